Source: an optimization exercise on an open RTL-to-GDS flow (aim: small area and a short achievable clock period). Production flows keep margins and buffers that such runs may drop. At most, simulation tests tie the RTL to the original design; equivalence was not proved. The runs stand in the order in which they began. Some may have run side by side, so a run need not build on the results above it, and the first need not be the original design. The series may have gaps, and a smaller design here may also do less where the tests do not look. For runs 2, 3, 5 to 8, 10, 13, 15, 17, 20, 23, 24, 37, 39 to 41, 44 and 45, only the layout was checked, not whether the RTL still works. No activity file was given, so power comes from the tool's default toggle rates.

[run.sh]
#!/bin/bash
# synth_recipe.tcl (not shown) runs the flow's synth.tcl, then flattens the netlist and writes it again
# the make line also repeats each setting of config.mk as NAME=value (left out here)
make -C /OpenROAD-flow-scripts/flow DESIGN_CONFIG=/design/flow/config.mk WORK_HOME=/design/flow/orfs CLKGATE_MAP_FILE= SYNTH_SCRIPT=/design/flow/synth_recipe.tcl finish
[design.v]
module divider
(
    input              clk,
    input              reset,
    input  [31:0]    A,
    input  [31:0]    B,
    input              start,
    input [7:0] Physical_address_in,
    input [31:0] PC_in,
    input divider_op_in,
    output reg divide_zero_exception,
    output reg [31:0] Result,
    output reg [7:0] Physical_address_out,
    output reg [31:0] PC_out,
    output reg             done
);
 localparam                      XLEN          = 32;
 localparam [31:0]               STAGE_LIST    = 32'b01010101010101010101010101010101;
   reg  [7:0]        Physical_address_in_reg [XLEN:0]; 
   reg [31:0]        PC_in_reg [XLEN:0];
   reg [3:0]         divider_op_in_reg [XLEN:0];
   reg               divide_zero_exception_reg [XLEN:0];
   reg               ready    [XLEN:0];
   reg [31:0]        dividend [XLEN:0];  
   reg [31:0]        divisor  [XLEN:0];
   reg [31:0]        quotient [XLEN:0];     
   wire [31:0]       quo, rem;
    always@(*) begin
        Physical_address_in_reg[0] = Physical_address_in;
        PC_in_reg[0] = PC_in;
        divider_op_in_reg[0] = divider_op_in;
        divide_zero_exception_reg[0] = (A != 0) && (B == 0);
        ready[0]    = start;    
        dividend[0] = A;
        divisor[0]  = B;
        quotient[0] = 0;
    end   
    generate
        genvar i;
        for (i = 0; i < XLEN; i = i + 1) begin: gen_div
            wire [i:0] m = dividend[i] >> (XLEN-i-1);
            wire [i:0] n = divisor[i];
            wire q = (|(divisor[i] >> (i+1))) ? 1'b0 : (m >= n);
            wire [i:0] t = q ? (m - n) : m;
            wire [XLEN-1:0] u = dividend[i] << (i+1);
            wire [XLEN+i:0] d = {t, u} >> (i+1);
            if (STAGE_LIST[XLEN-i-1]) begin: gen_ff
                always @ (posedge clk) begin
                    if (reset) begin
                        Physical_address_in_reg[i+1] <= 0;
                        PC_in_reg[i+1] <= 0;
                        divider_op_in_reg[i+1] <= 0;
                        divide_zero_exception_reg[i+1] <= 0;
                        ready[i+1] <= 0;
                        dividend[i+1] <= 0;
                        divisor[i+1] <= 0;
                        quotient[i+1] <= 0;
                    end else begin
                        Physical_address_in_reg[i+1] <= Physical_address_in_reg[i];
                        PC_in_reg[i+1] <= PC_in_reg[i];
                        divider_op_in_reg[i+1] <= divider_op_in_reg[i];
                        divide_zero_exception_reg[i+1] <= divide_zero_exception_reg[i];
                        ready[i+1] <= ready[i];
                        dividend[i+1] <= d;
                        divisor[i+1] <= divisor[i];
                        quotient[i+1] <= quotient[i] | (q << (XLEN-i-1));
                    end
                end
            end else begin: gen_comb
                always @* begin
                    Physical_address_in_reg[i+1] = Physical_address_in_reg[i];
                    PC_in_reg[i+1] = PC_in_reg[i];
                    divider_op_in_reg[i+1] = divider_op_in_reg[i];
                    divide_zero_exception_reg[i+1] = divide_zero_exception_reg[i];
                    ready[i+1]    = ready[i];
                    dividend[i+1] = d;
                    divisor[i+1]  = divisor[i];
                    quotient[i+1] = quotient[i] | (q << (XLEN-i-1));                  
                end
            end
        end
    endgenerate
    always @* begin
        Result = (divider_op_in_reg[XLEN] == 4'b0001) ? quo : rem;
        divide_zero_exception = divide_zero_exception_reg[XLEN];
        Physical_address_out = Physical_address_in_reg[XLEN];
        PC_out = PC_in_reg[XLEN];
        done = ready[XLEN];
    end
    assign quo = quotient[XLEN];
    assign rem = dividend[XLEN];
endmodule
[config.mk]
export PLATFORM = sky130hd
export DESIGN_NAME = divider
export DESIGN_NICKNAME = divider
export VERILOG_FILES = /design/flow/design.v
export SDC_FILE = /design/flow/constraint.sdc
export NUM_CORES = 8
export LEC_CHECK = 0
export CAP_MARGIN = 20
export CORE_MARGIN = 2
export CORE_UTILIZATION = 40
export SLEW_MARGIN = 20
[constraint.sdc]
create_clock -name core_clock -period 8.0 [get_ports {clk}]
set_input_delay 1.6000 -clock core_clock [delete_from_list [all_inputs] [get_ports {clk}]]
set_output_delay 1.6000 -clock core_clock [all_outputs]
set_load 0.01 [all_outputs]
==> results of run 1 <==
logic make-up after synthesis:
kind of cell	share of synthesized area (%)
AND/OR/NAND/NOR	20.8
flip-flops	47.2
AO/OA/AOI/OAI	12.1
buffers and inverters	3.57
adder cells (fa/ha/maj)	8.73
XOR/XNOR	4.08
multiplexers	3.44
final cells by class:
type / count / area, um2 / area share [%]
timing repair buffer: 235 / 2320 / 2.46
sequential: 1952 / 39100 / 41.4
tap: 2688 / 3360 / 3.56
antenna: 4 / 10.0 / 0.0106
inverter: 461 / 1730 / 1.83
clock inverter: 95 / 1450 / 1.54
clock buffer: 270 / 5590 / 5.92
multi-input combinational: 5982 / 40800 / 43.3
metrics by stage:
stage / cells / hold slack [ns] / util, % / setup slack (ns) / area (um2)
3_5_place_dp: 11300 / 0.420 / 42.5 / 1.13 / 87300
3_3_place_gp: 11300 / 0.415 / 42.5 / 1.02 / 87200
6_report: 11700 / 0.410 / 46.0 / 0.778 / 94400
2_1_floorplan: 8705 / 0.414 / - / 2.66 / 82800
5_1_grt: 11700 / 0.428 / 46.0 / 0.273 / 94300
4_1_cts: 11700 / 0.412 / 46.0 / 1.02 / 94300
path summary, 6_finish.rpt:
path                                            start                             endpoint  slack (ns)  cells past startpoint
hold / removal    divider_op_in_reg[16][0]$_SDFF_PP0_  divider_op_in_reg[18][0]$_SDFF_PP0_        0.41                      1
hold reg to reg   divider_op_in_reg[16][0]$_SDFF_PP0_  divider_op_in_reg[18][0]$_SDFF_PP0_        0.41                      1
setup reg to reg            divisor[30][1]$_SDFF_PP0_           dividend[32][3]$_SDFF_PP0_        0.78                     23
setup / recovery            divisor[30][1]$_SDFF_PP0_           dividend[32][3]$_SDFF_PP0_        0.78                     23
routing by layer:
metal | up-vias | wire length (um) | part of all wire (%) | global-route usage [%]
met2 | 1193 | 89600 | 45 | 30.0
met1 | 26900 | 94100 | 48 | 24.7
met4 | 0 | 5380 | 2.7 | 5.60
li1 | 29600 | - | - | -
met5 | - | 0 | 0 | 0
met3 | 287 | 8260 | 4.2 | 2.64
synth_stat cells, types with 11 or more instances:
cell type  number  share of area, %
or3_1          28              0.21
a211o_1        15              0.16
dfxtp_1      1952                47
nor2_1        736               3.3
o41ai_1        11              0.12
o211a_1        13              0.16
or4_1          12              0.11
o211ai_1       28              0.25
clkbuf_1      268               1.2
and2_1         22              0.17
o21a_1         70              0.63
nor2b_1      1509                11
o31ai_1        59              0.53
nor4_1         87              0.66
a21o_1        170               1.5
a31o_2         12              0.13
xnor2_1       238               2.5
nor3_1        110              0.66
buf_2          30              0.18
o31a_1         17              0.18
fa_1           31              0.75
a21boi_0       33              0.30
a21oi_1       467               2.8
o21bai_1       56              0.51
nand3_1       120              0.73
nand2b_1       57              0.43
xor2_1        148               1.6
nand4_1        75              0.57
inv_1         459               2.1
a311oi_1       12              0.13
o21ai_1        14             0.085
a31oi_1        50              0.38
nand2_1       376               1.7
and3_1         46              0.35
mux2_2        193               2.6
o21ai_0       295               1.8
mux2i_1        58              0.70
ha_1          528               8.0
a211oi_1       82              0.74
or2_2          19              0.14
a22o_1         25              0.26
worst register-to-register path: cells and delay by family (launching register included):
kind	cells	cell delay [ns]
AND/OR/NAND/NOR	6	1.43
flip-flops	1	0.41
AO/OA/AOI/OAI	12	3.90
adder cells (fa/ha/maj)	2	0.76
buffers and inverters	3	0.67
==> summary.txt, run 1 <==
Result of the run - no timing/DRC/antenna violations
Net count reported at finish - 9496
Post-CTS Hold Buffers - 0
Clk Latency, worst-skew pair - 0.84 ns
Buffers & Inverters on Critical Path - 3
WP data required - 8.77 ns
Startpoint-to-endpoint class of the critical path - reg2reg
Initial Util - 40.3%
RD Place Congestion - 0.923
Max-Cap Viols - 0
Final cycle utilization of the critical path - 90.3%
Count of vias placed by the detailed router - 58000
Post-CTS Setup Bufs - 0
Unique cell type count in the Yosys netlist - 101
Number of endpoints failing setup at the final stage - 0
Largest net degree at the start of global routing - 226
Vias in the first global route - 56500
Row cnt - 166
Highest-count cells in the layout ignoring fill and taps - dfxtp_1, nor2b_1, nor2_1
Hold Path Class - reg2reg
Yosys warns - 9
Most common cell after layout, fill and taps aside - dfxtp_1
Arr. time, crit path - 8.00 ns
Maximum clock frequency - 138 MHz
First-pass GRT wire length - 311000 um
Max_slew headroom - 32.3%
Layout-stage area growth over the synthesis result - 14.0%
Primary FF master, synth - dfxtp_1
Unrepaired setup endpoints after global routing - false
Core ar. - 205000 um2
Overall die area - 211000 um2
Filler Cells Inserted - 19400
CTS buffer count - 197
GRT overflow - 0
Clock transition at the registers of the reported paths - 0.06 ns
Horiz. Die Dim - 459 um
CP top delay family - compound AO/OA/AOI/OAI gates
Layout cell share with drive strength beyond 1 - 7.24%
Top-level I/O count - 182
Number of antenna violations at the first check in global routing - 13
Sequence of cells on the critical path - inv_1 > ha_1 > nand3b_1 > a21oi_1 > o311ai_0 > a31oi_1 > o21ai_1 > a211oi_1 > o21ai_2 > nand2_1 > o21ai_0 > inv_1 > fa_1 > nor2b_1 > o21ai_0 > a21bo_2 > nand3_1 > a21oi_1 > nor4_1 > o31a_1 > nand2_1 > inv_2 > a32o_1
Crit path launch type - flop
Total GRT Usage - 18.3%
Total negative slack - 0 ns
Final hold viol count - 0
Post-Synthesis Net Count - 9372
Clk Tree Root Cell - clkbuf_16
Number of sinks handled by clock tree synthesis - 1952
Critical path fanouts, max - 19
Number of levels the H-tree was split into - 4
Transition time of the tightest slew-check pin - 1.01 ns
Number of synthesized register bits - 1952
Minimum clock period after layout - 7.22 ns
Wire length per cell after detailed routing - 16.9 um
Number of slew-limit violations in the final report - 0
Synthesized area divided by synthesized cell count - 9.51 um2
1st-iter DRT viols - 3461
EDFF count, synth - 0
Synth async-reset ratio - 0%
DR DRC count - 0
Highest-delay cell along the critical path - o311ai_0
Critical Path End Type - flop
Clock buffer depth - 3
Via density per instance - 4.97
Cell count after synthesis - 8705
Wirelength, routed - 197000 um
Count of nets left with antenna violations after detail routing - 0
Setup clock skew after layout - 0.0313 ns
Height of the chip - 459 um
Number of gates resized after cts - 0
CTS tree - yes
Post-Syn Area - 82800 um2
Critical Path Max Stage Delay - 0.75 ns
DPL Wire Length - 149000 um
Number of iterations in the first detailed-routing pass - 6
Sequential fraction of the synthesis area - 47.2%
IO Port Bufs - 181
Testbench counts, summed over its fixed seeds: latency 384,000, ops 24,000.
Power of run 1 is not shown: the default activity estimate is doubtful for this run.
==> run 2, diff against run 1 <==
==> design.v (replaced) <==
module divider
(
    input              clk,
    input              reset,
    input  [31:0]      A,
    input  [31:0]      B,
    input              start,
    input  [7:0]       Physical_address_in,
    input  [31:0]      PC_in,
    input              divider_op_in,
    output             divide_zero_exception,
    output [31:0]      Result,
    output [7:0]       Physical_address_out,
    output [31:0]      PC_out,
    output             done
);
    wire [31:0] x0 = A;
    wire [31:0] d0 = B;
    wire        v0 = start;
    wire        op0 = divider_op_in;
    wire        z0 = (A != 32'd0) && (B == 32'd0);
    wire [7:0]  pa0 = Physical_address_in;
    wire [31:0] pc0 = PC_in;
    wire [31:0] x0_0 = x0;
    wire [0:0] m0_0 = x0_0[31:31];
    wire hz0_0 = ~|d0[31:1];
    wire [1:0] df0_0 = {1'b0, m0_0} - {1'b0, d0[0:0]};
    wire qb0_0 = hz0_0 & ~df0_0[1];
    wire [0:0] t0_0 = qb0_0 ? df0_0[0:0] : m0_0;
    wire [31:0] x0_1 = {t0_0, x0_0[30:0]};
    wire [1:0] m0_1 = x0_1[31:30];
    wire hz0_1 = ~|d0[31:2];
    wire [2:0] df0_1 = {1'b0, m0_1} - {1'b0, d0[1:0]};
    wire qb0_1 = hz0_1 & ~df0_1[2];
    wire [1:0] t0_1 = qb0_1 ? df0_1[1:0] : m0_1;
    wire [31:0] x0_2 = {t0_1, x0_1[29:0]};
    wire [2:0] m0_2 = x0_2[31:29];
    wire hz0_2 = ~|d0[31:3];
    wire [3:0] df0_2 = {1'b0, m0_2} - {1'b0, d0[2:0]};
    wire qb0_2 = hz0_2 & ~df0_2[3];
    wire [2:0] t0_2 = qb0_2 ? df0_2[2:0] : m0_2;
    wire [31:0] x0_3 = {t0_2, x0_2[28:0]};
    wire [2:0] qn0 = {qb0_0, qb0_1, qb0_2};
    reg [31:0] x1, d1;
    reg [2:0] q1;
    reg v1, op1, z1;
    reg [7:0] pa1;
    reg [31:0] pc1;
    always @(posedge clk) begin
        x1 <= x0_3;
        d1 <= d0;
        q1 <= qn0;
        op1 <= op0;
        z1 <= z0;
        pa1 <= pa0;
        pc1 <= pc0;
        v1 <= v0 & ~reset;
    end
    wire [31:0] x1_0 = x1;
    wire [3:0] m1_0 = x1_0[31:28];
    wire hz1_0 = ~|d1[31:4];
    wire [4:0] df1_0 = {1'b0, m1_0} - {1'b0, d1[3:0]};
    wire qb1_0 = hz1_0 & ~df1_0[4];
    wire [3:0] t1_0 = qb1_0 ? df1_0[3:0] : m1_0;
    wire [31:0] x1_1 = {t1_0, x1_0[27:0]};
    wire [4:0] m1_1 = x1_1[31:27];
    wire hz1_1 = ~|d1[31:5];
    wire [5:0] df1_1 = {1'b0, m1_1} - {1'b0, d1[4:0]};
    wire qb1_1 = hz1_1 & ~df1_1[5];
    wire [4:0] t1_1 = qb1_1 ? df1_1[4:0] : m1_1;
    wire [31:0] x1_2 = {t1_1, x1_1[26:0]};
    wire [5:0] m1_2 = x1_2[31:26];
    wire hz1_2 = ~|d1[31:6];
    wire [6:0] df1_2 = {1'b0, m1_2} - {1'b0, d1[5:0]};
    wire qb1_2 = hz1_2 & ~df1_2[6];
    wire [5:0] t1_2 = qb1_2 ? df1_2[5:0] : m1_2;
    wire [31:0] x1_3 = {t1_2, x1_2[25:0]};
    wire [5:0] qn1 = {q1, qb1_0, qb1_1, qb1_2};
    reg [31:0] x2, d2;
    reg [5:0] q2;
    reg v2, op2, z2;
    reg [7:0] pa2;
    reg [31:0] pc2;
    always @(posedge clk) begin
        x2 <= x1_3;
        d2 <= d1;
        q2 <= qn1;
        op2 <= op1;
        z2 <= z1;
        pa2 <= pa1;
        pc2 <= pc1;
        v2 <= v1 & ~reset;
    end
    wire [31:0] x2_0 = x2;
    wire [6:0] m2_0 = x2_0[31:25];
    wire hz2_0 = ~|d2[31:7];
    wire [7:0] df2_0 = {1'b0, m2_0} - {1'b0, d2[6:0]};
    wire qb2_0 = hz2_0 & ~df2_0[7];
    wire [6:0] t2_0 = qb2_0 ? df2_0[6:0] : m2_0;
    wire [31:0] x2_1 = {t2_0, x2_0[24:0]};
    wire [7:0] m2_1 = x2_1[31:24];
    wire hz2_1 = ~|d2[31:8];
    wire [8:0] df2_1 = {1'b0, m2_1} - {1'b0, d2[7:0]};
    wire qb2_1 = hz2_1 & ~df2_1[8];
    wire [7:0] t2_1 = qb2_1 ? df2_1[7:0] : m2_1;
    wire [31:0] x2_2 = {t2_1, x2_1[23:0]};
    wire [8:0] m2_2 = x2_2[31:23];
    wire hz2_2 = ~|d2[31:9];
    wire [9:0] df2_2 = {1'b0, m2_2} - {1'b0, d2[8:0]};
    wire qb2_2 = hz2_2 & ~df2_2[9];
    wire [8:0] t2_2 = qb2_2 ? df2_2[8:0] : m2_2;
    wire [31:0] x2_3 = {t2_2, x2_2[22:0]};
    wire [8:0] qn2 = {q2, qb2_0, qb2_1, qb2_2};
    reg [31:0] x3, d3;
    reg [8:0] q3;
    reg v3, op3, z3;
    reg [7:0] pa3;
    reg [31:0] pc3;
    always @(posedge clk) begin
        x3 <= x2_3;
        d3 <= d2;
        q3 <= qn2;
        op3 <= op2;
        z3 <= z2;
        pa3 <= pa2;
        pc3 <= pc2;
        v3 <= v2 & ~reset;
    end
    wire [31:0] x3_0 = x3;
    wire [9:0] m3_0 = x3_0[31:22];
    wire hz3_0 = ~|d3[31:10];
    wire [10:0] df3_0 = {1'b0, m3_0} - {1'b0, d3[9:0]};
    wire qb3_0 = hz3_0 & ~df3_0[10];
    wire [9:0] t3_0 = qb3_0 ? df3_0[9:0] : m3_0;
    wire [31:0] x3_1 = {t3_0, x3_0[21:0]};
    wire [10:0] m3_1 = x3_1[31:21];
    wire hz3_1 = ~|d3[31:11];
    wire [11:0] df3_1 = {1'b0, m3_1} - {1'b0, d3[10:0]};
    wire qb3_1 = hz3_1 & ~df3_1[11];
    wire [10:0] t3_1 = qb3_1 ? df3_1[10:0] : m3_1;
    wire [31:0] x3_2 = {t3_1, x3_1[20:0]};
    wire [11:0] m3_2 = x3_2[31:20];
    wire hz3_2 = ~|d3[31:12];
    wire [12:0] df3_2 = {1'b0, m3_2} - {1'b0, d3[11:0]};
    wire qb3_2 = hz3_2 & ~df3_2[12];
    wire [11:0] t3_2 = qb3_2 ? df3_2[11:0] : m3_2;
    wire [31:0] x3_3 = {t3_2, x3_2[19:0]};
    wire [11:0] qn3 = {q3, qb3_0, qb3_1, qb3_2};
    reg [31:0] x4, d4;
    reg [11:0] q4;
    reg v4, op4, z4;
    reg [7:0] pa4;
    reg [31:0] pc4;
    always @(posedge clk) begin
        x4 <= x3_3;
        d4 <= d3;
        q4 <= qn3;
        op4 <= op3;
        z4 <= z3;
        pa4 <= pa3;
        pc4 <= pc3;
        v4 <= v3 & ~reset;
    end
    wire [31:0] x4_0 = x4;
    wire [12:0] m4_0 = x4_0[31:19];
    wire hz4_0 = ~|d4[31:13];
    wire [13:0] df4_0 = {1'b0, m4_0} - {1'b0, d4[12:0]};
    wire qb4_0 = hz4_0 & ~df4_0[13];
    wire [12:0] t4_0 = qb4_0 ? df4_0[12:0] : m4_0;
    wire [31:0] x4_1 = {t4_0, x4_0[18:0]};
    wire [13:0] m4_1 = x4_1[31:18];
    wire hz4_1 = ~|d4[31:14];
    wire [14:0] df4_1 = {1'b0, m4_1} - {1'b0, d4[13:0]};
    wire qb4_1 = hz4_1 & ~df4_1[14];
    wire [13:0] t4_1 = qb4_1 ? df4_1[13:0] : m4_1;
    wire [31:0] x4_2 = {t4_1, x4_1[17:0]};
    wire [14:0] m4_2 = x4_2[31:17];
    wire hz4_2 = ~|d4[31:15];
    wire [15:0] df4_2 = {1'b0, m4_2} - {1'b0, d4[14:0]};
    wire qb4_2 = hz4_2 & ~df4_2[15];
    wire [14:0] t4_2 = qb4_2 ? df4_2[14:0] : m4_2;
    wire [31:0] x4_3 = {t4_2, x4_2[16:0]};
    wire [14:0] qn4 = {q4, qb4_0, qb4_1, qb4_2};
    reg [31:0] x5, d5;
    reg [14:0] q5;
    reg v5, op5, z5;
    reg [7:0] pa5;
    reg [31:0] pc5;
    always @(posedge clk) begin
        x5 <= x4_3;
        d5 <= d4;
        q5 <= qn4;
        op5 <= op4;
        z5 <= z4;
        pa5 <= pa4;
        pc5 <= pc4;
        v5 <= v4 & ~reset;
    end
    wire [31:0] x5_0 = x5;
    wire [15:0] m5_0 = x5_0[31:16];
    wire hz5_0 = ~|d5[31:16];
    wire [16:0] df5_0 = {1'b0, m5_0} - {1'b0, d5[15:0]};
    wire qb5_0 = hz5_0 & ~df5_0[16];
    wire [15:0] t5_0 = qb5_0 ? df5_0[15:0] : m5_0;
    wire [31:0] x5_1 = {t5_0, x5_0[15:0]};
    wire [16:0] m5_1 = x5_1[31:15];
    wire hz5_1 = ~|d5[31:17];
    wire [17:0] df5_1 = {1'b0, m5_1} - {1'b0, d5[16:0]};
    wire qb5_1 = hz5_1 & ~df5_1[17];
    wire [16:0] t5_1 = qb5_1 ? df5_1[16:0] : m5_1;
    wire [31:0] x5_2 = {t5_1, x5_1[14:0]};
    wire [17:0] m5_2 = x5_2[31:14];
    wire hz5_2 = ~|d5[31:18];
    wire [18:0] df5_2 = {1'b0, m5_2} - {1'b0, d5[17:0]};
    wire qb5_2 = hz5_2 & ~df5_2[18];
    wire [17:0] t5_2 = qb5_2 ? df5_2[17:0] : m5_2;
    wire [31:0] x5_3 = {t5_2, x5_2[13:0]};
    wire [17:0] qn5 = {q5, qb5_0, qb5_1, qb5_2};
    reg [31:0] x6, d6;
    reg [17:0] q6;
    reg v6, op6, z6;
    reg [7:0] pa6;
    reg [31:0] pc6;
    always @(posedge clk) begin
        x6 <= x5_3;
        d6 <= d5;
        q6 <= qn5;
        op6 <= op5;
        z6 <= z5;
        pa6 <= pa5;
        pc6 <= pc5;
        v6 <= v5 & ~reset;
    end
    wire [31:0] x6_0 = x6;
    wire [18:0] m6_0 = x6_0[31:13];
    wire hz6_0 = ~|d6[31:19];
    wire [19:0] df6_0 = {1'b0, m6_0} - {1'b0, d6[18:0]};
    wire qb6_0 = hz6_0 & ~df6_0[19];
    wire [18:0] t6_0 = qb6_0 ? df6_0[18:0] : m6_0;
    wire [31:0] x6_1 = {t6_0, x6_0[12:0]};
    wire [19:0] m6_1 = x6_1[31:12];
    wire hz6_1 = ~|d6[31:20];
    wire [20:0] df6_1 = {1'b0, m6_1} - {1'b0, d6[19:0]};
    wire qb6_1 = hz6_1 & ~df6_1[20];
    wire [19:0] t6_1 = qb6_1 ? df6_1[19:0] : m6_1;
    wire [31:0] x6_2 = {t6_1, x6_1[11:0]};
    wire [20:0] m6_2 = x6_2[31:11];
    wire hz6_2 = ~|d6[31:21];
    wire [21:0] df6_2 = {1'b0, m6_2} - {1'b0, d6[20:0]};
    wire qb6_2 = hz6_2 & ~df6_2[21];
    wire [20:0] t6_2 = qb6_2 ? df6_2[20:0] : m6_2;
    wire [31:0] x6_3 = {t6_2, x6_2[10:0]};
    wire [20:0] qn6 = {q6, qb6_0, qb6_1, qb6_2};
    reg [31:0] x7, d7;
    reg [20:0] q7;
    reg v7, op7, z7;
    reg [7:0] pa7;
    reg [31:0] pc7;
    always @(posedge clk) begin
        x7 <= x6_3;
        d7 <= d6;
        q7 <= qn6;
        op7 <= op6;
        z7 <= z6;
        pa7 <= pa6;
        pc7 <= pc6;
        v7 <= v6 & ~reset;
    end
    wire [31:0] x7_0 = x7;
    wire [21:0] m7_0 = x7_0[31:10];
    wire hz7_0 = ~|d7[31:22];
    wire [22:0] df7_0 = {1'b0, m7_0} - {1'b0, d7[21:0]};
    wire qb7_0 = hz7_0 & ~df7_0[22];
    wire [21:0] t7_0 = qb7_0 ? df7_0[21:0] : m7_0;
    wire [31:0] x7_1 = {t7_0, x7_0[9:0]};
    wire [22:0] m7_1 = x7_1[31:9];
    wire hz7_1 = ~|d7[31:23];
    wire [23:0] df7_1 = {1'b0, m7_1} - {1'b0, d7[22:0]};
    wire qb7_1 = hz7_1 & ~df7_1[23];
    wire [22:0] t7_1 = qb7_1 ? df7_1[22:0] : m7_1;
    wire [31:0] x7_2 = {t7_1, x7_1[8:0]};
    wire [23:0] m7_2 = x7_2[31:8];
    wire hz7_2 = ~|d7[31:24];
    wire [24:0] df7_2 = {1'b0, m7_2} - {1'b0, d7[23:0]};
    wire qb7_2 = hz7_2 & ~df7_2[24];
    wire [23:0] t7_2 = qb7_2 ? df7_2[23:0] : m7_2;
    wire [31:0] x7_3 = {t7_2, x7_2[7:0]};
    wire [23:0] qn7 = {q7, qb7_0, qb7_1, qb7_2};
    reg [31:0] x8, d8;
    reg [23:0] q8;
    reg v8, op8, z8;
    reg [7:0] pa8;
    reg [31:0] pc8;
    always @(posedge clk) begin
        x8 <= x7_3;
        d8 <= d7;
        q8 <= qn7;
        op8 <= op7;
        z8 <= z7;
        pa8 <= pa7;
        pc8 <= pc7;
        v8 <= v7 & ~reset;
    end
    wire [31:0] x8_0 = x8;
    wire [24:0] m8_0 = x8_0[31:7];
    wire hz8_0 = ~|d8[31:25];
    wire [25:0] df8_0 = {1'b0, m8_0} - {1'b0, d8[24:0]};
    wire qb8_0 = hz8_0 & ~df8_0[25];
    wire [24:0] t8_0 = qb8_0 ? df8_0[24:0] : m8_0;
    wire [31:0] x8_1 = {t8_0, x8_0[6:0]};
    wire [25:0] m8_1 = x8_1[31:6];
    wire hz8_1 = ~|d8[31:26];
    wire [26:0] df8_1 = {1'b0, m8_1} - {1'b0, d8[25:0]};
    wire qb8_1 = hz8_1 & ~df8_1[26];
    wire [25:0] t8_1 = qb8_1 ? df8_1[25:0] : m8_1;
    wire [31:0] x8_2 = {t8_1, x8_1[5:0]};
    wire [26:0] m8_2 = x8_2[31:5];
    wire hz8_2 = ~|d8[31:27];
    wire [27:0] df8_2 = {1'b0, m8_2} - {1'b0, d8[26:0]};
    wire qb8_2 = hz8_2 & ~df8_2[27];
    wire [26:0] t8_2 = qb8_2 ? df8_2[26:0] : m8_2;
    wire [31:0] x8_3 = {t8_2, x8_2[4:0]};
    wire [27:0] m8_3 = x8_3[31:4];
    wire hz8_3 = ~|d8[31:28];
    wire [28:0] df8_3 = {1'b0, m8_3} - {1'b0, d8[27:0]};
    wire qb8_3 = hz8_3 & ~df8_3[28];
    wire [27:0] t8_3 = qb8_3 ? df8_3[27:0] : m8_3;
    wire [31:0] x8_4 = {t8_3, x8_3[3:0]};
    wire [27:0] qn8 = {q8, qb8_0, qb8_1, qb8_2, qb8_3};
    reg [31:0] x9, d9;
    reg [27:0] q9;
    reg v9, op9, z9;
    reg [7:0] pa9;
    reg [31:0] pc9;
    always @(posedge clk) begin
        x9 <= x8_4;
        d9 <= d8;
        q9 <= qn8;
        op9 <= op8;
        z9 <= z8;
        pa9 <= pa8;
        pc9 <= pc8;
        v9 <= v8 & ~reset;
    end
    wire [31:0] x9_0 = x9;
    wire [28:0] m9_0 = x9_0[31:3];
    wire hz9_0 = ~|d9[31:29];
    wire [29:0] df9_0 = {1'b0, m9_0} - {1'b0, d9[28:0]};
    wire qb9_0 = hz9_0 & ~df9_0[29];
    wire [28:0] t9_0 = qb9_0 ? df9_0[28:0] : m9_0;
    wire [31:0] x9_1 = {t9_0, x9_0[2:0]};
    wire [29:0] m9_1 = x9_1[31:2];
    wire hz9_1 = ~|d9[31:30];
    wire [30:0] df9_1 = {1'b0, m9_1} - {1'b0, d9[29:0]};
    wire qb9_1 = hz9_1 & ~df9_1[30];
    wire [29:0] t9_1 = qb9_1 ? df9_1[29:0] : m9_1;
    wire [31:0] x9_2 = {t9_1, x9_1[1:0]};
    wire [30:0] m9_2 = x9_2[31:1];
    wire hz9_2 = ~|d9[31:31];
    wire [31:0] df9_2 = {1'b0, m9_2} - {1'b0, d9[30:0]};
    wire qb9_2 = hz9_2 & ~df9_2[31];
    wire [30:0] t9_2 = qb9_2 ? df9_2[30:0] : m9_2;
    wire [31:0] x9_3 = {t9_2, x9_2[0:0]};
    wire [31:0] m9_3 = x9_3[31:0];
    wire hz9_3 = 1'b1;
    wire [32:0] df9_3 = {1'b0, m9_3} - {1'b0, d9[31:0]};
    wire qb9_3 = hz9_3 & ~df9_3[32];
    wire [31:0] t9_3 = qb9_3 ? df9_3[31:0] : m9_3;
    wire [31:0] x9_4 = t9_3;
    wire [31:0] qn9 = {q9, qb9_0, qb9_1, qb9_2, qb9_3};
    reg [31:0] res_r;
    reg v_r, z_r;
    reg [7:0] pa_r;
    reg [31:0] pc_r;
    always @(posedge clk) begin
        res_r <= op9 ? qn9 : x9_4;
        z_r <= z9;
        pa_r <= pa9;
        pc_r <= pc9;
        v_r <= v9 & ~reset;
    end
    assign Result = res_r;
    assign divide_zero_exception = z_r;
    assign Physical_address_out = pa_r;
    assign PC_out = pc_r;
    assign done = v_r;
endmodule
==> run 2 against run 1 <==
Compared with the run above:
- the layout now fails its checks (negative setup slack)
- worst setup slack got worse by 2.8 ns
- first-iteration DRC count fell by 42%
- die area fell by 35%
- critical path depth rose by 28
- global-route usage rose by 3.0 points
- wire length fell by 24%
- cell count fell by 23%
- non-clock buffer count rose by 1457
- critical endpoint is now res_r[18]$_DFF_P_
- via count fell by 23%
- worst hold slack got worse by 0.11 ns
- final area fell by 19%
==> summary.txt, run 2 <==
Filler-free cell count of the finished design - 9045
Most frequent cell on the critical path - a21o_1
Final setup slack of the worst path - -2.06 ns
Number of endpoints failing setup at the final stage - 86
Synthesized area divided by synthesized cell count - 9.84 um2
Number of slew-limit violations in the final report - 0
Most common cell in the synthesized netlist - dfxtp_1
Count of vias placed by the detailed router - 44600
Global routing met2 resource utilization - 37.4%
Net count reported at finish - 7847
Horiz. Die Dim - 370 um
Result of the run - failed layout checks
Critical Path End Type - flop
Number of antenna violations at the first check in global routing - 1
Count of nets left with antenna violations after detail routing - 0
Main area contributors after synthesis - dfxtp_1, ha_1, mux2_2, a21oi_1, xnor2_1
Final design area excluding fillers - 76200 um2
Worst vdd rail ir drop - 191 uV
Startpoint-to-endpoint class of the critical path - reg2reg
Critical Path Max Stage Delay - 0.42 ns
Total negative slack - -109.28 ns
Number of synthesized register bits - 1173
Failed Checks - negative setup slack
Final hold viol count - 0
Pwr per Cell Area - 220 nW/um2
Crit path launch type - flop
Share of Yosys cell area claimed by the top area cell type - 43.8%
Post-Syn Area - 53700 um2
CTS tree - yes
Arr. time, crit path - 10.62 ns
Placed instance area - 68400 um2
DPL Wire Length - 118000 um
Primary FF master, synth - dfxtp_1
CTS buffer count - 111
IO Port Bufs - 181
Cell total after placement - 8688
Transition time of the tightest slew-check pin - 1.16 ns
Core ar. - 133000 um2
Cell count after synthesis - 5455
Clk Latency, worst-skew pair - 0.75 ns
WP data required - 8.56 ns
Leakage power - 34.9 nW
First-pass GRT wire length - 234000 um
DR DRC count - 0
EDFF count, synth - 0
Clock buffer depth - 3
Max-Cap Viols - 0
Number of sinks handled by clock tree synthesis - 1173
Most common cell after layout, fill and taps aside - buf_4
Synth async-reset ratio - 0%
Maximum clock frequency - 99.4 MHz
Wirelength, routed - 149000 um
Final cycle utilization of the critical path - 126%
Global route hottest layer - met2
Power Total - 0.0168 W
Sequential fraction of the synthesis area - 43.8%
Unique cell type count in the Yosys netlist - 99
Via density per instance - 4.93
Wire length per cell after detailed routing - 16.5 um
GRT overflow - 0
Highest-delay cell along the critical path - fa_2
Clk Tree Root Cell - clkbuf_16
Met1 Track Usage GR - 27.0%
Setup clock skew after layout - 0.0756 ns
Row cnt - 134
Height of the chip - 370 um
Total GRT Usage - 21.2%
Overall die area - 137000 um2
Largest net degree at the start of global routing - 51
Layout-stage area growth over the synthesis result - 42.1%
Number of iterations in the first detailed-routing pass - 5
Initial Util - 40.3%
Unrepaired setup endpoints after global routing - true
1st-iter DRT viols - 1994
Yosys warns - 1
Top-level I/O count - 182
Post-Synthesis Net Count - 6121
RD Place Congestion - 0.942
Critical path fanouts, max - 9
Vias in the first global route - 45000
Clock transition at the registers of the reported paths - 0.07 ns
Layout cell share with drive strength beyond 1 - 32.8%
Most instantiated cells after synthesis - dfxtp_1, ha_1, a21oi_1, nor2_1, inv_1
Max_slew headroom - 22.4%
Highest-count cells in the layout ignoring fill and taps - buf_4, dfxtp_1, ha_1
Routing usage on met3 - 2.56%
Number of levels the H-tree was split into - 3
Hold Path Class - reg2reg
Leading area contributor after synthesis - dfxtp_1
Minimum clock period after layout - 10.06 ns
==> run 2: area by class of cell <==
type	instances	area, um2
diodes	2	5.00
clock buffers	142	3030
clock inverters	65	947
fillers	11500	57000
inverters	382	1460
multi-input cells	3821	31100
flip-flops and latches	1173	23500
well taps	1768	2210
repair buffers	1692	14000
==> run 2: repair_timing <==
action                                  4_1_cts  5_1_grt
endpoints found under the setup margin      152      156
pin swaps                                   109      138
hold endpoints to repair                      0        0
setup buffers                                96       47
hold buffers                                  0        0
resized for setup                           281      243
gates cloned                                  8        3
==> run 2: through the flow <==
stage	util [%]	hold WS (ns)	worst slack [ns]
after CTS	56.1	0.296	-2.00
after global routing	57.2	0.313	-2.35
final	57.2	0.301	-2.06
after detailed placement	51.3	0.312	-2.63
after floorplan	-	0.310	-1.27
after global placement	51.3	0.310	-2.66
==> run 2: report_power, final <==
group / internal, W / leakage [nW] / switching [W]
Combinational: 0.00260 / 23.2 / 0.00229
Sequential: 0.00617 / 9.84 / 0.000159
Clock: 0.00324 / 1.93 / 0.00233
==> run 2: cells by family (layout without fill, tap and decap cells) <==
family | after synthesis | count (layout) | share of synthesized area [%]
compound gates | 1363 | 1363 | 16.3
xor+xnor | 385 | 385 | 6.28
fa+ha+maj | 558 | 558 | 13.4
buf+inv | 461 | 2281 | 3.39
flops | 1173 | 1173 | 43.8
mux | 278 | 278 | 5.76
other cells | 0 | 2 | 0
simple gates | 1237 | 1237 | 11.0
==> run 2: worst paths after layout <==
path | start | endpoint | slack [ns] | depth (start not counted)
max | d9[1]$_DFF_P_ | res_r[18]$_DFF_P_ | -2.06 | 51
min | x4[1]$_DFF_P_ | x5[1]$_DFF_P_ | 0.30 | 0
max reg2reg | d9[1]$_DFF_P_ | res_r[18]$_DFF_P_ | -2.06 | 51
min reg2reg | x4[1]$_DFF_P_ | x5[1]$_DFF_P_ | 0.30 | 0
==> run 2: layer usage <==
metal / wire length [um] / up-vias / share of wire (%)
li1: - / 22700 / -
met1: 68100 / 21000 / 46
met2: 71900 / 659 / 48
met3: 4580 / 246 / 3.1
met4: 4550 / 0 / 3.1
met5: 0 / - / 0
==> run 2: critical path: cells and delay by family, from the launching register on <==
kind,cells,cell delay (ns)
AOI/OAI and AO/OA,26,5.29
adders and majority gates,4,1.17
buffers and inverters,8,0.97
DFF,1,0.39
muxes,2,0.62
and+or+nand+nor,11,1.40
==> run 3, diff against run 2 <==
==> design.v (replaced) <==
module divider
(
    input              clk,
    input              reset,
    input  [31:0]      A,
    input  [31:0]      B,
    input              start,
    input  [7:0]       Physical_address_in,
    input  [31:0]      PC_in,
    input              divider_op_in,
    output             divide_zero_exception,
    output [31:0]      Result,
    output [7:0]       Physical_address_out,
    output [31:0]      PC_out,
    output             done
);
    wire [31:0] x0 = A;
    wire [31:0] d0 = B;
    wire        v0 = start;
    wire        op0 = divider_op_in;
    wire        z0 = (A != 32'd0) && (B == 32'd0);
    wire [7:0]  pa0 = Physical_address_in;
    wire [31:0] pc0 = PC_in;
    wire [31:0] x0_0 = x0;
    wire [0:0] m0_0 = x0_0[31:31];
    wire hz0_0 = ~|d0[31:1];
    wire [1:0] df0_0 = {1'b0, m0_0} - {1'b0, d0[0:0]};
    wire qb0_0 = hz0_0 & ~df0_0[1];
    wire [0:0] t0_0 = qb0_0 ? df0_0[0:0] : m0_0;
    wire [31:0] x0_1 = {t0_0, x0_0[30:0]};
    wire [1:0] m0_1 = x0_1[31:30];
    wire hz0_1 = ~|d0[31:2];
    wire [2:0] df0_1 = {1'b0, m0_1} - {1'b0, d0[1:0]};
    wire qb0_1 = hz0_1 & ~df0_1[2];
    wire [1:0] t0_1 = qb0_1 ? df0_1[1:0] : m0_1;
    wire [31:0] x0_2 = {t0_1, x0_1[29:0]};
    wire [2:0] m0_2 = x0_2[31:29];
    wire hz0_2 = ~|d0[31:3];
    wire [3:0] df0_2 = {1'b0, m0_2} - {1'b0, d0[2:0]};
    wire qb0_2 = hz0_2 & ~df0_2[3];
    wire [2:0] t0_2 = qb0_2 ? df0_2[2:0] : m0_2;
    wire [31:0] x0_3 = {t0_2, x0_2[28:0]};
    wire [3:0] m0_3 = x0_3[31:28];
    wire hz0_3 = ~|d0[31:4];
    wire [4:0] df0_3 = {1'b0, m0_3} - {1'b0, d0[3:0]};
    wire qb0_3 = hz0_3 & ~df0_3[4];
    wire [3:0] t0_3 = qb0_3 ? df0_3[3:0] : m0_3;
    wire [31:0] x0_4 = {t0_3, x0_3[27:0]};
    wire [3:0] qn0 = {qb0_0, qb0_1, qb0_2, qb0_3};
    reg [31:0] x1, d1;
    reg [3:0] q1;
    reg v1, op1, z1;
    reg [7:0] pa1;
    reg [31:0] pc1;
    always @(posedge clk) begin
        x1 <= x0_4;
        d1 <= d0;
        q1 <= qn0;
        op1 <= op0;
        z1 <= z0;
        pa1 <= pa0;
        pc1 <= pc0;
        v1 <= v0 & ~reset;
    end
    wire [31:0] x1_0 = x1;
    wire [4:0] m1_0 = x1_0[31:27];
    wire hz1_0 = ~|d1[31:5];
    wire [5:0] df1_0 = {1'b0, m1_0} - {1'b0, d1[4:0]};
    wire qb1_0 = hz1_0 & ~df1_0[5];
    wire [4:0] t1_0 = qb1_0 ? df1_0[4:0] : m1_0;
    wire [31:0] x1_1 = {t1_0, x1_0[26:0]};
    wire [5:0] m1_1 = x1_1[31:26];
    wire hz1_1 = ~|d1[31:6];
    wire [6:0] df1_1 = {1'b0, m1_1} - {1'b0, d1[5:0]};
    wire qb1_1 = hz1_1 & ~df1_1[6];
    wire [5:0] t1_1 = qb1_1 ? df1_1[5:0] : m1_1;
    wire [31:0] x1_2 = {t1_1, x1_1[25:0]};
    wire [6:0] m1_2 = x1_2[31:25];
    wire hz1_2 = ~|d1[31:7];
    wire [7:0] df1_2 = {1'b0, m1_2} - {1'b0, d1[6:0]};
    wire qb1_2 = hz1_2 & ~df1_2[7];
    wire [6:0] t1_2 = qb1_2 ? df1_2[6:0] : m1_2;
    wire [31:0] x1_3 = {t1_2, x1_2[24:0]};
    wire [7:0] m1_3 = x1_3[31:24];
    wire hz1_3 = ~|d1[31:8];
    wire [8:0] df1_3 = {1'b0, m1_3} - {1'b0, d1[7:0]};
    wire qb1_3 = hz1_3 & ~df1_3[8];
    wire [7:0] t1_3 = qb1_3 ? df1_3[7:0] : m1_3;
    wire [31:0] x1_4 = {t1_3, x1_3[23:0]};
    wire [7:0] qn1 = {q1, qb1_0, qb1_1, qb1_2, qb1_3};
    reg [31:0] x2, d2;
    reg [7:0] q2;
    reg v2, op2, z2;
    reg [7:0] pa2;
    reg [31:0] pc2;
    always @(posedge clk) begin
        x2 <= x1_4;
        d2 <= d1;
        q2 <= qn1;
        op2 <= op1;
        z2 <= z1;
        pa2 <= pa1;
        pc2 <= pc1;
        v2 <= v1 & ~reset;
    end
    wire [31:0] x2_0 = x2;
    wire [8:0] m2_0 = x2_0[31:23];
    wire hz2_0 = ~|d2[31:9];
    wire [9:0] df2_0 = {1'b0, m2_0} - {1'b0, d2[8:0]};
    wire qb2_0 = hz2_0 & ~df2_0[9];
    wire [8:0] t2_0 = qb2_0 ? df2_0[8:0] : m2_0;
    wire [31:0] x2_1 = {t2_0, x2_0[22:0]};
    wire [9:0] m2_1 = x2_1[31:22];
    wire hz2_1 = ~|d2[31:10];
    wire [10:0] df2_1 = {1'b0, m2_1} - {1'b0, d2[9:0]};
    wire qb2_1 = hz2_1 & ~df2_1[10];
    wire [9:0] t2_1 = qb2_1 ? df2_1[9:0] : m2_1;
    wire [31:0] x2_2 = {t2_1, x2_1[21:0]};
    wire [10:0] m2_2 = x2_2[31:21];
    wire hz2_2 = ~|d2[31:11];
    wire [11:0] df2_2 = {1'b0, m2_2} - {1'b0, d2[10:0]};
    wire qb2_2 = hz2_2 & ~df2_2[11];
    wire [10:0] t2_2 = qb2_2 ? df2_2[10:0] : m2_2;
    wire [31:0] x2_3 = {t2_2, x2_2[20:0]};
    wire [11:0] m2_3 = x2_3[31:20];
    wire hz2_3 = ~|d2[31:12];
    wire [12:0] df2_3 = {1'b0, m2_3} - {1'b0, d2[11:0]};
    wire qb2_3 = hz2_3 & ~df2_3[12];
    wire [11:0] t2_3 = qb2_3 ? df2_3[11:0] : m2_3;
    wire [31:0] x2_4 = {t2_3, x2_3[19:0]};
    wire [11:0] qn2 = {q2, qb2_0, qb2_1, qb2_2, qb2_3};
    reg [31:0] x3, d3;
    reg [11:0] q3;
    reg v3, op3, z3;
    reg [7:0] pa3;
    reg [31:0] pc3;
    always @(posedge clk) begin
        x3 <= x2_4;
        d3 <= d2;
        q3 <= qn2;
        op3 <= op2;
        z3 <= z2;
        pa3 <= pa2;
        pc3 <= pc2;
        v3 <= v2 & ~reset;
    end
    wire [31:0] x3_0 = x3;
    wire [12:0] m3_0 = x3_0[31:19];
    wire hz3_0 = ~|d3[31:13];
    wire [13:0] df3_0 = {1'b0, m3_0} - {1'b0, d3[12:0]};
    wire qb3_0 = hz3_0 & ~df3_0[13];
    wire [12:0] t3_0 = qb3_0 ? df3_0[12:0] : m3_0;
    wire [31:0] x3_1 = {t3_0, x3_0[18:0]};
    wire [13:0] m3_1 = x3_1[31:18];
    wire hz3_1 = ~|d3[31:14];
    wire [14:0] df3_1 = {1'b0, m3_1} - {1'b0, d3[13:0]};
    wire qb3_1 = hz3_1 & ~df3_1[14];
    wire [13:0] t3_1 = qb3_1 ? df3_1[13:0] : m3_1;
    wire [31:0] x3_2 = {t3_1, x3_1[17:0]};
    wire [14:0] m3_2 = x3_2[31:17];
    wire hz3_2 = ~|d3[31:15];
    wire [15:0] df3_2 = {1'b0, m3_2} - {1'b0, d3[14:0]};
    wire qb3_2 = hz3_2 & ~df3_2[15];
    wire [14:0] t3_2 = qb3_2 ? df3_2[14:0] : m3_2;
    wire [31:0] x3_3 = {t3_2, x3_2[16:0]};
    wire [15:0] m3_3 = x3_3[31:16];
    wire hz3_3 = ~|d3[31:16];
    wire [16:0] df3_3 = {1'b0, m3_3} - {1'b0, d3[15:0]};
    wire qb3_3 = hz3_3 & ~df3_3[16];
    wire [15:0] t3_3 = qb3_3 ? df3_3[15:0] : m3_3;
    wire [31:0] x3_4 = {t3_3, x3_3[15:0]};
    wire [15:0] qn3 = {q3, qb3_0, qb3_1, qb3_2, qb3_3};
    reg [31:0] x4, d4;
    reg [15:0] q4;
    reg v4, op4, z4;
    reg [7:0] pa4;
    reg [31:0] pc4;
    always @(posedge clk) begin
        x4 <= x3_4;
        d4 <= d3;
        q4 <= qn3;
        op4 <= op3;
        z4 <= z3;
        pa4 <= pa3;
        pc4 <= pc3;
        v4 <= v3 & ~reset;
    end
    wire [31:0] x4_0 = x4;
    wire [16:0] m4_0 = x4_0[31:15];
    wire hz4_0 = ~|d4[31:17];
    wire [17:0] df4_0 = {1'b0, m4_0} - {1'b0, d4[16:0]};
    wire qb4_0 = hz4_0 & ~df4_0[17];
    wire [16:0] t4_0 = qb4_0 ? df4_0[16:0] : m4_0;
    wire [31:0] x4_1 = {t4_0, x4_0[14:0]};
    wire [17:0] m4_1 = x4_1[31:14];
    wire hz4_1 = ~|d4[31:18];
    wire [18:0] df4_1 = {1'b0, m4_1} - {1'b0, d4[17:0]};
    wire qb4_1 = hz4_1 & ~df4_1[18];
    wire [17:0] t4_1 = qb4_1 ? df4_1[17:0] : m4_1;
    wire [31:0] x4_2 = {t4_1, x4_1[13:0]};
    wire [18:0] m4_2 = x4_2[31:13];
    wire hz4_2 = ~|d4[31:19];
    wire [19:0] df4_2 = {1'b0, m4_2} - {1'b0, d4[18:0]};
    wire qb4_2 = hz4_2 & ~df4_2[19];
    wire [18:0] t4_2 = qb4_2 ? df4_2[18:0] : m4_2;
    wire [31:0] x4_3 = {t4_2, x4_2[12:0]};
    wire [19:0] m4_3 = x4_3[31:12];
    wire hz4_3 = ~|d4[31:20];
    wire [20:0] df4_3 = {1'b0, m4_3} - {1'b0, d4[19:0]};
    wire qb4_3 = hz4_3 & ~df4_3[20];
    wire [19:0] t4_3 = qb4_3 ? df4_3[19:0] : m4_3;
    wire [31:0] x4_4 = {t4_3, x4_3[11:0]};
    wire [19:0] qn4 = {q4, qb4_0, qb4_1, qb4_2, qb4_3};
    reg [31:0] x5, d5;
    reg [19:0] q5;
    reg v5, op5, z5;
    reg [7:0] pa5;
    reg [31:0] pc5;
    always @(posedge clk) begin
        x5 <= x4_4;
        d5 <= d4;
        q5 <= qn4;
        op5 <= op4;
        z5 <= z4;
        pa5 <= pa4;
        pc5 <= pc4;
        v5 <= v4 & ~reset;
    end
    wire [31:0] x5_0 = x5;
    wire [20:0] m5_0 = x5_0[31:11];
    wire hz5_0 = ~|d5[31:21];
    wire [21:0] df5_0 = {1'b0, m5_0} - {1'b0, d5[20:0]};
    wire qb5_0 = hz5_0 & ~df5_0[21];
    wire [20:0] t5_0 = qb5_0 ? df5_0[20:0] : m5_0;
    wire [31:0] x5_1 = {t5_0, x5_0[10:0]};
    wire [21:0] m5_1 = x5_1[31:10];
    wire hz5_1 = ~|d5[31:22];
    wire [22:0] df5_1 = {1'b0, m5_1} - {1'b0, d5[21:0]};
    wire qb5_1 = hz5_1 & ~df5_1[22];
    wire [21:0] t5_1 = qb5_1 ? df5_1[21:0] : m5_1;
    wire [31:0] x5_2 = {t5_1, x5_1[9:0]};
    wire [22:0] m5_2 = x5_2[31:9];
    wire hz5_2 = ~|d5[31:23];
    wire [23:0] df5_2 = {1'b0, m5_2} - {1'b0, d5[22:0]};
    wire qb5_2 = hz5_2 & ~df5_2[23];
    wire [22:0] t5_2 = qb5_2 ? df5_2[22:0] : m5_2;
    wire [31:0] x5_3 = {t5_2, x5_2[8:0]};
    wire [23:0] m5_3 = x5_3[31:8];
    wire hz5_3 = ~|d5[31:24];
    wire [24:0] df5_3 = {1'b0, m5_3} - {1'b0, d5[23:0]};
    wire qb5_3 = hz5_3 & ~df5_3[24];
    wire [23:0] t5_3 = qb5_3 ? df5_3[23:0] : m5_3;
    wire [31:0] x5_4 = {t5_3, x5_3[7:0]};
    wire [23:0] qn5 = {q5, qb5_0, qb5_1, qb5_2, qb5_3};
    reg [31:0] x6, d6;
    reg [23:0] q6;
    reg v6, op6, z6;
    reg [7:0] pa6;
    reg [31:0] pc6;
    always @(posedge clk) begin
        x6 <= x5_4;
        d6 <= d5;
        q6 <= qn5;
        op6 <= op5;
        z6 <= z5;
        pa6 <= pa5;
        pc6 <= pc5;
        v6 <= v5 & ~reset;
    end
    wire [31:0] x6_0 = x6;
    wire [24:0] m6_0 = x6_0[31:7];
    wire hz6_0 = ~|d6[31:25];
    wire [25:0] df6_0 = {1'b0, m6_0} - {1'b0, d6[24:0]};
    wire qb6_0 = hz6_0 & ~df6_0[25];
    wire [24:0] t6_0 = qb6_0 ? df6_0[24:0] : m6_0;
    wire [31:0] x6_1 = {t6_0, x6_0[6:0]};
    wire [25:0] m6_1 = x6_1[31:6];
    wire hz6_1 = ~|d6[31:26];
    wire [26:0] df6_1 = {1'b0, m6_1} - {1'b0, d6[25:0]};
    wire qb6_1 = hz6_1 & ~df6_1[26];
    wire [25:0] t6_1 = qb6_1 ? df6_1[25:0] : m6_1;
    wire [31:0] x6_2 = {t6_1, x6_1[5:0]};
    wire [26:0] m6_2 = x6_2[31:5];
    wire hz6_2 = ~|d6[31:27];
    wire [27:0] df6_2 = {1'b0, m6_2} - {1'b0, d6[26:0]};
    wire qb6_2 = hz6_2 & ~df6_2[27];
    wire [26:0] t6_2 = qb6_2 ? df6_2[26:0] : m6_2;
    wire [31:0] x6_3 = {t6_2, x6_2[4:0]};
    wire [27:0] m6_3 = x6_3[31:4];
    wire hz6_3 = ~|d6[31:28];
    wire [28:0] df6_3 = {1'b0, m6_3} - {1'b0, d6[27:0]};
    wire qb6_3 = hz6_3 & ~df6_3[28];
    wire [27:0] t6_3 = qb6_3 ? df6_3[27:0] : m6_3;
    wire [31:0] x6_4 = {t6_3, x6_3[3:0]};
    wire [27:0] qn6 = {q6, qb6_0, qb6_1, qb6_2, qb6_3};
    reg [31:0] x7, d7;
    reg [27:0] q7;
    reg v7, op7, z7;
    reg [7:0] pa7;
    reg [31:0] pc7;
    always @(posedge clk) begin
        x7 <= x6_4;
        d7 <= d6;
        q7 <= qn6;
        op7 <= op6;
        z7 <= z6;
        pa7 <= pa6;
        pc7 <= pc6;
        v7 <= v6 & ~reset;
    end
    wire [31:0] x7_0 = x7;
    wire [28:0] m7_0 = x7_0[31:3];
    wire hz7_0 = ~|d7[31:29];
    wire [29:0] df7_0 = {1'b0, m7_0} - {1'b0, d7[28:0]};
    wire qb7_0 = hz7_0 & ~df7_0[29];
    wire [28:0] t7_0 = qb7_0 ? df7_0[28:0] : m7_0;
    wire [31:0] x7_1 = {t7_0, x7_0[2:0]};
    wire [29:0] m7_1 = x7_1[31:2];
    wire hz7_1 = ~|d7[31:30];
    wire [30:0] df7_1 = {1'b0, m7_1} - {1'b0, d7[29:0]};
    wire qb7_1 = hz7_1 & ~df7_1[30];
    wire [29:0] t7_1 = qb7_1 ? df7_1[29:0] : m7_1;
    wire [31:0] x7_2 = {t7_1, x7_1[1:0]};
    wire [30:0] m7_2 = x7_2[31:1];
    wire hz7_2 = ~|d7[31:31];
    wire [31:0] df7_2 = {1'b0, m7_2} - {1'b0, d7[30:0]};
    wire qb7_2 = hz7_2 & ~df7_2[31];
    wire [30:0] t7_2 = qb7_2 ? df7_2[30:0] : m7_2;
    wire [31:0] x7_3 = {t7_2, x7_2[0:0]};
    wire [31:0] m7_3 = x7_3[31:0];
    wire hz7_3 = 1'b1;
    wire [32:0] df7_3 = {1'b0, m7_3} - {1'b0, d7[31:0]};
    wire qb7_3 = hz7_3 & ~df7_3[32];
    wire [31:0] t7_3 = qb7_3 ? df7_3[31:0] : m7_3;
    wire [31:0] x7_4 = t7_3;
    wire [31:0] qn7 = {q7, qb7_0, qb7_1, qb7_2, qb7_3};
    reg [31:0] res_r;
    reg v_r, z_r;
    reg [7:0] pa_r;
    reg [31:0] pc_r;
    always @(posedge clk) begin
        res_r <= op7 ? qn7 : x7_4;
        z_r <= z7;
        pa_r <= pa7;
        pc_r <= pc7;
        v_r <= v7 & ~reset;
    end
    assign Result = res_r;
    assign divide_zero_exception = z_r;
    assign Physical_address_out = pa_r;
    assign PC_out = pc_r;
    assign done = v_r;
endmodule
==> run 3 against run 2 <==
Compared with the run above:
- the layout fails its checks (antenna violations, negative setup slack)
- power shrank 8.2%
- count of clock-buffer cells in the layout shrank 12
- global-route usage grew 3.1 points
- clock power shrank 15%
- die area fell by 6.5%
- sequential share of layout area fell by 6.6 points
- wire length rose by 9.5%
- cell count rose by 3.1%
- critical endpoint is now x7[21]$_DFF_P_
==> summary.txt, run 3 <==
Main area contributors after synthesis - dfxtp_1, ha_1, mux2_2, xnor2_1, a21oi_1
Max_slew headroom - 23.1%
Post-Synthesis Net Count - 6013
Total area of sequential cells - 18800 um2
Critical Path Max Stage Delay - 0.45 ns
Pwr per Cell Area - 199 nW/um2
Clk Latency, worst-skew pair - 0.73 ns
Wire length per cell after detailed routing - 17.5 um
Max-Cap Viols - 0
Final hold viol count - 0
Transition time of the tightest slew-check pin - 1.14 ns
Number of slew-limit violations in the final report - 0
Number of sinks handled by clock tree synthesis - 935
Overall die area - 128000 um2
Unique cell type count in the Yosys netlist - 94
CTS tree - yes
DPL Wire Length - 130000 um
Final cycle utilization of the critical path - 130%
Synthesized area divided by synthesized cell count - 9.38 um2
Worst vdd rail ir drop - 213 uV
Vias in the first global route - 46200
Startpoint-to-endpoint class of the critical path - reg2reg
Leading area contributor after synthesis - dfxtp_1
Clock transition at the registers of the reported paths - 0.07 ns
Result of the run - failed layout checks
Crit path launch type - flop
Final setup slack of the worst path - -2.37 ns
EDFF count, synth - 0
Pre-CTS WS - -3.11 ns
Highest-delay cell along the critical path - a2111o_1
Most instantiated cells after synthesis - dfxtp_1, ha_1, a21oi_1, inv_1, nor2_1
Number of synthesized register bits - 935
First-pass GRT wire length - 247000 um
Critical Path End Type - flop
Unrepaired setup endpoints after global routing - true
Maximum clock frequency - 96.5 MHz
Row cnt - 129
Total GRT Usage - 24.3%
RD Place Congestion - 0.975
Number of antenna violations at the first check in global routing - 6
1st-iter DRT viols - 2669
DR DRC count - 0
Most common cell in the synthesized netlist - dfxtp_1
Most common cell after layout, fill and taps aside - buf_4
Post-CTS Hold Buffers - 0
Layout-stage area growth over the synthesis result - 54.8%
Total negative slack - -217.02 ns
Hold Path Class - reg2reg
Post-Syn Area - 50100 um2
GRT overflow - 0
Largest net degree at the start of global routing - 43
Count of nets left with antenna violations after detail routing - 1
Failed Checks - antenna violations, negative setup slack
Arr. time, crit path - 10.92 ns
Initial Util - 40.4%
Critical path fanouts, max - 7
Horiz. Die Dim - 358 um
Layout cell share with drive strength beyond 1 - 41.0%
Cell count after synthesis - 5347
Net count reported at finish - 8269
Share of Yosys cell area claimed by the top area cell type - 37.3%
Count of vias placed by the detailed router - 47300
Minimum clock period after layout - 10.37 ns
Top-level I/O count - 182
Height of the chip - 358 um
Primary FF master, synth - dfxtp_1
Clk Tree Root Cell - clkbuf_16
Most frequent cell on the critical path - buf_12
Wirelength, routed - 163000 um
Leakage power - 36.2 nW
Multi-input logic area - 33600 um2
Via density per instance - 5.07
Clock buffer depth - 3
Core ar. - 124000 um2
Number of iterations in the first detailed-routing pass - 6
IO Port Bufs - 181
Sequential fraction of the synthesis area - 37.3%
CTS buffer count - 97
Yosys warns - 1
Highest-count cells in the layout ignoring fill and taps - buf_4, dfxtp_1, ha_1
Number of levels the H-tree was split into - 3
WP data required - 8.55 ns
Filler Cells Inserted - 10200
Number of endpoints failing setup at the final stage - 137
Setup clock skew after layout - 0.0617 ns
Synth async-reset ratio - 0%
[run 3: layout make-up]
class                   count  area share [%]
diodes                      8          0.0258
inverters                 389            1.93
repair inverters            1         0.00806
clock buffers             130            3.59
flip-flops and latches    935            24.2
multi-input cells        3933            43.3
repair buffers           2246            23.5
clock inverters            50           0.864
well taps                1637            2.64
[run 3: where the power goes]
| group | switching (W) | internal (W) | leakage [nW] |
|---|---|---|---|
| Combinational | 0.00260 | 0.00296 | 26.7 |
| Sequential | 0.000173 | 0.00493 | 7.84 |
| Clock | 0.00203 | 0.00273 | 1.67 |
| Total | 0.00480 | 0.0106 | 36.2 |
[run 3: worst paths after layout]
check / startpoint / endpoint / slack (ns) / cells after the start
worst max-delay path: d6[1]$_DFF_P_ / x7[21]$_DFF_P_ / -2.37 / 47
worst min-delay path: pa4[5]$_DFF_P_ / pa5[5]$_DFF_P_ / 0.29 / 0
worst max register to register: d6[1]$_DFF_P_ / x7[21]$_DFF_P_ / -2.37 / 47
worst min register to register: pa4[5]$_DFF_P_ / pa5[5]$_DFF_P_ / 0.29 / 0
[run 3: cells by family (layout without fill, tap and decap cells)]
kind of cell,Yosys count,count (layout),share of synthesized area [%]
flops,935,935,37.3
compound gates,1427,1427,18.6
buf+inv,480,2816,3.72
xor+xnor,355,355,6.20
other cells,0,8,0
simple gates,1252,1253,12.2
fa+ha+maj,558,558,14.4
mux,340,340,7.60
[run 3: per-stage QoR]
stage / total power (W) / cells / cell area (um2) / util, % / hold slack, ns
2_1_floorplan: 0.00781 / 5347 / 52100 / - / 0.310
3_3_place_gp: 0.00995 / 8926 / 69400 / 55.9 / 0.310
3_5_place_dp: 0.0100 / 8926 / 69400 / 55.9 / 0.312
4_1_cts: 0.0151 / 9214 / 75100 / 60.5 / 0.297
5_1_grt: 0.0162 / 9321 / 77600 / 62.5 / 0.293
6_report: 0.0154 / 9329 / 77600 / 62.5 / 0.294
[run 3: metal layers]
metal / routed length, um / vias up / part of all wire (%) / track usage [%]
met5: 0 / - / 0 / 0
met4: 5720 / 0 / 3.5 / 8.24
met3: 6670 / 249 / 4.1 / 3.13
met2: 78100 / 928 / 48 / 42.1
met1: 72800 / 22400 / 45 / 31.2
li1: - / 23700 / - / -
[run 3: timing repair]
item / in CTS / in global routing
gates resized for setup: 248 / 387
hold endpoints to repair: 0 / 0
setup buffers: 103 / 115
gates cloned: 8 / 8
endpoints found under the setup margin: 137 / 144
pin swaps: 129 / 188
[run 3: critical path, delay by kind of cell, from the launching register on]
kind,cells,cell delay (ns)
adders and majority gates,4,1.04
muxes,3,0.97
DFF,1,0.36
and+or+nand+nor,8,1.22
buffers and inverters,8,1.05
AOI/OAI and AO/OA,24,5.53
==> run 4: too many edits to list; what changed since run 3 <==
design.v: 353 -> 410 lines; modules unchanged: 0
  divider: edited, 353 -> 410 lines, not shown
==> run 4 against run 3 <==
Compared with the run above:
- fails the layout checks on negative setup slack
- global-route usage increased by 10 points
- power increased by 33%
- first-iteration DRC count increased by 110%
- largest power group unchanged
- sequential power increased by 1%
- maximum frequency increased by 22%
==> summary.txt, run 4 <==
Filler-free cell count of the finished design - 12900
Wire length per cell after detailed routing - 22.8 um
Clock transition at the registers of the reported paths - 0.09 ns
Arr. time, crit path - 9.18 ns
Number of slew-limit violations in the final report - 0
Global route hottest layer - met2
Most common cell in the synthesized netlist - dfxtp_1
Failed Checks - negative setup slack
Most instantiated cells after synthesis - dfxtp_1, ha_1, a21oi_1, nor2_1, inv_1
Highest-delay cell along the critical path - dfxtp_2
Routing usage on met3 - 3.53%
Critical Path End Type - flop
Share of Yosys cell area claimed by the top area cell type - 26.9%
Synthesized area divided by synthesized cell count - 8.33 um2
Worst vdd rail ir drop - 200 uV
GRT overflow - 0
Number of sinks handled by clock tree synthesis - 864
Utilization after layout - 62.5%
Number of synthesized register bits - 864
Setup clock skew after layout - 0.0461 ns
Critical Path Max Stage Delay - 0.43 ns
Post-Syn Area - 64200 um2
Switching power - 0.00802 W
Leading area contributor after synthesis - dfxtp_1
Layout-stage area growth over the synthesis result - 55.8%
Pwr per Cell Area - 205 nW/um2
Yosys warns - 1
Clock buffer depth - 3
DPL Wire Length - 244000 um
EDFF count, synth - 0
Critical path fanouts, max - 8
Row cnt - 147
Final cycle utilization of the critical path - 107%
Unrepaired setup endpoints after global routing - true
Total area of sequential cells - 17300 um2
Filler Cells Inserted - 13900
Overall die area - 164000 um2
Highest-count cells in the layout ignoring fill and taps - buf_4, dfxtp_1, ha_1
Most common cell after layout, fill and taps aside - buf_4
Synth async-reset ratio - 0%
Via density per instance - 5.50
Hold Path Origin - x2[11]$_DFF_P_
IO Port Bufs - 181
Critical path origin - x4[12]$_DFF_P_
Clock group share of total power - 22.2%
CTS tree - yes
Primary FF master, synth - dfxtp_1
Wirelength, routed - 294000 um
Top-level I/O count - 182
Net count reported at finish - 11700
Transition time of the tightest slew-check pin - 1.06 ns
Unique cell type count in the Yosys netlist - 103
CTS buffer count - 93
Number of antenna violations at the first check in global routing - 28
Number of iterations in the first detailed-routing pass - 7
Count of vias placed by the detailed router - 71000
Initial Util - 40.1%
Max-Cap Viols - 0
Post-CTS Hold Buffers - 0
Max_slew headroom - 28.8%
Most frequent cell on the critical path - buf_4
Internal power - 0.0125 W
Clk Tree Root Cell - clkbuf_16
DR DRC count - 0
Layout cell share with drive strength beyond 1 - 36.3%
Total negative slack - -29.87 ns
Met1 Track Usage GR - 44.5%
Sequential group share of total power - 25.2%
Number of levels the H-tree was split into - 3
WP data required - 8.65 ns
Multi-input logic area - 49800 um2
Core ar. - 160000 um2
Final setup slack of the worst path - -0.521 ns
Post-Synthesis Net Count - 8714
Startpoint of the worst-slack reg-to-reg timing path - x4[12]$_DFF_P_
Crit path launch type - flop
Final hold viol count - 0
Leakage power - 47.1 nW
Switching share of total power - 39.1%
Horiz. Die Dim - 405 um
Result of the run - failed layout checks
Height of the chip - 405 um
Hold Path Class - reg2reg
Cell total after placement - 12400
Number of endpoints failing setup at the final stage - 77
Global routing met2 resource utilization - 56.0%
RD Place Congestion - 1.04
Sequential fraction of the synthesis area - 26.9%
First-pass GRT wire length - 425000 um
Main area contributors after synthesis - dfxtp_1, ha_1, xnor2_1, a21oi_1, o21ai_0
Count of nets left with antenna violations after detail routing - 0
Cell count after synthesis - 7712
1st-iter DRT viols - 5560
Vias in the first global route - 69200
Maximum clock frequency - 117 MHz
Total GRT Usage - 34.4%
Part of the power in combinational logic - 52.6%
Largest net degree at the start of global routing - 50
Minimum clock period after layout - 8.52 ns
Startpoint-to-endpoint class of the critical path - reg2reg
Clk Latency, worst-skew pair - 0.77 ns
## run 4: cell types whose count changed after synthesis, sizes merged, moves of 119 or more
cell,delta
inv,+167
ha,+319
a21o,+119
xnor2,+151
nor2,+198
mux2,-255
nand2,+216
a21oi,+254
o21ai,+235
## run 4: routing by layer
metal / wire length [um] / vias to the layer above
li1: - / 34300
met1: 127000 / 33800
met2: 132000 / 2215
met3: 15600 / 639
met4: 19800 / 16
met5: 123 / -
## run 4: area by class of cell
class,instances,area share [%]
clock inverters,58,0.763
repair buffers,3057,24.9
diodes,10,0.0250
well taps,2086,2.61
multi-input cells,6155,49.8
flip-flops and latches,864,17.3
clock buffers,115,2.50
inverters,560,2.15
## run 4: repair_timing
item	4_1_cts	5_1_grt
pin swaps	349	309
gates resized for setup	785	511
gates cloned	14	2
buffers inserted	209	125
setup endpoints to repair	99	100
## run 4: power groups by stage
stage | clock [W] | sequential [W] | combinational (W)
after floorplan | 0 | 0.00503 | 0.00534
after global placement | 0 | 0.00524 | 0.00966
after detailed placement | 0 | 0.00524 | 0.00971
after CTS | 0.00466 | 0.00516 | 0.0103
after global routing | 0.00481 | 0.00519 | 0.0116
final | 0.00456 | 0.00517 | 0.0108
## run 4: per-stage QoR
stage / cell area, um2 / setup slack (ns) / hold slack [ns] / total power (W)
floorplan: 64800 / -0.0143 / 0.310 / 0.0104
global placement: 88300 / -1.42 / 0.310 / 0.0149
detailed placement: 88300 / -1.64 / 0.312 / 0.0150
CTS: 96800 / -0.471 / 0.297 / 0.0201
global route: 100000 / -0.861 / 0.313 / 0.0216
finish: 100000 / -0.521 / 0.302 / 0.0205
## run 4: worst max-delay path, delay by kind of cell, from the launching register on
kind | cells | cell delay (ns)
and+or+nand+nor | 9 | 1.14
adders and majority gates | 3 | 1.00
buffers and inverters | 10 | 1.59
DFF | 1 | 0.43
AOI/OAI and AO/OA | 21 | 4.19
## run 4: logic make-up (layout without fill, tap and decap cells)
| logic type | Yosys count | in the layout | synth area share, % |
|---|---|---|---|
| XOR/XNOR | 584 | 584 | 7.96 |
| multiplexers | 102 | 102 | 1.64 |
| adder cells (fa/ha/maj) | 894 | 894 | 18.0 |
| flip-flops | 864 | 864 | 26.9 |
| AO/OA/AOI/OAI | 2568 | 2568 | 26.3 |
| AND/OR/NAND/NOR | 2007 | 2007 | 15.1 |
| other | 0 | 10 | 0 |
| buffers and inverters | 693 | 3790 | 4.08 |
## run 4: final timing paths
path	slack [ns]	end	depth (start not counted)
max	-0.52	x5[11]$_DFF_P_	43
min reg2reg	0.30	x3[11]$_DFF_P_	0
min	0.30	x3[11]$_DFF_P_	0
max reg2reg	-0.52	x5[11]$_DFF_P_	43
Testbench counts for the RTL of run 4, summed over its fixed seeds: latency 144,000, ops 24,000.
## Run 5: large edit since run 4, in outline
design.v: 410 -> 429 lines; modules unchanged: 0
  divider: edited, 410 -> 429 lines, not shown
==> run 5 against run 4 <==
Compared with the run above:
- the layout still fails its checks (negative setup slack)
- sequential share of layout area increased by 5.5 points
- clock skew increased by 0.019 ns
- critical path depth increased by 4
- final area decreased by 12%
- maximum frequency decreased by 4.8%
- combinational power decreased by 9%
- flip-flop and latch count increased by 146
- global-route usage decreased by 6.4 points
- die area increased by 3.5%
==> summary.txt, run 5 <==
Cell count after synthesis - 7790
Share of Yosys cell area claimed by the top area cell type - 30.4%
Number of levels the H-tree was split into - 3
Unique cell type count in the Yosys netlist - 98
Synth async-reset ratio - 0%
RD Place Congestion - 1.02
Worst-case reg-to-reg path depth - 47
Synthesized-area fraction occupied by and/or/nand/nor cells - 14.6%
Final setup slack of the worst path - -0.952 ns
Worst hold margin - 0.319 ns
Wire length per cell after detailed routing - 20.9 um
1st-iter DRT viols - 4895
First-pass GRT wire length - 368000 um
DR DRC count - 0
Primary FF master, synth - dfxtp_1
Most frequent cell on the critical path - buf_6
Setup clock skew after layout - 0.0648 ns
Count of nets left with antenna violations after detail routing - 0
Startpoint-to-endpoint class of the critical path - reg2reg
Cells on Worst Hold Path - 0
Final design area excluding fillers - 88500 um2
Worst reg2reg setup slack - -0.95 ns
Most instantiated cells after synthesis - dfxtp_1, ha_1, a21oi_1, inv_1, nor2_1
Proportion of synthesized area in mux cells - 1.81%
Worst vdd rail ir drop - 213 uV
Main area contributors after synthesis - dfxtp_1, ha_1, xnor2_1, a21oi_1, o21ai_0
Xor/xnor cell area share of the yosys netlist - 7.62%
Core ar. - 165000 um2
Post-Syn Area - 66500 um2
Number of slew-limit violations in the final report - 0
Number of sinks handled by clock tree synthesis - 1010
Leading area contributor after synthesis - dfxtp_1
Post-Synthesis Net Count - 8792
Clock buffer depth - 3
Transition time of the tightest slew-check pin - 1.08 ns
Layout cell share with drive strength beyond 1 - 22.5%
GRT overflow - 0
CTS buffer count - 102
Hold Path Class - reg2reg
Critical Path End Type - flop
DPL Wire Length - 204000 um
CTS tree - yes
EDFF count, synth - 0
Number of synthesized register bits - 1010
Layout-stage area growth over the synthesis result - 33.1%
Synthesized-area fraction occupied by adder cells - 17.4%
Overall die area - 170000 um2
Startpoint of the worst-slack reg-to-reg timing path - x6[4]$_DFF_P_
Hold Path Origin - q3[13]$_DFF_P_
Number of antenna violations at the first check in global routing - 15
Most common cell after layout, fill and taps aside - buf_4
Initial Util - 40.3%
Maximum clock frequency - 112 MHz
Synthesized area divided by synthesized cell count - 8.54 um2
Top-level I/O count - 182
Number of endpoints failing setup at the final stage - 32
Via density per instance - 5.51
Pwr per Cell Area - 234 nW/um2
WHS Endpoint - q4[17]$_DFF_P_
Filler Cells Inserted - 15200
Final cycle utilization of the critical path - 112%
Sequential fraction of the synthesis area - 30.4%
Critical path fanouts, max - 9
Highest-count cells in the layout ignoring fill and taps - buf_4, dfxtp_1, ha_1
Final hold viol count - 0
Critical path origin - x6[4]$_DFF_P_
Minimum clock period after layout - 8.95 ns
IO Port Bufs - 181
Largest family of logic cells by synthesized area - compound AO/OA/AOI/OAI gates
Placed instance area - 82000 um2
Row cnt - 149
Largest net degree at the start of global routing - 49
Yosys warns - 1
Count of vias placed by the detailed router - 65000
Failed Checks - negative setup slack
Wirelength, routed - 247000 um
Arr. time, crit path - 9.54 ns
Clk Latency, worst-skew pair - 0.78 ns
Max-Cap Viols - 0
Clock transition at the registers of the reported paths - 0.06 ns
Crit path launch type - flop
Critical Path Max Stage Delay - 0.43 ns
Max_slew headroom - 28.1%
WP data required - 8.59 ns
Result of the run - failed layout checks
Most common cell in the synthesized netlist - dfxtp_1
Compound-gate portion of the synthesized area - 24.2%
Height of the chip - 412 um
Leakage power - 40.7 nW
Number of iterations in the first detailed-routing pass - 6
Unrepaired setup endpoints after global routing - true
Clk Tree Root Cell - clkbuf_16
Horiz. Die Dim - 412 um
Total GRT Usage - 28.1%
Highest-delay cell along the critical path - a2111oi_4
Vias in the first global route - 63100
Capture instance of the worst register-to-register path - res_r[2]$_DFF_P_
Net count reported at finish - 10500
-- run 5: repair_timing --
item,4_1_cts,5_1_grt
setup buffers,69,50
hold endpoints to repair,0,0
cloned,3,2
setup endpoints to repair,38,92
pin swaps,123,97
hold buffers,0,0
gates resized for setup,247,180
-- run 5: logic make-up (layout without fill, tap and decap cells) --
logic type / Yosys count / after routing
multiplexers: 116 / 116
buffers and inverters: 704 / 2513
adder cells (fa/ha/maj): 894 / 894
AO/OA/AOI/OAI: 2453 / 2453
flip-flops: 1010 / 1010
XOR/XNOR: 579 / 579
other: 0 / 6
AND/OR/NAND/NOR: 2034 / 2034
-- run 5: critical path: cells and delay by family, from the launching register on --
kind                       cells  cell delay [ns]
AOI/OAI and AO/OA             23             4.53
buffers and inverters         14             1.71
and+or+nand+nor                6             1.18
DFF                            1             0.32
adders and majority gates      4             1.04
-- run 5: layout make-up --
type                            instances  area [um2]  share of cell area [%]
Clock buffer                          133        2800                    3.16
Timing Repair Buffer                 1759       14200                    16.1
Inverter                              563        2120                    2.39
Sequential cell                      1010       20200                    22.9
Multi-Input combinational cell       6076       45600                    51.5
Tap cell                             2189        2740                    3.09
Antenna cell                            6        15.0                  0.0170
Clock inverter                         58         798                   0.902
-- run 5: where the power goes --
part           internal (W)  switching (W)  total [W]
combinational       0.00473        0.00507    0.00980
clock               0.00288        0.00216    0.00504
sequential          0.00549       0.000408    0.00590
-- run 5: worst max-delay path by stage --
stage                     depth (start not counted)  slack [ns]           endpoint
after detailed placement                         41       -1.80   res_r[5]$_DFF_P_
final                                            47       -0.95   res_r[2]$_DFF_P_
after global routing                             47       -1.26  res_r[27]$_DFF_P_
after floorplan                                  44       -0.21   res_r[7]$_DFF_P_
after global placement                           41       -1.72   res_r[5]$_DFF_P_
after CTS                                        43       -0.91   res_r[2]$_DFF_P_
-- run 5: metrics by stage --
step / setup slack, ns / util (%) / instances / setup TNS [ns] / total power (W)
4_1_cts: -0.908 / 52.8 / 11700 / -26.14 / 0.0204
3_5_place_dp: -1.80 / 49.7 / 11500 / -58.28 / 0.0149
3_3_place_gp: -1.72 / 49.7 / 11500 / -54.19 / 0.0148
5_1_grt: -1.26 / 53.6 / 11800 / -37.42 / 0.0219
6_report: -0.952 / 53.6 / 11800 / -28.23 / 0.0207
2_1_floorplan: -0.206 / - / 7790 / -3.30 / 0.0109
-- run 5: layer usage --
metal	routed length (um)	share of wire [%]	vias to the layer above	global-route usage, %
met5	36	0.015	-	0
met2	112000	46	2096	46.4
met4	14600	5.9	6	14.6
met3	15200	6.2	555	3.95
li1	-	-	31700	-
met1	105000	42	30500	35.4
==> run 6: too many edits to list; what changed since run 5 <==
design.v: 429 -> 590 lines; modules unchanged: 0
  divider: edited, 429 -> 590 lines, shown in part
==> module divider, changes in run 6, first 30 of 931 lines <==
@@ -15,400 +15,561 @@
     output             done
 );
-    wire [31:0] x0 = A;
-    wire [31:0] d0 = B;
-    wire [33:0] e0 = {2'b0, B} + {1'b0, B, 1'b0};   
+    wire        bz = (B == 32'd0);
+    wire        z16 = ~|B[31:16];
+    wire [31:0] n1 = z16 ? {B[15:0], 16'd0} : B;
+    wire        z8 = ~|n1[31:24];
+    wire [31:0] n2 = z8 ? {n1[23:0], 8'd0} : n1;
+    wire        z4 = ~|n2[31:28];
+    wire [31:0] n3 = z4 ? {n2[27:0], 4'd0} : n2;
+    wire        z2 = ~|n3[31:30];
+    wire [31:0] n4 = z2 ? {n3[29:0], 2'd0} : n3;
+    wire        z1 = ~n4[31];
+    wire [31:0] dn0 = z1 ? {n4[30:0], 1'd0} : n4;
+    wire [4:0]  s0 = bz ? 5'd0 : {z16, z8, z4, z2, z1};
+    wire [63:0] a1 = s0[4] ? {16'd0, A, 16'd0} : {32'd0, A};
+    wire [63:0] a2 = s0[3] ? {a1[55:0], 8'd0} : a1;
+    wire [63:0] a3 = s0[2] ? {a2[59:0], 4'd0} : a2;
+    wire [63:0] a4 = s0[1] ? {a3[61:0], 2'd0} : a3;
+    wire [63:0] an = s0[0] ? {a4[62:0], 1'd0} : a4;
+    wire [33:0] ps0 = {2'b00, an[63:32]};
+    wire [33:0] pc0_ = 34'd0;
+    wire [31:0] st0 = an[31:0];
     wire        v0 = start;
     wire        op0 = divider_op_in;
-    wire        z0 = (A != 32'd0) && (B == 32'd0);
+    wire        bz0 = bz;
==> run 6 against run 5 <==
Compared with the run above:
- the layout still fails its checks (negative setup slack)
- global-route usage is 5.1 points lower
- critical path depth is 18 higher
- final area increased by 11%
- via count is 12% lower
- worst hold slack got worse by 0.019 ns
- non-clock buffer count decreased by 377
- wire length is 11% lower
- critical endpoint is now res_r[26]$_DFF_P_
==> summary.txt, run 6 <==
DR DRC count - 0
Post-Syn Area - 75700 um2
Number of sinks handled by clock tree synthesis - 1229
Result of the run - failed layout checks
CTS tree - yes
Post-Synthesis Net Count - 9400
Hold Path Class - reg2reg
Endpoint of the most critical setup path - res_r[26]$_DFF_P_
Leading area contributor after synthesis - dfxtp_1
Wirelength, routed - 220000 um
EDFF count, synth - 0
Critical Path End Type - flop
Total negative slack - -716.50 ns
Arr. time, crit path - 12.83 ns
Buffers & Inverters on Critical Path - 9
Maximum clock frequency - 82.3 MHz
Via density per instance - 4.94
Synthesized area divided by synthesized cell count - 9.47 um2
Overall die area - 193000 um2
Clock buffer depth - 3
Most common cell in the synthesized netlist - dfxtp_1
Number of levels the H-tree was split into - 4
Hold Path Origin - pcx5[10]$_DFF_P_
Critical path depth - 65
Startpoint-to-endpoint class of the critical path - reg2reg
Horiz. Die Dim - 439 um
Capture instance of the worst register-to-register path - res_r[26]$_DFF_P_
Critical path fanouts, max - 7
Highest-delay cell along the critical path - fa_2
Total GRT Usage - 22.9%
Unrepaired setup endpoints after global routing - true
Wire length per cell after detailed routing - 18.9 um
Count of vias placed by the detailed router - 57500
Cell count after synthesis - 7991
Core ar. - 188000 um2
Layout cell share with drive strength beyond 1 - 26.7%
Height of the chip - 439 um
Number of iterations in the first detailed-routing pass - 6
IO Port Bufs - 181
Max-Cap Viols - 0
Clk Latency, worst-skew pair - 0.82 ns
Routed metal-1 wirelength - 87100 um
Critical Path Max Stage Delay - 0.49 ns
Largest net degree at the start of global routing - 60
Max_slew headroom - 27.3%
Synth async-reset ratio - 0%
Sequential fraction of the synthesis area - 32.5%
Final hold viol count - 0
Minimum clock period after layout - 12.14 ns
GRT overflow - 0
Setup clock skew after layout - 0.0452 ns
WP data required - 8.68 ns
Pre-CTS WS - -4.91 ns
Row cnt - 159
Number of slew-limit violations in the final report - 0
DPL Wire Length - 170000 um
Vias in the first global route - 61800
Most common cell after layout, fill and taps aside - dfxtp_1
Failed Checks - negative setup slack
CP top delay family - compound AO/OA/AOI/OAI gates
Clock transition at the registers of the reported paths - 0.06 ns
Antenna diodes - 0
Layout-stage area growth over the synthesis result - 30.2%
Final setup slack of the worst path - -4.14 ns
Clk Tree Root Cell - clkbuf_16
Number of synthesized register bits - 1229
CTS buffer count - 135
Top-level I/O count - 182
Critical path origin - pc6_[30]$_DFF_P_
Final design area excluding fillers - 98600 um2
Initial Util - 40.3%
Transition time of the tightest slew-check pin - 1.09 ns
Number of antenna violations at the first check in global routing - 4
1st-iter DRT viols - 2829
Met2 wire len - 113000 um
Startpoint of the worst-slack reg-to-reg timing path - pc6_[30]$_DFF_P_
Met3 layer wire length in the routed design - 8110 um
Unique cell type count in the Yosys netlist - 80
Final cycle utilization of the critical path - 152%
Highest-count cells in the layout ignoring fill and taps - dfxtp_1, inv_1, buf_4
First-pass GRT wire length - 346000 um
Number of endpoints failing setup at the final stage - 448
Net count reported at finish - 10400
RD Place Congestion - 0.927
Worst reg2reg setup slack - -4.14 ns
Worst-case reg-to-reg path depth - 65
Yosys warns - 1
Most instantiated cells after synthesis - dfxtp_1, inv_1, fa_1, nor2_1, a21oi_1
Primary FF master, synth - dfxtp_1
Crit path launch type - flop
Share of Yosys cell area claimed by the top area cell type - 32.5%
Main area contributors after synthesis - dfxtp_1, fa_1, a21oi_1, inv_1, nor2_1
Count of nets left with antenna violations after detail routing - 0
Placed instance area - 88100 um2
Max layer used - met4
Filler Cells Inserted - 16800
[run 6: changes by cell type after synthesis, moves of 116 or more]
cell / previous run / this run
fa_1: 48 / 1055
inv_1: 562 / 1174
ha_1: 846 / 246
nor2_1: 559 / 912
clkbuf_1: 113 / 453
a21oi_1: 637 / 890
xnor2_1: 367 / 116
dfxtp_1: 1010 / 1229
a21o_1: 226 / 69
o21a_1: 163 / 14
nor3_1: 181 / 39
xor2_1: 212 / 73
nor2b_1: 134 / 18
[run 6: final cells by class]
type	count	area, um2	area share [%]
clock inverters	66	937	0.951
well taps	2495	3120	3.17
repair buffers	1382	11800	12.0
inverters	1182	4440	4.51
multi-input cells	5098	49900	50.7
clock buffers	174	3690	3.75
flip-flops and latches	1229	24600	25.0
[run 6: layer usage]
layer	vias up	track usage [%]
met5	-	0
met4	0	11.0
li1	27400	-
met1	28500	26.3
met3	448	3.03
met2	1174	41.9
[run 6: kinds of logic (layout without fill, tap and decap cells)]
| group | after synthesis | after routing | synth area share [%] |
|---|---|---|---|
| AOI/OAI and AO/OA | 1633 | 1633 | 11.9 |
| xor gates and xnor gates | 193 | 193 | 2.30 |
| adders and majority gates | 1301 | 1301 | 32.0 |
| and+or+nand+nor | 1723 | 1723 | 9.18 |
| DFF | 1229 | 1229 | 32.5 |
| muxes | 248 | 248 | 3.85 |
| buffers and inverters | 1664 | 2804 | 8.30 |
[run 6: worst min path at each step]
| stage | end | slack [ns] | cells past startpoint |
|---|---|---|---|
| 2_1_floorplan | bz2$_DFF_P_ | 0.31 | 0 |
| 3_3_place_gp | pcx4[3]$_DFF_P_ | 0.31 | 0 |
| 3_5_place_dp | bz6$_DFF_P_ | 0.31 | 0 |
| 4_1_cts | qp6[25]$_DFF_P_ | 0.30 | 0 |
| 5_1_grt | pcx6[10]$_DFF_P_ | 0.30 | 0 |
| 6_report | pcx6[10]$_DFF_P_ | 0.30 | 0 |
[run 6: through the flow]
stage               hold WS [ns]  util (%)  instances
floorplan                  0.310         -       7991
finish                     0.300      52.5      11600
global placement           0.310      46.9      11100
global route               0.300      52.5      11600
CTS                        0.304      51.6      11600
detailed placement         0.312      46.9      11100
[run 6: repair_timing]
action / in CTS / in global routing
endpoints found under the hold margin: 0 / 0
cloned: 20 / 4
setup endpoints to repair: 443 / 450
buffers inserted: 259 / 71
hold buffers: 0 / 0
resized for setup: 408 / 304
pin swaps: 249 / 238
[run 6: worst reg2reg max path: cells and delay by family, from the launching register on]
kind / cells / cell delay (ns)
buffers and inverters: 9 / 0.92
XOR/XNOR: 6 / 1.06
AND/OR/NAND/NOR: 14 / 2.00
flip-flops: 1 / 0.35
adder cells (fa/ha/maj): 12 / 3.73
AO/OA/AOI/OAI: 24 / 4.00
Power of run 6 is left out: the tool's default activity adds up to more than one toggle a clock period on the data nets, which glitch-free logic cannot reach.
--- run 7: outline of the changes from run 6 ---
design.v: 590 -> 618 lines; modules unchanged: 0
  divider: edited, 590 -> 618 lines, not shown
==> run 7 against run 6 <==
Compared with the run above:
- global-route usage down 2.1 points
- via count up 0.44%
- critical path depth down 11
- sequential share of layout area up 2.9 points
- still fails the layout checks on negative setup slack
- non-clock buffer count down 230
- highest routed layer unchanged
- maximum frequency up 22%
- core utilization down 0.50 points
- area after synthesis up 4.9%
- first-iteration DRC count down 5.3%
- flip-flop and latch count up 196
==> summary.txt, run 7 <==
GRT overflow - 0
Largest family of logic cells by synthesized area - adder cells
Max_slew headroom - 25.2%
Number of synthesized register bits - 1425
Worst-case reg-to-reg path depth - 54
Final hold viol count - 0
Row cnt - 163
RD Place Congestion - 0.925
Worst reg2reg setup slack - -1.93 ns
Result of the run - failed layout checks
Synthesized-area fraction occupied by and/or/nand/nor cells - 9.21%
Unique cell type count in the Yosys netlist - 96
Number of sinks handled by clock tree synthesis - 1425
Main area contributors after synthesis - dfxtp_1, fa_1, a21oi_1, inv_1, ha_1
Number of antenna violations at the first check in global routing - 9
Most instantiated cells after synthesis - dfxtp_1, fa_1, inv_1, a21oi_1, nor2_1
Synthesized-area fraction occupied by adder cells - 30.1%
DR DRC count - 0
Overall die area - 202000 um2
1st-iter DRT viols - 2678
Critical Path Max Stage Delay - 0.56 ns
Clock transition at the registers of the reported paths - 0.06 ns
Share of Yosys cell area claimed by the top area cell type - 35.9%
Number of levels the H-tree was split into - 4
Most common cell after layout, fill and taps aside - dfxtp_1
Critical Path End Type - flop
Final cycle utilization of the critical path - 124%
DPL Wire Length - 168000 um
Filler Cells Inserted - 17400
Endpoint of the most critical setup path - ps6[13]$_DFF_P_
Leading area contributor after synthesis - dfxtp_1
First-pass GRT wire length - 337000 um
Clk Latency, worst-skew pair - 0.81 ns
Synth async-reset ratio - 0%
Post-Synthesis Net Count - 9542
Core ar. - 197000 um2
Layout-stage area growth over the synthesis result - 29.1%
Via density per instance - 4.93
Sequential fraction of the synthesis area - 35.9%
Startpoint of the worst-slack reg-to-reg timing path - ps5[31]$_DFF_P_
Highest-delay cell along the critical path - fa_1
Layout cell share with drive strength beyond 1 - 25.4%
Primary FF master, synth - dfxtp_1
Number of endpoints failing setup at the final stage - 362
Minimum clock period after layout - 9.93 ns
Setup clock skew after layout - 0.0421 ns
Failed Checks - negative setup slack
Arr. time, crit path - 10.57 ns
Total area of sequential cells - 28600 um2
Capture instance of the worst register-to-register path - ps6[13]$_DFF_P_
CTS tree - yes
Number of slew-limit violations in the final report - 0
Height of the chip - 450 um
Total GRT Usage - 20.9%
Wirelength, routed - 216000 um
EDFF count, synth - 0
Horiz. Die Dim - 450 um
Cell total after placement - 11200
Vias in the first global route - 60800
Initial Util - 40.3%
Critical path fanouts, max - 6
Post-CTS Hold Buffers - 0
Max-Cap Viols - 0
Startpoint-to-endpoint class of the critical path - reg2reg
Most frequent cell on the critical path - xnor2_2
Worst hold margin - 0.301 ns
Cell count after synthesis - 8147
Post-Syn Area - 79400 um2
Placed instance area - 91300 um2
Utilization after layout - 52.0%
Yosys warns - 1
Count of vias placed by the detailed router - 57700
Largest net degree at the start of global routing - 57
Filler-free cell count of the finished design - 11700
Multi-input logic area - 51100 um2
Highest-count cells in the layout ignoring fill and taps - dfxtp_1, inv_1, fa_1
Clk Tree Root Cell - clkbuf_16
Xor/xnor cell area share of the yosys netlist - 2.46%
Synthesized area divided by synthesized cell count - 9.74 um2
Clock buffer depth - 3
Compound-gate portion of the synthesized area - 12.1%
Proportion of synthesized area in mux cells - 3.03%
CTS buffer count - 154
Crit path launch type - flop
WP data required - 8.65 ns
Most common cell in the synthesized netlist - dfxtp_1
Critical path origin - ps5[31]$_DFF_P_
Unrepaired setup endpoints after global routing - true
Maximum clock frequency - 101 MHz
Count of nets left with antenna violations after detail routing - 0
Net count reported at finish - 10300
Final setup slack of the worst path - -1.93 ns
Final design area excluding fillers - 103000 um2
Wire length per cell after detailed routing - 18.5 um
Top-level I/O count - 182
Number of iterations in the first detailed-routing pass - 9
IO Port Bufs - 181
Transition time of the tightest slew-check pin - 1.12 ns
Hold Path Class - reg2reg
run 7: cell count changes after synthesis, moves of 11 or more:
cell and delta:
fa_1 -20, inv_1 -176, dfxtp_1 +196, mux4_2 -19, nand2_1 +134, mux4_1 +11
o21ai_0 +159, a21oi_1 -91, nor2_1 -127, xnor2_1 +34, nor3_1 +15, mux2i_1 -27
and3_1 +12
run 7: stage by stage:
| step | TNS, ns | setup slack, ns |
|---|---|---|
| after floorplan | -752.63 | -2.63 |
| after global placement | -445.72 | -1.72 |
| after detailed placement | -499.56 | -1.88 |
| after CTS | -467.39 | -1.80 |
| after global routing | -604.34 | -2.30 |
| final | -470.26 | -1.93 |
run 7: cell type report:
class                      count  share of cell area [%]
clock buffer                 208                    4.16
clock inverter                69                    1.07
inverter                    1006                    3.71
timing repair buffer        1152                    10.1
antenna                        2                 0.00488
multi-input combinational   5211                    49.8
tap                         2640                    3.22
sequential                  1425                    27.9
run 7: worst min-delay path by stage:
stage                                 end  slack, ns  cells past startpoint            start
after floorplan               bz2$_DFF_P_       0.31                      0      bz1$_DFF_P_
after global placement     pa5[1]$_DFF_P_       0.31                      0   pa4[1]$_DFF_P_
after detailed placement      bz3$_DFF_P_       0.31                      0      bz2$_DFF_P_
after CTS                  st5[0]$_DFF_P_       0.31                      0   st4[0]$_DFF_P_
after global routing      qn6[22]$_DFF_P_       0.32                      0  qn5[17]$_DFF_P_
final                      st5[9]$_DFF_P_       0.30                      0   st4[9]$_DFF_P_
run 7: cells by family after synthesis:
| logic type | after synthesis |
|---|---|
| AND/OR/NAND/NOR | 1784 |
| AO/OA/AOI/OAI | 1718 |
| buffers and inverters | 1511 |
| flip-flops | 1425 |
| adder cells (fa/ha/maj) | 1288 |
| XOR/XNOR | 217 |
| multiplexers | 204 |
run 7: worst max-delay path, delay by kind of cell, from the launching register on:
family | cells | cell delay, ns
adder cells (fa/ha/maj) | 10 | 3.56
AO/OA/AOI/OAI | 20 | 3.05
XOR/XNOR | 9 | 1.45
buffers and inverters | 13 | 1.22
flip-flops | 1 | 0.36
AND/OR/NAND/NOR | 2 | 0.13
run 7: routing by layer:
layer	track usage, %	wire length [um]	vias to the layer above
met2	38.3	113000	1198
met4	9.56	10200	0
li1	-	-	27700
met1	24.3	85900	28300
met3	2.31	7230	448
met5	0	0	-
run 7: repair_timing:
action                                  4_1_cts  5_1_grt
pin swaps                                   121      379
buffers inserted                             86      152
gates cloned                                 11       19
endpoints found under the setup margin      411      444
resized for setup                           177      641
Power of run 7 is left out for the same reason.
==> run 8: too many edits to list; what changed since run 7 <==
design.v: 618 -> 391 lines; modules unchanged: 0
  divider: edited, 618 -> 391 lines, not shown
--- a/config.mk
+++ b/config.mk
@@ -6,4 +6,5 @@
 export NUM_CORES = 8
 export LEC_CHECK = 0
+export ABC_AREA = 1
 export CAP_MARGIN = 20
 export CORE_MARGIN = 2
==> run 8 against run 7 <==
Compared with the run above:
- still fails the layout checks on negative setup slack
- critical path depth rose by 4
- wire length rose by 42%
- via count rose by 31%
- worst hold slack improved by 0.0083 ns
- clock skew rose by 0.015 ns
- cell count rose by 23%
==> summary.txt, run 8 <==
Top-level I/O count - 182
Primary FF master, synth - dfxtp_1
EDFF count, synth - 0
Cell count after synthesis - 9193
Crit path launch type - flop
Number of synthesized register bits - 698
Max_slew headroom - 19.9%
Critical path origin - x2[18]$_DFF_P_
Total GRT Usage - 36.4%
Layout cell share with drive strength beyond 1 - 32.8%
Final setup slack of the worst path - -0.109 ns
Overall die area - 161000 um2
Clock buffer depth - 3
Yosys warns - 1
Vias in the first global route - 73400
DPL Wire Length - 260000 um
Worst reg2reg setup slack - -0.11 ns
Unique cell type count in the Yosys netlist - 64
Critical path fanouts, max - 7
Count of nets left with antenna violations after detail routing - 0
Hold Path Class - reg2reg
Synth async-reset ratio - 0%
Total negative slack - -0.436 ns
Arr. time, crit path - 8.75 ns
Number of sinks handled by clock tree synthesis - 698
Startpoint of the worst-slack reg-to-reg timing path - x2[18]$_DFF_P_
Leakage power - 48.8 nW
Endpoint of the most critical setup path - x3[18]$_DFF_P_
Total area of sequential cells - 14000 um2
Filler-free cell count of the finished design - 14400
Net count reported at finish - 13200
Clock transition at the registers of the reported paths - 0.08 ns
Count of vias placed by the detailed router - 75600
Largest net degree at the start of global routing - 31
Final hold viol count - 0
Clk Tree Root Cell - clkbuf_16
Highest-count cells in the layout ignoring fill and taps - buf_4, nand2_1, inv_1
CTS buffer count - 77
Pwr per Cell Area - 205 nW/um2
Failed Checks - negative setup slack
Startpoint-to-endpoint class of the critical path - reg2reg
DR DRC count - 0
Layout-stage area growth over the synthesis result - 53.7%
Wirelength, routed - 308000 um
Number of levels the H-tree was split into - 3
Cell total after placement - 14100
Horiz. Die Dim - 401 um
CTS tree - yes
Power Total - 0.0198 W
Maximum clock frequency - 123 MHz
Transition time of the tightest slew-check pin - 1.19 ns
Worst hold margin - 0.309 ns
Clk Latency, worst-skew pair - 0.74 ns
Filler Cells Inserted - 14500
Most common cell after layout, fill and taps aside - buf_4
Leading area contributor after synthesis - dfxtp_1
Max-Cap Viols - 0
Share of Yosys cell area claimed by the top area cell type - 22.2%
Via density per instance - 5.27
IO Port Bufs - 181
1st-iter DRT viols - 6012
Most common cell in the synthesized netlist - nand2_1
Result of the run - failed layout checks
Number of antenna violations at the first check in global routing - 13
Post-CTS Hold Buffers - 0
Setup clock skew after layout - 0.0572 ns
Worst-case reg-to-reg path depth - 58
Critical Path Max Stage Delay - 0.39 ns
Number of slew-limit violations in the final report - 0
Sequential fraction of the synthesis area - 22.2%
Multi-input logic area - 48800 um2
Capture instance of the worst register-to-register path - x3[18]$_DFF_P_
Worst vdd rail ir drop - 200 uV
Synthesized area divided by synthesized cell count - 6.86 um2
Critical Path End Type - flop
Main area contributors after synthesis - dfxtp_1, ha_1, nand2_1, a21oi_1, inv_1
Height of the chip - 401 um
Final cycle utilization of the critical path - 101%
Most instantiated cells after synthesis - nand2_1, inv_1, a21oi_1, ha_1, dfxtp_1
Row cnt - 145
WP data required - 8.64 ns
Post-Synthesis Net Count - 10200
Minimum clock period after layout - 8.11 ns
Number of iterations in the first detailed-routing pass - 8
Wire length per cell after detailed routing - 21.4 um
GRT overflow - 0
Post-Syn Area - 63000 um2
Utilization after layout - 61.9%
Number of endpoints failing setup at the final stage - 11
RD Place Congestion - 1.06
Initial Util - 40.3%
Unrepaired setup endpoints after global routing - true
First-pass GRT wire length - 444000 um
Highest-delay cell along the critical path - fa_2
Core ar. - 156000 um2
==> run 8: cell count changes after synthesis, sizes merged, moves of 425 or more <==
cell | before | now
dfxtp | 1425 | 698
clkbuf | 462 | 37
nand3 | 71 | 557
fa | 1035 | 48
nand2 | 714 | 2072
ha | 252 | 846
==> run 8: final cells by class <==
class | instances | share of cell area (%)
Antenna cell | 13 | 0.0336
Tap cell | 2058 | 2.66
Clock inverter | 38 | 0.598
Clock buffer | 100 | 2.20
Timing Repair Buffer | 3063 | 25.1
Inverter | 1120 | 4.46
Multi-Input combinational cell | 7266 | 50.4
Sequential cell | 698 | 14.5
Timing Repair inverter | 2 | 0.0129
==> run 8: cells by family after synthesis <==
group	count (synthesis)	synth area share (%)
fa+ha+maj	894	18.3
simple gates	3650	24.5
flops	698	22.2
compound gates	2113	19.0
buf+inv	1231	7.52
xor+xnor	607	8.44
==> run 8: per-stage QoR <==
step | cell area, um2 | setup WS (ns)
finish | 96800 | -0.109
global route | 96800 | -0.501
CTS | 92300 | 0.00388
detailed placement | 87900 | -0.873
global placement | 87900 | -0.697
floorplan | 63100 | 0.0157
==> run 8: report_power, final <==
part           internal, W  switching [W]  leakage, nW
registers          0.00383       0.000273         5.86
clock network      0.00213        0.00162         1.30
logic              0.00556        0.00641         41.7
total               0.0115        0.00831         48.8
==> run 8: worst min-delay path by stage <==
stage | start | to | cells after the start
after global routing | q3[0]$_SDFF_PP1_ | q4[6]$_DFF_P_ | 0
after global placement | pc2[26]$_DFF_P_ | pc3[26]$_DFF_P_ | 0
after CTS | pc4[19]$_DFF_P_ | pc_r[19]$_DFF_P_ | 0
after detailed placement | pa4[6]$_DFF_P_ | pa_r[6]$_DFF_P_ | 0
after floorplan | op1$_DFF_P_ | op2$_DFF_P_ | 0
final | pc4[19]$_DFF_P_ | pc_r[19]$_DFF_P_ | 0
==> run 8: layer usage <==
metal	global-route usage (%)	share of wire, %	up-vias
met1	45.4	42	35300
met2	60.6	45	2465
li1	-	-	37100
met5	0	0.0036	-
met4	19.4	6.5	2
met3	5.28	6.4	748
==> run 8: what timing repair did <==
item                                    4_1_cts  5_1_grt
endpoints found under the setup margin       82      100
pin swaps                                    73      275
resized for setup                           343      901
buffers inserted                             49       97
gates cloned                                  2        9
==> run 8: critical path: cells and delay by family, from the launching register on <==
kind	cells	cell delay (ns)
AO/OA/AOI/OAI	17	2.54
AND/OR/NAND/NOR	22	2.17
buffers and inverters	14	1.62
adder cells (fa/ha/maj)	5	1.35
flip-flops	1	0.31
==> run 9, diff against run 8 <==
==> design.v: back to that of run 4 <==
==> run 9 against run 8 <==
Compared with the run above:
- the run now finishes clean
- maximum frequency increased by 3.9%
- first-iteration DRC count down 6.1%
- sequential share of layout area up 5.5 points
- area after synthesis grew 9.9%
- register-to-register slack gained 0.31 ns
- core utilization is 11 points lower
- power decreased by 8.8%
- critical endpoint is now x5[26]$_DFF_P_
- cell count down 2.8%
- clock power increased by 19%
- synthesized cell count up 11%
- wire length fell by 5.7%
==> summary.txt, run 9 <==
Startpoint of the worst-slack reg-to-reg timing path - e4[21]$_DFF_P_
Top-level I/O count - 182
Count of vias placed by the detailed router - 73400
Count of nets left with antenna violations after detail routing - 0
Arr. time, crit path - 8.46 ns
Critical Path Max Stage Delay - 0.44 ns
Core ar. - 172000 um2
Worst-case reg-to-reg path depth - 45
Via density per instance - 5.26
Number of sinks handled by clock tree synthesis - 864
Hold Path Class - reg2reg
Number of synthesized register bits - 864
Synthesized area divided by synthesized cell count - 6.81 um2
WP data required - 8.66 ns
Most frequent cell on the critical path - nand2_1
Final cycle utilization of the critical path - 97.5%
Post-CTS Hold Buffers - 0
Critical path depth - 45
Height of the chip - 420 um
Startpoint-to-endpoint class of the critical path - reg2reg
Critical path fanouts, max - 12
Transition time of the tightest slew-check pin - 1.00 ns
Horiz. Die Dim - 420 um
Number of antenna violations at the first check in global routing - 14
Primary FF master, synth - dfxtp_1
Max-Cap Viols - 0
Filler-free cell count of the finished design - 14000
Share of Yosys cell area claimed by the top area cell type - 25.0%
Result of the run - no timing/DRC/antenna violations
Main area contributors after synthesis - dfxtp_1, ha_1, nand2_1, a21oi_1, inv_1
Clk Tree Root Cell - clkbuf_16
Layout cell share with drive strength beyond 1 - 14.4%
Most instantiated cells after synthesis - nand2_1, inv_1, a21oi_1, dfxtp_1, ha_1
Clock transition at the registers of the reported paths - 0.06 ns
Cell count after synthesis - 10200
IO Port Bufs - 181
Total negative slack - 0 ns
Critical path origin - e4[21]$_DFF_P_
GRT overflow - 0
First-pass GRT wire length - 428000 um
CP top delay family - simple AND/OR/NAND/NOR gates
DPL Wire Length - 250000 um
Highest-count cells in the layout ignoring fill and taps - nand2_1, inv_1, buf_4
DR DRC count - 0
Number of endpoints failing setup at the final stage - 0
Highest-delay cell along the critical path - dfxtp_1
Vias in the first global route - 71400
Endpoint of the most critical setup path - x5[26]$_DFF_P_
EDFF count, synth - 0
Number of slew-limit violations in the final report - 0
Minimum clock period after layout - 7.80 ns
Worst reg2reg setup slack - 0.20 ns
Largest net degree at the start of global routing - 40
Most common cell in the synthesized netlist - nand2_1
Maximum clock frequency - 128 MHz
Buffers & Inverters on Critical Path - 9
Most common cell after layout, fill and taps aside - nand2_1
Worst vdd rail ir drop - 171 uV
Number of iterations in the first detailed-routing pass - 6
Sequential fraction of the synthesis area - 25.0%
RD Place Congestion - 1.03
Final hold viol count - 0
CTS tree - yes
Post-Synthesis Net Count - 11200
Layout-stage area growth over the synthesis result - 25.2%
Leading area contributor after synthesis - dfxtp_1
Yosys warns - 1
Wire length per cell after detailed routing - 20.8 um
Net count reported at finish - 12600
Number of levels the H-tree was split into - 3
Clk Latency, worst-skew pair - 0.77 ns
Overall die area - 177000 um2
Critical Path End Type - flop
Cell total after placement - 13800
Synth async-reset ratio - 0%
Leakage power - 44.2 nW
Post-Syn Area - 69300 um2
Capture instance of the worst register-to-register path - x5[26]$_DFF_P_
CTS buffer count - 89
Setup clock skew after layout - 0.111 ns
Crit path launch type - flop
1st-iter DRT viols - 5648
Max_slew headroom - 32.9%
Initial Util - 40.3%
Unique cell type count in the Yosys netlist - 74
Wirelength, routed - 290000 um
Row cnt - 152
Pwr per Cell Area - 208 nW/um2
Total GRT Usage - 32.0%
Clock buffer depth - 3
==> run 9: final cells by class <==
class / instances / area (um2)
fillers: 17600 / 85200
clock inverters: 52 / 790
repair buffers: 1419 / 11500
multi-input cells: 7858 / 46700
flip-flops and latches: 864 / 17300
diodes: 4 / 10.0
clock buffers: 111 / 2430
well taps: 2310 / 2890
inverters: 1341 / 5060
==> run 9: stage by stage <==
| step | area, um2 | power (W) | util (%) | worst slack (ns) | hold slack [ns] |
|---|---|---|---|---|---|
| global route | 86700 | 0.0192 | 50.4 | -0.0526 | 0.275 |
| CTS | 86300 | 0.0180 | 50.2 | 0.0237 | 0.255 |
| global placement | 83000 | 0.0134 | 48.3 | -0.00218 | 0.310 |
| floorplan | 69300 | 0.0101 | - | 1.44 | 0.310 |
| finish | 86700 | 0.0181 | 50.5 | 0.199 | 0.264 |
| detailed placement | 83000 | 0.0135 | 48.3 | -0.0741 | 0.312 |
==> run 9: how the worst min path moves through the flow <==
stage	from	slack, ns	to	depth (start not counted)
2_1_floorplan	op1$_DFF_P_	0.31	op2$_DFF_P_	0
3_3_place_gp	pc3[23]$_DFF_P_	0.31	pc4[23]$_DFF_P_	0
3_5_place_dp	pa4[6]$_DFF_P_	0.31	pa5[6]$_DFF_P_	0
4_1_cts	pc5[29]$_DFF_P_	0.26	pc_r[29]$_DFF_P_	0
5_1_grt	pc2[13]$_DFF_P_	0.28	pc3[13]$_DFF_P_	0
6_report	pc2[12]$_DFF_P_	0.26	pc3[12]$_DFF_P_	0
==> run 9: repair_timing <==
action / in CTS / in global routing
setup endpoints to repair: 2 / 78
pin swaps: 0 / 5
gates resized for setup: 3 / 110
setup buffers: 2 / 10
==> run 9: cell families after synthesis <==
group	share of synthesized area, %
mux	0.0144
xor+xnor	7.04
compound gates	16.5
simple gates	26.7
flops	25.0
buf+inv	8.10
fa+ha+maj	16.7
==> run 9: worst reg2reg max path: cells and delay by family (launching register included) <==
family	cells	cell delay (ns)
adder cells (fa/ha/maj)	3	0.96
AND/OR/NAND/NOR	22	2.63
buffers and inverters	9	1.44
AO/OA/AOI/OAI	11	2.27
flip-flops	1	0.44
==> run 9: layer usage <==
metal	GRT usage [%]	vias up	wire, um
met1	39.4	33700	121000
li1	-	36600	-
met5	0	-	163
met4	19.2	22	19900
met3	3.56	647	16300
met2	53.6	2433	133000
==> run 9: power breakdown <==
part / internal [W] / switching (W) / total, W
sequential: 0.00472 / 0.000404 / 0.00512
clock: 0.00252 / 0.00196 / 0.00448
combinational: 0.00341 / 0.00507 / 0.00848
Testbench counts for the RTL of run 9, summed over its fixed seeds: latency 144,000, ops 24,000.
==> run 10, diff against run 9 <==
==> design.v: back to that of run 3 <==
==> run 10 against run 9 <==
Compared with the run above:
- highest routed layer is now met4
- non-clock buffer count up 17
- first-iteration DRC count down 39%
- die area down 20%
- power down 16%
- critical path depth up 8
- clock skew down 0.067 ns
- global-route usage down 5.0 points
- maximum frequency up 0.69%
- clock power up 7.4%
==> summary.txt, run 10 <==
Result of the run - no timing/DRC/antenna violations
1st-iter DRT viols - 3469
Minimum clock period after layout - 7.75 ns
Total negative slack - 0 ns
Max_slew headroom - 38.9%
Total GRT Usage - 26.9%
Largest net degree at the start of global routing - 34
Layout-stage area growth over the synthesis result - 34.7%
Leading area contributor after synthesis - dfxtp_1
Startpoint-to-endpoint class of the critical path - reg2reg
Most common cell in the synthesized netlist - nand2_1
Proportion of synthesized area in mux cells - 0%
Xor/xnor cell area share of the yosys netlist - 5.57%
RD Place Congestion - 1.05
Setup clock skew after layout - 0.0443 ns
Most frequent cell on the critical path - nand2_1
Final design area excluding fillers - 74500 um2
Critical path depth - 53
Main area contributors after synthesis - dfxtp_1, nand2_1, ha_1, inv_1, nand3_1
DPL Wire Length - 165000 um
Share of Yosys cell area claimed by the top area cell type - 33.8%
Cell count after synthesis - 7707
Number of iterations in the first detailed-routing pass - 6
DR DRC count - 0
Filler Cells Inserted - 13200
Synthesized-area fraction occupied by and/or/nand/nor cells - 27.8%
Count of vias placed by the detailed router - 55200
Transition time of the tightest slew-check pin - 0.907 ns
Critical path fanouts, max - 11
Initial Util - 40.3%
Critical Path End Type - flop
Post-Syn Area - 55300 um2
Wire length per cell after detailed routing - 18.0 um
Clk Latency, worst-skew pair - 0.73 ns
Highest-count cells in the layout ignoring fill and taps - nand2_1, buf_4, inv_1
Max-Cap Viols - 0
Clk Tree Root Cell - clkbuf_16
Clock buffer depth - 3
Row cnt - 136
Cells on Worst Hold Path - 0
Pwr per Cell Area - 205 nW/um2
Unique cell type count in the Yosys netlist - 59
Synthesized area divided by synthesized cell count - 7.18 um2
Final cycle utilization of the critical path - 96.8%
Number of levels the H-tree was split into - 3
Core ar. - 137000 um2
Number of antenna violations at the first check in global routing - 7
First-pass GRT wire length - 296000 um
CP top delay family - simple AND/OR/NAND/NOR gates
Wirelength, routed - 199000 um
CTS tree - yes
Layout cell share with drive strength beyond 1 - 20.9%
Utilization after layout - 54.3%
Critical Path Max Stage Delay - 0.42 ns
GRT overflow - 0
Number of sinks handled by clock tree synthesis - 935
Worst vdd rail ir drop - 166 uV
Synthesized-area fraction occupied by adder cells - 13.0%
Post-CTS Hold Buffers - 0
Worst hold margin - 0.301 ns
Overall die area - 141000 um2
Largest family of logic cells by synthesized area - simple AND/OR/NAND/NOR gates
Arr. time, crit path - 8.35 ns
Yosys warns - 1
Hold Path Class - reg2reg
Sequential fraction of the synthesis area - 33.8%
EDFF count, synth - 0
Horiz. Die Dim - 376 um
Most instantiated cells after synthesis - nand2_1, inv_1, dfxtp_1, nand3_1, ha_1
Primary FF master, synth - dfxtp_1
Number of slew-limit violations in the final report - 0
Buffers & Inverters on Critical Path - 8
Final hold viol count - 0
Net count reported at finish - 9820
Compound-gate portion of the synthesized area - 12.1%
Multi-input logic area - 34300 um2
Highest-delay cell along the critical path - dfxtp_2
Via density per instance - 5.00
Top-level I/O count - 182
CTS buffer count - 99
Number of synthesized register bits - 935
Total area of sequential cells - 18800 um2
Count of nets left with antenna violations after detail routing - 0
Leakage power - 37.4 nW
Maximum clock frequency - 129 MHz
IO Port Bufs - 181
Synth async-reset ratio - 0%
Clock transition at the registers of the reported paths - 0.07 ns
Post-Synthesis Net Count - 8373
Worst-case reg-to-reg path depth - 53
Vias in the first global route - 53400
Height of the chip - 376 um
WP data required - 8.61 ns
Placed instance area - 68100 um2
Crit path launch type - flop
Most common cell after layout, fill and taps aside - nand2_1
Number of endpoints failing setup at the final stage - 0
==> run 10: worst reg2reg max path: cells and delay by family, from the launching register on <==
kind | cells | cell delay, ns
compound gates | 9 | 1.39
fa+ha+maj | 4 | 1.41
buf+inv | 8 | 1.11
flops | 1 | 0.42
simple gates | 32 | 3.33
==> run 10: layout make-up <==
| class | instances | area share (%) |
|---|---|---|
| inverter | 990 | 5.07 |
| clock buffer | 126 | 3.66 |
| sequential | 935 | 25.2 |
| tap | 1794 | 3.01 |
| timing repair inverter | 1 | 0.0101 |
| multi-input combinational | 5691 | 46.1 |
| clock inverter | 55 | 1.02 |
| timing repair buffer | 1436 | 16.0 |
| antenna | 2 | 0.00672 |
==> run 10: report_power, final <==
| group | internal (W) | switching [W] | total (W) | leakage (nW) |
|---|---|---|---|---|
| Combinational | 0.00242 | 0.00293 | 0.00534 | 27.9 |
| Sequential | 0.00493 | 0.000187 | 0.00511 | 7.84 |
| Clock | 0.00279 | 0.00202 | 0.00481 | 1.66 |
==> run 10: cells by family after synthesis <==
group,count (synthesis)
adders and majority gates,558
xor gates and xnor gates,352
AOI/OAI and AO/OA,1181
and+or+nand+nor,3600
buffers and inverters,1081
DFF,935
==> run 10: final timing paths <==
path,from,to,slack (ns)
max reg2reg,d5[19]$_DFF_P_,x6[27]$_DFF_P_,0.25
min reg2reg,pc2[30]$_DFF_P_,pc3[30]$_DFF_P_,0.30
min,pc2[30]$_DFF_P_,pc3[30]$_DFF_P_,0.30
max,d5[19]$_DFF_P_,x6[27]$_DFF_P_,0.25
==> run 10: layer usage <==
metal | routed length (um) | track usage (%)
met1 | 88000 | 34.8
met2 | 93200 | 46.0
met3 | 8740 | 2.81
met4 | 8710 | 10.8
met5 | 0 | 0
==> run 10: per-stage QoR <==
stage               instances  total power (W)  worst slack [ns]
floorplan                7707          0.00784             0.975
CTS                     11000           0.0150           0.00784
finish                  11000           0.0153             0.252
global placement        10800           0.0101            -0.497
global route            11000           0.0161            -0.129
detailed placement      10800           0.0101            -0.467
==> run 10: what timing repair did <==
action | CTS | global route
buffers inserted | 1 | 50
gates cloned | 0 | 14
gates resized for setup | 49 | 492
endpoints found under the setup margin | 86 | 141
pin swaps | 2 | 81
==> run 11, diff against run 10 <==
==> design.v: back to that of run 4 <==
--- a/config.mk
+++ b/config.mk
@@ -10,3 +10,4 @@
 export CORE_MARGIN = 2
 export CORE_UTILIZATION = 40
+export GPL_TIMING_DRIVEN = 0
 export SLEW_MARGIN = 20
==> run 11 against run 10 <==
Compared with the run above:
- core utilization fell by 7.1 points
- via count rose by 28%
- first-iteration DRC count rose by 71%
- largest cell class unchanged
- worst setup slack got worse by 0.022 ns
- count of clock-buffer cells in the layout fell by 14
==> summary.txt, run 11 <==
Number of levels the H-tree was split into - 3
Maximum clock frequency - 129 MHz
Critical path depth - 46
DPL Wire Length - 234000 um
IO Port Bufs - 181
Horiz. Die Dim - 420 um
Critical path fanouts, max - 10
Result of the run - no timing/DRC/antenna violations
Initial Util - 40.3%
Number of slew-limit violations in the final report - 0
Transition time of the tightest slew-check pin - 1.06 ns
Worst vdd rail ir drop - 213 uV
Power Total - 0.0175 W
RD Place Congestion - 1.04
Most common cell in the synthesized netlist - nand2_1
GRT overflow - 0
Clk Tree Root Cell - clkbuf_16
Number of endpoints failing setup at the final stage - 0
Vias in the first global route - 66500
Met3 layer wire length in the routed design - 16900 um
Buffers & Inverters on Critical Path - 8
Layout cell share with drive strength beyond 1 - 9.63%
Number of synthesized register bits - 864
Number of antenna violations at the first check in global routing - 16
Total negative slack - 0 ns
EDFF count, synth - 0
Leading area contributor after synthesis - dfxtp_1
Yosys warns - 1
Leakage power - 39.6 nW
Crit path launch type - flop
Share of Yosys cell area claimed by the top area cell type - 25.0%
Clk Latency, worst-skew pair - 0.77 ns
Highest-count cells in the layout ignoring fill and taps - nand2_1, inv_1, a21oi_1
Most common cell after layout, fill and taps aside - nand2_1
1st-iter DRT viols - 5942
Post-Syn Area - 69300 um2
Count of nets left with antenna violations after detail routing - 0
Number of iterations in the first detailed-routing pass - 8
Core ar. - 172000 um2
Unique cell type count in the Yosys netlist - 74
Via density per instance - 5.42
WP data required - 8.68 ns
Final cycle utilization of the critical path - 97.1%
Worst-case reg-to-reg path depth - 46
Net count reported at finish - 11600
CP top delay family - simple AND/OR/NAND/NOR gates
Synthesized area divided by synthesized cell count - 6.81 um2
Most frequent cell on the critical path - nand2_1
Largest net degree at the start of global routing - 17
Synth async-reset ratio - 0%
Routed metal-1 wirelength - 120000 um
Cell count after synthesis - 10200
Sequential fraction of the synthesis area - 25.0%
Wire length per cell after detailed routing - 21.7 um
Clock transition at the registers of the reported paths - 0.06 ns
Main area contributors after synthesis - dfxtp_1, ha_1, nand2_1, a21oi_1, inv_1
Critical Path Max Stage Delay - 0.58 ns
Final setup slack of the worst path - 0.230 ns
Highest-delay cell along the critical path - a21oi_1
First-pass GRT wire length - 411000 um
Final hold viol count - 0
Setup clock skew after layout - 0.0846 ns
Overall die area - 177000 um2
Wirelength, routed - 282000 um
DR DRC count - 0
Most instantiated cells after synthesis - nand2_1, inv_1, a21oi_1, dfxtp_1, ha_1
Number of sinks handled by clock tree synthesis - 864
Count of vias placed by the detailed router - 70500
Total GRT Usage - 30.8%
Met2 wire len - 126000 um
Minimum clock period after layout - 7.77 ns
CTS tree - yes
Cells on Worst Hold Path - 0
Primary FF master, synth - dfxtp_1
Pwr per Cell Area - 215 nW/um2
Filler-free cell count of the finished design - 13000
Startpoint-to-endpoint class of the critical path - reg2reg
Clock buffer depth - 3
Pre-CTS WS - -2.07 ns
CTS buffer count - 93
Top-level I/O count - 182
Layout-stage area growth over the synthesis result - 17.2%
Row cnt - 152
Max_slew headroom - 28.7%
Critical Path End Type - flop
Max layer used - met5
Arr. time, crit path - 8.45 ns
Post-Synthesis Net Count - 11200
Worst hold margin - 0.295 ns
Max-Cap Viols - 0
Cell total after placement - 12700
Height of the chip - 420 um
Hold Path Class - reg2reg
## run 11: changes by cell type in the layout (fill, tap and decap cells not counted), moves of 64 or more
cell and change:
a21oi_1 +500, and2_1 -86, buf_4 -1035, dfxtp_1 -97, ha_1 +308, inv_1 +289
nand2_1 +393, nand3_1 +64, nor2_1 +320, o211ai_1 +84, o21ai_0 +204, xor2_1 +155
## run 11: what timing repair did
item	CTS	global route
pin swaps	7	32
endpoints found under the setup margin	78	97
gates resized for setup	268	411
hold buffers	0	0
setup buffers	73	86
## run 11: cell type report
type / instances / area, um2
Fill cell: 17700 / 90700
Multi-Input combinational cell: 7858 / 48100
Timing Repair Buffer: 345 / 3310
Buffer: 116 / 792
Inverter: 1341 / 5280
Tap cell: 2310 / 2890
Clock buffer: 112 / 2480
Sequential cell: 864 / 17400
Clock inverter: 59 / 870
Antenna cell: 9 / 22.5
## run 11: cells by family after synthesis
family,after synthesis,synth area share [%]
AOI/OAI and AO/OA,2029,16.5
DFF,864,25.0
muxes,1,0.0144
xor gates and xnor gates,557,7.04
adders and majority gates,894,16.7
buffers and inverters,1457,8.10
and+or+nand+nor,4377,26.7
## run 11: worst paths after layout
kind / start / to / slack, ns
min reg2reg: pc1[19]$_DFF_P_ / pc2[19]$_DFF_P_ / 0.30
min: pc1[19]$_DFF_P_ / pc2[19]$_DFF_P_ / 0.30
max reg2reg: d4[8]$_DFF_P_ / x5[25]$_DFF_P_ / 0.23
max: d4[8]$_DFF_P_ / x5[25]$_DFF_P_ / 0.23
## run 11: routing by layer
layer / vias up / GRT usage (%)
met5: - / 0
met4: 6 / 18.9
met3: 594 / 3.69
met2: 2453 / 49.8
met1: 32700 / 39.1
li1: 34800 / -
## run 11: stage by stage
stage          util, %  instance area, um2
6_report          47.2               81200
3_3_place_gp      43.0               74000
4_1_cts           45.9               78900
2_1_floorplan        -               69300
3_5_place_dp      43.1               74100
5_1_grt           47.2               81200
## run 11: power breakdown
group          leakage [nW]  switching, W  internal, W
Sequential             7.26      0.000405      0.00471
Clock                  1.62       0.00195      0.00267
Combinational          30.8       0.00500      0.00275
Total                  39.6       0.00735       0.0101
Testbench counts for the RTL of run 11, summed over its fixed seeds: latency 144,000, ops 24,000.
==> run 12, diff against run 11 <==
--- a/config.mk
+++ b/config.mk
@@ -9,5 +9,4 @@
 export CAP_MARGIN = 20
 export CORE_MARGIN = 2
-export CORE_UTILIZATION = 40
-export GPL_TIMING_DRIVEN = 0
+export CORE_UTILIZATION = 65
 export SLEW_MARGIN = 20
==> run 12 against run 11 <==
Compared with the run above:
- now fails the layout checks on negative setup slack
- cell count fell by 6.4%
- count of clock-buffer cells in the layout fell by 2
- sequential share of layout area rose by 0.60 points
- sequential power rose by 1%
- flip-flop and latch count did not move
- critical endpoint is now x5[7]$_DFF_P_
- clock skew fell by 0.051 ns
- critical path depth fell by 2
==> summary.txt, run 12 <==
Number of antenna violations at the first check in global routing - 31
Most common cell after layout, fill and taps aside - nand2_1
Startpoint of the worst-slack reg-to-reg timing path - d4[31]$_DFF_P_
DR DRC count - 0
Count of nets left with antenna violations after detail routing - 0
Count of vias placed by the detailed router - 75600
Wire length per cell after detailed routing - 22.3 um
Xor/xnor cell area share of the yosys netlist - 7.04%
Post-CTS Hold Buffers - 0
Multi-input logic area - 46600 um2
Horiz. Die Dim - 330 um
Arr. time, crit path - 8.78 ns
Sequential fraction of the synthesis area - 25.0%
Max-Cap Viols - 0
Total area of sequential cells - 17300 um2
Wirelength, routed - 271000 um
Hold Path Origin - q3[0]$_SDFF_PP1_
Met1 Track Usage GR - 58.6%
EDFF count, synth - 0
Global routing met2 resource utilization - 70.2%
Global route hottest layer - met2
Leakage power - 39.8 nW
Pre-CTS WS - -0.0742 ns
Unique cell type count in the Yosys netlist - 74
Post-Syn Area - 69300 um2
CTS tree - yes
Number of iterations in the first detailed-routing pass - 12
IO Port Bufs - 181
Primary FF master, synth - dfxtp_1
Layout cell share with drive strength beyond 1 - 7.39%
Post-Synthesis Net Count - 11200
Startpoint-to-endpoint class of the critical path - reg2reg
Transition time of the tightest slew-check pin - 1.10 ns
Critical Path Max Stage Delay - 0.37 ns
Synthesized area divided by synthesized cell count - 6.81 um2
Largest family of logic cells by synthesized area - simple AND/OR/NAND/NOR gates
Synthesized-area fraction occupied by adder cells - 16.7%
Most common cell in the synthesized netlist - nand2_1
Total negative slack - -1.60 ns
Worst reg2reg setup slack - -0.13 ns
Max_slew headroom - 26.5%
Highest-delay cell along the critical path - nor2_1
Final hold viol count - 0
Initial Util - 65.6%
Crit path launch type - flop
Share of Yosys cell area claimed by the top area cell type - 25.0%
Failed Checks - negative setup slack
Critical path origin - d4[31]$_DFF_P_
CTS buffer count - 85
Number of endpoints failing setup at the final stage - 24
Proportion of synthesized area in mux cells - 0.0144%
Setup clock skew after layout - 0.0341 ns
Critical path fanouts, max - 25
Worst vdd rail ir drop - 229 uV
Routing usage on met3 - 15.2%
First-pass GRT wire length - 400000 um
Top-level I/O count - 182
Maximum clock frequency - 123 MHz
Clk Latency, worst-skew pair - 0.71 ns
Via density per instance - 6.21
Clock buffer depth - 3
Number of slew-limit violations in the final report - 0
Overall die area - 109000 um2
RD Place Congestion - 1.19
Compound-gate portion of the synthesized area - 16.5%
Total GRT Usage - 47.8%
Largest net degree at the start of global routing - 47
Number of synthesized register bits - 864
Height of the chip - 330 um
Critical Path End Type - flop
Final cycle utilization of the critical path - 102%
Layout-stage area growth over the synthesis result - 13.5%
Cell count after synthesis - 10200
Result of the run - failed layout checks
Final setup slack of the worst path - -0.129 ns
DPL Wire Length - 214000 um
Clock transition at the registers of the reported paths - 0.07 ns
Row cnt - 119
Most instantiated cells after synthesis - nand2_1, inv_1, a21oi_1, dfxtp_1, ha_1
Yosys warns - 1
Pwr per Cell Area - 220 nW/um2
WP data required - 8.65 ns
Main area contributors after synthesis - dfxtp_1, ha_1, nand2_1, a21oi_1, inv_1
Filler Cells Inserted - 8380
Synthesized-area fraction occupied by and/or/nand/nor cells - 26.7%
Hold Path Class - reg2reg
Minimum clock period after layout - 8.13 ns
Net count reported at finish - 11700
Number of sinks handled by clock tree synthesis - 864
Highest-count cells in the layout ignoring fill and taps - nand2_1, inv_1, a21oi_1
1st-iter DRT viols - 10400
GRT overflow - 0
Clk Tree Root Cell - clkbuf_16
Vias in the first global route - 69600
Core ar. - 106000 um2
Most frequent cell on the critical path - nand2_1
Synth async-reset ratio - 0%
Leading area contributor after synthesis - dfxtp_1
Number of levels the H-tree was split into - 3
[run 12: final cells by class]
type	instances	area share, %
multi-input cells	7858	59.3
flip-flops and latches	864	22.1
inverters	1341	6.46
repair buffers	563	6.18
clock buffers	110	2.95
well taps	1391	2.21
clock inverters	41	0.814
diodes	17	0.0541
repair inverters	1	0.00954
[run 12: critical path, delay by kind of cell (launching register included)]
kind / cells / cell delay, ns
AOI/OAI and AO/OA: 6 / 1.20
adders and majority gates: 2 / 0.57
DFF: 1 / 0.34
and+or+nand+nor: 28 / 4.77
buffers and inverters: 8 / 1.17
[run 12: worst paths after layout]
path / endpoint / cells past startpoint
hold reg to reg: q4[6]$_DFF_P_ / 0
setup / recovery: x5[7]$_DFF_P_ / 44
hold / removal: q4[6]$_DFF_P_ / 0
setup reg to reg: x5[7]$_DFF_P_ / 44
[run 12: repair_timing]
action / CTS / global route
endpoints found under the setup margin: 12 / 90
pin swaps: 0 / 9
buffers inserted: 0 / 22
cloned: 0 / 1
hold endpoints to repair: 0 / 0
resized for setup: 1 / 139
[run 12: kinds of logic (layout without fill, tap and decap cells)]
family | Yosys count | in the layout
AOI/OAI and AO/OA | 2029 | 2029
xor gates and xnor gates | 557 | 557
other | 0 | 17
and+or+nand+nor | 4377 | 4377
DFF | 864 | 864
adders and majority gates | 894 | 894
buffers and inverters | 1457 | 2056
muxes | 1 | 1
[run 12: metal layers]
metal,share of wire [%],vias up,wire [um]
met5,0.075,-,204
li1,-,34800,-
met2,40,5275,110000
met1,37,34100,101000
met3,13,1340,35800
met4,9.0,22,24400
[run 12: per-stage QoR]
stage / hold slack (ns) / power (W) / utilization [%] / instances / cell area, um2
after floorplan: 0.310 / 0.0101 / - / 10200 / 69300
after global placement: 0.309 / 0.0123 / 71.2 / 12000 / 75200
after detailed placement: 0.312 / 0.0125 / 71.2 / 12000 / 75200
after CTS: 0.319 / 0.0168 / 74.0 / 12100 / 78100
after global routing: 0.320 / 0.0181 / 74.5 / 12200 / 78600
final: 0.320 / 0.0173 / 74.5 / 12200 / 78700
[run 12: power breakdown]
part           switching (W)  internal (W)  leakage, nW  total (W)
Clock                0.00188       0.00242         1.43    0.00430
Combinational        0.00500       0.00281         31.1    0.00781
Sequential          0.000472       0.00472         7.25    0.00519
--- run 13: outline of the changes from run 12 ---
design.v: 410 -> 421 lines; modules unchanged: 0
  divider: edited, 410 -> 421 lines, not shown
--- a/config.mk
+++ b/config.mk
@@ -9,4 +9,5 @@
 export CAP_MARGIN = 20
 export CORE_MARGIN = 2
-export CORE_UTILIZATION = 65
+export CORE_UTILIZATION = 40
+export GPL_TIMING_DRIVEN = 0
 export SLEW_MARGIN = 20
==> run 13 against run 12 <==
Compared with the run above:
- the run now finishes clean
- final area rose by 1.6%
- cell count rose by 6.5%
- first-iteration DRC count fell by 41%
- sequential power rose by 6.0%
- synthesized cell count rose by 0.14%
- count of clock-buffer cells in the layout rose by 6
- clock skew rose by 0.052 ns
- worst setup slack improved by 0.31 ns
- power fell by 0.68%
- worst hold slack got worse by 0.074 ns
- combinational power fell by 11%
- flip-flop and latch count rose by 81
- critical endpoint is now x6[25]$_DFF_P_
- largest cell class unchanged
- largest power group unchanged
==> summary.txt, run 13 <==
Final hold viol count - 0
Main area contributors after synthesis - dfxtp_1, ha_1, nand2_1, inv_1, a21oi_1
Result of the run - no timing/DRC/antenna violations
Hold Path Origin - q5[10]$_DFF_P_
Final cycle utilization of the critical path - 97.7%
Unique cell type count in the Yosys netlist - 71
Layout-stage area growth over the synthesis result - 14.4%
Clock buffer depth - 3
Max-Cap Viols - 0
Critical path fanouts, max - 10
Wire length per cell after detailed routing - 22.2 um
Critical Path End Type - flop
EDFF count, synth - 0
Sequential fraction of the synthesis area - 27.1%
Arr. time, crit path - 8.43 ns
Worst vdd rail ir drop - 218 uV
Largest net degree at the start of global routing - 17
Final design area excluding fillers - 79900 um2
Sequential group share of total power - 32.0%
DR DRC count - 0
Part of the power in combinational logic - 40.6%
Highest-count cells in the layout ignoring fill and taps - nand2_1, inv_1, dfxtp_1
Clk Tree Root Cell - clkbuf_16
Yosys warns - 1
Worst-case reg-to-reg path depth - 40
Initial Util - 40.2%
WP data required - 8.61 ns
Number of sinks handled by clock tree synthesis - 945
Row cnt - 153
Cell count after synthesis - 10200
Share of Yosys cell area claimed by the top area cell type - 27.1%
Switching power - 0.00700 W
Highest-delay cell along the critical path - dfxtp_2
Startpoint-to-endpoint class of the critical path - reg2reg
Count of nets left with antenna violations after detail routing - 0
Number of iterations in the first detailed-routing pass - 8
Most common cell in the synthesized netlist - nand2_1
Filler Cells Inserted - 18100
IO Port Bufs - 181
RD Place Congestion - 1.08
Most instantiated cells after synthesis - nand2_1, inv_1, dfxtp_1, a21oi_1, ha_1
Synthesized area divided by synthesized cell count - 6.86 um2
Vias in the first global route - 66900
CTS buffer count - 96
Most common cell after layout, fill and taps aside - nand2_1
Number of slew-limit violations in the final report - 0
Pre-CTS WS - -0.782 ns
Crit path launch type - flop
Leading area contributor after synthesis - dfxtp_1
Setup clock skew after layout - 0.0864 ns
Count of vias placed by the detailed router - 70100
Core ar. - 174000 um2
Height of the chip - 422 um
Number of levels the H-tree was split into - 3
Overall die area - 178000 um2
Pwr per Cell Area - 215 nW/um2
Clk Latency, worst-skew pair - 0.77 ns
Most frequent cell on the critical path - nand2_1
Number of endpoints failing setup at the final stage - 0
DPL Wire Length - 239000 um
Number of antenna violations at the first check in global routing - 6
Top-level I/O count - 182
Hold Path Class - reg2reg
Primary FF master, synth - dfxtp_1
Placed instance area - 74600 um2
First-pass GRT wire length - 418000 um
Wirelength, routed - 289000 um
1st-iter DRT viols - 6127
Post-CTS Hold Buffers - 0
Layout cell share with drive strength beyond 1 - 7.47%
CTS tree - yes
Startpoint of the worst-slack reg-to-reg timing path - d5[26]$_DFF_P_
Number of synthesized register bits - 945
Minimum clock period after layout - 7.82 ns
Total GRT Usage - 31.3%
Internal power - 0.0102 W
Post-Syn Area - 69900 um2
Via density per instance - 5.40
Switching share of total power - 40.7%
Final setup slack of the worst path - 0.181 ns
Post-Synthesis Net Count - 11100
Clock group share of total power - 27.4%
Clock transition at the registers of the reported paths - 0.07 ns
Leakage power - 39.4 nW
Critical path origin - d5[26]$_DFF_P_
Maximum clock frequency - 128 MHz
Cells on Worst Hold Path - 0
Max_slew headroom - 27.6%
Transition time of the tightest slew-check pin - 1.08 ns
GRT overflow - 0
Horiz. Die Dim - 422 um
Critical Path Max Stage Delay - 0.55 ns
Net count reported at finish - 11500
Synth async-reset ratio - 0%
-- run 13: changes by cell type in the layout (fill, tap and decap cells not counted), moves of 35 or more --
cell,delta
ha_1,-79
nand4_1,+35
o21ai_0,-45
nand2_1,+182
nand3_1,+95
clkinvlp_4,+41
buf_4,-252
inv_1,-108
xor2_1,-69
buf_2,+53
o211ai_1,-35
dfxtp_1,+77
a21oi_1,-169
-- run 13: path summary, 6_finish.rpt --
check / end / slack [ns]
worst max-delay path: x6[25]$_DFF_P_ / 0.18
worst min-delay path: q6[15]$_DFF_P_ / 0.25
worst max register to register: x6[25]$_DFF_P_ / 0.18
worst min register to register: q6[15]$_DFF_P_ / 0.25
-- run 13: layout make-up --
type / instances / area (um2) / area share, %
sequential: 945 / 19000 / 23.7
clock buffer: 116 / 2570 / 3.21
buffer: 130 / 816 / 1.02
multi-input combinational: 7851 / 46200 / 57.8
antenna: 6 / 15.0 / 0.0188
tap: 2325 / 2910 / 3.64
inverter: 1267 / 4950 / 6.19
clock inverter: 55 / 781 / 0.977
timing repair buffer: 284 / 2750 / 3.44
-- run 13: what timing repair did --
item | 4_1_cts | 5_1_grt
setup endpoints to repair | 88 | 94
setup buffers | 41 | 62
pin swaps | 0 | 15
resized for setup | 80 | 228
-- run 13: power by group through the flow --
stage	sequential [W]	combinational [W]	clock [W]
after floorplan	0.00533	0.00469	0
after global placement	0.00558	0.00664	0
after detailed placement	0.00558	0.00664	0
after CTS	0.00549	0.00671	0.00481
after global routing	0.00552	0.00765	0.00500
final	0.00550	0.00698	0.00471
-- run 13: critical path, delay by kind of cell (launching register included) --
family | cells | cell delay [ns]
AND/OR/NAND/NOR | 22 | 3.14
buffers and inverters | 8 | 1.52
AO/OA/AOI/OAI | 7 | 1.23
adder cells (fa/ha/maj) | 3 | 1.19
flip-flops | 1 | 0.55
-- run 13: metal layers --
metal	wire length, um	vias up	track usage, %
met5	45	-	0
met4	23000	6	21.9
met3	18400	736	4.18
met2	129000	2622	50.8
met1	118000	32300	38.2
li1	-	34500	-
-- run 13: cell families after synthesis --
| group | synth area share (%) |
|---|---|
| AO/OA/AOI/OAI | 14.6 |
| adder cells (fa/ha/maj) | 15.5 |
| XOR/XNOR | 6.21 |
| AND/OR/NAND/NOR | 28.7 |
| flip-flops | 27.1 |
| buffers and inverters | 7.89 |
-- run 13: through the flow --
stage	hold slack [ns]	power (W)	cells	TNS, ns	utilization, %
floorplan	0.310	0.0100	10200	0	-
global placement	0.310	0.0122	12700	-38.82	42.9
detailed placement	0.312	0.0122	12700	-43.79	42.9
CTS	0.242	0.0170	12900	0	45.2
global route	0.273	0.0182	13000	-0.0665	46.0
finish	0.246	0.0172	13000	0	46.0
--- run 14: outline of the changes from run 13 ---
design.v: 421 -> 399 lines; modules unchanged: 0
  divider: edited, 421 -> 399 lines, not shown
==> run 14 against run 13 <==
Compared with the run above:
- core utilization grew 1.6 points
- largest cell class unchanged
- critical path type unchanged
- wire length shrank 0.34%
- clock power shrank 8.1%
- die area shrank 5.3%
- still clean
- first-iteration DRC count shrank 15%
- count of clock-buffer cells in the layout shrank 4
- power shrank 2.7%
- critical endpoint is now x5[16]$_DFF_P_
- non-clock buffer count grew 86
- largest power group unchanged
==> summary.txt, run 14 <==
Result of the run - no timing/DRC/antenna violations
Horiz. Die Dim - 411 um
Critical path origin - d4[30]$_DFF_P_
Internal power - 0.00953 W
Max_slew headroom - 35.7%
Arr. time, crit path - 8.40 ns
CTS buffer count - 88
Number of iterations in the first detailed-routing pass - 8
Startpoint of the worst-slack reg-to-reg timing path - d4[30]$_DFF_P_
Part of the power in combinational logic - 46.3%
Capture instance of the worst register-to-register path - x5[16]$_DFF_P_
Most common cell after layout, fill and taps aside - nand2_1
Clock transition at the registers of the reported paths - 0.06 ns
Layout cell share with drive strength beyond 1 - 11.3%
Row cnt - 149
Core ar. - 165000 um2
Utilization after layout - 47.6%
Endpoint of the most critical setup path - x5[16]$_DFF_P_
Worst hold margin - 0.301 ns
Number of endpoints failing setup at the final stage - 0
Number of synthesized register bits - 790
Clock buffer depth - 3
Count of nets left with antenna violations after detail routing - 0
Clk Tree Root Cell - clkbuf_16
Largest net degree at the start of global routing - 16
Switching share of total power - 43.0%
Layout-stage area growth over the synthesis result - 18.4%
Worst reg2reg setup slack - 0.19 ns
Total negative slack - 0 ns
Power Total - 0.0167 W
Crit path launch type - flop
Vias in the first global route - 65600
CTS tree - yes
Max-Cap Viols - 0
Leakage power - 37.5 nW
Top-level I/O count - 182
EDFF count, synth - 0
Wirelength, routed - 288000 um
Unrepaired setup endpoints after global routing - true
Final setup slack of the worst path - 0.189 ns
Leading area contributor after synthesis - dfxtp_1
Pwr per Cell Area - 213 nW/um2
Overall die area - 169000 um2
DR DRC count - 0
Number of slew-limit violations in the final report - 0
Net count reported at finish - 11100
Highest-delay cell along the critical path - o211ai_1
Hold Path Class - reg2reg
First-pass GRT wire length - 414000 um
Critical Path Max Stage Delay - 0.59 ns
Critical Path End Type - flop
Clk Latency, worst-skew pair - 0.77 ns
Maximum clock frequency - 128 MHz
Number of antenna violations at the first check in global routing - 5
Final hold viol count - 0
Main area contributors after synthesis - dfxtp_1, ha_1, nand2_1, a21oi_1, inv_1
Yosys warns - 1
Count of vias placed by the detailed router - 67300
Synthesized area divided by synthesized cell count - 6.86 um2
IO Port Bufs - 181
WP data required - 8.58 ns
Number of levels the H-tree was split into - 3
Sequential group share of total power - 27.8%
Height of the chip - 411 um
Setup clock skew after layout - 0.0662 ns
Via density per instance - 5.43
Sequential fraction of the synthesis area - 23.9%
Minimum clock period after layout - 7.81 ns
Wire length per cell after detailed routing - 23.2 um
1st-iter DRT viols - 5226
Cell count after synthesis - 9644
Number of sinks handled by clock tree synthesis - 790
Transition time of the tightest slew-check pin - 0.955 ns
Post-Syn Area - 66200 um2
DPL Wire Length - 239000 um
Initial Util - 40.2%
Switching power - 0.00718 W
Most frequent cell on the critical path - nand2_1
Pre-CTS WS - -2.02 ns
Most common cell in the synthesized netlist - nand2_1
Worst vdd rail ir drop - 162 uV
Most instantiated cells after synthesis - nand2_1, inv_1, a21oi_1, ha_1, dfxtp_1
Highest-count cells in the layout ignoring fill and taps - nand2_1, inv_1, a21oi_1
Worst-case reg-to-reg path depth - 43
Clock group share of total power - 25.9%
Total GRT Usage - 32.9%
Post-Synthesis Net Count - 10600
Final cycle utilization of the critical path - 97.6%
Startpoint-to-endpoint class of the critical path - reg2reg
Synth async-reset ratio - 0%
Unique cell type count in the Yosys netlist - 78
RD Place Congestion - 0.995
Share of Yosys cell area claimed by the top area cell type - 23.9%
GRT overflow - 0
Critical path fanouts, max - 10
Primary FF master, synth - dfxtp_1
==> run 14: what timing repair did <==
item                                    in CTS  in global routing
setup buffers                              115                 80
hold buffers                                 0                  0
pin swaps                                   18                 53
endpoints found under the hold margin        0                  0
endpoints found under the setup margin      82                 99
cloned                                       0                  1
resized for setup                          276                461
==> run 14: routing by layer <==
| metal | wire, um | share of wire [%] | track usage, % |
|---|---|---|---|
| met5 | 10 | 0.0035 | 0 |
| met4 | 17900 | 6.2 | 18.2 |
| met3 | 16900 | 5.9 | 4.54 |
| met2 | 133000 | 46 | 55.4 |
| met1 | 120000 | 42 | 40.5 |
==> run 14: logic make-up after synthesis <==
group | share of synthesized area [%]
flip-flops | 23.9
multiplexers | 0.0321
AND/OR/NAND/NOR | 25.6
XOR/XNOR | 7.46
adder cells (fa/ha/maj) | 17.4
buffers and inverters | 7.82
AO/OA/AOI/OAI | 17.7
==> run 14: cell type report <==
cell class              instances  area (um2)
inverters                    1198        4840
fillers                     16900       86300
repair buffers                382        3650
flip-flops and latches        790       15900
clock inverters                50         689
diodes                          3        7.51
multi-input cells            7539       47200
well taps                    2189        2740
clock buffers                 112        2410
plain buffers                 118         847
==> run 14: critical path: cells and delay by family (launching register included) <==
family / cells / cell delay (ns)
simple gates: 27 / 3.98
compound gates: 5 / 1.47
flops: 1 / 0.31
fa+ha+maj: 2 / 0.77
buf+inv: 9 / 1.13
==> run 14: through the flow <==
stage | cell area [um2] | std cells
detailed placement | 70800 | 12000
global route | 78400 | 12400
global placement | 70700 | 12000
finish | 78400 | 12400
floorplan | 66200 | 9644
CTS | 76000 | 12300
==> run 14: worst min path at each step <==
stage / from / endpoint / cells after the start
final: pc1[28]$_DFF_P_ / pc2[28]$_DFF_P_ / 0
after detailed placement: pa2[0]$_DFF_P_ / pa3[0]$_DFF_P_ / 0
after CTS: pc1[28]$_DFF_P_ / pc2[28]$_DFF_P_ / 0
after global placement: pa2[7]$_DFF_P_ / pa3[7]$_DFF_P_ / 0
after global routing: pc1[28]$_DFF_P_ / pc2[28]$_DFF_P_ / 0
after floorplan: op1$_DFF_P_ / op2$_DFF_P_ / 0
==> run 14: power groups by stage <==
stage | clock [W] | sequential (W) | combinational, W
after global placement | 0 | 0.00470 | 0.00718
final | 0.00433 | 0.00465 | 0.00773
after detailed placement | 0 | 0.00470 | 0.00717
after floorplan | 0 | 0.00449 | 0.00500
after CTS | 0.00442 | 0.00463 | 0.00738
after global routing | 0.00457 | 0.00467 | 0.00847
Testbench counts for the RTL of run 14, summed over its fixed seeds: latency 120,000, ops 24,000.
## Run 15: large edit since run 14, in outline
design.v: 399 -> 4143 lines; modules unchanged: 0
  divider: edited, 399 -> 4143 lines, not shown
==> run 15 against run 14 <==
Compared with the run above:
- still clean
- global-route usage down 5.8 points
- sequential share of layout area up 2.0 points
- area after synthesis down 8.2%
- maximum frequency up 0.70%
- die area down 8.1%
- critical path depth up 4
- cell count down 12%
- first-iteration DRC count down 10%
- clock power about the same
- critical path type unchanged
- critical endpoint is now x5[20]$_DFF_P_
==> summary.txt, run 15 <==
Via density per instance - 5.27
Number of endpoints failing setup at the final stage - 0
Number of synthesized register bits - 790
Critical path fanouts, max - 10
Clock transition at the registers of the reported paths - 0.06 ns
Multi-input logic area - 41000 um2
Startpoint-to-endpoint class of the critical path - reg2reg
WHS Endpoint - q4[6]$_DFF_P_
Row cnt - 143
Wire length per cell after detailed routing - 20.1 um
EDFF count, synth - 0
Yosys warns - 1
Primary FF master, synth - dfxtp_1
CTS tree - yes
Worst hold margin - 0.251 ns
RD Place Congestion - 0.989
Unique cell type count in the Yosys netlist - 72
Max_slew headroom - 23.1%
Leakage power - 36.0 nW
Arr. time, crit path - 8.37 ns
Sequential fraction of the synthesis area - 26.0%
Power Total - 0.0148 W
Number of iterations in the first detailed-routing pass - 6
CP top delay family - simple AND/OR/NAND/NOR gates
IO Port Bufs - 181
Count of vias placed by the detailed router - 57600
Capture instance of the worst register-to-register path - x5[20]$_DFF_P_
Minimum clock period after layout - 7.76 ns
Routing usage on met3 - 3.31%
Wirelength, routed - 220000 um
Synth async-reset ratio - 0%
Layout cell share with drive strength beyond 1 - 11.2%
Share of Yosys cell area claimed by the top area cell type - 26.0%
Final cycle utilization of the critical path - 97.0%
Most frequent cell on the critical path - nand2_1
Pwr per Cell Area - 207 nW/um2
Total GRT Usage - 27.2%
Leading area contributor after synthesis - dfxtp_1
Cells on Worst Hold Path - 0
Post-Syn Area - 60800 um2
CTS buffer count - 86
Post-CTS Hold Buffers - 0
Number of levels the H-tree was split into - 3
Number of sinks handled by clock tree synthesis - 790
Result of the run - no timing/DRC/antenna violations
Crit path launch type - flop
Highest-count cells in the layout ignoring fill and taps - nand2_1, inv_1, ha_1
Clock buffer depth - 3
Worst-case reg-to-reg path depth - 47
Critical Path Max Stage Delay - 0.41 ns
Cell total after placement - 10600
Hold Path Origin - q3[0]$_SDFF_PP1_
1st-iter DRT viols - 4678
Net count reported at finish - 9938
Worst vdd rail ir drop - 204 uV
Most common cell in the synthesized netlist - nand2_1
Post-Synthesis Net Count - 9484
First-pass GRT wire length - 322000 um
Initial Util - 40.2%
Most common cell after layout, fill and taps aside - nand2_1
Global routing met2 resource utilization - 43.7%
Count of nets left with antenna violations after detail routing - 0
Hold Path Class - reg2reg
Most instantiated cells after synthesis - nand2_1, inv_1, ha_1, dfxtp_1, nand3_1
DR DRC count - 0
Met1 Track Usage GR - 35.7%
Synthesized area divided by synthesized cell count - 7.25 um2
Largest net degree at the start of global routing - 17
Final hold viol count - 0
Number of antenna violations at the first check in global routing - 16
DPL Wire Length - 179000 um
Total area of sequential cells - 16000 um2
Core ar. - 151000 um2
Max-Cap Viols - 0
GRT overflow - 0
Highest-delay cell along the critical path - dfxtp_4
Top-level I/O count - 182
Global route hottest layer - met2
Maximum clock frequency - 129 MHz
Filler Cells Inserted - 15200
WP data required - 8.61 ns
Clk Tree Root Cell - clkbuf_16
Filler-free cell count of the finished design - 10900
Critical Path End Type - flop
Worst reg2reg setup slack - 0.24 ns
Buffers & Inverters on Critical Path - 10
Cell count after synthesis - 8380
Horiz. Die Dim - 394 um
Vias in the first global route - 54100
Clk Latency, worst-skew pair - 0.75 ns
Height of the chip - 394 um
Startpoint of the worst-slack reg-to-reg timing path - d4[5]$_DFF_P_
Setup clock skew after layout - 0.0937 ns
Critical path origin - d4[5]$_DFF_P_
Main area contributors after synthesis - dfxtp_1, ha_1, nand2_1, inv_1, fa_1
Transition time of the tightest slew-check pin - 1.15 ns
Layout-stage area growth over the synthesis result - 17.8%
Number of slew-limit violations in the final report - 0
Overall die area - 155000 um2
==> run 15: power breakdown <==
group	internal, W	total, W	switching (W)
Sequential	0.00427	0.00470	0.000434
Clock	0.00252	0.00434	0.00182
Combinational	0.00221	0.00575	0.00354
Total	0.00900	0.0148	0.00579
==> run 15: per-layer routing <==
metal	vias to the layer above	routed length [um]
met4	2	12500
met3	507	14300
li1	28200	-
met1	26900	94500
met5	-	15
met2	2011	98200
==> run 15: cells by family after synthesis <==
family / Yosys count / synth area share (%)
AO/OA/AOI/OAI: 1198 / 11.4
XOR/XNOR: 365 / 5.26
adder cells (fa/ha/maj): 996 / 22.7
buffers and inverters: 1318 / 8.51
flip-flops: 790 / 26.0
multiplexers: 1 / 0.0165
AND/OR/NAND/NOR: 3712 / 26.0
==> run 15: stage by stage <==
stage               area (um2)  setup WS [ns]  util, %  setup TNS (ns)
floorplan                60800           1.38        -               0
global placement         65100          -1.60     43.0         -100.81
detailed placement       65200          -1.60     43.0         -108.90
CTS                      69200        0.00111     45.7               0
global route             71600        -0.0978     47.3           -1.78
finish                   71600          0.243     47.3               0
==> run 15: what timing repair did <==
item,in CTS,in global routing
setup buffers,44,138
gates resized for setup,215,357
pin swaps,7,39
endpoints found under the setup margin,97,100
==> run 15: layout make-up <==
class / count / area share, %
diodes: 7 / 0.0245
repair buffers: 366 / 4.54
well taps: 2030 / 3.55
plain buffers: 121 / 1.31
inverters: 1197 / 6.60
flip-flops and latches: 790 / 22.3
multi-input cells: 6272 / 57.3
clock inverters: 59 / 1.23
clock buffers: 99 / 3.17
==> run 15: worst max path at each step <==
| stage | endpoint | slack (ns) | cells past startpoint |
|---|---|---|---|
| finish | x5[20]$_DFF_P_ | 0.24 | 47 |
| global route | x5[29]$_DFF_P_ | -0.1 | 53 |
| CTS | x4[14]$_DFF_P_ | 0.001 | 51 |
| detailed placement | x5[13]$_DFF_P_ | -1.60 | 43 |
| global placement | x5[30]$_DFF_P_ | -1.60 | 45 |
| floorplan | x4[8]$_DFF_P_ | 1.38 | 47 |
==> run 15: worst reg2reg max path, delay by kind of cell, from the launching register on <==
family	cells	cell delay, ns
AO/OA/AOI/OAI	9	1.65
adder cells (fa/ha/maj)	3	1.04
buffers and inverters	10	1.58
flip-flops	1	0.41
AND/OR/NAND/NOR	25	2.97
==> run 16: too many edits to list; what changed since run 15 <==
design.v: 4143 -> 3429 lines; modules unchanged: 0
  divider: edited, 4143 -> 3429 lines, not shown
==> run 16 against run 15 <==
Compared with the run above:
- still clean on timing, DRC and antenna
- critical path depth shrank 23
- via count shrank 12%
- worst setup slack improved by 0.021 ns
- power is 2.2% higher
- clock power about the same
- clock skew shrank 0.016 ns
- die area decreased by 3.2%
- register-to-register slack better by 0.06 ns
- maximum frequency up 0.27%
- synthesized cell count fell by 15%
==> summary.txt, run 16 <==
Result of the run - no timing/DRC/antenna violations
Max-Cap Viols - 0
Overall die area - 150000 um2
Main area contributors after synthesis - dfxtp_1, ha_1, fa_1, nand2_1, inv_1
Clock buffer depth - 3
Clk Tree Root Cell - clkbuf_16
Number of levels the H-tree was split into - 3
Count of vias placed by the detailed router - 50700
Via density per instance - 5.29
EDFF count, synth - 0
Layout-stage area growth over the synthesis result - 19.8%
Wire length per cell after detailed routing - 20.9 um
DPL Wire Length - 162000 um
Clk Latency, worst-skew pair - 0.73 ns
Synth async-reset ratio - 0%
Post-Synthesis Net Count - 8404
Highest-count cells in the layout ignoring fill and taps - nand2_1, inv_1, ha_1
Yosys warns - 1
RD Place Congestion - 0.986
Setup clock skew after layout - 0.0778 ns
Count of nets left with antenna violations after detail routing - 0
Core ar. - 146000 um2
Number of antenna violations at the first check in global routing - 25
Multi-input logic area - 40700 um2
Most common cell after layout, fill and taps aside - nand2_1
Height of the chip - 387 um
Worst vdd rail ir drop - 163 uV
Final hold viol count - 0
CTS buffer count - 89
Highest-delay cell along the critical path - nor2_1
Final cycle utilization of the critical path - 96.7%
Sequence of cells on the critical path - inv_1 > ha_1 > fa_1 > inv_1 > nand3_1 > nand2_1 > nand4_1 > nand2_1 > nand2_1 > nand2_1 > nand2_1 > nand2_1 > nand3_1 > o21ai_2 > nand3_2 > nand2_2 > buf_2 > nand2_1 > nand2_1 > nand2_1 > o21ai_0 > a21oi_1 > nor2_1 > clkdlybuf4s50_1
Total GRT Usage - 25.9%
Number of synthesized register bits - 790
Maximum clock frequency - 129 MHz
Post-Syn Area - 58800 um2
Critical Path End Type - primary output
Max_slew headroom - 23.3%
Worst-case reg-to-reg path depth - 49
Filler-free cell count of the finished design - 9582
1st-iter DRT viols - 3893
Leakage power - 34.3 nW
Leading area contributor after synthesis - dfxtp_1
Synthesized area divided by synthesized cell count - 8.30 um2
Vias in the first global route - 49700
Sequential fraction of the synthesis area - 26.9%
Unrepaired setup endpoints after global routing - true
Crit path launch type - flop
Number of iterations in the first detailed-routing pass - 5
Pwr per Cell Area - 215 nW/um2
Cell count after synthesis - 7087
Startpoint-to-endpoint class of the critical path - reg2out
Hold Path Class - reg2reg
Most frequent cell on the critical path - nand2_1
Total area of sequential cells - 16000 um2
CP top delay family - simple AND/OR/NAND/NOR gates
Most instantiated cells after synthesis - nand2_1, inv_1, ha_1, dfxtp_1, nand3_1
Critical path fanouts, max - 10
Top-level I/O count - 182
Filler Cells Inserted - 14000
Horiz. Die Dim - 387 um
GRT overflow - 0
Most common cell in the synthesized netlist - nand2_1
Minimum clock period after layout - 7.74 ns
Power Total - 0.0151 W
Share of Yosys cell area claimed by the top area cell type - 26.9%
Layout cell share with drive strength beyond 1 - 14.2%
Transition time of the tightest slew-check pin - 1.15 ns
Buffers & Inverters on Critical Path - 4
Wirelength, routed - 200000 um
Arr. time, crit path - 6.14 ns
Number of sinks handled by clock tree synthesis - 790
DR DRC count - 0
Row cnt - 140
Number of endpoints failing setup at the final stage - 0
Largest net degree at the start of global routing - 17
Number of slew-limit violations in the final report - 0
First-pass GRT wire length - 297000 um
Unique cell type count in the Yosys netlist - 65
Cells on Worst Hold Path - 0
Utilization after layout - 48.3%
Critical path depth - 24
Initial Util - 40.3%
Net count reported at finish - 8905
Cell total after placement - 9186
Primary FF master, synth - dfxtp_1
Critical Path Max Stage Delay - 0.85 ns
IO Port Bufs - 181
WP data required - 6.40 ns
Clock transition at the registers of the reported paths - 0.06 ns
CTS tree - yes
[run 16: worst paths after layout]
check,start,end,slack [ns]
setup / recovery,x5[0]$_DFF_P_,Result[5],0.26
hold / removal,x2[3]$_DFF_P_,x3[3]$_DFF_P_,0.25
setup reg to reg,d2[2]$_DFF_P_,x3[15]$_DFF_P_,0.30
hold reg to reg,x2[3]$_DFF_P_,x3[3]$_DFF_P_,0.25
[run 16: cell families (layout without fill, tap and decap cells)]
logic type | after synthesis | in the layout | synth area share, %
AOI/OAI and AO/OA | 937 | 937 | 9.81
buffers and inverters | 1019 | 1594 | 6.72
xor gates and xnor gates | 366 | 366 | 5.45
and+or+nand+nor | 2766 | 2766 | 20.4
adders and majority gates | 1209 | 1209 | 30.7
other | 0 | 3 | 0
DFF | 790 | 790 | 26.9
[run 16: final cells by class]
cell class	instances	area share, %
plain buffers	128	1.43
multi-input cells	5278	57.8
repair buffers	411	5.05
inverters	890	5.05
clock inverters	55	1.06
well taps	1917	3.41
flip-flops and latches	790	22.8
clock buffers	110	3.43
diodes	3	0.0107
[run 16: metal layers]
layer / wire length [um] / up-vias / track usage [%]
met5: 129 / - / 0
li1: - / 24300 / -
met3: 15000 / 504 / 5.24
met1: 82000 / 24100 / 32.2
met4: 12400 / 18 / 14.3
met2: 90800 / 1710 / 42.1
[run 16: repair_timing]
action,CTS,global route
resized for setup,370,383
cloned,0,0
pin swaps,29,63
setup endpoints to repair,100,100
hold buffers,0,0
setup buffers,106,123
[run 16: report_power, final]
group	leakage, nW	switching [W]	internal (W)
clock network	1.52	0.00185	0.00250
registers	6.64	0.000516	0.00430
logic	26.1	0.00353	0.00243
[run 16: per-stage QoR]
stage / TNS, ns / cell area, um2 / setup WS, ns / hold WS (ns)
after floorplan: 0 / 58800 / 0.703 / 0.310
after global placement: -138.34 / 63000 / -2.26 / 0.310
after detailed placement: -146.35 / 63000 / -2.33 / 0.312
after CTS: 0 / 68100 / 0.00474 / 0.239
after global routing: -1.50 / 70400 / -0.128 / 0.254
final: 0 / 70400 / 0.264 / 0.250
[run 16: worst reg2reg max path, delay by kind of cell, from the launching register on]
| kind | cells | cell delay [ns] |
|---|---|---|
| and+or+nand+nor | 30 | 3.27 |
| AOI/OAI and AO/OA | 9 | 1.86 |
| buffers and inverters | 7 | 1.10 |
| adders and majority gates | 3 | 0.93 |
| DFF | 1 | 0.42 |
Testbench counts for the RTL of run 16, summed over its fixed seeds: latency 120,000, ops 24,000.
--- run 17: outline of the changes from run 16 ---
design.v: 3429 -> 3296 lines; modules unchanged: 0
  divider: edited, 3429 -> 3296 lines, not shown
==> run 17 against run 16 <==
Compared with the run above:
- the layout now fails its checks (negative setup slack)
- count of clock-buffer cells in the layout down 9
- area after synthesis is 2.8% lower
- wire length decreased by 3.1%
- cell count decreased by 2.8%
- clock power shrank 5.5%
- power is 1.6% lower
- clock skew fell by 0.00083 ns
- critical path type unchanged
- largest cell class unchanged
==> summary.txt, run 17 <==
CTS buffer count - 82
Count of vias placed by the detailed router - 48900
Unrepaired setup endpoints after global routing - true
GRT overflow - 0
Max-Cap Viols - 0
Filler-free cell count of the finished design - 9316
Count of nets left with antenna violations after detail routing - 0
Layout cell share with drive strength beyond 1 - 18.9%
Row cnt - 138
Top-level I/O count - 182
Result of the run - failed layout checks
Unique cell type count in the Yosys netlist - 74
Number of synthesized register bits - 757
Utilization after layout - 49.3%
WP data required - 6.40 ns
Yosys warns - 1
Transition time of the tightest slew-check pin - 1.03 ns
Maximum clock frequency - 118 MHz
CTS tree - yes
Number of endpoints failing setup at the final stage - 32
Max_slew headroom - 30.6%
Final setup slack of the worst path - -0.495 ns
Final hold viol count - 0
EDFF count, synth - 0
Cell count after synthesis - 6810
Critical path fanouts, max - 6
Synth async-reset ratio - 0%
Main area contributors after synthesis - dfxtp_1, ha_1, fa_1, nand2_1, inv_1
Sequential fraction of the synthesis area - 26.5%
First-pass GRT wire length - 286000 um
Hold Path Class - reg2reg
Most common cell after layout, fill and taps aside - nand2_1
Horiz. Die Dim - 382 um
Clk Tree Root Cell - clkbuf_16
1st-iter DRT viols - 4102
Critical Path End Type - primary output
Via density per instance - 5.25
RD Place Congestion - 0.960
Number of sinks handled by clock tree synthesis - 757
Leakage power - 33.6 nW
Post-Syn Area - 57200 um2
Minimum clock period after layout - 8.49 ns
Most common cell in the synthesized netlist - nand2_1
Overall die area - 146000 um2
Final cycle utilization of the critical path - 106%
IO Port Bufs - 181
Total negative slack - -11.37 ns
Highest-delay cell along the critical path - fa_2
Post-Synthesis Net Count - 8080
Largest net degree at the start of global routing - 16
Pwr per Cell Area - 213 nW/um2
Clock transition at the registers of the reported paths - 0.07 ns
Wirelength, routed - 194000 um
Worst vdd rail ir drop - 211 uV
Most instantiated cells after synthesis - nand2_1, ha_1, inv_1, dfxtp_1, nand3_1
Number of slew-limit violations in the final report - 0
Vias in the first global route - 47200
Number of levels the H-tree was split into - 3
Startpoint-to-endpoint class of the critical path - reg2out
Share of Yosys cell area claimed by the top area cell type - 26.5%
Core ar. - 142000 um2
Clock buffer depth - 3
Net count reported at finish - 8628
DPL Wire Length - 155000 um
Cell total after placement - 8882
Initial Util - 40.3%
Total GRT Usage - 25.7%
Highest-count cells in the layout ignoring fill and taps - nand2_1, ha_1, inv_1
Critical Path Max Stage Delay - 0.47 ns
Leading area contributor after synthesis - dfxtp_1
Height of the chip - 382 um
Power Total - 0.0149 W
Wire length per cell after detailed routing - 20.8 um
DR DRC count - 0
Setup clock skew after layout - 0.0770 ns
Clk Latency, worst-skew pair - 0.72 ns
Synthesized area divided by synthesized cell count - 8.39 um2
Layout-stage area growth over the synthesis result - 22.2%
Failed Checks - negative setup slack
Number of iterations in the first detailed-routing pass - 6
Crit path launch type - flop
Number of antenna violations at the first check in global routing - 11
Arr. time, crit path - 6.89 ns
Primary FF master, synth - dfxtp_1
## run 17: cell count changes after synthesis, moves of 36 or more
cell / delta
inv_1: -98
inv_2: +42
nand2_2: +39
nand3_1: -86
nor2_1: -36
o21ai_0: -51
o21ai_1: +41
xor2_1: -37
## run 17: logic make-up (layout without fill, tap and decap cells)
kind of cell    after synthesis  count (layout)  synth area share, %
compound gates              921             921                 10.3
xor+xnor                    344             344                 5.30
fa+ha+maj                  1162            1162                 30.4
buf+inv                     961            1576                 6.94
flops                       757             757                 26.5
other cells                   0               1                    0
simple gates               2665            2665                 20.5
## run 17: per-stage QoR
step | instance area [um2] | worst slack (ns) | hold WS (ns)
CTS | 67200 | -0.597 | 0.251
floorplan | 57200 | 0.483 | 0.310
finish | 69900 | -0.495 | 0.259
global placement | 61300 | -1.57 | 0.310
detailed placement | 61400 | -1.63 | 0.312
global route | 69900 | -0.856 | 0.258
## run 17: worst max-delay path: cells and delay by family, from the launching register on
family / cells / cell delay [ns]
AOI/OAI and AO/OA: 13 / 1.88
adders and majority gates: 4 / 1.37
DFF: 1 / 0.35
and+or+nand+nor: 20 / 1.62
buffers and inverters: 9 / 0.96
## run 17: layout make-up
| type | instances | area (um2) |
|---|---|---|
| fill | 13400 | 71900 |
| multi-input combinational | 5092 | 40500 |
| sequential | 757 | 15400 |
| timing repair buffer | 465 | 3990 |
| inverter | 840 | 3400 |
| tap | 1890 | 2360 |
| clock buffer | 101 | 2240 |
| buffer | 120 | 1210 |
| clock inverter | 50 | 757 |
| antenna | 1 | 2.50 |
## run 17: worst paths after layout
check | startpoint | endpoint | slack [ns] | cells past startpoint
worst max register to register | d3[11]$_DFF_P_ | x4[30]$_DFF_P_ | 0.18 | 52
worst min register to register | x3[6]$_DFF_P_ | x4[6]$_DFF_P_ | 0.26 | 0
worst max-delay path | d5[6]$_DFF_P_ | Result[22] | -0.49 | 46
worst min-delay path | x3[6]$_DFF_P_ | x4[6]$_DFF_P_ | 0.26 | 0
## run 17: per-layer routing
metal	track usage (%)	routed length, um	vias up
met1	34.3	82200	23300
met3	3.65	13900	387
li1	-	-	23500
met4	10.0	8570	10
met2	42.0	89200	1744
met5	0	58	-
## run 17: repair_timing
item	in CTS	in global routing
setup endpoints to repair	130	132
hold buffers	0	0
buffers inserted	152	131
gates cloned	2	1
pin swaps	89	163
resized for setup	645	425
## run 17: power by group
group	internal [W]	leakage (nW)	total, W	switching [W]
combinational	0.00271	25.8	0.00627	0.00356
sequential	0.00409	6.37	0.00451	0.000414
clock	0.00241	1.43	0.00411	0.00171
total	0.00921	33.6	0.0149	0.00568
==> run 18, diff against run 17 <==
==> design.v: back to that of run 16 <==
--- a/config.mk
+++ b/config.mk
@@ -10,4 +10,5 @@
 export CORE_MARGIN = 2
 export CORE_UTILIZATION = 40
+export CTS_CLUSTER_SIZE = 24
 export GPL_TIMING_DRIVEN = 0
 export SLEW_MARGIN = 20
==> run 18 against run 17 <==
Compared with the run above:
- now clean on timing, DRC and antenna
- clock skew is 0.00083 ns higher
- area after synthesis is 2.8% higher
- critical path depth is 22 lower
- sequential share of layout area is 0.73 points higher
- sequential power is 6.9% higher
- count of clock-buffer cells in the layout is 9 higher
- combinational power is 4.9% lower
- critical endpoint is now Result[5]
==> summary.txt, run 18 <==
Core ar. - 146000 um2
Post-Synthesis Net Count - 8404
Unrepaired setup endpoints after global routing - true
CTS buffer count - 89
Layout cell share with drive strength beyond 1 - 14.2%
Final design area excluding fillers - 70400 um2
IO Port Bufs - 181
Clock buffer depth - 3
Most common cell after layout, fill and taps aside - nand2_1
EDFF count, synth - 0
Max-Cap Viols - 0
Initial Util - 40.3%
Transition time of the tightest slew-check pin - 1.15 ns
WP data required - 6.40 ns
CTS tree - yes
Largest net degree at the start of global routing - 17
Crit path launch type - flop
Net count reported at finish - 8905
Count of vias placed by the detailed router - 50700
Horiz. Die Dim - 387 um
Height of the chip - 387 um
Leading area contributor after synthesis - dfxtp_1
Worst-case reg-to-reg path depth - 49
Highest-delay cell along the critical path - nor2_1
Critical path fanouts, max - 10
Number of antenna violations at the first check in global routing - 25
Maximum clock frequency - 129 MHz
Overall die area - 150000 um2
Filler Cells Inserted - 14000
Total area of sequential cells - 16000 um2
Wire length per cell after detailed routing - 20.9 um
Multi-input logic area - 40700 um2
Number of levels the H-tree was split into - 3
Highest-count cells in the layout ignoring fill and taps - nand2_1, inv_1, ha_1
Utilization after layout - 48.3%
Post-Syn Area - 58800 um2
Setup clock skew after layout - 0.0778 ns
Clk Tree Root Cell - clkbuf_16
Critical Path End Type - primary output
Unique cell type count in the Yosys netlist - 65
Number of endpoints failing setup at the final stage - 0
Sequence of cells on the critical path - inv_1 > ha_1 > fa_1 > inv_1 > nand3_1 > nand2_1 > nand4_1 > nand2_1 > nand2_1 > nand2_1 > nand2_1 > nand2_1 > nand3_1 > o21ai_2 > nand3_2 > nand2_2 > buf_2 > nand2_1 > nand2_1 > nand2_1 > o21ai_0 > a21oi_1 > nor2_1 > clkdlybuf4s50_1
Pwr per Cell Area - 215 nW/um2
Total GRT Usage - 25.9%
Row cnt - 140
Synth async-reset ratio - 0%
Leakage power - 34.3 nW
Most instantiated cells after synthesis - nand2_1, inv_1, ha_1, dfxtp_1, nand3_1
Clock transition at the registers of the reported paths - 0.06 ns
Synthesized area divided by synthesized cell count - 8.30 um2
Minimum clock period after layout - 7.74 ns
Most common cell in the synthesized netlist - nand2_1
Critical Path Max Stage Delay - 0.85 ns
Vias in the first global route - 49700
Layout-stage area growth over the synthesis result - 19.8%
Count of nets left with antenna violations after detail routing - 0
Max_slew headroom - 23.3%
GRT overflow - 0
Clk Latency, worst-skew pair - 0.73 ns
Final hold viol count - 0
Primary FF master, synth - dfxtp_1
Cells on Worst Hold Path - 0
Placed instance area - 63000 um2
Number of slew-limit violations in the final report - 0
Main area contributors after synthesis - dfxtp_1, ha_1, fa_1, nand2_1, inv_1
RD Place Congestion - 0.986
Number of synthesized register bits - 790
Top-level I/O count - 182
Wirelength, routed - 200000 um
Via density per instance - 5.29
Share of Yosys cell area claimed by the top area cell type - 26.9%
Number of sinks handled by clock tree synthesis - 790
Result of the run - no timing/DRC/antenna violations
Hold Path Class - reg2reg
Sequential fraction of the synthesis area - 26.9%
Startpoint-to-endpoint class of the critical path - reg2out
Final cycle utilization of the critical path - 96.7%
Yosys warns - 1
DPL Wire Length - 162000 um
1st-iter DRT viols - 3893
Worst vdd rail ir drop - 163 uV
DR DRC count - 0
First-pass GRT wire length - 297000 um
Most frequent cell on the critical path - nand2_1
Number of iterations in the first detailed-routing pass - 5
Arr. time, crit path - 6.14 ns
Cell count after synthesis - 7087
==> run 18: area by class of cell <==
class / instances / share of cell area [%]
Buffer: 128 / 1.43
Clock inverter: 55 / 1.06
Timing Repair Buffer: 411 / 5.05
Clock buffer: 110 / 3.43
Sequential cell: 790 / 22.8
Inverter: 890 / 5.05
Tap cell: 1917 / 3.41
Multi-Input combinational cell: 5278 / 57.8
Antenna cell: 3 / 0.0107
==> run 18: power by group <==
group | internal (W) | switching [W] | total, W
sequential | 0.00430 | 0.000516 | 0.00482
combinational | 0.00243 | 0.00353 | 0.00596
clock | 0.00250 | 0.00185 | 0.00435
==> run 18: final timing paths <==
| kind | startpoint | endpoint | slack [ns] |
|---|---|---|---|
| worst min-delay path | x2[3]$_DFF_P_ | x3[3]$_DFF_P_ | 0.25 |
| worst max-delay path | x5[0]$_DFF_P_ | Result[5] | 0.26 |
| worst max register to register | d2[2]$_DFF_P_ | x3[15]$_DFF_P_ | 0.30 |
| worst min register to register | x2[3]$_DFF_P_ | x3[3]$_DFF_P_ | 0.25 |
==> run 18: kinds of logic after synthesis <==
kind of cell / Yosys count / synth area share (%)
AOI/OAI and AO/OA: 937 / 9.81
xor gates and xnor gates: 366 / 5.45
adders and majority gates: 1209 / 30.7
buffers and inverters: 1019 / 6.72
DFF: 790 / 26.9
and+or+nand+nor: 2766 / 20.4
==> run 18: layer usage <==
| metal | GRT usage [%] | vias up | share of wire, % |
|---|---|---|---|
| met4 | 14.3 | 18 | 6.2 |
| li1 | - | 24300 | - |
| met1 | 32.2 | 24100 | 41 |
| met3 | 5.24 | 504 | 7.5 |
| met5 | 0 | - | 0.064 |
| met2 | 42.1 | 1710 | 45 |
==> run 18: worst max-delay path: cells and delay by family, from the launching register on <==
kind                     cells  cell delay (ns)
flip-flops                   1             0.48
AO/OA/AOI/OAI                3             0.51
adder cells (fa/ha/maj)      2             0.62
buffers and inverters        4             1.25
AND/OR/NAND/NOR             15             2.51
==> run 18: per-stage QoR <==
step	hold WS [ns]	total power (W)	setup slack, ns	instances	TNS [ns]
after floorplan	0.310	0.00847	0.703	7087	0
after global placement	0.310	0.0102	-2.26	9185	-138.34
after detailed placement	0.312	0.0103	-2.33	9186	-146.35
after CTS	0.239	0.0149	0.00474	9457	0
after global routing	0.254	0.0161	-0.128	9579	-1.50
final	0.250	0.0151	0.264	9582	0
==> run 18: repair_timing <==
action                     in CTS  in global routing
hold buffers                    0                  0
setup endpoints to repair     100                100
gates resized for setup       370                383
pin swaps                      29                 63
buffers inserted              106                123
hold endpoints to repair        0                  0
Testbench counts for the RTL of run 18, summed over its fixed seeds: latency 120,000, ops 24,000.
==> run 19, diff against run 18 <==
--- a/config.mk
+++ b/config.mk
@@ -10,5 +10,6 @@
 export CORE_MARGIN = 2
 export CORE_UTILIZATION = 40
-export CTS_CLUSTER_SIZE = 24
+export CTS_CLUSTER_DIAMETER = 60
+export CTS_CLUSTER_SIZE = 20
 export GPL_TIMING_DRIVEN = 0
 export SLEW_MARGIN = 20
==> run 19 against run 18 <==
Compared with the run above:
- global-route usage is 0.076 points lower
- largest cell class unchanged
- wire length is 0.49% lower
- non-clock buffer count is 8 higher
- clock skew is 0.029 ns lower
- synthesized cell count stayed put
- critical path depth is 20 higher
- worst hold slack better by 0.046 ns
==> summary.txt, run 19 <==
Result of the run - no timing/DRC/antenna violations
Number of antenna violations at the first check in global routing - 25
IO Port Bufs - 181
Minimum clock period after layout - 7.72 ns
Most frequent cell on the critical path - nand2_1
Primary FF master, synth - dfxtp_1
Most common cell after layout, fill and taps aside - nand2_1
Layout-stage area growth over the synthesis result - 19.1%
Most common cell in the synthesized netlist - nand2_1
Top-level I/O count - 182
Hold Path Class - reg2reg
Wire length per cell after detailed routing - 20.8 um
Final setup slack of the worst path - 0.284 ns
Sequential fraction of the synthesis area - 26.9%
Number of slew-limit violations in the final report - 0
Clk Latency, worst-skew pair - 0.70 ns
Clk Tree Root Cell - clkbuf_16
Startpoint-to-endpoint class of the critical path - reg2reg
Cells on Worst Hold Path - 0
WP data required - 8.60 ns
Arr. time, crit path - 8.32 ns
EDFF count, synth - 0
Main area contributors after synthesis - dfxtp_1, ha_1, fa_1, nand2_1, inv_1
Crit path launch type - flop
Worst reg2reg setup slack - 0.28 ns
1st-iter DRT viols - 4022
Pre-CTS WS - -2.33 ns
DPL Wire Length - 162000 um
Highest-delay cell along the critical path - dfxtp_1
Worst-case reg-to-reg path depth - 44
Count of vias placed by the detailed router - 50500
Count of nets left with antenna violations after detail routing - 0
WHS Endpoint - pc4[10]$_DFF_P_
Capture instance of the worst register-to-register path - x4[30]$_DFF_P_
Max-Cap Viols - 0
Net count reported at finish - 8904
Synthesized area divided by synthesized cell count - 8.30 um2
Number of endpoints failing setup at the final stage - 0
Global route hottest layer - met2
Layout cell share with drive strength beyond 1 - 14.1%
Share of Yosys cell area claimed by the top area cell type - 26.9%
Critical Path End Type - flop
Row cnt - 140
Clock buffer depth - 3
Leading area contributor after synthesis - dfxtp_1
CTS tree - yes
Overall die area - 150000 um2
Utilization after layout - 48.0%
Maximum clock frequency - 130 MHz
Core ar. - 146000 um2
Max_slew headroom - 28.9%
Yosys warns - 1
Unique cell type count in the Yosys netlist - 65
CTS buffer count - 79
Global routing met2 resource utilization - 42.0%
RD Place Congestion - 0.986
Number of sinks handled by clock tree synthesis - 790
Worst vdd rail ir drop - 180 uV
Number of iterations in the first detailed-routing pass - 7
Number of levels the H-tree was split into - 3
Filler Cells Inserted - 14000
Transition time of the tightest slew-check pin - 1.06 ns
Pwr per Cell Area - 209 nW/um2
Post-Syn Area - 58800 um2
Hold Path Origin - pc3[10]$_DFF_P_
Clock transition at the registers of the reported paths - 0.08 ns
Cell count after synthesis - 7087
Most instantiated cells after synthesis - nand2_1, inv_1, ha_1, dfxtp_1, nand3_1
Horiz. Die Dim - 387 um
Initial Util - 40.3%
Post-Synthesis Net Count - 8404
GRT overflow - 0
Met1 Track Usage GR - 32.1%
Final hold viol count - 0
Post-CTS Hold Buffers - 0
Startpoint of the worst-slack reg-to-reg timing path - d3[18]$_DFF_P_
Routing usage on met3 - 5.18%
Via density per instance - 5.29
Leakage power - 34.1 nW
Critical Path Max Stage Delay - 0.61 ns
Height of the chip - 387 um
Setup clock skew after layout - 0.0491 ns
Vias in the first global route - 49600
Largest net degree at the start of global routing - 21
Number of synthesized register bits - 790
Critical path fanouts, max - 10
Synth async-reset ratio - 0%
Highest-count cells in the layout ignoring fill and taps - nand2_1, inv_1, ha_1
DR DRC count - 0
Total GRT Usage - 25.9%
First-pass GRT wire length - 296000 um
Wirelength, routed - 199000 um
Final cycle utilization of the critical path - 96.5%
-- run 19: changes by cell type in the layout (fill, tap and decap cells not counted), moves of 9 or more --
cell and delta:
clkinvlp_4 -9, clkinv_2 -10, buf_4 +9, clkbuf_16 -10
-- run 19: worst max-delay path by stage --
stage | from | to | slack (ns)
final | d3[18]$_DFF_P_ | x4[30]$_DFF_P_ | 0.28
after global routing | d4[5]$_DFF_P_ | x5[25]$_DFF_P_ | -0.10
after CTS | d4[2]$_DFF_P_ | x5[25]$_DFF_P_ | 0.0005
after detailed placement | e3[0]$_DFF_P_ | x4[13]$_DFF_P_ | -2.33
after global placement | e3[0]$_DFF_P_ | x4[13]$_DFF_P_ | -2.26
after floorplan | e3[0]$_DFF_P_ | x4[30]$_DFF_P_ | 0.70
-- run 19: what timing repair did --
item	in CTS	in global routing
setup endpoints to repair	100	100
cloned	0	1
resized for setup	378	384
pin swaps	26	60
setup buffers	100	138
-- run 19: kinds of logic after synthesis --
kind of cell | Yosys count | synth area share [%]
and+or+nand+nor | 2766 | 20.4
buffers and inverters | 1019 | 6.72
xor gates and xnor gates | 366 | 5.45
AOI/OAI and AO/OA | 937 | 9.81
DFF | 790 | 26.9
adders and majority gates | 1209 | 30.7
-- run 19: critical path, delay by kind of cell, from the launching register on --
family          cells  cell delay (ns)
compound gates     13             2.23
fa+ha+maj           4             1.50
buf+inv             7             1.13
flops               1             0.61
simple gates       20             2.08
-- run 19: layer usage --
layer,wire (um),vias up
met5,102,-
met1,81700,24100
li1,-,24300
met4,12700,18
met3,14900,498
met2,89800,1624
-- run 19: through the flow --
step / TNS, ns / instances / area [um2] / power [W] / hold WS, ns
finish: 0 / 9558 / 70000 / 0.0147 / 0.296
global route: -1.73 / 9555 / 70000 / 0.0157 / 0.310
CTS: 0 / 9418 / 67600 / 0.0144 / 0.303
detailed placement: -146.35 / 9186 / 63000 / 0.0103 / 0.312
global placement: -138.34 / 9185 / 63000 / 0.0102 / 0.310
floorplan: 0 / 7087 / 58800 / 0.00847 / 0.310
-- run 19: final cells by class --
class	instances	area, um2	area share (%)
timing repair buffer	420	3630	5.19
sequential	790	16000	22.9
clock buffer	83	2010	2.87
buffer	127	1000	1.43
antenna	3	7.51	0.0107
inverter	890	3550	5.08
tap	1917	2400	3.43
multi-input combinational	5279	40700	58.1
clock inverter	49	661	0.944
-- run 19: power by group --
part / leakage (nW) / switching, W / internal [W]
sequential: 6.64 / 0.000511 / 0.00430
combinational: 26.2 / 0.00354 / 0.00244
clock: 1.30 / 0.00187 / 0.00199
==> run 20, diff against run 19 <==
--- a/design.v
+++ b/design.v
@@ -17,5 +17,125 @@
     wire [31:0] x0 = A;
     wire [31:0] d0 = B;
-    wire [33:0] e0 = {2'b0, B} + {1'b0, B, 1'b0};   
+    wire [31:0] ea = B[31:1];
+    wire [31:0] eb = B[31:0];
+    wire [31:0] tb3_g0 = {1'b0, ea} & eb;
+    wire [31:0] tb3_p0 = {1'b0, ea} ^ eb;
+    wire tb3_l0_1_g = tb3_g0[1] | (tb3_p0[1] & tb3_g0[0]);
+    wire tb3_l0_1_p = tb3_p0[1] & tb3_p0[0];
+    wire tb3_l0_3_g = tb3_g0[3] | (tb3_p0[3] & tb3_g0[2]);
+    wire tb3_l0_3_p = tb3_p0[3] & tb3_p0[2];
+    wire tb3_l0_5_g = tb3_g0[5] | (tb3_p0[5] & tb3_g0[4]);
+    wire tb3_l0_5_p = tb3_p0[5] & tb3_p0[4];
+    wire tb3_l0_7_g = tb3_g0[7] | (tb3_p0[7] & tb3_g0[6]);
+    wire tb3_l0_7_p = tb3_p0[7] & tb3_p0[6];
+    wire tb3_l0_9_g = tb3_g0[9] | (tb3_p0[9] & tb3_g0[8]);
+    wire tb3_l0_9_p = tb3_p0[9] & tb3_p0[8];
+    wire tb3_l0_11_g = tb3_g0[11] | (tb3_p0[11] & tb3_g0[10]);
+    wire tb3_l0_11_p = tb3_p0[11] & tb3_p0[10];
+    wire tb3_l0_13_g = tb3_g0[13] | (tb3_p0[13] & tb3_g0[12]);
+    wire tb3_l0_13_p = tb3_p0[13] & tb3_p0[12];
+    wire tb3_l0_15_g = tb3_g0[15] | (tb3_p0[15] & tb3_g0[14]);
+    wire tb3_l0_15_p = tb3_p0[15] & tb3_p0[14];
+    wire tb3_l0_17_g = tb3_g0[17] | (tb3_p0[17] & tb3_g0[16]);
+    wire tb3_l0_17_p = tb3_p0[17] & tb3_p0[16];
+    wire tb3_l0_19_g = tb3_g0[19] | (tb3_p0[19] & tb3_g0[18]);
+    wire tb3_l0_19_p = tb3_p0[19] & tb3_p0[18];
+    wire tb3_l0_21_g = tb3_g0[21] | (tb3_p0[21] & tb3_g0[20]);
+    wire tb3_l0_21_p = tb3_p0[21] & tb3_p0[20];
+    wire tb3_l0_23_g = tb3_g0[23] | (tb3_p0[23] & tb3_g0[22]);
+    wire tb3_l0_23_p = tb3_p0[23] & tb3_p0[22];
+    wire tb3_l0_25_g = tb3_g0[25] | (tb3_p0[25] & tb3_g0[24]);
+    wire tb3_l0_25_p = tb3_p0[25] & tb3_p0[24];
+    wire tb3_l0_27_g = tb3_g0[27] | (tb3_p0[27] & tb3_g0[26]);
+    wire tb3_l0_27_p = tb3_p0[27] & tb3_p0[26];
+    wire tb3_l0_29_g = tb3_g0[29] | (tb3_p0[29] & tb3_g0[28]);
+    wire tb3_l0_29_p = tb3_p0[29] & tb3_p0[28];
+    wire tb3_l0_31_g = tb3_g0[31] | (tb3_p0[31] & tb3_g0[30]);
+    wire tb3_l0_31_p = tb3_p0[31] & tb3_p0[30];
+    wire tb3_l1_3_g = tb3_l0_3_g | (tb3_l0_3_p & tb3_l0_1_g);
+    wire tb3_l1_3_p = tb3_l0_3_p & tb3_l0_1_p;
+    wire tb3_l1_7_g = tb3_l0_7_g | (tb3_l0_7_p & tb3_l0_5_g);
+    wire tb3_l1_7_p = tb3_l0_7_p & tb3_l0_5_p;
+    wire tb3_l1_11_g = tb3_l0_11_g | (tb3_l0_11_p & tb3_l0_9_g);
+    wire tb3_l1_11_p = tb3_l0_11_p & tb3_l0_9_p;
+    wire tb3_l1_15_g = tb3_l0_15_g | (tb3_l0_15_p & tb3_l0_13_g);
+    wire tb3_l1_15_p = tb3_l0_15_p & tb3_l0_13_p;
+    wire tb3_l1_19_g = tb3_l0_19_g | (tb3_l0_19_p & tb3_l0_17_g);
+    wire tb3_l1_19_p = tb3_l0_19_p & tb3_l0_17_p;
+    wire tb3_l1_23_g = tb3_l0_23_g | (tb3_l0_23_p & tb3_l0_21_g);
+    wire tb3_l1_23_p = tb3_l0_23_p & tb3_l0_21_p;
+    wire tb3_l1_27_g = tb3_l0_27_g | (tb3_l0_27_p & tb3_l0_25_g);
+    wire tb3_l1_27_p = tb3_l0_27_p & tb3_l0_25_p;
+    wire tb3_l1_31_g = tb3_l0_31_g | (tb3_l0_31_p & tb3_l0_29_g);
+    wire tb3_l1_31_p = tb3_l0_31_p & tb3_l0_29_p;
+    wire tb3_l2_7_g = tb3_l1_7_g | (tb3_l1_7_p & tb3_l1_3_g);
+    wire tb3_l2_7_p = tb3_l1_7_p & tb3_l1_3_p;
+    wire tb3_l2_15_g = tb3_l1_15_g | (tb3_l1_15_p & tb3_l1_11_g);
+    wire tb3_l2_15_p = tb3_l1_15_p & tb3_l1_11_p;
+    wire tb3_l2_23_g = tb3_l1_23_g | (tb3_l1_23_p & tb3_l1_19_g);
+    wire tb3_l2_23_p = tb3_l1_23_p & tb3_l1_19_p;
+    wire tb3_l2_31_g = tb3_l1_31_g | (tb3_l1_31_p & tb3_l1_27_g);
+    wire tb3_l2_31_p = tb3_l1_31_p & tb3_l1_27_p;
+    wire tb3_l3_15_g = tb3_l2_15_g | (tb3_l2_15_p & tb3_l2_7_g);
+    wire tb3_l3_15_p = tb3_l2_15_p & tb3_l2_7_p;
+    wire tb3_l3_31_g = tb3_l2_31_g | (tb3_l2_31_p & tb3_l2_23_g);
+    wire tb3_l3_31_p = tb3_l2_31_p & tb3_l2_23_p;
+    wire tb3_l4_31_g = tb3_l3_31_g | (tb3_l3_31_p & tb3_l3_15_g);
+    wire tb3_l4_31_p = tb3_l3_31_p & tb3_l3_15_p;
+    wire tb3_l5_23_g = tb3_l2_23_g | (tb3_l2_23_p & tb3_l3_15_g);
+    wire tb3_l5_23_p = tb3_l2_23_p & tb3_l3_15_p;
+    wire tb3_l6_11_g = tb3_l1_11_g | (tb3_l1_11_p & tb3_l2_7_g);
+    wire tb3_l6_11_p = tb3_l1_11_p & tb3_l2_7_p;
+    wire tb3_l6_19_g = tb3_l1_19_g | (tb3_l1_19_p & tb3_l3_15_g);
+    wire tb3_l6_19_p = tb3_l1_19_p & tb3_l3_15_p;
+    wire tb3_l6_27_g = tb3_l1_27_g | (tb3_l1_27_p & tb3_l5_23_g);
+    wire tb3_l6_27_p = tb3_l1_27_p & tb3_l5_23_p;
+    wire tb3_l7_5_g = tb3_l0_5_g | (tb3_l0_5_p & tb3_l1_3_g);
+    wire tb3_l7_5_p = tb3_l0_5_p & tb3_l1_3_p;
+    wire tb3_l7_9_g = tb3_l0_9_g | (tb3_l0_9_p & tb3_l2_7_g);
+    wire tb3_l7_9_p = tb3_l0_9_p & tb3_l2_7_p;
+    wire tb3_l7_13_g = tb3_l0_13_g | (tb3_l0_13_p & tb3_l6_11_g);
+    wire tb3_l7_13_p = tb3_l0_13_p & tb3_l6_11_p;
+    wire tb3_l7_17_g = tb3_l0_17_g | (tb3_l0_17_p & tb3_l3_15_g);
+    wire tb3_l7_17_p = tb3_l0_17_p & tb3_l3_15_p;
+    wire tb3_l7_21_g = tb3_l0_21_g | (tb3_l0_21_p & tb3_l6_19_g);
+    wire tb3_l7_21_p = tb3_l0_21_p & tb3_l6_19_p;
+    wire tb3_l7_25_g = tb3_l0_25_g | (tb3_l0_25_p & tb3_l5_23_g);
+    wire tb3_l7_25_p = tb3_l0_25_p & tb3_l5_23_p;
+    wire tb3_l7_29_g = tb3_l0_29_g | (tb3_l0_29_p & tb3_l6_27_g);
+    wire tb3_l7_29_p = tb3_l0_29_p & tb3_l6_27_p;
+    wire tb3_l8_2_g = tb3_g0[2] | (tb3_p0[2] & tb3_l0_1_g);
+    wire tb3_l8_2_p = tb3_p0[2] & tb3_l0_1_p;
+    wire tb3_l8_4_g = tb3_g0[4] | (tb3_p0[4] & tb3_l1_3_g);
+    wire tb3_l8_4_p = tb3_p0[4] & tb3_l1_3_p;
+    wire tb3_l8_6_g = tb3_g0[6] | (tb3_p0[6] & tb3_l7_5_g);
+    wire tb3_l8_6_p = tb3_p0[6] & tb3_l7_5_p;
+    wire tb3_l8_8_g = tb3_g0[8] | (tb3_p0[8] & tb3_l2_7_g);
+    wire tb3_l8_8_p = tb3_p0[8] & tb3_l2_7_p;
+    wire tb3_l8_10_g = tb3_g0[10] | (tb3_p0[10] & tb3_l7_9_g);
+    wire tb3_l8_10_p = tb3_p0[10] & tb3_l7_9_p;
+    wire tb3_l8_12_g = tb3_g0[12] | (tb3_p0[12] & tb3_l6_11_g);
+    wire tb3_l8_12_p = tb3_p0[12] & tb3_l6_11_p;
+    wire tb3_l8_14_g = tb3_g0[14] | (tb3_p0[14] & tb3_l7_13_g);
+    wire tb3_l8_14_p = tb3_p0[14] & tb3_l7_13_p;
+    wire tb3_l8_16_g = tb3_g0[16] | (tb3_p0[16] & tb3_l3_15_g);
+    wire tb3_l8_16_p = tb3_p0[16] & tb3_l3_15_p;
+    wire tb3_l8_18_g = tb3_g0[18] | (tb3_p0[18] & tb3_l7_17_g);
+    wire tb3_l8_18_p = tb3_p0[18] & tb3_l7_17_p;
+    wire tb3_l8_20_g = tb3_g0[20] | (tb3_p0[20] & tb3_l6_19_g);
+    wire tb3_l8_20_p = tb3_p0[20] & tb3_l6_19_p;
+    wire tb3_l8_22_g = tb3_g0[22] | (tb3_p0[22] & tb3_l7_21_g);
+    wire tb3_l8_22_p = tb3_p0[22] & tb3_l7_21_p;
+    wire tb3_l8_24_g = tb3_g0[24] | (tb3_p0[24] & tb3_l5_23_g);
+    wire tb3_l8_24_p = tb3_p0[24] & tb3_l5_23_p;
+    wire tb3_l8_26_g = tb3_g0[26] | (tb3_p0[26] & tb3_l7_25_g);
+    wire tb3_l8_26_p = tb3_p0[26] & tb3_l7_25_p;
+    wire tb3_l8_28_g = tb3_g0[28] | (tb3_p0[28] & tb3_l6_27_g);
+    wire tb3_l8_28_p = tb3_p0[28] & tb3_l6_27_p;
+    wire tb3_l8_30_g = tb3_g0[30] | (tb3_p0[30] & tb3_l7_29_g);
+    wire tb3_l8_30_p = tb3_p0[30] & tb3_l7_29_p;
+    wire [31:0] tb3_cin = {tb3_l8_30_g, tb3_l7_29_g, tb3_l8_28_g, tb3_l6_27_g, tb3_l8_26_g, tb3_l7_25_g, tb3_l8_24_g, tb3_l5_23_g, tb3_l8_22_g, tb3_l7_21_g, tb3_l8_20_g, tb3_l6_19_g, tb3_l8_18_g, tb3_l7_17_g, tb3_l8_16_g, tb3_l3_15_g, tb3_l8_14_g, tb3_l7_13_g, tb3_l8_12_g, tb3_l6_11_g, tb3_l8_10_g, tb3_l7_9_g, tb3_l8_8_g, tb3_l2_7_g, tb3_l8_6_g, tb3_l7_5_g, tb3_l8_4_g, tb3_l1_3_g, tb3_l8_2_g, tb3_l0_1_g, tb3_g0[0], 1'b0};
+    wire [32:0] tb3_sum = {tb3_l4_31_g, tb3_p0 ^ tb3_cin};
+    wire [33:0] e0 = {tb3_sum, B[0]};   
     wire        v0 = start;
     wire        op0 = divider_op_in;
--- a/config.mk
+++ b/config.mk
@@ -10,6 +10,4 @@
 export CORE_MARGIN = 2
 export CORE_UTILIZATION = 40
-export CTS_CLUSTER_DIAMETER = 60
-export CTS_CLUSTER_SIZE = 20
 export GPL_TIMING_DRIVEN = 0
 export SLEW_MARGIN = 20
==> run 20 against run 19 <==
Compared with the run above:
- still clean on timing, DRC and antenna
- flip-flop and latch count unchanged
- area after synthesis fell by 1.1%
- cell count shrank 0.47%
- sequential power about the same
- global-route usage rose by 1.1 points
- combinational power decreased by 5.0%
- critical path depth fell by 1
- clock skew shrank 0.014 ns
- non-clock buffer count is 70 higher
- critical path type is now in2reg
- largest power group unchanged
- highest routed layer is now met4
==> summary.txt, run 20 <==
Count of vias placed by the detailed router - 50100
Buffers & Inverters on Critical Path - 6
Wirelength, routed - 204000 um
Cell count after synthesis - 6954
Result of the run - no timing/DRC/antenna violations
Filler-free cell count of the finished design - 9513
Via density per instance - 5.27
Maximum clock frequency - 129 MHz
Synth async-reset ratio - 0%
Primary FF master, synth - dfxtp_1
RD Place Congestion - 0.977
Max-Cap Viols - 0
GRT overflow - 0
Minimum clock period after layout - 7.74 ns
Final hold viol count - 0
Vias in the first global route - 48600
Number of antenna violations at the first check in global routing - 19
Horiz. Die Dim - 385 um
Final cycle utilization of the critical path - 96.8%
Clock transition at the registers of the reported paths - 0.06 ns
Largest net degree at the start of global routing - 15
Layout cell share with drive strength beyond 1 - 16.9%
Cells on Worst Hold Path - 0
Worst-case reg-to-reg path depth - 52
Worst reg2reg setup slack - 0.35 ns
Overall die area - 148000 um2
Leading area contributor after synthesis - dfxtp_1
Startpoint-to-endpoint class of the critical path - in2reg
Row cnt - 139
Unrepaired setup endpoints after global routing - true
CTS buffer count - 90
Synthesized area divided by synthesized cell count - 8.36 um2
Height of the chip - 385 um
Post-CTS Hold Buffers - 0
Power Total - 0.0148 W
Post-Synthesis Net Count - 8284
Most instantiated cells after synthesis - nand2_1, inv_1, ha_1, dfxtp_1, nand3_1
Unique cell type count in the Yosys netlist - 60
Main area contributors after synthesis - dfxtp_1, ha_1, fa_1, nand2_1, inv_1
Total GRT Usage - 26.9%
Most common cell in the synthesized netlist - nand2_1
Critical path depth - 43
Number of iterations in the first detailed-routing pass - 6
Hold Path Origin - x1[9]$_DFF_P_
DPL Wire Length - 163000 um
DR DRC count - 0
Most frequent cell on the critical path - nand2_2
Number of synthesized register bits - 790
Critical Path End Type - flop
Count of nets left with antenna violations after detail routing - 0
Worst hold margin - 0.304 ns
Most common cell after layout, fill and taps aside - nand2_1
WP data required - 8.59 ns
Startpoint of the worst-slack reg-to-reg timing path - d4[21]$_DFF_P_
Placed instance area - 62400 um2
Leakage power - 34.5 nW
Layout-stage area growth over the synthesis result - 22.3%
Arr. time, crit path - 8.33 ns
Setup clock skew after layout - 0.0350 ns
Worst vdd rail ir drop - 180 uV
1st-iter DRT viols - 3619
Sequential fraction of the synthesis area - 27.2%
Filler Cells Inserted - 13900
First-pass GRT wire length - 300000 um
Total negative slack - 0 ns
Critical Path Max Stage Delay - 0.50 ns
IO Port Bufs - 181
CTS tree - yes
Highest-delay cell along the critical path - fa_2
Initial Util - 40.4%
Transition time of the tightest slew-check pin - 1.29 ns
Number of sinks handled by clock tree synthesis - 790
Hold Path Class - reg2reg
Core ar. - 144000 um2
Clk Tree Root Cell - clkbuf_16
Yosys warns - 1
Number of levels the H-tree was split into - 3
Wire length per cell after detailed routing - 21.4 um
Net count reported at finish - 8860
Crit path launch type - input pin
CP top delay family - simple AND/OR/NAND/NOR gates
Critical path origin - B[4]
Share of Yosys cell area claimed by the top area cell type - 27.2%
Final design area excluding fillers - 71200 um2
Critical path fanouts, max - 6
Max_slew headroom - 13.2%
Top-level I/O count - 182
Pwr per Cell Area - 208 nW/um2
Clk Latency, worst-skew pair - 0.71 ns
Post-Syn Area - 58200 um2
EDFF count, synth - 0
Cell total after placement - 9040
Number of endpoints failing setup at the final stage - 0
Highest-count cells in the layout ignoring fill and taps - nand2_1, ha_1, inv_1
Clock buffer depth - 3
Number of slew-limit violations in the final report - 0
[run 20: final timing paths]
path                     to
min           x2[9]$_DFF_P_
max          x1[28]$_DFF_P_
max reg2reg  x5[20]$_DFF_P_
min reg2reg   x2[9]$_DFF_P_
[run 20: worst register-to-register path: cells and delay by family (launching register included)]
family                     cells  cell delay [ns]
AOI/OAI and AO/OA              7             1.26
and+or+nand+nor               35             3.54
adders and majority gates      3             1.03
buffers and inverters          7             1.26
DFF                            1             0.53
[run 20: repair_timing]
item	CTS	global route
setup buffers	132	168
pin swaps	50	134
endpoints found under the setup margin	100	101
cloned	0	3
resized for setup	509	528
[run 20: through the flow]
step / setup WS (ns) / utilization [%]
floorplan: 0.0345 / -
global placement: -2.95 / 43.3
detailed placement: -2.95 / 43.3
CTS: 0.0000542 / 47.1
global route: -0.116 / 49.4
finish: 0.258 / 49.4
[run 20: per-layer routing]
layer	track usage [%]	up-vias	wire length [um]	part of all wire, %
met5	0	-	0	0
met3	3.66	430	11700	5.7
li1	-	24100	-	-
met4	14.0	0	11700	5.7
met2	44.1	1644	94300	46
met1	34.5	24000	86200	42
[run 20: report_power, final]
part | switching (W) | total, W | internal, W
registers | 0.000543 | 0.00484 | 0.00430
clock network | 0.00176 | 0.00428 | 0.00252
logic | 0.00330 | 0.00569 | 0.00239
[run 20: cell type report]
class,count,area (um2),area share (%)
repair buffers,486,4210,5.92
flip-flops and latches,790,16000,22.5
plain buffers,131,1070,1.51
multi-input cells,5181,40900,57.5
diodes,10,25.0,0.0352
inverters,850,3450,4.85
clock inverters,46,597,0.839
clock buffers,116,2460,3.46
well taps,1903,2380,3.35
[run 20: cells by family (layout without fill, tap and decap cells)]
group           after synthesis  in the layout  synth area share (%)
other cells                   0             10                     0
xor+xnor                    351            351                  5.29
simple gates               2723           2723                  20.1
fa+ha+maj                  1222           1222                  31.6
buf+inv                     983           1629                  6.50
compound gates              885            885                  9.39
flops                       790            790                  27.2
==> run 21, diff against run 20 <==
==> design.v: back to that of run 16 <==
--- a/config.mk
+++ b/config.mk
@@ -10,4 +10,7 @@
 export CORE_MARGIN = 2
 export CORE_UTILIZATION = 40
+export CTS_CLUSTER_DIAMETER = 60
+export CTS_CLUSTER_SIZE = 20
 export GPL_TIMING_DRIVEN = 0
+export SETUP_SLACK_MARGIN = 0.4
 export SLEW_MARGIN = 20
==> run 21 against run 20 <==
Compared with the run above:
- non-clock buffer count increased by 65
- combinational power increased by 11%
- power increased by 1.2%
- largest power group unchanged
- clock power decreased by 9.8%
- highest routed layer is now met5
- maximum frequency increased by 4.0%
- sequential share of layout area decreased by 0.48 points
- area after synthesis increased by 1.1%
- register-to-register slack improved by 0.21 ns
==> summary.txt, run 21 <==
Result of the run - no timing/DRC/antenna violations
Wirelength, routed - 204000 um
Routed metal-1 wirelength - 82800 um
Initial Util - 40.3%
Leading area contributor after synthesis - dfxtp_1
1st-iter DRT viols - 3844
RD Place Congestion - 0.986
Share of Yosys cell area claimed by the top area cell type - 26.9%
CTS buffer count - 79
Clock buffer depth - 3
Most common cell in the synthesized netlist - nand2_1
Worst reg2reg setup slack - 0.56 ns
Number of synthesized register bits - 790
Max_slew headroom - 25.5%
Primary FF master, synth - dfxtp_1
First-pass GRT wire length - 300000 um
Post-Synthesis Net Count - 8404
Layout-stage area growth over the synthesis result - 24.1%
Critical Path End Type - flop
Cell count after synthesis - 7087
Layout cell share with drive strength beyond 1 - 19.0%
Top-level I/O count - 182
Internal power - 0.00893 W
Number of levels the H-tree was split into - 3
Leakage power - 35.0 nW
Setup clock skew after layout - 0.0483 ns
Post-CTS Hold Buffers - 0
Height of the chip - 387 um
Critical path origin - d3[3]$_DFF_P_
Critical Path Max Stage Delay - 0.51 ns
Unrepaired setup endpoints after global routing - true
Number of iterations in the first detailed-routing pass - 8
Most common cell after layout, fill and taps aside - nand2_1
DR DRC count - 0
Buffers & Inverters on Critical Path - 9
Startpoint of the worst-slack reg-to-reg timing path - d3[3]$_DFF_P_
Clk Latency, worst-skew pair - 0.70 ns
Sequential fraction of the synthesis area - 26.9%
Pwr per Cell Area - 205 nW/um2
Core ar. - 146000 um2
Sequential group share of total power - 32.1%
EDFF count, synth - 0
Power Total - 0.0150 W
Total negative slack - 0 ns
Arr. time, crit path - 7.99 ns
IO Port Bufs - 181
Startpoint-to-endpoint class of the critical path - reg2reg
Minimum clock period after layout - 7.44 ns
Count of nets left with antenna violations after detail routing - 0
CTS tree - yes
Number of endpoints failing setup at the final stage - 0
Transition time of the tightest slew-check pin - 1.11 ns
Met3 layer wire length in the routed design - 15100 um
Part of the power in combinational logic - 42.2%
Main area contributors after synthesis - dfxtp_1, ha_1, fa_1, nand2_1, inv_1
Critical path depth - 48
Clock transition at the registers of the reported paths - 0.08 ns
GRT overflow - 0
Post-Syn Area - 58800 um2
Max layer used - met5
Most frequent cell on the critical path - nand2_2
Net count reported at finish - 9038
Endpoint of the most critical setup path - x4[30]$_DFF_P_
Synthesized area divided by synthesized cell count - 8.30 um2
Vias in the first global route - 50300
Final cycle utilization of the critical path - 93.0%
Worst-case reg-to-reg path depth - 48
Number of slew-limit violations in the final report - 0
Met2 wire len - 91700 um
Wire length per cell after detailed routing - 21.0 um
Switching share of total power - 40.5%
Highest-delay cell along the critical path - fa_2
Row cnt - 140
Final hold viol count - 0
Highest-count cells in the layout ignoring fill and taps - nand2_1, inv_1, ha_1
WP data required - 8.55 ns
Total GRT Usage - 26.2%
Utilization after layout - 50.1%
Clock group share of total power - 25.8%
DPL Wire Length - 162000 um
Unique cell type count in the Yosys netlist - 65
Hold Path Class - reg2reg
Most instantiated cells after synthesis - nand2_1, inv_1, ha_1, dfxtp_1, nand3_1
Number of antenna violations at the first check in global routing - 17
Crit path launch type - flop
Horiz. Die Dim - 387 um
Count of vias placed by the detailed router - 51300
Critical path fanouts, max - 10
Switching power - 0.00607 W
Number of sinks handled by clock tree synthesis - 790
Via density per instance - 5.29
Largest net degree at the start of global routing - 21
Yosys warns - 1
Synth async-reset ratio - 0%
Worst vdd rail ir drop - 181 uV
Clk Tree Root Cell - clkbuf_16
Capture instance of the worst register-to-register path - x4[30]$_DFF_P_
Max-Cap Viols - 0
Maximum clock frequency - 134 MHz
Overall die area - 150000 um2
CP top delay family - simple AND/OR/NAND/NOR gates
run 21: changes by cell type in the layout (fill, tap and decap cells not counted), sizes merged, moves of 14 or more:
cell,previous run,this run
buf,392,466
or2,134,119
fa,408,393
nor4,35,21
a21oi,286,329
inv,801,865
nand3b,14,37
clkbuf,174,123
o21ai,213,229
nand2,1594,1564
nor2,264,323
run 21: metrics by stage:
stage	instances	hold WS [ns]	area, um2	setup WS (ns)
2_1_floorplan	7087	0.310	58800	0.703
3_5_place_dp	9186	0.312	63000	-2.33
5_1_grt	9689	0.310	72900	0.169
3_3_place_gp	9185	0.310	63000	-2.26
4_1_cts	9488	0.303	68900	0.361
6_report	9693	0.296	73000	0.556
run 21: power by group through the flow:
stage          Clock, W  Combinational [W]  Sequential, W
6_report        0.00386            0.00632        0.00481
5_1_grt         0.00411            0.00704        0.00484
4_1_cts         0.00396            0.00579        0.00480
3_5_place_dp          0            0.00545        0.00490
3_3_place_gp          0            0.00530        0.00489
2_1_floorplan         0            0.00385        0.00462
run 21: layer usage:
metal / up-vias / GRT usage, %
met5: - / 0
met1: 24500 / 32.1
met3: 538 / 5.72
met4: 12 / 15.1
met2: 1670 / 42.3
li1: 24600 / -
run 21: kinds of logic (layout without fill, tap and decap cells):
kind of cell | Yosys count | after routing | share of synthesized area (%)
other | 0 | 4 | 0
buffers and inverters | 1019 | 1704 | 6.72
adders and majority gates | 1209 | 1209 | 30.7
AOI/OAI and AO/OA | 937 | 937 | 9.81
DFF | 790 | 790 | 26.9
xor gates and xnor gates | 366 | 366 | 5.45
and+or+nand+nor | 2766 | 2766 | 20.4
run 21: worst min path at each step:
stage / startpoint / endpoint / slack (ns) / depth (start not counted)
after floorplan: op1$_DFF_P_ / op2$_DFF_P_ / 0.31 / 0
after global placement: pc4[20]$_DFF_P_ / pc5[20]$_DFF_P_ / 0.31 / 0
after detailed placement: pc1[16]$_DFF_P_ / pc2[16]$_DFF_P_ / 0.31 / 0
after CTS: pc3[10]$_DFF_P_ / pc4[10]$_DFF_P_ / 0.30 / 0
after global routing: pc3[10]$_DFF_P_ / pc4[10]$_DFF_P_ / 0.31 / 0
final: x2[2]$_DFF_P_ / x3[2]$_DFF_P_ / 0.30 / 0
run 21: repair_timing:
action / CTS / global route
setup buffers: 170 / 200
pin swaps: 62 / 175
setup endpoints to repair: 100 / 104
resized for setup: 588 / 618
gates cloned: 0 / 1
run 21: worst reg2reg max path, delay by kind of cell (launching register included):
| family | cells | cell delay [ns] |
|---|---|---|
| buffers and inverters | 9 | 1.18 |
| AOI/OAI and AO/OA | 12 | 1.97 |
| and+or+nand+nor | 23 | 2.41 |
| DFF | 1 | 0.43 |
| adders and majority gates | 4 | 1.29 |
run 21: layout make-up:
| cell class | instances | area, um2 |
|---|---|---|
| multi-input cells | 5278 | 42300 |
| well taps | 1917 | 2400 |
| repair buffers | 553 | 4710 |
| clock inverters | 49 | 661 |
| flip-flops and latches | 790 | 16100 |
| plain buffers | 129 | 1220 |
| clock buffers | 83 | 2010 |
| fillers | 13700 | 72800 |
| diodes | 4 | 10.0 |
| inverters | 890 | 3600 |
Testbench counts for the RTL of run 21, summed over its fixed seeds: latency 120,000, ops 24,000.
==> run 22, diff against run 21 <==
--- a/config.mk
+++ b/config.mk
@@ -13,4 +13,4 @@
 export CTS_CLUSTER_SIZE = 20
 export GPL_TIMING_DRIVEN = 0
-export SETUP_SLACK_MARGIN = 0.4
+export SETUP_SLACK_MARGIN = 0.8
 export SLEW_MARGIN = 20
==> run 22 against run 21 <==
Compared with the run above:
- synthesized cell count unchanged
- count of clock-buffer cells in the layout increased by 8
- worst setup slack got worse by 0.017 ns
- die area unchanged
- power increased by 1.1%
- sequential share of layout area decreased by 0.30 points
- critical path depth increased by 5
- clock power increased by 2%
- clock skew increased by 0.0041 ns
- sequential power about the same
- largest cell class unchanged
==> summary.txt, run 22 <==
DPL Wire Length - 166000 um
Initial Util - 40.3%
Highest-delay cell along the critical path - fa_2
Clock transition at the registers of the reported paths - 0.08 ns
Number of antenna violations at the first check in global routing - 26
1st-iter DRT viols - 3746
Share of Yosys cell area claimed by the top area cell type - 26.9%
Arr. time, crit path - 8.04 ns
Number of levels the H-tree was split into - 3
Clk Latency, worst-skew pair - 0.74 ns
Wirelength, routed - 210000 um
Most instantiated cells after synthesis - nand2_1, inv_1, ha_1, dfxtp_1, nand3_1
Number of iterations in the first detailed-routing pass - 6
Top-level I/O count - 182
Endpoint of the most critical setup path - x4[16]$_DFF_P_
WP data required - 8.58 ns
Unique cell type count in the Yosys netlist - 65
CTS buffer count - 80
Critical path origin - d3[3]$_DFF_P_
Worst hold margin - 0.312 ns
RD Place Congestion - 0.965
Overall die area - 150000 um2
Critical Path End Type - flop
Number of synthesized register bits - 790
Crit path launch type - flop
Total GRT Usage - 27.2%
Filler Cells Inserted - 13700
Hold Path Origin - q2[11]$_DFF_P_
Highest-count cells in the layout ignoring fill and taps - nand2_1, inv_1, ha_1
Pwr per Cell Area - 205 nW/um2
Unrepaired setup endpoints after global routing - true
Post-Synthesis Net Count - 8404
Maximum clock frequency - 134 MHz
Count of vias placed by the detailed router - 51500
Clock buffer depth - 3
Final hold viol count - 0
Post-CTS Hold Buffers - 0
Critical path fanouts, max - 7
Vias in the first global route - 51100
Synth async-reset ratio - 0%
Startpoint-to-endpoint class of the critical path - reg2reg
Max_slew headroom - 10.7%
Max-Cap Viols - 0
Number of endpoints failing setup at the final stage - 0
Final cycle utilization of the critical path - 93.3%
Startpoint of the worst-slack reg-to-reg timing path - d3[3]$_DFF_P_
Hold Path Class - reg2reg
DR DRC count - 0
Core ar. - 146000 um2
Wire length per cell after detailed routing - 21.7 um
Primary FF master, synth - dfxtp_1
Synthesized area divided by synthesized cell count - 8.30 um2
Horiz. Die Dim - 387 um
Minimum clock period after layout - 7.46 ns
GRT overflow - 0
Pre-CTS WS - -2.40 ns
Worst reg2reg setup slack - 0.54 ns
Total negative slack - 0 ns
Result of the run - no timing/DRC/antenna violations
CTS tree - yes
EDFF count, synth - 0
Height of the chip - 387 um
Worst vdd rail ir drop - 161 uV
Yosys warns - 1
Most common cell after layout, fill and taps aside - nand2_1
First-pass GRT wire length - 310000 um
Capture instance of the worst register-to-register path - x4[16]$_DFF_P_
Most common cell in the synthesized netlist - nand2_1
Worst-case reg-to-reg path depth - 53
Final setup slack of the worst path - 0.540 ns
Post-Syn Area - 58800 um2
Count of nets left with antenna violations after detail routing - 0
Layout-stage area growth over the synthesis result - 25.8%
Number of slew-limit violations in the final report - 0
Via density per instance - 5.30
Setup clock skew after layout - 0.0524 ns
Number of sinks handled by clock tree synthesis - 790
IO Port Bufs - 181
Row cnt - 140
Leakage power - 35.4 nW
Net count reported at finish - 9061
Sequential fraction of the synthesis area - 26.9%
Cell count after synthesis - 7087
Critical Path Max Stage Delay - 0.54 ns
Clk Tree Root Cell - clkbuf_16
Layout cell share with drive strength beyond 1 - 20.0%
Main area contributors after synthesis - dfxtp_1, ha_1, fa_1, nand2_1, inv_1
Largest net degree at the start of global routing - 21
Leading area contributor after synthesis - dfxtp_1
Transition time of the tightest slew-check pin - 1.33 ns
-- run 22: cell count changes in the layout (fill, tap and decap cells not counted), sizes merged --
| cell | before | now |
|---|---|---|
| diode | 4 | 5 |
| dlymetal6s2s | 16 | 15 |
| clkinv | 14 | 23 |
| clkdlybuf4s50 | 160 | 161 |
| clkbuf | 123 | 128 |
| inv | 865 | 850 |
| buf | 466 | 491 |
-- run 22: final cells by class --
type                            instances  area (um2)  share of cell area [%]
Clock inverter                         43         717                   0.969
Multi-Input combinational cell       5278       42600                    57.6
Clock buffer                           91        2090                    2.83
Inverter                              890        3640                    4.92
Tap cell                             1917        2400                    3.24
Buffer                                129        1290                    1.74
Antenna cell                            5        12.5                  0.0169
Sequential cell                       790       16100                    21.7
Timing Repair Buffer                  575        5150                    6.96
-- run 22: per-layer routing --
metal / part of all wire (%) / global-route usage (%) / up-vias
met1: 41 / 33.7 / 24600
met5: 0.059 / 0 / -
li1: - / - / 24600
met4: 6.2 / 14.3 / 22
met2: 46 / 44.9 / 1693
met3: 6.9 / 4.96 / 528
-- run 22: what timing repair did --
item                       in CTS  in global routing
gates cloned                    8                  3
resized for setup             771                576
pin swaps                     127                193
setup endpoints to repair     107                125
buffers inserted              265                117
-- run 22: cell families after synthesis --
group	after synthesis	share of synthesized area [%]
AO/OA/AOI/OAI	937	9.81
XOR/XNOR	366	5.45
adder cells (fa/ha/maj)	1209	30.7
buffers and inverters	1019	6.72
flip-flops	790	26.9
AND/OR/NAND/NOR	2766	20.4
-- run 22: worst min path at each step --
stage | end | slack [ns] | cells past startpoint
after floorplan | op2$_DFF_P_ | 0.31 | 0
after global placement | pa3[7]$_DFF_P_ | 0.31 | 0
after detailed placement | x4[6]$_DFF_P_ | 0.31 | 0
after CTS | pc3[21]$_DFF_P_ | 0.30 | 0
after global routing | q3[17]$_DFF_P_ | 0.31 | 0
final | q3[17]$_DFF_P_ | 0.31 | 0
-- run 22: through the flow --
step                std cells  util, %  power [W]  area [um2]
global placement         9185     43.2     0.0102       63000
CTS                      9593     48.5     0.0148       70700
floorplan                7087        -    0.00847       58800
detailed placement       9186     43.2     0.0104       63000
global route             9713     50.7     0.0162       74000
finish                   9718     50.8     0.0151       74000
-- run 22: worst max-delay path: cells and delay by family (launching register included) --
kind | cells | cell delay [ns]
buffers and inverters | 20 | 2.42
AND/OR/NAND/NOR | 21 | 2.11
adder cells (fa/ha/maj) | 4 | 1.33
AO/OA/AOI/OAI | 8 | 1.00
flip-flops | 1 | 0.44
-- run 22: report_power, final --
| part | internal [W] | switching [W] | leakage, nW |
|---|---|---|---|
| clock | 0.00205 | 0.00188 | 1.33 |
| combinational | 0.00269 | 0.00371 | 27.4 |
| sequential | 0.00430 | 0.000525 | 6.65 |
==> run 23: too many edits to list; what changed since run 22 <==
design.v: 3429 -> 3507 lines; modules unchanged: 0
  divider: edited, 3429 -> 3507 lines, not shown
--- a/config.mk
+++ b/config.mk
@@ -13,4 +13,3 @@
 export CTS_CLUSTER_SIZE = 20
 export GPL_TIMING_DRIVEN = 0
-export SETUP_SLACK_MARGIN = 0.8
 export SLEW_MARGIN = 20
==> run 23 against run 22 <==
Compared with the run above:
- now fails the layout checks on negative setup slack
- core utilization decreased by 1.7 points
- synthesized cell count decreased by 2.7%
- worst setup slack got worse by 0.67 ns
- final area decreased by 3.9%
- wire length decreased by 3.3%
- clock skew decreased by 0.018 ns
- register-to-register slack got worse by 0.42 ns
- critical path type is now in2reg
- critical endpoint is now x1[30]$_DFF_P_
- highest routed layer unchanged
==> summary.txt, run 23 <==
Transition time of the tightest slew-check pin - 1.23 ns
Clk Latency, worst-skew pair - 0.70 ns
Count of vias placed by the detailed router - 50100
Worst reg2reg setup slack - 0.12 ns
Number of iterations in the first detailed-routing pass - 6
Initial Util - 40.1%
Hold Path Class - reg2reg
Overall die area - 149000 um2
Final cycle utilization of the critical path - 102%
Filler Cells Inserted - 13800
Count of nets left with antenna violations after detail routing - 0
Crit path launch type - input pin
Switching power - 0.00567 W
DPL Wire Length - 164000 um
Wirelength, routed - 203000 um
Cell count after synthesis - 6897
Utilization after layout - 49.0%
Net count reported at finish - 8779
Final setup slack of the worst path - -0.130 ns
EDFF count, synth - 0
Via density per instance - 5.31
1st-iter DRT viols - 3990
Top-level I/O count - 182
Final design area excluding fillers - 71100 um2
Result of the run - failed layout checks
Sequential fraction of the synthesis area - 27.2%
Critical Path Max Stage Delay - 0.51 ns
WP data required - 8.57 ns
CTS buffer count - 70
Minimum clock period after layout - 8.13 ns
Pwr per Cell Area - 199 nW/um2
Number of slew-limit violations in the final report - 0
Worst vdd rail ir drop - 187 uV
GRT overflow - 0
Setup clock skew after layout - 0.0348 ns
Height of the chip - 386 um
Most instantiated cells after synthesis - nand2_1, inv_1, dfxtp_1, ha_1, nand3_1
Main area contributors after synthesis - dfxtp_1, ha_1, fa_1, nand2_1, inv_1
Leading area contributor after synthesis - dfxtp_1
Core ar. - 145000 um2
Post-Syn Area - 58200 um2
Horiz. Die Dim - 386 um
Layout cell share with drive strength beyond 1 - 17.9%
Max-Cap Viols - 0
Internal power - 0.00849 W
Critical Path End Type - flop
Number of endpoints failing setup at the final stage - 7
First-pass GRT wire length - 297000 um
Clock transition at the registers of the reported paths - 0.08 ns
Vias in the first global route - 48000
Most common cell in the synthesized netlist - nand2_1
Placed instance area - 62600 um2
RD Place Congestion - 0.961
Unrepaired setup endpoints after global routing - true
Most common cell after layout, fill and taps aside - nand2_1
Failed Checks - negative setup slack
Unique cell type count in the Yosys netlist - 72
DR DRC count - 0
Max_slew headroom - 17.5%
Highest-delay cell along the critical path - fa_2
Sequential group share of total power - 34.3%
Synth async-reset ratio - 0%
Largest net degree at the start of global routing - 21
Share of Yosys cell area claimed by the top area cell type - 27.2%
Critical path fanouts, max - 5
Switching share of total power - 40.0%
CTS tree - yes
Primary FF master, synth - dfxtp_1
Post-Synthesis Net Count - 8209
Worst hold margin - 0.303 ns
Total GRT Usage - 26.7%
Startpoint-to-endpoint class of the critical path - in2reg
Leakage power - 34.2 nW
Part of the power in combinational logic - 40.4%
Maximum clock frequency - 123 MHz
Number of levels the H-tree was split into - 3
Highest-count cells in the layout ignoring fill and taps - nand2_1, inv_1, dfxtp_1
Wire length per cell after detailed routing - 21.6 um
Number of antenna violations at the first check in global routing - 20
IO Port Bufs - 181
Clk Tree Root Cell - clkbuf_16
Clock group share of total power - 25.3%
Row cnt - 140
Number of synthesized register bits - 790
Power Total - 0.0142 W
Yosys warns - 1
Post-CTS Hold Buffers - 0
Layout-stage area growth over the synthesis result - 22.1%
Arr. time, crit path - 8.70 ns
Clock buffer depth - 3
Number of sinks handled by clock tree synthesis - 790
Final hold viol count - 0
Most frequent cell on the critical path - fa_2
Synthesized area divided by synthesized cell count - 8.44 um2
[run 23: cell types whose count changed after synthesis, sizes merged, moves of 21 or more]
| cell | delta |
|---|---|
| ha | -38 |
| nand3b | -27 |
| fa | +33 |
| clkbuf | -22 |
| or2 | -25 |
| buf | +25 |
| nand2 | -21 |
| nor2 | -58 |
| a21oi | -31 |
[run 23: per-stage QoR]
| stage | setup slack [ns] | std cells | TNS, ns |
|---|---|---|---|
| 6_report | -0.130 | 9434 | -0.644 |
| 2_1_floorplan | -0.181 | 6897 | -0.785 |
| 3_5_place_dp | -2.45 | 8995 | -142.83 |
| 5_1_grt | -0.392 | 9432 | -4.97 |
| 3_3_place_gp | -2.35 | 8995 | -139.27 |
| 4_1_cts | -0.154 | 9269 | -0.494 |
[run 23: kinds of logic after synthesis]
logic type,Yosys count,synth area share (%)
buffers and inverters,1048,7.23
AO/OA/AOI/OAI,890,9.67
adder cells (fa/ha/maj),1204,31.4
flip-flops,790,27.2
XOR/XNOR,334,5.02
multiplexers,1,0.0172
AND/OR/NAND/NOR,2630,19.5
[run 23: routing by layer]
| metal | track usage, % | part of all wire (%) | vias to the layer above |
|---|---|---|---|
| met4 | 11.6 | 5.2 | 4 |
| met1 | 35.3 | 43 | 24000 |
| met3 | 4.08 | 7.0 | 450 |
| met5 | 0 | 0.013 | - |
| met2 | 43.2 | 45 | 1848 |
| li1 | - | - | 23800 |
[run 23: power groups by stage]
| stage | combinational, W | clock (W) | sequential [W] |
|---|---|---|---|
| final | 0.00572 | 0.00359 | 0.00485 |
| after global routing | 0.00641 | 0.00382 | 0.00487 |
| after detailed placement | 0.00514 | 0 | 0.00494 |
| after floorplan | 0.00370 | 0 | 0.00461 |
| after global placement | 0.00503 | 0 | 0.00493 |
| after CTS | 0.00539 | 0.00367 | 0.00484 |
[run 23: worst paths after layout]
| check | startpoint | to | cells after the start |
|---|---|---|---|
| min reg2reg | q3[6]$_DFF_P_ | q4[12]$_DFF_P_ | 0 |
| max | B[1] | x1[30]$_DFF_P_ | 43 |
| max reg2reg | d1[1]$_DFF_P_ | x2[31]$_DFF_P_ | 46 |
| min | q3[6]$_DFF_P_ | q4[12]$_DFF_P_ | 0 |
[run 23: critical path, delay by kind of cell]
family / cells / cell delay (ns)
fa+ha+maj: 8 / 3.18
simple gates: 23 / 2.32
compound gates: 5 / 1.00
buf+inv: 7 / 0.59
[run 23: cell type report]
| type | count | area [um2] | area share (%) |
|---|---|---|---|
| inverters | 916 | 3700 | 5.20 |
| flip-flops and latches | 790 | 16000 | 22.5 |
| clock buffers | 80 | 1860 | 2.62 |
| multi-input cells | 5060 | 41100 | 57.9 |
| plain buffers | 130 | 1080 | 1.53 |
| well taps | 1917 | 2400 | 3.37 |
| clock inverters | 39 | 581 | 0.817 |
| diodes | 3 | 7.51 | 0.0106 |
| repair buffers | 499 | 4310 | 6.06 |
[run 23: repair_timing]
action	4_1_cts	5_1_grt
resized for setup	548	459
setup buffers	157	160
endpoints found under the setup margin	100	100
cloned	0	3
pin swaps	120	167
--- run 24: outline of the changes from run 23 ---
design.v: 3507 -> 3420 lines; modules unchanged: 0
  divider: edited, 3507 -> 3420 lines, not shown
==> run 24 against run 23 <==
Compared with the run above:
- still fails the layout checks on negative setup slack
- die area shrank 3.9%
- first-iteration DRC count fell by 26%
- cell count decreased by 2.8%
- via count down 5.1%
- sequential share of layout area is 0.72 points lower
- area after synthesis shrank 3.9%
==> summary.txt, run 24 <==
Number of endpoints failing setup at the final stage - 101
1st-iter DRT viols - 2950
Highest-delay cell along the critical path - fa_2
CTS tree - yes
Cell count after synthesis - 6467
Post-Synthesis Net Count - 7753
Highest-count cells in the layout ignoring fill and taps - nand2_1, inv_1, dfxtp_1
Layout-stage area growth over the synthesis result - 32.2%
Final hold viol count - 0
WHS Endpoint - x2[14]$_DFF_P_
Most instantiated cells after synthesis - nand2_1, inv_1, dfxtp_1, ha_1, fa_1
Clock buffer depth - 3
Number of iterations in the first detailed-routing pass - 5
Worst reg2reg setup slack - -1.03 ns
Number of levels the H-tree was split into - 3
Largest net degree at the start of global routing - 21
Crit path launch type - flop
Vias in the first global route - 47100
Utilization after layout - 53.1%
Initial Util - 40.2%
Transition time of the tightest slew-check pin - 1.01 ns
Hold Path Origin - x1[14]$_DFF_P_
Critical Path End Type - flop
Leakage power - 34.2 nW
Max layer used - met5
Leading area contributor after synthesis - dfxtp_1
Share of Yosys cell area claimed by the top area cell type - 28.4%
DPL Wire Length - 148000 um
Arr. time, crit path - 9.63 ns
Total area of sequential cells - 16100 um2
Number of slew-limit violations in the final report - 0
Startpoint-to-endpoint class of the critical path - reg2reg
Maximum clock frequency - 111 MHz
Pwr per Cell Area - 193 nW/um2
DR DRC count - 0
Top-level I/O count - 182
Overall die area - 143000 um2
Unrepaired setup endpoints after global routing - true
Most frequent cell on the critical path - nand2_2
Count of nets left with antenna violations after detail routing - 0
IO Port Bufs - 181
Core ar. - 139000 um2
Worst-case reg-to-reg path depth - 62
Layout cell share with drive strength beyond 1 - 25.0%
Clk Tree Root Cell - clkbuf_16
Max-Cap Viols - 0
Number of synthesized register bits - 794
Yosys warns - 1
Capture instance of the worst register-to-register path - x4[31]$_DFF_P_
Count of vias placed by the detailed router - 47500
Critical path fanouts, max - 8
Final cycle utilization of the critical path - 113%
Total negative slack - -73.74 ns
Horiz. Die Dim - 378 um
Wire length per cell after detailed routing - 20.5 um
WP data required - 8.60 ns
Wirelength, routed - 188000 um
Multi-input logic area - 41400 um2
Filler Cells Inserted - 12700
Unique cell type count in the Yosys netlist - 64
Setup clock skew after layout - 0.0577 ns
Row cnt - 137
Most common cell after layout, fill and taps aside - nand2_1
Number of sinks handled by clock tree synthesis - 794
GRT overflow - 0
Worst vdd rail ir drop - 189 uV
Main area contributors after synthesis - dfxtp_1, ha_1, fa_1, nand2_1, inv_1
Number of antenna violations at the first check in global routing - 7
Hold Path Class - reg2reg
Cells on Worst Hold Path - 0
CTS buffer count - 80
Clock transition at the registers of the reported paths - 0.07 ns
Via density per instance - 5.18
Cell total after placement - 8525
Met3 layer wire length in the routed design - 6900 um
EDFF count, synth - 0
Synthesized area divided by synthesized cell count - 8.65 um2
Max_slew headroom - 32.3%
Net count reported at finish - 8518
Height of the chip - 378 um
RD Place Congestion - 0.943
Most common cell in the synthesized netlist - nand2_1
Startpoint of the worst-slack reg-to-reg timing path - x3[11]$_DFF_P_
Power Total - 0.0143 W
Met2 wire len - 93600 um
Final setup slack of the worst path - -1.03 ns
Critical Path Max Stage Delay - 0.46 ns
Total GRT Usage - 25.4%
First-pass GRT wire length - 276000 um
Clk Latency, worst-skew pair - 0.71 ns
Synth async-reset ratio - 0%
Filler-free cell count of the finished design - 9171
Primary FF master, synth - dfxtp_1
Result of the run - failed layout checks
Sequential fraction of the synthesis area - 28.4%
Routed metal-1 wirelength - 77600 um
Minimum clock period after layout - 9.03 ns
Post-Syn Area - 56000 um2
Failed Checks - negative setup slack
run 24: changes by cell type after synthesis, sizes merged, moves of 20 or more:
cell	previous run	this run
a21o	102	82
a21oi	298	386
a22oi	1	24
buf	109	46
clkbuf	23	59
nand2	1543	1208
nand3	565	251
nor2	265	392
o21ai	218	268
o221ai	9	58
or2	94	24
run 24: worst max-delay path by stage:
stage,cells past startpoint,slack [ns],startpoint,endpoint
6_report,62,-1.03,x3[11]$_DFF_P_,x4[31]$_DFF_P_
5_1_grt,67,-1.44,x3[11]$_DFF_P_,x4[31]$_DFF_P_
4_1_cts,66,-1.07,e3[0]$_DFF_P_,x4[30]$_DFF_P_
3_5_place_dp,53,-3.76,d4[5]$_DFF_P_,x5[2]$_DFF_P_
3_3_place_gp,53,-3.79,d4[5]$_DFF_P_,x5[11]$_DFF_P_
2_1_floorplan,57,-0.30,B[3],x1[25]$_DFF_P_
run 24: layout make-up:
class / instances / area share, %
diodes: 1 / 0.00338
plain buffers: 104 / 1.73
clock buffers: 84 / 2.77
clock inverters: 60 / 1.21
inverters: 912 / 5.10
multi-input cells: 4659 / 55.9
flip-flops and latches: 794 / 21.8
well taps: 1876 / 3.17
repair buffers: 681 / 8.26
run 24: per-stage QoR:
| stage | cell area (um2) | hold slack, ns | worst slack (ns) |
|---|---|---|---|
| after CTS | 69300 | 0.288 | -1.07 |
| after global placement | 60900 | 0.310 | -3.79 |
| after detailed placement | 60900 | 0.312 | -3.76 |
| after global routing | 74000 | 0.295 | -1.44 |
| final | 74000 | 0.287 | -1.03 |
| after floorplan | 56700 | 0.310 | -0.305 |
run 24: what timing repair did:
| action | in CTS | in global routing |
|---|---|---|
| buffers inserted | 250 | 238 |
| hold buffers | 0 | 0 |
| setup endpoints to repair | 106 | 102 |
| cloned | 8 | 9 |
| pin swaps | 189 | 334 |
| gates resized for setup | 872 | 717 |
run 24: logic make-up after synthesis:
family	Yosys count	share of synthesized area, %
buffers and inverters	1017	6.94
xor gates and xnor gates	335	5.24
and+or+nand+nor	2039	15.3
DFF	794	28.4
AOI/OAI and AO/OA	1104	12.2
adders and majority gates	1178	31.9
run 24: routing by layer:
metal	GRT usage (%)	vias up
met5	0	-
met4	11.6	2
met3	2.46	399
met2	44.8	1180
met1	31.1	23000
li1	-	23000
run 24: power breakdown:
part | total, W | internal, W | switching, W
clock network | 0.00404 | 0.00211 | 0.00193
registers | 0.00471 | 0.00430 | 0.000412
logic | 0.00553 | 0.00244 | 0.00308
run 24: critical path, delay by kind of cell, from the launching register on:
family          cells  cell delay [ns]
simple gates       34             3.12
compound gates      9             1.77
fa+ha+maj           7             2.27
buf+inv            12             1.37
flops               1             0.32
==> run 25, diff against run 24 <==
==> design.v: back to that of run 16 <==
--- a/config.mk
+++ b/config.mk
@@ -10,6 +10,6 @@
 export CORE_MARGIN = 2
 export CORE_UTILIZATION = 40
-export CTS_CLUSTER_DIAMETER = 60
-export CTS_CLUSTER_SIZE = 20
+export CTS_CLUSTER_DIAMETER = 100
+export CTS_CLUSTER_SIZE = 28
 export GPL_TIMING_DRIVEN = 0
 export SLEW_MARGIN = 20
==> run 25 against run 24 <==
Compared with the run above:
- now clean on timing, DRC and antenna
- wire length is 5.6% higher
- cell count is 3.7% higher
- clock power is about 30% lower
- critical endpoint is now Result[5]
- largest power group unchanged
==> summary.txt, run 25 <==
Setup clock skew after layout - 0.0733 ns
Number of endpoints failing setup at the final stage - 0
Final cycle utilization of the critical path - 96.6%
WP data required - 6.40 ns
Sequence of cells on the critical path - inv_1 > ha_1 > fa_1 > inv_1 > nand3_1 > nand2_1 > nand4_1 > nand2_1 > nand2_1 > nand2_1 > nand2_1 > nand2_1 > nand3_1 > o21ai_2 > nand3_2 > nand2_2 > buf_2 > nand2_1 > nand2_1 > nand2_1 > o21ai_0 > a21oi_1 > nor2_1 > clkdlybuf4s50_1
CTS tree - yes
Clock transition at the registers of the reported paths - 0.11 ns
Number of slew-limit violations in the final report - 0
CP top delay family - simple AND/OR/NAND/NOR gates
Core ar. - 146000 um2
Total area of sequential cells - 16000 um2
WHS Endpoint - x2[2]$_DFF_P_
Cells on Worst Hold Path - 0
Post-Syn Area - 58800 um2
Transition time of the tightest slew-check pin - 1.15 ns
GRT overflow - 0
Pre-CTS WS - -2.33 ns
Net count reported at finish - 8883
Overall die area - 150000 um2
Maximum clock frequency - 129 MHz
Count of nets left with antenna violations after detail routing - 0
Unrepaired setup endpoints after global routing - true
Post-Synthesis Net Count - 8404
Total GRT Usage - 25.8%
Clock buffer depth - 3
Count of vias placed by the detailed router - 50300
Yosys warns - 1
Wire length per cell after detailed routing - 20.9 um
Most common cell in the synthesized netlist - nand2_1
Cell count after synthesis - 7087
Height of the chip - 387 um
Result of the run - no timing/DRC/antenna violations
Synth async-reset ratio - 0%
Layout-stage area growth over the synthesis result - 17.5%
IO Port Bufs - 181
Highest-delay cell along the critical path - nor2_1
Startpoint-to-endpoint class of the critical path - reg2out
Most common cell after layout, fill and taps aside - nand2_1
Post-CTS Hold Buffers - 0
Capture instance of the worst register-to-register path - x5[24]$_DFF_P_
Multi-input logic area - 40700 um2
Share of Yosys cell area claimed by the top area cell type - 26.9%
Number of levels the H-tree was split into - 2
Top-level I/O count - 182
Max-Cap Viols - 0
Leakage power - 33.6 nW
Most instantiated cells after synthesis - nand2_1, inv_1, ha_1, dfxtp_1, nand3_1
Sequential fraction of the synthesis area - 26.9%
Leading area contributor after synthesis - dfxtp_1
DR DRC count - 0
Main area contributors after synthesis - dfxtp_1, ha_1, fa_1, nand2_1, inv_1
Filler Cells Inserted - 14100
Unique cell type count in the Yosys netlist - 65
Filler-free cell count of the finished design - 9510
Number of sinks handled by clock tree synthesis - 790
Worst vdd rail ir drop - 154 uV
Max_slew headroom - 23.2%
Arr. time, crit path - 6.13 ns
Final setup slack of the worst path - 0.269 ns
Minimum clock period after layout - 7.73 ns
Worst-case reg-to-reg path depth - 47
Horiz. Die Dim - 387 um
First-pass GRT wire length - 295000 um
Row cnt - 140
Final hold viol count - 0
Critical Path End Type - primary output
Pwr per Cell Area - 197 nW/um2
Number of synthesized register bits - 790
RD Place Congestion - 0.986
Wirelength, routed - 199000 um
CTS buffer count - 47
Initial Util - 40.3%
Primary FF master, synth - dfxtp_1
Number of antenna violations at the first check in global routing - 21
Cell total after placement - 9186
Hold Path Class - reg2reg
Critical path fanouts, max - 10
DPL Wire Length - 162000 um
Via density per instance - 5.29
Layout cell share with drive strength beyond 1 - 13.5%
Buffers & Inverters on Critical Path - 4
Crit path launch type - flop
Clk Tree Root Cell - clkbuf_16
Startpoint of the worst-slack reg-to-reg timing path - e4[3]$_DFF_P_
Highest-count cells in the layout ignoring fill and taps - nand2_1, inv_1, ha_1
Number of iterations in the first detailed-routing pass - 6
Synthesized area divided by synthesized cell count - 8.30 um2
Worst reg2reg setup slack - 0.28 ns
Vias in the first global route - 49300
Largest net degree at the start of global routing - 29
Hold Path Origin - x1[2]$_DFF_P_
Critical Path Max Stage Delay - 0.88 ns
Clk Latency, worst-skew pair - 0.73 ns
1st-iter DRT viols - 3902
Most frequent cell on the critical path - nand2_1
EDFF count, synth - 0
run 25: changes by cell type after synthesis, sizes merged, moves of 24 or more:
| cell | delta |
|---|---|
| a21oi | -57 |
| buf | +38 |
| ha | +54 |
| nand2 | +356 |
| nand3 | +324 |
| nand3b | +24 |
| nor2 | -69 |
| o21ai | -39 |
| o221ai | -55 |
| or2 | +95 |
| xor2 | +30 |
run 25: power breakdown:
group	total (W)	internal (W)	switching [W]	leakage, nW
Combinational	0.00600	0.00245	0.00355	26.2
Clock	0.00281	0.00118	0.00163	0.778
Sequential	0.00481	0.00429	0.000511	6.64
run 25: cell type report:
class | instances | share of cell area (%)
multi-input cells | 5278 | 58.9
clock inverters | 24 | 0.686
flip-flops and latches | 790 | 23.2
plain buffers | 129 | 1.44
clock buffers | 49 | 1.71
repair buffers | 430 | 5.40
diodes | 3 | 0.0109
well taps | 1917 | 3.47
inverters | 890 | 5.15
run 25: kinds of logic after synthesis:
kind of cell,after synthesis,share of synthesized area (%)
adder cells (fa/ha/maj),1209,30.7
buffers and inverters,1019,6.72
AO/OA/AOI/OAI,937,9.81
AND/OR/NAND/NOR,2766,20.4
flip-flops,790,26.9
XOR/XNOR,366,5.45
run 25: routing by layer:
metal	up-vias	wire length [um]	global-route usage (%)
li1	24200	-	-
met1	24000	82100	32.3
met2	1610	89700	41.7
met3	477	14500	4.79
met4	16	12400	14.2
met5	-	100	0
run 25: stage by stage:
stage          total power [W]  setup TNS, ns  hold slack (ns)  utilization [%]  cell area (um2)
2_1_floorplan          0.00847              0            0.310                -            58800
6_report                0.0136              0            0.316             47.4            69100
5_1_grt                 0.0146          -1.39            0.308             47.4            69100
3_3_place_gp            0.0102        -138.34            0.310             43.2            63000
4_1_cts                 0.0134              0            0.298             45.7            66700
3_5_place_dp            0.0103        -146.35            0.312             43.2            63000
run 25: repair_timing:
item                                    4_1_cts  5_1_grt
buffers inserted                            106      142
pin swaps                                    27       72
gates resized for setup                     377      378
endpoints found under the setup margin      100      100
run 25: worst register-to-register path: cells and delay by family, from the launching register on:
kind | cells | cell delay [ns]
adders and majority gates | 4 | 1.40
DFF | 1 | 0.43
buffers and inverters | 8 | 1.14
AOI/OAI and AO/OA | 8 | 1.41
and+or+nand+nor | 27 | 3.25
run 25: how the worst max path moves through the flow:
stage | from | to | slack (ns) | depth (start not counted)
3_3_place_gp | e3[0]$_DFF_P_ | x4[13]$_DFF_P_ | -2.26 | 54
2_1_floorplan | e3[0]$_DFF_P_ | x4[30]$_DFF_P_ | 0.70 | 53
6_report | x5[0]$_DFF_P_ | Result[5] | 0.27 | 24
3_5_place_dp | e3[0]$_DFF_P_ | x4[13]$_DFF_P_ | -2.33 | 54
5_1_grt | x4[6]$_DFF_P_ | x5[25]$_DFF_P_ | -0.11 | 61
4_1_cts | d2[2]$_DFF_P_ | x3[21]$_DFF_P_ | 0.004 | 48
Testbench counts for the RTL of run 25, summed over its fixed seeds: latency 120,000, ops 24,000.
==> run 26, diff against run 25 <==
--- a/config.mk
+++ b/config.mk
@@ -10,6 +10,6 @@
 export CORE_MARGIN = 2
 export CORE_UTILIZATION = 40
-export CTS_CLUSTER_DIAMETER = 100
-export CTS_CLUSTER_SIZE = 28
+export CTS_CLUSTER_DIAMETER = 80
+export CTS_CLUSTER_SIZE = 32
 export GPL_TIMING_DRIVEN = 0
 export SLEW_MARGIN = 20
==> run 26 against run 25 <==
Compared with the run above:
- register-to-register slack barely moved
- maximum frequency shrank 0.50%
- die area stayed put
- via count decreased by 0.18%
- wire length fell by 0.32%
- worst setup slack got worse by 0.039 ns
- highest routed layer unchanged
==> summary.txt, run 26 <==
Result of the run - no timing/DRC/antenna violations
Number of sinks handled by clock tree synthesis - 790
Synthesized area divided by synthesized cell count - 8.30 um2
Minimum clock period after layout - 7.77 ns
Synth async-reset ratio - 0%
Final hold viol count - 0
Clk Latency, worst-skew pair - 0.71 ns
Most common cell after layout, fill and taps aside - nand2_1
Internal power - 0.00820 W
Highest-delay cell along the critical path - nor2_1
Row cnt - 140
EDFF count, synth - 0
Height of the chip - 387 um
RD Place Congestion - 0.986
Number of slew-limit violations in the final report - 0
Worst-case reg-to-reg path depth - 55
Most instantiated cells after synthesis - nand2_1, inv_1, ha_1, dfxtp_1, nand3_1
Largest net degree at the start of global routing - 33
Clock buffer depth - 3
Most common cell in the synthesized netlist - nand2_1
Buffers & Inverters on Critical Path - 4
GRT overflow - 0
Wirelength, routed - 198000 um
Hold Path Class - reg2reg
DR DRC count - 0
Primary FF master, synth - dfxtp_1
Core ar. - 146000 um2
Share of Yosys cell area claimed by the top area cell type - 26.9%
WP data required - 6.40 ns
Maximum clock frequency - 129 MHz
Wire length per cell after detailed routing - 20.8 um
Top-level I/O count - 182
Crit path launch type - flop
DPL Wire Length - 162000 um
Yosys warns - 1
Part of the power in combinational logic - 42.6%
Net count reported at finish - 8873
Worst vdd rail ir drop - 206 uV
Worst hold margin - 0.311 ns
Post-Synthesis Net Count - 8404
Transition time of the tightest slew-check pin - 1.09 ns
Clk Tree Root Cell - clkbuf_16
Leakage power - 33.8 nW
Final cycle utilization of the critical path - 97.1%
Number of levels the H-tree was split into - 2
Number of endpoints failing setup at the final stage - 0
Total GRT Usage - 25.7%
CTS tree - yes
Utilization after layout - 47.7%
Switching share of total power - 41.5%
Vias in the first global route - 49400
Highest-count cells in the layout ignoring fill and taps - nand2_1, inv_1, ha_1
Count of nets left with antenna violations after detail routing - 0
Setup clock skew after layout - 0.0430 ns
Arr. time, crit path - 6.17 ns
Pwr per Cell Area - 202 nW/um2
Max-Cap Viols - 0
Layout cell share with drive strength beyond 1 - 13.7%
Number of iterations in the first detailed-routing pass - 6
Number of antenna violations at the first check in global routing - 23
Initial Util - 40.3%
Critical path depth - 24
Critical Path Max Stage Delay - 0.84 ns
Cell count after synthesis - 7087
CP top delay family - simple AND/OR/NAND/NOR gates
Overall die area - 150000 um2
Layout-stage area growth over the synthesis result - 18.2%
Clock transition at the registers of the reported paths - 0.11 ns
Startpoint-to-endpoint class of the critical path - reg2out
Cells on Worst Hold Path - 0
1st-iter DRT viols - 3699
Number of synthesized register bits - 790
Horiz. Die Dim - 387 um
Main area contributors after synthesis - dfxtp_1, ha_1, fa_1, nand2_1, inv_1
Unique cell type count in the Yosys netlist - 65
CTS buffer count - 54
Via density per instance - 5.28
Post-Syn Area - 58800 um2
Switching power - 0.00582 W
Sequential fraction of the synthesis area - 26.9%
Critical path fanouts, max - 10
Leading area contributor after synthesis - dfxtp_1
Clock group share of total power - 23.1%
IO Port Bufs - 181
Sequential group share of total power - 34.3%
Max_slew headroom - 27.1%
Sequence of cells on the critical path - inv_1 > ha_1 > fa_1 > inv_1 > nand3_1 > nand2_1 > nand4_1 > nand2_1 > nand2_1 > nand2_1 > nand2_1 > nand2_1 > nand3_1 > o21ai_2 > nand3_2 > nand2_2 > buf_2 > nand2_1 > nand2_1 > nand2_1 > o21ai_0 > a21oi_1 > nor2_1 > clkdlybuf4s50_1
Critical Path End Type - primary output
Filler Cells Inserted - 14000
Count of vias placed by the detailed router - 50200
First-pass GRT wire length - 295000 um
Most frequent cell on the critical path - nand2_1
[run 26: layout make-up]
class	instances	area [um2]	area share (%)
Sequential cell	790	16000	23.1
Clock buffer	58	1390	2.00
Clock inverter	39	771	1.11
Buffer	128	996	1.43
Inverter	890	3560	5.13
Multi-Input combinational cell	5278	40700	58.6
Tap cell	1917	2400	3.45
Timing Repair Buffer	414	3590	5.16
Antenna cell	2	5.00	0.00720
[run 26: worst reg2reg max path, delay by kind of cell (launching register included)]
kind	cells	cell delay, ns
fa+ha+maj	3	0.97
simple gates	40	4.51
buf+inv	9	1.33
flops	1	0.44
compound gates	3	0.40
[run 26: timing repair]
action,in CTS,in global routing
setup endpoints to repair,100,100
setup buffers,102,130
resized for setup,371,410
pin swaps,26,65
hold buffers,0,0
hold endpoints to repair,0,0
cloned,0,0
[run 26: final timing paths]
| path | slack [ns] | to | start |
|---|---|---|---|
| worst min register to register | 0.31 | q2[7]$_DFF_P_ | q1[1]$_SDFF_PP1_ |
| worst max register to register | 0.28 | x5[25]$_DFF_P_ | e4[3]$_DFF_P_ |
| worst max-delay path | 0.23 | Result[7] | x5[0]$_DFF_P_ |
| worst min-delay path | 0.31 | q2[7]$_DFF_P_ | q1[1]$_SDFF_PP1_ |
[run 26: cell families (layout without fill, tap and decap cells)]
logic type                 count (synthesis)  count (layout)  share of synthesized area (%)
and+or+nand+nor                         2766            2766                           20.4
adders and majority gates               1209            1209                           30.7
buffers and inverters                   1019            1529                           6.72
AOI/OAI and AO/OA                        937             937                           9.81
DFF                                      790             790                           26.9
xor gates and xnor gates                 366             366                           5.45
other                                      0               2                              0
[run 26: through the flow]
stage	worst slack (ns)	cell area, um2	instances	setup TNS (ns)	total power (W)
after floorplan	0.703	58800	7087	0	0.00847
after global placement	-2.26	63000	9185	-138.34	0.0102
after detailed placement	-2.33	63000	9186	-146.35	0.0103
after CTS	-0.0351	67100	9385	-0.0351	0.0138
after global routing	-0.123	69500	9514	-1.83	0.0150
final	0.231	69500	9516	0	0.0140
[run 26: per-layer routing]
layer / track usage [%] / up-vias / routed length, um
met4: 14.0 / 18 / 12500
li1: - / 24200 / -
met1: 32.0 / 23900 / 81300
met2: 41.6 / 1643 / 89200
met3: 5.28 / 481 / 15100
met5: 0 / - / 103
[run 26: power groups by stage]
stage | sequential, W | clock, W | combinational [W]
after global routing | 0.00485 | 0.00349 | 0.00670
after CTS | 0.00480 | 0.00334 | 0.00566
after detailed placement | 0.00490 | 0 | 0.00545
after floorplan | 0.00462 | 0 | 0.00385
after global placement | 0.00489 | 0 | 0.00530
final | 0.00481 | 0.00324 | 0.00597
==> run 27, diff against run 26 <==
==> flow/run.sh (new file) <==
#!/bin/bash
set -euo pipefail
export BUFFER_PORTS_ARGS="-buffer_cell sky130_fd_sc_hd__buf_2"
export RECOVER_POWER=100
bash standard.sh > standard.log 2>&1
==> standard.sh (new file) <==
#!/bin/bash
# synth_recipe.tcl (not shown) runs the flow's synth.tcl, then flattens the netlist and writes it again
# the make line also repeats each setting of config.mk as NAME=value (left out here)
make -C /OpenROAD-flow-scripts/flow DESIGN_CONFIG=/design/flow/config.mk WORK_HOME=/design/flow/orfs CLKGATE_MAP_FILE= SYNTH_SCRIPT=/design/flow/synth_recipe.tcl "${@:-finish}"
--- a/config.mk
+++ b/config.mk
@@ -10,6 +10,6 @@
 export CORE_MARGIN = 2
 export CORE_UTILIZATION = 40
-export CTS_CLUSTER_DIAMETER = 80
-export CTS_CLUSTER_SIZE = 32
+export CTS_CLUSTER_DIAMETER = 100
+export CTS_CLUSTER_SIZE = 28
 export GPL_TIMING_DRIVEN = 0
 export SLEW_MARGIN = 20
removed: run.sh
==> run 27 against run 26 <==
Compared with the run above:
- still clean on timing, DRC and antenna
- sequential power about the same
- via count is 0.50% lower
- final area is 2.2% lower
- first-iteration DRC count decreased by 8.2%
- power decreased by 5.7%
- worst setup slack improved by 0.046 ns
- clock power decreased by 21%
- area after synthesis unchanged
- flip-flop and latch count stayed put
- clock skew grew 0.015 ns
- critical endpoint is now x5[25]$_DFF_P_
- largest power group unchanged
==> summary.txt, run 27 <==
Number of levels the H-tree was split into - 2
Critical path fanouts, max - 10
Highest-count cells in the layout ignoring fill and taps - nand2_1, inv_1, ha_1
Synth async-reset ratio - 0%
Leading area contributor after synthesis - dfxtp_1
CTS tree - yes
Unrepaired setup endpoints after global routing - true
IO Port Bufs - 181
Yosys warns - 1
First-pass GRT wire length - 300000 um
Max_slew headroom - 27.4%
Maximum clock frequency - 129 MHz
Worst-case reg-to-reg path depth - 44
Switching share of total power - 41.8%
Pwr per Cell Area - 194 nW/um2
Internal power - 0.00769 W
Worst reg2reg setup slack - 0.28 ns
Worst vdd rail ir drop - 154 uV
Sequential fraction of the synthesis area - 26.9%
Count of vias placed by the detailed router - 50000
Main area contributors after synthesis - dfxtp_1, ha_1, fa_1, nand2_1, inv_1
Synthesized area divided by synthesized cell count - 8.30 um2
Post-Syn Area - 58800 um2
Hold Path Origin - x2[3]$_DFF_P_
Clock group share of total power - 19.3%
Highest-delay cell along the critical path - dfxtp_1
Clock transition at the registers of the reported paths - 0.11 ns
Result of the run - no timing/DRC/antenna violations
Unique cell type count in the Yosys netlist - 65
Critical Path Max Stage Delay - 0.58 ns
Count of nets left with antenna violations after detail routing - 0
Final hold viol count - 0
Clock buffer depth - 3
Clk Tree Root Cell - clkbuf_16
DPL Wire Length - 166000 um
RD Place Congestion - 0.981
Total GRT Usage - 26.2%
Core ar. - 146000 um2
Number of iterations in the first detailed-routing pass - 5
Most frequent cell on the critical path - nand2_1
GRT overflow - 0
Post-Synthesis Net Count - 8404
Xor/xnor cell area share of the yosys netlist - 5.45%
Largest family of logic cells by synthesized area - adder cells
WHS Endpoint - x3[3]$_DFF_P_
Most common cell after layout, fill and taps aside - nand2_1
Minimum clock period after layout - 7.72 ns
Largest net degree at the start of global routing - 29
Capture instance of the worst register-to-register path - x5[25]$_DFF_P_
Horiz. Die Dim - 387 um
Height of the chip - 387 um
Switching power - 0.00553 W
Number of antenna violations at the first check in global routing - 20
Clk Latency, worst-skew pair - 0.68 ns
Most instantiated cells after synthesis - nand2_1, inv_1, ha_1, dfxtp_1, nand3_1
WP data required - 8.61 ns
Power Total - 0.0132 W
Number of slew-limit violations in the final report - 0
Top-level I/O count - 182
EDFF count, synth - 0
Wirelength, routed - 202000 um
Cells on Worst Hold Path - 0
Hold Path Class - reg2reg
Setup clock skew after layout - 0.0580 ns
Initial Util - 40.3%
Most common cell in the synthesized netlist - nand2_1
Compound-gate portion of the synthesized area - 9.81%
Net count reported at finish - 8855
DR DRC count - 0
CTS buffer count - 42
Row cnt - 140
Utilization after layout - 46.6%
Number of endpoints failing setup at the final stage - 0
Wire length per cell after detailed routing - 21.3 um
Crit path launch type - flop
Via density per instance - 5.27
Max-Cap Viols - 0
1st-iter DRT viols - 3396
Startpoint of the worst-slack reg-to-reg timing path - e4[15]$_DFF_P_
Number of sinks handled by clock tree synthesis - 790
Proportion of synthesized area in mux cells - 0%
Share of Yosys cell area claimed by the top area cell type - 26.9%
Synthesized-area fraction occupied by adder cells - 30.7%
Layout cell share with drive strength beyond 1 - 15.8%
Final cycle utilization of the critical path - 96.5%
Leakage power - 33.3 nW
Transition time of the tightest slew-check pin - 1.08 ns
Arr. time, crit path - 8.33 ns
Startpoint-to-endpoint class of the critical path - reg2reg
Sequential group share of total power - 36.4%
Critical Path End Type - flop
Overall die area - 150000 um2
Primary FF master, synth - dfxtp_1
Post-CTS Hold Buffers - 0
Layout-stage area growth over the synthesis result - 15.6%
Vias in the first global route - 49100
Number of synthesized register bits - 790
Synthesized-area fraction occupied by and/or/nand/nor cells - 20.4%
Part of the power in combinational logic - 44.3%
Cell count after synthesis - 7087
==> run 27: cell types whose count changed in the layout (fill, tap and decap cells not counted), sizes merged, moves of 8 or more <==
cell / previous run / this run
clkdlybuf4s50: 165 / 0
clkinv: 24 / 8
inv: 854 / 846
dlymetal6s2s: 14 / 0
buf: 324 / 496
clkbuf: 97 / 83
==> run 27: layer usage <==
metal | wire, um | share of wire (%) | up-vias | track usage, %
met5 | 75 | 0.037 | - | 0
met4 | 10600 | 5.2 | 12 | 12.1
met3 | 13000 | 6.5 | 376 | 4.55
met2 | 93000 | 46 | 1461 | 43.6
met1 | 84900 | 42 | 24000 | 33.0
li1 | - | - | 24200 | -
==> run 27: power by group through the flow <==
stage | Combinational (W) | Clock (W) | Sequential (W)
2_1_floorplan | 0.00385 | 0 | 0.00462
4_1_cts | 0.00559 | 0.00263 | 0.00481
3_3_place_gp | 0.00523 | 0 | 0.00490
5_1_grt | 0.00660 | 0.00277 | 0.00485
6_report | 0.00586 | 0.00255 | 0.00481
3_5_place_dp | 0.00536 | 0 | 0.00491
==> run 27: critical path, delay by kind of cell (launching register included) <==
kind            cells  cell delay (ns)
xor+xnor            1             0.13
buf+inv             5             0.66
flops               1             0.58
simple gates       27             3.36
fa+ha+maj           4             1.50
compound gates      7             1.38
==> run 27: how the worst max path moves through the flow <==
stage / startpoint / endpoint / cells past startpoint
2_1_floorplan: e3[0]$_DFF_P_ / x4[30]$_DFF_P_ / 53
3_3_place_gp: e3[0]$_DFF_P_ / x4[13]$_DFF_P_ / 54
3_5_place_dp: e3[0]$_DFF_P_ / x4[13]$_DFF_P_ / 54
4_1_cts: e2[0]$_DFF_P_ / x3[21]$_DFF_P_ / 48
5_1_grt: e3[0]$_DFF_P_ / x4[30]$_DFF_P_ / 50
6_report: e4[15]$_DFF_P_ / x5[25]$_DFF_P_ / 44
==> run 27: layout make-up <==
class / instances / area (um2)
diodes: 5 / 12.5
clock buffers: 43 / 1050
plain buffers: 129 / 1040
inverters: 890 / 3570
well taps: 1917 / 2400
multi-input cells: 5278 / 40900
fillers: 14400 / 77800
repair buffers: 407 / 2670
clock inverters: 20 / 347
flip-flops and latches: 790 / 16000
==> run 27: cells by family after synthesis <==
family / count (synthesis)
compound gates: 937
xor+xnor: 366
flops: 790
fa+ha+maj: 1209
simple gates: 2766
buf+inv: 1019
==> run 27: what timing repair did <==
| item | in CTS | in global routing |
|---|---|---|
| setup endpoints to repair | 93 | 100 |
| cloned | 0 | 1 |
| resized for setup | 401 | 385 |
| setup buffers | 108 | 116 |
| pin swaps | 32 | 66 |
==> run 27: per-stage QoR <==
stage | TNS (ns) | setup slack [ns] | std cells | hold WS [ns] | instance area [um2]
after CTS | 0 | 0.000764 | 9357 | 0.329 | 65600
final | 0 | 0.277 | 9479 | 0.327 | 68000
after global routing | -1.20 | -0.0842 | 9474 | 0.332 | 68000
after global placement | -139.23 | -2.44 | 9185 | 0.310 | 62100
after floorplan | 0 | 0.703 | 7087 | 0.310 | 58800
after detailed placement | -145.91 | -2.48 | 9186 | 0.312 | 62100
==> run 28, diff against run 27 <==
--- a/config.mk
+++ b/config.mk
@@ -13,3 +13,4 @@
 export CTS_CLUSTER_SIZE = 28
 export GPL_TIMING_DRIVEN = 0
+export SETUP_SLACK_MARGIN = 0.1
 export SLEW_MARGIN = 20
==> run 28 against run 27 <==
Compared with the run above:
- critical path depth grew 3
- flip-flop and latch count is the same
- still clean
- clock skew grew 0.0027 ns
==> summary.txt, run 28 <==
Total GRT Usage - 26.3%
CTS tree - yes
Clk Latency, worst-skew pair - 0.68 ns
Vias in the first global route - 49200
Unique cell type count in the Yosys netlist - 65
1st-iter DRT viols - 3242
Number of endpoints failing setup at the final stage - 0
IO Port Bufs - 181
Number of sinks handled by clock tree synthesis - 790
Share of Yosys cell area claimed by the top area cell type - 26.9%
Post-Synthesis Net Count - 8404
Layout-stage area growth over the synthesis result - 16.2%
Utilization after layout - 46.9%
Number of slew-limit violations in the final report - 0
Number of levels the H-tree was split into - 2
Sequential fraction of the synthesis area - 26.9%
Yosys warns - 1
Arr. time, crit path - 8.30 ns
Synthesized area divided by synthesized cell count - 8.30 um2
Final cycle utilization of the critical path - 96.4%
Wire length per cell after detailed routing - 21.3 um
Clock buffer depth - 3
Number of antenna violations at the first check in global routing - 18
Number of synthesized register bits - 790
First-pass GRT wire length - 301000 um
Synth async-reset ratio - 0%
Leading area contributor after synthesis - dfxtp_1
Highest-count cells in the layout ignoring fill and taps - nand2_1, inv_1, ha_1
Via density per instance - 5.27
Overall die area - 150000 um2
Multi-input logic area - 41100 um2
Post-Syn Area - 58800 um2
Filler Cells Inserted - 14400
Setup clock skew after layout - 0.0607 ns
Power Total - 0.0133 W
Horiz. Die Dim - 387 um
Minimum clock period after layout - 7.71 ns
Wirelength, routed - 202000 um
Height of the chip - 387 um
Hold Path Class - reg2reg
Final hold viol count - 0
Clock transition at the registers of the reported paths - 0.11 ns
Clk Tree Root Cell - clkbuf_16
WP data required - 8.59 ns
GRT overflow - 0
Row cnt - 140
Top-level I/O count - 182
Maximum clock frequency - 130 MHz
DPL Wire Length - 166000 um
Unrepaired setup endpoints after global routing - true
Max-Cap Viols - 0
Count of vias placed by the detailed router - 50100
Critical path fanouts, max - 10
Primary FF master, synth - dfxtp_1
Layout cell share with drive strength beyond 1 - 15.1%
Leakage power - 33.2 nW
Critical Path Max Stage Delay - 0.60 ns
Most common cell in the synthesized netlist - nand2_1
CTS buffer count - 42
RD Place Congestion - 0.981
DR DRC count - 0
Pwr per Cell Area - 194 nW/um2
Initial Util - 40.3%
Highest-delay cell along the critical path - dfxtp_1
Largest net degree at the start of global routing - 29
Core ar. - 146000 um2
Crit path launch type - flop
Most common cell after layout, fill and taps aside - nand2_1
Result of the run - no timing/DRC/antenna violations
Startpoint-to-endpoint class of the critical path - reg2reg
Transition time of the tightest slew-check pin - 1.23 ns
Number of iterations in the first detailed-routing pass - 6
Most instantiated cells after synthesis - nand2_1, inv_1, ha_1, dfxtp_1, nand3_1
Net count reported at finish - 8888
Count of nets left with antenna violations after detail routing - 0
EDFF count, synth - 0
Worst vdd rail ir drop - 154 uV
Total area of sequential cells - 16000 um2
Max_slew headroom - 18.2%
Cell count after synthesis - 7087
Most frequent cell on the critical path - nand2_1
Main area contributors after synthesis - dfxtp_1, ha_1, fa_1, nand2_1, inv_1
Critical Path End Type - flop
-- run 28: cell type report --
| class | instances | share of cell area (%) |
|---|---|---|
| flip-flops and latches | 790 | 23.4 |
| well taps | 1917 | 3.51 |
| diodes | 6 | 0.0220 |
| multi-input cells | 5278 | 60.2 |
| repair buffers | 440 | 4.04 |
| clock buffers | 43 | 1.54 |
| inverters | 890 | 5.23 |
| clock inverters | 20 | 0.507 |
| plain buffers | 129 | 1.54 |
-- run 28: per-layer routing --
metal  vias to the layer above  track usage [%]  part of all wire [%]
li1                      24200                -                     -
met1                     24000             33.2                    42
met2                      1444             43.9                    46
met3                       401             4.41                   6.6
met4                        12             12.0                   5.5
met5                         -                0                 0.039
-- run 28: final timing paths --
check,slack (ns),depth (start not counted),endpoint,start
setup reg to reg,0.29,47,x4[31]$_DFF_P_,e3[3]$_DFF_P_
hold / removal,0.32,0,x3[3]$_DFF_P_,x2[3]$_DFF_P_
setup / recovery,0.29,47,x4[31]$_DFF_P_,e3[3]$_DFF_P_
hold reg to reg,0.32,0,x3[3]$_DFF_P_,x2[3]$_DFF_P_
-- run 28: cell families (layout without fill, tap and decap cells) --
group	after synthesis	after routing	synth area share, %
simple gates	2766	2766	20.4
other cells	0	6	0
compound gates	937	937	9.81
flops	790	790	26.9
fa+ha+maj	1209	1209	30.7
xor+xnor	366	366	5.45
buf+inv	1019	1522	6.72
-- run 28: where the power goes --
part           internal, W  switching, W  total [W]
logic              0.00235       0.00356    0.00591
registers          0.00429      0.000520    0.00481
clock network      0.00107       0.00148    0.00255
total              0.00771       0.00556     0.0133
-- run 28: critical path, delay by kind of cell (launching register included) --
family | cells | cell delay [ns]
and+or+nand+nor | 20 | 1.99
buffers and inverters | 9 | 1.25
AOI/OAI and AO/OA | 13 | 2.04
xor gates and xnor gates | 1 | 0.21
adders and majority gates | 4 | 1.48
DFF | 1 | 0.60
-- run 28: repair_timing --
| item | CTS | global route |
|---|---|---|
| gates resized for setup | 456 | 396 |
| cloned | 0 | 1 |
| setup buffers | 122 | 135 |
| setup endpoints to repair | 98 | 100 |
| pin swaps | 39 | 83 |
| hold buffers | 0 | 0 |
-- run 28: metrics by stage --
step	setup slack [ns]	hold WS (ns)	area, um2	setup TNS, ns	cells
CTS	0.100	0.329	65900	0	9371
detailed placement	-2.48	0.312	62100	-145.91	9186
global route	-0.0455	0.332	68300	-0.247	9507
global placement	-2.44	0.310	62100	-139.23	9185
floorplan	0.703	0.310	58800	0	7087
finish	0.288	0.325	68300	0	9513
==> run 29, diff against run 28 <==
--- a/config.mk
+++ b/config.mk
@@ -7,5 +7,5 @@
 export LEC_CHECK = 0
 export ABC_AREA = 1
-export CAP_MARGIN = 20
+export CAP_MARGIN = 5
 export CORE_MARGIN = 2
 export CORE_UTILIZATION = 40
@@ -13,4 +13,3 @@
 export CTS_CLUSTER_SIZE = 28
 export GPL_TIMING_DRIVEN = 0
-export SETUP_SLACK_MARGIN = 0.1
-export SLEW_MARGIN = 20
+export SLEW_MARGIN = 5
==> run 29 against run 28 <==
Compared with the run above:
- largest cell class unchanged
- wire length down 0.16%
- worst setup slack better by 0.041 ns
- power up 0.67%
- cell count down 0.42%
- die area unchanged
- still clean
==> summary.txt, run 29 <==
Total negative slack - 0 ns
Height of the chip - 387 um
Pwr per Cell Area - 196 nW/um2
Leakage power - 33.4 nW
Via density per instance - 5.25
Wirelength, routed - 202000 um
1st-iter DRT viols - 3193
Highest-delay cell along the critical path - dfxtp_4
Critical Path Max Stage Delay - 0.43 ns
Vias in the first global route - 49300
Number of slew-limit violations in the final report - 0
DPL Wire Length - 166000 um
Layout cell share with drive strength beyond 1 - 15.8%
Utilization after layout - 46.7%
Post-CTS Hold Buffers - 0
Part of the power in combinational logic - 43.9%
Startpoint-to-endpoint class of the critical path - reg2reg
Synth async-reset ratio - 0%
Cell count after synthesis - 7087
Number of synthesized register bits - 790
Critical path depth - 54
Top-level I/O count - 182
Most common cell in the synthesized netlist - nand2_1
Critical path fanouts, max - 6
Number of antenna violations at the first check in global routing - 17
Post-Syn Area - 58800 um2
Core ar. - 146000 um2
First-pass GRT wire length - 300000 um
Switching share of total power - 41.8%
Power Total - 0.0134 W
Startpoint of the worst-slack reg-to-reg timing path - d3[2]$_DFF_P_
Wire length per cell after detailed routing - 21.3 um
Clock buffer depth - 3
WP data required - 8.59 ns
Final hold viol count - 0
Arr. time, crit path - 8.26 ns
Overall die area - 150000 um2
Synthesized area divided by synthesized cell count - 8.30 um2
Layout-stage area growth over the synthesis result - 15.8%
Number of iterations in the first detailed-routing pass - 9
Final cycle utilization of the critical path - 95.9%
Total area of sequential cells - 16000 um2
Met1 Track Usage GR - 32.9%
Sequential group share of total power - 36.1%
Clock group share of total power - 20.1%
Buffers & Inverters on Critical Path - 9
Max-Cap Viols - 0
Internal power - 0.00778 W
DR DRC count - 0
Number of endpoints failing setup at the final stage - 0
Primary FF master, synth - dfxtp_1
CP top delay family - simple AND/OR/NAND/NOR gates
Yosys warns - 1
Number of levels the H-tree was split into - 2
Crit path launch type - flop
Worst reg2reg setup slack - 0.33 ns
Count of vias placed by the detailed router - 49700
Share of Yosys cell area claimed by the top area cell type - 26.9%
Leading area contributor after synthesis - dfxtp_1
Max_slew headroom - 16.3%
Filler Cells Inserted - 14300
Clock transition at the registers of the reported paths - 0.10 ns
Pre-CTS WS - -2.52 ns
Horiz. Die Dim - 387 um
Initial Util - 40.3%
Most common cell after layout, fill and taps aside - nand2_1
CTS tree - yes
Worst-case reg-to-reg path depth - 54
RD Place Congestion - 0.981
Main area contributors after synthesis - dfxtp_1, ha_1, fa_1, nand2_1, inv_1
Routing usage on met3 - 4.87%
Net count reported at finish - 8842
Global route hottest layer - met2
Clk Tree Root Cell - clkbuf_16
Worst vdd rail ir drop - 150 uV
Total GRT Usage - 26.3%
Transition time of the tightest slew-check pin - 1.24 ns
Result of the run - no timing/DRC/antenna violations
Unrepaired setup endpoints after global routing - true
Post-Synthesis Net Count - 8404
Highest-count cells in the layout ignoring fill and taps - nand2_1, inv_1, ha_1
Count of nets left with antenna violations after detail routing - 0
Clk Latency, worst-skew pair - 0.70 ns
Switching power - 0.00558 W
Maximum clock frequency - 130 MHz
Hold Path Class - reg2reg
Cell total after placement - 9186
Most instantiated cells after synthesis - nand2_1, inv_1, ha_1, dfxtp_1, nand3_1
Unique cell type count in the Yosys netlist - 65
GRT overflow - 0
Multi-input logic area - 41000 um2
Setup clock skew after layout - 0.0591 ns
Critical Path End Type - flop
CTS buffer count - 45
Capture instance of the worst register-to-register path - x4[30]$_DFF_P_
Global routing met2 resource utilization - 43.6%
EDFF count, synth - 0
IO Port Bufs - 181
Largest net degree at the start of global routing - 29
Sequential fraction of the synthesis area - 26.9%
Filler-free cell count of the finished design - 9473
Endpoint of the most critical setup path - x4[30]$_DFF_P_
Row cnt - 140
Final setup slack of the worst path - 0.330 ns
Number of sinks handled by clock tree synthesis - 790
Minimum clock period after layout - 7.67 ns
Critical path origin - d3[2]$_DFF_P_
==> run 29: power by group through the flow <==
stage | registers (W) | logic, W | clock network, W
global placement | 0.00490 | 0.00523 | 0
CTS | 0.00482 | 0.00560 | 0.00277
finish | 0.00482 | 0.00586 | 0.00268
detailed placement | 0.00491 | 0.00535 | 0
global route | 0.00485 | 0.00661 | 0.00289
floorplan | 0.00462 | 0.00385 | 0
==> run 29: worst min path at each step <==
stage	from	to	slack (ns)	cells after the start
after floorplan	op1$_DFF_P_	op2$_DFF_P_	0.31	0
after global placement	pc2[21]$_DFF_P_	pc3[21]$_DFF_P_	0.31	0
after detailed placement	pa4[1]$_DFF_P_	pa5[1]$_DFF_P_	0.31	0
after CTS	pc3[2]$_DFF_P_	pc4[2]$_DFF_P_	0.32	0
after global routing	pc3[2]$_DFF_P_	pc4[2]$_DFF_P_	0.32	0
final	pc3[2]$_DFF_P_	pc4[2]$_DFF_P_	0.32	0
==> run 29: kinds of logic (layout without fill, tap and decap cells) <==
logic type	count (synthesis)	count (layout)	synth area share, %
flip-flops	790	790	26.9
buffers and inverters	1019	1480	6.72
adder cells (fa/ha/maj)	1209	1209	30.7
other	0	8	0
AND/OR/NAND/NOR	2766	2766	20.4
XOR/XNOR	366	366	5.45
AO/OA/AOI/OAI	937	937	9.81
==> run 29: worst reg2reg max path: cells and delay by family (launching register included) <==
kind | cells | cell delay [ns]
AO/OA/AOI/OAI | 10 | 1.62
adder cells (fa/ha/maj) | 4 | 1.20
buffers and inverters | 9 | 1.00
flip-flops | 1 | 0.43
AND/OR/NAND/NOR | 31 | 3.32
==> run 29: routing by layer <==
metal / up-vias / part of all wire, % / wire length (um)
li1: 24200 / - / -
met3: 388 / 6.8 / 13700
met2: 1400 / 46 / 92500
met5: - / 0.032 / 65
met1: 23800 / 42 / 84400
met4: 10 / 5.6 / 11200
==> run 29: final cells by class <==
cell class	count	area share (%)
clock inverters	23	0.575
well taps	1917	3.52
repair buffers	391	3.70
diodes	8	0.0294
multi-input cells	5278	60.2
flip-flops and latches	790	23.5
inverters	890	5.23
plain buffers	129	1.51
clock buffers	47	1.68
==> run 29: what timing repair did <==
item | CTS | global route
gates resized for setup | 423 | 367
cloned | 0 | 1
setup buffers | 113 | 95
pin swaps | 37 | 65
endpoints found under the setup margin | 92 | 100
==> run 29: through the flow <==
stage	hold slack, ns	area [um2]
2_1_floorplan	0.310	58800
3_3_place_gp	0.310	62100
6_report	0.320	68100
5_1_grt	0.318	68000
4_1_cts	0.317	65800
3_5_place_dp	0.312	62100
==> run 30, diff against run 29 <==
==> flow/run.sh (replaced) <==
#!/bin/bash
set -euo pipefail
export BUFFER_PORTS_ARGS="-buffer_cell sky130_fd_sc_hd__buf_1"
export RECOVER_POWER=100

bash standard.sh > standard.log 2>&1
--- a/config.mk
+++ b/config.mk
@@ -13,3 +13,4 @@
 export CTS_CLUSTER_SIZE = 28
 export GPL_TIMING_DRIVEN = 0
+export SETUP_SLACK_MARGIN = 0.1
 export SLEW_MARGIN = 5
==> run 30 against run 29 <==
Compared with the run above:
- first-iteration DRC count is 14% higher
- non-clock buffer count rose by 57
- clock skew increased by 0.0041 ns
- clock power fell by 4%
- cell count is 0.51% higher
- worst hold slack got worse by 0.0032 ns
- sequential share of layout area fell by 0.057 points
- via count rose by 0.82%
- area after synthesis unchanged
- power down 0.59%
- sequential power barely moved
- count of clock-buffer cells in the layout is the same
- largest cell class unchanged
- still clean on timing, DRC and antenna
==> summary.txt, run 30 <==
Synthesized-area fraction occupied by and/or/nand/nor cells - 20.4%
Proportion of synthesized area in mux cells - 0%
Clock buffer depth - 3
GRT overflow - 0
Startpoint-to-endpoint class of the critical path - reg2reg
Core ar. - 146000 um2
Largest family of logic cells by synthesized area - adder cells
Clock group share of total power - 19.4%
Number of slew-limit violations in the final report - 0
Horiz. Die Dim - 387 um
EDFF count, synth - 0
Synthesized area divided by synthesized cell count - 8.30 um2
Wire length per cell after detailed routing - 21.1 um
Count of vias placed by the detailed router - 50200
Count of nets left with antenna violations after detail routing - 0
Row cnt - 140
Vias in the first global route - 49200
Post-Syn Area - 58800 um2
Critical path fanouts, max - 10
Arr. time, crit path - 8.31 ns
Synthesized-area fraction occupied by adder cells - 30.7%
Unrepaired setup endpoints after global routing - true
Overall die area - 150000 um2
Worst vdd rail ir drop - 175 uV
DPL Wire Length - 165000 um
Wirelength, routed - 201000 um
Switching power - 0.00557 W
Multi-input logic area - 41100 um2
Number of sinks handled by clock tree synthesis - 790
Most common cell after layout, fill and taps aside - nand2_1
RD Place Congestion - 0.979
Number of antenna violations at the first check in global routing - 18
Power Total - 0.0133 W
Internal power - 0.00771 W
Highest-count cells in the layout ignoring fill and taps - nand2_1, inv_1, ha_1
Part of the power in combinational logic - 44.4%
Critical Path End Type - flop
Layout-stage area growth over the synthesis result - 16.1%
Share of Yosys cell area claimed by the top area cell type - 26.9%
Final hold viol count - 0
Most frequent cell on the critical path - nand2_2
Final cycle utilization of the critical path - 96.6%
1st-iter DRT viols - 3635
Clk Tree Root Cell - clkbuf_16
Net count reported at finish - 8898
Unique cell type count in the Yosys netlist - 65
Post-Synthesis Net Count - 8404
Synth async-reset ratio - 0%
Initial Util - 40.3%
Number of synthesized register bits - 790
Most instantiated cells after synthesis - nand2_1, inv_1, ha_1, dfxtp_1, nand3_1
Largest net degree at the start of global routing - 29
Worst hold margin - 0.317 ns
Top-level I/O count - 182
Via density per instance - 5.27
Crit path launch type - flop
Leading area contributor after synthesis - dfxtp_1
Setup clock skew after layout - 0.0632 ns
IO Port Bufs - 181
CTS buffer count - 43
Total negative slack - 0 ns
Height of the chip - 387 um
CTS tree - yes
Pwr per Cell Area - 195 nW/um2
Maximum clock frequency - 129 MHz
Sequential fraction of the synthesis area - 26.9%
Result of the run - no timing/DRC/antenna violations
Number of endpoints failing setup at the final stage - 0
Switching share of total power - 42.0%
Clk Latency, worst-skew pair - 0.69 ns
Highest-delay cell along the critical path - dfxtp_1
Compound-gate portion of the synthesized area - 9.81%
Number of levels the H-tree was split into - 2
Yosys warns - 1
Buffers & Inverters on Critical Path - 6
First-pass GRT wire length - 298000 um
Leakage power - 33.0 nW
WP data required - 8.58 ns
Max_slew headroom - 19.9%
Primary FF master, synth - dfxtp_1
Xor/xnor cell area share of the yosys netlist - 5.45%
Main area contributors after synthesis - dfxtp_1, ha_1, fa_1, nand2_1, inv_1
Clock transition at the registers of the reported paths - 0.10 ns
Hold Path Class - reg2reg
Most common cell in the synthesized netlist - nand2_1
Layout cell share with drive strength beyond 1 - 14.0%
DR DRC count - 0
Max-Cap Viols - 0
Critical Path Max Stage Delay - 0.56 ns
Total area of sequential cells - 16000 um2
CP top delay family - compound AO/OA/AOI/OAI gates
Total GRT Usage - 26.0%
Number of iterations in the first detailed-routing pass - 6
Cell count after synthesis - 7087
Transition time of the tightest slew-check pin - 1.19 ns
Minimum clock period after layout - 7.72 ns
Filler Cells Inserted - 14200
Sequential group share of total power - 36.2%
[run 30: cell counts after synthesis]
Identical to the previous run, type by type.
[run 30: kinds of logic (layout without fill, tap and decap cells)]
logic type               after synthesis  count (layout)
AO/OA/AOI/OAI                        937             937
XOR/XNOR                             366             366
adder cells (fa/ha/maj)             1209            1209
buffers and inverters               1019            1533
flip-flops                           790             790
other                                  0               3
AND/OR/NAND/NOR                     2766            2766
[run 30: final timing paths]
check                                    start        endpoint  slack (ns)  cells after the start
worst max-delay path             e3[3]$_DFF_P_  x4[30]$_DFF_P_        0.28                     45
worst min-delay path            q4[13]$_DFF_P_  q5[19]$_DFF_P_        0.32                      0
worst max register to register   e3[3]$_DFF_P_  x4[30]$_DFF_P_        0.28                     45
worst min register to register  q4[13]$_DFF_P_  q5[19]$_DFF_P_        0.32                      0
[run 30: final cells by class]
type	count	share of cell area [%]
Tap cell	1917	3.52
Clock buffer	47	1.64
Inverter	890	5.23
Sequential cell	790	23.5
Antenna cell	3	0.0110
Timing Repair inverter	1	0.00733
Clock inverter	18	0.475
Timing Repair Buffer	448	3.94
Multi-Input combinational cell	5278	60.2
Buffer	129	1.54
[run 30: power groups by stage]
stage / Sequential (W) / Clock, W / Combinational [W]
finish: 0.00481 / 0.00258 / 0.00589
global route: 0.00484 / 0.00281 / 0.00662
CTS: 0.00481 / 0.00267 / 0.00556
detailed placement: 0.00491 / 0 / 0.00532
global placement: 0.00490 / 0 / 0.00518
floorplan: 0.00462 / 0 / 0.00385
[run 30: stage by stage]
stage          cells  instance area, um2  util, %  worst slack [ns]
6_report        9521               68200     46.8             0.275
5_1_grt         9518               68200     46.8           -0.0492
4_1_cts         9371               65500     45.0             0.101
3_5_place_dp    9186               61900     42.5             -2.46
3_3_place_gp    9185               61900     42.5             -2.38
2_1_floorplan   7087               58800        -             0.703
[run 30: per-layer routing]
layer	global-route usage (%)	part of all wire, %
met5	0	0.066
met4	13.2	6.0
met3	4.62	6.9
met2	42.6	45
met1	32.8	42
[run 30: what timing repair did]
action,CTS,global route
endpoints found under the setup margin,100,100
endpoints found under the hold margin,0,0
gates cloned,0,2
buffers inserted,120,145
pin swaps,35,85
resized for setup,423,438
hold buffers,0,0
==> run 31, diff against run 30 <==
==> flow/run.sh (replaced) <==
#!/bin/bash
set -euo pipefail
export BUFFER_PORTS_ARGS="-buffer_cell sky130_fd_sc_hd__buf_2"
export RECOVER_POWER=100
export SKIP_GATE_CLONING=1
bash standard.sh > standard.log 2>&1
==> run 31 against run 30 <==
Compared with the run above:
- critical endpoint unchanged
- critical path type unchanged
- combinational power up 0.7%
- largest power group unchanged
- worst hold slack better by 0.0031 ns
- area after synthesis unchanged
- register-to-register slack better by 0.02 ns
- wire length up 1.2%
- synthesized cell count unchanged
==> summary.txt, run 31 <==
Part of the power in combinational logic - 44.2%
Number of sinks handled by clock tree synthesis - 790
Number of iterations in the first detailed-routing pass - 8
Minimum clock period after layout - 7.70 ns
Buffers & Inverters on Critical Path - 22
Clock group share of total power - 20.0%
Clock buffer depth - 3
Yosys warns - 1
Global routing met2 resource utilization - 43.9%
Startpoint of the worst-slack reg-to-reg timing path - d3[2]$_DFF_P_
IO Port Bufs - 181
Power Total - 0.0134 W
Transition time of the tightest slew-check pin - 1.22 ns
Cell count after synthesis - 7087
Unrepaired setup endpoints after global routing - true
Wire length per cell after detailed routing - 21.3 um
Clk Tree Root Cell - clkbuf_16
Count of nets left with antenna violations after detail routing - 0
Sequential group share of total power - 35.9%
Largest net degree at the start of global routing - 29
Height of the chip - 387 um
Most frequent cell on the critical path - buf_4
Endpoint of the most critical setup path - x4[30]$_DFF_P_
Vias in the first global route - 49500
Most common cell after layout, fill and taps aside - nand2_1
Utilization after layout - 47.1%
Wirelength, routed - 203000 um
Clock transition at the registers of the reported paths - 0.10 ns
Critical path fanouts, max - 8
Maximum clock frequency - 130 MHz
Count of vias placed by the detailed router - 50100
Worst vdd rail ir drop - 150 uV
Number of endpoints failing setup at the final stage - 0
Highest-count cells in the layout ignoring fill and taps - nand2_1, inv_1, ha_1
Via density per instance - 5.26
Post-Syn Area - 58800 um2
Pre-CTS WS - -2.52 ns
Row cnt - 140
Critical Path Max Stage Delay - 0.44 ns
DPL Wire Length - 166000 um
Result of the run - no timing/DRC/antenna violations
Hold Path Class - reg2reg
CP top delay family - buffers and inverters
Overall die area - 150000 um2
Layout-stage area growth over the synthesis result - 16.7%
1st-iter DRT viols - 3362
Critical path depth - 54
Internal power - 0.00781 W
Number of antenna violations at the first check in global routing - 17
Total GRT Usage - 26.4%
Setup clock skew after layout - 0.0594 ns
CTS tree - yes
Highest-delay cell along the critical path - fa_1
RD Place Congestion - 0.981
GRT overflow - 0
Top-level I/O count - 182
Crit path launch type - flop
Clk Latency, worst-skew pair - 0.70 ns
Worst reg2reg setup slack - 0.30 ns
Post-Synthesis Net Count - 8404
Routing usage on met3 - 4.81%
Startpoint-to-endpoint class of the critical path - reg2reg
Switching power - 0.00562 W
Max_slew headroom - 18.2%
Critical path origin - d3[2]$_DFF_P_
Cell total after placement - 9186
Leakage power - 33.3 nW
Final setup slack of the worst path - 0.298 ns
Most instantiated cells after synthesis - nand2_1, inv_1, ha_1, dfxtp_1, nand3_1
Final cycle utilization of the critical path - 96.3%
Core ar. - 146000 um2
WP data required - 8.59 ns
Share of Yosys cell area claimed by the top area cell type - 26.9%
CTS buffer count - 45
Layout cell share with drive strength beyond 1 - 15.1%
Arr. time, crit path - 8.29 ns
Worst-case reg-to-reg path depth - 54
Net count reported at finish - 8903
Switching share of total power - 41.8%
Initial Util - 40.3%
Number of levels the H-tree was split into - 2
First-pass GRT wire length - 302000 um
Met1 Track Usage GR - 33.1%
Most common cell in the synthesized netlist - nand2_1
Synth async-reset ratio - 0%
Number of synthesized register bits - 790
Pwr per Cell Area - 196 nW/um2
EDFF count, synth - 0
Global route hottest layer - met2
Final hold viol count - 0
Max-Cap Viols - 0
Synthesized area divided by synthesized cell count - 8.30 um2
Leading area contributor after synthesis - dfxtp_1
Main area contributors after synthesis - dfxtp_1, ha_1, fa_1, nand2_1, inv_1
Horiz. Die Dim - 387 um
Unique cell type count in the Yosys netlist - 65
Number of slew-limit violations in the final report - 0
DR DRC count - 0
Sequential fraction of the synthesis area - 26.9%
Filler-free cell count of the finished design - 9533
Primary FF master, synth - dfxtp_1
Capture instance of the worst register-to-register path - x4[30]$_DFF_P_
Filler Cells Inserted - 14300
Critical Path End Type - flop
==> run 31: logic make-up after synthesis <==
group	Yosys count	synth area share, %
simple gates	2766	20.4
fa+ha+maj	1209	30.7
buf+inv	1019	6.72
xor+xnor	366	5.45
compound gates	937	9.81
flops	790	26.9
==> run 31: power groups by stage <==
| stage | Combinational (W) | Sequential, W | Clock [W] |
|---|---|---|---|
| floorplan | 0.00385 | 0.00462 | 0 |
| global placement | 0.00523 | 0.00490 | 0 |
| detailed placement | 0.00535 | 0.00491 | 0 |
| CTS | 0.00563 | 0.00482 | 0.00277 |
| global route | 0.00667 | 0.00485 | 0.00289 |
| finish | 0.00593 | 0.00481 | 0.00268 |
==> run 31: repair_timing <==
| item | 4_1_cts | 5_1_grt |
|---|---|---|
| pin swaps | 42 | 93 |
| buffers inserted | 149 | 121 |
| setup endpoints to repair | 96 | 100 |
| hold endpoints to repair | 0 | 0 |
| gates resized for setup | 472 | 408 |
| hold buffers | 0 | 0 |
==> run 31: how the worst min path moves through the flow <==
stage                         start              end  slack [ns]  depth (start not counted)
finish               pc3[2]$_DFF_P_   pc4[2]$_DFF_P_        0.32                          0
global route         pc3[2]$_DFF_P_   pc4[2]$_DFF_P_        0.32                          0
CTS                  pc3[2]$_DFF_P_   pc4[2]$_DFF_P_        0.32                          0
detailed placement   pa4[1]$_DFF_P_   pa5[1]$_DFF_P_        0.31                          0
global placement    pc2[21]$_DFF_P_  pc3[21]$_DFF_P_        0.31                          0
floorplan               op1$_DFF_P_      op2$_DFF_P_        0.31                          0
==> run 31: cell type report <==
class	instances	area (um2)	share of cell area, %
multi-input combinational	5278	41200	60.1
buffer	129	1040	1.51
clock inverter	23	392	0.571
antenna	7	17.5	0.0255
tap	1917	2400	3.50
timing repair buffer	452	2790	4.07
clock buffer	47	1140	1.67
inverter	890	3580	5.21
sequential	790	16000	23.3
==> run 31: layer usage <==
| metal | wire (um) | part of all wire (%) |
|---|---|---|
| met4 | 11700 | 5.7 |
| met2 | 93100 | 46 |
| met1 | 85300 | 42 |
| met3 | 13200 | 6.5 |
| met5 | 74 | 0.036 |
==> run 31: worst reg2reg max path: cells and delay by family, from the launching register on <==
kind | cells | cell delay, ns
buf+inv | 22 | 2.75
simple gates | 20 | 1.95
compound gates | 9 | 1.42
fa+ha+maj | 3 | 1.06
flops | 1 | 0.43
==> run 31: through the flow <==
stage                     area (um2)  hold slack [ns]  TNS, ns
after CTS                      66300            0.317        0
after floorplan                58800            0.310        0
after detailed placement       62100            0.312  -146.14
after global routing           68600            0.318        0
final                          68600            0.320        0
after global placement         62100            0.310  -139.23
==> run 32, diff against run 31 <==
==> flow/run.sh (replaced) <==
#!/bin/bash
set -euo pipefail
export BUFFER_PORTS_ARGS="-buffer_cell sky130_fd_sc_hd__buf_2"
export RECOVER_POWER=100

bash standard.sh > standard.log 2>&1
--- a/config.mk
+++ b/config.mk
@@ -13,4 +13,5 @@
 export CTS_CLUSTER_SIZE = 28
 export GPL_TIMING_DRIVEN = 0
+export PLACE_DENSITY = 0.7
 export SETUP_SLACK_MARGIN = 0.1
 export SLEW_MARGIN = 5
==> run 32 against run 31 <==
Compared with the run above:
- largest power group unchanged
- still clean on timing, DRC and antenna
- final area down 0.27%
- critical path type unchanged
- critical endpoint is now x5[18]$_DFF_P_
- first-iteration DRC count up 30%
- wire length up 0.73%
- sequential power up 1%
==> summary.txt, run 32 <==
Top-level I/O count - 182
Total negative slack - 0 ns
Critical path fanouts, max - 10
Largest net degree at the start of global routing - 29
Clk Latency, worst-skew pair - 0.69 ns
Yosys warns - 1
Synthesized-area fraction occupied by and/or/nand/nor cells - 20.4%
DR DRC count - 0
IO Port Bufs - 181
Most frequent cell on the critical path - nand2_1
Max_slew headroom - 27.5%
CTS buffer count - 44
1st-iter DRT viols - 4371
Final hold viol count - 0
Layout-stage area growth over the synthesis result - 16.4%
Sequential fraction of the synthesis area - 26.9%
Clk Tree Root Cell - clkbuf_16
Worst hold margin - 0.317 ns
Wirelength, routed - 205000 um
Routing usage on met3 - 3.73%
Via density per instance - 5.38
GRT overflow - 0
WP data required - 8.58 ns
Pre-CTS WS - -1.98 ns
Critical Path End Type - flop
Critical path origin - e4[22]$_DFF_P_
Clock transition at the registers of the reported paths - 0.10 ns
Transition time of the tightest slew-check pin - 1.08 ns
Worst vdd rail ir drop - 182 uV
Primary FF master, synth - dfxtp_1
Number of sinks handled by clock tree synthesis - 790
Count of nets left with antenna violations after detail routing - 0
Highest-delay cell along the critical path - dfxtp_1
Vias in the first global route - 49500
RD Place Congestion - 0.993
Proportion of synthesized area in mux cells - 0%
Setup clock skew after layout - 0.0345 ns
Number of iterations in the first detailed-routing pass - 8
Max-Cap Viols - 0
Highest-count cells in the layout ignoring fill and taps - nand2_1, inv_1, ha_1
Xor/xnor cell area share of the yosys netlist - 5.45%
Cell count after synthesis - 7087
DPL Wire Length - 164000 um
Unrepaired setup endpoints after global routing - true
Unique cell type count in the Yosys netlist - 65
Result of the run - no timing/DRC/antenna violations
Row cnt - 140
Number of synthesized register bits - 790
Synthesized area divided by synthesized cell count - 8.30 um2
Largest family of logic cells by synthesized area - adder cells
Post-Syn Area - 58800 um2
Number of slew-limit violations in the final report - 0
Arr. time, crit path - 8.34 ns
Hold Path Class - reg2reg
Global routing met2 resource utilization - 42.5%
Minimum clock period after layout - 7.77 ns
Post-Synthesis Net Count - 8404
Height of the chip - 387 um
Final setup slack of the worst path - 0.234 ns
Hold Path Origin - pa4[2]$_DFF_P_
Count of vias placed by the detailed router - 51200
Post-CTS Hold Buffers - 0
Global route hottest layer - met2
Main area contributors after synthesis - dfxtp_1, ha_1, fa_1, nand2_1, inv_1
Met1 Track Usage GR - 34.0%
Synth async-reset ratio - 0%
Maximum clock frequency - 129 MHz
Leading area contributor after synthesis - dfxtp_1
Net count reported at finish - 8894
Number of antenna violations at the first check in global routing - 12
Pwr per Cell Area - 197 nW/um2
Synthesized-area fraction occupied by adder cells - 30.7%
Crit path launch type - flop
Most instantiated cells after synthesis - nand2_1, inv_1, ha_1, dfxtp_1, nand3_1
Total GRT Usage - 26.4%
Compound-gate portion of the synthesized area - 9.81%
Utilization after layout - 47.0%
Clock buffer depth - 3
CTS tree - yes
Number of levels the H-tree was split into - 2
Wire length per cell after detailed routing - 21.5 um
Leakage power - 33.3 nW
Layout cell share with drive strength beyond 1 - 14.9%
Critical Path Max Stage Delay - 0.73 ns
Share of Yosys cell area claimed by the top area cell type - 26.9%
Startpoint of the worst-slack reg-to-reg timing path - e4[22]$_DFF_P_
Horiz. Die Dim - 387 um
Startpoint-to-endpoint class of the critical path - reg2reg
Overall die area - 150000 um2
Core ar. - 146000 um2
Most common cell in the synthesized netlist - nand2_1
Initial Util - 40.3%
Final cycle utilization of the critical path - 97.1%
First-pass GRT wire length - 301000 um
Number of endpoints failing setup at the final stage - 0
EDFF count, synth - 0
Most common cell after layout, fill and taps aside - nand2_1
==> run 32: worst paths after layout <==
path | endpoint | slack (ns) | cells past startpoint
min | pa5[2]$_DFF_P_ | 0.32 | 0
max reg2reg | x5[18]$_DFF_P_ | 0.23 | 48
min reg2reg | pa5[2]$_DFF_P_ | 0.32 | 0
max | x5[18]$_DFF_P_ | 0.23 | 48
==> run 32: timing repair <==
item	4_1_cts	5_1_grt
setup buffers	113	147
setup endpoints to repair	98	100
pin swaps	26	79
gates resized for setup	401	452
cloned	0	2
==> run 32: kinds of logic (layout without fill, tap and decap cells) <==
group                      after synthesis  count (layout)
AOI/OAI and AO/OA                      937             937
and+or+nand+nor                       2766            2766
xor gates and xnor gates               366             366
buffers and inverters                 1019            1532
adders and majority gates             1209            1209
DFF                                    790             790
other                                    0               5
==> run 32: worst max-delay path: cells and delay by family, from the launching register on <==
kind	cells	cell delay (ns)
simple gates	33	3.84
compound gates	7	1.26
fa+ha+maj	3	0.95
buf+inv	5	0.84
flops	1	0.73
==> run 32: report_power, final <==
part	leakage (nW)	switching (W)	internal, W	total, W
Clock	0.740	0.00152	0.00115	0.00267
Sequential	6.65	0.000594	0.00429	0.00488
Combinational	25.9	0.00354	0.00236	0.00590
Total	33.3	0.00565	0.00780	0.0134
==> run 32: per-layer routing <==
| layer | vias up | routed length [um] |
|---|---|---|
| li1 | 24300 | - |
| met1 | 24300 | 83300 |
| met2 | 2087 | 91900 |
| met3 | 547 | 16300 |
| met4 | 12 | 13300 |
| met5 | - | 82 |
==> run 32: layout make-up <==
class,count,area (um2)
Fill cell,14200,77300
Multi-Input combinational cell,5278,41100
Sequential cell,790,16000
Inverter,890,3560
Timing Repair Buffer,444,2760
Tap cell,1917,2400
Clock buffer,45,1110
Buffer,129,1040
Clock inverter,24,449
Antenna cell,5,12.5
==> run 32: through the flow <==
stage | area (um2) | instances | power, W
2_1_floorplan | 58800 | 7087 | 0.00847
5_1_grt | 68400 | 9518 | 0.0144
3_3_place_gp | 62100 | 9185 | 0.0101
6_report | 68400 | 9522 | 0.0134
3_5_place_dp | 62100 | 9186 | 0.0103
4_1_cts | 65700 | 9368 | 0.0131
==> run 33, diff against run 32 <==
==> flow/run.sh (replaced) <==
#!/bin/bash
set -euo pipefail
export BUFFER_PORTS_ARGS="-buffer_cell sky130_fd_sc_hd__buf_2"
export RECOVER_POWER=100
bash standard.sh > standard.log 2>&1
--- a/config.mk
+++ b/config.mk
@@ -12,6 +12,6 @@
 export CTS_CLUSTER_DIAMETER = 100
 export CTS_CLUSTER_SIZE = 28
+export GPL_ROUTABILITY_DRIVEN = 0
 export GPL_TIMING_DRIVEN = 0
-export PLACE_DENSITY = 0.7
 export SETUP_SLACK_MARGIN = 0.1
 export SLEW_MARGIN = 5
==> run 33 against run 32 <==
Compared with the run above:
- final area down 0.51%
- clock skew rose by 0.024 ns
- worst hold slack improved by 0.0056 ns
- via count down 1.7%
- non-clock buffer count down 32
- flip-flop and latch count unchanged
- die area is the same
- cell count fell by 0.34%
- register-to-register slack better by 0.07 ns
- sequential share of layout area increased by 0.083 points
- worst setup slack gained 0.065 ns
- critical path type unchanged
- critical endpoint is now x5[25]$_DFF_P_
- highest routed layer unchanged
==> summary.txt, run 33 <==
Worst vdd rail ir drop - 190 uV
Clock buffer depth - 3
Routing usage on met3 - 5.16%
Most instantiated cells after synthesis - nand2_1, inv_1, ha_1, dfxtp_1, nand3_1
Unrepaired setup endpoints after global routing - true
Leakage power - 33.1 nW
Most common cell in the synthesized netlist - nand2_1
Result of the run - no timing/DRC/antenna violations
WP data required - 8.57 ns
Cell count after synthesis - 7087
Leading area contributor after synthesis - dfxtp_1
Number of endpoints failing setup at the final stage - 0
Number of levels the H-tree was split into - 2
Wirelength, routed - 198000 um
Height of the chip - 387 um
Clock transition at the registers of the reported paths - 0.10 ns
1st-iter DRT viols - 3841
Unique cell type count in the Yosys netlist - 65
Number of sinks handled by clock tree synthesis - 790
Vias in the first global route - 49000
Total GRT Usage - 25.5%
Initial Util - 40.3%
Number of slew-limit violations in the final report - 0
Layout cell share with drive strength beyond 1 - 14.2%
Via density per instance - 5.31
Global routing met2 resource utilization - 41.4%
Clk Tree Root Cell - clkbuf_16
Synthesized area divided by synthesized cell count - 8.30 um2
Transition time of the tightest slew-check pin - 1.16 ns
IO Port Bufs - 181
Layout-stage area growth over the synthesis result - 15.8%
Top-level I/O count - 182
Most common cell after layout, fill and taps aside - nand2_1
Met1 Track Usage GR - 31.8%
Primary FF master, synth - dfxtp_1
Minimum clock period after layout - 7.70 ns
Startpoint-to-endpoint class of the critical path - reg2reg
Horiz. Die Dim - 387 um
Row cnt - 140
Largest net degree at the start of global routing - 29
Max_slew headroom - 21.7%
EDFF count, synth - 0
Highest-delay cell along the critical path - dfxtp_1
Final hold viol count - 0
Arr. time, crit path - 8.27 ns
Post-Synthesis Net Count - 8404
Critical Path End Type - flop
Worst-case reg-to-reg path depth - 54
Hold Path Class - reg2reg
Final design area excluding fillers - 68100 um2
DR DRC count - 0
Count of nets left with antenna violations after detail routing - 0
Crit path launch type - flop
Wire length per cell after detailed routing - 20.9 um
Number of iterations in the first detailed-routing pass - 6
Number of synthesized register bits - 790
Filler-free cell count of the finished design - 9490
Critical path fanouts, max - 10
Synth async-reset ratio - 0%
Cell total after placement - 9186
Pwr per Cell Area - 196 nW/um2
Core ar. - 146000 um2
Most frequent cell on the critical path - nand2_1
Filler Cells Inserted - 14200
Clk Latency, worst-skew pair - 0.69 ns
Post-Syn Area - 58800 um2
Final cycle utilization of the critical path - 96.3%
Yosys warns - 1
Setup clock skew after layout - 0.0589 ns
CTS buffer count - 44
Count of vias placed by the detailed router - 50400
CTS tree - yes
Main area contributors after synthesis - dfxtp_1, ha_1, fa_1, nand2_1, inv_1
Share of Yosys cell area claimed by the top area cell type - 26.9%
Cells on Worst Hold Path - 0
DPL Wire Length - 161000 um
Number of antenna violations at the first check in global routing - 23
Placed instance area - 62100 um2
Sequential fraction of the synthesis area - 26.9%
First-pass GRT wire length - 293000 um
Max-Cap Viols - 0
Global route hottest layer - met2
Maximum clock frequency - 130 MHz
GRT overflow - 0
Net count reported at finish - 8862
Highest-count cells in the layout ignoring fill and taps - nand2_1, inv_1, ha_1
Overall die area - 150000 um2
Critical Path Max Stage Delay - 0.55 ns
Worst reg2reg setup slack - 0.30 ns
Post-CTS Hold Buffers - 0
run 33: cell counts after synthesis:
Identical to the previous run, type by type.
run 33: power by group:
| part | internal, W | switching (W) | total (W) |
|---|---|---|---|
| combinational | 0.00232 | 0.00354 | 0.00585 |
| sequential | 0.00429 | 0.000519 | 0.00481 |
| clock | 0.00118 | 0.00152 | 0.00270 |
run 33: logic make-up (layout without fill, tap and decap cells):
family / after synthesis / after routing / synth area share (%)
simple gates: 2766 / 2766 / 20.4
buf+inv: 1019 / 1500 / 6.72
flops: 790 / 790 / 26.9
compound gates: 937 / 937 / 9.81
xor+xnor: 366 / 366 / 5.45
other cells: 0 / 5 / 0
fa+ha+maj: 1209 / 1209 / 30.7
run 33: worst paths after layout:
check	from	end
setup / recovery	e4[13]$_DFF_P_	x5[25]$_DFF_P_
hold / removal	pc4[26]$_DFF_P_	pc5[26]$_DFF_P_
setup reg to reg	e4[13]$_DFF_P_	x5[25]$_DFF_P_
hold reg to reg	pc4[26]$_DFF_P_	pc5[26]$_DFF_P_
run 33: critical path: cells and delay by family (launching register included):
kind            cells  cell delay, ns
simple gates       36            3.71
compound gates      8            1.28
buf+inv             7            1.00
fa+ha+maj           3            0.97
flops               1            0.55
run 33: layout make-up:
type | instances | area, um2 | share of cell area [%]
Buffer | 129 | 1050 | 1.54
Sequential cell | 790 | 16000 | 23.5
Clock buffer | 47 | 1140 | 1.68
Multi-Input combinational cell | 5278 | 41000 | 60.2
Timing Repair Buffer | 412 | 2530 | 3.72
Antenna cell | 5 | 12.5 | 0.0184
Tap cell | 1917 | 2400 | 3.52
Clock inverter | 22 | 380 | 0.559
Inverter | 890 | 3570 | 5.24
run 33: per-layer routing:
metal  wire [um]  vias up
li1            -    24200
met1       80800    23900
met2       89100     1746
met3       15900      459
met4       12300       14
met5          80        -
run 33: per-stage QoR:
step,utilization (%),power (W),setup WS [ns],hold WS [ns],setup TNS (ns)
floorplan,-,0.00847,0.703,0.310,0
global placement,42.6,0.0101,-2.21,0.310,-131.64
detailed placement,42.6,0.0102,-2.31,0.312,-139.51
CTS,45.1,0.0131,0.100,0.329,0
global route,46.7,0.0143,-0.0352,0.333,-0.0907
finish,46.7,0.0134,0.299,0.322,0
run 33: timing repair:
| action | CTS | global route |
|---|---|---|
| endpoints found under the setup margin | 93 | 100 |
| pin swaps | 30 | 81 |
| gates cloned | 0 | 0 |
| buffers inserted | 106 | 124 |
| gates resized for setup | 416 | 408 |
==> run 34, diff against run 33 <==
--- a/config.mk
+++ b/config.mk
@@ -12,5 +12,4 @@
 export CTS_CLUSTER_DIAMETER = 100
 export CTS_CLUSTER_SIZE = 28
-export GPL_ROUTABILITY_DRIVEN = 0
 export GPL_TIMING_DRIVEN = 0
 export SETUP_SLACK_MARGIN = 0.1
==> run 34 against run 33 <==
Compared with the run above:
- still clean on timing, DRC and antenna
- area after synthesis is the same
- register-to-register slack is essentially flat
- core utilization grew 0.37 points
- maximum frequency about the same
- worst hold slack worse by 0.0024 ns
- final area increased by 0.78%
- non-clock buffer count grew 40
- die area did not move
- critical path depth unchanged
- first-iteration DRC count is 12% lower
- largest cell class unchanged
- largest power group unchanged
==> summary.txt, run 34 <==
Core ar. - 146000 um2
Number of slew-limit violations in the final report - 0
Sequential group share of total power - 35.9%
Worst-case reg-to-reg path depth - 54
Final cycle utilization of the critical path - 96.3%
Top-level I/O count - 182
Pwr per Cell Area - 196 nW/um2
Filler-free cell count of the finished design - 9533
CTS buffer count - 45
Filler Cells Inserted - 14300
Maximum clock frequency - 130 MHz
Total area of sequential cells - 16000 um2
Final hold viol count - 0
Number of iterations in the first detailed-routing pass - 8
Hold Path Class - reg2reg
Number of antenna violations at the first check in global routing - 17
Cell count after synthesis - 7087
Unrepaired setup endpoints after global routing - true
Synthesized area divided by synthesized cell count - 8.30 um2
Leakage power - 33.3 nW
Unique cell type count in the Yosys netlist - 65
Sequential fraction of the synthesis area - 26.9%
Clk Latency, worst-skew pair - 0.70 ns
Worst reg2reg setup slack - 0.30 ns
Power Total - 0.0134 W
Clk Tree Root Cell - clkbuf_16
Number of sinks handled by clock tree synthesis - 790
Share of Yosys cell area claimed by the top area cell type - 26.9%
Most common cell after layout, fill and taps aside - nand2_1
Max-Cap Viols - 0
Startpoint of the worst-slack reg-to-reg timing path - d3[2]$_DFF_P_
Switching share of total power - 41.8%
Most instantiated cells after synthesis - nand2_1, inv_1, ha_1, dfxtp_1, nand3_1
DPL Wire Length - 166000 um
Leading area contributor after synthesis - dfxtp_1
Most common cell in the synthesized netlist - nand2_1
Max_slew headroom - 18.2%
Setup clock skew after layout - 0.0594 ns
Count of nets left with antenna violations after detail routing - 0
Net count reported at finish - 8903
WP data required - 8.59 ns
Total GRT Usage - 26.4%
Capture instance of the worst register-to-register path - x4[30]$_DFF_P_
CTS tree - yes
RD Place Congestion - 0.981
Result of the run - no timing/DRC/antenna violations
1st-iter DRT viols - 3362
Wirelength, routed - 203000 um
Primary FF master, synth - dfxtp_1
Transition time of the tightest slew-check pin - 1.22 ns
Part of the power in combinational logic - 44.2%
Overall die area - 150000 um2
Clock transition at the registers of the reported paths - 0.10 ns
Cell total after placement - 9186
Buffers & Inverters on Critical Path - 22
Worst vdd rail ir drop - 150 uV
Cells on Worst Hold Path - 0
Via density per instance - 5.26
Initial Util - 40.3%
Most frequent cell on the critical path - buf_4
Placed instance area - 62100 um2
Minimum clock period after layout - 7.70 ns
Layout-stage area growth over the synthesis result - 16.7%
Critical Path End Type - flop
Crit path launch type - flop
Critical Path Max Stage Delay - 0.44 ns
Synth async-reset ratio - 0%
Yosys warns - 1
Final design area excluding fillers - 68600 um2
EDFF count, synth - 0
Wire length per cell after detailed routing - 21.3 um
Count of vias placed by the detailed router - 50100
Height of the chip - 387 um
WHS Endpoint - pc4[2]$_DFF_P_
Critical path fanouts, max - 8
Total negative slack - 0 ns
Vias in the first global route - 49500
Highest-delay cell along the critical path - fa_1
CP top delay family - buffers and inverters
Main area contributors after synthesis - dfxtp_1, ha_1, fa_1, nand2_1, inv_1
Row cnt - 140
DR DRC count - 0
Hold Path Origin - pc3[2]$_DFF_P_
Switching power - 0.00562 W
IO Port Bufs - 181
Startpoint-to-endpoint class of the critical path - reg2reg
Worst hold margin - 0.320 ns
Horiz. Die Dim - 387 um
Post-Synthesis Net Count - 8404
Number of synthesized register bits - 790
Largest net degree at the start of global routing - 29
Layout cell share with drive strength beyond 1 - 15.1%
Clock buffer depth - 3
Post-Syn Area - 58800 um2
Multi-input logic area - 41200 um2
Number of levels the H-tree was split into - 2
Highest-count cells in the layout ignoring fill and taps - nand2_1, inv_1, ha_1
Arr. time, crit path - 8.29 ns
Internal power - 0.00781 W
Post-CTS Hold Buffers - 0
Number of endpoints failing setup at the final stage - 0
First-pass GRT wire length - 302000 um
Clock group share of total power - 20.0%
GRT overflow - 0
[run 34: cell counts after synthesis]
No cell type changed its count.
[run 34: what timing repair did]
item                                    CTS  global route
setup buffers                           149           121
resized for setup                       472           408
pin swaps                                42            93
endpoints found under the setup margin   96           100
[run 34: area by class of cell]
cell class                 count  share of cell area [%]
inverter                     890                    5.21
clock inverter                23                   0.571
multi-input combinational   5278                    60.1
sequential                   790                    23.3
buffer                       129                    1.51
antenna                        7                  0.0255
clock buffer                  47                    1.67
timing repair buffer         452                    4.07
tap                         1917                    3.50
[run 34: layer usage]
metal | wire [um] | share of wire [%] | GRT usage (%) | vias up
met2 | 93100 | 46 | 43.9 | 1426
met3 | 13200 | 6.5 | 4.81 | 402
li1 | - | - | - | 24300
met5 | 74 | 0.036 | 0 | -
met1 | 85300 | 42 | 33.1 | 24000
met4 | 11700 | 5.7 | 12.4 | 12
[run 34: power groups by stage]
stage               logic [W]  clock network, W  registers [W]
floorplan             0.00385                 0        0.00462
finish                0.00593           0.00268        0.00481
global placement      0.00523                 0        0.00490
global route          0.00667           0.00289        0.00485
CTS                   0.00563           0.00277        0.00482
detailed placement    0.00535                 0        0.00491
[run 34: worst max-delay path by stage]
stage,startpoint,endpoint,slack (ns),depth (start not counted)
after floorplan,e3[0]$_DFF_P_,x4[30]$_DFF_P_,0.70,53
after global placement,e3[0]$_DFF_P_,x4[13]$_DFF_P_,-2.44,54
after detailed placement,e3[0]$_DFF_P_,x4[8]$_DFF_P_,-2.52,52
after CTS,d4[2]$_DFF_P_,x5[25]$_DFF_P_,0.10,61
after global routing,e3[5]$_DFF_P_,x4[31]$_DFF_P_,0.003,52
final,d3[2]$_DFF_P_,x4[30]$_DFF_P_,0.30,54
[run 34: logic make-up (layout without fill, tap and decap cells)]
family | Yosys count | in the layout | synth area share [%]
xor+xnor | 366 | 366 | 5.45
flops | 790 | 790 | 26.9
simple gates | 2766 | 2766 | 20.4
compound gates | 937 | 937 | 9.81
buf+inv | 1019 | 1541 | 6.72
other cells | 0 | 7 | 0
fa+ha+maj | 1209 | 1209 | 30.7
[run 34: stage by stage]
step / worst slack, ns / utilization (%)
4_1_cts: 0.101 / 45.5
3_5_place_dp: -2.52 / 42.6
3_3_place_gp: -2.44 / 42.6
6_report: 0.298 / 47.1
5_1_grt: 0.00251 / 47.1
2_1_floorplan: 0.703 / -
==> run 35, diff against run 34 <==
--- a/config.mk
+++ b/config.mk
@@ -13,4 +13,4 @@
 export CTS_CLUSTER_SIZE = 28
 export GPL_TIMING_DRIVEN = 0
-export SETUP_SLACK_MARGIN = 0.1
+export SETUP_SLACK_MARGIN = 0.25
 export SLEW_MARGIN = 5
==> run 35 against run 34 <==
Compared with the run above:
- worst hold slack is essentially flat
- sequential share of layout area shrank 0.42 points
- largest cell class unchanged
- area after synthesis is the same
- highest routed layer unchanged
- non-clock buffer count grew 62
- clock power is essentially flat
- sequential power is essentially flat
==> summary.txt, run 35 <==
Result of the run - no timing/DRC/antenna violations
Number of antenna violations at the first check in global routing - 19
Synth async-reset ratio - 0%
CTS buffer count - 45
Share of Yosys cell area claimed by the top area cell type - 26.9%
Final cycle utilization of the critical path - 96.3%
Crit path launch type - flop
Max_slew headroom - 21.2%
Minimum clock period after layout - 7.71 ns
Vias in the first global route - 49700
Cell count after synthesis - 7087
Clock buffer depth - 3
Power Total - 0.0135 W
Unrepaired setup endpoints after global routing - true
Number of iterations in the first detailed-routing pass - 6
Sequential fraction of the synthesis area - 26.9%
Height of the chip - 387 um
CTS tree - yes
Top-level I/O count - 182
DPL Wire Length - 166000 um
Max-Cap Viols - 0
Hold Path Class - reg2reg
Leading area contributor after synthesis - dfxtp_1
Capture instance of the worst register-to-register path - x5[25]$_DFF_P_
Leakage power - 33.9 nW
Yosys warns - 1
Primary FF master, synth - dfxtp_1
Synthesized area divided by synthesized cell count - 8.30 um2
Hold Path Origin - pc3[2]$_DFF_P_
Net count reported at finish - 8965
Count of vias placed by the detailed router - 50500
Final hold viol count - 0
Utilization after layout - 47.8%
Worst vdd rail ir drop - 149 uV
Critical path fanouts, max - 10
Horiz. Die Dim - 387 um
Multi-input logic area - 41700 um2
Number of slew-limit violations in the final report - 0
Post-Syn Area - 58800 um2
Filler Cells Inserted - 14200
WHS Endpoint - pc4[2]$_DFF_P_
Pwr per Cell Area - 194 nW/um2
Unique cell type count in the Yosys netlist - 65
Worst-case reg-to-reg path depth - 52
Initial Util - 40.3%
Overall die area - 150000 um2
Highest-delay cell along the critical path - dfxtp_1
Layout cell share with drive strength beyond 1 - 17.5%
Row cnt - 140
Count of nets left with antenna violations after detail routing - 0
Wire length per cell after detailed routing - 21.3 um
Cells on Worst Hold Path - 0
Number of levels the H-tree was split into - 2
Most common cell after layout, fill and taps aside - nand2_1
Highest-count cells in the layout ignoring fill and taps - nand2_1, inv_1, ha_1
Most frequent cell on the critical path - nand2_1
GRT overflow - 0
Main area contributors after synthesis - dfxtp_1, ha_1, fa_1, nand2_1, inv_1
WP data required - 8.62 ns
Layout-stage area growth over the synthesis result - 18.5%
Wirelength, routed - 205000 um
RD Place Congestion - 0.981
Total area of sequential cells - 16000 um2
Clk Tree Root Cell - clkbuf_16
Number of sinks handled by clock tree synthesis - 790
Core ar. - 146000 um2
Number of synthesized register bits - 790
Most instantiated cells after synthesis - nand2_1, inv_1, ha_1, dfxtp_1, nand3_1
Transition time of the tightest slew-check pin - 1.17 ns
Clock transition at the registers of the reported paths - 0.10 ns
DR DRC count - 0
1st-iter DRT viols - 3336
Total GRT Usage - 26.5%
Largest net degree at the start of global routing - 29
Post-Synthesis Net Count - 8404
Via density per instance - 5.26
Clk Latency, worst-skew pair - 0.70 ns
Worst reg2reg setup slack - 0.29 ns
Critical Path End Type - flop
Startpoint-to-endpoint class of the critical path - reg2reg
EDFF count, synth - 0
Setup clock skew after layout - 0.0566 ns
Startpoint of the worst-slack reg-to-reg timing path - e4[13]$_DFF_P_
Number of endpoints failing setup at the final stage - 0
Maximum clock frequency - 130 MHz
Arr. time, crit path - 8.32 ns
Critical Path Max Stage Delay - 0.59 ns
Total negative slack - 0 ns
IO Port Bufs - 181
First-pass GRT wire length - 303000 um
Most common cell in the synthesized netlist - nand2_1
## run 35: timing repair
item | CTS | global route
gates resized for setup | 536 | 476
pin swaps | 52 | 128
cloned | 0 | 1
endpoints found under the setup margin | 99 | 100
endpoints found under the hold margin | 0 | 0
buffers inserted | 167 | 164
hold buffers | 0 | 0
## run 35: how the worst max path moves through the flow
stage                   startpoint             end  slack, ns  cells past startpoint
floorplan            e3[0]$_DFF_P_  x4[30]$_DFF_P_       0.70                     53
global placement     e3[0]$_DFF_P_  x4[13]$_DFF_P_      -2.44                     54
detailed placement   e3[0]$_DFF_P_   x4[8]$_DFF_P_      -2.52                     52
CTS                  e4[3]$_DFF_P_  x5[25]$_DFF_P_       0.22                     58
global route         d4[6]$_DFF_P_  x5[31]$_DFF_P_      -0.01                     51
finish              e4[13]$_DFF_P_  x5[25]$_DFF_P_       0.29                     52
## run 35: kinds of logic after synthesis
family	after synthesis	share of synthesized area [%]
XOR/XNOR	366	5.45
AND/OR/NAND/NOR	2766	20.4
adder cells (fa/ha/maj)	1209	30.7
buffers and inverters	1019	6.72
flip-flops	790	26.9
AO/OA/AOI/OAI	937	9.81
## run 35: cell type report
cell class,count,area share (%)
Timing Repair Buffer,514,4.80
Buffer,129,1.60
Sequential cell,790,22.9
Clock buffer,47,1.64
Inverter,890,5.16
Clock inverter,23,0.562
Antenna cell,5,0.0180
Tap cell,1917,3.44
Multi-Input combinational cell,5278,59.8
## run 35: metal layers
metal	up-vias	track usage (%)	part of all wire [%]
met1	24100	33.2	42
li1	24400	-	-
met3	424	4.68	6.6
met2	1502	44.2	46
met4	14	12.3	5.6
met5	-	0	0.043
## run 35: critical path, delay by kind of cell (launching register included)
| family | cells | cell delay [ns] |
|---|---|---|
| flip-flops | 1 | 0.59 |
| buffers and inverters | 8 | 1.22 |
| adder cells (fa/ha/maj) | 3 | 1.10 |
| AND/OR/NAND/NOR | 34 | 3.41 |
| AO/OA/AOI/OAI | 7 | 1.26 |
## run 35: where the power goes
group,switching (W),internal [W]
combinational,0.00361,0.00243
sequential,0.000524,0.00429
clock,0.00152,0.00116
## run 35: through the flow
step / cells / hold WS, ns / instance area, um2 / worst slack, ns
floorplan: 7087 / 0.310 / 58800 / 0.703
global placement: 9185 / 0.310 / 62100 / -2.44
detailed placement: 9186 / 0.312 / 62100 / -2.52
CTS: 9423 / 0.317 / 66700 / 0.216
global route: 9589 / 0.318 / 69700 / -0.0128
finish: 9593 / 0.320 / 69700 / 0.295
==> run 36, diff against run 35 <==
--- a/config.mk
+++ b/config.mk
@@ -13,4 +13,4 @@
 export CTS_CLUSTER_SIZE = 28
 export GPL_TIMING_DRIVEN = 0
-export SETUP_SLACK_MARGIN = 0.25
+export SETUP_SLACK_MARGIN = 0.5
 export SLEW_MARGIN = 5
==> run 36 against run 35 <==
Compared with the run above:
- final area rose by 3.2%
- largest power group unchanged
- clock skew rose by 0.0057 ns
- maximum frequency rose by 1.1%
- die area did not move
- largest cell class unchanged
- flip-flop and latch count did not move
- critical path type unchanged
- critical path depth fell by 3
- cell count rose by 0.95%
==> summary.txt, run 36 <==
Cell count after synthesis - 7087
Number of sinks handled by clock tree synthesis - 790
Sequential fraction of the synthesis area - 26.9%
Unrepaired setup endpoints after global routing - true
Filler-free cell count of the finished design - 9684
DPL Wire Length - 166000 um
Height of the chip - 387 um
Net count reported at finish - 9057
Clock transition at the registers of the reported paths - 0.10 ns
Main area contributors after synthesis - dfxtp_1, ha_1, fa_1, nand2_1, inv_1
Core ar. - 146000 um2
Primary FF master, synth - dfxtp_1
Clk Tree Root Cell - clkbuf_16
Crit path launch type - flop
Placed instance area - 62100 um2
Most instantiated cells after synthesis - nand2_1, inv_1, ha_1, dfxtp_1, nand3_1
Pwr per Cell Area - 192 nW/um2
Synthesized area divided by synthesized cell count - 8.30 um2
Critical Path End Type - flop
Highest-count cells in the layout ignoring fill and taps - nand2_1, inv_1, dfxtp_1
DR DRC count - 0
Startpoint-to-endpoint class of the critical path - reg2reg
Cell total after placement - 9186
Number of iterations in the first detailed-routing pass - 6
Synth async-reset ratio - 0%
Critical Path Max Stage Delay - 0.54 ns
Post-Syn Area - 58800 um2
Post-Synthesis Net Count - 8404
Leakage power - 34.4 nW
Result of the run - no timing/DRC/antenna violations
Count of nets left with antenna violations after detail routing - 0
Number of levels the H-tree was split into - 2
Post-CTS Hold Buffers - 0
Minimum clock period after layout - 7.62 ns
Clk Latency, worst-skew pair - 0.70 ns
Hold Path Class - reg2reg
Count of vias placed by the detailed router - 51300
Maximum clock frequency - 131 MHz
First-pass GRT wire length - 306000 um
1st-iter DRT viols - 3430
Number of slew-limit violations in the final report - 0
Largest net degree at the start of global routing - 29
Final hold viol count - 0
Final setup slack of the worst path - 0.376 ns
CTS buffer count - 45
Number of antenna violations at the first check in global routing - 22
CTS tree - yes
Most common cell in the synthesized netlist - nand2_1
Row cnt - 140
Critical path fanouts, max - 8
Clock buffer depth - 3
Unique cell type count in the Yosys netlist - 65
Most common cell after layout, fill and taps aside - nand2_1
Highest-delay cell along the critical path - dfxtp_1
RD Place Congestion - 0.981
Via density per instance - 5.29
Arr. time, crit path - 8.16 ns
Worst hold margin - 0.319 ns
Layout cell share with drive strength beyond 1 - 19.9%
Final cycle utilization of the critical path - 95.3%
Wirelength, routed - 210000 um
Share of Yosys cell area claimed by the top area cell type - 26.9%
Wire length per cell after detailed routing - 21.6 um
Leading area contributor after synthesis - dfxtp_1
Utilization after layout - 49.3%
Initial Util - 40.3%
WP data required - 8.54 ns
Max-Cap Viols - 0
EDFF count, synth - 0
Number of synthesized register bits - 790
Top-level I/O count - 182
GRT overflow - 0
Vias in the first global route - 50300
Transition time of the tightest slew-check pin - 1.26 ns
Layout-stage area growth over the synthesis result - 22.3%
Setup clock skew after layout - 0.0623 ns
Max_slew headroom - 15.5%
Total GRT Usage - 26.8%
Worst vdd rail ir drop - 149 uV
Horiz. Die Dim - 387 um
Yosys warns - 1
Number of endpoints failing setup at the final stage - 0
Most frequent cell on the critical path - nand2_4
IO Port Bufs - 181
Pre-CTS WS - -2.52 ns
Overall die area - 150000 um2
Final design area excluding fillers - 71900 um2
==> run 36: cell counts after synthesis <==
Identical to the previous run, type by type.
==> run 36: timing repair <==
action | CTS | global route
pin swaps | 107 | 263
resized for setup | 726 | 654
buffers inserted | 248 | 167
gates cloned | 1 | 8
endpoints found under the setup margin | 100 | 100
==> run 36: kinds of logic (layout without fill, tap and decap cells) <==
kind of cell	Yosys count	in the layout	share of synthesized area (%)
other cells	0	4	0
flops	790	790	26.9
compound gates	937	937	9.81
xor+xnor	366	366	5.45
simple gates	2766	2766	20.4
buf+inv	1019	1695	6.72
fa+ha+maj	1209	1209	30.7
==> run 36: metal layers <==
metal  track usage, %  share of wire, %  up-vias
met2             44.4                46     1618
met1             33.6                41    24500
met3             4.60               6.8      516
met4             13.5               6.4       12
li1                 -                 -    24600
met5                0             0.039        -
==> run 36: power by group <==
part           internal [W]  switching [W]  leakage (nW)  total [W]
Sequential          0.00429       0.000519          6.64    0.00481
Clock               0.00116        0.00152         0.737    0.00268
Combinational       0.00256        0.00373          27.0    0.00629
==> run 36: worst paths after layout <==
check | startpoint | endpoint | slack (ns) | cells after the start
worst min-delay path | x1[5]$_DFF_P_ | x2[5]$_DFF_P_ | 0.32 | 0
worst max register to register | d3[17]$_DFF_P_ | x4[30]$_DFF_P_ | 0.38 | 49
worst max-delay path | d3[17]$_DFF_P_ | x4[30]$_DFF_P_ | 0.38 | 49
worst min register to register | x1[5]$_DFF_P_ | x2[5]$_DFF_P_ | 0.32 | 0
==> run 36: cell type report <==
type                            instances  area [um2]
Tap cell                             1917        2400
Antenna cell                            4        10.0
Fill cell                           14000       73800
Clock inverter                         23         392
Clock buffer                           47        1140
Inverter                              890        3670
Sequential cell                       790       16000
Buffer                                129        1280
Timing Repair inverter                  1        8.76
Timing Repair Buffer                  605        4140
Multi-Input combinational cell       5278       42900
==> run 36: per-stage QoR <==
step / setup TNS [ns] / total power (W)
after global routing: 0 / 0.0148
after floorplan: 0 / 0.00847
final: 0 / 0.0138
after global placement: -139.23 / 0.0101
after detailed placement: -146.14 / 0.0103
after CTS: 0 / 0.0134
==> run 36: worst max-delay path, delay by kind of cell (launching register included) <==
family	cells	cell delay, ns
DFF	1	0.54
and+or+nand+nor	26	2.73
adders and majority gates	3	0.91
buffers and inverters	8	1.06
AOI/OAI and AO/OA	12	2.19
==> run 37, diff against run 36 <==
==> design.v: back to that of run 20 <==
--- a/config.mk
+++ b/config.mk
@@ -13,4 +13,4 @@
 export CTS_CLUSTER_SIZE = 28
 export GPL_TIMING_DRIVEN = 0
-export SETUP_SLACK_MARGIN = 0.5
+export SETUP_SLACK_MARGIN = 0.1
 export SLEW_MARGIN = 5
==> run 37 against run 36 <==
Compared with the run above:
- flip-flop and latch count unchanged
- synthesized cell count is 1.9% lower
- via count down 2.8%
- sequential share of layout area up 0.89 points
- sequential power about the same
- count of clock-buffer cells in the layout shrank 1
- worst setup slack got worse by 0.11 ns
- largest power group unchanged
==> summary.txt, run 37 <==
Result of the run - no timing/DRC/antenna violations
DPL Wire Length - 163000 um
Number of synthesized register bits - 790
IO Port Bufs - 181
Row cnt - 139
Minimum clock period after layout - 7.74 ns
Arr. time, crit path - 8.35 ns
Clk Tree Root Cell - clkbuf_16
First-pass GRT wire length - 298000 um
Number of antenna violations at the first check in global routing - 19
Transition time of the tightest slew-check pin - 1.26 ns
Maximum clock frequency - 129 MHz
Sequential fraction of the synthesis area - 27.2%
Main area contributors after synthesis - dfxtp_1, ha_1, fa_1, nand2_1, inv_1
Height of the chip - 385 um
Clk Latency, worst-skew pair - 0.70 ns
Post-Synthesis Net Count - 8284
Filler Cells Inserted - 13900
CTS buffer count - 45
Critical Path End Type - flop
CP top delay family - simple AND/OR/NAND/NOR gates
RD Place Congestion - 0.953
Worst vdd rail ir drop - 204 uV
Wirelength, routed - 203000 um
Yosys warns - 1
Crit path launch type - input pin
Overall die area - 148000 um2
Number of slew-limit violations in the final report - 0
Hold Path Class - reg2reg
Count of vias placed by the detailed router - 49800
Post-Syn Area - 58200 um2
DR DRC count - 0
Pre-CTS WS - -3.18 ns
Layout cell share with drive strength beyond 1 - 19.4%
Critical path fanouts, max - 6
Buffers & Inverters on Critical Path - 5
Unrepaired setup endpoints after global routing - true
Number of sinks handled by clock tree synthesis - 790
Power Total - 0.0132 W
Leading area contributor after synthesis - dfxtp_1
Synthesized area divided by synthesized cell count - 8.36 um2
Net count reported at finish - 8873
Leakage power - 34.0 nW
Unique cell type count in the Yosys netlist - 60
Highest-delay cell along the critical path - fa_1
Primary FF master, synth - dfxtp_1
WP data required - 8.61 ns
Number of levels the H-tree was split into - 2
Most common cell in the synthesized netlist - nand2_1
Layout-stage area growth over the synthesis result - 19.4%
Number of iterations in the first detailed-routing pass - 6
Setup clock skew after layout - 0.0710 ns
Largest net degree at the start of global routing - 29
Final setup slack of the worst path - 0.263 ns
Critical Path Max Stage Delay - 0.53 ns
Initial Util - 40.4%
1st-iter DRT viols - 3496
EDFF count, synth - 0
Most instantiated cells after synthesis - nand2_1, inv_1, ha_1, dfxtp_1, nand3_1
Most frequent cell on the critical path - nand2_2
Vias in the first global route - 48500
Total GRT Usage - 26.7%
Highest-count cells in the layout ignoring fill and taps - nand2_1, ha_1, inv_1
Most common cell after layout, fill and taps aside - nand2_1
Count of nets left with antenna violations after detail routing - 0
Clock transition at the registers of the reported paths - 0.09 ns
Wire length per cell after detailed routing - 21.4 um
Pwr per Cell Area - 190 nW/um2
Final cycle utilization of the critical path - 96.7%
Horiz. Die Dim - 385 um
Number of endpoints failing setup at the final stage - 0
Startpoint-to-endpoint class of the critical path - in2reg
CTS tree - yes
Share of Yosys cell area claimed by the top area cell type - 27.2%
Synth async-reset ratio - 0%
GRT overflow - 0
Via density per instance - 5.26
Max_slew headroom - 15.5%
Final hold viol count - 0
Cell count after synthesis - 6954
Core ar. - 144000 um2
Max-Cap Viols - 0
Clock buffer depth - 3
Top-level I/O count - 182
## run 37: changes by cell type after synthesis, sizes merged, moves of 12 or more
cell and change:
inv -46, or2 +15, nand2 +30, clkbuf +26
a21oi -43, nand3b -23, nor3 -12, nor4 +14
o21ai -16, nor2 -59, buf -22, fa +15
## run 37: final timing paths
kind / start / endpoint / slack (ns) / cells past startpoint
min: x2[10]$_DFF_P_ / x3[10]$_DFF_P_ / 0.30 / 0
max: B[1] / x1[30]$_DFF_P_ / 0.26 / 44
min reg2reg: x2[10]$_DFF_P_ / x3[10]$_DFF_P_ / 0.30 / 0
max reg2reg: e3[2]$_DFF_P_ / q4[1]$_SDFF_PP1_ / 0.30 / 51
## run 37: layout make-up
| type | count | area (um2) | share of cell area [%] |
|---|---|---|---|
| Antenna cell | 5 | 12.5 | 0.0180 |
| Buffer | 133 | 1130 | 1.63 |
| Clock buffer | 46 | 1130 | 1.63 |
| Clock inverter | 27 | 469 | 0.676 |
| Inverter | 850 | 3460 | 4.98 |
| Multi-Input combinational cell | 5181 | 41100 | 59.2 |
| Sequential cell | 790 | 16000 | 23.1 |
| Tap cell | 1903 | 2380 | 3.43 |
| Timing Repair Buffer | 542 | 3720 | 5.35 |
## run 37: kinds of logic (layout without fill, tap and decap cells)
logic type,count (synthesis),in the layout,share of synthesized area [%]
simple gates,2723,2723,20.1
fa+ha+maj,1222,1222,31.6
buf+inv,983,1598,6.50
compound gates,885,885,9.39
flops,790,790,27.2
xor+xnor,351,351,5.29
other cells,0,5,0
## run 37: per-stage QoR
step / setup TNS [ns] / hold WS, ns / instance area (um2) / util (%) / instances
detailed placement: -218.67 / 0.312 / 61500 / 42.7 / 9040
CTS: 0 / 0.302 / 66000 / 45.8 / 9267
finish: 0 / 0.302 / 69400 / 48.2 / 9477
floorplan: 0 / 0.310 / 58200 / - / 6954
global route: -1.85 / 0.318 / 69400 / 48.2 / 9472
global placement: -208.63 / 0.310 / 61500 / 42.7 / 9038
## run 37: what timing repair did
action | 4_1_cts | 5_1_grt
setup buffers | 154 | 202
setup endpoints to repair | 100 | 100
hold buffers | 0 | 0
gates resized for setup | 554 | 500
pin swaps | 73 | 172
gates cloned | 0 | 2
## run 37: metal layers
metal  wire length [um]  GRT usage, %  share of wire [%]  vias to the layer above
met3              11500          3.21                5.7                      407
met5                 30             0              0.015                        -
li1                   -             -                  -                    24000
met4              12200          13.2                6.0                        4
met1              86600          34.4                 43                    23900
met2              92900          44.2                 46                     1465
## run 37: power breakdown
| group | leakage, nW | switching (W) | internal [W] |
|---|---|---|---|
| Combinational | 26.6 | 0.00331 | 0.00233 |
| Clock | 0.757 | 0.00159 | 0.00117 |
| Sequential | 6.65 | 0.000535 | 0.00429 |
| Total | 34.0 | 0.00544 | 0.00779 |
==> run 38, diff against run 37 <==
==> design.v: back to that of run 16 <==
--- a/config.mk
+++ b/config.mk
@@ -9,5 +9,5 @@
 export CAP_MARGIN = 5
 export CORE_MARGIN = 2
-export CORE_UTILIZATION = 40
+export CORE_UTILIZATION = 45
 export CTS_CLUSTER_DIAMETER = 100
 export CTS_CLUSTER_SIZE = 28
==> run 38 against run 37 <==
Compared with the run above:
- sequential power fell by 0.8%
- global-route usage grew 2.4 points
- combinational power rose by 3%
- flip-flop and latch count stayed put
- cell count is 1.3% lower
- wire length decreased by 2.2%
- clock power shrank 2%
- critical path type is now reg2reg
- largest cell class unchanged
- highest routed layer unchanged
==> summary.txt, run 38 <==
Leakage power - 33.3 nW
Yosys warns - 1
Switching power - 0.00555 W
Worst reg2reg setup slack - 0.33 ns
Pre-CTS WS - -2.40 ns
Most common cell after layout, fill and taps aside - nand2_1
Number of iterations in the first detailed-routing pass - 6
Internal power - 0.00777 W
Hold Path Class - reg2reg
RD Place Congestion - 0.970
Vias in the first global route - 48500
Synth async-reset ratio - 0%
Cell total after placement - 9011
Critical path fanouts, max - 5
Initial Util - 45.3%
Row cnt - 132
Max-Cap Viols - 0
Highest-count cells in the layout ignoring fill and taps - nand2_1, inv_1, ha_1
Total area of sequential cells - 16100 um2
Most common cell in the synthesized netlist - nand2_1
Critical Path End Type - flop
Wirelength, routed - 199000 um
Highest-delay cell along the critical path - dfxtp_2
Number of endpoints failing setup at the final stage - 0
Most frequent cell on the critical path - inv_2
Setup clock skew after layout - 0.0535 ns
Worst hold margin - 0.317 ns
Clk Latency, worst-skew pair - 0.70 ns
Max_slew headroom - 20.2%
Layout cell share with drive strength beyond 1 - 14.9%
Post-Syn Area - 58800 um2
Synthesized area divided by synthesized cell count - 8.30 um2
Number of levels the H-tree was split into - 2
Critical Path Max Stage Delay - 0.50 ns
Leading area contributor after synthesis - dfxtp_1
Part of the power in combinational logic - 43.7%
Horiz. Die Dim - 365 um
Number of synthesized register bits - 790
Count of nets left with antenna violations after detail routing - 0
Unrepaired setup endpoints after global routing - true
Cells on Worst Hold Path - 0
Arr. time, crit path - 8.27 ns
Share of Yosys cell area claimed by the top area cell type - 26.9%
Maximum clock frequency - 130 MHz
GRT overflow - 0
Post-Synthesis Net Count - 8404
Wire length per cell after detailed routing - 21.2 um
Count of vias placed by the detailed router - 50000
Most instantiated cells after synthesis - nand2_1, inv_1, ha_1, dfxtp_1, nand3_1
Largest net degree at the start of global routing - 29
Clock group share of total power - 20.3%
Core ar. - 130000 um2
Startpoint-to-endpoint class of the critical path - reg2reg
Clk Tree Root Cell - clkbuf_16
IO Port Bufs - 181
Primary FF master, synth - dfxtp_1
Height of the chip - 365 um
Worst-case reg-to-reg path depth - 49
Pwr per Cell Area - 195 nW/um2
Post-CTS Hold Buffers - 0
DPL Wire Length - 163000 um
Transition time of the tightest slew-check pin - 1.19 ns
Layout-stage area growth over the synthesis result - 16.1%
Via density per instance - 5.34
Cell count after synthesis - 7087
Number of slew-limit violations in the final report - 0
Minimum clock period after layout - 7.67 ns
EDFF count, synth - 0
Hold Path Origin - q4[1]$_SDFF_PP1_
Result of the run - no timing/DRC/antenna violations
DR DRC count - 0
Clock buffer depth - 3
Net count reported at finish - 8905
Number of antenna violations at the first check in global routing - 16
CTS tree - yes
Crit path launch type - flop
Overall die area - 134000 um2
Filler Cells Inserted - 12400
Main area contributors after synthesis - dfxtp_1, ha_1, fa_1, nand2_1, inv_1
Top-level I/O count - 182
Number of sinks handled by clock tree synthesis - 790
CTS buffer count - 45
Capture instance of the worst register-to-register path - x4[30]$_DFF_P_
Final hold viol count - 0
Worst vdd rail ir drop - 169 uV
1st-iter DRT viols - 3745
Multi-input logic area - 41000 um2
Filler-free cell count of the finished design - 9358
Unique cell type count in the Yosys netlist - 65
WHS Endpoint - q5[7]$_DFF_P_
Sequential fraction of the synthesis area - 26.9%
Total GRT Usage - 29.1%
Clock transition at the registers of the reported paths - 0.10 ns
First-pass GRT wire length - 293000 um
Startpoint of the worst-slack reg-to-reg timing path - d3[14]$_DFF_P_
WP data required - 8.60 ns
Final setup slack of the worst path - 0.328 ns
Switching share of total power - 41.7%
Sequential group share of total power - 36.0%
Final cycle utilization of the critical path - 95.9%
==> run 38: cell type report <==
cell class | instances | share of cell area (%)
Multi-Input combinational cell | 5279 | 60.1
Tap cell | 1742 | 3.19
Inverter | 890 | 5.25
Buffer | 129 | 1.56
Sequential cell | 790 | 23.5
Timing Repair Buffer | 453 | 4.07
Clock inverter | 24 | 0.611
Antenna cell | 4 | 0.0147
Clock buffer | 47 | 1.69
==> run 38: cell families after synthesis <==
group | synth area share (%)
compound gates | 9.81
fa+ha+maj | 30.7
flops | 26.9
xor+xnor | 5.45
simple gates | 20.4
buf+inv | 6.72
==> run 38: power groups by stage <==
stage	logic, W	registers [W]	clock network (W)
final	0.00582	0.00479	0.00271
after CTS	0.00551	0.00479	0.00280
after floorplan	0.00385	0.00462	0
after global routing	0.00656	0.00483	0.00293
after global placement	0.00516	0.00489	0
after detailed placement	0.00529	0.00489	0
==> run 38: how the worst max path moves through the flow <==
stage                     depth (start not counted)      startpoint              to
after detailed placement                         52   d3[1]$_DFF_P_  x4[30]$_DFF_P_
after global placement                           52   d3[1]$_DFF_P_  x4[30]$_DFF_P_
after CTS                                        51   d3[1]$_DFF_P_  x4[30]$_DFF_P_
final                                            49  d3[14]$_DFF_P_  x4[30]$_DFF_P_
after global routing                             51   d3[3]$_DFF_P_  x4[30]$_DFF_P_
after floorplan                                  53   e3[0]$_DFF_P_  x4[30]$_DFF_P_
==> run 38: routing by layer <==
layer / wire [um] / global-route usage (%) / part of all wire, % / vias up
li1: - / - / - / 24300
met1: 84800 / 37.8 / 43 / 23800
met2: 89600 / 47.0 / 45 / 1511
met3: 14100 / 5.54 / 7.1 / 395
met4: 10100 / 13.1 / 5.1 / 16
met5: 104 / 0 / 0.052 / -
==> run 38: repair_timing <==
action	in CTS	in global routing
pin swaps	35	93
setup endpoints to repair	98	100
resized for setup	405	459
setup buffers	108	162
gates cloned	0	2
==> run 38: through the flow <==
step	TNS, ns	total power [W]	util (%)	area (um2)
floorplan	0	0.00847	-	58800
finish	0	0.0133	52.6	68200
global placement	-137.79	0.0100	47.7	61900
CTS	0	0.0131	50.5	65500
global route	-0.0851	0.0143	52.6	68200
detailed placement	-147.22	0.0102	47.7	61900
==> run 38: critical path, delay by kind of cell, from the launching register on <==
| family | cells | cell delay (ns) |
|---|---|---|
| and+or+nand+nor | 25 | 2.84 |
| AOI/OAI and AO/OA | 11 | 1.62 |
| buffers and inverters | 9 | 1.20 |
| DFF | 1 | 0.50 |
| adders and majority gates | 4 | 1.39 |
Testbench counts for the RTL of run 38, summed over its fixed seeds: latency 120,000, ops 24,000.
==> run 39, diff against run 38 <==
--- a/design.v
+++ b/design.v
@@ -82,12 +82,10 @@
     wire s0_1_s1_l0_1_g = s0_1_s1_G0[1] | (s0_1_s1_P0[1] & s0_1_s1_G0[0]);
     wire s0_1_s1_l0_1_p = s0_1_s1_P0[1] & s0_1_s1_P0[0];
-    wire s0_1_s1_l0_3_g = s0_1_s1_G0[3] | (s0_1_s1_P0[3] & s0_1_s1_G0[2]);
-    wire s0_1_s1_l0_3_p = s0_1_s1_P0[3] & s0_1_s1_P0[2];
-    wire s0_1_s1_l1_3_g = s0_1_s1_l0_3_g | (s0_1_s1_l0_3_p & s0_1_s1_l0_1_g);
-    wire s0_1_s1_l1_3_p = s0_1_s1_l0_3_p & s0_1_s1_l0_1_p;
-    wire s0_1_s1_l2_2_g = s0_1_s1_G0[2] | (s0_1_s1_P0[2] & s0_1_s1_l0_1_g);
-    wire s0_1_s1_l2_2_p = s0_1_s1_P0[2] & s0_1_s1_l0_1_p;
-    wire s0_1_s1_co = s0_1_s1_l1_3_g;
-    wire [3:0] s0_1_s1_cin = {s0_1_s1_l2_2_g, s0_1_s1_l0_1_g, s0_1_s1_G0[0], 1'b1};
+    wire s0_1_s1_l1_2_g = s0_1_s1_G0[2] | (s0_1_s1_P0[2] & s0_1_s1_l0_1_g);
+    wire s0_1_s1_l1_2_p = s0_1_s1_P0[2] & s0_1_s1_l0_1_p;
+    wire s0_1_s1_l2_3_g = s0_1_s1_G0[3] | (s0_1_s1_P0[3] & s0_1_s1_l1_2_g);
+    wire s0_1_s1_l2_3_p = s0_1_s1_P0[3] & s0_1_s1_l1_2_p;
+    wire s0_1_s1_co = s0_1_s1_l2_3_g;
+    wire [3:0] s0_1_s1_cin = {s0_1_s1_l1_2_g, s0_1_s1_l0_1_g, s0_1_s1_G0[0], 1'b1};
     wire [3:0] s0_1_s1_df = s0_1_s1_p0 ^ s0_1_s1_cin;
     wire [4:0] s0_1_d1 = {~s0_1_s1_co, s0_1_s1_df};
@@ -102,12 +100,10 @@
     wire s0_1_s2_l0_1_g = s0_1_s2_G0[1] | (s0_1_s2_P0[1] & s0_1_s2_G0[0]);
     wire s0_1_s2_l0_1_p = s0_1_s2_P0[1] & s0_1_s2_P0[0];
-    wire s0_1_s2_l0_3_g = s0_1_s2_G0[3] | (s0_1_s2_P0[3] & s0_1_s2_G0[2]);
-    wire s0_1_s2_l0_3_p = s0_1_s2_P0[3] & s0_1_s2_P0[2];
-    wire s0_1_s2_l1_3_g = s0_1_s2_l0_3_g | (s0_1_s2_l0_3_p & s0_1_s2_l0_1_g);
-    wire s0_1_s2_l1_3_p = s0_1_s2_l0_3_p & s0_1_s2_l0_1_p;
-    wire s0_1_s2_l2_2_g = s0_1_s2_G0[2] | (s0_1_s2_P0[2] & s0_1_s2_l0_1_g);
-    wire s0_1_s2_l2_2_p = s0_1_s2_P0[2] & s0_1_s2_l0_1_p;
-    wire s0_1_s2_co = s0_1_s2_l1_3_g;
-    wire [3:0] s0_1_s2_cin = {s0_1_s2_l2_2_g, s0_1_s2_l0_1_g, s0_1_s2_G0[0], 1'b1};
+    wire s0_1_s2_l1_2_g = s0_1_s2_G0[2] | (s0_1_s2_P0[2] & s0_1_s2_l0_1_g);
+    wire s0_1_s2_l1_2_p = s0_1_s2_P0[2] & s0_1_s2_l0_1_p;
+    wire s0_1_s2_l2_3_g = s0_1_s2_G0[3] | (s0_1_s2_P0[3] & s0_1_s2_l1_2_g);
+    wire s0_1_s2_l2_3_p = s0_1_s2_P0[3] & s0_1_s2_l1_2_p;
+    wire s0_1_s2_co = s0_1_s2_l2_3_g;
+    wire [3:0] s0_1_s2_cin = {s0_1_s2_l1_2_g, s0_1_s2_l0_1_g, s0_1_s2_G0[0], 1'b1};
     wire [3:0] s0_1_s2_df = s0_1_s2_p0 ^ s0_1_s2_cin;
     wire [4:0] s0_1_d2 = {~s0_1_s2_co, s0_1_s2_df};
@@ -122,12 +118,10 @@
     wire s0_1_s3_l0_1_g = s0_1_s3_G0[1] | (s0_1_s3_P0[1] & s0_1_s3_G0[0]);
     wire s0_1_s3_l0_1_p = s0_1_s3_P0[1] & s0_1_s3_P0[0];
-    wire s0_1_s3_l0_3_g = s0_1_s3_G0[3] | (s0_1_s3_P0[3] & s0_1_s3_G0[2]);
-    wire s0_1_s3_l0_3_p = s0_1_s3_P0[3] & s0_1_s3_P0[2];
-    wire s0_1_s3_l1_3_g = s0_1_s3_l0_3_g | (s0_1_s3_l0_3_p & s0_1_s3_l0_1_g);
-    wire s0_1_s3_l1_3_p = s0_1_s3_l0_3_p & s0_1_s3_l0_1_p;
-    wire s0_1_s3_l2_2_g = s0_1_s3_G0[2] | (s0_1_s3_P0[2] & s0_1_s3_l0_1_g);
-    wire s0_1_s3_l2_2_p = s0_1_s3_P0[2] & s0_1_s3_l0_1_p;
-    wire s0_1_s3_co = s0_1_s3_l1_3_g;
-    wire [3:0] s0_1_s3_cin = {s0_1_s3_l2_2_g, s0_1_s3_l0_1_g, s0_1_s3_G0[0], 1'b1};
+    wire s0_1_s3_l1_2_g = s0_1_s3_G0[2] | (s0_1_s3_P0[2] & s0_1_s3_l0_1_g);
+    wire s0_1_s3_l1_2_p = s0_1_s3_P0[2] & s0_1_s3_l0_1_p;
+    wire s0_1_s3_l2_3_g = s0_1_s3_G0[3] | (s0_1_s3_P0[3] & s0_1_s3_l1_2_g);
+    wire s0_1_s3_l2_3_p = s0_1_s3_P0[3] & s0_1_s3_l1_2_p;
+    wire s0_1_s3_co = s0_1_s3_l2_3_g;
+    wire [3:0] s0_1_s3_cin = {s0_1_s3_l1_2_g, s0_1_s3_l0_1_g, s0_1_s3_G0[0], 1'b1};
     wire [3:0] s0_1_s3_df = s0_1_s3_p0 ^ s0_1_s3_cin;
     wire [4:0] s0_1_d3 = {~s0_1_s3_co, s0_1_s3_df};
@@ -147,18 +141,14 @@
     wire s0_2_s1_l0_1_g = s0_2_s1_G0[1] | (s0_2_s1_P0[1] & s0_2_s1_G0[0]);
     wire s0_2_s1_l0_1_p = s0_2_s1_P0[1] & s0_2_s1_P0[0];
-    wire s0_2_s1_l0_3_g = s0_2_s1_G0[3] | (s0_2_s1_P0[3] & s0_2_s1_G0[2]);
-    wire s0_2_s1_l0_3_p = s0_2_s1_P0[3] & s0_2_s1_P0[2];
-    wire s0_2_s1_l0_5_g = s0_2_s1_G0[5] | (s0_2_s1_P0[5] & s0_2_s1_G0[4]);
-    wire s0_2_s1_l0_5_p = s0_2_s1_P0[5] & s0_2_s1_P0[4];
-    wire s0_2_s1_l1_3_g = s0_2_s1_l0_3_g | (s0_2_s1_l0_3_p & s0_2_s1_l0_1_g);
-    wire s0_2_s1_l1_3_p = s0_2_s1_l0_3_p & s0_2_s1_l0_1_p;
-    wire s0_2_s1_l2_5_g = s0_2_s1_l0_5_g | (s0_2_s1_l0_5_p & s0_2_s1_l1_3_g);
-    wire s0_2_s1_l2_5_p = s0_2_s1_l0_5_p & s0_2_s1_l1_3_p;
-    wire s0_2_s1_l3_2_g = s0_2_s1_G0[2] | (s0_2_s1_P0[2] & s0_2_s1_l0_1_g);
-    wire s0_2_s1_l3_2_p = s0_2_s1_P0[2] & s0_2_s1_l0_1_p;
-    wire s0_2_s1_l3_4_g = s0_2_s1_G0[4] | (s0_2_s1_P0[4] & s0_2_s1_l1_3_g);
-    wire s0_2_s1_l3_4_p = s0_2_s1_P0[4] & s0_2_s1_l1_3_p;
-    wire s0_2_s1_co = s0_2_s1_l2_5_g;
-    wire [5:0] s0_2_s1_cin = {s0_2_s1_l3_4_g, s0_2_s1_l1_3_g, s0_2_s1_l3_2_g, s0_2_s1_l0_1_g, s0_2_s1_G0[0], 1'b1};
+    wire s0_2_s1_l1_2_g = s0_2_s1_G0[2] | (s0_2_s1_P0[2] & s0_2_s1_l0_1_g);
+    wire s0_2_s1_l1_2_p = s0_2_s1_P0[2] & s0_2_s1_l0_1_p;
+    wire s0_2_s1_l2_3_g = s0_2_s1_G0[3] | (s0_2_s1_P0[3] & s0_2_s1_l1_2_g);
+    wire s0_2_s1_l2_3_p = s0_2_s1_P0[3] & s0_2_s1_l1_2_p;
+    wire s0_2_s1_l3_4_g = s0_2_s1_G0[4] | (s0_2_s1_P0[4] & s0_2_s1_l2_3_g);
+    wire s0_2_s1_l3_4_p = s0_2_s1_P0[4] & s0_2_s1_l2_3_p;
+    wire s0_2_s1_l4_5_g = s0_2_s1_G0[5] | (s0_2_s1_P0[5] & s0_2_s1_l3_4_g);
+    wire s0_2_s1_l4_5_p = s0_2_s1_P0[5] & s0_2_s1_l3_4_p;
+    wire s0_2_s1_co = s0_2_s1_l4_5_g;
+    wire [5:0] s0_2_s1_cin = {s0_2_s1_l3_4_g, s0_2_s1_l2_3_g, s0_2_s1_l1_2_g, s0_2_s1_l0_1_g, s0_2_s1_G0[0], 1'b1};
     wire [5:0] s0_2_s1_df = s0_2_s1_p0 ^ s0_2_s1_cin;
     wire [6:0] s0_2_d1 = {~s0_2_s1_co, s0_2_s1_df};
@@ -173,18 +163,14 @@
     wire s0_2_s2_l0_1_g = s0_2_s2_G0[1] | (s0_2_s2_P0[1] & s0_2_s2_G0[0]);
     wire s0_2_s2_l0_1_p = s0_2_s2_P0[1] & s0_2_s2_P0[0];
-    wire s0_2_s2_l0_3_g = s0_2_s2_G0[3] | (s0_2_s2_P0[3] & s0_2_s2_G0[2]);
-    wire s0_2_s2_l0_3_p = s0_2_s2_P0[3] & s0_2_s2_P0[2];
-    wire s0_2_s2_l0_5_g = s0_2_s2_G0[5] | (s0_2_s2_P0[5] & s0_2_s2_G0[4]);
-    wire s0_2_s2_l0_5_p = s0_2_s2_P0[5] & s0_2_s2_P0[4];
-    wire s0_2_s2_l1_3_g = s0_2_s2_l0_3_g | (s0_2_s2_l0_3_p & s0_2_s2_l0_1_g);
-    wire s0_2_s2_l1_3_p = s0_2_s2_l0_3_p & s0_2_s2_l0_1_p;
-    wire s0_2_s2_l2_5_g = s0_2_s2_l0_5_g | (s0_2_s2_l0_5_p & s0_2_s2_l1_3_g);
-    wire s0_2_s2_l2_5_p = s0_2_s2_l0_5_p & s0_2_s2_l1_3_p;
-    wire s0_2_s2_l3_2_g = s0_2_s2_G0[2] | (s0_2_s2_P0[2] & s0_2_s2_l0_1_g);
-    wire s0_2_s2_l3_2_p = s0_2_s2_P0[2] & s0_2_s2_l0_1_p;
-    wire s0_2_s2_l3_4_g = s0_2_s2_G0[4] | (s0_2_s2_P0[4] & s0_2_s2_l1_3_g);
-    wire s0_2_s2_l3_4_p = s0_2_s2_P0[4] & s0_2_s2_l1_3_p;
-    wire s0_2_s2_co = s0_2_s2_l2_5_g;
-    wire [5:0] s0_2_s2_cin = {s0_2_s2_l3_4_g, s0_2_s2_l1_3_g, s0_2_s2_l3_2_g, s0_2_s2_l0_1_g, s0_2_s2_G0[0], 1'b1};
+    wire s0_2_s2_l1_2_g = s0_2_s2_G0[2] | (s0_2_s2_P0[2] & s0_2_s2_l0_1_g);
+    wire s0_2_s2_l1_2_p = s0_2_s2_P0[2] & s0_2_s2_l0_1_p;
+    wire s0_2_s2_l2_3_g = s0_2_s2_G0[3] | (s0_2_s2_P0[3] & s0_2_s2_l1_2_g);
+    wire s0_2_s2_l2_3_p = s0_2_s2_P0[3] & s0_2_s2_l1_2_p;
+    wire s0_2_s2_l3_4_g = s0_2_s2_G0[4] | (s0_2_s2_P0[4] & s0_2_s2_l2_3_g);
+    wire s0_2_s2_l3_4_p = s0_2_s2_P0[4] & s0_2_s2_l2_3_p;
+    wire s0_2_s2_l4_5_g = s0_2_s2_G0[5] | (s0_2_s2_P0[5] & s0_2_s2_l3_4_g);
+    wire s0_2_s2_l4_5_p = s0_2_s2_P0[5] & s0_2_s2_l3_4_p;
+    wire s0_2_s2_co = s0_2_s2_l4_5_g;
+    wire [5:0] s0_2_s2_cin = {s0_2_s2_l3_4_g, s0_2_s2_l2_3_g, s0_2_s2_l1_2_g, s0_2_s2_l0_1_g, s0_2_s2_G0[0], 1'b1};
     wire [5:0] s0_2_s2_df = s0_2_s2_p0 ^ s0_2_s2_cin;
     wire [6:0] s0_2_d2 = {~s0_2_s2_co, s0_2_s2_df};
@@ -199,18 +185,14 @@
     wire s0_2_s3_l0_1_g = s0_2_s3_G0[1] | (s0_2_s3_P0[1] & s0_2_s3_G0[0]);
     wire s0_2_s3_l0_1_p = s0_2_s3_P0[1] & s0_2_s3_P0[0];
-    wire s0_2_s3_l0_3_g = s0_2_s3_G0[3] | (s0_2_s3_P0[3] & s0_2_s3_G0[2]);
-    wire s0_2_s3_l0_3_p = s0_2_s3_P0[3] & s0_2_s3_P0[2];
-    wire s0_2_s3_l0_5_g = s0_2_s3_G0[5] | (s0_2_s3_P0[5] & s0_2_s3_G0[4]);
-    wire s0_2_s3_l0_5_p = s0_2_s3_P0[5] & s0_2_s3_P0[4];
-    wire s0_2_s3_l1_3_g = s0_2_s3_l0_3_g | (s0_2_s3_l0_3_p & s0_2_s3_l0_1_g);
-    wire s0_2_s3_l1_3_p = s0_2_s3_l0_3_p & s0_2_s3_l0_1_p;
-    wire s0_2_s3_l2_5_g = s0_2_s3_l0_5_g | (s0_2_s3_l0_5_p & s0_2_s3_l1_3_g);
-    wire s0_2_s3_l2_5_p = s0_2_s3_l0_5_p & s0_2_s3_l1_3_p;
-    wire s0_2_s3_l3_2_g = s0_2_s3_G0[2] | (s0_2_s3_P0[2] & s0_2_s3_l0_1_g);
-    wire s0_2_s3_l3_2_p = s0_2_s3_P0[2] & s0_2_s3_l0_1_p;
-    wire s0_2_s3_l3_4_g = s0_2_s3_G0[4] | (s0_2_s3_P0[4] & s0_2_s3_l1_3_g);
-    wire s0_2_s3_l3_4_p = s0_2_s3_P0[4] & s0_2_s3_l1_3_p;
-    wire s0_2_s3_co = s0_2_s3_l2_5_g;
-    wire [5:0] s0_2_s3_cin = {s0_2_s3_l3_4_g, s0_2_s3_l1_3_g, s0_2_s3_l3_2_g, s0_2_s3_l0_1_g, s0_2_s3_G0[0], 1'b1};
+    wire s0_2_s3_l1_2_g = s0_2_s3_G0[2] | (s0_2_s3_P0[2] & s0_2_s3_l0_1_g);
+    wire s0_2_s3_l1_2_p = s0_2_s3_P0[2] & s0_2_s3_l0_1_p;
+    wire s0_2_s3_l2_3_g = s0_2_s3_G0[3] | (s0_2_s3_P0[3] & s0_2_s3_l1_2_g);
+    wire s0_2_s3_l2_3_p = s0_2_s3_P0[3] & s0_2_s3_l1_2_p;
+    wire s0_2_s3_l3_4_g = s0_2_s3_G0[4] | (s0_2_s3_P0[4] & s0_2_s3_l2_3_g);
+    wire s0_2_s3_l3_4_p = s0_2_s3_P0[4] & s0_2_s3_l2_3_p;
+    wire s0_2_s3_l4_5_g = s0_2_s3_G0[5] | (s0_2_s3_P0[5] & s0_2_s3_l3_4_g);
+    wire s0_2_s3_l4_5_p = s0_2_s3_P0[5] & s0_2_s3_l3_4_p;
+    wire s0_2_s3_co = s0_2_s3_l4_5_g;
+    wire [5:0] s0_2_s3_cin = {s0_2_s3_l3_4_g, s0_2_s3_l2_3_g, s0_2_s3_l1_2_g, s0_2_s3_l0_1_g, s0_2_s3_G0[0], 1'b1};
     wire [5:0] s0_2_s3_df = s0_2_s3_p0 ^ s0_2_s3_cin;
     wire [6:0] s0_2_d3 = {~s0_2_s3_co, s0_2_s3_df};
--- a/config.mk
+++ b/config.mk
@@ -9,5 +9,5 @@
 export CAP_MARGIN = 5
 export CORE_MARGIN = 2
-export CORE_UTILIZATION = 45
+export CORE_UTILIZATION = 40
 export CTS_CLUSTER_DIAMETER = 100
 export CTS_CLUSTER_SIZE = 28
==> run 39 against run 38 <==
Compared with the run above:
- still clean
- core utilization shrank 5.4 points
- register-to-register slack worse by 0.07 ns
- wire length is 0.88% higher
- maximum frequency shrank 0.89%
- combinational power down 5.7%
- global-route usage down 3.3 points
- worst hold slack lost 0.012 ns
- count of clock-buffer cells in the layout decreased by 4
- clock skew grew 0.0073 ns
- largest cell class unchanged
==> summary.txt, run 39 <==
Number of slew-limit violations in the final report - 0
DR DRC count - 0
Number of synthesized register bits - 790
Share of Yosys cell area claimed by the top area cell type - 27.0%
Sequential group share of total power - 37.5%
Critical path fanouts, max - 10
Net count reported at finish - 8935
Yosys warns - 1
Most common cell in the synthesized netlist - nand2_1
Cells on Worst Hold Path - 0
Number of antenna violations at the first check in global routing - 12
CTS buffer count - 42
Hold Path Class - reg2reg
Critical Path End Type - flop
Max_slew headroom - 13.4%
WP data required - 8.64 ns
Sequential fraction of the synthesis area - 27.0%
Overall die area - 150000 um2
1st-iter DRT viols - 3924
Clock transition at the registers of the reported paths - 0.10 ns
DPL Wire Length - 162000 um
Final hold viol count - 0
Switching power - 0.00525 W
Vias in the first global route - 48200
Clock group share of total power - 19.8%
Result of the run - no timing/DRC/antenna violations
Total GRT Usage - 25.8%
Most common cell after layout, fill and taps aside - nand2_1
EDFF count, synth - 0
Post-Syn Area - 58600 um2
Largest net degree at the start of global routing - 29
Worst vdd rail ir drop - 168 uV
Final cycle utilization of the critical path - 96.8%
Core ar. - 146000 um2
Minimum clock period after layout - 7.74 ns
Via density per instance - 5.30
Hold Path Origin - pc2[3]$_DFF_P_
Leakage power - 33.5 nW
Synthesized area divided by synthesized cell count - 8.25 um2
Clock buffer depth - 3
Number of levels the H-tree was split into - 2
Unique cell type count in the Yosys netlist - 60
Number of endpoints failing setup at the final stage - 0
Max-Cap Viols - 0
Cell count after synthesis - 7101
Post-CTS Hold Buffers - 0
Row cnt - 140
Synth async-reset ratio - 0%
Worst hold margin - 0.306 ns
GRT overflow - 0
RD Place Congestion - 0.969
Layout cell share with drive strength beyond 1 - 16.9%
Transition time of the tightest slew-check pin - 1.29 ns
Capture instance of the worst register-to-register path - x5[18]$_DFF_P_
Worst reg2reg setup slack - 0.26 ns
Most instantiated cells after synthesis - nand2_1, inv_1, ha_1, dfxtp_1, nand3_1
Cell total after placement - 9201
Pwr per Cell Area - 187 nW/um2
Height of the chip - 387 um
Count of vias placed by the detailed router - 50700
Filler-free cell count of the finished design - 9567
Startpoint-to-endpoint class of the critical path - reg2reg
Horiz. Die Dim - 387 um
Primary FF master, synth - dfxtp_1
Arr. time, crit path - 8.38 ns
Clk Latency, worst-skew pair - 0.70 ns
IO Port Bufs - 181
Leading area contributor after synthesis - dfxtp_1
Switching share of total power - 40.8%
Layout-stage area growth over the synthesis result - 17.4%
Maximum clock frequency - 129 MHz
CTS tree - yes
Count of nets left with antenna violations after detail routing - 0
Wire length per cell after detailed routing - 21.0 um
Internal power - 0.00762 W
Initial Util - 40.3%
Post-Synthesis Net Count - 8409
First-pass GRT wire length - 294000 um
Clk Tree Root Cell - clkbuf_16
Critical Path Max Stage Delay - 0.44 ns
Top-level I/O count - 182
Highest-delay cell along the critical path - dfxtp_4
Worst-case reg-to-reg path depth - 53
Wirelength, routed - 200000 um
Startpoint of the worst-slack reg-to-reg timing path - d4[1]$_DFF_P_
Number of iterations in the first detailed-routing pass - 6
Setup clock skew after layout - 0.0608 ns
Part of the power in combinational logic - 42.7%
Main area contributors after synthesis - dfxtp_1, ha_1, fa_1, nand2_1, inv_1
Number of sinks handled by clock tree synthesis - 790
Unrepaired setup endpoints after global routing - true
WHS Endpoint - pc3[3]$_DFF_P_
Highest-count cells in the layout ignoring fill and taps - nand2_1, inv_1, ha_1
Crit path launch type - flop
-- run 39: changes by cell type after synthesis, moves of 13 or more --
| cell | before | now |
|---|---|---|
| nand2_1 | 1540 | 1565 |
| nand3b_1 | 37 | 14 |
| nand3_1 | 572 | 509 |
| a21o_1 | 96 | 110 |
| or2_2 | 68 | 99 |
| nor2_1 | 318 | 346 |
| a21boi_0 | 9 | 22 |
| ha_1 | 816 | 798 |
| o21ai_0 | 188 | 221 |
| or2_0 | 31 | 7 |
| xnor2_1 | 197 | 175 |
-- run 39: kinds of logic after synthesis --
logic type | share of synthesized area (%)
DFF | 27.0
adders and majority gates | 30.8
xor gates and xnor gates | 5.12
AOI/OAI and AO/OA | 10.3
buffers and inverters | 6.88
and+or+nand+nor | 19.9
-- run 39: worst max path at each step --
stage / to / cells after the start / start
3_3_place_gp: x5[17]$_DFF_P_ / 50 / d4[1]$_DFF_P_
6_report: x5[18]$_DFF_P_ / 53 / d4[1]$_DFF_P_
2_1_floorplan: x1[30]$_DFF_P_ / 36 / B[1]
4_1_cts: x5[25]$_DFF_P_ / 56 / d4[1]$_DFF_P_
5_1_grt: x5[24]$_DFF_P_ / 45 / d4[22]$_DFF_P_
3_5_place_dp: x5[25]$_DFF_P_ / 50 / d4[1]$_DFF_P_
-- run 39: layout make-up --
cell class                 count  area (um2)
buffer                       130        1110
clock buffer                  43        1050
antenna                        4        10.0
timing repair buffer         483        3130
tap                         1917        2400
inverter                     912        3660
clock inverter                20         377
multi-input combinational   5268       41000
sequential                   790       16100
fill                       14200       76700
-- run 39: power groups by stage --
stage          clock [W]  sequential (W)  combinational [W]
6_report         0.00255         0.00483            0.00549
2_1_floorplan          0         0.00460            0.00363
3_5_place_dp           0         0.00491            0.00489
3_3_place_gp           0         0.00491            0.00478
4_1_cts          0.00263         0.00482            0.00515
5_1_grt          0.00276         0.00486            0.00620
-- run 39: layer usage --
metal / GRT usage, % / wire, um / vias to the layer above
met5: 0 / 23 / -
met4: 11.1 / 9690 / 4
met3: 3.29 / 13600 / 388
met2: 41.9 / 91100 / 1780
met1: 34.4 / 86100 / 24300
li1: - / - / 24300
-- run 39: repair_timing --
action                                  4_1_cts  5_1_grt
setup buffers                               121      176
endpoints found under the setup margin      100      100
cloned                                        1        3
hold endpoints to repair                      0        0
gates resized for setup                     487      461
pin swaps                                    38      115
-- run 39: worst max-delay path, delay by kind of cell (launching register included) --
family | cells | cell delay (ns)
and+or+nand+nor | 36 | 4.03
AOI/OAI and AO/OA | 7 | 1.35
buffers and inverters | 7 | 1.08
adders and majority gates | 3 | 0.72
DFF | 1 | 0.44
-- run 39: through the flow --
stage	utilization [%]	total power, W	setup TNS, ns	cell area (um2)	setup slack, ns
final	47.3	0.0129	0	68800	0.260
after global routing	47.3	0.0138	-0.211	68800	-0.0356
after CTS	45.2	0.0126	0	65800	0.0750
after detailed placement	42.6	0.00980	-167.26	62000	-2.22
after global placement	42.5	0.00969	-162.61	61900	-2.08
after floorplan	-	0.00823	0	58600	0.120
--- run 40: outline of the changes from run 39 ---
design.v: 3411 -> 3280 lines; modules unchanged: 0
  divider: edited, 3411 -> 3280 lines, not shown
==> run 40 against run 39 <==
Compared with the run above:
- the layout now fails its checks (negative setup slack)
- sequential share of layout area decreased by 2.4 points
- core utilization increased by 6.2 points
- power increased by 7.3%
- critical endpoint unchanged
- largest power group unchanged
==> summary.txt, run 40 <==
1st-iter DRT viols - 3305
Final hold viol count - 0
Arr. time, crit path - 10.97 ns
Number of endpoints failing setup at the final stage - 104
Number of synthesized register bits - 762
Count of vias placed by the detailed router - 49400
Internal power - 0.00803 W
Main area contributors after synthesis - dfxtp_1, ha_1, fa_1, nand2_1, inv_1
Initial Util - 40.2%
Startpoint-to-endpoint class of the critical path - reg2reg
GRT overflow - 0
Placed instance area - 60200 um2
Minimum clock period after layout - 10.43 ns
Met1 Track Usage GR - 32.4%
Vias in the first global route - 49400
CP top delay family - compound AO/OA/AOI/OAI gates
Switching power - 0.00578 W
Synthesized area divided by synthesized cell count - 8.60 um2
First-pass GRT wire length - 297000 um
Wire length per cell after detailed routing - 22.4 um
Most frequent cell on the critical path - nand2_2
CTS tree - yes
Highest-count cells in the layout ignoring fill and taps - nand2_1, inv_1, dfxtp_1
Number of levels the H-tree was split into - 2
Count of nets left with antenna violations after detail routing - 0
Primary FF master, synth - dfxtp_1
Result of the run - failed layout checks
Critical Path End Type - flop
Number of iterations in the first detailed-routing pass - 5
IO Port Bufs - 181
Synth async-reset ratio - 0%
Largest net degree at the start of global routing - 30
Worst vdd rail ir drop - 171 uV
Clock transition at the registers of the reported paths - 0.12 ns
Net count reported at finish - 8549
Yosys warns - 1
Most common cell in the synthesized netlist - nand2_1
Clock group share of total power - 19.3%
Hold Path Class - reg2reg
Pwr per Cell Area - 188 nW/um2
Unique cell type count in the Yosys netlist - 62
Wirelength, routed - 204000 um
Layout cell share with drive strength beyond 1 - 28.5%
Overall die area - 141000 um2
Clock buffer depth - 3
Total GRT Usage - 27.8%
Setup clock skew after layout - 0.0671 ns
Number of slew-limit violations in the final report - 0
Maximum clock frequency - 95.9 MHz
Unrepaired setup endpoints after global routing - true
Critical Path Max Stage Delay - 0.44 ns
Post-Synthesis Net Count - 7681
Global routing met2 resource utilization - 47.5%
Post-Syn Area - 55100 um2
Clk Tree Root Cell - clkbuf_16
Most instantiated cells after synthesis - nand2_1, inv_1, dfxtp_1, ha_1, fa_1
Top-level I/O count - 182
RD Place Congestion - 0.971
Sequential group share of total power - 32.9%
Leakage power - 33.8 nW
Via density per instance - 5.43
DR DRC count - 0
Total negative slack - -176.48 ns
Routing usage on met3 - 4.03%
Critical path fanouts, max - 10
Part of the power in combinational logic - 47.8%
Post-CTS Hold Buffers - 0
WP data required - 8.54 ns
Failed Checks - negative setup slack
Clk Latency, worst-skew pair - 0.69 ns
Core ar. - 137000 um2
Horiz. Die Dim - 375 um
Number of sinks handled by clock tree synthesis - 762
Leading area contributor after synthesis - dfxtp_1
Height of the chip - 375 um
Buffers & Inverters on Critical Path - 12
Most common cell after layout, fill and taps aside - nand2_1
Switching share of total power - 41.8%
Power Total - 0.0138 W
Transition time of the tightest slew-check pin - 1.28 ns
CTS buffer count - 44
Final setup slack of the worst path - -2.43 ns
DPL Wire Length - 155000 um
Share of Yosys cell area claimed by the top area cell type - 27.7%
Max-Cap Viols - 0
Number of antenna violations at the first check in global routing - 14
Final design area excluding fillers - 73300 um2
Highest-delay cell along the critical path - a221o_1
Final cycle utilization of the critical path - 130%
Global route hottest layer - met2
Worst hold margin - 0.319 ns
Crit path launch type - flop
Layout-stage area growth over the synthesis result - 33.0%
EDFF count, synth - 0
Max_slew headroom - 13.8%
Pre-CTS WS - -6.13 ns
Row cnt - 136
Sequential fraction of the synthesis area - 27.7%
Cell count after synthesis - 6411
==> run 40: changes by cell type after synthesis, sizes merged, moves of 38 or more <==
cell | previous run | this run
or2 | 119 | 4
a21o | 110 | 71
nor2 | 353 | 391
buf | 82 | 21
o221ai | 2 | 59
o21ai | 262 | 338
nand3 | 511 | 225
a21oi | 329 | 401
nand2 | 1586 | 1131
ha | 798 | 760
==> run 40: kinds of logic (layout without fill, tap and decap cells) <==
kind of cell | Yosys count | count (layout) | synth area share (%)
DFF | 762 | 762 | 27.7
xor gates and xnor gates | 301 | 301 | 4.78
buffers and inverters | 1017 | 1911 | 6.97
muxes | 10 | 10 | 0.182
and+or+nand+nor | 1872 | 1872 | 14.2
AOI/OAI and AO/OA | 1287 | 1287 | 14.4
adders and majority gates | 1162 | 1162 | 31.8
other | 0 | 6 | 0
==> run 40: power groups by stage <==
stage,logic [W],registers [W],clock network [W]
after floorplan,0.00372,0.00442,0
after global placement,0.00510,0.00462,0
after detailed placement,0.00524,0.00462,0
after CTS,0.00606,0.00453,0.00273
after global routing,0.00725,0.00457,0.00288
final,0.00661,0.00454,0.00267
==> run 40: what timing repair did <==
item,in CTS,in global routing
buffers inserted,408,224
cloned,9,5
resized for setup,980,597
endpoints found under the setup margin,107,104
pin swaps,314,370
==> run 40: final timing paths <==
check | cells past startpoint | startpoint | end | slack, ns
worst max-delay path | 67 | e4[0]$_DFF_P_ | x5[18]$_DFF_P_ | -2.43
worst min-delay path | 0 | x1[17]$_DFF_P_ | x2[17]$_DFF_P_ | 0.32
worst max register to register | 67 | e4[0]$_DFF_P_ | x5[18]$_DFF_P_ | -2.43
worst min register to register | 0 | x1[17]$_DFF_P_ | x2[17]$_DFF_P_ | 0.32
==> run 40: routing by layer <==
layer,part of all wire [%],vias up
li1,-,23200
met4,8.6,14
met5,0.044,-
met1,38,23800
met3,5.7,708
met2,47,1711
==> run 40: area by class of cell <==
type	count	area (um2)
Sequential cell	762	15300
Buffer	105	1700
Fill cell	12400	63800
Antenna cell	6	15.0
Timing Repair Buffer	822	6350
Tap cell	1794	2240
Multi-Input combinational cell	4632	42300
Clock inverter	24	425
Clock buffer	48	1140
Inverter	910	3800
Timing Repair inverter	2	16.3
==> run 40: worst reg2reg max path, delay by kind of cell (launching register included) <==
| family | cells | cell delay, ns |
|---|---|---|
| AO/OA/AOI/OAI | 20 | 3.78 |
| adder cells (fa/ha/maj) | 7 | 2.03 |
| buffers and inverters | 12 | 1.40 |
| flip-flops | 1 | 0.41 |
| AND/OR/NAND/NOR | 28 | 2.67 |
==> run 40: per-stage QoR <==
| stage | util [%] | std cells |
|---|---|---|
| 6_report | 53.5 | 9105 |
| 5_1_grt | 53.5 | 9099 |
| 4_1_cts | 50.6 | 8875 |
| 3_5_place_dp | 43.9 | 8386 |
| 3_3_place_gp | 43.9 | 8386 |
| 2_1_floorplan | - | 6411 |
==> run 41, diff against run 40 <==
==> design.v: back to that of run 17 <==
==> run 41 against run 40 <==
Compared with the run above:
- still fails the layout checks on negative setup slack
- sequential share of layout area up 1.6 points
- wire length down 5.0%
- area after synthesis up 3.7%
- first-iteration DRC count up 28%
- synthesized cell count up 6.2%
- critical path type is now reg2out
- critical endpoint is now Result[30]
- largest cell class unchanged
- largest power group unchanged
==> summary.txt, run 41 <==
Crit path launch type - flop
Unique cell type count in the Yosys netlist - 74
Highest-count cells in the layout ignoring fill and taps - nand2_1, ha_1, dfxtp_1
CTS buffer count - 40
Transition time of the tightest slew-check pin - 1.34 ns
Filler Cells Inserted - 13700
Max-Cap Viols - 0
Post-Syn Area - 57200 um2
Worst reg2reg setup slack - -0.27 ns
Startpoint of the worst-slack reg-to-reg timing path - d3[7]$_DFF_P_
Row cnt - 138
Clk Latency, worst-skew pair - 0.67 ns
Compound-gate portion of the synthesized area - 10.3%
Vias in the first global route - 47200
Height of the chip - 382 um
Result of the run - failed layout checks
Xor/xnor cell area share of the yosys netlist - 5.30%
Max_slew headroom - 10.2%
Layout cell share with drive strength beyond 1 - 18.5%
Proportion of synthesized area in mux cells - 0%
Worst-case reg-to-reg path depth - 49
Placed instance area - 60500 um2
Leakage power - 32.7 nW
Final design area excluding fillers - 67700 um2
DR DRC count - 0
Wire length per cell after detailed routing - 20.9 um
Cell count after synthesis - 6810
Final cycle utilization of the critical path - 104%
Layout-stage area growth over the synthesis result - 18.5%
Cells on Worst Hold Path - 0
Clock buffer depth - 3
WP data required - 6.40 ns
Post-Synthesis Net Count - 8080
GRT overflow - 0
Top-level I/O count - 182
Unrepaired setup endpoints after global routing - true
Clock transition at the registers of the reported paths - 0.10 ns
Share of Yosys cell area claimed by the top area cell type - 26.5%
Initial Util - 40.3%
Number of levels the H-tree was split into - 2
Capture instance of the worst register-to-register path - x4[30]$_DFF_P_
CTS tree - yes
Wirelength, routed - 194000 um
WHS Endpoint - x2[4]$_DFF_P_
Hold Path Class - reg2reg
First-pass GRT wire length - 288000 um
Number of sinks handled by clock tree synthesis - 757
Count of vias placed by the detailed router - 48500
Overall die area - 146000 um2
Startpoint-to-endpoint class of the critical path - reg2out
Total negative slack - -13.43 ns
Number of synthesized register bits - 757
Clk Tree Root Cell - clkbuf_16
Core ar. - 142000 um2
Via density per instance - 5.24
Setup clock skew after layout - 0.0550 ns
Multi-input logic area - 40700 um2
Hold Path Origin - x1[4]$_DFF_P_
Synth async-reset ratio - 0%
Total area of sequential cells - 15200 um2
EDFF count, synth - 0
Final setup slack of the worst path - -0.314 ns
Synthesized-area fraction occupied by and/or/nand/nor cells - 20.5%
Highest-delay cell along the critical path - fa_2
Number of iterations in the first detailed-routing pass - 9
Critical path fanouts, max - 5
1st-iter DRT viols - 4234
Post-CTS Hold Buffers - 0
Most frequent cell on the critical path - nand2_2
Failed Checks - negative setup slack
Critical Path End Type - primary output
Synthesized-area fraction occupied by adder cells - 30.4%
Main area contributors after synthesis - dfxtp_1, ha_1, fa_1, nand2_1, inv_1
Horiz. Die Dim - 382 um
Final hold viol count - 0
Most common cell after layout, fill and taps aside - nand2_1
Arr. time, crit path - 6.71 ns
Largest family of logic cells by synthesized area - adder cells
Total GRT Usage - 25.9%
Number of endpoints failing setup at the final stage - 75
Critical Path Max Stage Delay - 0.44 ns
Number of slew-limit violations in the final report - 0
Filler-free cell count of the finished design - 9271
Sequential fraction of the synthesis area - 26.5%
Pwr per Cell Area - 194 nW/um2
Cell total after placement - 8882
Power Total - 0.0131 W
Primary FF master, synth - dfxtp_1
Pre-CTS WS - -1.65 ns
Synthesized area divided by synthesized cell count - 8.39 um2
Leading area contributor after synthesis - dfxtp_1
Most instantiated cells after synthesis - nand2_1, ha_1, inv_1, dfxtp_1, nand3_1
Worst vdd rail ir drop - 184 uV
Number of antenna violations at the first check in global routing - 8
Minimum clock period after layout - 8.31 ns
DPL Wire Length - 156000 um
Most common cell in the synthesized netlist - nand2_1
Count of nets left with antenna violations after detail routing - 0
Yosys warns - 1
Net count reported at finish - 8632
RD Place Congestion - 0.970
IO Port Bufs - 181
Maximum clock frequency - 120 MHz
Largest net degree at the start of global routing - 29
-- run 41: cell count changes in the layout (fill, tap and decap cells not counted), moves of 49 or more --
cell / delta
a21oi_2: -49
ha_1: +96
o21ai_0: -100
ha_4: -74
nand2_1: +501
xnor2_1: +69
buf_4: -223
nand3_1: +306
-- run 41: how the worst max path moves through the flow --
stage / startpoint / end / slack [ns] / cells after the start
finish: d5[5]$_DFF_P_ / Result[30] / -0.31 / 43
detailed placement: d3[2]$_DFF_P_ / x4[22]$_DFF_P_ / -1.65 / 50
global route: d5[5]$_DFF_P_ / Result[30] / -0.69 / 43
global placement: d3[8]$_DFF_P_ / x4[30]$_DFF_P_ / -1.59 / 50
floorplan: x5[1]$_DFF_P_ / Result[31] / 0.48 / 49
CTS: x5[1]$_DFF_P_ / Result[30] / -0.50 / 46
-- run 41: cells by family (layout without fill, tap and decap cells) --
logic type	after synthesis	after routing
XOR/XNOR	344	344
other	0	1
AND/OR/NAND/NOR	2665	2665
buffers and inverters	961	1531
flip-flops	757	757
AO/OA/AOI/OAI	921	921
adder cells (fa/ha/maj)	1162	1162
-- run 41: repair_timing --
item	in CTS	in global routing
pin swaps	95	158
gates cloned	6	1
setup endpoints to repair	124	128
resized for setup	582	425
buffers inserted	189	149
-- run 41: report_power, final --
group	leakage, nW	switching [W]	internal (W)
registers	6.36	0.000409	0.00408
logic	25.6	0.00355	0.00265
clock network	0.665	0.00139	0.00105
total	32.7	0.00535	0.00779
-- run 41: stage by stage --
step | hold slack (ns) | utilization (%)
floorplan | 0.310 | -
global placement | 0.309 | 42.6
detailed placement | 0.312 | 42.6
CTS | 0.307 | 46.0
global route | 0.324 | 47.8
finish | 0.311 | 47.8
-- run 41: per-layer routing --
metal | GRT usage, % | vias up | part of all wire (%)
met1 | 34.0 | 23200 | 43
li1 | - | 23400 | -
met5 | 0 | - | 0.042
met4 | 9.51 | 12 | 4.2
met2 | 42.8 | 1561 | 46
met3 | 4.05 | 312 | 7.0
-- run 41: worst max-delay path: cells and delay by family (launching register included) --
family | cells | cell delay, ns
AO/OA/AOI/OAI | 13 | 2.10
flip-flops | 1 | 0.33
buffers and inverters | 4 | 0.53
AND/OR/NAND/NOR | 22 | 1.77
adder cells (fa/ha/maj) | 4 | 1.31
-- run 41: layout make-up --
cell class	instances	area share, %
multi-input cells	5092	60.1
flip-flops and latches	757	22.5
inverters	840	5.04
repair buffers	510	5.02
well taps	1890	3.49
plain buffers	120	1.84
clock buffers	42	1.54
clock inverters	18	0.486
repair inverters	1	0.00739
diodes	1	0.00369
==> run 42: too many edits to list; what changed since run 41 <==
design.v: 3296 -> 3406 lines; modules unchanged: 0
  divider: edited, 3296 -> 3406 lines, not shown
==> run 42 against run 41 <==
Compared with the run above:
- now clean on timing, DRC and antenna
- maximum frequency is 8.9% higher
- sequential share of layout area rose by 0.46 points
- register-to-register slack improved by 0.64 ns
- power decreased by 6.6%
- synthesized cell count grew 8.5%
- die area is 2.4% higher
- via count grew 4.9%
- critical path type is now reg2reg
- largest cell class unchanged
- highest routed layer unchanged
==> summary.txt, run 42 <==
Result of the run - no timing/DRC/antenna violations
Core ar. - 146000 um2
Most common cell after layout, fill and taps aside - nand2_1
1st-iter DRT viols - 3481
Synth async-reset ratio - 0%
Net count reported at finish - 9084
Most frequent cell on the critical path - nand2_1
Setup clock skew after layout - 0.0441 ns
Top-level I/O count - 182
Max-Cap Viols - 0
Sequential fraction of the synthesis area - 25.9%
First-pass GRT wire length - 298000 um
Horiz. Die Dim - 387 um
Worst-case reg-to-reg path depth - 45
WP data required - 8.61 ns
Final setup slack of the worst path - 0.366 ns
Number of antenna violations at the first check in global routing - 15
Critical Path End Type - flop
Unique cell type count in the Yosys netlist - 66
Internal power - 0.00724 W
DR DRC count - 0
Sequential group share of total power - 36.4%
Clk Latency, worst-skew pair - 0.66 ns
Utilization after layout - 46.0%
Clock group share of total power - 19.6%
Max_slew headroom - 21.4%
Most instantiated cells after synthesis - nand2_1, inv_1, ha_1, dfxtp_1, nand3_1
Pwr per Cell Area - 184 nW/um2
CTS tree - yes
Layout-stage area growth over the synthesis result - 14.3%
Power Total - 0.0123 W
Via density per instance - 5.22
Overall die area - 149000 um2
Filler-free cell count of the finished design - 9752
Initial Util - 40.2%
Post-Synthesis Net Count - 8656
Count of vias placed by the detailed router - 50900
Clock transition at the registers of the reported paths - 0.10 ns
Primary FF master, synth - dfxtp_1
RD Place Congestion - 0.980
Largest net degree at the start of global routing - 29
Number of synthesized register bits - 757
Hold Path Class - reg2reg
Part of the power in combinational logic - 44.0%
Unrepaired setup endpoints after global routing - true
Critical path fanouts, max - 10
Leading area contributor after synthesis - dfxtp_1
Cell count after synthesis - 7386
Final hold viol count - 0
Height of the chip - 387 um
Switching power - 0.00504 W
Post-Syn Area - 58500 um2
Worst hold margin - 0.323 ns
Row cnt - 140
IO Port Bufs - 181
Yosys warns - 1
Final cycle utilization of the critical path - 95.4%
Wire length per cell after detailed routing - 20.5 um
Cells on Worst Hold Path - 0
CTS buffer count - 40
Synthesized area divided by synthesized cell count - 7.93 um2
Transition time of the tightest slew-check pin - 1.17 ns
Layout cell share with drive strength beyond 1 - 12.9%
Number of levels the H-tree was split into - 2
Pre-CTS WS - -1.80 ns
Clk Tree Root Cell - clkbuf_16
Arr. time, crit path - 8.24 ns
Post-CTS Hold Buffers - 0
GRT overflow - 0
Maximum clock frequency - 131 MHz
Number of sinks handled by clock tree synthesis - 757
Leakage power - 33.5 nW
Clock buffer depth - 3
Highest-count cells in the layout ignoring fill and taps - nand2_1, inv_1, ha_1
Startpoint-to-endpoint class of the critical path - reg2reg
Main area contributors after synthesis - dfxtp_1, ha_1, fa_1, nand2_1, inv_1
Worst vdd rail ir drop - 178 uV
Critical Path Max Stage Delay - 0.45 ns
Switching share of total power - 41.0%
Number of endpoints failing setup at the final stage - 0
Highest-delay cell along the critical path - dfxtp_4
Share of Yosys cell area claimed by the top area cell type - 25.9%
EDFF count, synth - 0
Number of slew-limit violations in the final report - 0
Crit path launch type - flop
DPL Wire Length - 165000 um
Minimum clock period after layout - 7.63 ns
Most common cell in the synthesized netlist - nand2_1
Wirelength, routed - 199000 um
Vias in the first global route - 49400
Total GRT Usage - 26.1%
Number of iterations in the first detailed-routing pass - 6
Cell total after placement - 9487
Count of nets left with antenna violations after detail routing - 0
run 42: cell count changes in the layout (fill, tap and decap cells not counted), moves of 68 or more:
cell,delta
buf_4,-86
inv_1,+257
nand2_1,+360
nand2_2,-75
nand3_1,+79
o21ai_0,+68
run 42: per-stage QoR:
| stage | setup TNS, ns | instance area, um2 |
|---|---|---|
| floorplan | 0 | 58500 |
| global placement | -114.85 | 61800 |
| detailed placement | -124.71 | 61900 |
| CTS | 0 | 64700 |
| global route | -0.116 | 66900 |
| finish | 0 | 66900 |
run 42: routing by layer:
metal | global-route usage (%) | vias up | part of all wire, %
li1 | - | 24800 | -
met1 | 33.8 | 24200 | 43
met2 | 43.9 | 1471 | 46
met3 | 2.98 | 427 | 5.7
met4 | 11.0 | 4 | 5.2
met5 | 0 | - | 0.012
run 42: cells by family (layout without fill, tap and decap cells):
| kind of cell | count (synthesis) | count (layout) | share of synthesized area (%) |
|---|---|---|---|
| xor gates and xnor gates | 320 | 320 | 4.79 |
| AOI/OAI and AO/OA | 872 | 872 | 9.12 |
| other | 0 | 4 | 0 |
| DFF | 757 | 757 | 25.9 |
| buffers and inverters | 1174 | 1619 | 7.69 |
| and+or+nand+nor | 3101 | 3101 | 22.8 |
| adders and majority gates | 1162 | 1162 | 29.7 |
run 42: final timing paths:
kind         slack [ns]         endpoint             from
max                0.37   x5[30]$_DFF_P_    d4[1]$_DFF_P_
min                0.32  pc2[28]$_DFF_P_  pc1[28]$_DFF_P_
max reg2reg        0.37   x5[30]$_DFF_P_    d4[1]$_DFF_P_
min reg2reg        0.32  pc2[28]$_DFF_P_  pc1[28]$_DFF_P_
run 42: worst max-delay path: cells and delay by family, from the launching register on:
kind,cells,cell delay (ns)
AO/OA/AOI/OAI,8,1.27
AND/OR/NAND/NOR,22,2.81
flip-flops,1,0.45
XOR/XNOR,1,0.18
buffers and inverters,9,1.17
adder cells (fa/ha/maj),5,1.68
run 42: repair_timing:
action                     4_1_cts  5_1_grt
pin swaps                       12       46
setup endpoints to repair      110      125
gates resized for setup        311      423
gates cloned                     0        1
setup buffers                   86      115
run 42: power by group through the flow:
stage	combinational [W]	sequential, W	clock, W
6_report	0.00540	0.00447	0.00241
5_1_grt	0.00611	0.00450	0.00262
4_1_cts	0.00511	0.00447	0.00250
3_5_place_dp	0.00497	0.00455	0
3_3_place_gp	0.00485	0.00455	0
2_1_floorplan	0.00366	0.00433	0
run 42: final cells by class:
cell class                      count  area [um2]
Tap cell                         1917        2400
Clock inverter                     18         338
Timing Repair Buffer              386        2350
Inverter                         1054        4190
Fill cell                       14400       78700
Sequential cell                   757       15400
Buffer                            120         868
Clock buffer                       41        1000
Multi-Input combinational cell   5455       40400
Antenna cell                        4        10.0
Testbench counts for the RTL of run 42, summed over its fixed seeds: latency 120,000, ops 24,000.
==> run 43, diff against run 42 <==
--- a/config.mk
+++ b/config.mk
@@ -13,4 +13,3 @@
 export CTS_CLUSTER_SIZE = 28
 export GPL_TIMING_DRIVEN = 0
-export SETUP_SLACK_MARGIN = 0.1
 export SLEW_MARGIN = 5
==> run 43 against run 42 <==
Compared with the run above:
- still clean
- register-to-register slack got worse by 0.07 ns
- sequential power about the same
- combinational power is 0.9% lower
- critical path depth shrank 1
- sequential share of layout area rose by 0.090 points
- count of clock-buffer cells in the layout unchanged
==> summary.txt, run 43 <==
Filler Cells Inserted - 14400
Crit path launch type - flop
Max-Cap Viols - 0
DPL Wire Length - 165000 um
Worst reg2reg setup slack - 0.30 ns
Hold Path Origin - pc1[28]$_DFF_P_
Part of the power in combinational logic - 43.7%
Power Total - 0.0122 W
Post-Syn Area - 58500 um2
Worst vdd rail ir drop - 177 uV
Cell count after synthesis - 7386
WHS Endpoint - pc2[28]$_DFF_P_
Initial Util - 40.2%
Largest net degree at the start of global routing - 29
Critical Path End Type - flop
Maximum clock frequency - 130 MHz
CTS tree - yes
Main area contributors after synthesis - dfxtp_1, ha_1, fa_1, nand2_1, inv_1
First-pass GRT wire length - 298000 um
Proportion of synthesized area in mux cells - 0%
Switching share of total power - 41.1%
Largest family of logic cells by synthesized area - adder cells
Primary FF master, synth - dfxtp_1
Final design area excluding fillers - 66700 um2
Core ar. - 146000 um2
Count of vias placed by the detailed router - 50800
Cell total after placement - 9487
Share of Yosys cell area claimed by the top area cell type - 25.9%
EDFF count, synth - 0
Height of the chip - 387 um
Worst-case reg-to-reg path depth - 44
Net count reported at finish - 9055
Filler-free cell count of the finished design - 9726
Number of iterations in the first detailed-routing pass - 6
Final cycle utilization of the critical path - 96.3%
DR DRC count - 0
Sequential fraction of the synthesis area - 25.9%
Clock buffer depth - 3
Row cnt - 140
Final setup slack of the worst path - 0.298 ns
Worst hold margin - 0.324 ns
Max_slew headroom - 23.1%
Arr. time, crit path - 8.31 ns
Via density per instance - 5.22
Minimum clock period after layout - 7.70 ns
Post-CTS Hold Buffers - 0
RD Place Congestion - 0.980
Layout-stage area growth over the synthesis result - 13.9%
Clock group share of total power - 19.7%
Count of nets left with antenna violations after detail routing - 0
Internal power - 0.00721 W
CTS buffer count - 40
Final hold viol count - 0
Top-level I/O count - 182
Number of endpoints failing setup at the final stage - 0
Synth async-reset ratio - 0%
Number of synthesized register bits - 757
Overall die area - 149000 um2
Most common cell in the synthesized netlist - nand2_1
Number of sinks handled by clock tree synthesis - 757
Clock transition at the registers of the reported paths - 0.10 ns
Transition time of the tightest slew-check pin - 1.14 ns
Pre-CTS WS - -1.80 ns
Most common cell after layout, fill and taps aside - nand2_1
Placed instance area - 61900 um2
Horiz. Die Dim - 387 um
Unrepaired setup endpoints after global routing - true
Synthesized-area fraction occupied by adder cells - 29.7%
Number of slew-limit violations in the final report - 0
Switching power - 0.00502 W
WP data required - 8.60 ns
Critical path fanouts, max - 10
Total GRT Usage - 26.0%
Wire length per cell after detailed routing - 20.5 um
Xor/xnor cell area share of the yosys netlist - 4.79%
Most frequent cell on the critical path - nand2_1
GRT overflow - 0
Highest-delay cell along the critical path - fa_1
Clk Tree Root Cell - clkbuf_16
Synthesized area divided by synthesized cell count - 7.93 um2
Yosys warns - 1
Startpoint-to-endpoint class of the critical path - reg2reg
Layout cell share with drive strength beyond 1 - 13.7%
Most instantiated cells after synthesis - nand2_1, inv_1, ha_1, dfxtp_1, nand3_1
IO Port Bufs - 181
Sequential group share of total power - 36.5%
Critical Path Max Stage Delay - 0.46 ns
Highest-count cells in the layout ignoring fill and taps - nand2_1, inv_1, ha_1
Leakage power - 33.6 nW
Pwr per Cell Area - 183 nW/um2
Startpoint of the worst-slack reg-to-reg timing path - d4[3]$_DFF_P_
Post-Synthesis Net Count - 8656
Vias in the first global route - 49400
Cells on Worst Hold Path - 0
Number of antenna violations at the first check in global routing - 15
Capture instance of the worst register-to-register path - x5[30]$_DFF_P_
1st-iter DRT viols - 3421
Number of levels the H-tree was split into - 2
Compound-gate portion of the synthesized area - 9.12%
Setup clock skew after layout - 0.0448 ns
Result of the run - no timing/DRC/antenna violations
Unique cell type count in the Yosys netlist - 66
Wirelength, routed - 199000 um
Leading area contributor after synthesis - dfxtp_1
Clk Latency, worst-skew pair - 0.67 ns
Synthesized-area fraction occupied by and/or/nand/nor cells - 22.8%
Hold Path Class - reg2reg
-- run 43: how the worst max path moves through the flow --
stage                     slack [ns]              to  cells after the start          start
final                           0.30  x5[30]$_DFF_P_                     44  d4[3]$_DFF_P_
after global routing           -0.08  x5[30]$_DFF_P_                     46  d4[1]$_DFF_P_
after CTS                      0.005  x4[30]$_DFF_P_                     43  d3[3]$_DFF_P_
after detailed placement       -1.80  x5[30]$_DFF_P_                     46  d4[2]$_DFF_P_
after global placement         -1.71  x3[30]$_DFF_P_                     46  d2[1]$_DFF_P_
after floorplan                 0.92  x4[30]$_DFF_P_                     41  d3[1]$_DFF_P_
-- run 43: kinds of logic after synthesis --
family / count (synthesis)
AOI/OAI and AO/OA: 872
xor gates and xnor gates: 320
adders and majority gates: 1162
buffers and inverters: 1174
DFF: 757
and+or+nand+nor: 3101
-- run 43: power by group through the flow --
stage          combinational (W)  sequential (W)  clock [W]
2_1_floorplan            0.00366         0.00433          0
3_3_place_gp             0.00485         0.00455          0
3_5_place_dp             0.00497         0.00455          0
4_1_cts                  0.00509         0.00447    0.00250
5_1_grt                  0.00605         0.00450    0.00262
6_report                 0.00535         0.00447    0.00241
-- run 43: stage by stage --
stage	utilization [%]	setup TNS [ns]
finish	45.8	0
global route	45.8	-0.718
CTS	44.4	0
detailed placement	42.5	-124.71
global placement	42.5	-114.85
floorplan	-	0
-- run 43: cell type report --
type	instances	area [um2]	share of cell area, %
diodes	7	17.5	0.0263
plain buffers	120	835	1.25
clock buffers	41	1000	1.51
clock inverters	18	338	0.507
inverters	1054	4190	6.28
multi-input cells	5455	40300	60.4
flip-flops and latches	757	15400	23.1
well taps	1917	2400	3.60
repair buffers	357	2250	3.38
-- run 43: layer usage --
layer	up-vias	GRT usage (%)	share of wire (%)
li1	24800	-	-
met1	24100	33.7	43
met2	1536	43.7	46
met3	401	3.02	6.0
met4	6	11.2	5.1
met5	-	0	0.019
-- run 43: what timing repair did --
item | 4_1_cts | 5_1_grt
endpoints found under the setup margin | 104 | 118
gates resized for setup | 292 | 387
pin swaps | 7 | 29
setup buffers | 81 | 91
gates cloned | 0 | 1
-- run 43: worst max-delay path: cells and delay by family, from the launching register on --
| kind | cells | cell delay (ns) |
|---|---|---|
| AND/OR/NAND/NOR | 23 | 3.02 |
| adder cells (fa/ha/maj) | 5 | 1.77 |
| AO/OA/AOI/OAI | 8 | 1.37 |
| buffers and inverters | 7 | 0.85 |
| flip-flops | 1 | 0.44 |
| XOR/XNOR | 1 | 0.17 |
## Run 44: large edit since run 43, in outline
design.v: 3406 -> 3964 lines; modules unchanged: 0
  divider: edited, 3406 -> 3964 lines, not shown
--- a/config.mk
+++ b/config.mk
@@ -13,3 +13,4 @@
 export CTS_CLUSTER_SIZE = 28
 export GPL_TIMING_DRIVEN = 0
+export SETUP_SLACK_MARGIN = 0.1
 export SLEW_MARGIN = 5
==> run 44 against run 43 <==
Compared with the run above:
- count of clock-buffer cells in the layout rose by 2
- maximum frequency barely moved
- critical path depth rose by 6
- core utilization fell by 0.077 points
- combinational power rose by 7.7%
- worst setup slack improved by 0.0076 ns
- clock skew rose by 0.011 ns
- cell count rose by 10%
- via count rose by 9.7%
- critical path type unchanged
- largest power group unchanged
==> summary.txt, run 44 <==
Result of the run - no timing/DRC/antenna violations
Vias in the first global route - 51800
Horiz. Die Dim - 390 um
Crit path launch type - flop
Capture instance of the worst register-to-register path - x5[19]$_DFF_P_
Overall die area - 152000 um2
Unique cell type count in the Yosys netlist - 69
Transition time of the tightest slew-check pin - 0.940 ns
Final cycle utilization of the critical path - 96.2%
Count of nets left with antenna violations after detail routing - 0
Cell count after synthesis - 8344
Leading area contributor after synthesis - dfxtp_1
Number of sinks handled by clock tree synthesis - 757
DPL Wire Length - 172000 um
Arr. time, crit path - 8.24 ns
1st-iter DRT viols - 4189
Initial Util - 40.3%
Wirelength, routed - 207000 um
Most frequent cell on the critical path - nand2_1
Number of endpoints failing setup at the final stage - 0
Leakage power - 34.7 nW
Number of iterations in the first detailed-routing pass - 6
Cells on Worst Hold Path - 0
Via density per instance - 5.21
Minimum clock period after layout - 7.69 ns
Startpoint-to-endpoint class of the critical path - reg2reg
Primary FF master, synth - dfxtp_1
Post-Syn Area - 59500 um2
Critical path fanouts, max - 10
Highest-count cells in the layout ignoring fill and taps - nand2_1, inv_1, ha_1
RD Place Congestion - 0.973
Most common cell after layout, fill and taps aside - nand2_1
Synthesized area divided by synthesized cell count - 7.13 um2
Highest-delay cell along the critical path - dfxtp_1
Row cnt - 141
Max-Cap Viols - 0
Number of synthesized register bits - 757
Unrepaired setup endpoints after global routing - true
Max_slew headroom - 36.7%
Clock buffer depth - 3
Worst reg2reg setup slack - 0.31 ns
EDFF count, synth - 0
Setup clock skew after layout - 0.0563 ns
Share of Yosys cell area claimed by the top area cell type - 25.5%
Final design area excluding fillers - 67500 um2
CTS buffer count - 41
Hold Path Class - reg2reg
Yosys warns - 1
Clock transition at the registers of the reported paths - 0.10 ns
Synth async-reset ratio - 0%
Wire length per cell after detailed routing - 19.3 um
IO Port Bufs - 181
First-pass GRT wire length - 304000 um
Placed instance area - 62900 um2
Main area contributors after synthesis - dfxtp_1, ha_1, nand2_1, inv_1, fa_1
Maximum clock frequency - 130 MHz
Critical Path Max Stage Delay - 0.40 ns
Top-level I/O count - 182
Most instantiated cells after synthesis - nand2_1, inv_1, ha_1, dfxtp_1, nand3_1
Net count reported at finish - 9816
Number of levels the H-tree was split into - 2
Number of slew-limit violations in the final report - 0
Final hold viol count - 0
Clk Tree Root Cell - clkbuf_16
Core ar. - 148000 um2
Clk Latency, worst-skew pair - 0.69 ns
Number of antenna violations at the first check in global routing - 16
CTS tree - yes
Startpoint of the worst-slack reg-to-reg timing path - d4[5]$_DFF_P_
Critical Path End Type - flop
Utilization after layout - 45.7%
Most common cell in the synthesized netlist - nand2_1
DR DRC count - 0
Filler Cells Inserted - 15000
Pwr per Cell Area - 187 nW/um2
Layout cell share with drive strength beyond 1 - 11.8%
Post-Synthesis Net Count - 9413
Count of vias placed by the detailed router - 55700
Height of the chip - 390 um
Sequential fraction of the synthesis area - 25.5%
Hold Path Origin - pa1[6]$_DFF_P_
Worst-case reg-to-reg path depth - 50
Total GRT Usage - 26.1%
GRT overflow - 0
Worst vdd rail ir drop - 207 uV
WP data required - 8.55 ns
Layout-stage area growth over the synthesis result - 13.5%
Largest net degree at the start of global routing - 29
WHS Endpoint - pa2[6]$_DFF_P_
run 44: cell types whose count changed in the layout (fill, tap and decap cells not counted), moves of 47 or more:
cell / change
nand2_1: +400
a21oi_1: +222
fa_1: -201
inv_1: +181
nor2_1: +168
nand3_1: +107
a21o_1: -74
xor2_1: +71
o21ai_0: +70
buf_2: -57
clkbuf_1: +48
a31oi_1: -47
run 44: timing repair:
action / 4_1_cts / 5_1_grt
hold buffers: 0 / 0
endpoints found under the setup margin: 124 / 131
gates resized for setup: 195 / 418
cloned: 0 / 1
buffers inserted: 33 / 142
pin swaps: 3 / 41
hold endpoints to repair: 0 / 0
run 44: how the worst max path moves through the flow:
stage                   start              to  slack, ns  depth (start not counted)
6_report        d4[5]$_DFF_P_  x5[19]$_DFF_P_       0.31                         50
5_1_grt        d4[24]$_DFF_P_  x5[19]$_DFF_P_      -0.16                         45
4_1_cts        d4[13]$_DFF_P_  x5[19]$_DFF_P_       0.01                         42
3_5_place_dp   d4[15]$_DFF_P_  x5[19]$_DFF_P_      -1.62                         44
3_3_place_gp   e4[31]$_DFF_P_  x5[19]$_DFF_P_      -2.49                         39
2_1_floorplan   d4[1]$_DFF_P_  x5[19]$_DFF_P_       1.37                         48
run 44: stage by stage:
step	hold WS [ns]	worst slack, ns	instances	TNS, ns	total power [W]
final	0.301	0.306	10700	0	0.0126
after CTS	0.303	0.0144	10600	0	0.0123
after floorplan	0.310	1.37	8344	0	0.00825
after global placement	0.310	-2.49	10500	-115.28	0.00970
after global routing	0.299	-0.157	10700	-0.310	0.0135
after detailed placement	0.312	-1.62	10500	-92.21	0.00981
run 44: cell type report:
cell class | instances | area [um2] | share of cell area [%]
repair buffers | 359 | 2180 | 3.23
well taps | 1930 | 2410 | 3.58
clock inverters | 18 | 347 | 0.513
clock buffers | 43 | 1040 | 1.55
diodes | 3 | 7.51 | 0.0111
multi-input cells | 6249 | 40500 | 60.0
flip-flops and latches | 757 | 15300 | 22.7
plain buffers | 114 | 938 | 1.39
inverters | 1225 | 4790 | 7.09
run 44: where the power goes:
group,internal (W),switching [W]
sequential,0.00407,0.000327
clock,0.00103,0.00142
combinational,0.00216,0.00360
total,0.00725,0.00535
run 44: worst max-delay path: cells and delay by family (launching register included):
family	cells	cell delay (ns)
XOR/XNOR	1	0.14
AND/OR/NAND/NOR	24	2.45
AO/OA/AOI/OAI	10	1.56
adder cells (fa/ha/maj)	4	1.46
buffers and inverters	11	1.51
flip-flops	1	0.40
run 44: layer usage:
layer  up-vias  part of all wire (%)  GRT usage [%]
met3       376                   6.0           2.80
met4         2                   5.2           11.9
met1     25900                    43           33.9
met5         -                0.0043              0
met2      1694                    46           43.6
li1      27700                     -              -
run 44: cell families (layout without fill, tap and decap cells):
group,after synthesis,count (layout),share of synthesized area (%)
and+or+nand+nor,3831,3832,27.5
buffers and inverters,1339,1759,8.77
xor gates and xnor gates,351,351,5.16
AOI/OAI and AO/OA,1104,1104,10.7
adders and majority gates,961,961,22.4
DFF,757,757,25.5
other,0,3,0
muxes,1,1,0.0168
## Run 45: large edit since run 44, in outline
design.v: 3964 -> 3379 lines; modules unchanged: 0
  divider: edited, 3964 -> 3379 lines, not shown
==> run 45 against run 44 <==
Compared with the run above:
- still clean
- die area fell by 1.6%
- via count fell by 9.5%
- clock power barely moved
- wire length fell by 4.9%
- final area rose by 0.38%
- worst hold slack improved by 0.023 ns
- maximum frequency rose by 0.35%
- worst setup slack improved by 0.027 ns
- core utilization rose by 0.83 points
- area after synthesis fell by 1.6%
- critical path type is now in2reg
- largest cell class unchanged
==> summary.txt, run 45 <==
Result of the run - no timing/DRC/antenna violations
Number of slew-limit violations in the final report - 0
Cells on Worst Hold Path - 0
Switching power - 0.00484 W
Routing usage on met3 - 3.92%
Highest-count cells in the layout ignoring fill and taps - nand2_1, inv_1, ha_1
Final cycle utilization of the critical path - 95.8%
Number of iterations in the first detailed-routing pass - 7
Critical Path Max Stage Delay - 0.47 ns
Filler-free cell count of the finished design - 9724
Capture instance of the worst register-to-register path - x4[31]$_DFF_P_
Worst vdd rail ir drop - 187 uV
Row cnt - 140
Post-Syn Area - 58600 um2
Transition time of the tightest slew-check pin - 1.11 ns
Filler Cells Inserted - 14400
Startpoint of the worst-slack reg-to-reg timing path - e3[5]$_DFF_P_
Largest net degree at the start of global routing - 29
Count of nets left with antenna violations after detail routing - 0
Wirelength, routed - 197000 um
Most common cell after layout, fill and taps aside - nand2_1
Maximum clock frequency - 130 MHz
Number of sinks handled by clock tree synthesis - 757
DPL Wire Length - 166000 um
Crit path launch type - input pin
Total GRT Usage - 25.7%
Unrepaired setup endpoints after global routing - true
Hold Path Class - reg2reg
Net count reported at finish - 9048
Share of Yosys cell area claimed by the top area cell type - 25.9%
CTS tree - yes
Number of endpoints failing setup at the final stage - 0
Sequential group share of total power - 36.9%
Number of levels the H-tree was split into - 2
Vias in the first global route - 48600
Count of vias placed by the detailed router - 50400
1st-iter DRT viols - 3843
Cell count after synthesis - 7357
First-pass GRT wire length - 294000 um
Number of synthesized register bits - 757
IO Port Bufs - 181
Layout-stage area growth over the synthesis result - 15.7%
Wire length per cell after detailed routing - 20.2 um
Yosys warns - 1
Leading area contributor after synthesis - dfxtp_1
Final hold viol count - 0
Leakage power - 33.7 nW
GRT overflow - 0
Sequential fraction of the synthesis area - 25.9%
Global route hottest layer - met2
Total negative slack - 0 ns
Max-Cap Viols - 0
Horiz. Die Dim - 387 um
Max_slew headroom - 26.1%
Clk Latency, worst-skew pair - 0.65 ns
Worst-case reg-to-reg path depth - 46
Layout cell share with drive strength beyond 1 - 15.7%
Critical path fanouts, max - 5
WP data required - 8.60 ns
Clk Tree Root Cell - clkbuf_16
Part of the power in combinational logic - 42.9%
Post-Synthesis Net Count - 8619
Minimum clock period after layout - 7.67 ns
Initial Util - 40.3%
Most common cell in the synthesized netlist - nand2_1
Via density per instance - 5.18
Setup clock skew after layout - 0.0559 ns
Synthesized area divided by synthesized cell count - 7.96 um2
Cell total after placement - 9458
Primary FF master, synth - dfxtp_1
Global routing met2 resource utilization - 42.1%
Clock group share of total power - 20.2%
Synth async-reset ratio - 0%
Top-level I/O count - 182
EDFF count, synth - 0
Utilization after layout - 46.6%
Final setup slack of the worst path - 0.333 ns
Startpoint-to-endpoint class of the critical path - in2reg
Highest-delay cell along the critical path - fa_1
Met1 Track Usage GR - 34.3%
Main area contributors after synthesis - dfxtp_1, ha_1, fa_1, nand2_1, inv_1
Switching share of total power - 40.1%
Number of antenna violations at the first check in global routing - 11
CTS buffer count - 39
RD Place Congestion - 0.948
WHS Endpoint - x4[1]$_DFF_P_
Pwr per Cell Area - 178 nW/um2
Clock transition at the registers of the reported paths - 0.11 ns
Pre-CTS WS - -2.16 ns
Arr. time, crit path - 8.26 ns
DR DRC count - 0
Core ar. - 146000 um2
Critical Path End Type - flop
Post-CTS Hold Buffers - 0
Unique cell type count in the Yosys netlist - 69
Height of the chip - 387 um
Worst reg2reg setup slack - 0.35 ns
Hold Path Origin - x3[1]$_DFF_P_
Overall die area - 150000 um2
Clock buffer depth - 3
Internal power - 0.00722 W
Most instantiated cells after synthesis - nand2_1, inv_1, ha_1, dfxtp_1, nand3_1
-- run 45: changes by cell type in the layout (fill, tap and decap cells not counted), moves of 42 or more --
cell     delta
nand3_1    -78
o21ai_0   -105
a21oi_1   -253
a21o_1     +70
inv_1     -186
a31oi_1    +42
nand2_1   -457
fa_1      +194
xor2_1     -59
nor2_1    -211
-- run 45: cell type report --
| cell class | count | area, um2 | share of cell area (%) |
|---|---|---|---|
| multi-input cells | 5420 | 41000 | 60.5 |
| inverters | 1051 | 4190 | 6.18 |
| diodes | 4 | 10.0 | 0.0148 |
| clock buffers | 39 | 976 | 1.44 |
| repair buffers | 388 | 2440 | 3.60 |
| clock inverters | 19 | 378 | 0.557 |
| well taps | 1917 | 2400 | 3.54 |
| flip-flops and latches | 757 | 15400 | 22.7 |
| plain buffers | 129 | 1000 | 1.48 |
-- run 45: how the worst max path moves through the flow --
stage	to	slack, ns	depth (start not counted)	startpoint
final	x1[30]$_DFF_P_	0.33	43	B[19]
after global placement	x1[30]$_DFF_P_	-2.05	42	B[1]
after CTS	x5[28]$_DFF_P_	0.06	47	x4[6]$_DFF_P_
after detailed placement	x1[30]$_DFF_P_	-2.16	42	B[1]
after floorplan	x1[30]$_DFF_P_	0.11	42	B[0]
after global routing	x1[28]$_DFF_P_	-0.05	47	B[19]
-- run 45: layer usage --
metal / up-vias / wire, um
li1: 24700 / -
met3: 314 / 14100
met4: 6 / 7710
met5: - / 41
met2: 1514 / 89500
met1: 23900 / 85500
-- run 45: power by group through the flow --
stage	clock (W)	sequential, W	combinational (W)
detailed placement	0	0.00454	0.00468
finish	0.00243	0.00445	0.00517
global placement	0	0.00453	0.00458
global route	0.00263	0.00448	0.00586
CTS	0.00250	0.00446	0.00484
floorplan	0	0.00433	0.00346
-- run 45: metrics by stage --
step | total power [W] | area (um2) | hold WS (ns)
after floorplan | 0.00779 | 58600 | 0.310
after global placement | 0.00911 | 61900 | 0.309
after detailed placement | 0.00922 | 61900 | 0.312
after CTS | 0.0118 | 64900 | 0.329
after global routing | 0.0130 | 67800 | 0.334
final | 0.0121 | 67800 | 0.324
-- run 45: kinds of logic after synthesis --
| group | synth area share, % |
|---|---|
| compound gates | 9.00 |
| flops | 25.9 |
| simple gates | 22.9 |
| fa+ha+maj | 29.4 |
| xor+xnor | 4.92 |
| buf+inv | 7.88 |
-- run 45: critical path: cells and delay by family --
kind,cells,cell delay (ns)
AO/OA/AOI/OAI,3,0.34
adder cells (fa/ha/maj),6,2.29
buffers and inverters,8,0.92
AND/OR/NAND/NOR,26,3.07
-- run 45: timing repair --
action                                  4_1_cts  5_1_grt
gates cloned                                  0        0
pin swaps                                    23      119
endpoints found under the setup margin      110      130
setup buffers                                80      124
resized for setup                           327      548
==> run 46, diff against run 45 <==
==> design.v: back to that of run 42 <==
--- a/config.mk
+++ b/config.mk
@@ -15,2 +15,3 @@
 export SETUP_SLACK_MARGIN = 0.1
 export SLEW_MARGIN = 5
+export TNS_END_PERCENT = 60
==> run 46 against run 45 <==
Compared with the run above:
- still clean
- count of clock-buffer cells in the layout up 2
- first-iteration DRC count decreased by 8.3%
- area after synthesis hardly changed
- wire length increased by 1.6%
- final area down 1.2%
- register-to-register slack worse by 0.04 ns
- cell count grew 0.41%
- worst hold slack lost 0.00062 ns
- non-clock buffer count is 2 lower
- critical endpoint is now x5[31]$_DFF_P_
- largest power group unchanged
- highest routed layer unchanged
==> summary.txt, run 46 <==
Critical Path End Type - flop
Post-Syn Area - 58500 um2
Final design area excluding fillers - 67000 um2
DR DRC count - 0
Crit path launch type - flop
Placed instance area - 61900 um2
Most frequent cell on the critical path - nand2_1
Layout cell share with drive strength beyond 1 - 13.0%
Clock buffer depth - 3
Critical path fanouts, max - 6
Pwr per Cell Area - 183 nW/um2
Highest-delay cell along the critical path - fa_1
Filler-free cell count of the finished design - 9764
Transition time of the tightest slew-check pin - 1.16 ns
Setup clock skew after layout - 0.0436 ns
Most common cell after layout, fill and taps aside - nand2_1
Total area of sequential cells - 15400 um2
Layout-stage area growth over the synthesis result - 14.4%
Switching share of total power - 41.0%
Clk Latency, worst-skew pair - 0.67 ns
Yosys warns - 1
Total GRT Usage - 26.1%
First-pass GRT wire length - 298000 um
Part of the power in combinational logic - 44.0%
Cell total after placement - 9487
Unique cell type count in the Yosys netlist - 66
Hold Path Class - reg2reg
Final cycle utilization of the critical path - 96.2%
Max_slew headroom - 21.7%
WP data required - 8.55 ns
Hold Path Origin - pc1[28]$_DFF_P_
Count of vias placed by the detailed router - 51000
Startpoint of the worst-slack reg-to-reg timing path - d4[1]$_DFF_P_
Internal power - 0.00724 W
GRT overflow - 0
Number of endpoints failing setup at the final stage - 0
DPL Wire Length - 165000 um
Minimum clock period after layout - 7.69 ns
Synthesized area divided by synthesized cell count - 7.93 um2
Initial Util - 40.2%
Worst hold margin - 0.323 ns
Number of sinks handled by clock tree synthesis - 757
Post-CTS Hold Buffers - 0
Number of synthesized register bits - 757
Sequential group share of total power - 36.4%
Critical Path Max Stage Delay - 0.45 ns
Post-Synthesis Net Count - 8656
Switching power - 0.00504 W
Final hold viol count - 0
Startpoint-to-endpoint class of the critical path - reg2reg
Row cnt - 140
Clock transition at the registers of the reported paths - 0.10 ns
Arr. time, crit path - 8.24 ns
Main area contributors after synthesis - dfxtp_1, ha_1, fa_1, nand2_1, inv_1
1st-iter DRT viols - 3523
Multi-input logic area - 40400 um2
Primary FF master, synth - dfxtp_1
Clk Tree Root Cell - clkbuf_16
Worst vdd rail ir drop - 177 uV
Share of Yosys cell area claimed by the top area cell type - 25.9%
EDFF count, synth - 0
Core ar. - 146000 um2
RD Place Congestion - 0.980
Height of the chip - 387 um
CTS tree - yes
Overall die area - 149000 um2
Net count reported at finish - 9093
Most common cell in the synthesized netlist - nand2_1
Count of nets left with antenna violations after detail routing - 0
Wirelength, routed - 200000 um
Wire length per cell after detailed routing - 20.5 um
Horiz. Die Dim - 387 um
Vias in the first global route - 49400
Cell count after synthesis - 7386
Max-Cap Viols - 0
Leakage power - 33.5 nW
Result of the run - no timing/DRC/antenna violations
Most instantiated cells after synthesis - nand2_1, inv_1, ha_1, dfxtp_1, nand3_1
Filler Cells Inserted - 14400
Synth async-reset ratio - 0%
Number of iterations in the first detailed-routing pass - 6
Critical path origin - d4[1]$_DFF_P_
Unrepaired setup endpoints after global routing - true
Largest net degree at the start of global routing - 29
CTS buffer count - 40
Maximum clock frequency - 130 MHz
Via density per instance - 5.22
Leading area contributor after synthesis - dfxtp_1
Number of slew-limit violations in the final report - 0
Clock group share of total power - 19.6%
IO Port Bufs - 181
Top-level I/O count - 182
Number of levels the H-tree was split into - 2
Highest-count cells in the layout ignoring fill and taps - nand2_1, inv_1, ha_1
Number of antenna violations at the first check in global routing - 15
Sequential fraction of the synthesis area - 25.9%
## run 46: worst paths after layout
check | slack [ns] | cells after the start | to
setup reg to reg | 0.31 | 43 | x5[31]$_DFF_P_
hold reg to reg | 0.32 | 0 | pc2[28]$_DFF_P_
hold / removal | 0.32 | 0 | pc2[28]$_DFF_P_
setup / recovery | 0.31 | 43 | x5[31]$_DFF_P_
## run 46: critical path: cells and delay by family, from the launching register on
kind	cells	cell delay (ns)
buffers and inverters	7	0.90
adders and majority gates	5	1.78
AOI/OAI and AO/OA	8	1.57
xor gates and xnor gates	1	0.17
and+or+nand+nor	22	2.70
DFF	1	0.44
## run 46: area by class of cell
type	instances	share of cell area (%)
Multi-Input combinational cell	5455	60.3
Clock buffer	41	1.50
Inverter	1054	6.26
Tap cell	1917	3.58
Antenna cell	7	0.0262
Clock inverter	18	0.504
Sequential cell	757	22.9
Timing Repair Buffer	395	3.61
Buffer	120	1.31
## run 46: stage by stage
stage               TNS, ns  total power, W  util, %  setup slack (ns)
detailed placement  -124.71         0.00952     42.5             -1.80
global route        -0.0851          0.0132     46.0           -0.0337
floorplan                 0         0.00799        -             0.923
finish                    0          0.0123     46.0             0.308
global placement    -114.85         0.00939     42.5             -1.71
CTS                       0          0.0121     44.4            0.0352
## run 46: what timing repair did
item	4_1_cts	5_1_grt
hold endpoints to repair	0	0
pin swaps	12	49
resized for setup	307	435
gates cloned	0	1
setup endpoints to repair	110	129
setup buffers	86	124
## run 46: cell families (layout without fill, tap and decap cells)
kind of cell | count (synthesis) | count (layout) | synth area share (%)
AO/OA/AOI/OAI | 872 | 872 | 9.12
XOR/XNOR | 320 | 320 | 4.79
adder cells (fa/ha/maj) | 1162 | 1162 | 29.7
buffers and inverters | 1174 | 1628 | 7.69
flip-flops | 757 | 757 | 25.9
other | 0 | 7 | 0
AND/OR/NAND/NOR | 3101 | 3101 | 22.8
## run 46: routing by layer
layer,part of all wire [%],up-vias,track usage (%)
li1,-,24800,-
met1,43,24200,33.8
met2,46,1502,43.9
met3,5.9,407,2.99
met4,5.1,4,11.0
met5,0.012,-,0
## run 46: power groups by stage
stage          registers [W]  clock network (W)  logic (W)
2_1_floorplan        0.00433                  0    0.00366
3_3_place_gp         0.00455                  0    0.00485
3_5_place_dp         0.00455                  0    0.00497
4_1_cts              0.00447            0.00250    0.00511
5_1_grt              0.00450            0.00262    0.00611
6_report             0.00447            0.00241    0.00541
Testbench counts for the RTL of run 46, summed over its fixed seeds: latency 120,000, ops 24,000.

## port drivers added, routing unchanged
Ports are ideal in the flow. The routed layouts listed here were re-timed in OpenROAD. Step 1, drivers: a clkbuf_16 drives clk and a buf_2 each remaining input, both assumed. Step 2, shift: input delay + t, output delay - t, t = (earliest + latest rising clock arrival at the registers) / 2. This alone moves slack from input paths to output paths. Three values: ideal, step 1, step 2; two values: the first two.
run | t, ns | setup slack, ns | worst setup path at the end
run 1 | 0.905 | 0.778 / 0.778 / 0.778 | register to register
run 2 | 0.780 | -2.062 / -2.062 / -2.062 | register to register
run 3 | 0.771 | -2.367 / -2.367 / -2.367 | register to register
run 4 | 0.837 | -0.521 / -0.521 / -0.628 | input to register
run 5 | 0.826 | -0.952 / -0.952 / -0.952 | register to register
run 6 | 0.881 | -4.144 / -4.144 / -4.144 | register to register
run 7 | 0.873 | -1.927 / -1.927 / -1.927 | register to register
run 8 | 0.799 | -0.109 / -0.109 / -0.147 | input to register
run 9 | 0.797 | 0.199 / 0.199 / 0.085 | input to register
run 10 | 0.785 | 0.252 / 0.252 / 0.252 | register to register
run 11 | 0.817 | 0.230 / 0.230 / -0.363 | input to register
run 12 | 0.780 | -0.129 / -0.129 / -0.129 | register to register
run 13 | 0.807 | 0.181 / 0.181 / 0.181 | register to register
run 14 | 0.809 | 0.189 / 0.189 / -0.344 | input to register
run 15 | 0.793 | 0.243 / 0.243 / -0.175 | input to register
run 16 | 0.777 | 0.264 / 0.182 / -0.103 | input to register
run 17 | 0.746 | -0.495 / -0.564 / -0.183 | input to register
run 18 | 0.777 | 0.264 / 0.182 / -0.103 | input to register
run 19 | 0.762 | 0.284 / 0.271 / -0.101 | input to register
run 20 | 0.780 | 0.258 / 0.284 / -0.495 | input to register
run 21 | 0.762 | 0.556 / 0.556 / 0.100 | input to register
run 22 | 0.784 | 0.540 / 0.540 / -0.035 | input to register
run 23 | 0.755 | -0.130 / -0.100 / -0.855 | input to register
run 24 | 0.752 | -1.034 / -1.034 / -1.408 | input to register
run 25 | 0.777 | 0.269 / 0.190 / -0.120 | input to register
run 26 | 0.766 | 0.231 / 0.153 / -0.114 | input to register
run 27 | 0.740 | 0.277 / 0.277 / -0.077 | input to register
run 28 | 0.740 | 0.288 / 0.288 / -0.110 | input to register
run 29 | 0.746 | 0.330 / 0.330 / 0.021 | input to register
run 30 | 0.744 | 0.275 / 0.275 / -0.143 | input to register
run 31 | 0.749 | 0.298 / 0.298 / -0.042 | input to register
run 32 | 0.748 | 0.234 / 0.234 / -0.100 | input to register
run 33 | 0.744 | 0.299 / 0.299 / -0.079 | input to register
run 34 | 0.749 | 0.298 / 0.298 / -0.042 | input to register
run 35 | 0.748 | 0.295 / 0.295 / 0.077 | input to register
run 36 | 0.750 | 0.376 / 0.376 / -0.013 | input to register
run 37 | 0.751 | 0.263 / 0.290 / -0.461 | input to register
run 38 | 0.754 | 0.328 / 0.328 / -0.196 | input to register
run 39 | 0.752 | 0.260 / 0.260 / -0.366 | input to register
run 40 | 0.742 | -2.432 / -2.432 / -2.432 | register to register
run 41 | 0.714 | -0.314 / -0.387 / -0.665 | input to register
run 42 | 0.716 | 0.366 / 0.366 / -0.002 | input to register
run 43 | 0.716 | 0.298 / 0.298 / -0.083 | input to register
run 44 | 0.733 | 0.306 / 0.306 / -0.054 | input to register
run 45 | 0.701 | 0.333 / 0.348 / -0.348 | input to register
run 46 | 0.716 | 0.308 / 0.308 / -0.055 | input to register
With both steps, setup timing fails in 26 of these runs, where it was met with ideal ports. The setup slack of run 20, which loses most, moves by +0.026 ns with the drivers and by -0.753 ns with both steps.
